Context: an optimization exercise on an open-source flow, tuned for small area, a short achievable clock period and few clock cycles. The choices shown serve that exercise and are no tape-out recipe.
Where RTL was checked, it was by simulation tests only, not by an equivalence proof against the original.
Order is by start time. A run may have started before the one above it ended, and the first run may already hold edits.
Not every run is shown, and edits may drop behaviour that the tests do not exercise.
Only the layout flow was run in runs 5 to 12, 15 to 19, 24, 25, 29 to 31, 42 and 43; the RTL was not checked for function there.
The clock cells of runs 23 to 43 come from the design's own scripts or RTL, not from TritonCTS.
The clock input has no modelled driver; a real chip could not lean on it and would need a root buffer or a full tree.
Power and IR drop assume default switching activity.

### design/flow/design.v
module STI_DAC(clk ,reset, load, pi_data, pi_length, pi_fill, pi_msb, pi_low, pi_end,
	       so_data, so_valid,
	       oem_finish, oem_dataout, oem_addr,
	       odd1_wr, odd2_wr, odd3_wr, odd4_wr, even1_wr, even2_wr, even3_wr, even4_wr);
input		clk, reset;
input		load, pi_msb, pi_low, pi_end; 
input	[15:0]	pi_data;
input	[1:0]	pi_length;
input		pi_fill;
output	reg so_data, so_valid;
output  reg odd1_wr, odd2_wr, odd3_wr, odd4_wr, even1_wr, even2_wr, even3_wr, even4_wr;
output oem_finish;
output  reg [4:0] oem_addr;
output   [7:0] oem_dataout;
parameter IDLE = 0,	  
		  CLEAR = 1,
		  CLEAR2 = 2,
		  READ = 3,
		  WAIT = 4,
		  DATA_OUT8 = 5,
		  DATA_OUT16 = 6,
		  DATA_OUT24 = 7,
		  DATA_OUT32 = 8,
		  DONE = 9;
reg [9:0] cs, ns;
reg [7:0] o_8bit;
reg [15:0] o_16bit;
reg [23:0] o_24bit;
reg [31:0] o_32bit;
reg [4:0] so_cnt;
wire [0:7] o_8bit_rev;
wire [0:15] o_16bit_rev;
wire [0:23] o_24bit_rev;
wire [0:31] o_32bit_rev;
always@(*)begin
	case(pi_length)
		2'b00:begin
			o_8bit = (pi_low)? (pi_data[15:8]):(pi_data[7:0]);
			o_16bit = 'd0;
			o_24bit = 'd0;
			o_32bit = 'd0;
		end
		2'b01: begin
			o_8bit = 'd0;
			o_16bit = pi_data;
			o_24bit = 'd0;
			o_32bit = 'd0;
		end
		2'b10: begin
			o_8bit = 'd0;
			o_16bit = 'd0;
			o_24bit = (pi_fill)? ({pi_data,{8'd0}}):({{8'd0},pi_data});
			o_32bit = 'd0;
		end
		2'b11:begin
			o_8bit = 'd0;
			o_16bit = 'd0;
			o_24bit = 'd0;
			o_32bit = (pi_fill)? ({pi_data,{16'd0}}):({{16'd0},pi_data});
		end
	endcase
end
assign o_8bit_rev[0:7] = o_8bit[7:0];
assign o_16bit_rev[0:15] = o_16bit[15:0];
assign o_24bit_rev[0:23] = o_24bit[23:0];
assign o_32bit_rev[0:31] = o_32bit[31:0];
always@(posedge clk or posedge reset)begin
	if(reset)begin
		cs <= 'd0;
		cs[IDLE] <= 1'd1;
	end
	else cs <= ns;
end
always@(*)begin
	ns = 'd0;
	case(1'd1)
		cs[IDLE]: ns[CLEAR] = 1'd1;
		cs[CLEAR]: ns[CLEAR2] = 1'd1;
		cs[CLEAR2]: begin
			if(so_cnt == 'd31) ns[READ] = 1'd1;
			else ns[CLEAR] = 1'd1;
		end
		cs[READ]:begin
			case(pi_length)
				2'b00: ns[DATA_OUT8] = 1'd1;
				2'b01: ns[DATA_OUT16] = 1'd1;
				2'b10: ns[DATA_OUT24] = 1'd1;
				2'b11: ns[DATA_OUT32] = 1'd1;
			endcase
		end
		cs[DATA_OUT8]:begin
			if(so_cnt == 5'd0) ns[WAIT] = 1'd1;
			else ns[DATA_OUT8] = 1'd1;
		end
		cs[DATA_OUT16]:begin
			if(so_cnt == 5'd0) ns[WAIT] = 1'd1;
			else ns[DATA_OUT16] = 1'd1;
		end
		cs[DATA_OUT24]:begin
			if(so_cnt == 5'd0) ns[WAIT] = 1'd1;
			else ns[DATA_OUT24] = 1'd1;
		end
		cs[DATA_OUT32]:begin
			if(so_cnt == 5'd0) ns[WAIT] = 1'd1;
			else ns[DATA_OUT32] = 1'd1;
		end
		cs[WAIT]:begin
			if(pi_end) ns[DONE] = 1'd1;
			else if(load) ns[READ] = 1'd1;
			else ns[WAIT] = 1'd1;
		end
		cs[DONE]: ns[DONE] = 1'd1;
		default: ns[IDLE] = 1'd1;
	endcase
end
always@(posedge clk or posedge reset)begin
	if(reset)begin
		so_data <= 1'd0;
		so_valid <= 1'd0;
		so_cnt <= 'd0;
	end
	else begin
		case(1'd1)
			cs[IDLE]:begin 
				so_data <= 1'd0;
				so_valid <= 1'd0;
				so_cnt <= 'd31;
			end
			cs[CLEAR]:begin
				so_cnt <= so_cnt + 1'd1;
			end
			cs[CLEAR2]:begin
			end
			cs[WAIT]:begin
				so_valid <= 1'd0;
			end
			cs[READ]:begin
				case(pi_length)
					2'b00: so_cnt <= 5'd7;
					2'b01: so_cnt <= 5'd15;
					2'b10: so_cnt <= 5'd23;
					2'b11: so_cnt <= 5'd31;
				endcase
			end
			cs[DATA_OUT8]:begin
				so_valid <= 1'd1;
				so_cnt <= so_cnt - 1'd1;
				if(pi_msb)	so_data <= o_8bit[so_cnt];
				else 		so_data <= o_8bit_rev[so_cnt];
			end
			cs[DATA_OUT16]:begin
				so_valid <= 1'd1;
				so_cnt <= so_cnt - 1'd1;
				if(pi_msb)	so_data <= o_16bit[so_cnt];
				else 		so_data <= o_16bit_rev[so_cnt];
			end
			cs[DATA_OUT24]:begin
				so_valid <= 1'd1;
				so_cnt <= so_cnt - 1'd1;
				if(pi_msb)	so_data <= o_24bit[so_cnt];
				else 		so_data <= o_24bit_rev[so_cnt];
			end
			cs[DATA_OUT32]:begin
				so_valid <= 1'd1;
				so_cnt <= so_cnt - 1'd1;
				if(pi_msb)	so_data <= o_32bit[so_cnt];
				else 		so_data <= o_32bit_rev[so_cnt];
			end
			cs[DONE]:begin
			end
		endcase
	end
end
reg [8:0] mem_num;
reg [3:0] line_cnt;
reg [7:0] data_buffer;
reg [3:0] data_cnt;
reg [4:0] odd_cnt;
reg [4:0] even_cnt;
reg odd_even;
wire line_en;
wire data_buffer_en;
assign line_en = (line_cnt == 4'd7)? 1'd1: 1'd0;
assign data_buffer_en = ((data_cnt == 4'd7))? 1'd1: 1'd0;
assign oem_dataout = data_buffer;
assign oem_finish = (mem_num == 9'd255 );
always@(posedge clk or posedge reset)begin
	if(reset) data_cnt <= 4'd0;
	else if (so_valid)begin
		if(data_cnt == 4'd7) data_cnt <= 'd0;
		else data_cnt <= data_cnt + 1'd1;
	end
end
always@(posedge clk or posedge reset)begin
	if(reset) line_cnt <= 4'd0;
	else if(data_buffer_en) begin
		if(line_cnt == 4'd7) line_cnt <= 'd0;
		else line_cnt <= line_cnt + 1'd1;
	end
end
always@(posedge clk or posedge reset)begin
	if(reset) mem_num <= 9'd0;
	else if(pi_end) mem_num <= mem_num + 1'd1;
	else if (data_buffer_en) begin
		if(mem_num == 9'd255) mem_num <= 'd0;
		else mem_num <= mem_num + 1'd1;
	end
end
always@(posedge clk or posedge reset)begin
	if(reset) begin
		data_buffer <= 'd0;
	end
	else if(so_valid)begin
		data_buffer <= data_buffer << 1'd1;
		data_buffer[0] <= so_data;
	end
end
always@(posedge clk or posedge reset)begin
	if(reset) oem_addr <= 'd0;
	else if(cs == 'd2) oem_addr <= so_cnt;
	else oem_addr <= (odd_even)? odd_cnt: even_cnt;
end
always@(posedge clk or posedge reset)begin
	if(reset)begin
		odd_even <= 1'd1;
	end
	else if(data_buffer_en && line_en) odd_even <= odd_even;
	else if(data_buffer_en) odd_even <= ~odd_even;
end
always@(posedge clk or posedge reset)begin
	if(reset)begin
		odd_cnt <= 'd0;
		even_cnt <= 'd0;
	end
	else if(data_buffer_en)begin
		if(odd_even) odd_cnt <= odd_cnt + 1'd1;
		else even_cnt <= even_cnt + 1'd1;
	end
end
always@(posedge clk or posedge reset)begin
	if(reset)begin
		odd1_wr <= 'd0;
		even1_wr <= 'd0;
	end
	else if(cs  == 'd2)begin
		odd1_wr <= 1'd1;
		even1_wr <= 1'd1;
	end
	else if(cs == 'd4)begin
		odd1_wr <= 1'd0;
		even1_wr <= 1'd0;
	end
	else if(mem_num <= 9'd63)begin
		if(data_buffer_en)begin
			if(odd_even)begin
				odd1_wr <= 1'd1;
				even1_wr <= 1'd0;
			end
			else begin
				odd1_wr <= 1'd0;
				even1_wr <= 1'd1;
			end
		end
		else begin
			odd1_wr <= 'd0;
			even1_wr <= 'd0;
		end
	end
	else begin
		odd1_wr <= 'd0;
		even1_wr <= 'd0;
	end
end	
always@(posedge clk or posedge reset)begin
	if(reset)begin
		odd2_wr <= 'd0;
		even2_wr <= 'd0;
	end
	else if(cs  == 'd2)begin
		odd2_wr <= 1'd1;
		even2_wr <= 1'd1;
	end
	else if(cs == 'd4)begin
		odd2_wr <= 1'd0;
		even2_wr <= 1'd0;
	end
	else if((9'd63 < mem_num) && (mem_num <= 9'd127))begin
		if(data_buffer_en)begin
			if(odd_even)begin
				odd2_wr <= 1'd1;
				even2_wr <= 1'd0;
			end
			else begin
				odd2_wr <= 1'd0;
				even2_wr <= 1'd1;
			end
		end
		else begin
			odd2_wr <= 'd0;
			even2_wr <= 'd0;
		end
	end
	else begin
		odd2_wr <= 'd0;
		even2_wr <= 'd0;
	end
end
always@(posedge clk or posedge reset)begin
	if(reset)begin
		odd3_wr <= 'd0;
		even3_wr <= 'd0;
	end
	else if(cs  == 'd2)begin
		odd3_wr <= 1'd1;
		even3_wr <= 1'd1;
	end
	else if(cs == 'd2)begin
		odd3_wr <= 1'd0;
		even3_wr <= 1'd0;
	end
	else if((9'd127 < mem_num) && (mem_num <= 9'd191))begin
		if(data_buffer_en)begin
			if(odd_even)begin
				odd3_wr <= 1'd1;
				even3_wr <= 1'd0;
			end
			else begin
				odd3_wr <= 1'd0;
				even3_wr <= 1'd1;
			end
		end
		else begin
			odd3_wr <= 'd0;
			even3_wr <= 'd0;
		end
	end
	else begin
		odd3_wr <= 'd0;
		even3_wr <= 'd0;
	end
end
always@(posedge clk or posedge reset)begin
	if(reset)begin
		odd4_wr <= 'd0;
		even4_wr <= 'd0;
	end
	else if(cs  == 'd2)begin
		odd4_wr <= 1'd1;
		even4_wr <= 1'd1;
	end
	else if(cs == 'd4)begin
		odd4_wr <= 1'd0;
		even4_wr <= 1'd0;
	end
	else if((9'd191 < mem_num) && (mem_num <= 9'd255))begin
		if(data_buffer_en)begin
			if(odd_even)begin
				odd4_wr <= 1'd1;
				even4_wr <= 1'd0;
			end
			else begin
				odd4_wr <= 1'd0;
				even4_wr <= 1'd1;
			end
		end
		else begin
			odd4_wr <= 'd0;
			even4_wr <= 'd0;
		end
	end
	else begin
		odd4_wr <= 'd0;
		even4_wr <= 'd0;
	end
end
endmodule
### design/flow/run.sh
#!/bin/bash
# synth_recipe.tcl (not shown) runs the flow's synth.tcl, then flattens the netlist and writes it again
# the make line also repeats each setting of config.mk as NAME=value (left out here)
make -C /OpenROAD-flow-scripts/flow DESIGN_CONFIG=/design/flow/config.mk WORK_HOME=/design/flow/orfs CLKGATE_MAP_FILE= SYNTH_SCRIPT=/design/flow/synth_recipe.tcl finish
### design/flow/config.mk
export PLATFORM = sky130hd
export DESIGN_NAME = STI_DAC
export DESIGN_NICKNAME = STI_DAC
export VERILOG_FILES = /design/flow/design.v
export SDC_FILE = /design/flow/constraint.sdc
export NUM_CORES = 4
export LEC_CHECK = 0
export CAP_MARGIN = 20
export CORE_MARGIN = 2
export CORE_UTILIZATION = 40
export SLEW_MARGIN = 20
### design/flow/constraint.sdc
create_clock -name core_clock -period 4.0 [get_ports {clk}]
set_input_delay 0.8000 -clock core_clock [delete_from_list [all_inputs] [get_ports {clk}]]
set_output_delay 0.8000 -clock core_clock [all_outputs]
set_load 0.01 [all_outputs]
==> notes.md, run 1 <==
* Prevailing post-synth register cell: dfrtp_1
* Netlist Area Pre-Place at 0.00464 mm^2
* Row Count at 39
* I/O Pins at 49
* Cells after Synth at 485
* First-pass GRT wire length at 19.9 mm
* Min-delay worst type: flip-flop to flip-flop
* Synth Register Bits at 66
* Initial DRC count at 359
* DR vias/cell at 6.01
* Clk root buf: clkbuf_16
* Max Fanout on Critical Path at 16
* Outcome: no timing/DRC/antenna violations
* Worst Path Required at 4.21 ns
* Clk slew on worst S/H paths at 0.06 ns
* Final Skew at 0.00983 ns
* Leak pwr at 2.26 nW
* CP Launch Type: input port
* Syn avg cell area at 9.58 um^2
* Routed WL per cell at 18.5 um
* ANT cells at 0
* Distinct cell type count of the synthesized netlist at 67
* Setup-failing EPs final at 0
* Post-route antenna net violation count at 0
* Final nets at 552
* GRT Residual Overflow at 0
* GR peak layer: met2
* Vias in the first global route at 3843
* Worst slew pin tran at 0.839 ns
* Tot Pwr at 0.00361 W
* Total routed wirelength at 12.3 mm
* Buffers added on ports at 48
* DRC at 0
* CP Data Arrival Time at 3.31 ns
* Most numerous cell in the Yosys netlist: dfrtp_1
* Endpoint class of the critical path: flip-flop
* Clk sinks at 66
* CTS max path bufs at 2
* Sequential-to-total area share from yosys stat at 35.6%
* Largest net degree at the start of global routing at 33
* Die width at 112 um
* Final Hold Fails at 0
* Max IR drop VDD at 0.390 mV
* CTS tree: built
* Cell area power density at 656 mW/mm^2
* Yosys top cell area share at 34.5%
* Min cycle time layout at 3.10 ns
* Core Region at 0.0114 mm^2
* Met2 Usage GRT at 32.2%
* Cts repair resizes at 0
* CTS Hold Bufs at 0
* 1st-pass router iterations at 5
* TritonCTS Buffers at 9
* Largest area contributor in the netlist: dfrtp_1
* Period utilization at 77.4%
* Number of synthesized flops with an enable pin at 0
* Global routing usage on met3 at 2.72%
* Hpwl dp at 8.70 mm
* Max Clock Freq at 0.323 GHz
* Fillers at 1067
* GR Layer Usage met1 at 27.1%
* Setup total negative slack at 0 ns
* Fin. max-slew vios at 0
* Area Growth Syn to Fin at 18.5%
* YS warnings at 1
* Via count at 3997
* GP Congestion at 0.930
* # Max-Cap Violations at 0
* Largest cells by area after synthesis: dfrtp_1 (34%), mux4_2 (5.8%), mux4_1 (5.1%), a21oi_1 (3.7%), nand2_1 (3.5%)
* Share of cells above drive strength 1 at 11.3%
* Setup Crit Path Kind: input port to flip-flop
* Initial antenna violation count at 0
* Die area at 0.0125 mm^2
* RSZ-0062 raised after global routing: no
* Headroom to the max-slew limit at 44.1%
* Fraction of registers with async set/reset at 100%
* GRT Util Overall at 19.7%
* Cells after DPL at 649
* H-tree levels at 3
* Synth cell count leaders: dfrtp_1 (64), nand2_1 (43), a21oi_1 (34), nor2_1 (34), o21ai_0 (26)
* Die extent in y at 112 um
* Finished Layout Cells at 665
* Latest clock arrival within the worst-skew pair at 0.33 ns
* Initial Util at 40.8%
* Setup bufs post-CTS at 0
cell type report:
| cell class | instances | area (um^2) | area share, % |
|---|---|---|---|
| Clock inverter | 6 | 63.8 | 1.16 |
| Multi-Input combinational cell | 370 | 2750 | 50.0 |
| Timing Repair Buffer | 58 | 568 | 10.3 |
| Tap cell | 143 | 179 | 3.25 |
| Sequential cell | 66 | 1650 | 30.1 |
| Inverter | 12 | 45.0 | 0.819 |
| Clock buffer | 10 | 239 | 4.34 |
where the power goes:
group          switching [W]  total, W  leakage [nW]  internal, W
clock               0.000289  0.000788         0.145     0.000499
sequential          0.000293   0.00118         0.847     0.000883
combinational       0.000849   0.00165          1.27     0.000796
per-stage QoR:
step / setup WS, ns / util (%) / hold WS, ns / cell area, um^2
6_report: 0.905 / 48.4 / 0.478 / 5500
5_1_grt: 0.687 / 48.4 / 0.500 / 5500
4_1_cts: 0.955 / 48.4 / 0.474 / 5500
3_5_place_dp: 0.617 / 45.7 / 0.460 / 5200
3_3_place_gp: 0.615 / 45.6 / 0.460 / 5180
2_1_floorplan: 1.49 / - / 0.441 / 4640
per-layer routing:
metal	up-vias	part of all wire [%]
li1	1893	-
met1	1944	46
met2	145	47
met3	15	5.3
met4	0	1.8
met5	-	0
placed cells by master, fill, tap and decap left out, types with 6 or more instances in the layout:
cell type and n:
dfrtp_1 64, clkdlybuf4s50_1 48, nand2_1 43, nor2_1 34
a21oi_1 34, o21ai_0 26, nor3_1 16, xnor2_1 15
mux2i_1 15, nand3_1 15, mux2_2 13, mux4_2 12
a31oi_1 10, nand4_1 10, ha_1 10, inv_1 9
mux4_1 9, clkbuf_16 9, buf_4 9, and3_1 8
nor2b_1 8, nand2b_1 7, or3_1 6
path summary, 6_finish.rpt:
kind	start	to	slack, ns	cells after the start
min reg2reg	even_cnt[4]	even_cnt[4]	0.48	1
max reg2reg	so_cnt[1]	so_data	1.06	7
min	even_cnt[4]	even_cnt[4]	0.48	1
max in group asynchronous	reset	even3_wr	2.38	4
min in group asynchronous	reset	data_buffer[1]	0.81	2
max	pi_fill	so_data	0.90	8
sequential cells by signal (all words and copies together) (netlist names), 5 cells and up:
register and count:
cs 10, mem_num 9, data_buffer 8, even_cnt 5, odd_cnt 5, oem_addr 5
so_cnt 5
kinds of logic (layout without fill, tap and decap cells):
logic type,count (synthesis),count (layout),share of synthesized area (%)
xor+xnor,18,18,3.39
buf+inv,49,86,5.09
compound gates,122,122,16.8
simple gates,170,170,18.6
fa+ha+maj,10,10,2.69
mux,50,50,17.8
flops,66,66,35.6
worst max-delay path, cell delays in order:
cell	delay [ns]
clkdlybuf4s50_1	0.83
buf_4	0.29
mux4_2	0.50
nand4_1	0.11
o2111ai_1	0.11
a221oi_1	0.36
a311oi_1	0.08
a31o_1	0.22
Testbench counts, summed over its fixed seeds: cycles 13,134.
==> run 2, diff against run 1 <==
==> design/flow/design.v (replaced) <==
module STI_DAC(clk ,reset, load, pi_data, pi_length, pi_fill, pi_msb, pi_low, pi_end,
	       so_data, so_valid,
	       oem_finish, oem_dataout, oem_addr,
	       odd1_wr, odd2_wr, odd3_wr, odd4_wr, even1_wr, even2_wr, even3_wr, even4_wr);
input		clk, reset;
input		load, pi_msb, pi_low, pi_end;
input	[15:0]	pi_data;
input	[1:0]	pi_length;
input		pi_fill;
output		so_data;
output	reg	so_valid;
output		odd1_wr, odd2_wr, odd3_wr, odd4_wr, even1_wr, even2_wr, even3_wr, even4_wr;
output	reg	oem_finish;
output	[4:0]	oem_addr;
output	[7:0]	oem_dataout;
reg		busy;		 
reg	[2:0]	bit_cnt;	 
reg	[1:0]	byte_cnt;	 
reg	[7:0]	shift;		 
reg		wr_pend;	 
reg	[7:0]	pix;		 
reg	[5:0]	clr;		 
wire issue = load | busy;
wire byte_end = (bit_cnt == 3'd7);
wire last = byte_end & (byte_cnt == pi_length);
reg hi, zero;
always @(*) begin
	hi = 1'b0;
	zero = 1'b0;
	case (pi_length)
	2'd0: hi = pi_low;
	2'd1: hi = pi_msb ^ byte_cnt[0];
	2'd2: begin
		case (byte_cnt)
		2'd0: begin zero = pi_msb ^ pi_fill; hi = pi_msb; end
		2'd1: hi = ~pi_fill;
		default: begin zero = ~(pi_msb ^ pi_fill); hi = ~pi_msb; end
		endcase
	end
	default: begin
		zero = byte_cnt[1] ^ pi_msb ^ pi_fill;
		hi = pi_msb ^ byte_cnt[0];
	end
	endcase
end
wire [3:0] sel = {hi, bit_cnt ^ {3{pi_msb}}};
wire bit_out = ~zero & pi_data[sel];
always @(posedge clk or posedge reset) begin
	if (reset) begin
		busy <= 1'b0;
		so_valid <= 1'b0;
		bit_cnt <= 3'd0;
		byte_cnt <= 2'd0;
		wr_pend <= 1'b0;
	end else begin
		busy <= issue & ~last;
		so_valid <= issue;
		wr_pend <= issue & byte_end;
		if (issue) begin
			bit_cnt <= bit_cnt + 3'd1;
			if (byte_end) byte_cnt <= last ? 2'd0 : byte_cnt + 2'd1;
		end
	end
end
always @(posedge clk)
	if (issue) shift <= {shift[6:0], bit_out};
assign so_data = shift[0];
always @(posedge clk or posedge reset) begin
	if (reset) begin
		pix <= 8'd0;
		clr <= 6'd0;
		oem_finish <= 1'b0;
	end else begin
		if (wr_pend) pix <= pix + 8'd1;
		else if (~clr[5]) clr <= clr + 6'd1;
		oem_finish <= pi_end & clr[5];
	end
end
wire clearing = ~wr_pend & ~clr[5];
wire odd = ~(pix[3] ^ pix[0]);
wire [3:0] bank = {pix[7:6] == 2'd3, pix[7:6] == 2'd2, pix[7:6] == 2'd1, pix[7:6] == 2'd0};
assign {odd4_wr, odd3_wr, odd2_wr, odd1_wr} = clearing ? 4'hf : {4{wr_pend & odd}} & bank;
assign {even4_wr, even3_wr, even2_wr, even1_wr} = clearing ? 4'hf : {4{wr_pend & ~odd}} & bank;
assign oem_addr = wr_pend ? pix[5:1] : clr[4:0];
assign oem_dataout = shift & {8{wr_pend}};
endmodule
==> run 2 against run 1 <==
Against the previous run: still clean; clock power shrank 71%; power shrank 50%; clock skew shrank 0.0037 ns; sequential share of layout area grew 2.9 points; worst setup slack gained 0.15 ns; via count shrank 61%; flip-flop and latch count shrank 35; die area shrank 56%.
==> notes.md, run 2 <==
* Die area at 0.00544 mm^2 (was 0.0125 mm^2)
* Sequential-to-total area share from yosys stat at 41.9% (was 35.6%)
* Min-delay worst type: flip-flop to flip-flop (unchanged)
* Commonest cells after routing, fill and taps aside: clkdlybuf4s50_1 (48), dfrtp_1 (23), nand2_1 (17), xnor2_1 (12), o21ai_0 (10) (was dfrtp_1 (64), clkdlybuf4s50_1 (48), nand2_1 (43), nor2_1 (34), a21oi_1 (34))
* GRT Util Overall at 17.4% (was 19.7%)
* Most numerous cell in the Yosys netlist: dfrtp_1 (unchanged)
* GP Congestion at 0.875 (was 0.930)
* Largest cells by area after synthesis: dfrtp_1 (30%), edfxtp_1 (12%), xnor2_1 (5.4%), mux2_2 (4.6%), ha_1 (3.9%) (was dfrtp_1 (34%), mux4_2 (5.8%), mux4_1 (5.1%), a21oi_1 (3.7%), nand2_1 (3.5%))
* Max Fanout on Critical Path at 23 (was 16)
* CTS tree: built (unchanged)
* CP Launch Type: flip-flop (was input port)
* Distinct cell type count of the synthesized netlist at 45 (was 67)
* Share of cells above drive strength 1 at 11.3% (about the same)
* Largest net degree at the start of global routing at 24 (was 33)
* GRT Residual Overflow at 0 (unchanged)
* Endpoint class of the critical path: output pin (was flip-flop)
* Headroom to the max-slew limit at 41.8% (was 44.1%)
* # Max-Cap Violations at 0 (unchanged)
* Worst setup margin at 1.06 ns (was 0.905 ns)
* Clk slew on worst S/H paths at 0.06 ns (about the same)
* Prevailing post-synth register cell: dfrtp_1 (unchanged)
* Setup bufs post-CTS at 0 (unchanged)
* Synth cell count leaders: dfrtp_1 (23), nand2_1 (17), xnor2_1 (12), o21ai_0 (10), and2_1 (9) (was dfrtp_1 (64), nand2_1 (43), a21oi_1 (34), nor2_1 (34), o21ai_0 (26))
* Setup total negative slack at 0 ns (unchanged)
* Outcome: no timing/DRC/antenna violations (unchanged)
* Hpwl dp at 3.30 mm (was 8.70 mm)
* Regs by FF count: pix (8), shift (8), clr (6) (was cs (10), mem_num (9), data_buffer (8))
* TritonCTS Buffers at 5 (was 9)
* Initial antenna violation count at 0 (unchanged)
* Via count at 1559 (was 3997)
* Latest clock arrival within the worst-skew pair at 0.27 ns (was 0.33 ns)
* Total routed wirelength at 4.28 mm (was 12.3 mm)
* Vias in the first global route at 1571 (was 3843)
* Placement Setup Slack at 1.31 ns (was 0.617 ns)
* Clk sinks at 31 (was 66)
* Final Hold Fails at 0 (unchanged)
* Worst Path Required at 3.20 ns (was 4.21 ns)
* Yosys top cell area share at 29.6% (was 34.5%)
* CP Data Arrival Time at 2.14 ns (was 3.31 ns)
* Core Region at 0.00469 mm^2 (was 0.0114 mm^2)
* Die extent in y at 73.7 um (was 112 um)
* Area post-placement at 0.00240 mm^2 (was 0.00520 mm^2)
* Clk root buf: clkbuf_8 (was clkbuf_16)
* Fraction of registers with async set/reset at 74.2% (was 100%)
* CTS Hold Bufs at 0 (unchanged)
* Fin. max-slew vios at 0 (unchanged)
* Post-route antenna net violation count at 0 (unchanged)
* Cts repair resizes at 0 (unchanged)
* Netlist Area Pre-Place at 0.00195 mm^2 (was 0.00464 mm^2)
* Min cycle time layout at 2.94 ns (was 3.10 ns)
* Setup-failing EPs final at 0 (unchanged)
* H-tree levels at 2 (was 3)
* YS warnings at 1 (unchanged)
* Setup Crit Path Kind: flip-flop to output pin (was input port to flip-flop)
* DR vias/cell at 5.47 (was 6.01)
* Worst slew pin tran at 0.872 ns (was 0.839 ns)
* Number of synthesized flops with an enable pin at 8 (was 0)
* 1st-pass router iterations at 4 (was 5)
* First-pass GRT wire length at 7.28 mm (was 19.9 mm)
* Max IR drop VDD at 0.304 mV (was 0.390 mV)
* Die width at 73.7 um (was 112 um)
* Final Skew at 0.00611 ns (was 0.00983 ns)
* Buffers added on ports at 48 (unchanged)
* CTS max path bufs at 2 (unchanged)
* Tot Pwr at 0.00181 W (was 0.00361 W)
* Syn avg cell area at 10.3 um^2 (was 9.58 um^2)
* DRC at 0 (unchanged)
* Most common cell after layout, fill and taps aside: clkdlybuf4s50_1 (was dfrtp_1)
* Initial Util at 41.5% (was 40.8%)
* Synth Register Bits at 31 (was 66)
* Final instance area at 0.00248 mm^2 (was 0.00550 mm^2)
* Area Growth Syn to Fin at 27.3% (was 18.5%)
* Initial DRC count at 52 (was 359)
* RSZ-0062 raised after global routing: no (unchanged)
* I/O Pins at 49 (unchanged)
* Max Clock Freq at 0.340 GHz (was 0.323 GHz)
* ANT cells at 0 (unchanged)
* Cells after Synth at 188 (was 485)
* Leak pwr at 0.970 nW (was 2.26 nW)
* Routed WL per cell at 15.0 um (was 18.5 um)
* Period utilization at 73.6% (was 77.4%)
* Cell area power density at 732 mW/mm^2 (was 656 mW/mm^2)
* Row Count at 25 (was 39)
* Final nets at 261 (was 552)
* Largest area contributor in the netlist: dfrtp_1 (unchanged)
[run 2: changes by cell type after synthesis, moves of 13 or more]
cell,change
mux2i_1,-15
a21oi_1,-31
o21ai_0,-16
nand2_1,-26
clkbuf_1,-19
dfrtp_1,-41
nand3_1,-13
nor2_1,-27
[run 2: final timing paths]
path,endpoint,from,slack [ns],cells past startpoint
setup / recovery,odd2_wr,wr_pend,1.06,3
hold / removal,shift[7],shift[6],0.45,0
setup reg to reg,shift[0],byte_cnt[0],2.02,7
hold reg to reg,shift[7],shift[6],0.45,0
max in group asynchronous,busy,reset,2.44,2
min in group asynchronous,pix[3],reset,1.01,2
[run 2: per-stage QoR]
step,hold WS (ns),util (%),std cells
6_report,0.448,52.8,285
3_5_place_dp,0.439,51.1,277
3_3_place_gp,0.427,51.1,277
5_1_grt,0.467,52.8,285
4_1_cts,0.454,52.8,285
2_1_floorplan,0.418,-,188
[run 2: layer usage]
layer	GRT usage, %	wire (um)	up-vias
met2	28.6	2080	46
li1	-	-	765
met1	21.8	1960	744
met4	5.66	31	0
met3	5.21	216	4
met5	0	0	-
[run 2: area by class of cell]
class | instances | area [um^2]
well taps | 54 | 67.6
clock inverters | 1 | 5.00
fillers | 415 | 2210
flip-flops and latches | 31 | 816
multi-input cells | 138 | 1010
inverters | 6 | 22.5
clock buffers | 7 | 76.3
repair buffers | 48 | 480
[run 2: critical path, cell delays in order, from the launching register on]
cell and delay [ns]:
dfrtp_1 0.79, nand2_1 0.23, o31ai_1 0.27, clkdlybuf4s50_1 0.58
[run 2: kinds of logic after synthesis]
kind of cell | count (synthesis) | share of synthesized area (%)
buffers and inverters | 19 | 6.17
AO/OA/AOI/OAI | 41 | 15.8
flip-flops | 31 | 41.9
AND/OR/NAND/NOR | 64 | 18.6
multiplexers | 8 | 4.63
XOR/XNOR | 19 | 8.94
adder cells (fa/ha/maj) | 6 | 3.86
[run 2: power breakdown]
| group | internal (W) | switching (W) | leakage (nW) | total, W |
|---|---|---|---|---|
| combinational | 0.000518 | 0.000389 | 0.559 | 0.000907 |
| sequential | 0.000474 | 0.000207 | 0.369 | 0.000681 |
| clock | 0.000122 | 0.000104 | 0.0422 | 0.000226 |
| total | 0.00111 | 0.000700 | 0.970 | 0.00181 |
Testbench counts for the RTL of run 2, summed over its fixed seeds: cycles 10,845.
==> run 3, diff against run 2 <==
--- a/design/flow/config.mk
+++ b/design/flow/config.mk
@@ -9,3 +9,4 @@
 export CORE_MARGIN = 2
 export CORE_UTILIZATION = 40
+export SETUP_SLACK_MARGIN = 1.8
 export SLEW_MARGIN = 20
==> run 3 against run 2 <==
Against the previous run: still clean on timing, DRC and antenna; area after synthesis stayed put; critical path depth is 1 higher; first-iteration DRC count is 13% higher; maximum frequency is 33% higher; final cell count is 2.5% higher; count of clock-buffer cells in the layout stayed put; critical endpoint is now odd1_wr; largest cell class unchanged.
==> notes.md, run 3 <==
* RR Endpoint: shift[0] (unchanged)
* R2R depth at 7 (unchanged)
* Post-synthesis mux area share at 4.63% (unchanged)
* GP Congestion at 0.875 (unchanged)
* Min-delay worst type: flip-flop to flip-flop (unchanged)
* Routed WL per cell at 15.4 um (was 15.0 um)
* Prevailing post-synth register cell: dfrtp_1 (unchanged)
* TritonCTS Buffers at 5 (unchanged)
* Final nets at 268 (was 261)
* Max Clock Freq at 0.452 GHz (was 0.340 GHz)
* Most numerous cell in the Yosys netlist: dfrtp_1 (unchanged)
* Buffers added on ports at 48 (unchanged)
* Initial antenna violation count at 0 (unchanged)
* Commonest cells after routing, fill and taps aside: clkdlybuf4s50_1 (26), dfrtp_1 (20), nand2_1 (17), xnor2_1 (11), and2_1 (9) (was clkdlybuf4s50_1 (48), dfrtp_1 (23), nand2_1 (17), xnor2_1 (12), o21ai_0 (10))
* Finished Layout Cells at 292 (was 285)
* Compound-cell area share of the yosys netlist at 15.8% (unchanged)
* Headroom to the max-slew limit at 41.8% (about the same)
* Synth Register Bits at 31 (unchanged)
* Fraction of registers with async set/reset at 74.2% (unchanged)
* GRT Util Overall at 18.2% (was 17.4%)
* Startpoint of the worst hold path: shift[6] (unchanged)
* Setup total negative slack at 0 ns (unchanged)
* Die area at 0.00544 mm^2 (unchanged)
* Largest family of logic cells by synthesized area: simple AND/OR/NAND/NOR gates (unchanged)
* Hpwl dp at 3.30 mm (unchanged)
* I/O Pins at 49 (unchanged)
* Die extent in y at 73.7 um (unchanged)
* Netlist Area Pre-Place at 0.00195 mm^2 (unchanged)
* DRC at 0 (unchanged)
* CP Data Arrival Time at 1.41 ns (was 2.14 ns)
* Simple-Gate Fraction of Synth Area at 18.6% (unchanged)
* Largest area contributor in the netlist: dfrtp_1 (unchanged)
* Clk root buf: clkbuf_8 (unchanged)
* DR vias/cell at 5.48 (was 5.47)
* Tot Pwr at 0.00182 W (was 0.00181 W)
* Worst-case register-to-register setup slack at 2.02 ns (about the same)
* Vias in the first global route at 1631 (was 1571)
* Share of cells above drive strength 1 at 21.8% (was 11.3%)
* Core Region at 0.00469 mm^2 (unchanged)
* Post-Synth XOR/XNOR Area at 8.94% (unchanged)
* Fin. max-slew vios at 0 (unchanged)
* Clk sinks at 31 (unchanged)
* Period utilization at 55.3% (was 73.6%)
* H-tree levels at 2 (unchanged)
* RSZ-0062 raised after global routing: yes (was no)
* Distinct cell type count of the synthesized netlist at 45 (unchanged)
* Hold Path Stages at 0 (unchanged)
* Worst reg2reg path startpoint: byte_cnt[0] (unchanged)
* GRT Residual Overflow at 0 (unchanged)
* Largest net degree at the start of global routing at 24 (unchanged)
* Clk slew on worst S/H paths at 0.06 ns (about the same)
* Post-route antenna net violation count at 0 (unchanged)
* Min cycle time layout at 2.21 ns (was 2.94 ns)
* Fillers at 418 (was 415)
* Adder-cell share of the synthesized area at 3.86% (unchanged)
* Number of synthesized flops with an enable pin at 8 (unchanged)
* 1st-pass router iterations at 4 (unchanged)
* YS warnings at 1 (unchanged)
* CTS tree: built (unchanged)
* Setup Crit Path Kind: flip-flop to output pin (unchanged)
* Total routed wirelength at 4.51 mm (was 4.28 mm)
* Outcome: no timing/DRC/antenna violations (unchanged)
* Max IR drop VDD at 0.293 mV (was 0.304 mV)
* Syn avg cell area at 10.3 um^2 (unchanged)
* Regs by FF count: pix (8), shift (8), clr (6) (unchanged)
* Area Growth Syn to Fin at 28.0% (was 27.3%)
* Largest cells by area after synthesis: dfrtp_1 (30%), edfxtp_1 (12%), xnor2_1 (5.4%), mux2_2 (4.6%), ha_1 (3.9%) (unchanged)
* Row Count at 25 (unchanged)
* Cells after Synth at 188 (unchanged)
* Worst slew pin tran at 0.872 ns (about the same)
* Hold endpoint: shift[7] (unchanged)
* Worst Path Required at 3.20 ns (about the same)
* Synth cell count leaders: dfrtp_1 (23), nand2_1 (17), xnor2_1 (12), o21ai_0 (10), and2_1 (9) (unchanged)
* ANT cells at 0 (unchanged)
* Cells after DPL at 277 (unchanged)
* CTS max path bufs at 2 (unchanged)
* Setup-failing EPs final at 0 (unchanged)
* Most common cell after layout, fill and taps aside: clkdlybuf4s50_1 (unchanged)
* Leak pwr at 1.05 nW (was 0.970 nW)
* Latest clock arrival within the worst-skew pair at 0.27 ns (about the same)
* Sequential-to-total area share from yosys stat at 41.9% (unchanged)
* Final Hold Fails at 0 (unchanged)
* # Max-Cap Violations at 0 (unchanged)
* Initial DRC count at 59 (was 52)
* Cell area power density at 730 mW/mm^2 (was 732 mW/mm^2)
* Max Fanout on Critical Path at 6 (was 23)
* Die width at 73.7 um (unchanged)
* Endpoint class of the critical path: output pin (unchanged)
* Hold slack at 0.447 ns (was 0.448 ns)
* Yosys top cell area share at 29.6% (unchanged)
* First-pass GRT wire length at 7.57 mm (was 7.28 mm)
* CP Launch Type: flip-flop (unchanged)
* Final Skew at 0.00502 ns (was 0.00611 ns)
* Via count at 1601 (was 1559)
* Initial Util at 41.5% (unchanged)
-- run 3: changes by cell type in the layout (fill, tap and decap cells not counted), moves of 5 or more --
cell             delta
buf_4               +5
clkdlybuf4s50_1    -22
buf_2               +8
dlygate4sd2_1       +7
clkbuf_2            +5
-- run 3: repair_timing --
action / in CTS / in global routing
resized for setup: 56 / 17
buffers inserted: 5 / 1
gates cloned: 1 / 0
pin swaps: 1 / 1
setup endpoints to repair: 22 / 19
hold buffers: 0 / 0
-- run 3: stage by stage --
stage          utilization (%)  cell area [um^2]  worst slack [ns]
2_1_floorplan                -              1950              1.97
3_3_place_gp              51.1              2400              1.31
3_5_place_dp              51.1              2400              1.31
4_1_cts                   53.1              2490              1.70
5_1_grt                   53.1              2490              1.72
6_report                  53.1              2490              1.79
-- run 3: area by class of cell --
cell class | instances | area [um^2] | area share (%)
clock buffer | 7 | 76.3 | 3.07
clock inverter | 1 | 5.00 | 0.201
inverter | 6 | 22.5 | 0.905
multi-input combinational | 139 | 1040 | 41.8
sequential | 31 | 822 | 33.0
tap | 54 | 67.6 | 2.71
timing repair buffer | 54 | 455 | 18.3
-- run 3: logic make-up (layout without fill, tap and decap cells) --
group	count (synthesis)	count (layout)
fa+ha+maj	6	6
simple gates	64	65
compound gates	41	41
xor+xnor	19	19
mux	8	8
buf+inv	19	68
flops	31	31
-- run 3: how the worst max path moves through the flow --
stage	startpoint	to	slack (ns)	depth (start not counted)
2_1_floorplan	pi_msb	shift[0]	1.97	7
3_3_place_gp	pi_msb	shift[0]	1.31	6
3_5_place_dp	wr_pend	odd2_wr	1.31	3
4_1_cts	wr_pend	oem_addr[2]	1.70	3
5_1_grt	wr_pend	even3_wr	1.72	4
6_report	wr_pend	odd1_wr	1.79	4
-- run 3: power breakdown --
group          total [W]  internal (W)  switching (W)
combinational   0.000915      0.000485       0.000430
sequential      0.000677      0.000479       0.000198
clock           0.000226      0.000122       0.000104
-- run 3: routing by layer --
metal / up-vias / routed length (um) / global-route usage (%)
li1: 778 / - / -
met1: 768 / 2060 / 23.0
met2: 49 / 2130 / 29.8
met3: 6 / 239 / 5.08
met4: 0 / 67 / 6.67
met5: - / 0 / 0
-- run 3: worst max-delay path, cell delays in order, from the launching register on --
cell and delay, ns:
dfrtp_4 0.51, buf_6 0.15, or2_4 0.25, o31ai_1 0.07, buf_2 0.17
==> run 4, diff against run 3 <==
--- a/design/flow/config.mk
+++ b/design/flow/config.mk
@@ -9,4 +9,4 @@
 export CORE_MARGIN = 2
 export CORE_UTILIZATION = 40
-export SETUP_SLACK_MARGIN = 1.8
+export SETUP_SLACK_MARGIN = 2.3
 export SLEW_MARGIN = 20
==> run 4 against run 3 <==
Against the previous run: largest cell class unchanged; maximum frequency decreased by 0.70%; sequential power fell by 3%; clock power barely moved; clock skew is 0.0019 ns lower.
==> notes.md, run 4 <==
* Outcome: no timing/DRC/antenna violations (unchanged)
* DRC at 0 (unchanged)
* Prevailing post-synth register cell: dfrtp_1 (unchanged)
* H-tree levels at 2 (unchanged)
* Switching Share at 39.1% (was 40.3%)
* Synth Register Bits at 31 (unchanged)
* Fillers at 377 (was 418)
* Final nets at 293 (was 268)
* Regs by FF count: pix (8), shift (8), clr (6) (unchanged)
* Finished Core Util at 64.6% (was 53.1%)
* Die extent in y at 73.7 um (unchanged)
* Distinct cell type count of the synthesized netlist at 45 (unchanged)
* ANT cells at 0 (unchanged)
* Via count at 1685 (was 1601)
* Max Fanout on Critical Path at 3 (was 6)
* Clk slew on worst S/H paths at 0.06 ns (about the same)
* First-pass GRT wire length at 7.71 mm (was 7.57 mm)
* CTS tree: built (unchanged)
* # Max-Cap Violations at 0 (unchanged)
* Netlist Area Pre-Place at 0.00195 mm^2 (unchanged)
* Final Skew at 0.00309 ns (was 0.00502 ns)
* Adder-cell share of the synthesized area at 3.86% (unchanged)
* Latest clock arrival within the worst-skew pair at 0.28 ns (was 0.27 ns)
* Die width at 73.7 um (unchanged)
* CP Launch Type: flip-flop (unchanged)
* Core Region at 0.00469 mm^2 (unchanged)
* Initial antenna violation count at 0 (unchanged)
* 1st-pass router iterations at 4 (unchanged)
* Initial DRC count at 57 (was 59)
* Setup-failing EPs final at 0 (unchanged)
* I/O Pins at 49 (unchanged)
* Headroom to the max-slew limit at 65.3% (was 41.8%)
* Number of synthesized flops with an enable pin at 8 (unchanged)
* Hpwl dp at 3.21 mm (was 3.30 mm)
* Sequential share of power at 28.1% (was 37.2%)
* Share of cells above drive strength 1 at 51.3% (was 21.8%)
* CP Data Arrival Time at 1.43 ns (was 1.41 ns)
* Buffers added on ports at 48 (unchanged)
* Register cell area after layout at 831 um^2 (was 822 um^2)
* GP Congestion at 0.878 (was 0.875)
* TritonCTS Buffers at 5 (unchanged)
* Clk root buf: clkbuf_8 (unchanged)
* Routed WL per cell at 14.9 um (was 15.4 um)
* Area Growth Syn to Fin at 55.7% (was 28.0%)
* Post-Synth XOR/XNOR Area at 8.94% (unchanged)
* Sequential-to-total area share from yosys stat at 41.9% (unchanged)
* Final Hold Fails at 0 (unchanged)
* Largest family of logic cells by synthesized area: simple AND/OR/NAND/NOR gates (unchanged)
* Gate power share at 62.3% (was 50.3%)
* Post-route antenna net violation count at 0 (unchanged)
* Min-delay worst type: flip-flop to flip-flop (unchanged)
* Syn avg cell area at 10.3 um^2 (unchanged)
* Multi-input gate area in the final layout at 0.00131 mm^2 (was 0.00104 mm^2)
* Most common cell after layout, fill and taps aside: buf_4 (was clkdlybuf4s50_1)
* Endpoint class of the critical path: output pin (unchanged)
* Largest cells by area after synthesis: dfrtp_1 (30%), edfxtp_1 (12%), xnor2_1 (5.4%), mux2_2 (4.6%), ha_1 (3.9%) (unchanged)
* Cell area power density at 774 mW/mm^2 (was 730 mW/mm^2)
* YS warnings at 1 (unchanged)
* Fraction of registers with async set/reset at 74.2% (unchanged)
* Largest area contributor in the netlist: dfrtp_1 (unchanged)
* Max Clock Freq at 0.449 GHz (was 0.452 GHz)
* GRT Util Overall at 18.4% (was 18.2%)
* Min cycle time layout at 2.23 ns (was 2.21 ns)
* Most numerous cell in the Yosys netlist: dfrtp_1 (unchanged)
* Clk sinks at 31 (unchanged)
* Cells after Synth at 188 (unchanged)
* Sw Pwr at 0.000918 W (was 0.000732 W)
* Setup total negative slack at 0 ns (unchanged)
* Simple-Gate Fraction of Synth Area at 18.6% (unchanged)
* Setup Crit Path Kind: flip-flop to output pin (unchanged)
* CTS max path bufs at 2 (unchanged)
* Period utilization at 55.7% (was 55.3%)
* Largest net degree at the start of global routing at 24 (unchanged)
* Die area at 0.00544 mm^2 (unchanged)
* DR vias/cell at 5.32 (was 5.48)
* CTS Hold Bufs at 0 (unchanged)
* Commonest cells after routing, fill and taps aside: buf_4 (22), buf_6 (21), dfrtp_1 (17), nand2_1 (13) (was clkdlybuf4s50_1 (26), dfrtp_1 (20), nand2_1 (17), xnor2_1 (11), and2_1 (9))
* Leak pwr at 1.26 nW (was 1.05 nW)
* Vias in the first global route at 1641 (was 1631)
* Total routed wirelength at 4.74 mm (was 4.51 mm)
* Initial Util at 41.5% (unchanged)
* GRT Residual Overflow at 0 (unchanged)
* RSZ-0062 raised after global routing: yes (unchanged)
* Max IR drop VDD at 0.361 mV (was 0.293 mV)
* Fin. max-slew vios at 0 (unchanged)
* Yosys top cell area share at 29.6% (unchanged)
* Compound-cell area share of the yosys netlist at 15.8% (unchanged)
* Internal power at 0.00143 W (was 0.00109 W)
* Synth cell count leaders: dfrtp_1 (23), nand2_1 (17), xnor2_1 (12), o21ai_0 (10), and2_1 (9) (unchanged)
* Worst slew pin tran at 0.519 ns (was 0.872 ns)
* Clock share of power at 9.6% (was 12.4%)
* Post-synthesis mux area share at 4.63% (unchanged)
* Worst Path Required at 3.20 ns (about the same)
* Row Count at 25 (unchanged)
run 4: cell count changes in the layout (fill, tap and decap cells not counted), moves of 5 or more:
| cell | change |
|---|---|
| buf_6 | +20 |
| and2_4 | +7 |
| and2_1 | -7 |
| o221ai_1 | -5 |
| buf_4 | +17 |
| clkdlybuf4s50_1 | -19 |
| o221ai_2 | +5 |
run 4: path summary, 6_finish.rpt:
kind	start	end	slack (ns)	depth (start not counted)
worst max-delay path	pix[0]	odd1_wr	1.77	4
worst min-delay path	shift[1]	shift[2]	0.45	0
worst max register to register	byte_cnt[0]	shift[0]	2.21	6
worst min register to register	shift[1]	shift[2]	0.45	0
max in group asynchronous	reset	bit_cnt[1]	2.75	2
min in group asynchronous	reset	oem_finish	0.90	2
run 4: critical path, cell delays in order, from the launching register on:
cell	delay, ns
dfrtp_2	0.48
xor2_4	0.22
buf_12	0.14
o31ai_4	0.15
buf_2	0.16
run 4: metrics by stage:
stage	power (W)	hold WS, ns	instances	area (um^2)	setup slack [ns]
3_5_place_dp	0.00176	0.433	277	2570	1.31
3_3_place_gp	0.00172	0.425	277	2570	1.37
2_1_floorplan	0.00145	0.418	188	2150	2.02
4_1_cts	0.00222	0.454	307	2910	1.75
6_report	0.00235	0.449	317	3030	1.77
5_1_grt	0.00252	0.475	317	3030	1.72
run 4: cell families (layout without fill, tap and decap cells):
kind of cell / after synthesis / in the layout
simple gates: 64 / 65
mux: 8 / 8
compound gates: 41 / 41
fa+ha+maj: 6 / 6
flops: 31 / 31
xor+xnor: 19 / 19
buf+inv: 19 / 93
run 4: power groups by stage:
stage	sequential (W)	clock, W	combinational, W
after floorplan	0.000584	0	0.000869
after global placement	0.000697	0	0.00102
after detailed placement	0.000707	0	0.00105
after CTS	0.000671	0.000233	0.00132
after global routing	0.000688	0.000247	0.00159
final	0.000659	0.000226	0.00146
run 4: layout make-up:
type	count	share of cell area, %
multi-input combinational	139	43.2
sequential	31	27.4
timing repair buffer	79	23.5
clock buffer	6	2.40
tap	54	2.23
inverter	6	1.03
clock inverter	2	0.248
run 4: what timing repair did:
action,in CTS,in global routing
resized for setup,172,16
endpoints found under the hold margin,0,0
gates cloned,1,0
pin swaps,25,11
setup buffers,21,10
setup endpoints to repair,28,25
run 4: per-layer routing:
layer	vias to the layer above	global-route usage, %	wire (um)
met5	-	0	0
met1	794	25.7	2280
li1	837	-	-
met2	44	28.6	2200
met4	0	5.25	53
met3	10	4.12	201
==> run 5, diff against run 4 <==
--- a/design/flow/design.v
+++ b/design/flow/design.v
@@ -15,5 +15,7 @@
 output	[7:0]	oem_dataout;
 reg		busy;		 
-reg	[2:0]	bit_cnt;	 
+reg	[2:0]	idx;		 
+reg		hi;		 
+reg		zero;		 
 reg	[1:0]	byte_cnt;	 
 reg	[7:0]	shift;		 
@@ -21,48 +23,62 @@
 reg	[7:0]	pix;		 
 reg	[5:0]	clr;		 
-wire issue = load | busy;
-wire byte_end = (bit_cnt == 3'd7);
+function [1:0] byte_src;	 
+	input [1:0] len;
+	input msb, fill, low;
+	input [1:0] b;
+	reg bz, bh;
+	begin
+		bz = 1'b0;
+		bh = 1'b0;
+		case (len)
+		2'd0: bh = low;
+		2'd1: bh = msb ^ b[0];
+		2'd2: begin
+			case (b)
+			2'd0: begin bz = msb ^ fill; bh = msb; end
+			2'd1: bh = ~fill;
+			default: begin bz = ~(msb ^ fill); bh = ~msb; end
+			endcase
+		end
+		default: begin
+			bz = b[1] ^ msb ^ fill;
+			bh = msb ^ b[0];
+		end
+		endcase
+		byte_src = {bz, bh};
+	end
+endfunction
+wire [1:0] src0 = byte_src(pi_length, pi_msb, pi_fill, pi_low, 2'd0);
+wire first_bit = ~src0[1] & (pi_msb ? (src0[0] ? pi_data[15] : pi_data[7])
+				  : (src0[0] ? pi_data[8] : pi_data[0]));
+wire next_bit = ~zero & pi_data[{hi, idx}];
+wire byte_end = busy & (idx == {3{~pi_msb}});
 wire last = byte_end & (byte_cnt == pi_length);
-reg hi, zero;
-always @(*) begin
-	hi = 1'b0;
-	zero = 1'b0;
-	case (pi_length)
-	2'd0: hi = pi_low;
-	2'd1: hi = pi_msb ^ byte_cnt[0];
-	2'd2: begin
-		case (byte_cnt)
-		2'd0: begin zero = pi_msb ^ pi_fill; hi = pi_msb; end
-		2'd1: hi = ~pi_fill;
-		default: begin zero = ~(pi_msb ^ pi_fill); hi = ~pi_msb; end
-		endcase
-	end
-	default: begin
-		zero = byte_cnt[1] ^ pi_msb ^ pi_fill;
-		hi = pi_msb ^ byte_cnt[0];
-	end
-	endcase
-end
-wire [3:0] sel = {hi, bit_cnt ^ {3{pi_msb}}};
-wire bit_out = ~zero & pi_data[sel];
+wire [1:0] bc_next = load ? 2'd0 : byte_cnt + 2'd1;
+wire [1:0] src_next = byte_src(pi_length, pi_msb, pi_fill, pi_low, bc_next);
 always @(posedge clk or posedge reset) begin
 	if (reset) begin
 		busy <= 1'b0;
 		so_valid <= 1'b0;
-		bit_cnt <= 3'd0;
-		byte_cnt <= 2'd0;
 		wr_pend <= 1'b0;
 	end else begin
-		busy <= issue & ~last;
-		so_valid <= issue;
-		wr_pend <= issue & byte_end;
-		if (issue) begin
-			bit_cnt <= bit_cnt + 3'd1;
-			if (byte_end) byte_cnt <= last ? 2'd0 : byte_cnt + 2'd1;
-		end
+		busy <= load | (busy & ~last);
+		so_valid <= load | busy;
+		wr_pend <= byte_end;
 	end
 end
-always @(posedge clk)
-	if (issue) shift <= {shift[6:0], bit_out};
+always @(posedge clk) begin
+	if (load) begin
+		idx <= pi_msb ? 3'd6 : 3'd1;
+	end else if (busy) begin
+		idx <= pi_msb ? idx - 3'd1 : idx + 3'd1;
+	end
+	if (load | byte_end) begin
+		byte_cnt <= bc_next;
+		{zero, hi} <= src_next;
+	end
+	if (load) shift <= {shift[6:0], first_bit};
+	else if (busy) shift <= {shift[6:0], next_bit};
+end
 assign so_data = shift[0];
 always @(posedge clk or posedge reset) begin
==> run 5 against run 4 <==
Against the previous run: synthesized cell count decreased by 10%; maximum frequency increased by 0.83%; largest cell class unchanged; worst setup slack improved by 0.018 ns; area after synthesis decreased by 4.4%; first-iteration DRC count rose by 1.8%; power decreased by 23%; via count shrank 13%; global-route usage decreased by 1.1 points; count of clock-buffer cells in the layout did not move; critical path depth unchanged.
==> notes.md, run 5 <==
* GRT Util Overall at 17.3% (was 18.4%)
* # Max-Cap Violations at 0 (unchanged)
* Largest area contributor in the netlist: dfrtp_1 (unchanged)
* Leak pwr at 1.23 nW (was 1.26 nW)
* Min cycle time layout at 2.21 ns (was 2.23 ns)
* Largest net degree at the start of global routing at 19 (was 24)
* Area Growth Syn to Fin at 52.5% (was 55.7%)
* Sequential-to-total area share from yosys stat at 48.5% (was 41.9%)
* Gate power share at 47.5% (was 62.3%)
* I/O Pins at 49 (unchanged)
* Synth cell count leaders: dfrtp_1 (18), xnor2_1 (16), edfxtp_1 (15), nand2_1 (14) (was dfrtp_1 (23), nand2_1 (17), xnor2_1 (12), o21ai_0 (10), and2_1 (9))
* DRC at 0 (unchanged)
* Endpoint class of the critical path: output pin (unchanged)
* Headroom to the max-slew limit at 51.9% (was 65.3%)
* Cells after Synth at 169 (was 188)
* Crit path cell chain: xor2_4, buf_6, o31ai_4, buf_2 (was xor2_4, buf_12, o31ai_4, buf_2)
* Vias in the first global route at 1434 (was 1641)
* Internal power at 0.00118 W (was 0.00143 W)
* RSZ-0062 raised after global routing: yes (unchanged)
* Final nets at 263 (was 293)
* Die extent in y at 72.2 um (was 73.7 um)
* Syn avg cell area at 11.0 um^2 (was 10.3 um^2)
* Die width at 72.2 um (was 73.7 um)
* Worst Path Required at 3.20 ns (about the same)
* Final Hold Fails at 0 (unchanged)
* Total routed wirelength at 4.24 mm (was 4.74 mm)
* Final instance area at 0.00284 mm^2 (was 0.00303 mm^2)
* Yosys top cell area share at 24.2% (was 29.6%)
* Netlist Area Pre-Place at 0.00186 mm^2 (was 0.00195 mm^2)
* TritonCTS Buffers at 5 (unchanged)
* Initial DRC count at 58 (was 57)
* Largest cells by area after synthesis: dfrtp_1 (24%), edfxtp_1 (24%), xnor2_1 (7.5%), mux2i_1 (4.8%), mux2_2 (3.6%) (was dfrtp_1 (30%), edfxtp_1 (12%), xnor2_1 (5.4%), mux2_2 (4.6%), ha_1 (3.9%))
* CP delay by family, top: flip-flops (unchanged)
* Clk slew on worst S/H paths at 0.06 ns (about the same)
* CP Data Arrival Time at 1.41 ns (was 1.43 ns)
* Sequential share of power at 34.5% (was 28.1%)
* Routed WL per cell at 14.8 um (was 14.9 um)
* Row Count at 24 (was 25)
* Area post-placement at 0.00248 mm^2 (was 0.00257 mm^2)
* Setup Crit Path Kind: flip-flop to output pin (unchanged)
* Finished Core Util at 64.2% (was 64.6%)
* ANT cells at 0 (unchanged)
* Max Clock Freq at 0.453 GHz (was 0.449 GHz)
* First-pass GRT wire length at 6.90 mm (was 7.71 mm)
* Worst Setup SP: pix[3] (was pix[0])
* Hold slack at 0.461 ns (was 0.449 ns)
* Core Region at 0.00441 mm^2 (was 0.00469 mm^2)
* 1st-pass router iterations at 4 (unchanged)
* Commonest cells after routing, fill and taps aside: buf_6 (21), buf_2 (16), xnor2_1 (15), edfxtp_1 (15), dfrtp_1 (14) (was buf_4 (22), buf_6 (21), dfrtp_1 (17), nand2_1 (13))
* Share of cells above drive strength 1 at 46.0% (was 51.3%)
* Distinct cell type count of the synthesized netlist at 42 (was 45)
* Most common cell after layout, fill and taps aside: buf_6 (was buf_4)
* Max Fanout on Critical Path at 3 (unchanged)
* Final Skew at 0.00911 ns (was 0.00309 ns)
* Regs by FF count: pix (8), shift (8), clr (6) (unchanged)
* Initial Util at 42.1% (was 41.5%)
* Simple-Gate Fraction of Synth Area at 16.5% (was 18.6%)
* Period utilization at 55.2% (was 55.7%)
* YS warnings at 1 (unchanged)
* Latest clock arrival within the worst-skew pair at 0.29 ns (was 0.28 ns)
* Post-synthesis mux area share at 9.69% (was 4.63%)
* Adder-cell share of the synthesized area at 3.10% (was 3.86%)
* Switching Share at 35.0% (was 39.1%)
* CTS tree: built (unchanged)
* Bufs and invs on worst path at 2 (unchanged)
* GRT Residual Overflow at 0 (unchanged)
* Synth Register Bits at 33 (was 31)
* Compound-cell area share of the yosys netlist at 8.28% (was 15.8%)
* Setup-failing EPs final at 0 (unchanged)
* Max IR drop VDD at 0.337 mV (was 0.361 mV)
* Post-Synth XOR/XNOR Area at 9.89% (was 8.94%)
* Sw Pwr at 0.000633 W (was 0.000918 W)
* GP Congestion at 0.955 (was 0.878)
* CTS max path bufs at 2 (unchanged)
* Most numerous cell in the Yosys netlist: dfrtp_1 (unchanged)
* Post-route antenna net violation count at 0 (unchanged)
* Hpwl dp at 2.86 mm (was 3.21 mm)
* Outcome: no timing/DRC/antenna violations (unchanged)
* Fraction of registers with async set/reset at 54.5% (was 74.2%)
* Clk sinks at 33 (was 31)
* Slowest-stage cell, CP: dfrtp_2 (unchanged)
* Prevailing post-synth register cell: dfrtp_1 (unchanged)
* Worst slew pin tran at 0.721 ns (was 0.519 ns)
* CP Launch Type: flip-flop (unchanged)
* Worst reg2reg path startpoint: idx[0] (was byte_cnt[0])
* Via count at 1473 (was 1685)
* H-tree levels at 2 (unchanged)
* Clock share of power at 18.0% (was 9.6%)
* Initial antenna violation count at 0 (unchanged)
* Number of synthesized flops with an enable pin at 15 (was 8)
* Cell area power density at 639 mW/mm^2 (was 774 mW/mm^2)
* Fin. max-slew vios at 0 (unchanged)
* Clk root buf: clkbuf_8 (unchanged)
* Startpoint of the worst hold path: shift[6] (was shift[1])
* Setup total negative slack at 0 ns (unchanged)
* CP peak stage delay at 0.48 ns (about the same)
* Die area at 0.00521 mm^2 (was 0.00544 mm^2)
* Largest family of logic cells by synthesized area: simple AND/OR/NAND/NOR gates (unchanged)
* Min-delay worst type: flip-flop to flip-flop (unchanged)
* CTS Hold Bufs at 0 (unchanged)
* Buffers added on ports at 48 (unchanged)
* DR vias/cell at 5.13 (was 5.32)
==> run 5: changes by cell type after synthesis, sizes merged, moves of 4 or more <==
cell    before  now
mux2i        0    9
edfxtp       8   15
o221ai       7    0
nor3b        7    1
dfrtp       23   18
o21ai       10    5
buf          9    5
nand2b       5    1
o22ai        5    1
==> run 5: metal layers <==
metal | track usage (%) | wire length, um | part of all wire [%]
met2 | 28.2 | 2010 | 48
met5 | 0 | 0 | 0
met3 | 3.89 | 197 | 4.6
met4 | 5.66 | 48 | 1.1
met1 | 23.0 | 1980 | 47
==> run 5: worst reg2reg max path: cells and delay by family, from the launching register on <==
| family | cells | cell delay, ns |
|---|---|---|
| and+or+nand+nor | 1 | 0.09 |
| muxes | 1 | 0.56 |
| DFF | 1 | 0.51 |
| AOI/OAI and AO/OA | 2 | 0.37 |
==> run 5: area by class of cell <==
| class | count | area (um^2) |
|---|---|---|
| Clock buffer | 6 | 82.6 |
| Clock inverter | 2 | 37.5 |
| Fill cell | 347 | 1580 |
| Inverter | 6 | 30.0 |
| Multi-Input combinational cell | 120 | 1090 |
| Sequential cell | 33 | 908 |
| Tap cell | 52 | 65.1 |
| Timing Repair Buffer | 68 | 619 |
==> run 5: path summary, 6_finish.rpt <==
kind | cells after the start | endpoint | slack, ns
setup / recovery | 4 | odd1_wr | 1.79
hold / removal | 0 | shift[7] | 0.46
setup reg to reg | 4 | shift[0] | 2.22
hold reg to reg | 0 | shift[7] | 0.46
max in group asynchronous | 2 | wr_pend | 2.53
min in group asynchronous | 2 | so_valid | 0.93
==> run 5: kinds of logic (layout without fill, tap and decap cells) <==
logic type / count (synthesis) / after routing
mux: 16 / 16
simple gates: 57 / 57
xor+xnor: 21 / 21
flops: 33 / 33
buf+inv: 16 / 82
compound gates: 22 / 22
fa+ha+maj: 4 / 4
==> run 5: power by group through the flow <==
stage	sequential [W]	clock (W)	combinational [W]
2_1_floorplan	0.000560	0	0.000563
3_3_place_gp	0.000651	0	0.000684
3_5_place_dp	0.000656	0	0.000698
4_1_cts	0.000631	0.000336	0.000812
5_1_grt	0.000646	0.000347	0.000937
6_report	0.000625	0.000326	0.000860
==> run 5: timing repair <==
| action | CTS | global route |
|---|---|---|
| buffers inserted | 13 | 7 |
| setup endpoints to repair | 50 | 31 |
| gates resized for setup | 151 | 46 |
| pin swaps | 9 | 12 |
==> run 5: stage by stage <==
stage	instances	power [W]	setup slack [ns]
finish	287	0.00181	1.79
global route	287	0.00193	1.72
CTS	280	0.00178	1.77
detailed placement	259	0.00135	1.27
global placement	259	0.00133	1.34
floorplan	169	0.00112	2.07
==> run 6, diff against run 5 <==
--- a/design/flow/config.mk
+++ b/design/flow/config.mk
@@ -9,4 +9,4 @@
 export CORE_MARGIN = 2
 export CORE_UTILIZATION = 40
-export SETUP_SLACK_MARGIN = 2.3
+export SETUP_SLACK_MARGIN = 2.0
 export SLEW_MARGIN = 20
==> run 6 against run 5 <==
Against the previous run: still clean on timing, DRC and antenna; first-iteration DRC count is 26% lower; clock skew fell by 0.0058 ns; worst setup slack improved by 0.048 ns; largest cell class unchanged.
==> notes.md, run 6 <==
* Period utilization at 54.0% (was 55.2%)
* Initial DRC count at 43 (was 58)
* Worst Setup SP: pix[0] (was pix[3])
* Cells after Synth at 169 (unchanged)
* Distinct cell type count of the synthesized netlist at 42 (unchanged)
* Setup Crit Path Kind: flip-flop to output pin (unchanged)
* Final Skew at 0.00330 ns (was 0.00911 ns)
* Endpoint class of the critical path: output pin (unchanged)
* Outcome: no timing/DRC/antenna violations (unchanged)
* Latest clock arrival within the worst-skew pair at 0.27 ns (was 0.29 ns)
* 1st-pass router iterations at 4 (unchanged)
* Leak pwr at 1.15 nW (was 1.23 nW)
* Clk root buf: clkbuf_8 (unchanged)
* YS warnings at 1 (unchanged)
* Yosys top cell area share at 24.2% (unchanged)
* Row Count at 24 (unchanged)
* First-pass GRT wire length at 6.58 mm (was 6.90 mm)
* Routed WL per cell at 14.7 um (was 14.8 um)
* Prevailing post-synth register cell: dfrtp_1 (unchanged)
* Tot Pwr at 0.00163 W (was 0.00181 W)
* Cell area power density at 621 mW/mm^2 (was 639 mW/mm^2)
* Synth cell count leaders: dfrtp_1 (18), xnor2_1 (16), edfxtp_1 (15), nand2_1 (14) (unchanged)
* Initial Util at 42.1% (unchanged)
* Headroom to the max-slew limit at 55.5% (was 51.9%)
* Synth Register Bits at 33 (unchanged)
* CP Data Arrival Time at 1.36 ns (was 1.41 ns)
* TritonCTS Buffers at 5 (unchanged)
* Hpwl dp at 2.83 mm (was 2.86 mm)
* Clk sinks at 33 (unchanged)
* Vias in the first global route at 1427 (was 1434)
* Sequential-to-total area share from yosys stat at 48.5% (unchanged)
* Largest cells by area after synthesis: dfrtp_1 (24%), edfxtp_1 (24%), xnor2_1 (7.5%), mux2i_1 (4.8%), mux2_2 (3.6%) (unchanged)
* ANT cells at 0 (unchanged)
* Worst slew pin tran at 0.667 ns (was 0.721 ns)
* Min cycle time layout at 2.16 ns (was 2.21 ns)
* CTS max path bufs at 2 (unchanged)
* Max Fanout on Critical Path at 3 (unchanged)
* Buffers added on ports at 48 (unchanged)
* Die width at 72.2 um (unchanged)
* Netlist Area Pre-Place at 0.00186 mm^2 (unchanged)
* Largest area contributor in the netlist: dfrtp_1 (unchanged)
* CTS tree: built (unchanged)
* Setup-failing EPs final at 0 (unchanged)
* GRT Residual Overflow at 0 (unchanged)
* Largest net degree at the start of global routing at 19 (unchanged)
* Fin. max-slew vios at 0 (unchanged)
* Commonest cells after routing, fill and taps aside: xnor2_1 (15), dfrtp_1 (15), edfxtp_1 (15), clkdlybuf4s50_1 (15), buf_2 (13) (was buf_6 (21), buf_2 (16), xnor2_1 (15), edfxtp_1 (15), dfrtp_1 (14))
* RSZ-0062 raised after global routing: yes (unchanged)
* Post-route antenna net violation count at 0 (unchanged)
* Syn avg cell area at 11.0 um^2 (unchanged)
* Initial antenna violation count at 0 (unchanged)
* CP Launch Type: flip-flop (unchanged)
* GRT Util Overall at 16.4% (was 17.3%)
* Max Clock Freq at 0.463 GHz (was 0.453 GHz)
* Area Growth Syn to Fin at 40.8% (was 52.5%)
* Fraction of registers with async set/reset at 54.5% (unchanged)
* GP Congestion at 0.861 (was 0.955)
* Fillers at 391 (was 347)
* DRC at 0 (unchanged)
* Final nets at 257 (was 263)
* Final Hold Fails at 0 (unchanged)
* Min-delay worst type: flip-flop to flip-flop (unchanged)
* Via count at 1454 (was 1473)
* Max IR drop VDD at 0.269 mV (was 0.337 mV)
* DR vias/cell at 5.17 (was 5.13)
* Setup total negative slack at 0 ns (unchanged)
* Clk slew on worst S/H paths at 0.06 ns (about the same)
* Worst reg2reg path startpoint: idx[0] (unchanged)
* Most numerous cell in the Yosys netlist: dfrtp_1 (unchanged)
* Die area at 0.00521 mm^2 (unchanged)
* H-tree levels at 2 (unchanged)
* # Max-Cap Violations at 0 (unchanged)
* Number of synthesized flops with an enable pin at 15 (unchanged)
* Startpoint of the worst hold path: shift[2] (was shift[6])
* Share of cells above drive strength 1 at 31.4% (was 46.0%)
* Die extent in y at 72.2 um (unchanged)
* Worst Path Required at 3.20 ns (about the same)
* Core Region at 0.00441 mm^2 (unchanged)
* I/O Pins at 49 (unchanged)
* Total routed wirelength at 4.13 mm (was 4.24 mm)
* Regs by FF count: pix (8), shift (8), clr (6) (unchanged)
[run 6: changes by cell type in the layout (fill, tap and decap cells not counted), sizes merged]
cell	change
dlygate4sd2	+8
clkinv	+1
clkdlybuf4s15	+2
clkdlybuf4s50	+8
clkinvlp	-1
buf	-19
dlymetal6s2s	-4
clkbuf	-1
[run 6: repair_timing]
action / 4_1_cts / 5_1_grt
buffers inserted: 9 / 5
setup endpoints to repair: 42 / 28
hold buffers: 0 / 0
resized for setup: 119 / 14
pin swaps: 9 / 7
[run 6: worst paths after layout]
check,endpoint,slack [ns],cells after the start
worst max-delay path,odd4_wr,1.84,4
worst min register to register,shift[3],0.45,0
min in group asynchronous,oem_finish,0.92,2
worst min-delay path,shift[3],0.45,0
worst max register to register,byte_cnt[0],2.18,4
max in group asynchronous,wr_pend,2.59,2
[run 6: where the power goes]
group	total (W)	switching [W]	internal (W)	leakage, nW
Combinational	0.000698	0.000305	0.000394	0.718
Clock	0.000296	0.000112	0.000184	0.0528
Sequential	0.000633	0.000147	0.000486	0.378
[run 6: critical path, cell delays in order (launching register included)]
cell,delay (ns)
dfrtp_2,0.49
xnor2_4,0.24
nand2_2,0.09
o21ai_1,0.13
buf_2,0.14
[run 6: routing by layer]
| metal | up-vias | GRT usage, % | routed length, um |
|---|---|---|---|
| met1 | 690 | 21.1 | 1850 |
| met2 | 42 | 27.6 | 2040 |
| met4 | 0 | 5.24 | 40 |
| met5 | - | 0 | 0 |
| met3 | 7 | 3.75 | 203 |
| li1 | 715 | - | - |
[run 6: cell type report]
class                   instances  area (um^2)  share of cell area, %
flip-flops and latches         33          907                   34.6
inverters                       6         22.5                  0.860
well taps                      52         65.1                   2.48
clock inverters                 2         33.8                   1.29
repair buffers                 62          528                   20.2
multi-input cells             120          990                   37.8
clock buffers                   6         72.6                   2.77
[run 6: cell families after synthesis]
logic type,after synthesis,share of synthesized area [%]
AND/OR/NAND/NOR,57,16.5
flip-flops,33,48.5
AO/OA/AOI/OAI,22,8.28
XOR/XNOR,21,9.89
buffers and inverters,16,4.10
multiplexers,16,9.69
adder cells (fa/ha/maj),4,3.10
[run 6: metrics by stage]
| step | hold WS, ns | cell area (um^2) | setup slack (ns) | util [%] | std cells |
|---|---|---|---|---|---|
| 2_1_floorplan | 0.418 | 1860 | 1.98 | - | 169 |
| 3_3_place_gp | 0.426 | 2350 | 1.37 | 53.3 | 259 |
| 3_5_place_dp | 0.432 | 2350 | 1.29 | 53.3 | 259 |
| 4_1_cts | 0.452 | 2540 | 1.83 | 57.5 | 276 |
| 5_1_grt | 0.471 | 2620 | 1.75 | 59.3 | 281 |
| 6_report | 0.451 | 2620 | 1.84 | 59.3 | 281 |
==> run 7, diff against run 6 <==
==> design/flow/flow/run.sh (new file) <==
#!/bin/bash
# Standard synthesis and layout, with plain buf_1 port buffers and free cell sizing.
set -euo pipefail
bash standard.sh synth > synth.log 2>&1
bash standard.sh 'BUFFER_PORTS_ARGS=-buffer_cell sky130_fd_sc_hd__buf_1' MATCH_CELL_FOOTPRINT=0 finish > layout.log 2>&1
==> design/flow/standard.sh (new file) <==
#!/bin/bash
# synth_recipe.tcl (not shown) runs the flow's synth.tcl, then flattens the netlist and writes it again
# the make line also repeats each setting of config.mk as NAME=value (left out here)
make -C /OpenROAD-flow-scripts/flow DESIGN_CONFIG=/design/flow/config.mk WORK_HOME=/design/flow/orfs CLKGATE_MAP_FILE= SYNTH_SCRIPT=/design/flow/synth_recipe.tcl "${@:-finish}"
removed: design/flow/run.sh
==> run 7 against run 6 <==
Against the previous run: flip-flop and latch count unchanged; count of clock-buffer cells in the layout is 1 lower; combinational power is 14% lower; largest power group is now sequential cells; sequential power is 2% lower; non-clock buffer count down 2; hold slack worse by 0.0039 ns; clock power grew 25%; critical path depth decreased by 1; final cell count shrank 0.71%; first-iteration DRC count is 16% higher; synthesized cell count stayed put; die area unchanged.
==> notes.md, run 7 <==
* Outcome: no timing/DRC/antenna violations (unchanged)
* First-pass GRT wire length at 6.19 mm (was 6.58 mm)
* Core Region at 0.00441 mm^2 (unchanged)
* Max IR drop VDD at 0.277 mV (was 0.269 mV)
* Leak pwr at 1.00 nW (was 1.15 nW)
* Initial DRC count at 50 (was 43)
* R2R depth at 4 (unchanged)
* Max Fanout on Critical Path at 8 (was 3)
* GRT Util Overall at 15.4% (was 16.4%)
* Regs by FF count: pix (8), shift (8), clr (6) (unchanged)
* Row Count at 24 (unchanged)
* Hold endpoint: shift[3] (unchanged)
* Worst Path Required at 3.20 ns (about the same)
* Latest clock arrival within the worst-skew pair at 0.28 ns (was 0.27 ns)
* Netlist Area Pre-Place at 0.00186 mm^2 (unchanged)
* YS warnings at 1 (unchanged)
* Setup-failing EPs final at 0 (unchanged)
* Distinct cell type count of the synthesized netlist at 42 (unchanged)
* Fillers at 422 (was 391)
* Compound-cell area share of the yosys netlist at 8.28% (unchanged)
* CP Data Arrival Time at 1.35 ns (was 1.36 ns)
* Max Clock Freq at 0.464 GHz (was 0.463 GHz)
* Setup Crit Path Kind: flip-flop to output pin (unchanged)
* CP Launch Type: flip-flop (unchanged)
* Final Skew at 0.00669 ns (was 0.00330 ns)
* Post-route antenna net violation count at 0 (unchanged)
* Die width at 72.2 um (unchanged)
* DRC at 0 (unchanged)
* Syn avg cell area at 11.0 um^2 (unchanged)
* Worst reg2reg path startpoint: idx[0] (unchanged)
* 1st-pass router iterations at 6 (was 4)
* Min-delay worst type: flip-flop to flip-flop (unchanged)
* Via count at 1446 (was 1454)
* GP Congestion at 0.804 (was 0.861)
* Number of synthesized flops with an enable pin at 15 (unchanged)
* Initial Util at 42.1% (unchanged)
* Fin. max-slew vios at 0 (unchanged)
* Largest area contributor in the netlist: dfrtp_1 (unchanged)
* Most common cell after layout, fill and taps aside: buf_1
* Synth cell count leaders: dfrtp_1 (18), xnor2_1 (16), edfxtp_1 (15), nand2_1 (14) (unchanged)
* DR vias/cell at 5.18 (was 5.17)
* GRT Residual Overflow at 0 (unchanged)
* Largest family of logic cells by synthesized area: simple AND/OR/NAND/NOR gates (unchanged)
* Post-Synth XOR/XNOR Area at 9.89% (unchanged)
* Cells after Synth at 169 (unchanged)
* Largest cells by area after synthesis: dfrtp_1 (24%), edfxtp_1 (24%), xnor2_1 (7.5%), mux2i_1 (4.8%), mux2_2 (3.6%) (unchanged)
* Routed WL per cell at 13.3 um (was 14.7 um)
* Setup total negative slack at 0 ns (unchanged)
* Post-synthesis mux area share at 9.69% (unchanged)
* Share of cells above drive strength 1 at 26.4% (was 31.4%)
* Fraction of registers with async set/reset at 54.5% (unchanged)
* I/O Pins at 49 (unchanged)
* Adder-cell share of the synthesized area at 3.10% (unchanged)
* Simple-Gate Fraction of Synth Area at 16.5% (unchanged)
* Endpoint class of the critical path: output pin (unchanged)
* Hold Path Stages at 0 (unchanged)
* Vias in the first global route at 1363 (was 1427)
* Min cycle time layout at 2.15 ns (was 2.16 ns)
* Prevailing post-synth register cell: dfrtp_1 (unchanged)
* Die area at 0.00521 mm^2 (unchanged)
* Startpoint of the worst hold path: shift[2] (unchanged)
* Commonest cells after routing, fill and taps aside: buf_1 (29), xnor2_1 (15), dfrtp_1 (15), edfxtp_1 (15), nand2_1 (14) (was xnor2_1 (15), dfrtp_1 (15), edfxtp_1 (15), clkdlybuf4s50_1 (15), buf_2 (13))
* Largest net degree at the start of global routing at 19 (unchanged)
* ANT cells at 0 (unchanged)
* Headroom to the max-slew limit at 52.7% (was 55.5%)
* Clk sinks at 33 (unchanged)
* Yosys top cell area share at 24.2% (unchanged)
* Total routed wirelength at 3.70 mm (was 4.13 mm)
* Buffers added on ports at 48 (unchanged)
* Period utilization at 53.9% (was 54.0%)
* Final Hold Fails at 0 (unchanged)
* Synth Register Bits at 33 (unchanged)
* Area Growth Syn to Fin at 28.3% (was 40.8%)
* Hpwl dp at 2.58 mm (was 2.83 mm)
* RSZ-0062 raised after global routing: yes (unchanged)
* Worst-case register-to-register setup slack at 2.20 ns (was 2.18 ns)
* Cell area power density at 666 mW/mm^2 (was 621 mW/mm^2)
* CTS max path bufs at 2 (unchanged)
* Clk root buf: clkbuf_8 (unchanged)
* Clk slew on worst S/H paths at 0.07 ns (was 0.06 ns)
* Finished Core Util at 54.0% (was 59.3%)
* CTS tree: built (unchanged)
* Initial antenna violation count at 0 (unchanged)
* H-tree levels at 2 (unchanged)
* Final nets at 255 (was 257)
* TritonCTS Buffers at 5 (unchanged)
* RR Endpoint: shift[0] (was byte_cnt[0])
* Die extent in y at 72.2 um (unchanged)
* CTS Hold Bufs at 0 (unchanged)
* Worst slew pin tran at 0.709 ns (was 0.667 ns)
* Sequential-to-total area share from yosys stat at 48.5% (unchanged)
* Most numerous cell in the Yosys netlist: dfrtp_1 (unchanged)
* # Max-Cap Violations at 0 (unchanged)
-- run 7: cell counts after synthesis --
No cell type changed its count.
-- run 7: worst max-delay path by stage --
stage,endpoint,from
3_5_place_dp,idx[2],pi_msb
3_3_place_gp,idx[2],pi_msb
6_report,oem_addr[1],wr_pend
5_1_grt,odd2_wr,pix[0]
2_1_floorplan,idx[2],pi_msb
4_1_cts,oem_addr[1],wr_pend
-- run 7: worst max-delay path, cell delays in order, from the launching register on --
cell	delay (ns)
dfrtp_4	0.54
buf_6	0.14
mux2_2	0.28
buf_6	0.12
-- run 7: cell type report --
cell class | count | area, um^2 | share of cell area, %
Sequential cell | 33 | 907 | 38.0
Clock inverter | 3 | 65.1 | 2.73
Multi-Input combinational cell | 120 | 910 | 38.1
Inverter | 6 | 22.5 | 0.944
Tap cell | 52 | 65.1 | 2.73
Timing Repair Buffer | 60 | 347 | 14.5
Clock buffer | 5 | 68.8 | 2.89
-- run 7: cell families after synthesis --
| group | Yosys count |
|---|---|
| buf+inv | 16 |
| compound gates | 22 |
| simple gates | 57 |
| flops | 33 |
| xor+xnor | 21 |
| fa+ha+maj | 4 |
| mux | 16 |
-- run 7: power breakdown --
| part | internal [W] | switching, W |
|---|---|---|
| logic | 0.000327 | 0.000272 |
| clock network | 0.000248 | 0.000123 |
| registers | 0.000486 | 0.000132 |
| total | 0.00106 | 0.000527 |
-- run 7: per-stage QoR --
stage | setup slack, ns | power (W) | cell area (um^2) | cells | hold WS (ns)
global placement | 1.67 | 0.00108 | 2050 | 259 | 0.432
CTS | 1.85 | 0.00157 | 2300 | 274 | 0.446
detailed placement | 1.63 | 0.00109 | 2050 | 259 | 0.432
floorplan | 1.98 | 0.000952 | 1860 | 169 | 0.418
global route | 1.80 | 0.00169 | 2380 | 279 | 0.453
finish | 1.85 | 0.00159 | 2380 | 279 | 0.447
-- run 7: metal layers --
layer	global-route usage, %	share of wire [%]
met1	19.0	46
met2	26.2	48
met4	5.66	1.6
met3	3.47	4.1
met5	0	0
-- run 7: timing repair --
action | 4_1_cts | 5_1_grt
cloned | 0 | 0
setup buffers | 7 | 5
resized for setup | 37 | 21
setup endpoints to repair | 22 | 23
pin swaps | 2 | 3
==> run 8, diff against run 7 <==
--- a/design/flow/design.v
+++ b/design/flow/design.v
@@ -22,5 +22,8 @@
 reg		wr_pend;	 
 reg	[7:0]	pix;		 
-reg	[5:0]	clr;		 
+reg	[5:0]	clr;
+reg		ev;		 
+wire clearing = ~wr_pend & ~clr[5];
+wire [7:0] pix_inc = pix + {7'd0, wr_pend};		 
 function [1:0] byte_src;	 
 	input [1:0] len;
@@ -69,15 +72,11 @@
 end
 always @(posedge clk) begin
-	if (load) begin
-		idx <= pi_msb ? 3'd6 : 3'd1;
-	end else if (busy) begin
-		idx <= pi_msb ? idx - 3'd1 : idx + 3'd1;
-	end
+	if (load) idx <= pi_msb ? 3'd6 : 3'd1;
+	else idx <= pi_msb ? idx - 3'd1 : idx + 3'd1;
 	if (load | byte_end) begin
 		byte_cnt <= bc_next;
 		{zero, hi} <= src_next;
 	end
-	if (load) shift <= {shift[6:0], first_bit};
-	else if (busy) shift <= {shift[6:0], next_bit};
+	shift <= {shift[6:0], load ? first_bit : next_bit};
 end
 assign so_data = shift[0];
@@ -87,15 +86,15 @@
 		clr <= 6'd0;
 		oem_finish <= 1'b0;
+		ev <= 1'b0;
 	end else begin
-		if (wr_pend) pix <= pix + 8'd1;
-		else if (~clr[5]) clr <= clr + 6'd1;
+		pix <= pix_inc;
+		ev <= pix_inc[3] ^ pix_inc[0];
+		clr <= clr + {5'd0, clearing};
 		oem_finish <= pi_end & clr[5];
 	end
 end
-wire clearing = ~wr_pend & ~clr[5];
-wire odd = ~(pix[3] ^ pix[0]);
 wire [3:0] bank = {pix[7:6] == 2'd3, pix[7:6] == 2'd2, pix[7:6] == 2'd1, pix[7:6] == 2'd0};
-assign {odd4_wr, odd3_wr, odd2_wr, odd1_wr} = clearing ? 4'hf : {4{wr_pend & odd}} & bank;
-assign {even4_wr, even3_wr, even2_wr, even1_wr} = clearing ? 4'hf : {4{wr_pend & ~odd}} & bank;
+assign {odd4_wr, odd3_wr, odd2_wr, odd1_wr} = clearing ? 4'hf : {4{wr_pend & ~ev}} & bank;
+assign {even4_wr, even3_wr, even2_wr, even1_wr} = clearing ? 4'hf : {4{wr_pend & ev}} & bank;
 assign oem_addr = wr_pend ? pix[5:1] : clr[4:0];
 assign oem_dataout = shift & {8{wr_pend}};
==> design/flow/run.sh (new file) <==
#!/bin/bash
# synth_recipe.tcl (not shown) runs the flow's synth.tcl, then flattens the netlist and writes it again
# the make line also repeats each setting of config.mk as NAME=value (left out here)
make -C /OpenROAD-flow-scripts/flow DESIGN_CONFIG=/design/flow/config.mk WORK_HOME=/design/flow/orfs CLKGATE_MAP_FILE= SYNTH_SCRIPT=/design/flow/synth_recipe.tcl finish
removed: design/flow/flow/run.sh
removed: design/flow/standard.sh
==> run 8 against run 7 <==
Against the previous run: still clean; register-to-register slack got worse by 0.06 ns; clock power decreased by 31%; synthesized cell count decreased by 5.3%; wire length decreased by 2.5%; final area decreased by 1.3%; utilization increased by 3.6 points; power decreased by 15%; clock skew increased by 0.0067 ns; via count decreased by 8.3%; largest cell class unchanged; highest routed layer unchanged.
==> notes.md, run 8 <==
* Outcome: no timing/DRC/antenna violations (unchanged)
* Max IR drop VDD at 0.327 mV (was 0.277 mV)
* YS warnings at 1 (unchanged)
* Fillers at 354 (was 422)
* Period utilization at 52.7% (was 53.9%)
* Syn avg cell area at 10.8 um^2 (was 11.0 um^2)
* Hpwl dp at 2.71 mm (was 2.58 mm)
* Sequential-to-total area share from yosys stat at 47.1% (was 48.5%)
* RSZ-0062 raised after global routing: yes (unchanged)
* Clock share of power at 19.0% (was 23.3%)
* Cells after Synth at 160 (was 169)
* Most numerous cell in the Yosys netlist: dfrtp_1 (unchanged)
* Setup Crit Path Kind: flip-flop to output pin (unchanged)
* Via count at 1326 (was 1446)
* TritonCTS Buffers at 5 (unchanged)
* Number of synthesized flops with an enable pin at 4 (was 15)
* Internal power at 0.000898 W (was 0.00106 W)
* Setup total negative slack at 0 ns (unchanged)
* Hold endpoint: shift[2] (was shift[3])
* Die width at 69.8 um (was 72.2 um)
* Latest clock arrival within the worst-skew pair at 0.29 ns (was 0.28 ns)
* Buffers added on ports at 48 (unchanged)
* Leak pwr at 1.07 nW (was 1.00 nW)
* Sw Pwr at 0.000448 W (was 0.000527 W)
* # Max-Cap Violations at 0 (unchanged)
* Row Count at 23 (was 24)
* Synth cell count leaders: dfrtp_1 (19), xnor2_1 (13), dfxtp_1 (11), and2_1 (9), mux2i_1 (9) (was dfrtp_1 (18), xnor2_1 (16), edfxtp_1 (15), nand2_1 (14))
* Vias in the first global route at 1333 (was 1363)
* R2R depth at 4 (unchanged)
* Area post-placement at 0.00223 mm^2 (was 0.00205 mm^2)
* Worst Path Required at 3.20 ns (about the same)
* Register cell area after layout at 818 um^2 (was 907 um^2)
* Min-delay worst type: flip-flop to flip-flop (unchanged)
* GRT Util Overall at 16.5% (was 15.4%)
* Crit path cell chain: buf_6, or2_4, o31ai_1, buf_2 (was buf_6, mux2_2, buf_6)
* Worst setup margin at 1.89 ns (was 1.85 ns)
* Core Region at 0.00409 mm^2 (was 0.00441 mm^2)
* Headroom to the max-slew limit at 50.6% (was 52.7%)
* Worst reg2reg path startpoint: idx[0] (unchanged)
* DR vias/cell at 4.98 (was 5.18)
* Initial Util at 42.4% (was 42.1%)
* CP delay by family, top: flip-flops (unchanged)
* Final instance area at 0.00235 mm^2 (was 0.00238 mm^2)
* RR Endpoint: shift[0] (unchanged)
* Regs by FF count: pix (8), shift (8), clr (6) (unchanged)
* Share of cells above drive strength 1 at 24.1% (was 26.4%)
* Setup-failing EPs final at 0 (unchanged)
* Slowest-stage cell, CP: dfrtp_2 (was dfrtp_4)
* Commonest cells after routing, fill and taps aside: dfrtp_1 (17), clkdlybuf4s50_1 (17), buf_2 (16), xnor2_1 (13), dfxtp_1 (11) (was buf_1 (29), xnor2_1 (15), dfrtp_1 (15), edfxtp_1 (15), nand2_1 (14))
* Bufs and invs on worst path at 2 (unchanged)
* Multi-input gate area in the final layout at 901 um^2 (was 910 um^2)
* GRT Residual Overflow at 0 (unchanged)
* Cell area power density at 572 mW/mm^2 (was 666 mW/mm^2)
* Initial antenna violation count at 0 (unchanged)
* GP Congestion at 0.750 (was 0.804)
* Fraction of registers with async set/reset at 55.9% (was 54.5%)
* Worst-case register-to-register setup slack at 2.14 ns (was 2.20 ns)
* CP Launch Type: flip-flop (unchanged)
* ANT cells at 0 (unchanged)
* Die area at 0.00487 mm^2 (was 0.00521 mm^2)
* Post-route antenna net violation count at 0 (unchanged)
* Worst slew pin tran at 0.740 ns (was 0.709 ns)
* Routed WL per cell at 13.6 um (was 13.3 um)
* CP peak stage delay at 0.43 ns (was 0.54 ns)
* Initial DRC count at 41 (was 50)
* Max Clock Freq at 0.475 GHz (was 0.464 GHz)
* DRC at 0 (unchanged)
* 1st-pass router iterations at 4 (was 6)
* Switching Share at 33.3% (was 33.2%)
* Largest net degree at the start of global routing at 20 (was 19)
* Final Skew at 0.0134 ns (was 0.00669 ns)
* Clk root buf: clkbuf_8 (unchanged)
* H-tree levels at 2 (unchanged)
* Clk sinks at 34 (was 33)
* Startpoint of the worst hold path: shift[1] (was shift[2])
* Prevailing post-synth register cell: dfrtp_1 (unchanged)
* Largest area contributor in the netlist: dfrtp_1 (unchanged)
* Total routed wirelength at 3.61 mm (was 3.70 mm)
* Yosys top cell area share at 27.5% (was 24.2%)
* First-pass GRT wire length at 6.32 mm (was 6.19 mm)
* Distinct cell type count of the synthesized netlist at 41 (was 42)
* Synth Register Bits at 34 (was 33)
* Final nets at 246 (was 255)
* Gate power share at 39.5% (was 37.7%)
* Final Hold Fails at 0 (unchanged)
* Max Fanout on Critical Path at 5 (was 8)
* CTS Hold Bufs at 0 (unchanged)
* Sequential share of power at 41.5% (was 38.9%)
* Min cycle time layout at 2.11 ns (was 2.15 ns)
* Netlist Area Pre-Place at 0.00173 mm^2 (was 0.00186 mm^2)
* Endpoint class of the critical path: output pin (unchanged)
* Tot Pwr at 0.00135 W (was 0.00159 W)
* Finished Core Util at 57.6% (was 54.0%)
* Largest cells by area after synthesis: dfrtp_1 (27%), dfxtp_1 (13%), edfxtp_1 (6.9%), xnor2_1 (6.6%), mux2i_1 (5.2%) (was dfrtp_1 (24%), edfxtp_1 (24%), xnor2_1 (7.5%), mux2i_1 (4.8%), mux2_2 (3.6%))
* Area Growth Syn to Fin at 35.9% (was 28.3%)
* Fin. max-slew vios at 0 (unchanged)
* Hold Path Stages at 0 (unchanged)
* Die extent in y at 69.8 um (was 72.2 um)
* CP Data Arrival Time at 1.31 ns (was 1.35 ns)
* I/O Pins at 49 (unchanged)
* CTS max path bufs at 2 (unchanged)
* Placement Setup Slack at 1.34 ns (was 1.63 ns)
* Clk slew on worst S/H paths at 0.06 ns (was 0.07 ns)
* CTS tree: built (unchanged)
run 8: power groups by stage:
| stage | Combinational (W) | Clock (W) | Sequential [W] |
|---|---|---|---|
| 2_1_floorplan | 0.000307 | 0 | 0.000522 |
| 3_3_place_gp | 0.000491 | 0 | 0.000562 |
| 3_5_place_dp | 0.000505 | 0 | 0.000568 |
| 4_1_cts | 0.000524 | 0.000266 | 0.000558 |
| 5_1_grt | 0.000586 | 0.000280 | 0.000577 |
| 6_report | 0.000532 | 0.000256 | 0.000559 |
run 8: worst max-delay path by stage:
stage / startpoint / end / slack [ns] / depth (start not counted)
6_report: wr_pend / odd1_wr / 1.89 / 4
5_1_grt: wr_pend / odd3_wr / 1.84 / 4
4_1_cts: wr_pend / odd3_wr / 1.88 / 4
3_5_place_dp: pi_msb / idx[2] / 1.34 / 6
3_3_place_gp: pi_msb / byte_cnt[1] / 1.43 / 4
2_1_floorplan: wr_pend / even3_wr / 1.98 / 4
run 8: cells by family after synthesis:
group | Yosys count | synth area share [%]
adders and majority gates | 6 | 4.77
muxes | 15 | 9.75
xor gates and xnor gates | 19 | 9.61
DFF | 34 | 47.1
AOI/OAI and AO/OA | 21 | 8.02
buffers and inverters | 14 | 4.41
and+or+nand+nor | 51 | 16.3
run 8: per-layer routing:
metal  vias to the layer above  wire length, um  track usage (%)
li1                        670                -                -
met3                         5              206             5.23
met5                         -                0                0
met4                         0               63             7.69
met2                        44             1630             24.9
met1                       607             1710             21.6
run 8: through the flow:
| step | hold WS, ns | std cells |
|---|---|---|
| floorplan | 0.323 | 160 |
| global placement | 0.328 | 251 |
| global route | 0.351 | 266 |
| finish | 0.343 | 266 |
| CTS | 0.346 | 266 |
| detailed placement | 0.332 | 251 |
run 8: final cells by class:
cell class / instances / share of cell area, %
clock buffers: 8 / 3.83
inverters: 7 / 1.12
multi-input cells: 113 / 38.3
flip-flops and latches: 34 / 34.8
well taps: 50 / 2.66
repair buffers: 54 / 19.4
run 8: repair_timing:
action / in CTS / in global routing
resized for setup: 113 / 13
setup endpoints to repair: 31 / 25
setup buffers: 6 / 0
pin swaps: 4 / 1
cloned: 1 / 0
run 8: worst register-to-register path, stage by stage (launching register included):
cell	delay, ns
dfxtp_1	0.62
mux4_2	0.58
nor2_1	0.12
a31oi_1	0.05
a221o_1	0.38
==> run 9, diff against run 8 <==
==> design/flow/flow/run.sh (new file) <==
#!/bin/bash
# Standard synthesis and layout, with plain buf_1 port buffers and free cell sizing.
set -euo pipefail
bash standard.sh synth > synth.log 2>&1
bash standard.sh 'BUFFER_PORTS_ARGS=-buffer_cell sky130_fd_sc_hd__buf_1' MATCH_CELL_FOOTPRINT=0 finish > layout.log 2>&1
==> design/flow/standard.sh (new file) <==
#!/bin/bash
# synth_recipe.tcl (not shown) runs the flow's synth.tcl, then flattens the netlist and writes it again
# the make line also repeats each setting of config.mk as NAME=value (left out here)
make -C /OpenROAD-flow-scripts/flow DESIGN_CONFIG=/design/flow/config.mk WORK_HOME=/design/flow/orfs CLKGATE_MAP_FILE= SYNTH_SCRIPT=/design/flow/synth_recipe.tcl "${@:-finish}"
--- a/design/flow/config.mk
+++ b/design/flow/config.mk
@@ -9,4 +9,4 @@
 export CORE_MARGIN = 2
 export CORE_UTILIZATION = 40
-export SETUP_SLACK_MARGIN = 2.0
+export SETUP_SLACK_MARGIN = 2.1
 export SLEW_MARGIN = 20
removed: design/flow/run.sh
==> run 9 against run 8 <==
Against the previous run: worst setup slack got worse by 0.044 ns; largest power group unchanged; power decreased by 0.16%; final cell count decreased by 1.5%; area after synthesis unchanged; clock skew decreased by 0.0079 ns; wire length decreased by 0.86%; register-to-register slack improved by 0.08 ns; via count decreased by 0.83%; count of clock-buffer cells in the layout decreased by 1; synthesized cell count unchanged.
==> notes.md, run 9 <==
* Core Region at 0.00409 mm^2 (unchanged)
* Headroom to the max-slew limit at 53.4% (was 50.6%)
* Via count at 1315 (was 1326)
* H-tree levels at 2 (unchanged)
* Final Hold Fails at 0 (unchanged)
* Largest family of logic cells by synthesized area: simple AND/OR/NAND/NOR gates (unchanged)
* Regs by FF count: pix (8), shift (8), clr (6) (unchanged)
* CP peak stage delay at 0.50 ns (was 0.43 ns)
* Crit path cell chain: buf_12, mux2_4, buf_6 (was buf_6, or2_4, o31ai_1, buf_2)
* Setup total negative slack at 0 ns (unchanged)
* Clk root buf: clkbuf_8 (unchanged)
* Top Layer Used: met4 (unchanged)
* Initial Util at 42.4% (unchanged)
* Compound-cell area share of the yosys netlist at 8.02% (unchanged)
* Routed wl met3 at 167 um (was 206 um)
* Largest area contributor in the netlist: dfrtp_1 (unchanged)
* TritonCTS Buffers at 5 (unchanged)
* GRT Residual Overflow at 0 (unchanged)
* Slowest-stage cell, CP: dfrtp_2 (unchanged)
* Final Skew at 0.00548 ns (was 0.0134 ns)
* Share of cells above drive strength 1 at 20.3% (was 24.1%)
* Post-route antenna net violation count at 0 (unchanged)
* RSZ-0062 raised after global routing: yes (unchanged)
* Routed WL per cell at 13.7 um (was 13.6 um)
* Clk slew on worst S/H paths at 0.06 ns (about the same)
* Leak pwr at 0.911 nW (was 1.07 nW)
* Setup-failing EPs final at 0 (unchanged)
* Hpwl dp at 2.62 mm (was 2.71 mm)
* GP Congestion at 0.798 (was 0.750)
* CTS max path bufs at 2 (unchanged)
* I/O Pins at 49 (unchanged)
* Worst slew pin tran at 0.698 ns (was 0.740 ns)
* Largest cells by area after synthesis: dfrtp_1 (27%), dfxtp_1 (13%), edfxtp_1 (6.9%), xnor2_1 (6.6%), mux2i_1 (5.2%) (unchanged)
* Endpoint class of the critical path: output pin (unchanged)
* CP Data Arrival Time at 1.35 ns (was 1.31 ns)
* Row Count at 23 (unchanged)
* GRT Util Overall at 15.4% (was 16.5%)
* Latest clock arrival within the worst-skew pair at 0.28 ns (was 0.29 ns)
* Netlist Area Pre-Place at 0.00173 mm^2 (unchanged)
* Simple-Gate Fraction of Synth Area at 16.3% (unchanged)
* Metal-1 WL at 1.64 mm (was 1.71 mm)
* First-pass GRT wire length at 6.02 mm (was 6.32 mm)
* Buffers added on ports at 48 (unchanged)
* Clk sinks at 34 (unchanged)
* Most numerous cell in the Yosys netlist: dfrtp_1 (unchanged)
* Max Clock Freq at 0.465 GHz (was 0.475 GHz)
* Worst Path Required at 3.20 ns (about the same)
* ANT cells at 0 (unchanged)
* Area Growth Syn to Fin at 25.0% (was 35.9%)
* Met2 wire length at 1.73 mm (was 1.63 mm)
* Post-Synth XOR/XNOR Area at 9.61% (unchanged)
* Most common cell after layout, fill and taps aside: buf_1
* Initial antenna violation count at 0 (unchanged)
* Commonest cells after routing, fill and taps aside: buf_1 (34), dfrtp_1 (18), xnor2_1 (13), dfxtp_1 (11) (was dfrtp_1 (17), clkdlybuf4s50_1 (17), buf_2 (16), xnor2_1 (13), dfxtp_1 (11))
* Max IR drop VDD at 0.228 mV (was 0.327 mV)
* Initial DRC count at 61 (was 41)
* Outcome: no timing/DRC/antenna violations (unchanged)
* Cell area power density at 621 mW/mm^2 (was 572 mW/mm^2)
* Number of synthesized flops with an enable pin at 4 (unchanged)
* CTS Hold Bufs at 0 (unchanged)
* Final instance area at 0.00216 mm^2 (was 0.00235 mm^2)
* Synth cell count leaders: dfrtp_1 (19), xnor2_1 (13), dfxtp_1 (11), and2_1 (9), mux2i_1 (9) (unchanged)
* Post-synthesis mux area share at 9.75% (unchanged)
* Fillers at 366 (was 354)
* # Max-Cap Violations at 0 (unchanged)
* Adder-cell share of the synthesized area at 4.77% (unchanged)
* Synth Register Bits at 34 (unchanged)
* Sequential-to-total area share from yosys stat at 47.1% (unchanged)
* Die extent in y at 69.8 um (unchanged)
* Min cycle time layout at 2.15 ns (was 2.11 ns)
* Period utilization at 53.8% (was 52.7%)
* Area post-placement at 0.00196 mm^2 (was 0.00223 mm^2)
* Finished Core Util at 53.0% (was 57.6%)
* Syn avg cell area at 10.8 um^2 (unchanged)
* Final nets at 242 (was 246)
* Fin. max-slew vios at 0 (unchanged)
* Die area at 0.00487 mm^2 (unchanged)
* DRC at 0 (unchanged)
* Fraction of registers with async set/reset at 55.9% (unchanged)
* Yosys top cell area share at 27.5% (unchanged)
* Distinct cell type count of the synthesized netlist at 41 (unchanged)
* CTS tree: built (unchanged)
* Min-delay worst type: flip-flop to flip-flop (unchanged)
* YS warnings at 1 (unchanged)
* 1st-pass router iterations at 4 (unchanged)
* Prevailing post-synth register cell: dfrtp_1 (unchanged)
* CP Launch Type: flip-flop (unchanged)
* DR vias/cell at 5.02 (was 4.98)
* Max Fanout on Critical Path at 8 (was 5)
* Die width at 69.8 um (unchanged)
* Setup Crit Path Kind: flip-flop to output pin (unchanged)
* Cells after Synth at 160 (unchanged)
* Total routed wirelength at 3.58 mm (was 3.61 mm)
* Vias in the first global route at 1315 (was 1333)
* Largest net degree at the start of global routing at 20 (unchanged)
[run 9: cell counts after synthesis]
No cell type changed its count.
[run 9: cell families (layout without fill, tap and decap cells)]
logic type | after synthesis | in the layout
xor gates and xnor gates | 19 | 19
AOI/OAI and AO/OA | 21 | 21
adders and majority gates | 6 | 6
muxes | 15 | 15
DFF | 34 | 34
buffers and inverters | 14 | 65
and+or+nand+nor | 51 | 52
[run 9: critical path: cells and delay by family (launching register included)]
kind | cells | cell delay, ns
muxes | 1 | 0.29
buffers and inverters | 2 | 0.29
DFF | 1 | 0.50
[run 9: what timing repair did]
item,in CTS,in global routing
pin swaps,1,2
setup endpoints to repair,29,22
gates cloned,0,1
resized for setup,9,29
buffers inserted,2,0
[run 9: final timing paths]
kind,startpoint,to,slack [ns],depth (start not counted)
setup / recovery,wr_pend,oem_addr[2],1.85,3
hold / removal,shift[2],shift[3],0.35,0
setup reg to reg,idx[0],shift[0],2.22,4
hold reg to reg,shift[2],shift[3],0.35,0
max in group asynchronous,reset,wr_pend,2.91,2
min in group asynchronous,reset,oem_finish,0.59,2
[run 9: final cells by class]
class | instances | area (um^2) | area share, %
multi-input cells | 113 | 906 | 41.8
flip-flops and latches | 34 | 817 | 37.7
repair buffers | 50 | 246 | 11.4
clock buffers | 7 | 76.3 | 3.53
well taps | 50 | 62.6 | 2.89
clock inverters | 1 | 30.0 | 1.39
inverters | 7 | 26.3 | 1.21
[run 9: layer usage]
layer	GRT usage (%)	vias to the layer above
li1	-	658
met1	19.5	617
met2	25.2	35
met3	4.80	5
met4	4.49	0
met5	0	-
[run 9: per-stage QoR]
stage	worst slack (ns)	total power (W)	hold slack, ns	std cells
global placement	1.76	0.000948	0.328	251
finish	1.85	0.00134	0.348	262
detailed placement	1.64	0.000972	0.335	251
floorplan	2.07	0.000854	0.323	160
CTS	1.86	0.00131	0.351	261
global route	1.79	0.00144	0.356	262
[run 9: report_power, final]
group          total (W)  internal [W]  switching, W
clock network   0.000302      0.000186      0.000115
logic           0.000486      0.000261      0.000226
registers       0.000556      0.000453      0.000103
total            0.00134      0.000900      0.000444
==> run 10, diff against run 9 <==
--- a/design/flow/config.mk
+++ b/design/flow/config.mk
@@ -9,4 +9,4 @@
 export CORE_MARGIN = 2
 export CORE_UTILIZATION = 40
-export SETUP_SLACK_MARGIN = 2.1
+export SETUP_SLACK_MARGIN = 2.3
 export SLEW_MARGIN = 20
==> run 10 against run 9 <==
Against the previous run: clock power grew 9.3%; register-to-register slack gained 0.17 ns; count of clock-buffer cells in the layout is the same; synthesized cell count is the same; combinational power grew 8.6%; maximum frequency shrank 1.3%; largest cell class unchanged.
==> notes.md, run 10 <==
* GRT Util Overall at 15.6% (was 15.4%)
* Initial Util at 42.4% (unchanged)
* Setup total negative slack at 0 ns (unchanged)
* Commonest cells after routing, fill and taps aside: buf_1 (27), dfrtp_1 (17), xnor2_1 (13), clkbuf_2 (12), dfxtp_1 (10) (was buf_1 (34), dfrtp_1 (18), xnor2_1 (13), dfxtp_1 (11))
* Synth cell count leaders: dfrtp_1 (19), xnor2_1 (13), dfxtp_1 (11), and2_1 (9), mux2i_1 (9) (unchanged)
* Largest net degree at the start of global routing at 20 (unchanged)
* DRC at 0 (unchanged)
* Row Count at 23 (unchanged)
* Fraction of registers with async set/reset at 55.9% (unchanged)
* I/O Pins at 49 (unchanged)
* CP delay by family, top: flip-flops (unchanged)
* Worst Path Required at 3.20 ns (about the same)
* Fin. max-slew vios at 0 (unchanged)
* Post-route antenna net violation count at 0 (unchanged)
* Clk sinks at 34 (unchanged)
* GRT Residual Overflow at 0 (unchanged)
* Endpoint class of the critical path: output pin (unchanged)
* Max Clock Freq at 0.459 GHz (was 0.465 GHz)
* Largest family of logic cells by synthesized area: simple AND/OR/NAND/NOR gates (unchanged)
* Largest area contributor in the netlist: dfrtp_1 (unchanged)
* Yosys top cell area share at 27.5% (unchanged)
* CTS max path bufs at 2 (unchanged)
* Sequential share of power at 39.5% (was 41.4%)
* Regs by FF count: pix (8), shift (8), clr (6) (unchanged)
* CTS tree: built (unchanged)
* Clock share of power at 23.2% (was 22.4%)
* Initial antenna violation count at 0 (unchanged)
* Gate power share at 37.2% (was 36.2%)
* Max IR drop VDD at 0.315 mV (was 0.228 mV)
* Setup-failing EPs final at 0 (unchanged)
* Adder-cell share of the synthesized area at 4.77% (unchanged)
* Final nets at 246 (was 242)
* Internal power at 0.000931 W (was 0.000900 W)
* Tot Pwr at 0.00142 W (was 0.00134 W)
* Die width at 69.8 um (unchanged)
* Clk root buf: clkbuf_8 (unchanged)
* Synth Register Bits at 34 (unchanged)
* GP Congestion at 0.815 (was 0.798)
* Slowest-stage cell, CP: dfrtp_4 (was dfrtp_2)
* Worst slew pin tran at 0.739 ns (was 0.698 ns)
* Setup Crit Path Kind: flip-flop to output pin (unchanged)
* Cells after Synth at 160 (unchanged)
* Simple-Gate Fraction of Synth Area at 16.3% (unchanged)
* Most numerous cell in the Yosys netlist: dfrtp_1 (unchanged)
* Core Region at 0.00409 mm^2 (unchanged)
* Crit path cell chain: or2_4, o31ai_4, buf_2 (was buf_12, mux2_4, buf_6)
* Number of synthesized flops with an enable pin at 4 (unchanged)
* Bufs and invs on worst path at 1 (was 2)
* Die extent in y at 69.8 um (unchanged)
* Finished Layout Cells at 266 (was 262)
* Finished Core Util at 56.6% (was 53.0%)
* Min cycle time layout at 2.18 ns (was 2.15 ns)
* # Max-Cap Violations at 0 (unchanged)
* ANT cells at 0 (unchanged)
* Cells after DPL at 251 (unchanged)
* DR vias/cell at 5.08 (was 5.02)
* CP Launch Type: flip-flop (unchanged)
* TritonCTS Buffers at 5 (unchanged)
* Distinct cell type count of the synthesized netlist at 41 (unchanged)
* Most common cell after layout, fill and taps aside: buf_1 (unchanged)
* Sw Pwr at 0.000487 W (was 0.000444 W)
* H-tree levels at 2 (unchanged)
* Area Growth Syn to Fin at 33.7% (was 25.0%)
* Share of cells above drive strength 1 at 29.2% (was 20.3%)
* Outcome: no timing/DRC/antenna violations (unchanged)
* Final Skew at 0.00431 ns (was 0.00548 ns)
* Initial DRC count at 44 (was 61)
* Max Fanout on Critical Path at 8 (unchanged)
* Period utilization at 54.5% (was 53.8%)
* Total routed wirelength at 3.58 mm (unchanged)
* 1st-pass router iterations at 4 (unchanged)
* Switching Share at 34.3% (was 33.0%)
* Netlist Area Pre-Place at 0.00173 mm^2 (unchanged)
* Post-synthesis mux area share at 9.75% (unchanged)
* Sequential-to-total area share from yosys stat at 47.1% (unchanged)
* Global routing usage on met3 at 5.52% (was 4.80%)
* Min-delay worst type: flip-flop to flip-flop (unchanged)
* First-pass GRT wire length at 5.95 mm (was 6.02 mm)
* Die area at 0.00487 mm^2 (unchanged)
* Fillers at 379 (was 366)
* Final Hold Fails at 0 (unchanged)
* GR peak layer: met2 (unchanged)
* Leak pwr at 0.971 nW (was 0.911 nW)
* Hold slack at 0.354 ns (was 0.348 ns)
* Prevailing post-synth register cell: dfrtp_1 (unchanged)
* Syn avg cell area at 10.8 um^2 (unchanged)
* Post-Synth XOR/XNOR Area at 9.61% (unchanged)
* Headroom to the max-slew limit at 50.7% (was 53.4%)
* RSZ-0062 raised after global routing: yes (unchanged)
* Buffers added on ports at 48 (unchanged)
* YS warnings at 1 (unchanged)
* Compound-cell area share of the yosys netlist at 8.02% (unchanged)
* Largest cells by area after synthesis: dfrtp_1 (27%), dfxtp_1 (13%), edfxtp_1 (6.9%), xnor2_1 (6.6%), mux2i_1 (5.2%) (unchanged)
* Vias in the first global route at 1247 (was 1315)
* Clk slew on worst S/H paths at 0.07 ns (was 0.06 ns)
* Latest clock arrival within the worst-skew pair at 0.29 ns (was 0.28 ns)
* Routed WL per cell at 13.4 um (was 13.7 um)
* Met2 Usage GRT at 24.4% (was 25.2%)
* CP Data Arrival Time at 1.38 ns (was 1.35 ns)
* Hpwl dp at 2.62 mm (about the same)
* CP peak stage delay at 0.53 ns (was 0.50 ns)
* GR Layer Usage met1 at 20.0% (was 19.5%)
* Via count at 1350 (was 1315)
* Cell area power density at 612 mW/mm^2 (was 621 mW/mm^2)
run 10: layout make-up:
class                           instances  area, um^2  share of cell area (%)
Sequential cell                        34         822                    35.5
Clock inverter                          1        8.76                   0.378
Timing Repair Buffer                   54         284                    12.3
Multi-Input combinational cell        113         992                    42.9
Tap cell                               50        62.6                    2.70
Inverter                                7        26.3                    1.14
Clock buffer                            7         119                    5.14
run 10: kinds of logic (layout without fill, tap and decap cells):
group                    Yosys count  in the layout
AO/OA/AOI/OAI                     21             21
adder cells (fa/ha/maj)            6              6
buffers and inverters             14             69
multiplexers                      15             15
flip-flops                        34             34
XOR/XNOR                          19             19
AND/OR/NAND/NOR                   51             52
run 10: worst register-to-register path: cells and delay by family, from the launching register on:
kind	cells	cell delay, ns
DFF	1	0.48
and+or+nand+nor	1	0.10
AOI/OAI and AO/OA	2	0.39
muxes	1	0.53
run 10: what timing repair did:
action,CTS,global route
buffers inserted,5,1
endpoints found under the setup margin,36,29
pin swaps,3,3
hold buffers,0,0
hold endpoints to repair,0,0
cloned,1,0
resized for setup,30,19
run 10: final timing paths:
| path | startpoint | slack [ns] | endpoint | cells past startpoint |
|---|---|---|---|---|
| setup / recovery | wr_pend | 1.82 | odd1_wr | 3 |
| hold / removal | shift[3] | 0.35 | shift[4] | 0 |
| setup reg to reg | idx[0] | 2.39 | shift[0] | 4 |
| hold reg to reg | shift[3] | 0.35 | shift[4] | 0 |
| max in group asynchronous | reset | 2.86 | wr_pend | 2 |
| min in group asynchronous | reset | 0.60 | clr[4] | 2 |
run 10: per-stage QoR:
stage | worst slack [ns] | instance area [um^2]
after floorplan | 2.16 | 1890
after global placement | 1.78 | 2040
after detailed placement | 1.69 | 2040
after CTS | 1.80 | 2250
after global routing | 1.78 | 2310
final | 1.82 | 2310
run 10: routing by layer:
| layer | wire length [um] | vias up |
|---|---|---|
| li1 | - | 669 |
| met2 | 1740 | 38 |
| met5 | 0 | - |
| met4 | 42 | 0 |
| met3 | 201 | 5 |
| met1 | 1590 | 638 |
run 10: power groups by stage:
| stage | clock [W] | sequential, W | combinational (W) |
|---|---|---|---|
| 2_1_floorplan | 0 | 0.000527 | 0.000415 |
| 3_3_place_gp | 0 | 0.000562 | 0.000449 |
| 3_5_place_dp | 0 | 0.000570 | 0.000464 |
| 4_1_cts | 0.000338 | 0.000561 | 0.000507 |
| 5_1_grt | 0.000357 | 0.000579 | 0.000579 |
| 6_report | 0.000330 | 0.000560 | 0.000528 |
==> run 11, diff against run 10 <==
--- a/design/flow/design.v
+++ b/design/flow/design.v
@@ -20,10 +20,11 @@
 reg	[1:0]	byte_cnt;	 
 reg	[7:0]	shift;		 
-reg		wr_pend;	 
-reg	[7:0]	pix;		 
-reg	[5:0]	clr;
-reg		ev;		 
-wire clearing = ~wr_pend & ~clr[5];
-wire [7:0] pix_inc = pix + {7'd0, wr_pend};		 
+reg		wr_odd;		 
+reg		wr_even;	 
+reg	[5:0]	pix;		 
+reg	[3:0]	bank;		 
+reg	[5:0]	clr;		 
+reg		clearing;	 
+reg		clearing_n;	 
 function [1:0] byte_src;	 
 	input [1:0] len;
@@ -64,9 +65,7 @@
 		busy <= 1'b0;
 		so_valid <= 1'b0;
-		wr_pend <= 1'b0;
 	end else begin
 		busy <= load | (busy & ~last);
 		so_valid <= load | busy;
-		wr_pend <= byte_end;
 	end
 end
@@ -81,21 +80,32 @@
 end
 assign so_data = shift[0];
+wire pix_ev = pix[3] ^ pix[0];
+wire [5:0] clr_inc = clr + {5'd0, clearing};
 always @(posedge clk or posedge reset) begin
 	if (reset) begin
-		pix <= 8'd0;
+		pix <= 6'd0;
+		bank <= 4'b0001;
+		wr_odd <= 1'b0;
+		wr_even <= 1'b0;
 		clr <= 6'd0;
+		clearing <= 1'b1;
+		clearing_n <= 1'b0;
 		oem_finish <= 1'b0;
-		ev <= 1'b0;
 	end else begin
-		pix <= pix_inc;
-		ev <= pix_inc[3] ^ pix_inc[0];
-		clr <= clr + {5'd0, clearing};
+		wr_odd <= byte_end & ~pix_ev;
+		wr_even <= byte_end & pix_ev;
+		if (wr_odd | wr_even) begin
+			pix <= pix + 6'd1;
+			if (pix == 6'd63) bank <= {bank[2:0], bank[3]};
+		end
+		clr <= clr_inc;
+		clearing <= ~byte_end & ~clr_inc[5];
+		clearing_n <= byte_end | clr_inc[5];
 		oem_finish <= pi_end & clr[5];
 	end
 end
-wire [3:0] bank = {pix[7:6] == 2'd3, pix[7:6] == 2'd2, pix[7:6] == 2'd1, pix[7:6] == 2'd0};
-assign {odd4_wr, odd3_wr, odd2_wr, odd1_wr} = clearing ? 4'hf : {4{wr_pend & ~ev}} & bank;
-assign {even4_wr, even3_wr, even2_wr, even1_wr} = clearing ? 4'hf : {4{wr_pend & ev}} & bank;
-assign oem_addr = wr_pend ? pix[5:1] : clr[4:0];
-assign oem_dataout = shift & {8{wr_pend}};
+assign {odd4_wr, odd3_wr, odd2_wr, odd1_wr} = {4{clearing}} | {4{wr_odd}} & bank;
+assign {even4_wr, even3_wr, even2_wr, even1_wr} = {4{clearing}} | {4{wr_even}} & bank;
+assign oem_addr = clearing ? clr[4:0] : pix[5:1];
+assign oem_dataout = shift & {8{clearing_n}};
 endmodule
==> run 11 against run 10 <==
Against the previous run: still clean on timing, DRC and antenna; wire length down 1.4%; hold slack lost 0.00053 ns; first-iteration DRC count grew 140%; global-route usage fell by 1.7 points; final area rose by 2.5%.
==> notes.md, run 11 <==
* Gate power share at 38.6% (was 37.2%)
* Worst reg2reg path startpoint: clearing (was idx[0])
* Crit path cell chain: mux2_4, buf_6 (was or2_4, o31ai_4, buf_2)
* Buffers added on ports at 48 (unchanged)
* Met2 wire length at 1.56 mm (was 1.74 mm)
* Fin. max-slew vios at 0 (unchanged)
* Worst slew pin tran at 0.851 ns (was 0.739 ns)
* Netlist Area Pre-Place at 0.00188 mm^2 (was 0.00173 mm^2)
* Core Region at 0.00444 mm^2 (was 0.00409 mm^2)
* Total routed wirelength at 3.53 mm (was 3.58 mm)
* # Max-Cap Violations at 0 (unchanged)
* Synth Register Bits at 38 (was 34)
* Period utilization at 54.5% (about the same)
* GRT Util Overall at 13.9% (was 15.6%)
* Sequential share of power at 41.9% (was 39.5%)
* Largest cells by area after synthesis: dfrtp_1 (28%), dfxtp_1 (12%), edfxtp_1 (6.4%), mux2_2 (6.0%), xnor2_1 (5.1%) (was dfrtp_1 (27%), dfxtp_1 (13%), edfxtp_1 (6.9%), xnor2_1 (6.6%), mux2i_1 (5.2%))
* Latest clock arrival within the worst-skew pair at 0.29 ns (about the same)
* GP Congestion at 0.805 (was 0.815)
* Commonest cells after routing, fill and taps aside: buf_1 (30), dfrtp_1 (20), clkbuf_2 (12), xnor2_1 (11), dfxtp_1 (10) (was buf_1 (27), dfrtp_1 (17), xnor2_1 (13), clkbuf_2 (12), dfxtp_1 (10))
* CTS tree: built (unchanged)
* Max Clock Freq at 0.459 GHz (about the same)
* RSZ-0062 raised after global routing: yes (unchanged)
* Max IR drop VDD at 0.186 mV (was 0.315 mV)
* Area post-placement at 0.00208 mm^2 (was 0.00204 mm^2)
* Worst Path Required at 3.20 ns (about the same)
* Metal-1 WL at 1.71 mm (was 1.59 mm)
* Largest net degree at the start of global routing at 24 (was 20)
* Distinct cell type count of the synthesized netlist at 40 (was 41)
* Min cycle time layout at 2.18 ns (about the same)
* CP delay by family, top: flip-flops (unchanged)
* Fillers at 405 (was 379)
* End point of the critical path: oem_addr[0] (was odd1_wr)
* DRC at 0 (unchanged)
* Endpoint class of the critical path: output pin (unchanged)
* Die width at 72.5 um (was 69.8 um)
* Share of cells above drive strength 1 at 29.5% (was 29.2%)
* YS warnings at 1 (unchanged)
* Setup Crit Path Kind: flip-flop to output pin (unchanged)
* R2R depth at 7 (was 4)
* Largest reg by FF count: shift
* Final Skew at 0.00238 ns (was 0.00431 ns)
* TritonCTS Buffers at 5 (unchanged)
* First-pass GRT wire length at 5.66 mm (was 5.95 mm)
* CP Data Arrival Time at 1.38 ns (about the same)
* Worst Setup SP: clearing (was wr_pend)
* Setup-failing EPs final at 0 (unchanged)
* Fraction of registers with async set/reset at 60.5% (was 55.9%)
* Vias in the first global route at 1200 (was 1247)
* Headroom to the max-slew limit at 43.2% (was 50.7%)
* Clk sinks at 38 (was 34)
* RR Endpoint: clearing_n (was shift[0])
* Sequential-to-total area share from yosys stat at 48.9% (was 47.1%)
* Final Hold Fails at 0 (unchanged)
* Internal power at 0.00101 W (was 0.000931 W)
* H-tree levels at 2 (unchanged)
* Routed WL per cell at 13.0 um (was 13.4 um)
* DR vias/cell at 4.98 (was 5.08)
* Most common cell after layout, fill and taps aside: buf_1 (unchanged)
* Syn avg cell area at 11.4 um^2 (was 10.8 um^2)
* Max reg flops at 8
* Routed wl met3 at 231 um (was 201 um)
* CP peak stage delay at 0.64 ns (was 0.53 ns)
* CTS Hold Bufs at 0 (unchanged)
* Clk slew on worst S/H paths at 0.08 ns (was 0.07 ns)
* Worst-case register-to-register setup slack at 2.27 ns (was 2.39 ns)
* Cells after Synth at 165 (was 160)
* Switching Share at 34.0% (was 34.3%)
* Min-delay worst type: flip-flop to flip-flop (unchanged)
* Hpwl dp at 2.52 mm (was 2.62 mm)
* Prevailing post-synth register cell: dfrtp_1 (unchanged)
* Most numerous cell in the Yosys netlist: dfrtp_1 (unchanged)
* CP Launch Type: flip-flop (unchanged)
* Largest area contributor in the netlist: dfrtp_1 (unchanged)
* Setup total negative slack at 0 ns (unchanged)
* Row Count at 24 (was 23)
* Die extent in y at 72.5 um (was 69.8 um)
* Cell area power density at 642 mW/mm^2 (was 612 mW/mm^2)
* CTS max path bufs at 2 (unchanged)
* Initial DRC count at 106 (was 44)
* Clk root buf: clkbuf_8 (unchanged)
* Outcome: no timing/DRC/antenna violations (unchanged)
* Final nets at 249 (was 246)
* Slowest-stage cell, CP: dfstp_2 (was dfrtp_4)
* Initial antenna violation count at 0 (unchanged)
* Die area at 0.00526 mm^2 (was 0.00487 mm^2)
* Synth cell count leaders: dfrtp_1 (21), dfxtp_1 (11), xnor2_1 (11), mux2_2 (10), nor2_1 (10) (was dfrtp_1 (19), xnor2_1 (13), dfxtp_1 (11), and2_1 (9), mux2i_1 (9))
* Top Layer Used: met4 (unchanged)
* Regs by FF count: shift (8), clr (6), pix (6) (was pix (8), shift (8), clr (6))
* Final instance area at 0.00237 mm^2 (was 0.00231 mm^2)
* ANT cells at 0 (unchanged)
* Bufs and invs on worst path at 1 (unchanged)
* Number of synthesized flops with an enable pin at 4 (unchanged)
* Via count at 1355 (was 1350)
* Clock share of power at 19.5% (was 23.2%)
* Yosys top cell area share at 28.0% (was 27.5%)
* Leak pwr at 1.06 nW (was 0.971 nW)
* Area Growth Syn to Fin at 26.4% (was 33.7%)
* GRT Residual Overflow at 0 (unchanged)
* Sw Pwr at 0.000519 W (was 0.000487 W)
* Critical Path Stages at 2 (was 3)
* Max Fanout on Critical Path at 6 (was 8)
* Post-route antenna net violation count at 0 (unchanged)
* I/O Pins at 49 (unchanged)
* Initial Util at 42.3% (was 42.4%)
* 1st-pass router iterations at 4 (unchanged)
## run 11: metal layers
layer	up-vias	track usage, %
li1	679	-
met1	627	20.3
met2	45	19.1
met3	4	4.72
met4	0	4.94
met5	-	0
## run 11: worst min path at each step
stage,startpoint,endpoint,cells after the start
2_1_floorplan,shift[1],shift[2],0
3_3_place_gp,shift[6],shift[7],0
3_5_place_dp,shift[1],shift[2],0
4_1_cts,shift[1],shift[2],0
5_1_grt,shift[1],shift[2],0
6_report,shift[2],shift[3],0
## run 11: kinds of logic after synthesis
kind of cell / synth area share [%]
mux: 12.0
fa+ha+maj: 3.73
xor+xnor: 8.39
compound gates: 9.53
buf+inv: 3.86
flops: 48.9
simple gates: 13.6
## run 11: timing repair
action,in CTS,in global routing
setup endpoints to repair,34,29
setup buffers,2,4
pin swaps,2,3
gates resized for setup,23,33
## run 11: cell type report
| class | instances | area [um^2] | area share (%) |
|---|---|---|---|
| Multi-Input combinational cell | 114 | 976 | 41.1 |
| Inverter | 6 | 22.5 | 0.949 |
| Clock inverter | 2 | 10.0 | 0.422 |
| Sequential cell | 38 | 921 | 38.8 |
| Tap cell | 52 | 65.1 | 2.74 |
| Clock buffer | 6 | 93.8 | 3.95 |
| Timing Repair Buffer | 54 | 285 | 12.0 |
## run 11: through the flow
step / hold WS [ns] / utilization [%] / setup WS (ns) / total power [W] / cells
after detailed placement: 0.337 / 46.9 / 1.70 / 0.00109 / 258
after global routing: 0.366 / 53.4 / 1.78 / 0.00162 / 272
after CTS: 0.353 / 50.5 / 1.82 / 0.00144 / 268
after floorplan: 0.324 / - / 2.14 / 0.000968 / 165
after global placement: 0.329 / 46.9 / 1.70 / 0.00109 / 258
final: 0.354 / 53.4 / 1.82 / 0.00152 / 272
## run 11: power by group through the flow
stage / registers (W) / logic (W) / clock network (W)
after global placement: 0.000644 / 0.000446 / 0
after global routing: 0.000661 / 0.000646 / 0.000318
after floorplan: 0.000586 / 0.000381 / 0
after detailed placement: 0.000647 / 0.000446 / 0
final: 0.000639 / 0.000588 / 0.000297
after CTS: 0.000631 / 0.000510 / 0.000301
## run 11: worst reg2reg max path, cell delays in order, from the launching register on
cell and delay [ns]:
dfstp_2 0.64, buf_6 0.16, buf_4 0.11, ha_1 0.18, nand3_2 0.12, nor2_4 0.12, xor2_2 0.20, nand2b_1 0.14
==> run 12, diff against run 11 <==
--- a/design/flow/config.mk
+++ b/design/flow/config.mk
@@ -9,4 +9,4 @@
 export CORE_MARGIN = 2
 export CORE_UTILIZATION = 40
-export SETUP_SLACK_MARGIN = 2.3
+export SETUP_SLACK_MARGIN = 2.1
 export SLEW_MARGIN = 20
==> run 12 against run 11 <==
Against the previous run: combinational power down 9.9%; final area down 4.1%; worst setup slack worse by 0.00062 ns; flip-flop and latch count unchanged; maximum frequency about the same; global-route usage about the same; critical path type unchanged; wire length down 3.7%; final cell count down 1.5%; die area unchanged.
==> notes.md, run 12 <==
* Outcome: no timing/DRC/antenna violations (unchanged)
* Max Clock Freq at 0.459 GHz (about the same)
* Syn avg cell area at 11.4 um^2 (unchanged)
* Placement Setup Slack at 1.66 ns (was 1.70 ns)
* GRT Residual Overflow at 0 (unchanged)
* Number of synthesized flops with an enable pin at 4 (unchanged)
* Yosys top cell area share at 28.0% (unchanged)
* Distinct cell type count of the synthesized netlist at 40 (unchanged)
* Max Fanout on Critical Path at 7 (was 6)
* RSZ-0062 raised after global routing: yes (unchanged)
* CP delay by family, top: flip-flops (unchanged)
* Cells after DPL at 258 (unchanged)
* Share of cells above drive strength 1 at 15.3% (was 29.5%)
* Slowest-stage cell, CP: dfstp_2 (unchanged)
* Largest cells by area after synthesis: dfrtp_1 (28%), dfxtp_1 (12%), edfxtp_1 (6.4%), mux2_2 (6.0%), xnor2_1 (5.1%) (unchanged)
* Regs by FF count: shift (8), clr (6), pix (6) (unchanged)
* Area Growth Syn to Fin at 21.2% (was 26.4%)
* Synth Register Bits at 38 (unchanged)
* Bufs and invs on worst path at 1 (unchanged)
* Largest reg by FF count: shift (unchanged)
* Via count at 1305 (was 1355)
* Multi-input gate area in the final layout at 906 um^2 (was 976 um^2)
* Routed WL per cell at 12.7 um (was 13.0 um)
* Leak pwr at 0.999 nW (was 1.06 nW)
* Vias in the first global route at 1239 (was 1200)
* Headroom to the max-slew limit at 43.6% (was 43.2%)
* Commonest cells after routing, fill and taps aside: buf_1 (41), dfrtp_1 (20), xnor2_1 (11), dfxtp_1 (11), nor2_1 (10) (was buf_1 (30), dfrtp_1 (20), clkbuf_2 (12), xnor2_1 (11), dfxtp_1 (10))
* Cell area power density at 657 mW/mm^2 (was 642 mW/mm^2)
* 1st-pass router iterations at 4 (unchanged)
* CP Launch Type: flip-flop (unchanged)
* GP Congestion at 0.773 (was 0.805)
* I/O Pins at 49 (unchanged)
* # Max-Cap Violations at 0 (unchanged)
* YS warnings at 1 (unchanged)
* CTS max path bufs at 2 (unchanged)
* GRT Util Overall at 13.9% (about the same)
* ANT cells at 0 (unchanged)
* Most common cell after layout, fill and taps aside: buf_1 (unchanged)
* Die width at 72.5 um (unchanged)
* Clk sinks at 38 (unchanged)
* Clk root buf: clkbuf_8 (unchanged)
* H-tree levels at 2 (unchanged)
* Register cell area after layout at 920 um^2 (was 921 um^2)
* Worst slew pin tran at 0.845 ns (was 0.851 ns)
* Clk slew on worst S/H paths at 0.08 ns (about the same)
* Fillers at 411 (was 405)
* Hpwl dp at 2.52 mm (about the same)
* Row Count at 24 (unchanged)
* Prevailing post-synth register cell: dfrtp_1 (unchanged)
* Netlist Area Pre-Place at 0.00188 mm^2 (unchanged)
* Max reg flops at 8 (unchanged)
* Final nets at 245 (was 249)
* Largest net degree at the start of global routing at 24 (unchanged)
* TritonCTS Buffers at 5 (unchanged)
* Worst setup margin at 1.82 ns (about the same)
* Fraction of registers with async set/reset at 60.5% (unchanged)
* Total routed wirelength at 3.40 mm (was 3.53 mm)
* Final Hold Fails at 0 (unchanged)
* Most numerous cell in the Yosys netlist: dfrtp_1 (unchanged)
* Endpoint class of the critical path: output pin (unchanged)
* Setup Crit Path Kind: flip-flop to output pin (unchanged)
* DR vias/cell at 4.87 (was 4.98)
* CTS tree: built (unchanged)
* Setup total negative slack at 0 ns (unchanged)
* Final Skew at 0.00721 ns (was 0.00238 ns)
* Die extent in y at 72.5 um (unchanged)
* Fin. max-slew vios at 0 (unchanged)
* CP Data Arrival Time at 1.38 ns (about the same)
* Initial DRC count at 84 (was 106)
* Post-route antenna net violation count at 0 (unchanged)
* Synth cell count leaders: dfrtp_1 (21), dfxtp_1 (11), xnor2_1 (11), mux2_2 (10), nor2_1 (10) (unchanged)
* Largest area contributor in the netlist: dfrtp_1 (unchanged)
* Die area at 0.00526 mm^2 (unchanged)
* Sequential-to-total area share from yosys stat at 48.9% (unchanged)
* First-pass GRT wire length at 5.71 mm (was 5.66 mm)
* CP peak stage delay at 0.64 ns (about the same)
* Initial Util at 42.3% (unchanged)
* Core Region at 0.00444 mm^2 (unchanged)
* Finished Layout Cells at 268 (was 272)
* Period utilization at 54.5% (about the same)
* Latest clock arrival within the worst-skew pair at 0.28 ns (was 0.29 ns)
* DRC at 0 (unchanged)
* Buffers added on ports at 48 (unchanged)
* Crit path cell chain: mux2_4, buf_6 (unchanged)
* Setup-failing EPs final at 0 (unchanged)
* CTS Hold Bufs at 0 (unchanged)
* Min-delay worst type: flip-flop to flip-flop (unchanged)
* Cells after Synth at 165 (unchanged)
* Initial antenna violation count at 0 (unchanged)
* Worst Path Required at 3.20 ns (about the same)
* Min cycle time layout at 2.18 ns (about the same)
* Max IR drop VDD at 0.270 mV (was 0.186 mV)
-- run 12: cell types whose count changed in the layout (fill, tap and decap cells not counted), sizes merged --
cell and change:
clkinv -1, clkbuf -9, buf +6
-- run 12: layout make-up --
type | instances | area share (%)
Clock inverter | 1 | 0.385
Tap cell | 52 | 2.86
Inverter | 6 | 0.990
Clock buffer | 7 | 5.22
Sequential cell | 38 | 40.4
Multi-Input combinational cell | 114 | 39.8
Timing Repair Buffer | 50 | 10.3
-- run 12: through the flow --
stage	utilization [%]	area (um^2)	hold WS (ns)	power, W
final	51.2	2280	0.346	0.00150
after global routing	51.2	2280	0.360	0.00160
after CTS	50.6	2250	0.349	0.00148
after detailed placement	46.6	2070	0.330	0.00108
after global placement	46.6	2070	0.331	0.00108
after floorplan	-	1880	0.324	0.000950
-- run 12: what timing repair did --
action,CTS,global route
endpoints found under the setup margin,19,22
gates resized for setup,16,7
pin swaps,0,1
buffers inserted,1,1
gates cloned,0,0
-- run 12: logic make-up after synthesis --
kind of cell / Yosys count / synth area share, %
simple gates: 47 / 13.6
flops: 38 / 48.9
compound gates: 24 / 9.53
mux: 20 / 12.0
xor+xnor: 18 / 8.39
buf+inv: 13 / 3.86
fa+ha+maj: 5 / 3.73
-- run 12: power by group --
part | internal [W] | leakage (nW) | switching [W] | total [W]
clock | 0.000200 | 0.0647 | 0.000138 | 0.000337
sequential | 0.000504 | 0.413 | 0.000124 | 0.000629
combinational | 0.000299 | 0.521 | 0.000231 | 0.000530
total | 0.00100 | 0.999 | 0.000493 | 0.00150
-- run 12: final timing paths --
path	startpoint	end	slack (ns)	cells past startpoint
setup / recovery	clearing	oem_addr[3]	1.82	2
hold / removal	shift[4]	shift[5]	0.35	0
setup reg to reg	idx[0]	shift[0]	2.20	4
hold reg to reg	shift[4]	shift[5]	0.35	0
max in group asynchronous	reset	clearing_n	2.76	2
min in group asynchronous	reset	clr[0]	0.65	2
-- run 12: worst reg2reg max path: cells and delay by family, from the launching register on --
kind             cells  cell delay (ns)
AND/OR/NAND/NOR      1             0.10
AO/OA/AOI/OAI        2             0.38
flip-flops           1             0.61
multiplexers         1             0.58
-- run 12: layer usage --
metal  part of all wire (%)  GRT usage (%)
met2                     44           20.9
met5                      0              0
met4                    1.4           5.56
met3                    4.5           3.06
met1                     50           19.4
==> run 13, diff against run 12 <==
--- a/design/flow/design.v
+++ b/design/flow/design.v
@@ -20,11 +20,10 @@
 reg	[1:0]	byte_cnt;	 
 reg	[7:0]	shift;		 
+reg	[5:0]	pix;		 
+reg	[3:1]	bge;		 
+reg	[2:1]	beq;		 
 reg		wr_odd;		 
 reg		wr_even;	 
-reg	[5:0]	pix;		 
-reg	[3:0]	bank;		 
-reg	[5:0]	clr;		 
-reg		clearing;	 
-reg		clearing_n;	 
+reg		wr_data;	 
 function [1:0] byte_src;	 
 	input [1:0] len;
@@ -81,31 +80,36 @@
 assign so_data = shift[0];
 wire pix_ev = pix[3] ^ pix[0];
-wire [5:0] clr_inc = clr + {5'd0, clearing};
+wire fill = pi_end & ~bge[1] & ~(wr_odd | wr_even);
+wire slot = byte_end | fill;
 always @(posedge clk or posedge reset) begin
 	if (reset) begin
 		pix <= 6'd0;
-		bank <= 4'b0001;
+		bge <= 3'd0;
+		beq <= 2'd0;
 		wr_odd <= 1'b0;
 		wr_even <= 1'b0;
-		clr <= 6'd0;
-		clearing <= 1'b1;
-		clearing_n <= 1'b0;
+		wr_data <= 1'b0;
 		oem_finish <= 1'b0;
 	end else begin
-		wr_odd <= byte_end & ~pix_ev;
-		wr_even <= byte_end & pix_ev;
-		if (wr_odd | wr_even) begin
-			pix <= pix + 6'd1;
-			if (pix == 6'd63) bank <= {bank[2:0], bank[3]};
+		wr_odd <= slot & ~pix_ev;
+		wr_even <= slot & pix_ev;
+		wr_data <= byte_end;
+		if ((wr_odd | wr_even) & (pix == 6'd63)) begin
+			bge <= {bge[2:1], 1'b1};
+			beq <= {beq[1], ~bge[1]};
 		end
-		clr <= clr_inc;
-		clearing <= ~byte_end & ~clr_inc[5];
-		clearing_n <= byte_end | clr_inc[5];
-		oem_finish <= pi_end & clr[5];
+		if (wr_odd | wr_even) pix <= pix + 6'd1;
+		oem_finish <= pi_end & bge[1];
 	end
 end
-assign {odd4_wr, odd3_wr, odd2_wr, odd1_wr} = {4{clearing}} | {4{wr_odd}} & bank;
-assign {even4_wr, even3_wr, even2_wr, even1_wr} = {4{clearing}} | {4{wr_even}} & bank;
-assign oem_addr = clearing ? clr[4:0] : pix[5:1];
-assign oem_dataout = shift & {8{clearing_n}};
+assign odd1_wr  = wr_odd & ~bge[1];
+assign even1_wr = wr_even & ~bge[1];
+assign odd2_wr  = wr_odd & beq[1] | ~wr_data & ~bge[1];
+assign even2_wr = wr_even & beq[1] | ~wr_data & ~bge[1];
+assign odd3_wr  = wr_odd & beq[2] | ~wr_data & ~bge[2];
+assign even3_wr = wr_even & beq[2] | ~wr_data & ~bge[2];
+assign odd4_wr  = wr_odd & bge[3] | ~wr_data & ~bge[3];
+assign even4_wr = wr_even & bge[3] | ~wr_data & ~bge[3];
+assign oem_addr = pix[5:1];
+assign oem_dataout = shift & {8{wr_data}};
 endmodule
--- a/design/flow/config.mk
+++ b/design/flow/config.mk
@@ -9,4 +9,4 @@
 export CORE_MARGIN = 2
 export CORE_UTILIZATION = 40
-export SETUP_SLACK_MARGIN = 2.1
+export SETUP_SLACK_MARGIN = 2.4
 export SLEW_MARGIN = 20
==> run 13 against run 12 <==
Against the previous run: still clean; power fell by 24%; non-clock buffer count rose by 15; combinational power fell by about 20%; first-iteration DRC count fell by 50%; global-route usage rose by 0.79 points; clock skew rose by 0.00088 ns; die area fell by 12%; count of clock-buffer cells in the layout did not move; final cell count fell by 0.75%; critical path depth rose by 1; sequential power fell by 23%; critical endpoint is now oem_dataout[1]; largest power group unchanged; highest routed layer unchanged.
==> notes.md, run 13 <==
* Outcome: no timing/DRC/antenna violations (unchanged)
* Clock share of power at 20.1% (was 22.5%)
* Endpoint class of the critical path: output pin (unchanged)
* Initial DRC count at 42 (was 84)
* First-pass GRT wire length at 5.08 mm (was 5.71 mm)
* Most common cell after layout, fill and taps aside: buf_1 (unchanged)
* Min cycle time layout at 1.92 ns (was 2.18 ns)
* Netlist Area Pre-Place at 0.00164 mm^2 (was 0.00188 mm^2)
* Min-delay worst type: flip-flop to flip-flop (unchanged)
* Internal power at 0.000770 W (was 0.00100 W)
* CP peak stage delay at 0.45 ns (was 0.64 ns)
* Setup-failing EPs final at 0 (unchanged)
* Cells after DPL at 241 (was 258)
* Hpwl dp at 2.38 mm (was 2.52 mm)
* Total routed wirelength at 3.38 mm (was 3.40 mm)
* Cells after Synth at 154 (was 165)
* Final nets at 243 (was 245)
* Fin. max-slew vios at 0 (unchanged)
* GP Congestion at 0.755 (was 0.773)
* Leak pwr at 0.957 nW (was 0.999 nW)
* Die width at 68.0 um (was 72.5 um)
* Buffers added on ports at 48 (unchanged)
* DR vias/cell at 4.89 (was 4.87)
* Max Clock Freq at 0.522 GHz (was 0.459 GHz)
* Finished Layout Cells at 266 (was 268)
* # Max-Cap Violations at 0 (unchanged)
* RR Endpoint: hi (was shift[0])
* Max Fanout on Critical Path at 8 (was 7)
* Fillers at 366 (was 411)
* Share of cells above drive strength 1 at 34.7% (was 15.3%)
* CP delay by family, top: flip-flops (unchanged)
* Headroom to the max-slew limit at 57.8% (was 43.6%)
* Post-route antenna net violation count at 0 (unchanged)
* Vias in the first global route at 1149 (was 1239)
* Core Region at 0.00397 mm^2 (was 0.00444 mm^2)
* Area Growth Syn to Fin at 34.5% (was 21.2%)
* Largest reg by FF count: shift (unchanged)
* Number of synthesized flops with an enable pin at 4 (unchanged)
* Final Hold Fails at 0 (unchanged)
* Commonest cells after routing, fill and taps aside: buf_1 (22), buf_4 (16), dfrtp_1 (13), clkbuf_2 (13) (was buf_1 (41), dfrtp_1 (20), xnor2_1 (11), dfxtp_1 (11), nor2_1 (10))
* Slowest-stage cell, CP: dfrtp_2 (was dfstp_2)
* Initial Util at 41.2% (was 42.3%)
* Prevailing post-synth register cell: dfrtp_1 (unchanged)
* Routed WL per cell at 12.7 um (about the same)
* Via count at 1302 (was 1305)
* Sequential share of power at 42.6% (was 42.0%)
* Worst reg2reg path startpoint: byte_cnt[0] (was idx[0])
* Setup total negative slack at 0 ns (unchanged)
* CTS tree: built (unchanged)
* Distinct cell type count of the synthesized netlist at 42 (was 40)
* R2R depth at 4 (unchanged)
* I/O Pins at 49 (unchanged)
* RSZ-0062 raised after global routing: yes (unchanged)
* Clk sinks at 32 (was 38)
* Regs by FF count: shift (8), pix (6) (was shift (8), clr (6), pix (6))
* Cell area power density at 519 mW/mm^2 (was 657 mW/mm^2)
* ANT cells at 0 (unchanged)
* CTS Hold Bufs at 0 (unchanged)
* Sw Pwr at 0.000373 W (was 0.000493 W)
* Worst-case register-to-register setup slack at 2.48 ns (was 2.20 ns)
* End point of the critical path: oem_dataout[1] (was oem_addr[3])
* Period utilization at 47.9% (was 54.5%)
* Die area at 0.00462 mm^2 (was 0.00526 mm^2)
* Cell mode on critical path: buf_6
* CP Launch Type: flip-flop (unchanged)
* TritonCTS Buffers at 5 (unchanged)
* Final Skew at 0.00809 ns (was 0.00721 ns)
* Fraction of registers with async set/reset at 53.1% (was 60.5%)
* Clk root buf: clkbuf_8 (unchanged)
* Bufs and invs on worst path at 2 (was 1)
* Syn avg cell area at 10.6 um^2 (was 11.4 um^2)
* Clk slew on worst S/H paths at 0.06 ns (was 0.08 ns)
* Yosys top cell area share at 26.0% (was 28.0%)
* Switching Share at 32.7% (was 32.9%)
* Critical Path Stages at 3 (was 2)
* Max IR drop VDD at 0.210 mV (was 0.270 mV)
* 1st-pass router iterations at 4 (unchanged)
* Gate power share at 37.3% (was 35.4%)
* DRC at 0 (unchanged)
* Max reg flops at 8 (unchanged)
* Largest area contributor in the netlist: dfrtp_1 (unchanged)
* Most numerous cell in the Yosys netlist: dfrtp_1 (unchanged)
* Synth cell count leaders: dfrtp_1 (17), dfxtp_1 (11), xnor2_1 (11), nand2_1 (10), nor2_1 (10) (was dfrtp_1 (21), dfxtp_1 (11), xnor2_1 (11), mux2_2 (10), nor2_1 (10))
* Latest clock arrival within the worst-skew pair at 0.28 ns (about the same)
* Crit path cell chain: buf_6, and2_4, buf_6 (was mux2_4, buf_6)
* Worst Setup SP: wr_data (was clearing)
* CTS max path bufs at 2 (unchanged)
* GRT Residual Overflow at 0 (unchanged)
* Setup Crit Path Kind: flip-flop to output pin (unchanged)
* YS warnings at 1 (unchanged)
* Largest net degree at the start of global routing at 18 (was 24)
* H-tree levels at 2 (unchanged)
* GRT Util Overall at 14.7% (was 13.9%)
* Largest cells by area after synthesis: dfrtp_1 (26%), dfxtp_1 (13%), edfxtp_1 (7.3%), xnor2_1 (5.9%), mux2i_1 (4.3%) (was dfrtp_1 (28%), dfxtp_1 (12%), edfxtp_1 (6.4%), mux2_2 (6.0%), xnor2_1 (5.1%))
* Sequential-to-total area share from yosys stat at 46.8% (was 48.9%)
* CP Data Arrival Time at 1.12 ns (was 1.38 ns)
* Worst slew pin tran at 0.633 ns (was 0.845 ns)
* Synth Register Bits at 32 (was 38)
* Worst Path Required at 3.20 ns (about the same)
* Initial antenna violation count at 0 (unchanged)
* Row Count at 23 (was 24)
* Die extent in y at 68.0 um (was 72.5 um)
## run 13: cell count changes in the layout (fill, tap and decap cells not counted), moves of 7 or more
cell      delta
buf_1       -19
a21o_1       -7
and2_4       +7
dfrtp_1      -7
and2_1       -7
clkbuf_2    +11
buf_4       +14
## run 13: area by class of cell
cell class / instances / area (um^2) / area share, %
Sequential cell: 32 / 771 / 35.0
Multi-Input combinational cell: 103 / 825 / 37.5
Timing Repair Buffer: 65 / 432 / 19.6
Tap cell: 50 / 62.6 / 2.84
Clock buffer: 7 / 76.3 / 3.47
Clock inverter: 1 / 5.00 / 0.227
Inverter: 8 / 30.0 / 1.36
## run 13: cell families after synthesis
| group | count (synthesis) | share of synthesized area, % |
|---|---|---|
| compound gates | 23 | 9.63 |
| xor+xnor | 14 | 7.49 |
| fa+ha+maj | 3 | 2.75 |
| buf+inv | 19 | 6.65 |
| flops | 32 | 46.8 |
| mux | 15 | 11.2 |
| simple gates | 48 | 15.5 |
## run 13: how the worst min path moves through the flow
stage / start / end / slack, ns / cells after the start
floorplan: shift[1] / shift[2] / 0.32 / 0
global placement: shift[6] / shift[7] / 0.33 / 0
detailed placement: shift[1] / shift[2] / 0.33 / 0
CTS: shift[1] / shift[2] / 0.35 / 0
global route: shift[1] / shift[2] / 0.36 / 0
finish: shift[1] / shift[2] / 0.35 / 0
## run 13: power by group through the flow
stage / Sequential, W / Clock (W) / Combinational [W]
CTS: 0.000483 / 0.000237 / 0.000374
global route: 0.000497 / 0.000250 / 0.000473
finish: 0.000486 / 0.000230 / 0.000426
floorplan: 0.000470 / 0 / 0.000271
detailed placement: 0.000510 / 0 / 0.000288
global placement: 0.000505 / 0 / 0.000280
## run 13: metal layers
layer	track usage, %	routed length (um)	vias to the layer above
li1	-	-	645
met1	18.8	1490	618
met2	24.0	1680	34
met3	4.61	182	5
met4	3.75	34	0
met5	0	0	-
## run 13: timing repair
item,CTS,global route
buffers inserted,11,6
endpoints found under the setup margin,38,33
pin swaps,3,7
cloned,0,0
gates resized for setup,26,58
## run 13: per-stage QoR
step / power, W / util [%] / hold slack (ns) / instance area, um^2 / setup WS (ns)
finish: 0.00114 / 55.4 / 0.354 / 2200 / 2.08
global route: 0.00122 / 55.4 / 0.361 / 2200 / 2.04
CTS: 0.00109 / 51.0 / 0.345 / 2030 / 2.09
detailed placement: 0.000798 / 45.6 / 0.332 / 1810 / 1.68
global placement: 0.000785 / 45.6 / 0.331 / 1810 / 1.73
floorplan: 0.000741 / - / 0.324 / 1650 / 2.10
Testbench counts for the RTL of run 13, summed over its fixed seeds: cycles 10,845.
==> run 14, diff against run 13 <==
--- a/design/flow/config.mk
+++ b/design/flow/config.mk
@@ -9,4 +9,4 @@
 export CORE_MARGIN = 2
 export CORE_UTILIZATION = 40
-export SETUP_SLACK_MARGIN = 2.4
+export SETUP_SLACK_MARGIN = 2.1
 export SLEW_MARGIN = 20
==> run 14 against run 13 <==
Against the previous run: register-to-register slack worse by 0.11 ns; utilization shrank 4.6 points; die area unchanged; power is 4.7% lower; flip-flop and latch count stayed put; synthesized cell count unchanged; combinational power fell by 26%; sequential power rose by 4.1%; sequential share of layout area grew 3.1 points; final cell count down 5.6%; final area down 8.4%; worst setup slack worse by 0.018 ns; largest power group unchanged.
==> notes.md, run 14 <==
* Regs by FF count: shift (8), pix (6) (unchanged)
* Max reg flops at 8 (unchanged)
* GRT Util Overall at 15.3% (was 14.7%)
* CTS tree: built (unchanged)
* Fin. max-slew vios at 0 (unchanged)
* Cells after Synth at 154 (unchanged)
* Distinct cell type count of the synthesized netlist at 42 (unchanged)
* Die extent in y at 68.0 um (unchanged)
* Latest clock arrival within the worst-skew pair at 0.28 ns (about the same)
* # Max-Cap Violations at 0 (unchanged)
* Worst Path Required at 3.20 ns (about the same)
* Max Fanout on Critical Path at 8 (unchanged)
* Prevailing post-synth register cell: dfrtp_1 (unchanged)
* Setup Crit Path Kind: flip-flop to output pin (unchanged)
* GP Congestion at 0.752 (was 0.755)
* Startpoint of the worst hold path: shift[3] (was shift[1])
* Syn avg cell area at 10.6 um^2 (unchanged)
* Area Growth Syn to Fin at 23.2% (was 34.5%)
* Hpwl dp at 2.41 mm (was 2.38 mm)
* Headroom to the max-slew limit at 58.1% (was 57.8%)
* Sw Pwr at 0.000354 W (was 0.000373 W)
* DR vias/cell at 4.92 (was 4.89)
* RSZ-0062 raised after global routing: yes (unchanged)
* YS warnings at 1 (unchanged)
* Netlist Area Pre-Place at 0.00164 mm^2 (unchanged)
* Vias in the first global route at 1198 (was 1149)
* H-tree levels at 2 (unchanged)
* Min-delay worst type: flip-flop to flip-flop (unchanged)
* Via count at 1236 (was 1302)
* Max IR drop VDD at 0.333 mV (was 0.210 mV)
* Row Count at 23 (unchanged)
* Sequential-to-total area share from yosys stat at 46.8% (unchanged)
* Die width at 68.0 um (unchanged)
* Initial DRC count at 42 (unchanged)
* Leak pwr at 0.836 nW (was 0.957 nW)
* Final Hold Fails at 0 (unchanged)
* Worst reg2reg path startpoint: pix[0] (was byte_cnt[0])
* Clk sinks at 32 (unchanged)
* Number of synthesized flops with an enable pin at 4 (unchanged)
* Largest area contributor in the netlist: dfrtp_1 (unchanged)
* First-pass GRT wire length at 5.33 mm (was 5.08 mm)
* Largest net degree at the start of global routing at 18 (unchanged)
* TritonCTS Buffers at 5 (unchanged)
* Worst-case register-to-register setup slack at 2.37 ns (was 2.48 ns)
* Clock share of power at 24.6% (was 20.1%)
* Cell area power density at 540 mW/mm^2 (was 519 mW/mm^2)
* Initial Util at 41.2% (unchanged)
* Yosys top cell area share at 26.0% (unchanged)
* 1st-pass router iterations at 4 (unchanged)
* DRC at 0 (unchanged)
* Post-route antenna net violation count at 0 (unchanged)
* Worst Setup SP: wr_data (unchanged)
* Max Clock Freq at 0.517 GHz (was 0.522 GHz)
* Finished Core Util at 50.8% (was 55.4%)
* Final Skew at 0.00521 ns (was 0.00809 ns)
* Synth Register Bits at 32 (unchanged)
* Initial antenna violation count at 0 (unchanged)
* CTS max path bufs at 2 (unchanged)
* Total routed wirelength at 3.23 mm (was 3.38 mm)
* Routed WL per cell at 12.9 um (was 12.7 um)
* Synth cell count leaders: dfrtp_1 (17), dfxtp_1 (11), xnor2_1 (11), nand2_1 (10), nor2_1 (10) (unchanged)
* I/O Pins at 49 (unchanged)
* Period utilization at 48.4% (was 47.9%)
* Largest cells by area after synthesis: dfrtp_1 (26%), dfxtp_1 (13%), edfxtp_1 (7.3%), xnor2_1 (5.9%), mux2i_1 (4.3%) (unchanged)
* Most common cell after layout, fill and taps aside: buf_1 (unchanged)
* Setup-failing EPs final at 0 (unchanged)
* Share of cells above drive strength 1 at 21.4% (was 34.7%)
* Worst slew pin tran at 0.627 ns (was 0.633 ns)
* Endpoint class of the critical path: output pin (unchanged)
* Core Region at 0.00397 mm^2 (unchanged)
* ANT cells at 0 (unchanged)
* CP Launch Type: flip-flop (unchanged)
* Die area at 0.00462 mm^2 (unchanged)
* Sequential share of power at 46.5% (was 42.6%)
* GRT Residual Overflow at 0 (unchanged)
* Fraction of registers with async set/reset at 53.1% (unchanged)
* Internal power at 0.000735 W (was 0.000770 W)
* Buffers added on ports at 48 (unchanged)
* Outcome: no timing/DRC/antenna violations (unchanged)
* Commonest cells after routing, fill and taps aside: buf_1 (34), dfrtp_1 (14), xnor2_1 (11), dfxtp_1 (11) (was buf_1 (22), buf_4 (16), dfrtp_1 (13), clkbuf_2 (13))
* CP Data Arrival Time at 1.13 ns (was 1.12 ns)
* Setup total negative slack at 0 ns (unchanged)
* Min cycle time layout at 1.93 ns (was 1.92 ns)
* Gate power share at 29.0% (was 37.3%)
* Largest reg by FF count: shift (unchanged)
* Switching Share at 32.5% (was 32.7%)
* Clk slew on worst S/H paths at 0.07 ns (was 0.06 ns)
* Final nets at 228 (was 243)
* Most numerous cell in the Yosys netlist: dfrtp_1 (unchanged)
* Clk root buf: clkbuf_8 (unchanged)
-- run 14: routing by layer --
layer | vias to the layer above | track usage (%) | routed length, um
li1 | 614 | - | -
met2 | 28 | 24.3 | 1630
met5 | - | 0 | 0
met3 | 2 | 4.61 | 147
met4 | 0 | 5.25 | 12
met1 | 592 | 19.9 | 1440
-- run 14: logic make-up after synthesis --
logic type / synth area share (%)
AND/OR/NAND/NOR: 15.5
flip-flops: 46.8
AO/OA/AOI/OAI: 9.63
buffers and inverters: 6.65
multiplexers: 11.2
XOR/XNOR: 7.49
adder cells (fa/ha/maj): 2.75
-- run 14: final cells by class --
type	count	area [um^2]
inverter	8	30.0
tap	50	62.6
timing repair buffer	50	270
multi-input combinational	103	785
sequential	32	769
clock buffer	8	100
fill	384	1950
-- run 14: metrics by stage --
step           worst slack [ns]  power, W  instance area, um^2  std cells  hold slack (ns)
2_1_floorplan              2.10  0.000739                 1640        154            0.324
3_3_place_gp               1.74  0.000783                 1800        241            0.333
3_5_place_dp               1.67  0.000796                 1800        241            0.331
4_1_cts                    2.07   0.00108                 1950        251            0.341
5_1_grt                    2.02   0.00116                 2020        251            0.361
6_report                   2.07   0.00109                 2020        251            0.346
-- run 14: worst max-delay path, cell delays in order, from the launching register on --
cell	delay (ns)
dfrtp_2	0.46
buf_6	0.15
and2_4	0.13
buf_6	0.11
-- run 14: repair_timing --
action / 4_1_cts / 5_1_grt
gates resized for setup: 20 / 29
setup buffers: 2 / 0
hold buffers: 0 / 0
setup endpoints to repair: 22 / 19
-- run 14: final timing paths --
check | cells past startpoint | endpoint
setup / recovery | 3 | oem_dataout[2]
hold / removal | 0 | shift[4]
setup reg to reg | 4 | bge[3]
hold reg to reg | 0 | shift[4]
max in group asynchronous | 2 | wr_even
min in group asynchronous | 2 | pix[4]
-- run 14: power by group through the flow --
stage                     Clock [W]  Combinational, W  Sequential (W)
after global placement            0          0.000278        0.000505
after global routing       0.000288          0.000355        0.000519
final                      0.000267          0.000315        0.000506
after detailed placement          0          0.000287        0.000509
after CTS                  0.000273          0.000305        0.000503
after floorplan                   0          0.000269        0.000470
==> run 15, diff against run 14 <==
--- a/design/flow/design.v
+++ b/design/flow/design.v
@@ -19,4 +19,5 @@
 reg		zero;		 
 reg	[1:0]	byte_cnt;	 
+reg		be;		 
 reg	[7:0]	shift;		 
 reg	[5:0]	pix;		 
@@ -26,4 +27,5 @@
 reg		wr_even;	 
 reg		wr_data;	 
+reg		zen_n;		 
 function [1:0] byte_src;	 
 	input [1:0] len;
@@ -56,5 +58,5 @@
 				  : (src0[0] ? pi_data[8] : pi_data[0]));
 wire next_bit = ~zero & pi_data[{hi, idx}];
-wire byte_end = busy & (idx == {3{~pi_msb}});
+wire byte_end = be;
 wire last = byte_end & (byte_cnt == pi_length);
 wire [1:0] bc_next = load ? 2'd0 : byte_cnt + 2'd1;
@@ -64,12 +66,16 @@
 		busy <= 1'b0;
 		so_valid <= 1'b0;
+		be <= 1'b0;
 	end else begin
 		busy <= load | (busy & ~last);
 		so_valid <= load | busy;
+		be <= busy & (idx == (pi_msb ? 3'd1 : 3'd6));
 	end
 end
+wire [2:0] idx_up = idx + 3'd1;
+wire [2:0] idx_dn = idx - 3'd1;
 always @(posedge clk) begin
 	if (load) idx <= pi_msb ? 3'd6 : 3'd1;
-	else idx <= pi_msb ? idx - 3'd1 : idx + 3'd1;
+	else idx <= pi_msb ? idx_dn : idx_up;
 	if (load | byte_end) begin
 		byte_cnt <= bc_next;
@@ -90,4 +96,5 @@
 		wr_even <= 1'b0;
 		wr_data <= 1'b0;
+		zen_n <= 1'b0;
 		oem_finish <= 1'b0;
 	end else begin
@@ -95,4 +102,5 @@
 		wr_even <= slot & pix_ev;
 		wr_data <= byte_end;
+		zen_n <= byte_end | ~(load | busy | pi_end);
 		if ((wr_odd | wr_even) & (pix == 6'd63)) begin
 			bge <= {bge[2:1], 1'b1};
@@ -105,10 +113,10 @@
 assign odd1_wr  = wr_odd & ~bge[1];
 assign even1_wr = wr_even & ~bge[1];
-assign odd2_wr  = wr_odd & beq[1] | ~wr_data & ~bge[1];
-assign even2_wr = wr_even & beq[1] | ~wr_data & ~bge[1];
-assign odd3_wr  = wr_odd & beq[2] | ~wr_data & ~bge[2];
-assign even3_wr = wr_even & beq[2] | ~wr_data & ~bge[2];
-assign odd4_wr  = wr_odd & bge[3] | ~wr_data & ~bge[3];
-assign even4_wr = wr_even & bge[3] | ~wr_data & ~bge[3];
+assign odd2_wr  = wr_odd & beq[1] | ~zen_n & ~bge[1];
+assign even2_wr = wr_even & beq[1] | ~zen_n & ~bge[1];
+assign odd3_wr  = wr_odd & beq[2] | ~zen_n & ~bge[2];
+assign even3_wr = wr_even & beq[2] | ~zen_n & ~bge[2];
+assign odd4_wr  = wr_odd & bge[3] | ~zen_n & ~bge[3];
+assign even4_wr = wr_even & bge[3] | ~zen_n & ~bge[3];
 assign oem_addr = pix[5:1];
 assign oem_dataout = shift & {8{wr_data}};
--- a/design/flow/config.mk
+++ b/design/flow/config.mk
@@ -9,4 +9,4 @@
 export CORE_MARGIN = 2
 export CORE_UTILIZATION = 40
-export SETUP_SLACK_MARGIN = 2.1
+export SETUP_SLACK_MARGIN = 2.2
 export SLEW_MARGIN = 20
==> run 15 against run 14 <==
Against the previous run: clock power about the same; still clean on timing, DRC and antenna; sequential power up 4%; largest cell class is now sequential cells; final area up 3.0%; critical path type unchanged; synthesized cell count up 3.9%; via count up 5.0%.
==> notes.md, run 15 <==
* Outcome: no timing/DRC/antenna violations (unchanged)
* Max IR drop VDD at 0.312 mV (was 0.333 mV)
* Synth Register Bits at 34 (was 32)
* Cells after DPL at 249 (was 241)
* Largest family of logic cells by synthesized area: simple AND/OR/NAND/NOR gates (unchanged)
* Crit path cell chain: nor2b_4, a21oi_2, buf_2 (was buf_6, and2_4, buf_6)
* Setup Crit Path Kind: flip-flop to output pin (unchanged)
* Max Fanout on Critical Path at 5 (was 8)
* Register cell area after layout at 820 um^2 (was 769 um^2)
* Largest area contributor in the netlist: dfrtp_1 (unchanged)
* Share of cells above drive strength 1 at 27.5% (was 21.4%)
* Fraction of registers with async set/reset at 55.9% (was 53.1%)
* Cell area power density at 540 mW/mm^2 (about the same)
* Multi-input gate area in the final layout at 807 um^2 (was 785 um^2)
* CTS Hold Bufs at 0 (unchanged)
* Endpoint class of the critical path: output pin (unchanged)
* Placement Setup Slack at 1.78 ns (was 1.67 ns)
* Die area at 0.00474 mm^2 (was 0.00462 mm^2)
* Routed WL per cell at 12.6 um (was 12.9 um)
* Initial DRC count at 74 (was 42)
* Row Count at 23 (unchanged)
* Simple-Gate Fraction of Synth Area at 15.5% (about the same)
* Finished Layout Cells at 261 (was 251)
* Min-delay worst type: flip-flop to flip-flop (unchanged)
* GP Congestion at 0.789 (was 0.752)
* Slowest-stage cell, CP: dfrtp_1 (was dfrtp_2)
* Adder-cell share of the synthesized area at 2.68% (was 2.75%)
* Final nets at 238 (was 228)
* Buffers added on ports at 48 (unchanged)
* Min cycle time layout at 1.91 ns (was 1.93 ns)
* Setup-failing EPs final at 0 (unchanged)
* CTS max path bufs at 2 (unchanged)
* Clk root buf: clkbuf_8 (unchanged)
* Most common cell after layout, fill and taps aside: buf_1 (unchanged)
* Worst slew pin tran at 0.689 ns (was 0.627 ns)
* Sequential-to-total area share from yosys stat at 48.5% (was 46.8%)
* Most numerous cell in the Yosys netlist: dfrtp_1 (unchanged)
* DR vias/cell at 4.97 (was 4.92)
* Post-synthesis mux area share at 10.7% (was 11.2%)
* Regs by FF count: shift (8), pix (6) (unchanged)
* Number of synthesized flops with an enable pin at 4 (unchanged)
* Fin. max-slew vios at 0 (unchanged)
* First-pass GRT wire length at 5.13 mm (was 5.33 mm)
* Area Growth Syn to Fin at 23.5% (was 23.2%)
* Max Clock Freq at 0.524 GHz (was 0.517 GHz)
* H-tree levels at 2 (unchanged)
* CTS tree: built (unchanged)
* Leak pwr at 0.894 nW (was 0.836 nW)
* Prevailing post-synth register cell: dfrtp_1 (unchanged)
* CP peak stage delay at 0.42 ns (was 0.46 ns)
* Via count at 1298 (was 1236)
* Bufs and invs on worst path at 1 (was 2)
* Max reg flops at 8 (unchanged)
* ANT cells at 0 (unchanged)
* Post-route antenna net violation count at 0 (unchanged)
* # Max-Cap Violations at 0 (unchanged)
* Clk sinks at 34 (was 32)
* Final Skew at 0.00179 ns (was 0.00521 ns)
* CP Data Arrival Time at 1.11 ns (was 1.13 ns)
* Netlist Area Pre-Place at 0.00168 mm^2 (was 0.00164 mm^2)
* Worst Path Required at 3.20 ns (about the same)
* Yosys top cell area share at 28.3% (was 26.0%)
* Hpwl dp at 2.47 mm (was 2.41 mm)
* 1st-pass router iterations at 4 (unchanged)
* Die extent in y at 68.9 um (was 68.0 um)
* Vias in the first global route at 1171 (was 1198)
* Die width at 68.9 um (was 68.0 um)
* Initial Util at 41.8% (was 41.2%)
* DRC at 0 (unchanged)
* CP Launch Type: flip-flop (unchanged)
* Commonest cells after routing, fill and taps aside: buf_1 (30), dfrtp_1 (16), xnor2_1 (12), nand2_1 (11), dfxtp_1 (11) (was buf_1 (34), dfrtp_1 (14), xnor2_1 (11), dfxtp_1 (11))
* Cells after Synth at 160 (was 154)
* Total routed wirelength at 3.28 mm (was 3.23 mm)
* Syn avg cell area at 10.5 um^2 (was 10.6 um^2)
* GRT Util Overall at 14.8% (was 15.3%)
* Core Region at 0.00403 mm^2 (was 0.00397 mm^2)
* GRT Residual Overflow at 0 (unchanged)
* Final Hold Fails at 0 (unchanged)
* I/O Pins at 49 (unchanged)
* Worst setup margin at 2.09 ns (was 2.07 ns)
* RSZ-0062 raised after global routing: yes (unchanged)
* Period utilization at 47.7% (was 48.4%)
* TritonCTS Buffers at 5 (unchanged)
* Largest reg by FF count: shift (unchanged)
* Synth cell count leaders: dfrtp_1 (19), xnor2_1 (12), dfxtp_1 (11), nand2_1 (11) (was dfrtp_1 (17), dfxtp_1 (11), xnor2_1 (11), nand2_1 (10), nor2_1 (10))
* Fillers at 389 (was 384)
* Post-Synth XOR/XNOR Area at 7.29% (was 7.49%)
* Distinct cell type count of the synthesized netlist at 38 (was 42)
* Compound-cell area share of the yosys netlist at 9.07% (was 9.63%)
* Clk slew on worst S/H paths at 0.06 ns (was 0.07 ns)
* Initial antenna violation count at 0 (unchanged)
* Latest clock arrival within the worst-skew pair at 0.27 ns (was 0.28 ns)
* Setup total negative slack at 0 ns (unchanged)
* CP delay by family, top: flip-flops (unchanged)
* Largest net degree at the start of global routing at 20 (was 18)
* Headroom to the max-slew limit at 54.0% (was 58.1%)
* YS warnings at 1 (unchanged)
* Largest cells by area after synthesis: dfrtp_1 (28%), dfxtp_1 (13%), edfxtp_1 (7.1%), xnor2_1 (6.2%), mux2i_1 (5.4%) (was dfrtp_1 (26%), dfxtp_1 (13%), edfxtp_1 (7.3%), xnor2_1 (5.9%), mux2i_1 (4.3%))
## run 15: changes by cell type after synthesis, sizes merged, moves of 2 or more
cell	delta
inv	+2
dfrtp	+2
mux2i	+2
nand3	+3
buf	-2
o211ai	-2
## run 15: cell type report
type,count,area share (%)
Tap cell,50,3.01
Timing Repair Buffer,52,12.1
Sequential cell,34,39.4
Clock buffer,7,4.64
Multi-Input combinational cell,107,38.8
Clock inverter,1,0.181
Inverter,10,1.81
## run 15: power by group
group	switching (W)	internal (W)
Clock	0.000113	0.000154
Sequential	0.0000900	0.000435
Combinational	0.000158	0.000172
## run 15: worst paths after layout
path / start / to / slack [ns] / cells past startpoint
hold / removal: shift[5] / shift[6] / 0.35 / 0
max in group asynchronous: reset / wr_odd / 2.92 / 2
setup reg to reg: pix[0] / beq[1] / 2.38 / 4
min in group asynchronous: reset / so_valid / 0.60 / 2
setup / recovery: zen_n / even4_wr / 2.09 / 3
hold reg to reg: shift[5] / shift[6] / 0.35 / 0
## run 15: metrics by stage
stage               area, um^2  power, W  hold WS, ns  util [%]
floorplan                 1690  0.000765        0.324         -
global placement          1860  0.000813        0.331      46.1
detailed placement        1860  0.000826        0.335      46.1
CTS                       2000   0.00111        0.350      49.7
global route              2080   0.00121        0.358      51.6
finish                    2080   0.00112        0.346      51.6
## run 15: worst register-to-register path: stages, from the launching register on
cell and delay [ns]:
dfrtp_1 0.42, ha_1 0.19, o2111ai_1 0.18, nor2_1 0.35
mux2_2 0.38
## run 15: what timing repair did
item / in CTS / in global routing
hold endpoints to repair: 0 / 0
buffers inserted: 3 / 1
gates resized for setup: 15 / 31
endpoints found under the setup margin: 11 / 16
pin swaps: 0 / 1
## run 15: kinds of logic after synthesis
group | after synthesis
flops | 34
xor+xnor | 14
fa+ha+maj | 3
buf+inv | 19
mux | 16
simple gates | 51
compound gates | 23
## run 15: layer usage
layer | vias to the layer above | global-route usage (%) | wire length [um]
met5 | - | 0 | 0
met4 | 0 | 5.15 | 43
met3 | 6 | 4.38 | 157
met2 | 35 | 24.9 | 1720
met1 | 617 | 18.1 | 1360
li1 | 640 | - | -
==> run 16, diff against run 15 <==
--- a/design/flow/design.v
+++ b/design/flow/design.v
@@ -9,5 +9,5 @@
 input		pi_fill;
 output		so_data;
-output	reg	so_valid;
+output		so_valid;
 output		odd1_wr, odd2_wr, odd3_wr, odd4_wr, even1_wr, even2_wr, even3_wr, even4_wr;
 output	reg	oem_finish;
@@ -65,9 +65,7 @@
 	if (reset) begin
 		busy <= 1'b0;
-		so_valid <= 1'b0;
 		be <= 1'b0;
 	end else begin
 		busy <= load | (busy & ~last);
-		so_valid <= load | busy;
 		be <= busy & (idx == (pi_msb ? 3'd1 : 3'd6));
 	end
@@ -107,5 +105,5 @@
 			beq <= {beq[1], ~bge[1]};
 		end
-		if (wr_odd | wr_even) pix <= pix + 6'd1;
+		pix <= pix + {5'd0, wr_odd | wr_even};
 		oem_finish <= pi_end & bge[1];
 	end
@@ -120,4 +118,5 @@
 assign even4_wr = wr_even & bge[3] | ~zen_n & ~bge[3];
 assign oem_addr = pix[5:1];
+assign so_valid = busy | wr_data;
 assign oem_dataout = shift & {8{wr_data}};
 endmodule
==> design/flow/flow/run.sh (replaced) <==
#!/bin/bash
# Standard synthesis and layout, with plain buf_1 port buffers and free cell sizing.
set -euo pipefail
bash standard.sh synth > synth.log 2>&1
bash standard.sh 'BUFFER_PORTS_ARGS=-buffer_cell sky130_fd_sc_hd__buf_1' MATCH_CELL_FOOTPRINT=0 'CTS_ARGS=-sink_clustering_enable -repair_clock_nets -dont_use_dummy_load' finish > layout.log 2>&1
==> run 16 against run 15 <==
Against the previous run: sequential share of layout area is 0.99 points lower; combinational power shrank 2%; global-route usage up 0.78 points; first-iteration DRC count is 28% lower; largest power group unchanged; largest cell class is now multi-input gates; clock skew grew 0.012 ns; critical endpoint is now odd4_wr; die area fell by 1.5%; via count down 2.3%; power down 6.0%.
==> notes.md, run 16 <==
* Worst slew pin tran at 0.694 ns (was 0.689 ns)
* Fin. max-slew vios at 0 (unchanged)
* Worst reg2reg path startpoint: idx[0] (was pix[0])
* Routed WL per cell at 12.9 um (was 12.6 um)
* Sequential-to-total area share from yosys stat at 47.7% (was 48.5%)
* Outcome: no timing/DRC/antenna violations (unchanged)
* CP Launch Type: flip-flop (unchanged)
* Largest area contributor in the netlist: dfrtp_1 (unchanged)
* H-tree levels at 2 (unchanged)
* I/O Pins at 49 (unchanged)
* Crit path cell chain: nor2b_4, a21oi_2, buf_2 (unchanged)
* Hold endpoint: shift[7] (was shift[6])
* Finished Layout Cells at 256 (was 261)
* Initial Util at 41.4% (was 41.8%)
* Headroom to the max-slew limit at 53.7% (was 54.0%)
* Final instance area at 0.00206 mm^2 (was 0.00208 mm^2)
* Distinct cell type count of the synthesized netlist at 37 (was 38)
* Post-route antenna net violation count at 0 (unchanged)
* Endpoint class of the critical path: output pin (unchanged)
* Syn avg cell area at 10.5 um^2 (about the same)
* Clk sinks at 33 (was 34)
* Clk slew on worst S/H paths at 0.07 ns (was 0.06 ns)
* Period utilization at 47.4% (was 47.7%)
* Share of cells above drive strength 1 at 27.7% (was 27.5%)
* Cell area power density at 511 mW/mm^2 (was 540 mW/mm^2)
* Largest reg by FF count: shift (unchanged)
* Final nets at 237 (was 238)
* Startpoint of the worst hold path: shift[6] (was shift[5])
* Vias in the first global route at 1245 (was 1171)
* Worst-case register-to-register setup slack at 2.29 ns (was 2.38 ns)
* Leak pwr at 0.898 nW (was 0.894 nW)
* Max IR drop VDD at 0.207 mV (was 0.312 mV)
* Prevailing post-synth register cell: dfrtp_1 (unchanged)
* First-pass GRT wire length at 5.37 mm (was 5.13 mm)
* GRT Residual Overflow at 0 (unchanged)
* Buffers added on ports at 48 (unchanged)
* CTS Hold Bufs at 0 (unchanged)
* Synth Register Bits at 33 (was 34)
* Largest net degree at the start of global routing at 19 (was 20)
* Register cell area after layout at 793 um^2 (was 820 um^2)
* Most common cell after layout, fill and taps aside: buf_1 (unchanged)
* Synth cell count leaders: dfrtp_1 (18), dfxtp_1 (11), inv_1 (10), nor2_1 (10) (was dfrtp_1 (19), xnor2_1 (12), dfxtp_1 (11), nand2_1 (11))
* Setup Crit Path Kind: flip-flop to output pin (unchanged)
* ANT cells at 0 (unchanged)
* Min cycle time layout at 1.89 ns (was 1.91 ns)
* Regs by FF count: shift (8), pix (6) (unchanged)
* Setup-failing EPs final at 0 (unchanged)
* DRC at 0 (unchanged)
* Hpwl dp at 2.45 mm (was 2.47 mm)
* Area Growth Syn to Fin at 24.5% (was 23.5%)
* Worst Path Required at 3.20 ns (about the same)
* Fillers at 379 (was 389)
* YS warnings at 1 (unchanged)
* Die area at 0.00467 mm^2 (was 0.00474 mm^2)
* Total routed wirelength at 3.31 mm (was 3.28 mm)
* Initial antenna violation count at 0 (unchanged)
* CTS max path bufs at 2 (unchanged)
* RSZ-0062 raised after global routing: yes (unchanged)
* Die width at 68.4 um (was 68.9 um)
* Initial DRC count at 53 (was 74)
* Area post-placement at 0.00183 mm^2 (was 0.00186 mm^2)
* 1st-pass router iterations at 4 (unchanged)
* CP peak stage delay at 0.43 ns (was 0.42 ns)
* Hold slack at 0.355 ns (was 0.346 ns)
* Max reg flops at 8 (unchanged)
* Slowest-stage cell, CP: dfrtp_1 (unchanged)
* Largest cells by area after synthesis: dfrtp_1 (27%), dfxtp_1 (13%), edfxtp_1 (7.3%), mux2i_1 (5.4%), xnor2_1 (4.8%) (was dfrtp_1 (28%), dfxtp_1 (13%), edfxtp_1 (7.1%), xnor2_1 (6.2%), mux2i_1 (5.4%))
* Multi-input gate area in the final layout at 798 um^2 (was 807 um^2)
* GP Congestion at 0.801 (was 0.789)
* CP Data Arrival Time at 1.09 ns (was 1.11 ns)
* Yosys top cell area share at 27.2% (was 28.3%)
* GRT Util Overall at 15.6% (was 14.8%)
* Commonest cells after routing, fill and taps aside: buf_1 (29), dfrtp_1 (16), dfxtp_1 (11), buf_6 (11), nor2_1 (10) (was buf_1 (30), dfrtp_1 (16), xnor2_1 (12), nand2_1 (11), dfxtp_1 (11))
* Latest clock arrival within the worst-skew pair at 0.28 ns (was 0.27 ns)
* Via count at 1268 (was 1298)
* Final Hold Fails at 0 (unchanged)
* Hold Path Stages at 0 (unchanged)
* Most numerous cell in the Yosys netlist: dfrtp_1 (unchanged)
* Row Count at 23 (unchanged)
* Max Fanout on Critical Path at 5 (unchanged)
* Cells after Synth at 158 (was 160)
* DR vias/cell at 4.95 (was 4.97)
* R2R depth at 4 (unchanged)
* Die extent in y at 68.4 um (was 68.9 um)
* Cells after DPL at 247 (was 249)
* Final Skew at 0.0139 ns (was 0.00179 ns)
* Core Region at 0.00400 mm^2 (was 0.00403 mm^2)
* Fraction of registers with async set/reset at 54.5% (was 55.9%)
* CTS tree: built (unchanged)
* # Max-Cap Violations at 0 (unchanged)
* Setup total negative slack at 0 ns (unchanged)
* Netlist Area Pre-Place at 0.00166 mm^2 (was 0.00168 mm^2)
* Max Clock Freq at 0.528 GHz (was 0.524 GHz)
* RR Endpoint: shift[0] (was beq[1])
* Number of synthesized flops with an enable pin at 4 (unchanged)
* TritonCTS Buffers at 5 (unchanged)
* Clk root buf: clkbuf_8 (unchanged)
* Min-delay worst type: flip-flop to flip-flop (unchanged)
[run 16: layer usage]
layer / vias up / track usage (%) / part of all wire [%]
met5: - / 0 / 0
met4: 0 / 6.25 / 0.97
met3: 4 / 4.28 / 5.3
met2: 40 / 27.2 / 51
met1: 591 / 18.0 / 43
li1: 633 / - / -
[run 16: power by group]
| group | internal, W | switching (W) |
|---|---|---|
| registers | 0.000424 | 0.0000925 |
| clock network | 0.000112 | 0.000104 |
| logic | 0.000165 | 0.000158 |
[run 16: cells by family (layout without fill, tap and decap cells)]
family | count (synthesis) | count (layout) | share of synthesized area (%)
AOI/OAI and AO/OA | 20 | 20 | 8.16
xor gates and xnor gates | 13 | 13 | 6.87
buffers and inverters | 19 | 67 | 6.57
adders and majority gates | 4 | 4 | 3.47
and+or+nand+nor | 55 | 55 | 17.7
DFF | 33 | 33 | 47.7
muxes | 14 | 14 | 9.52
[run 16: worst max path at each step]
stage / startpoint / to / depth (start not counted)
floorplan: pi_data[0] / shift[0] / 4
global placement: load / hi / 5
detailed placement: load / hi / 5
CTS: zen_n / odd4_wr / 3
global route: zen_n / odd4_wr / 3
finish: zen_n / odd4_wr / 3
[run 16: through the flow]
stage	setup WS (ns)	total power, W	utilization (%)
final	2.11	0.00105	51.6
after global routing	2.03	0.00113	51.6
after CTS	2.09	0.00105	50.3
after detailed placement	1.64	0.000802	45.8
after global placement	1.78	0.000785	45.8
after floorplan	2.21	0.000745	-
[run 16: layout make-up]
| cell class | count | area share [%] |
|---|---|---|
| sequential | 33 | 38.4 |
| timing repair buffer | 52 | 14.6 |
| inverter | 10 | 1.94 |
| multi-input combinational | 106 | 38.7 |
| tap | 50 | 3.03 |
| clock buffer | 5 | 3.34 |
[run 16: critical path, delay by kind of cell, from the launching register on]
kind	cells	cell delay, ns
flops	1	0.43
simple gates	1	0.16
buf+inv	1	0.13
compound gates	1	0.09
[run 16: what timing repair did]
item / CTS / global route
setup buffers: 3 / 1
cloned: 0 / 0
setup endpoints to repair: 19 / 19
hold endpoints to repair: 0 / 0
pin swaps: 1 / 0
gates resized for setup: 41 / 24
==> run 17, diff against run 16 <==
==> design/flow/flow/run.sh (replaced) <==
#!/bin/bash
# Standard synthesis and layout, with plain buf_1 port buffers and free cell sizing.
set -euo pipefail
bash standard.sh synth > synth.log 2>&1
bash standard.sh 'BUFFER_PORTS_ARGS=-buffer_cell sky130_fd_sc_hd__buf_1' MATCH_CELL_FOOTPRINT=0 'CTS_ARGS=-sink_clustering_enable -repair_clock_nets -dont_use_dummy_load -sink_clustering_size 50 -sink_clustering_max_diameter 400' finish > layout.log 2>&1
==> run 17 against run 16 <==
Against the previous run: via count unchanged; critical path depth unchanged; still clean; largest power group unchanged; die area unchanged; hold slack is the same; wire length is the same; area after synthesis did not move; largest cell class unchanged; first-iteration DRC count is the same.
==> notes.md, run 17 <==
* Largest reg by FF count: shift (unchanged)
* Hold slack at 0.355 ns (unchanged)
* Outcome: no timing/DRC/antenna violations (unchanged)
* Largest cells by area after synthesis: dfrtp_1 (27%), dfxtp_1 (13%), edfxtp_1 (7.3%), mux2i_1 (5.4%), xnor2_1 (4.8%) (unchanged)
* Final instance area at 0.00206 mm^2 (unchanged)
* Fin. max-slew vios at 0 (unchanged)
* Setup-failing EPs final at 0 (unchanged)
* Max Fanout on Critical Path at 5 (unchanged)
* Initial Util at 41.4% (unchanged)
* Cells after Synth at 158 (unchanged)
* Largest family of logic cells by synthesized area: simple AND/OR/NAND/NOR gates (unchanged)
* Routed WL per cell at 12.9 um (unchanged)
* CTS Hold Bufs at 0 (unchanged)
* Max IR drop VDD at 0.207 mV (unchanged)
* Post-route antenna net violation count at 0 (unchanged)
* Clk sinks at 33 (unchanged)
* Clk slew on worst S/H paths at 0.07 ns (about the same)
* First-pass GRT wire length at 5.37 mm (unchanged)
* Initial antenna violation count at 0 (unchanged)
* Row Count at 23 (unchanged)
* Core Region at 0.00400 mm^2 (unchanged)
* YS warnings at 1 (unchanged)
* Final Skew at 0.0139 ns (unchanged)
* Initial DRC count at 53 (unchanged)
* Synth Register Bits at 33 (unchanged)
* CP Launch Type: flip-flop (unchanged)
* Switching Share at 33.6% (unchanged)
* Total routed wirelength at 3.31 mm (unchanged)
* Hpwl dp at 2.45 mm (unchanged)
* Setup Crit Path Kind: flip-flop to output pin (unchanged)
* CTS max path bufs at 2 (unchanged)
* GRT Residual Overflow at 0 (unchanged)
* # Max-Cap Violations at 0 (unchanged)
* Endpoint class of the critical path: output pin (unchanged)
* Compound-cell area share of the yosys netlist at 8.16% (unchanged)
* Simple-Gate Fraction of Synth Area at 17.7% (unchanged)
* CP Data Arrival Time at 1.09 ns (about the same)
* Sequential share of power at 49.0% (about the same)
* DR vias/cell at 4.95 (unchanged)
* Distinct cell type count of the synthesized netlist at 37 (unchanged)
* Period utilization at 47.4% (unchanged)
* ANT cells at 0 (unchanged)
* Largest net degree at the start of global routing at 19 (unchanged)
* Post-synthesis mux area share at 9.52% (unchanged)
* Adder-cell share of the synthesized area at 3.47% (unchanged)
* Buffers added on ports at 48 (unchanged)
* Fraction of registers with async set/reset at 54.5% (unchanged)
* Area Growth Syn to Fin at 24.5% (unchanged)
* CTS tree: built (unchanged)
* Latest clock arrival within the worst-skew pair at 0.28 ns (about the same)
* Most numerous cell in the Yosys netlist: dfrtp_1 (unchanged)
* Syn avg cell area at 10.5 um^2 (unchanged)
* Worst Path Required at 3.20 ns (about the same)
* Min cycle time layout at 1.89 ns (unchanged)
* Die extent in y at 68.4 um (unchanged)
* Final nets at 237 (unchanged)
* GP Congestion at 0.801 (unchanged)
* I/O Pins at 49 (unchanged)
* Cell area power density at 511 mW/mm^2 (unchanged)
* Internal power at 0.000701 W (unchanged)
* Regs by FF count: shift (8), pix (6) (unchanged)
* Worst slew pin tran at 0.694 ns (unchanged)
* Clk root buf: clkbuf_8 (unchanged)
* Tot Pwr at 0.00105 W (unchanged)
* Number of synthesized flops with an enable pin at 4 (unchanged)
* Gate power share at 30.6% (about the same)
* GRT Util Overall at 15.6% (unchanged)
* Most common cell after layout, fill and taps aside: buf_1 (unchanged)
* Max Clock Freq at 0.528 GHz (unchanged)
* RSZ-0062 raised after global routing: yes (unchanged)
* TritonCTS Buffers at 5 (unchanged)
* Post-Synth XOR/XNOR Area at 6.87% (unchanged)
* Commonest cells after routing, fill and taps aside: buf_1 (29), dfrtp_1 (16), dfxtp_1 (11), buf_6 (11), nor2_1 (10) (unchanged)
* Vias in the first global route at 1245 (unchanged)
* H-tree levels at 2 (unchanged)
* Die area at 0.00467 mm^2 (unchanged)
* Sequential-to-total area share from yosys stat at 47.7% (unchanged)
* Netlist Area Pre-Place at 0.00166 mm^2 (unchanged)
* Final Hold Fails at 0 (unchanged)
* Largest area contributor in the netlist: dfrtp_1 (unchanged)
* Via count at 1268 (unchanged)
* Area post-placement at 0.00183 mm^2 (unchanged)
* Prevailing post-synth register cell: dfrtp_1 (unchanged)
* Min-delay worst type: flip-flop to flip-flop (unchanged)
* Share of cells above drive strength 1 at 27.7% (unchanged)
* Die width at 68.4 um (unchanged)
* Max reg flops at 8 (unchanged)
* DRC at 0 (unchanged)
* Clock share of power at 20.4% (about the same)
* Setup total negative slack at 0 ns (unchanged)
* Leak pwr at 0.898 nW (unchanged)
* Sw Pwr at 0.000354 W (unchanged)
* Synth cell count leaders: dfrtp_1 (18), dfxtp_1 (11), inv_1 (10), nor2_1 (10) (unchanged)
* 1st-pass router iterations at 4 (unchanged)
* Yosys top cell area share at 27.2% (unchanged)
* Headroom to the max-slew limit at 53.7% (unchanged)
==> run 17: cell counts after synthesis <==
No cell type changed its count.
==> run 17: per-stage QoR <==
| stage | setup slack (ns) | std cells | utilization, % |
|---|---|---|---|
| finish | 2.11 | 256 | 51.6 |
| global route | 2.03 | 256 | 51.6 |
| CTS | 2.09 | 255 | 50.3 |
| detailed placement | 1.64 | 247 | 45.8 |
| global placement | 1.78 | 247 | 45.8 |
| floorplan | 2.21 | 158 | - |
==> run 17: timing repair <==
| item | 4_1_cts | 5_1_grt |
|---|---|---|
| pin swaps | 1 | 0 |
| setup buffers | 3 | 1 |
| gates resized for setup | 41 | 24 |
| endpoints found under the setup margin | 19 | 19 |
==> run 17: kinds of logic (layout without fill, tap and decap cells) <==
logic type | count (synthesis) | in the layout
AO/OA/AOI/OAI | 20 | 20
XOR/XNOR | 13 | 13
adder cells (fa/ha/maj) | 4 | 4
buffers and inverters | 19 | 67
flip-flops | 33 | 33
multiplexers | 14 | 14
AND/OR/NAND/NOR | 55 | 55
==> run 17: area by class of cell <==
class	instances	area, um^2
inverter	10	40.0
fill	379	1940
timing repair buffer	52	300
sequential	33	793
clock buffer	5	68.8
multi-input combinational	106	798
tap	50	62.6
==> run 17: power by group through the flow <==
stage / Sequential, W / Combinational, W / Clock [W]
final: 0.000517 / 0.000323 / 0.000215
after global routing: 0.000527 / 0.000369 / 0.000235
after CTS: 0.000514 / 0.000314 / 0.000224
after detailed placement: 0.000519 / 0.000283 / 0
after global placement: 0.000514 / 0.000272 / 0
after floorplan: 0.000488 / 0.000256 / 0
==> run 17: final timing paths <==
path / end / slack, ns / startpoint / depth (start not counted)
min in group asynchronous: be / 0.59 / reset / 2
min reg2reg: shift[7] / 0.35 / shift[6] / 0
max: odd4_wr / 2.11 / zen_n / 3
max reg2reg: shift[0] / 2.29 / idx[0] / 4
min: shift[7] / 0.35 / shift[6] / 0
max in group asynchronous: bge[1] / 2.91 / reset / 2
==> run 17: critical path, stage by stage, from the launching register on <==
cell	delay, ns
dfrtp_1	0.43
nor2b_4	0.16
a21oi_2	0.09
buf_2	0.13
==> run 17: metal layers <==
metal	GRT usage (%)	share of wire (%)	vias to the layer above
li1	-	-	633
met1	18.0	43	591
met5	0	0	-
met2	27.2	51	40
met4	6.25	0.97	0
met3	4.28	5.3	4
==> run 18, diff against run 17 <==
==> design/flow/flow/run.sh (replaced) <==
#!/bin/bash
# Standard synthesis and layout, with plain buf_1 port buffers and free cell sizing.
set -euo pipefail
bash standard.sh synth > synth.log 2>&1
bash standard.sh 'BUFFER_PORTS_ARGS=-buffer_cell sky130_fd_sc_hd__buf_1' MATCH_CELL_FOOTPRINT=0 'CTS_ARGS=-sink_clustering_enable -repair_clock_nets -dont_use_dummy_load' finish > layout.log 2>&1
--- a/design/flow/config.mk
+++ b/design/flow/config.mk
@@ -9,4 +9,4 @@
 export CORE_MARGIN = 2
 export CORE_UTILIZATION = 40
-export SETUP_SLACK_MARGIN = 2.2
+export SETUP_SLACK_MARGIN = 2.4
 export SLEW_MARGIN = 20
==> run 18 against run 17 <==
Against the previous run: still clean on timing, DRC and antenna; die area stayed put; clock skew is 0.0042 ns lower; non-clock buffer count is 6 higher; hold slack worse by 0.0041 ns; synthesized cell count stayed put; via count is 3.2% higher; global-route usage hardly changed; count of clock-buffer cells in the layout stayed put; register-to-register slack better by 0.12 ns; utilization is 2.8 points higher; critical path depth stayed put; clock power is 2% lower; highest routed layer unchanged; largest cell class unchanged.
==> notes.md, run 18 <==
* Outcome: no timing/DRC/antenna violations (unchanged)
* Clk root buf: clkbuf_8 (unchanged)
* Min cycle time layout at 1.87 ns (was 1.89 ns)
* Setup total negative slack at 0 ns (unchanged)
* Finished Core Util at 54.4% (was 51.6%)
* Max Fanout on Critical Path at 5 (unchanged)
* GP Congestion at 0.901 (was 0.801)
* Sequential-to-total area share from yosys stat at 47.7% (unchanged)
* Largest cells by area after synthesis: dfrtp_1 (27%), dfxtp_1 (13%), edfxtp_1 (7.3%), mux2i_1 (5.4%), xnor2_1 (4.8%) (unchanged)
* Initial antenna violation count at 0 (unchanged)
* Largest net degree at the start of global routing at 19 (unchanged)
* Max IR drop VDD at 0.206 mV (was 0.207 mV)
* Yosys top cell area share at 27.2% (unchanged)
* GRT Util Overall at 15.6% (about the same)
* Hold slack at 0.351 ns (was 0.355 ns)
* DRC at 0 (unchanged)
* Syn avg cell area at 10.5 um^2 (unchanged)
* DR vias/cell at 5.00 (was 4.95)
* TritonCTS Buffers at 5 (unchanged)
* Area post-placement at 0.00184 mm^2 (was 0.00183 mm^2)
* Distinct cell type count of the synthesized netlist at 37 (unchanged)
* Vias in the first global route at 1274 (was 1245)
* Crit path cell chain: nor2b_4, a21oi_2, buf_2 (unchanged)
* Area Growth Syn to Fin at 31.4% (was 24.5%)
* Number of synthesized flops with an enable pin at 4 (unchanged)
* Clk sinks at 33 (unchanged)
* Headroom to the max-slew limit at 56.1% (was 53.7%)
* Largest area contributor in the netlist: dfrtp_1 (unchanged)
* Total routed wirelength at 3.26 mm (was 3.31 mm)
* Endpoint class of the critical path: output pin (unchanged)
* Initial DRC count at 26 (was 53)
* Met2 Usage GRT at 26.7% (was 27.2%)
* Most numerous cell in the Yosys netlist: dfrtp_1 (unchanged)
* Largest reg by FF count: shift (unchanged)
* Slowest-stage cell, CP: dfrtp_2 (was dfrtp_1)
* Max Clock Freq at 0.534 GHz (was 0.528 GHz)
* Share of cells above drive strength 1 at 38.2% (was 27.7%)
* Most common cell after layout, fill and taps aside: buf_1 (unchanged)
* Final Skew at 0.00966 ns (was 0.0139 ns)
* Synth Register Bits at 33 (unchanged)
* Final Hold Fails at 0 (unchanged)
* Initial Util at 41.4% (unchanged)
* H-tree levels at 2 (unchanged)
* Worst Path Required at 3.20 ns (about the same)
* Finished Layout Cells at 262 (was 256)
* Latest clock arrival within the worst-skew pair at 0.27 ns (was 0.28 ns)
* Period utilization at 46.8% (was 47.4%)
* Setup-failing EPs final at 0 (unchanged)
* Die extent in y at 68.4 um (unchanged)
* Prevailing post-synth register cell: dfrtp_1 (unchanged)
* Final nets at 243 (was 237)
* Min-delay worst type: flip-flop to flip-flop (unchanged)
* Bufs and invs on worst path at 1 (unchanged)
* CP delay by family, top: flip-flops (unchanged)
* Fin. max-slew vios at 0 (unchanged)
* Die width at 68.4 um (unchanged)
* Core Region at 0.00400 mm^2 (unchanged)
* GR Layer Usage met1 at 17.9% (was 18.0%)
* Die area at 0.00467 mm^2 (unchanged)
* CTS max path bufs at 2 (unchanged)
* Via count at 1309 (was 1268)
* Hpwl dp at 2.42 mm (was 2.45 mm)
* First-pass GRT wire length at 5.44 mm (was 5.37 mm)
* Commonest cells after routing, fill and taps aside: buf_1 (21), dfrtp_1 (15), buf_6 (13) (was buf_1 (29), dfrtp_1 (16), dfxtp_1 (11), buf_6 (11), nor2_1 (10))
* Global routing usage on met3 at 4.93% (was 4.28%)
* CP Data Arrival Time at 1.07 ns (was 1.09 ns)
* GRT Residual Overflow at 0 (unchanged)
* Synth cell count leaders: dfrtp_1 (18), dfxtp_1 (11), inv_1 (10), nor2_1 (10) (unchanged)
* ANT cells at 0 (unchanged)
* Buffers added on ports at 48 (unchanged)
* Clk slew on worst S/H paths at 0.06 ns (was 0.07 ns)
* GR peak layer: met2 (unchanged)
* # Max-Cap Violations at 0 (unchanged)
* I/O Pins at 49 (unchanged)
* YS warnings at 1 (unchanged)
* CP peak stage delay at 0.44 ns (was 0.43 ns)
* Cells after Synth at 158 (unchanged)
* CTS tree: built (unchanged)
* Final instance area at 0.00218 mm^2 (was 0.00206 mm^2)
* Routed WL per cell at 12.5 um (was 12.9 um)
* Row Count at 23 (unchanged)
* Leak pwr at 0.970 nW (was 0.898 nW)
* Cell area power density at 513 mW/mm^2 (was 511 mW/mm^2)
* CP Launch Type: flip-flop (unchanged)
* Post-route antenna net violation count at 0 (unchanged)
* RSZ-0062 raised after global routing: yes (unchanged)
* 1st-pass router iterations at 4 (unchanged)
* Setup Crit Path Kind: flip-flop to output pin (unchanged)
* Fraction of registers with async set/reset at 54.5% (unchanged)
* Max reg flops at 8 (unchanged)
* Regs by FF count: shift (8), pix (6) (unchanged)
* Worst slew pin tran at 0.658 ns (was 0.694 ns)
* Netlist Area Pre-Place at 0.00166 mm^2 (unchanged)
* Cells after DPL at 247 (unchanged)
-- run 18: where the power goes --
group / total [W] / leakage, nW / internal [W] / switching (W)
Clock: 0.000210 / 0.0359 / 0.000112 / 0.0000985
Sequential: 0.000504 / 0.361 / 0.000426 / 0.0000776
Combinational: 0.000402 / 0.573 / 0.000213 / 0.000190
Total: 0.00112 / 0.970 / 0.000750 / 0.000366
-- run 18: routing by layer --
metal	share of wire, %	up-vias
met5	0	-
met4	2.1	0
met3	5.8	8
met2	50	38
met1	42	622
li1	-	641
-- run 18: logic make-up after synthesis --
logic type                 Yosys count  synth area share (%)
AOI/OAI and AO/OA                   20                  8.16
xor gates and xnor gates            13                  6.87
adders and majority gates            4                  3.47
buffers and inverters               19                  6.57
DFF                                 33                  47.7
muxes                               14                  9.52
and+or+nand+nor                     55                  17.7
-- run 18: repair_timing --
item,in CTS,in global routing
cloned,0,0
resized for setup,45,50
hold buffers,0,0
setup endpoints to repair,31,29
setup buffers,9,1
pin swaps,2,3
-- run 18: through the flow --
step / power, W / setup WS (ns)
finish: 0.00112 / 2.13
global route: 0.00120 / 2.06
CTS: 0.00109 / 2.11
detailed placement: 0.000806 / 1.65
global placement: 0.000787 / 1.77
floorplan: 0.000747 / 2.21
-- run 18: layout make-up --
class | instances | area [um^2]
Sequential cell | 33 | 798
Clock buffer | 5 | 68.8
Tap cell | 50 | 62.6
Inverter | 10 | 50.0
Fill cell | 376 | 1820
Timing Repair Buffer | 58 | 365
Multi-Input combinational cell | 106 | 832
-- run 18: path summary, 6_finish.rpt --
kind / startpoint / depth (start not counted) / slack [ns] / to
hold / removal: shift[1] / 0 / 0.35 / shift[2]
setup / recovery: zen_n / 3 / 2.13 / odd4_wr
min in group asynchronous: reset / 2 / 0.59 / beq[1]
setup reg to reg: idx[0] / 4 / 2.41 / shift[0]
max in group asynchronous: reset / 2 / 2.95 / bge[1]
hold reg to reg: shift[1] / 0 / 0.35 / shift[2]
-- run 18: worst register-to-register path, cell delays in order (launching register included) --
cell	delay, ns
dfxtp_2	0.45
mux4_2	0.54
nor2_2	0.10
a31oi_1	0.05
a221o_1	0.33
==> run 19, diff against run 18 <==
--- a/design/flow/config.mk
+++ b/design/flow/config.mk
@@ -9,4 +9,4 @@
 export CORE_MARGIN = 2
 export CORE_UTILIZATION = 40
-export SETUP_SLACK_MARGIN = 2.4
+export SETUP_SLACK_MARGIN = 1.9
 export SLEW_MARGIN = 20
==> run 19 against run 18 <==
Against the previous run: critical path depth fell by 1; clock skew is 0.0019 ns higher; die area unchanged; still clean on timing, DRC and antenna; via count decreased by 6.2%; flip-flop and latch count is the same; critical path type unchanged; critical endpoint is now so_valid; hold slack worse by 0.0019 ns.
==> notes.md, run 19 <==
* Regs by FF count: shift (8), pix (6) (unchanged)
* Bufs and invs on worst path at 1 (unchanged)
* Period utilization at 48.8% (was 46.8%)
* Setup Crit Path Kind: flip-flop to output pin (unchanged)
* Via count at 1228 (was 1309)
* Setup bufs post-CTS at 0 (was 9)
* Worst Path Required at 3.20 ns (about the same)
* R2R depth at 4 (unchanged)
* GRT Util Overall at 14.9% (was 15.6%)
* Synth cell count leaders: dfrtp_1 (18), dfxtp_1 (11), inv_1 (10), nor2_1 (10) (unchanged)
* Total routed wirelength at 3.23 mm (was 3.26 mm)
* Slowest-stage cell, CP: dfrtp_1 (was dfrtp_2)
* Max reg flops at 8 (unchanged)
* Cells after Synth at 158 (unchanged)
* Yosys top cell area share at 27.2% (unchanged)
* Core Region at 0.00400 mm^2 (unchanged)
* CTS max path bufs at 2 (unchanged)
* Post-route antenna net violation count at 0 (unchanged)
* ANT cells at 0 (unchanged)
* Largest area contributor in the netlist: dfrtp_1 (unchanged)
* Latest clock arrival within the worst-skew pair at 0.28 ns (was 0.27 ns)
* Hold slack at 0.349 ns (was 0.351 ns)
* Share of cells above drive strength 1 at 9.41% (was 38.2%)
* DRC at 0 (unchanged)
* Final nets at 233 (was 243)
* Endpoint class of the critical path: output pin (unchanged)
* Startpoint of the worst hold path: shift[2] (was shift[1])
* Cell area power density at 531 mW/mm^2 (was 513 mW/mm^2)
* Setup-failing EPs final at 0 (unchanged)
* Worst-case register-to-register setup slack at 2.30 ns (was 2.41 ns)
* Max IR drop VDD at 0.295 mV (was 0.206 mV)
* Synth Register Bits at 33 (unchanged)
* Initial antenna violation count at 0 (unchanged)
* Setup total negative slack at 0 ns (unchanged)
* Buffers added on ports at 48 (unchanged)
* Syn avg cell area at 10.5 um^2 (unchanged)
* Largest reg by FF count: shift (unchanged)
* Number of synthesized flops with an enable pin at 4 (unchanged)
* Hold Path Stages at 0 (unchanged)
* Row Count at 23 (unchanged)
* I/O Pins at 49 (unchanged)
* DR vias/cell at 4.87 (was 5.00)
* GP Congestion at 0.733 (was 0.901)
* CP Launch Type: flip-flop (unchanged)
* Netlist Area Pre-Place at 0.00166 mm^2 (unchanged)
* Sequential-to-total area share from yosys stat at 47.7% (unchanged)
* Leak pwr at 0.800 nW (was 0.970 nW)
* Largest cells by area after synthesis: dfrtp_1 (27%), dfxtp_1 (13%), edfxtp_1 (7.3%), mux2i_1 (5.4%), xnor2_1 (4.8%) (unchanged)
* Die area at 0.00467 mm^2 (unchanged)
* Max Fanout on Critical Path at 9 (was 5)
* # Max-Cap Violations at 0 (unchanged)
* Clk sinks at 33 (unchanged)
* Largest net degree at the start of global routing at 19 (unchanged)
* 1st-pass router iterations at 4 (unchanged)
* Area Growth Syn to Fin at 14.7% (was 31.4%)
* TritonCTS Buffers at 5 (unchanged)
* RSZ-0062 raised after global routing: no (was yes)
* Max Clock Freq at 0.512 GHz (was 0.534 GHz)
* Most common cell after layout, fill and taps aside: buf_1 (unchanged)
* Initial DRC count at 34 (was 26)
* Hold endpoint: shift[3] (was shift[2])
* Hpwl dp at 2.55 mm (was 2.42 mm)
* Outcome: no timing/DRC/antenna violations (unchanged)
* Worst reg2reg path startpoint: idx[0] (unchanged)
* Commonest cells after routing, fill and taps aside: buf_1 (46), dfrtp_1 (18), dfxtp_1 (11), nor2_1 (10), inv_1 (10) (was buf_1 (21), dfrtp_1 (15), buf_6 (13))
* Crit path cell chain: or2_2, buf_1 (was nor2b_4, a21oi_2, buf_2)
* Headroom to the max-slew limit at 55.0% (was 56.1%)
* RR Endpoint: shift[0] (unchanged)
* Fraction of registers with async set/reset at 54.5% (unchanged)
* Most numerous cell in the Yosys netlist: dfrtp_1 (unchanged)
* Distinct cell type count of the synthesized netlist at 37 (unchanged)
* Prevailing post-synth register cell: dfrtp_1 (unchanged)
* First-pass GRT wire length at 5.08 mm (was 5.44 mm)
* CP peak stage delay at 0.44 ns (about the same)
* GRT Residual Overflow at 0 (unchanged)
* Min cycle time layout at 1.95 ns (was 1.87 ns)
* Initial Util at 41.4% (unchanged)
* Fin. max-slew vios at 0 (unchanged)
* Final Hold Fails at 0 (unchanged)
* Routed WL per cell at 12.8 um (was 12.5 um)
* Finished Core Util at 47.5% (was 54.4%)
* Clk root buf: clkbuf_8 (unchanged)
* Min-delay worst type: flip-flop to flip-flop (unchanged)
* CTS tree: built (unchanged)
* Clk slew on worst S/H paths at 0.06 ns (about the same)
* YS warnings at 1 (unchanged)
* Worst slew pin tran at 0.675 ns (was 0.658 ns)
* Final Skew at 0.0116 ns (was 0.00966 ns)
* CP delay by family, top: flip-flops (unchanged)
* Die width at 68.4 um (unchanged)
* Vias in the first global route at 1194 (was 1274)
* Die extent in y at 68.4 um (unchanged)
* H-tree levels at 2 (unchanged)
* CP Data Arrival Time at 1.15 ns (was 1.07 ns)
==> run 19: cell counts after synthesis <==
Identical to the previous run, type by type.
==> run 19: worst max path at each step <==
stage	from	endpoint	slack, ns	cells past startpoint
after floorplan	pi_msb	idx[2]	1.93	6
after CTS	pi_msb	idx[2]	1.95	6
after global placement	load	hi	1.77	5
final	wr_data	so_valid	2.05	2
after global routing	wr_data	so_valid	1.99	2
after detailed placement	pi_msb	idx[2]	1.65	6
==> run 19: repair_timing <==
item | CTS | global route
endpoints found under the setup margin | 0 | 2
hold buffers | 0 | 0
resized for setup | 0 | 2
==> run 19: report_power, final <==
part           switching (W)  total (W)  leakage, nW  internal (W)
sequential         0.0000914   0.000515        0.366      0.000424
clock               0.000104   0.000216       0.0359      0.000112
combinational       0.000147   0.000278        0.399      0.000131
==> run 19: stage by stage <==
| stage | total power, W | worst slack [ns] | instances | area [um^2] |
|---|---|---|---|---|
| 3_3_place_gp | 0.000787 | 1.77 | 247 | 1830 |
| 2_1_floorplan | 0.000743 | 1.93 | 158 | 1660 |
| 5_1_grt | 0.00108 | 1.99 | 252 | 1900 |
| 6_report | 0.00101 | 2.05 | 252 | 1900 |
| 4_1_cts | 0.00103 | 1.95 | 252 | 1900 |
| 3_5_place_dp | 0.000808 | 1.65 | 247 | 1830 |
==> run 19: final cells by class <==
cell class,instances,area [um^2]
clock buffers,5,68.8
fillers,411,2100
inverters,10,37.5
multi-input cells,106,757
flip-flops and latches,33,791
well taps,50,62.6
repair buffers,48,183
==> run 19: cells by family after synthesis <==
| family | share of synthesized area [%] |
|---|---|
| and+or+nand+nor | 17.7 |
| DFF | 47.7 |
| AOI/OAI and AO/OA | 8.16 |
| buffers and inverters | 6.57 |
| muxes | 9.52 |
| xor gates and xnor gates | 6.87 |
| adders and majority gates | 3.47 |
==> run 19: layer usage <==
metal	up-vias	routed length (um)	track usage [%]
met1	565	1390	16.9
met4	0	38	5.50
li1	623	-	-
met2	36	1620	26.5
met5	-	0	0
met3	4	185	4.11
==> run 20, diff against run 19 <==
--- a/design/flow/design.v
+++ b/design/flow/design.v
@@ -18,5 +18,4 @@
 reg		hi;		 
 reg		zero;		 
-reg	[1:0]	byte_cnt;	 
 reg		be;		 
 reg	[7:0]	shift;		 
@@ -28,38 +27,24 @@
 reg		wr_data;	 
 reg		zen_n;		 
-function [1:0] byte_src;	 
-	input [1:0] len;
-	input msb, fill, low;
-	input [1:0] b;
-	reg bz, bh;
-	begin
-		bz = 1'b0;
-		bh = 1'b0;
-		case (len)
-		2'd0: bh = low;
-		2'd1: bh = msb ^ b[0];
-		2'd2: begin
-			case (b)
-			2'd0: begin bz = msb ^ fill; bh = msb; end
-			2'd1: bh = ~fill;
-			default: begin bz = ~(msb ^ fill); bh = ~msb; end
-			endcase
-		end
-		default: begin
-			bz = b[1] ^ msb ^ fill;
-			bh = msb ^ b[0];
-		end
-		endcase
-		byte_src = {bz, bh};
-	end
-endfunction
-wire [1:0] src0 = byte_src(pi_length, pi_msb, pi_fill, pi_low, 2'd0);
-wire first_bit = ~src0[1] & (pi_msb ? (src0[0] ? pi_data[15] : pi_data[7])
-				  : (src0[0] ? pi_data[8] : pi_data[0]));
+wire off = pi_length[1] & (pi_msb ^ pi_fill);	 
+reg zero0, hi0;					 
+always @(*) begin
+	case (pi_length)
+	2'd0: begin zero0 = 1'b0; hi0 = pi_low; end
+	2'd1: begin zero0 = 1'b0; hi0 = pi_msb; end
+	2'd2: begin zero0 = off; hi0 = off ^ pi_msb; end	 
+	default: begin zero0 = off; hi0 = pi_msb; end		 
+	endcase
+end
+wire k1 = hi ^ pi_msb;
+wire last_byte = (pi_length == 2'd0)
+	| (~zero & k1 & ((pi_length == 2'd1) | off))		 
+	| (zero & ~off & (pi_length == 2'd2) & ~k1)		 
+	| (zero & ~off & (pi_length == 2'd3) & k1);		 
+wire first_bit = ~zero0 & (pi_msb ? (hi0 ? pi_data[15] : pi_data[7])
+				  : (hi0 ? pi_data[8] : pi_data[0]));
 wire next_bit = ~zero & pi_data[{hi, idx}];
 wire byte_end = be;
-wire last = byte_end & (byte_cnt == pi_length);
-wire [1:0] bc_next = load ? 2'd0 : byte_cnt + 2'd1;
-wire [1:0] src_next = byte_src(pi_length, pi_msb, pi_fill, pi_low, bc_next);
+wire last = byte_end & last_byte;
 always @(posedge clk or posedge reset) begin
 	if (reset) begin
@@ -76,7 +61,10 @@
 	if (load) idx <= pi_msb ? 3'd6 : 3'd1;
 	else idx <= pi_msb ? idx_dn : idx_up;
-	if (load | byte_end) begin
-		byte_cnt <= bc_next;
-		{zero, hi} <= src_next;
+	if (load) begin
+		zero <= zero0;
+		hi <= hi0;
+	end else if (byte_end) begin
+		zero <= zero ^ k1;
+		hi <= ~hi;
 	end
 	shift <= {shift[6:0], load ? first_bit : next_bit};
--- a/design/flow/config.mk
+++ b/design/flow/config.mk
@@ -9,4 +9,4 @@
 export CORE_MARGIN = 2
 export CORE_UTILIZATION = 40
-export SETUP_SLACK_MARGIN = 1.9
+export SETUP_SLACK_MARGIN = 2.2
 export SLEW_MARGIN = 20
==> run 20 against run 19 <==
Against the previous run: still clean on timing, DRC and antenna; final area increased by 3.4%; clock skew up 0.0018 ns; register-to-register slack gained 0.05 ns; utilization grew 5.3 points; worst setup slack better by 0.070 ns; largest power group unchanged.
==> notes.md, run 20 <==
* CP Launch Type: flip-flop (unchanged)
* Largest reg by FF count: shift (unchanged)
* Syn avg cell area at 10.1 um^2 (was 10.5 um^2)
* Max Clock Freq at 0.531 GHz (was 0.512 GHz)
* RSZ-0062 raised after global routing: yes (was no)
* CTS Hold Bufs at 0 (unchanged)
* Worst slew pin tran at 0.673 ns (was 0.675 ns)
* ANT cells at 0 (unchanged)
* Routed WL per cell at 12.4 um (was 12.8 um)
* Fraction of registers with async set/reset at 58.1% (was 54.5%)
* TritonCTS Buffers at 5 (unchanged)
* Final Skew at 0.0134 ns (was 0.0116 ns)
* Endpoint class of the critical path: output pin (unchanged)
* Most numerous cell in the Yosys netlist: dfrtp_1 (unchanged)
* Final Hold Fails at 0 (unchanged)
* Worst Setup SP: zen_n (was wr_data)
* Share of cells above drive strength 1 at 27.7% (was 9.41%)
* Total routed wirelength at 3.10 mm (was 3.23 mm)
* DR vias/cell at 4.93 (was 4.87)
* CTS max path bufs at 2 (unchanged)
* Max Fanout on Critical Path at 5 (was 9)
* Leak pwr at 0.899 nW (was 0.800 nW)
* Buffers added on ports at 48 (unchanged)
* Period utilization at 47.1% (was 48.8%)
* DRC at 0 (unchanged)
* Prevailing post-synth register cell: dfrtp_1 (unchanged)
* Latest clock arrival within the worst-skew pair at 0.28 ns (about the same)
* Min cycle time layout at 1.88 ns (was 1.95 ns)
* Max reg flops at 8 (unchanged)
* Outcome: no timing/DRC/antenna violations (unchanged)
* Core Region at 0.00372 mm^2 (was 0.00400 mm^2)
* Commonest cells after routing, fill and taps aside: buf_1 (28), dfrtp_1 (16), nand2_1 (12), dfxtp_1 (11) (was buf_1 (46), dfrtp_1 (18), dfxtp_1 (11), nor2_1 (10), inv_1 (10))
* Regs by FF count: shift (8), pix (6) (unchanged)
* # Max-Cap Violations at 0 (unchanged)
* Netlist Area Pre-Place at 0.00156 mm^2 (was 0.00166 mm^2)
* Clk sinks at 31 (was 33)
* Clk slew on worst S/H paths at 0.06 ns (about the same)
* Post-route antenna net violation count at 0 (unchanged)
* Final nets at 234 (was 233)
* Setup total negative slack at 0 ns (unchanged)
* Sequential-to-total area share from yosys stat at 46.8% (was 47.7%)
* Worst reg2reg path startpoint: idx[1] (was idx[0])
* Via count at 1232 (was 1228)
* Distinct cell type count of the synthesized netlist at 36 (was 37)
* GRT Util Overall at 15.9% (was 14.9%)
* Max IR drop VDD at 0.254 mV (was 0.295 mV)
* Cells after Synth at 155 (was 158)
* Headroom to the max-slew limit at 55.1% (was 55.0%)
* Setup Crit Path Kind: flip-flop to output pin (unchanged)
* Largest cells by area after synthesis: dfrtp_1 (29%), dfxtp_1 (14%), mux2i_1 (5.1%), edfxtp_1 (3.8%), and2_1 (3.6%) (was dfrtp_1 (27%), dfxtp_1 (13%), edfxtp_1 (7.3%), mux2i_1 (5.4%), xnor2_1 (4.8%))
* CP Data Arrival Time at 1.08 ns (was 1.15 ns)
* Vias in the first global route at 1212 (was 1194)
* Row Count at 22 (was 23)
* Initial DRC count at 32 (was 34)
* Worst Path Required at 3.20 ns (about the same)
* 1st-pass router iterations at 4 (unchanged)
* GP Congestion at 0.846 (was 0.733)
* Initial antenna violation count at 0 (unchanged)
* Most common cell after layout, fill and taps aside: buf_1 (unchanged)
* Min-delay worst type: flip-flop to flip-flop (unchanged)
* Number of synthesized flops with an enable pin at 2 (was 4)
* YS warnings at 1 (unchanged)
* Area Growth Syn to Fin at 25.6% (was 14.7%)
* First-pass GRT wire length at 5.28 mm (was 5.08 mm)
* Setup-failing EPs final at 0 (unchanged)
* Die extent in y at 66.5 um (was 68.4 um)
* Cell area power density at 517 mW/mm^2 (was 531 mW/mm^2)
* I/O Pins at 49 (unchanged)
* Synth cell count leaders: dfrtp_1 (18), inv_1 (13), nand2_1 (12), dfxtp_1 (11), and2_1 (9) (was dfrtp_1 (18), dfxtp_1 (11), inv_1 (10), nor2_1 (10))
* Largest net degree at the start of global routing at 19 (unchanged)
* H-tree levels at 2 (unchanged)
* Die area at 0.00442 mm^2 (was 0.00467 mm^2)
* Clk root buf: clkbuf_8 (unchanged)
* Hpwl dp at 2.38 mm (was 2.55 mm)
* GRT Residual Overflow at 0 (unchanged)
* Tot Pwr at 0.00101 W (about the same)
* Yosys top cell area share at 28.8% (was 27.2%)
* Initial Util at 42.1% (was 41.4%)
* Fin. max-slew vios at 0 (unchanged)
* Synth Register Bits at 31 (was 33)
* Die width at 66.5 um (was 68.4 um)
* Startpoint of the worst hold path: shift[1] (was shift[2])
* CTS tree: built (unchanged)
* Largest area contributor in the netlist: dfrtp_1 (unchanged)
## run 20: report_power, final
group / switching, W / leakage [nW] / total [W] / internal (W)
clock network: 0.000101 / 0.0359 / 0.000213 / 0.000112
logic: 0.000152 / 0.521 / 0.000314 / 0.000163
registers: 0.0000868 / 0.342 / 0.000488 / 0.000401
total: 0.000339 / 0.899 / 0.00101 / 0.000675
## run 20: worst max-delay path, stage by stage (launching register included)
cell	delay (ns)
dfrtp_1	0.42
nor2b_4	0.15
a21oi_1	0.11
buf_2	0.14
## run 20: worst paths after layout
check,end,slack (ns),depth (start not counted)
worst max-delay path,odd4_wr,2.12,3
worst min-delay path,shift[2],0.35,0
worst min register to register,shift[2],0.35,0
worst max register to register,shift[0],2.35,4
max in group asynchronous,bge[1],2.93,2
min in group asynchronous,pix[1],0.59,2
## run 20: repair_timing
action / 4_1_cts / 5_1_grt
gates resized for setup: 40 / 24
cloned: 0 / 0
setup endpoints to repair: 18 / 18
pin swaps: 1 / 2
buffers inserted: 3 / 1
## run 20: cell families (layout without fill, tap and decap cells)
| logic type | count (synthesis) | count (layout) | synth area share [%] |
|---|---|---|---|
| fa+ha+maj | 5 | 5 | 4.48 |
| xor+xnor | 9 | 9 | 5.04 |
| flops | 31 | 31 | 46.8 |
| buf+inv | 23 | 70 | 7.77 |
| simple gates | 51 | 51 | 17.0 |
| mux | 14 | 14 | 10.9 |
| compound gates | 22 | 22 | 8.09 |
## run 20: through the flow
stage	hold WS, ns	instance area [um^2]	cells	worst slack (ns)	util (%)
floorplan	0.324	1580	155	2.22	-
global placement	0.325	1740	241	1.86	46.9
detailed placement	0.333	1740	241	1.85	46.9
CTS	0.348	1910	249	2.12	51.3
global route	0.357	1960	250	2.08	52.8
finish	0.353	1960	250	2.12	52.8
## run 20: layer usage
layer | GRT usage (%) | up-vias | wire length [um]
li1 | - | 607 | -
met1 | 18.0 | 572 | 1310
met2 | 26.5 | 45 | 1530
met3 | 4.22 | 8 | 184
met4 | 9.44 | 0 | 75
met5 | 0 | - | 0
## run 20: cell type report
type	instances	area (um^2)
fillers	339	1750
multi-input cells	101	754
flip-flops and latches	31	733
repair buffers	52	295
clock buffers	5	68.8
well taps	48	60.1
inverters	13	51.3
Testbench counts for the RTL of run 20, summed over its fixed seeds: cycles 10,845.
==> run 21, diff against run 20 <==
--- a/design/flow/config.mk
+++ b/design/flow/config.mk
@@ -9,4 +9,4 @@
 export CORE_MARGIN = 2
 export CORE_UTILIZATION = 40
-export SETUP_SLACK_MARGIN = 2.2
+export SETUP_SLACK_MARGIN = 1.9
 export SLEW_MARGIN = 20
==> run 21 against run 20 <==
Against the previous run: final cell count shrank 1.6%; area after synthesis is the same; power shrank 5.2%; synthesized cell count is the same; non-clock buffer count shrank 4; clock skew shrank 0.0032 ns; critical path depth shrank 1; final area shrank 8.3%; utilization shrank 4.4 points; critical endpoint is now so_valid; largest power group unchanged.
==> notes.md, run 21 <==
* Period utilization at 48.9% (was 47.1%)
* GRT Residual Overflow at 0 (unchanged)
* 1st-pass router iterations at 4 (unchanged)
* CTS max path bufs at 2 (unchanged)
* GP Congestion at 0.839 (was 0.846)
* Max Fanout on Critical Path at 9 (was 5)
* Die width at 66.5 um (unchanged)
* Outcome: no timing/DRC/antenna violations (unchanged)
* Max Clock Freq at 0.511 GHz (was 0.531 GHz)
* Worst-case register-to-register setup slack at 2.36 ns (was 2.35 ns)
* Final Hold Fails at 0 (unchanged)
* Latest clock arrival within the worst-skew pair at 0.27 ns (was 0.28 ns)
* CP Data Arrival Time at 1.16 ns (was 1.08 ns)
* Crit path cell chain: or2_2, buf_1 (was nor2b_4, a21oi_1, buf_2)
* ANT cells at 0 (unchanged)
* Cells after DPL at 241 (unchanged)
* Post-route antenna net violation count at 0 (unchanged)
* TritonCTS Buffers at 5 (unchanged)
* Slowest-stage cell, CP: dfrtp_1 (unchanged)
* Endpoint class of the critical path: output pin (unchanged)
* Regs by FF count: shift (8), pix (6) (unchanged)
* Setup-failing EPs final at 0 (unchanged)
* DRC at 0 (unchanged)
* Die area at 0.00442 mm^2 (unchanged)
* Hpwl dp at 2.35 mm (was 2.38 mm)
* Fraction of registers with async set/reset at 58.1% (unchanged)
* Routed WL per cell at 11.9 um (was 12.4 um)
* First-pass GRT wire length at 5.07 mm (was 5.28 mm)
* Setup bufs post-CTS at 0 (was 3)
* Cell area power density at 535 mW/mm^2 (was 517 mW/mm^2)
* Most numerous cell in the Yosys netlist: dfrtp_1 (unchanged)
* Worst Path Required at 3.20 ns (about the same)
* Finished Core Util at 48.4% (was 52.8%)
* Fillers at 392 (was 339)
* Cts repair resizes at 0 (was 40)
* Largest reg by FF count: shift (unchanged)
* # Max-Cap Violations at 0 (unchanged)
* Prevailing post-synth register cell: dfrtp_1 (unchanged)
* DR vias/cell at 4.88 (was 4.93)
* Distinct cell type count of the synthesized netlist at 36 (unchanged)
* CP Launch Type: flip-flop (unchanged)
* Setup total negative slack at 0 ns (unchanged)
* I/O Pins at 49 (unchanged)
* Worst slew pin tran at 0.660 ns (was 0.673 ns)
* Area Growth Syn to Fin at 15.1% (was 25.6%)
* Final instance area at 0.00180 mm^2 (was 0.00196 mm^2)
* Syn avg cell area at 10.1 um^2 (unchanged)
* Initial DRC count at 55 (was 32)
* Die extent in y at 66.5 um (unchanged)
* RSZ-0062 raised after global routing: no (was yes)
* GRT Util Overall at 15.3% (was 15.9%)
* Synth cell count leaders: dfrtp_1 (18), inv_1 (13), nand2_1 (12), dfxtp_1 (11), and2_1 (9) (unchanged)
* Yosys top cell area share at 28.8% (unchanged)
* Min cycle time layout at 1.96 ns (was 1.88 ns)
* Max reg flops at 8 (unchanged)
* CTS Hold Bufs at 0 (unchanged)
* Largest cells by area after synthesis: dfrtp_1 (29%), dfxtp_1 (14%), mux2i_1 (5.1%), edfxtp_1 (3.8%), and2_1 (3.6%) (unchanged)
* Buffers added on ports at 48 (unchanged)
* Largest area contributor in the netlist: dfrtp_1 (unchanged)
* Cells after Synth at 155 (unchanged)
* Commonest cells after routing, fill and taps aside: buf_1 (48), dfrtp_1 (18), inv_1 (13), nand2_1 (12), dfxtp_1 (11) (was buf_1 (28), dfrtp_1 (16), nand2_1 (12), dfxtp_1 (11))
* Leak pwr at 0.792 nW (was 0.899 nW)
* Max IR drop VDD at 0.219 mV (was 0.254 mV)
* Final nets at 230 (was 234)
* H-tree levels at 2 (unchanged)
* Core Region at 0.00372 mm^2 (unchanged)
* Number of synthesized flops with an enable pin at 2 (unchanged)
* Most common cell after layout, fill and taps aside: buf_1 (unchanged)
* Setup Crit Path Kind: flip-flop to output pin (unchanged)
* Total routed wirelength at 2.92 mm (was 3.10 mm)
* Final Skew at 0.0101 ns (was 0.0134 ns)
* Area post-placement at 0.00173 mm^2 (was 0.00174 mm^2)
* Initial Util at 42.1% (unchanged)
* Row Count at 22 (unchanged)
* Headroom to the max-slew limit at 55.9% (was 55.1%)
* Min-delay worst type: flip-flop to flip-flop (unchanged)
* Clk sinks at 31 (unchanged)
* Initial antenna violation count at 0 (unchanged)
* Netlist Area Pre-Place at 0.00156 mm^2 (unchanged)
* CP peak stage delay at 0.44 ns (was 0.42 ns)
* Via count at 1201 (was 1232)
* Share of cells above drive strength 1 at 7.58% (was 27.7%)
* CTS tree: built (unchanged)
* Register cell area after layout at 731 um^2 (was 733 um^2)
* Clk slew on worst S/H paths at 0.06 ns (about the same)
* Sequential-to-total area share from yosys stat at 46.8% (unchanged)
* Largest net degree at the start of global routing at 19 (unchanged)
* Multi-input gate area in the final layout at 711 um^2 (was 754 um^2)
* Synth Register Bits at 31 (unchanged)
* Finished Layout Cells at 246 (was 250)
* YS warnings at 1 (unchanged)
* Vias in the first global route at 1195 (was 1212)
* Fin. max-slew vios at 0 (unchanged)
* Clk root buf: clkbuf_8 (unchanged)
-- run 21: critical path: cells and delay by family, from the launching register on --
| kind | cells | cell delay (ns) |
|---|---|---|
| buffers and inverters | 1 | 0.13 |
| and+or+nand+nor | 1 | 0.31 |
| DFF | 1 | 0.44 |
-- run 21: layout make-up --
type	count	area share [%]
clock buffer	5	3.82
inverter	13	2.71
multi-input combinational	101	39.5
sequential	31	40.6
tap	48	3.34
timing repair buffer	48	10.0
-- run 21: final timing paths --
kind / from / endpoint / depth (start not counted)
worst max-delay path: wr_data / so_valid / 2
worst min register to register: shift[3] / shift[4] / 0
worst max register to register: idx[1] / shift[0] / 4
max in group asynchronous: reset / pix[5] / 2
min in group asynchronous: reset / wr_data / 2
worst min-delay path: shift[3] / shift[4] / 0
-- run 21: per-stage QoR --
step | total power (W) | hold slack, ns | setup WS, ns
6_report | 0.000962 | 0.347 | 2.04
5_1_grt | 0.00104 | 0.356 | 1.92
4_1_cts | 0.000983 | 0.346 | 2.01
3_5_place_dp | 0.000766 | 0.334 | 1.78
3_3_place_gp | 0.000752 | 0.328 | 1.82
2_1_floorplan | 0.000708 | 0.324 | 2.12
-- run 21: where the power goes --
group          internal [W]  switching (W)
registers          0.000400      0.0000819
logic              0.000128       0.000145
clock network      0.000111      0.0000956
-- run 21: cell families after synthesis --
logic type | count (synthesis) | share of synthesized area (%)
buffers and inverters | 23 | 7.77
DFF | 31 | 46.8
xor gates and xnor gates | 9 | 5.04
muxes | 14 | 10.9
and+or+nand+nor | 51 | 17.0
adders and majority gates | 5 | 4.48
AOI/OAI and AO/OA | 22 | 8.09
-- run 21: routing by layer --
metal	wire length (um)	vias to the layer above	GRT usage, %
met5	0	-	0
met4	50	0	5.36
met3	166	5	5.07
met2	1510	34	28.4
met1	1200	559	15.9
li1	-	603	-
==> run 22, diff against run 21 <==
--- a/design/flow/config.mk
+++ b/design/flow/config.mk
@@ -9,4 +9,4 @@
 export CORE_MARGIN = 2
 export CORE_UTILIZATION = 40
-export SETUP_SLACK_MARGIN = 1.9
+export SETUP_SLACK_MARGIN = 1.6
 export SLEW_MARGIN = 20
==> run 22 against run 21 <==
Against the previous run: still clean; sequential power barely moved; maximum frequency did not move; largest cell class unchanged; worst setup slack did not move; register-to-register slack barely moved; final area did not move.
==> notes.md, run 22 <==
* Number of synthesized flops with an enable pin at 2 (unchanged)
* Final Hold Fails at 0 (unchanged)
* I/O Pins at 49 (unchanged)
* Fraction of registers with async set/reset at 58.1% (unchanged)
* GP Congestion at 0.839 (unchanged)
* Share of cells above drive strength 1 at 7.58% (unchanged)
* Area Growth Syn to Fin at 15.1% (unchanged)
* Die area at 0.00442 mm^2 (unchanged)
* Most common cell after layout, fill and taps aside: buf_1 (unchanged)
* Max Fanout on Critical Path at 9 (unchanged)
* Headroom to the max-slew limit at 55.9% (unchanged)
* Sequential-to-total area share from yosys stat at 46.8% (unchanged)
* Die extent in y at 66.5 um (unchanged)
* Hpwl dp at 2.35 mm (unchanged)
* Most numerous cell in the Yosys netlist: dfrtp_1 (unchanged)
* Compound-cell area share of the yosys netlist at 8.09% (unchanged)
* First-pass GRT wire length at 5.07 mm (unchanged)
* Setup Crit Path Kind: flip-flop to output pin (unchanged)
* Multi-input gate area in the final layout at 711 um^2 (unchanged)
* Max Clock Freq at 0.511 GHz (unchanged)
* Largest cells by area after synthesis: dfrtp_1 (29%), dfxtp_1 (14%), mux2i_1 (5.1%), edfxtp_1 (3.8%), and2_1 (3.6%) (unchanged)
* ANT cells at 0 (unchanged)
* Setup-failing EPs final at 0 (unchanged)
* TritonCTS Buffers at 5 (unchanged)
* CTS tree: built (unchanged)
* Register cell area after layout at 731 um^2 (unchanged)
* CTS max path bufs at 2 (unchanged)
* H-tree levels at 2 (unchanged)
* Core Region at 0.00372 mm^2 (unchanged)
* Setup bufs post-CTS at 0 (unchanged)
* GRT Util Overall at 15.3% (unchanged)
* YS warnings at 1 (unchanged)
* Fin. max-slew vios at 0 (unchanged)
* CTS Hold Bufs at 0 (unchanged)
* Prevailing post-synth register cell: dfrtp_1 (unchanged)
* Max IR drop VDD at 0.219 mV (unchanged)
* Min-delay worst type: flip-flop to flip-flop (unchanged)
* Regs by FF count: shift (8), pix (6) (unchanged)
* Leak pwr at 0.792 nW (unchanged)
* Hold slack at 0.347 ns (unchanged)
* Synth Register Bits at 31 (unchanged)
* Die width at 66.5 um (unchanged)
* DRC at 0 (unchanged)
* Max reg flops at 8 (unchanged)
* Total routed wirelength at 2.92 mm (unchanged)
* Simple-Gate Fraction of Synth Area at 17.0% (unchanged)
* Post-route antenna net violation count at 0 (unchanged)
* CP Launch Type: flip-flop (unchanged)
* Cell area power density at 535 mW/mm^2 (unchanged)
* Post-synthesis mux area share at 10.9% (unchanged)
* Largest area contributor in the netlist: dfrtp_1 (unchanged)
* Row Count at 22 (unchanged)
* Via count at 1201 (unchanged)
* Period utilization at 48.9% (unchanged)
* Initial DRC count at 55 (unchanged)
* Setup total negative slack at 0 ns (unchanged)
* Largest net degree at the start of global routing at 19 (unchanged)
* Cells after Synth at 155 (unchanged)
* Latest clock arrival within the worst-skew pair at 0.27 ns (about the same)
* CP Data Arrival Time at 1.16 ns (about the same)
* Adder-cell share of the synthesized area at 4.48% (unchanged)
* GRT Residual Overflow at 0 (unchanged)
* Commonest cells after routing, fill and taps aside: buf_1 (48), dfrtp_1 (18), inv_1 (13), nand2_1 (12), dfxtp_1 (11) (unchanged)
* Final instance area at 0.00180 mm^2 (unchanged)
* Min cycle time layout at 1.96 ns (unchanged)
* Worst slew pin tran at 0.660 ns (unchanged)
* Fillers at 392 (unchanged)
* Final nets at 230 (unchanged)
* Endpoint class of the critical path: output pin (unchanged)
* Distinct cell type count of the synthesized netlist at 36 (unchanged)
* Buffers added on ports at 48 (unchanged)
* Initial Util at 42.1% (unchanged)
* Netlist Area Pre-Place at 0.00156 mm^2 (unchanged)
* Clk slew on worst S/H paths at 0.06 ns (about the same)
* Area post-placement at 0.00173 mm^2 (unchanged)
* Worst Path Required at 3.20 ns (about the same)
* Final Skew at 0.0101 ns (unchanged)
* Largest family of logic cells by synthesized area: simple AND/OR/NAND/NOR gates (unchanged)
* Initial antenna violation count at 0 (unchanged)
* Clk sinks at 31 (unchanged)
* DR vias/cell at 4.88 (unchanged)
* RSZ-0062 raised after global routing: no (unchanged)
* Yosys top cell area share at 28.8% (unchanged)
* Vias in the first global route at 1195 (unchanged)
* Cts repair resizes at 0 (unchanged)
* Tot Pwr at 0.000962 W (unchanged)
* Largest reg by FF count: shift (unchanged)
* # Max-Cap Violations at 0 (unchanged)
* Clk root buf: clkbuf_8 (unchanged)
* 1st-pass router iterations at 4 (unchanged)
* Outcome: no timing/DRC/antenna violations (unchanged)
* Post-Synth XOR/XNOR Area at 5.04% (unchanged)
* Synth cell count leaders: dfrtp_1 (18), inv_1 (13), nand2_1 (12), dfxtp_1 (11), and2_1 (9) (unchanged)
* Syn avg cell area at 10.1 um^2 (unchanged)
* Routed WL per cell at 11.9 um (unchanged)
[run 22: per-layer routing]
layer,up-vias,global-route usage (%),wire length (um)
met2,34,28.4,1510
met3,5,5.07,166
li1,603,-,-
met4,0,5.36,50
met1,559,15.9,1200
met5,-,0,0
[run 22: cell families after synthesis]
| kind of cell | count (synthesis) |
|---|---|
| simple gates | 51 |
| flops | 31 |
| buf+inv | 23 |
| compound gates | 22 |
| mux | 14 |
| xor+xnor | 9 |
| fa+ha+maj | 5 |
[run 22: final timing paths]
| kind | endpoint | from | depth (start not counted) | slack [ns] |
|---|---|---|---|---|
| worst max-delay path | so_valid | wr_data | 2 | 2.04 |
| worst min-delay path | shift[4] | shift[3] | 0 | 0.35 |
| worst max register to register | shift[0] | idx[1] | 4 | 2.36 |
| worst min register to register | shift[4] | shift[3] | 0 | 0.35 |
| max in group asynchronous | pix[5] | reset | 2 | 2.98 |
| min in group asynchronous | wr_data | reset | 2 | 0.59 |
[run 22: cell type report]
| type | instances | share of cell area (%) |
|---|---|---|
| Clock buffer | 5 | 3.82 |
| Timing Repair Buffer | 48 | 10.0 |
| Inverter | 13 | 2.71 |
| Sequential cell | 31 | 40.6 |
| Multi-Input combinational cell | 101 | 39.5 |
| Tap cell | 48 | 3.34 |
[run 22: power by group]
| part | internal [W] | total [W] | switching [W] | leakage [nW] |
|---|---|---|---|---|
| Clock | 0.000111 | 0.000207 | 0.0000956 | 0.0359 |
| Combinational | 0.000128 | 0.000273 | 0.000145 | 0.410 |
| Sequential | 0.000400 | 0.000482 | 0.0000819 | 0.345 |
| Total | 0.000640 | 0.000962 | 0.000322 | 0.792 |
[run 22: stage by stage]
| step | setup WS [ns] | cells | utilization (%) |
|---|---|---|---|
| 3_5_place_dp | 1.78 | 241 | 46.6 |
| 6_report | 2.04 | 246 | 48.4 |
| 5_1_grt | 1.92 | 246 | 48.4 |
| 2_1_floorplan | 2.12 | 155 | - |
| 3_3_place_gp | 1.82 | 241 | 46.6 |
| 4_1_cts | 2.01 | 246 | 48.4 |
[run 22: worst max-delay path: stages, from the launching register on]
cell	delay (ns)
dfrtp_1	0.44
or2_2	0.31
buf_1	0.13
==> run 23, diff against run 22 <==
==> design/flow/flow/run.sh (replaced) <==
#!/bin/bash
# Standard synthesis and layout, with plain buf_1 port buffers, free cell
# sizing, and a single clock buffer in place of the clock tree (pre_cts.tcl).
set -euo pipefail
here=$(pwd)
bash standard.sh synth > synth.log 2>&1
bash standard.sh 'BUFFER_PORTS_ARGS=-buffer_cell sky130_fd_sc_hd__buf_1' MATCH_CELL_FOOTPRINT=0 "PRE_CTS_TCL=$here/flow/pre_cts.tcl" finish > layout.log 2>&1
==> design/flow/flow/pre_cts.tcl (new file) <==
# Clock tree: one clkbuf_16, placed at the centre of the registers, drives
# every register's clock pin (the design has about 30 registers). This
# replaces ORFS's two-level H-tree; all registers still see the same clock.
set block [ord::get_db_block]
set clknet [$block findNet clk]
set sinks {}
set sx 0
set sy 0
foreach it [$clknet getITerms] {
  set inst [$it getInst]
  set box [$inst getBBox]
  set sx [expr {$sx + ([$box xMin] + [$box xMax]) / 2}]
  set sy [expr {$sy + ([$box yMin] + [$box yMax]) / 2}]
  lappend sinks $it
}
set n [llength $sinks]
puts "pre_cts: $n clock sinks"
set master [[ord::get_db] findMaster sky130_fd_sc_hd__clkbuf_16]
set buf [odb::dbInst_create $block $master clkbuf_root]
set leaf [odb::dbNet_create $block clknet_root]
$leaf setSigType CLOCK
foreach it $sinks {
  $it disconnect
  $it connect $leaf
}
[$buf findITerm A] connect $clknet
[$buf findITerm X] connect $leaf
$buf setLocation [expr {$sx / $n}] [expr {$sy / $n}]
$buf setPlacementStatus PLACED
set_propagated_clock [all_clocks]
# the tree is built; skip ORFS's clock tree synthesis
proc clock_tree_synthesis {args} { puts "pre_cts: clock_tree_synthesis skipped" }
==> run 23 against run 22 <==
Against the previous run: clock skew down 0.0068 ns; critical endpoint is now idx[2]; wire length is 1.7% lower; largest cell class unchanged; hold slack better by 0.0085 ns; final cell count fell by 1.6%; clock power is 42% lower; first-iteration DRC count grew 7.3%; combinational power about the same; power fell by 9.2%; sequential power barely moved; maximum frequency shrank 2.4%; critical path type is now input port to flip-flop.
==> notes.md, run 23 <==
* Via count at 1195 (was 1201)
* Largest net degree at the start of global routing at 32 (was 19)
* Core Region at 0.00372 mm^2 (unchanged)
* CTS Hold Bufs at 0 (unchanged)
* Row Count at 22 (unchanged)
* Initial DRC count at 59 (was 55)
* First-pass GRT wire length at 5.00 mm (was 5.07 mm)
* Leak pwr at 0.768 nW (was 0.792 nW)
* Startpoint of the worst hold path: shift[1] (was shift[3])
* Commonest cells after routing, fill and taps aside: buf_1 (48), dfrtp_1 (18), inv_1 (13), nand2_1 (12), dfxtp_1 (11) (unchanged)
* Die width at 66.5 um (unchanged)
* I/O Pins at 49 (unchanged)
* Area Growth Syn to Fin at 12.3% (was 15.1%)
* Setup total negative slack at 0 ns (unchanged)
* Max Fanout on Critical Path at 8 (was 9)
* Headroom to the max-slew limit at 55.7% (was 55.9%)
* Yosys top cell area share at 28.8% (unchanged)
* GP Congestion at 0.839 (unchanged)
* Hold endpoint: shift[2] (was shift[4])
* Cells after Synth at 155 (unchanged)
* Synth cell count leaders: dfrtp_1 (18), inv_1 (13), nand2_1 (12), dfxtp_1 (11), and2_1 (9) (unchanged)
* # Max-Cap Violations at 0 (unchanged)
* Final Skew at 0.00330 ns (was 0.0101 ns)
* GRT Util Overall at 13.8% (was 15.3%)
* Max reg flops at 8 (unchanged)
* RSZ-0062 raised after global routing: no (unchanged)
* Final Hold Fails at 0 (unchanged)
* DR vias/cell at 4.94 (was 4.88)
* Outcome: no timing/DRC/antenna violations (unchanged)
* Die extent in y at 66.5 um (unchanged)
* Buffers added on ports at 48 (unchanged)
* Synth Register Bits at 31 (unchanged)
* Latest clock arrival within the worst-skew pair at 0.17 ns (was 0.27 ns)
* ANT cells at 0 (unchanged)
* CP Data Arrival Time at 2.11 ns (was 1.16 ns)
* Final nets at 226 (was 230)
* Fillers at 392 (unchanged)
* Vias in the first global route at 1168 (was 1195)
* Max IR drop VDD at 0.258 mV (was 0.219 mV)
* Hpwl dp at 2.35 mm (unchanged)
* Min cycle time layout at 2.01 ns (was 1.96 ns)
* Worst setup margin at 1.99 ns (was 2.04 ns)
* Routed WL per cell at 11.9 um (about the same)
* CP Launch Type: input port (was flip-flop)
* Setup Crit Path Kind: input port to flip-flop (was flip-flop to output pin)
* Max Clock Freq at 0.499 GHz (was 0.511 GHz)
* Fin. max-slew vios at 0 (unchanged)
* Worst slew pin tran at 0.663 ns (was 0.660 ns)
* YS warnings at 1 (unchanged)
* Sequential-to-total area share from yosys stat at 46.8% (unchanged)
* Worst Path Required at 4.11 ns (was 3.20 ns)
* Worst reg2reg path startpoint: idx[1] (unchanged)
* Largest reg by FF count: shift (unchanged)
* Largest cells by area after synthesis: dfrtp_1 (29%), dfxtp_1 (14%), mux2i_1 (5.1%), edfxtp_1 (3.8%), and2_1 (3.6%) (unchanged)
* Min-delay worst type: flip-flop to flip-flop (unchanged)
* Total routed wirelength at 2.87 mm (was 2.92 mm)
* Most numerous cell in the Yosys netlist: dfrtp_1 (unchanged)
* Period utilization at 50.1% (was 48.9%)
* Placement Setup Slack at 1.78 ns (unchanged)
* Number of synthesized flops with an enable pin at 2 (unchanged)
* Most common cell after layout, fill and taps aside: buf_1 (unchanged)
* Syn avg cell area at 10.1 um^2 (unchanged)
* Largest area contributor in the netlist: dfrtp_1 (unchanged)
* Cts repair resizes at 0 (unchanged)
* Hold Path Stages at 0 (unchanged)
* Post-route antenna net violation count at 0 (unchanged)
* GRT Residual Overflow at 0 (unchanged)
* Initial Util at 42.1% (unchanged)
* Netlist Area Pre-Place at 0.00156 mm^2 (unchanged)
* Regs by FF count: shift (8), pix (6) (unchanged)
* Prevailing post-synth register cell: dfrtp_1 (unchanged)
* Endpoint class of the critical path: flip-flop (was output pin)
* Cell area power density at 497 mW/mm^2 (was 535 mW/mm^2)
* Setup-failing EPs final at 0 (unchanged)
* R2R depth at 4 (unchanged)
* Die area at 0.00442 mm^2 (unchanged)
* Setup bufs post-CTS at 0 (unchanged)
* Initial antenna violation count at 0 (unchanged)
* Distinct cell type count of the synthesized netlist at 36 (unchanged)
* RR Endpoint: shift[0] (unchanged)
* Fraction of registers with async set/reset at 58.1% (unchanged)
* 1st-pass router iterations at 4 (unchanged)
* DRC at 0 (unchanged)
* Worst-case register-to-register setup slack at 2.35 ns (was 2.36 ns)
* Share of cells above drive strength 1 at 5.67% (was 7.58%)
* Clk slew on worst S/H paths at 0.11 ns (was 0.06 ns)
run 23: area by class of cell:
class,count,area [um^2],area share [%]
inverters,13,48.8,2.78
well taps,48,60.1,3.42
repair buffers,48,180,10.3
multi-input cells,101,711,40.5
flip-flops and latches,31,731,41.6
plain buffers,1,25.0,1.43
run 23: how the worst max path moves through the flow:
stage	start	slack, ns	cells after the start	end
final	pi_msb	1.99	6	idx[2]
after global routing	pi_msb	1.83	6	idx[2]
after CTS	pi_msb	1.97	6	idx[2]
after detailed placement	pi_msb	1.78	6	idx[2]
after global placement	pi_msb	1.82	6	idx[2]
after floorplan	pi_msb	2.12	6	idx[2]
run 23: per-layer routing:
metal / track usage [%] / up-vias / wire length [um]
li1: - / 593 / -
met5: 0 / - / 0
met1: 16.6 / 571 / 1210
met3: 0.507 / 2 / 127
met4: 1.28 / 0 / 33
met2: 27.9 / 29 / 1510
run 23: cell families after synthesis:
group / after synthesis / synth area share (%)
AND/OR/NAND/NOR: 51 / 17.0
flip-flops: 31 / 46.8
buffers and inverters: 23 / 7.77
AO/OA/AOI/OAI: 22 / 8.09
multiplexers: 14 / 10.9
XOR/XNOR: 9 / 5.04
adder cells (fa/ha/maj): 5 / 4.48
run 23: worst max-delay path: stages:
cell and delay (ns):
buf_1 0.28, inv_1 0.19, fa_1 0.46, xor2_1 0.15, nor2_1 0.12, xnor2_1 0.12
run 23: power by group:
group	internal [W]	switching, W	total, W
Clock	0.0000465	0.0000739	0.000120
Combinational	0.000128	0.000144	0.000272
Sequential	0.000399	0.0000816	0.000481
Total	0.000574	0.000299	0.000873
run 23: through the flow:
step / instances / total power [W] / util, % / cell area [um^2] / hold WS, ns
after floorplan: 155 / 0.000708 / - / 1560 / 0.324
after global placement: 241 / 0.000752 / 46.6 / 1730 / 0.328
after detailed placement: 241 / 0.000766 / 46.6 / 1730 / 0.334
after CTS: 242 / 0.000887 / 47.2 / 1760 / 0.357
after global routing: 242 / 0.000946 / 47.2 / 1760 / 0.364
final: 242 / 0.000873 / 47.2 / 1760 / 0.355
==> run 24, diff against run 23 <==
--- a/design/flow/design.v
+++ b/design/flow/design.v
@@ -19,4 +19,6 @@
 reg		zero;		 
 reg		be;		 
+reg		lb;		 
+reg		msb_r;		 
 reg	[7:0]	shift;		 
 reg	[5:0]	pix;		 
@@ -37,14 +39,14 @@
 	endcase
 end
-wire k1 = hi ^ pi_msb;
-wire last_byte = (pi_length == 2'd0)
-	| (~zero & k1 & ((pi_length == 2'd1) | off))		 
-	| (zero & ~off & (pi_length == 2'd2) & ~k1)		 
-	| (zero & ~off & (pi_length == 2'd3) & k1);		 
-wire first_bit = ~zero0 & (pi_msb ? (hi0 ? pi_data[15] : pi_data[7])
-				  : (hi0 ? pi_data[8] : pi_data[0]));
+wire k1 = hi ^ msb_r;
+wire next_last = ((pi_length == 2'd1) | off) & ~zero & ~k1		 
+	| (pi_length == 2'd2) & ~off & ~zero & k1			 
+	| (pi_length == 2'd3) & ~off & zero & ~k1;			 
+wire first_bit = pi_msb ? ((pi_length == 2'd0) ? (pi_low ? pi_data[15] : pi_data[7])
+					       : ~(pi_length[1] & ~pi_fill) & pi_data[15])
+			: ((pi_length == 2'd0) ? (pi_low ? pi_data[8] : pi_data[0])
+					       : ~(pi_length[1] & pi_fill) & pi_data[0]);
 wire next_bit = ~zero & pi_data[{hi, idx}];
 wire byte_end = be;
-wire last = byte_end & last_byte;
 always @(posedge clk or posedge reset) begin
 	if (reset) begin
@@ -52,6 +54,6 @@
 		be <= 1'b0;
 	end else begin
-		busy <= load | (busy & ~last);
-		be <= busy & (idx == (pi_msb ? 3'd1 : 3'd6));
+		busy <= load | (busy & ~(be & lb));
+		be <= busy & (idx == (msb_r ? 3'd1 : 3'd6));
 	end
 end
@@ -59,12 +61,15 @@
 wire [2:0] idx_dn = idx - 3'd1;
 always @(posedge clk) begin
+	msb_r <= pi_msb;
 	if (load) idx <= pi_msb ? 3'd6 : 3'd1;
-	else idx <= pi_msb ? idx_dn : idx_up;
+	else idx <= msb_r ? idx_dn : idx_up;
 	if (load) begin
 		zero <= zero0;
 		hi <= hi0;
+		lb <= pi_length == 2'd0;
 	end else if (byte_end) begin
 		zero <= zero ^ k1;
 		hi <= ~hi;
+		lb <= next_last;
 	end
 	shift <= {shift[6:0], load ? first_bit : next_bit};
--- a/design/flow/config.mk
+++ b/design/flow/config.mk
@@ -9,4 +9,4 @@
 export CORE_MARGIN = 2
 export CORE_UTILIZATION = 40
-export SETUP_SLACK_MARGIN = 1.6
+export SETUP_SLACK_MARGIN = 2.3
 export SLEW_MARGIN = 20
==> run 24 against run 23 <==
Against the previous run: maximum frequency rose by 11%; utilization increased by 4.9 points; flip-flop and latch count is 2 higher; clock power up 7%; sequential share of layout area decreased by 3.9 points; still clean on timing, DRC and antenna; worst setup slack improved by 0.20 ns; global-route usage decreased by 1.2 points; first-iteration DRC count is 20% lower; combinational power grew 14%; largest cell class is now multi-input gates.
==> notes.md, run 24 <==
* Outcome: no timing/DRC/antenna violations (unchanged)
* YS warnings at 1 (unchanged)
* Clk slew on worst S/H paths at 0.12 ns (was 0.11 ns)
* Commonest cells after routing, fill and taps aside: buf_1 (26), dfrtp_1 (16), mux2i_1 (12), o21ai_0 (11), buf_6 (11) (was buf_1 (48), dfrtp_1 (18), inv_1 (13), nand2_1 (12), dfxtp_1 (11))
* Area Growth Syn to Fin at 26.2% (was 12.3%)
* Fraction of registers with async set/reset at 54.5% (was 58.1%)
* Max reg flops at 8 (unchanged)
* Share of cells above drive strength 1 at 30.3% (was 5.67%)
* Largest net degree at the start of global routing at 34 (was 32)
* Vias in the first global route at 1080 (was 1168)
* Core Region at 0.00400 mm^2 (was 0.00372 mm^2)
* Yosys top cell area share at 27.2% (was 28.8%)
* CP Launch Type: flip-flop (was input port)
* GP Congestion at 0.736 (was 0.839)
* Prevailing post-synth register cell: dfrtp_1 (unchanged)
* Initial DRC count at 47 (was 59)
* Distinct cell type count of the synthesized netlist at 39 (was 36)
* Leak pwr at 0.910 nW (was 0.768 nW)
* ANT cells at 0 (unchanged)
* Max Fanout on Critical Path at 7 (was 8)
* Cell area power density at 449 mW/mm^2 (was 497 mW/mm^2)
* Die area at 0.00467 mm^2 (was 0.00442 mm^2)
* Number of synthesized flops with an enable pin at 3 (was 2)
* Most common cell after layout, fill and taps aside: buf_1 (unchanged)
* I/O Pins at 49 (unchanged)
* GRT Util Overall at 12.7% (was 13.8%)
* Fillers at 357 (was 392)
* Tot Pwr at 0.000936 W (was 0.000873 W)
* First-pass GRT wire length at 4.72 mm (was 5.00 mm)
* Total routed wirelength at 2.98 mm (was 2.87 mm)
* Die extent in y at 68.3 um (was 66.5 um)
* Min-delay worst type: flip-flop to flip-flop (unchanged)
* Most numerous cell in the Yosys netlist: dfrtp_1 (unchanged)
* Final Hold Fails at 0 (unchanged)
* Row Count at 23 (was 22)
* Synth Register Bits at 33 (was 31)
* Synth cell count leaders: dfrtp_1 (18), dfxtp_1 (12), mux2i_1 (12), o21ai_0 (11) (was dfrtp_1 (18), inv_1 (13), nand2_1 (12), dfxtp_1 (11), and2_1 (9))
* DR vias/cell at 4.88 (was 4.94)
* Setup Crit Path Kind: flip-flop to output pin (was input port to flip-flop)
* Largest cells by area after synthesis: dfrtp_1 (27%), dfxtp_1 (15%), mux2i_1 (7.3%), edfxtp_1 (5.4%), and2_1 (3.4%) (was dfrtp_1 (29%), dfxtp_1 (14%), mux2i_1 (5.1%), edfxtp_1 (3.8%), and2_1 (3.6%))
* RSZ-0062 raised after global routing: yes (was no)
* Cells after Synth at 162 (was 155)
* Worst Path Required at 3.20 ns (was 4.11 ns)
* Min cycle time layout at 1.80 ns (was 2.01 ns)
* Max IR drop VDD at 0.228 mV (was 0.258 mV)
* Hpwl dp at 2.26 mm (was 2.35 mm)
* Fin. max-slew vios at 0 (unchanged)
* # Max-Cap Violations at 0 (unchanged)
* DRC at 0 (unchanged)
* Final Skew at 0.0123 ns (was 0.00330 ns)
* Setup total negative slack at 0 ns (unchanged)
* Netlist Area Pre-Place at 0.00165 mm^2 (was 0.00156 mm^2)
* Buffers added on ports at 48 (unchanged)
* Slowest-stage cell, CP: dfrtp_2 (was fa_1)
* Final nets at 239 (was 226)
* Setup-failing EPs final at 0 (unchanged)
* Syn avg cell area at 10.2 um^2 (was 10.1 um^2)
* Cell mode on critical path: buf_6
* Endpoint class of the critical path: output pin (was flip-flop)
* Register cell area after layout at 787 um^2 (was 731 um^2)
* Multi-input gate area in the final layout at 838 um^2 (was 711 um^2)
* Sequential-to-total area share from yosys stat at 47.2% (was 46.8%)
* Crit path cell chain: buf_6, and2_4, buf_6 (was buf_1, inv_1, fa_1, xor2_1, nor2_1, xnor2_1)
* Die width at 68.3 um (was 66.5 um)
* Latest clock arrival within the worst-skew pair at 0.18 ns (was 0.17 ns)
* Via count at 1259 (was 1195)
* Initial Util at 41.4% (was 42.1%)
* Headroom to the max-slew limit at 54.9% (was 55.7%)
* 1st-pass router iterations at 4 (unchanged)
* CTS Hold Bufs at 0 (unchanged)
* CP Data Arrival Time at 1.00 ns (was 2.11 ns)
* CP peak stage delay at 0.45 ns (was 0.46 ns)
* Post-route antenna net violation count at 0 (unchanged)
* Worst slew pin tran at 0.675 ns (was 0.663 ns)
* Largest reg by FF count: shift (unchanged)
* Max Clock Freq at 0.555 GHz (was 0.499 GHz)
* Initial antenna violation count at 0 (unchanged)
* GRT Residual Overflow at 0 (unchanged)
* Period utilization at 45.1% (was 50.1%)
* Routed WL per cell at 11.5 um (was 11.9 um)
* Largest area contributor in the netlist: dfrtp_1 (unchanged)
* Regs by FF count: shift (8), pix (6) (unchanged)
-- run 24: changes by cell type after synthesis, sizes merged, moves of 3 or more --
cell and delta:
mux2i +4, o32ai +3, inv -3, o21ai +3
a21oi -4, nand3 +3
-- run 24: path summary, 6_finish.rpt --
| kind | start | end | slack, ns | cells past startpoint |
|---|---|---|---|---|
| worst max-delay path | wr_data | oem_dataout[6] | 2.20 | 3 |
| worst min-delay path | shift[5] | shift[6] | 0.36 | 0 |
| worst max register to register | idx[2] | shift[0] | 2.34 | 4 |
| worst min register to register | shift[5] | shift[6] | 0.36 | 0 |
| max in group asynchronous | reset | wr_data | 2.86 | 2 |
| min in group asynchronous | reset | pix[5] | 0.67 | 2 |
-- run 24: per-stage QoR --
stage	hold WS (ns)	area [um^2]	setup slack [ns]	util, %	instances
2_1_floorplan	0.324	1660	2.19	-	162
3_3_place_gp	0.327	1830	2.03	45.8	250
3_5_place_dp	0.334	1830	2.02	45.8	250
4_1_cts	0.359	1980	2.21	49.5	257
5_1_grt	0.364	2090	2.15	52.2	258
6_report	0.362	2090	2.20	52.2	258
-- run 24: per-layer routing --
metal | up-vias | global-route usage [%] | share of wire [%]
met5 | - | 0 | 0
li1 | 650 | - | -
met2 | 34 | 23.1 | 46
met3 | 2 | 1.15 | 5.1
met1 | 573 | 16.9 | 48
met4 | 0 | 1.00 | 0.77
-- run 24: kinds of logic (layout without fill, tap and decap cells) --
kind of cell	after synthesis	in the layout	synth area share (%)
flops	33	33	47.2
fa+ha+maj	4	4	3.48
buf+inv	20	66	6.28
mux	17	17	10.7
xor+xnor	10	10	5.29
simple gates	53	53	17.5
compound gates	25	25	9.61
-- run 24: critical path: cells and delay by family, from the launching register on --
kind                   cells  cell delay, ns
buffers and inverters      2            0.24
DFF                        1            0.45
and+or+nand+nor            1            0.13
-- run 24: area by class of cell --
cell class,count,area share [%]
Tap cell,50,3.00
Inverter,10,1.80
Buffer,1,1.20
Sequential cell,33,37.7
Timing Repair Buffer,55,16.1
Multi-Input combinational cell,109,40.2
-- run 24: where the power goes --
group / internal (W) / switching, W
Clock: 0.0000469 / 0.0000812
Combinational: 0.000165 / 0.000143
Sequential: 0.000414 / 0.0000854
Total: 0.000626 / 0.000310
-- run 24: timing repair --
item	4_1_cts	5_1_grt
endpoints found under the setup margin	24	20
buffers inserted	6	1
gates cloned	0	0
pin swaps	0	7
resized for setup	41	39
==> run 25, diff against run 24 <==
--- a/design/flow/config.mk
+++ b/design/flow/config.mk
@@ -9,4 +9,4 @@
 export CORE_MARGIN = 2
 export CORE_UTILIZATION = 40
-export SETUP_SLACK_MARGIN = 2.3
+export SETUP_SLACK_MARGIN = 2.1
 export SLEW_MARGIN = 20
==> run 25 against run 24 <==
Against the previous run: still clean on timing, DRC and antenna; final area fell by 10%; worst setup slack got worse by 0.015 ns; power fell by 5.9%; first-iteration DRC count rose by 38%; sequential power fell by 0.8%; synthesized cell count did not move; combinational power fell by 15%; critical endpoint is now shift[0].
==> notes.md, run 25 <==
* Outcome: no timing/DRC/antenna violations (unchanged)
* First-pass GRT wire length at 4.46 mm (was 4.72 mm)
* Cell area power density at 471 mW/mm^2 (was 449 mW/mm^2)
* Final instance area at 0.00187 mm^2 (was 0.00209 mm^2)
* Die extent in y at 68.3 um (unchanged)
* Commonest cells after routing, fill and taps aside: buf_1 (47), dfrtp_1 (16), mux2i_1 (12), o21ai_0 (11), dfxtp_1 (11) (was buf_1 (26), dfrtp_1 (16), mux2i_1 (12), o21ai_0 (11), buf_6 (11))
* Area Growth Syn to Fin at 13.2% (was 26.2%)
* Hold endpoint: shift[6] (unchanged)
* Hpwl dp at 2.19 mm (was 2.26 mm)
* Number of synthesized flops with an enable pin at 3 (unchanged)
* Syn avg cell area at 10.2 um^2 (unchanged)
* YS warnings at 1 (unchanged)
* 1st-pass router iterations at 4 (unchanged)
* CTS Hold Bufs at 0 (unchanged)
* Via count at 1228 (was 1259)
* CP delay by family, top: simple AND/OR/NAND/NOR gates (was flip-flops)
* Max IR drop VDD at 0.249 mV (was 0.228 mV)
* Final Skew at 0.00355 ns (was 0.0123 ns)
* Latest clock arrival within the worst-skew pair at 0.17 ns (was 0.18 ns)
* DRC at 0 (unchanged)
* GRT Util Overall at 11.8% (was 12.7%)
* Largest area contributor in the netlist: dfrtp_1 (unchanged)
* Final Hold Fails at 0 (unchanged)
* Most numerous cell in the Yosys netlist: dfrtp_1 (unchanged)
* Period utilization at 45.4% (was 45.1%)
* Routed WL per cell at 11.2 um (was 11.5 um)
* I/O Pins at 49 (unchanged)
* Worst Path Required at 4.08 ns (was 3.20 ns)
* GP Congestion at 0.736 (about the same)
* Startpoint of the worst hold path: shift[5] (unchanged)
* CP Launch Type: input port (was flip-flop)
* Compound-cell area share of the yosys netlist at 9.61% (unchanged)
* Share of cells above drive strength 1 at 8.91% (was 30.3%)
* GRT Residual Overflow at 0 (unchanged)
* Largest net degree at the start of global routing at 34 (unchanged)
* Fin. max-slew vios at 0 (unchanged)
* Cells after DPL at 250 (unchanged)
* Max Fanout on Critical Path at 3 (was 7)
* Fraction of registers with async set/reset at 54.5% (unchanged)
* # Max-Cap Violations at 0 (unchanged)
* Max Clock Freq at 0.550 GHz (was 0.555 GHz)
* Worst slew pin tran at 0.674 ns (was 0.675 ns)
* Clk slew on worst S/H paths at 0.11 ns (was 0.12 ns)
* Critical Path Stages at 5 (was 3)
* Die width at 68.3 um (unchanged)
* Setup total negative slack at 0 ns (unchanged)
* Buffers added on ports at 48 (unchanged)
* DR vias/cell at 4.87 (was 4.88)
* Prevailing post-synth register cell: dfrtp_1 (unchanged)
* Synth cell count leaders: dfrtp_1 (18), dfxtp_1 (12), mux2i_1 (12), o21ai_0 (11) (unchanged)
* Initial DRC count at 65 (was 47)
* Post-Synth XOR/XNOR Area at 5.30% (unchanged)
* Initial antenna violation count at 0 (unchanged)
* Hold slack at 0.353 ns (was 0.362 ns)
* Core Region at 0.00400 mm^2 (unchanged)
* Endpoint class of the critical path: flip-flop (was output pin)
* Die area at 0.00467 mm^2 (unchanged)
* Leak pwr at 0.777 nW (was 0.910 nW)
* Most common cell after layout, fill and taps aside: buf_1 (unchanged)
* Min cycle time layout at 1.82 ns (was 1.80 ns)
* R2R depth at 5 (was 4)
* Distinct cell type count of the synthesized netlist at 39 (unchanged)
* Total routed wirelength at 2.82 mm (was 2.98 mm)
* Crit path cell chain: buf_1, mux2i_1, o32ai_1, or4_1, a32o_1 (was buf_6, and2_4, buf_6)
* Initial Util at 41.4% (unchanged)
* Post-route antenna net violation count at 0 (unchanged)
* Largest family of logic cells by synthesized area: simple AND/OR/NAND/NOR gates (unchanged)
* Headroom to the max-slew limit at 55.0% (was 54.9%)
* Finished Layout Cells at 252 (was 258)
* Area post-placement at 0.00183 mm^2 (unchanged)
* Netlist Area Pre-Place at 0.00165 mm^2 (unchanged)
* Synth Register Bits at 33 (unchanged)
* RSZ-0062 raised after global routing: no (was yes)
* Worst reg2reg path startpoint: idx[1] (was idx[2])
* Setup-failing EPs final at 0 (unchanged)
* CP peak stage delay at 0.54 ns (was 0.45 ns)
* Worst-case register-to-register setup slack at 2.26 ns (was 2.34 ns)
* CP Data Arrival Time at 1.90 ns (was 1.00 ns)
* Simple-Gate Fraction of Synth Area at 17.5% (unchanged)
* Fillers at 410 (was 357)
* Bufs and invs on worst path at 1 (was 2)
* Row Count at 23 (unchanged)
* Regs by FF count: shift (8), pix (6) (unchanged)
* Vias in the first global route at 1031 (was 1080)
* Adder-cell share of the synthesized area at 3.48% (unchanged)
* Hold Path Stages at 0 (unchanged)
* Slowest-stage cell, CP: or4_1 (was dfrtp_2)
* Sequential-to-total area share from yosys stat at 47.2% (unchanged)
* Max reg flops at 8 (unchanged)
* Final nets at 233 (was 239)
* ANT cells at 0 (unchanged)
* Setup Crit Path Kind: input port to flip-flop (was flip-flop to output pin)
* Min-delay worst type: flip-flop to flip-flop (unchanged)
* Largest cells by area after synthesis: dfrtp_1 (27%), dfxtp_1 (15%), mux2i_1 (7.3%), edfxtp_1 (5.4%), and2_1 (3.4%) (unchanged)
* Cells after Synth at 162 (unchanged)
* Post-synthesis mux area share at 10.7% (unchanged)
* Largest reg by FF count: shift (unchanged)
* Yosys top cell area share at 27.2% (unchanged)
* RR Endpoint: idx[2] (was shift[0])
-- run 25: repair_timing --
item                                    in CTS  in global routing
pin swaps                                    0                  0
resized for setup                            1                  4
setup buffers                                0                  1
endpoints found under the setup margin       1                  8
-- run 25: metrics by stage --
step	total power (W)	utilization (%)	setup WS, ns
2_1_floorplan	0.000715	-	2.17
6_report	0.000881	46.8	2.18
5_1_grt	0.000958	46.8	2.11
3_5_place_dp	0.000764	45.8	1.96
3_3_place_gp	0.000761	45.8	2.01
4_1_cts	0.000889	46.4	2.11
-- run 25: report_power, final --
part | total [W] | switching [W] | internal, W
Clock | 0.000125 | 0.0000783 | 0.0000467
Sequential | 0.000495 | 0.0000812 | 0.000413
Combinational | 0.000262 | 0.000134 | 0.000127
-- run 25: worst max path at each step --
stage	startpoint	endpoint	slack, ns
final	pi_data[0]	shift[0]	2.18
after detailed placement	pi_data[0]	shift[0]	1.96
after CTS	wr_data	so_valid	2.11
after global placement	pi_data[0]	shift[0]	2.01
after floorplan	pi_data[5]	shift[0]	2.17
after global routing	zen_n	odd4_wr	2.11
-- run 25: final cells by class --
class	instances	area, um^2	share of cell area, %
Tap cell	50	62.6	3.34
Timing Repair Buffer	49	189	10.1
Inverter	10	37.5	2.00
Buffer	1	25.0	1.34
Multi-Input combinational cell	109	774	41.3
Sequential cell	33	785	41.9
-- run 25: cells by family (layout without fill, tap and decap cells) --
family | after synthesis | after routing
flip-flops | 33 | 33
AND/OR/NAND/NOR | 53 | 53
AO/OA/AOI/OAI | 25 | 25
adder cells (fa/ha/maj) | 4 | 4
buffers and inverters | 20 | 60
multiplexers | 17 | 17
XOR/XNOR | 10 | 10
-- run 25: routing by layer --
layer / part of all wire, % / GRT usage (%) / vias up
li1: - / - / 632
met1: 50 / 16.5 / 557
met2: 45 / 21.1 / 37
met3: 4.9 / 0.658 / 2
met4: 0.92 / 0.750 / 0
met5: 0 / 0 / -
==> run 26, diff against run 25 <==
--- a/design/flow/design.v
+++ b/design/flow/design.v
@@ -19,6 +19,4 @@
 reg		zero;		 
 reg		be;		 
-reg		lb;		 
-reg		msb_r;		 
 reg	[7:0]	shift;		 
 reg	[5:0]	pix;		 
@@ -39,14 +37,14 @@
 	endcase
 end
-wire k1 = hi ^ msb_r;
-wire next_last = ((pi_length == 2'd1) | off) & ~zero & ~k1		 
-	| (pi_length == 2'd2) & ~off & ~zero & k1			 
-	| (pi_length == 2'd3) & ~off & zero & ~k1;			 
-wire first_bit = pi_msb ? ((pi_length == 2'd0) ? (pi_low ? pi_data[15] : pi_data[7])
-					       : ~(pi_length[1] & ~pi_fill) & pi_data[15])
-			: ((pi_length == 2'd0) ? (pi_low ? pi_data[8] : pi_data[0])
-					       : ~(pi_length[1] & pi_fill) & pi_data[0]);
+wire k1 = hi ^ pi_msb;
+wire last_byte = (pi_length == 2'd0)
+	| (~zero & k1 & ((pi_length == 2'd1) | off))		 
+	| (zero & ~off & (pi_length == 2'd2) & ~k1)		 
+	| (zero & ~off & (pi_length == 2'd3) & k1);		 
+wire first_bit = ~zero0 & (pi_msb ? (hi0 ? pi_data[15] : pi_data[7])
+				  : (hi0 ? pi_data[8] : pi_data[0]));
 wire next_bit = ~zero & pi_data[{hi, idx}];
 wire byte_end = be;
+wire last = byte_end & last_byte;
 always @(posedge clk or posedge reset) begin
 	if (reset) begin
@@ -54,6 +52,6 @@
 		be <= 1'b0;
 	end else begin
-		busy <= load | (busy & ~(be & lb));
-		be <= busy & (idx == (msb_r ? 3'd1 : 3'd6));
+		busy <= load | (busy & ~last);
+		be <= busy & (idx == (pi_msb ? 3'd1 : 3'd6));
 	end
 end
@@ -61,15 +59,12 @@
 wire [2:0] idx_dn = idx - 3'd1;
 always @(posedge clk) begin
-	msb_r <= pi_msb;
 	if (load) idx <= pi_msb ? 3'd6 : 3'd1;
-	else idx <= msb_r ? idx_dn : idx_up;
+	else idx <= pi_msb ? idx_dn : idx_up;
 	if (load) begin
 		zero <= zero0;
 		hi <= hi0;
-		lb <= pi_length == 2'd0;
 	end else if (byte_end) begin
 		zero <= zero ^ k1;
 		hi <= ~hi;
-		lb <= next_last;
 	end
 	shift <= {shift[6:0], load ? first_bit : next_bit};
--- a/design/flow/config.mk
+++ b/design/flow/config.mk
@@ -6,4 +6,5 @@
 export NUM_CORES = 4
 export LEC_CHECK = 0
+export ABC_AREA = 1
 export CAP_MARGIN = 20
 export CORE_MARGIN = 2
==> run 26 against run 25 <==
Against the previous run: power is 0.77% lower; register-to-register slack better by 0.23 ns; die area is 1.1% higher; critical path depth is 2 lower; combinational power is 14% higher; critical endpoint is now even4_wr; critical path type is now flip-flop to output pin; final area is 1.9% higher; maximum frequency is 1.8% lower; first-iteration DRC count is 6.2% higher; synthesized cell count is 36% higher; worst setup slack worse by 0.033 ns; final cell count is 24% higher; highest routed layer unchanged; largest power group unchanged; clock skew is 0.0079 ns higher; still clean on timing, DRC and antenna.
==> notes.md, run 26 <==
* DR vias/cell at 4.55 (was 4.87)
* Final nets at 295 (was 233)
* Sw Pwr at 0.000317 W (was 0.000294 W)
* CP Data Arrival Time at 1.05 ns (was 1.90 ns)
* R2R depth at 5 (unchanged)
* Initial Util at 41.8% (was 41.4%)
* Gate power share at 34.1% (was 29.7%)
* Worst slew pin tran at 0.663 ns (was 0.674 ns)
* Internal power at 0.000558 W (was 0.000587 W)
* Min cycle time layout at 1.85 ns (was 1.82 ns)
* Endpoint class of the critical path: output pin (was flip-flop)
* Synth Register Bits at 31 (was 33)
* GRT Util Overall at 13.6% (was 11.8%)
* Worst reg2reg path startpoint: idx[0] (was idx[1])
* Most common cell after layout, fill and taps aside: nand2_1 (was buf_1)
* Cells after Synth at 221 (was 162)
* Distinct cell type count of the synthesized netlist at 29 (was 39)
* Crit path cell chain: or2_4, o21ai_0, buf_2 (was buf_1, mux2i_1, o32ai_1, or4_1, a32o_1)
* Die area at 0.00472 mm^2 (was 0.00467 mm^2)
* Syn avg cell area at 7.57 um^2 (was 10.2 um^2)
* GRT Residual Overflow at 0 (unchanged)
* Sequential share of power at 51.8% (was 56.1%)
* YS warnings at 1 (unchanged)
* Buffers added on ports at 48 (unchanged)
* Initial antenna violation count at 0 (unchanged)
* Critical Path Stages at 3 (was 5)
* Headroom to the max-slew limit at 55.8% (was 55.0%)
* CTS Hold Bufs at 0 (unchanged)
* Largest cells by area after synthesis: dfrtp_1 (27%), nand2_1 (15%), dfxtp_1 (13%), inv_1 (9.4%), nand3_1 (4.5%) (was dfrtp_1 (27%), dfxtp_1 (15%), mux2i_1 (7.3%), edfxtp_1 (5.4%), and2_1 (3.4%))
* Final Hold Fails at 0 (unchanged)
* Synth cell count leaders: nand2_1 (68), inv_1 (42), dfrtp_1 (18), nand3_1 (15), dfxtp_1 (11) (was dfrtp_1 (18), dfxtp_1 (12), mux2i_1 (12), o21ai_0 (11))
* Max Clock Freq at 0.540 GHz (was 0.550 GHz)
* Slowest-stage cell, CP: dfrtp_1 (was or4_1)
* CP Launch Type: flip-flop (was input port)
* Prevailing post-synth register cell: dfrtp_1 (unchanged)
* Vias in the first global route at 1223 (was 1031)
* Setup Crit Path Kind: flip-flop to output pin (was input port to flip-flop)
* Bufs and invs on worst path at 1 (unchanged)
* GP Congestion at 0.796 (was 0.736)
* CP peak stage delay at 0.41 ns (was 0.54 ns)
* Latest clock arrival within the worst-skew pair at 0.17 ns (about the same)
* Yosys top cell area share at 26.9% (was 27.2%)
* Core Region at 0.00400 mm^2 (unchanged)
* Hpwl dp at 2.41 mm (was 2.19 mm)
* DRC at 0 (unchanged)
* RR Endpoint: idx[2] (unchanged)
* Worst-case register-to-register setup slack at 2.49 ns (was 2.26 ns)
* Tot Pwr at 0.000875 W (was 0.000881 W)
* Setup-failing EPs final at 0 (unchanged)
* Cell area power density at 458 mW/mm^2 (was 471 mW/mm^2)
* Clk slew on worst S/H paths at 0.11 ns (about the same)
* Clock share of power at 14.1% (was 14.2%)
* Fraction of registers with async set/reset at 58.1% (was 54.5%)
* Most numerous cell in the Yosys netlist: nand2_1 (was dfrtp_1)
* Number of synthesized flops with an enable pin at 2 (was 3)
* Regs by FF count: shift (8), pix (6) (unchanged)
* Die extent in y at 68.7 um (was 68.3 um)
* Initial DRC count at 69 (was 65)
* Leak pwr at 1.03 nW (was 0.777 nW)
* First-pass GRT wire length at 5.06 mm (was 4.46 mm)
* Cells after DPL at 309 (was 250)
* Setup total negative slack at 0 ns (unchanged)
* Max reg flops at 8 (unchanged)
* Switching Share at 36.2% (was 33.3%)
* Post-route antenna net violation count at 0 (unchanged)
* ANT cells at 0 (unchanged)
* Die width at 68.7 um (was 68.3 um)
* Min-delay worst type: flip-flop to flip-flop (unchanged)
* Sequential-to-total area share from yosys stat at 43.7% (was 47.2%)
* # Max-Cap Violations at 0 (unchanged)
* Largest area contributor in the netlist: dfrtp_1 (unchanged)
* Final Skew at 0.0114 ns (was 0.00355 ns)
* Via count at 1424 (was 1228)
* Worst Setup SP: bge[3] (was pi_data[0])
* I/O Pins at 49 (unchanged)
* Netlist Area Pre-Place at 0.00167 mm^2 (was 0.00165 mm^2)
* 1st-pass router iterations at 4 (unchanged)
* Outcome: no timing/DRC/antenna violations (unchanged)
* RSZ-0062 raised after global routing: yes (was no)
* Share of cells above drive strength 1 at 9.13% (was 8.91%)
* Largest net degree at the start of global routing at 32 (was 34)
* Worst Path Required at 3.20 ns (was 4.08 ns)
* Fin. max-slew vios at 0 (unchanged)
* Total routed wirelength at 3.07 mm (was 2.82 mm)
* Max IR drop VDD at 0.245 mV (was 0.249 mV)
* Area Growth Syn to Fin at 14.1% (was 13.2%)
* Period utilization at 46.3% (was 45.4%)
* End point of the critical path: even4_wr (was shift[0])
* Routed WL per cell at 9.82 um (was 11.2 um)
* Largest reg by FF count: shift (unchanged)
* CP delay by family, top: flip-flops (was simple AND/OR/NAND/NOR gates)
* Max Fanout on Critical Path at 3 (unchanged)
* Commonest cells after routing, fill and taps aside: nand2_1 (68), inv_1 (42), buf_1 (42), dfrtp_1 (17), nand3_1 (15) (was buf_1 (47), dfrtp_1 (16), mux2i_1 (12), o21ai_0 (11), dfxtp_1 (11))
* Finished Layout Cells at 313 (was 252)
* Row Count at 23 (unchanged)
run 26: metal layers:
layer  vias to the layer above  wire length, um  global-route usage [%]  part of all wire (%)
li1                        758                -                       -                     -
met1                       625             1490                    17.8                    48
met2                        39             1390                    25.4                    45
met3                         2              155                   0.649                   5.0
met4                         0               35                    1.25                   1.1
met5                         -                0                       0                     0
run 26: how the worst min path moves through the flow:
stage | slack [ns] | to | depth (start not counted) | from
after floorplan | 0.33 | shift[2] | 0 | shift[1]
after global placement | 0.33 | shift[2] | 0 | shift[1]
after detailed placement | 0.34 | shift[3] | 0 | shift[2]
after CTS | 0.36 | shift[3] | 0 | shift[2]
after global routing | 0.36 | shift[3] | 0 | shift[2]
final | 0.36 | shift[3] | 0 | shift[2]
run 26: what timing repair did:
action | in CTS | in global routing
pin swaps | 0 | 1
setup endpoints to repair | 3 | 8
gates resized for setup | 4 | 12
buffers inserted | 1 | 2
cloned | 0 | 0
run 26: metrics by stage:
stage,instance area (um^2),hold WS [ns],setup WS [ns],utilization [%]
2_1_floorplan,1670,0.331,2.23,-
3_3_place_gp,1840,0.334,1.94,45.9
3_5_place_dp,1840,0.335,1.91,45.9
4_1_cts,1870,0.357,2.10,46.8
5_1_grt,1910,0.362,2.10,47.7
6_report,1910,0.356,2.15,47.7
run 26: area by class of cell:
class                           count  area (um^2)
Fill cell                         433         2090
Sequential cell                    31          732
Multi-Input combinational cell    135          698
Timing Repair Buffer               51          216
Inverter                           45          174
Tap cell                           50         62.6
Buffer                              1         25.0
run 26: cells by family after synthesis:
kind of cell    count (synthesis)  share of synthesized area [%]
flops                          31                           43.7
buf+inv                        55                           15.1
compound gates                 20                           6.81
xor+xnor                        6                           3.14
fa+ha+maj                       5                           4.19
simple gates                  104                           27.1
run 26: power groups by stage:
stage          combinational (W)  clock, W  sequential, W
2_1_floorplan           0.000251         0       0.000444
3_3_place_gp            0.000282         0       0.000462
3_5_place_dp            0.000286         0       0.000463
4_1_cts                 0.000292  0.000126       0.000455
5_1_grt                 0.000345  0.000140       0.000465
6_report                0.000298  0.000124       0.000453
Testbench counts for the RTL of run 26, summed over its fixed seeds: cycles 10,845.
==> run 27, diff against run 26 <==
--- a/design/flow/config.mk
+++ b/design/flow/config.mk
@@ -6,5 +6,5 @@
 export NUM_CORES = 4
 export LEC_CHECK = 0
-export ABC_AREA = 1
+export ABC_CLOCK_PERIOD_IN_PS = 1200
 export CAP_MARGIN = 20
 export CORE_MARGIN = 2
==> run 27 against run 26 <==
Against the previous run: still clean; area after synthesis shrank 6.6%; clock power is essentially flat; final cell count is 22% lower; die area decreased by 6.2%; final area decreased by 6.9%; synthesized cell count fell by 30%; utilization up 0.11 points; maximum frequency is 2.2% higher; register-to-register slack worse by 0.14 ns; largest cell class unchanged; highest routed layer unchanged.
==> notes.md, run 27 <==
* Outcome: no timing/DRC/antenna violations (unchanged)
* Endpoint class of the critical path: output pin (unchanged)
* CP delay by family, top: flip-flops (unchanged)
* Setup Crit Path Kind: flip-flop to output pin (unchanged)
* Final Hold Fails at 0 (unchanged)
* ANT cells at 0 (unchanged)
* 1st-pass router iterations at 4 (unchanged)
* Most common cell after layout, fill and taps aside: buf_1 (was nand2_1)
* Largest net degree at the start of global routing at 32 (unchanged)
* Setup-failing EPs final at 0 (unchanged)
* Die extent in y at 66.5 um (was 68.7 um)
* First-pass GRT wire length at 5.00 mm (was 5.06 mm)
* Period utilization at 45.2% (was 46.3%)
* Vias in the first global route at 1168 (was 1223)
* Yosys top cell area share at 28.8% (was 26.9%)
* Fraction of registers with async set/reset at 58.1% (unchanged)
* Largest cells by area after synthesis: dfrtp_1 (29%), dfxtp_1 (14%), mux2i_1 (5.1%), edfxtp_1 (3.8%), and2_1 (3.6%) (was dfrtp_1 (27%), nand2_1 (15%), dfxtp_1 (13%), inv_1 (9.4%), nand3_1 (4.5%))
* CP peak stage delay at 0.43 ns (was 0.41 ns)
* Bufs and invs on worst path at 1 (unchanged)
* Die area at 0.00442 mm^2 (was 0.00472 mm^2)
* Buffers added on ports at 48 (unchanged)
* Slowest-stage cell, CP: dfrtp_1 (unchanged)
* Max Fanout on Critical Path at 5 (was 3)
* Sequential share of power at 54.5% (was 51.8%)
* Area post-placement at 0.00173 mm^2 (was 0.00184 mm^2)
* Fillers at 387 (was 433)
* Regs by FF count: shift (8), pix (6) (unchanged)
* Final Skew at 0.00495 ns (was 0.0114 ns)
* Most numerous cell in the Yosys netlist: dfrtp_1 (was nand2_1)
* Sw Pwr at 0.000301 W (was 0.000317 W)
* Hold Path Stages at 0 (unchanged)
* Hold slack at 0.356 ns (about the same)
* Placement Setup Slack at 1.78 ns (was 1.91 ns)
* Sequential-to-total area share from yosys stat at 46.8% (was 43.7%)
* Crit path cell chain: nor2b_1, a21oi_1, clkbuf_2 (was or2_4, o21ai_0, buf_2)
* Min-delay worst type: flip-flop to flip-flop (unchanged)
* Row Count at 22 (was 23)
* Internal power at 0.000578 W (was 0.000558 W)
* CP Data Arrival Time at 1.01 ns (was 1.05 ns)
* Max reg flops at 8 (unchanged)
* Setup total negative slack at 0 ns (unchanged)
* GRT Util Overall at 13.8% (was 13.6%)
* R2R depth at 4 (was 5)
* Clock share of power at 13.8% (was 14.1%)
* Initial antenna violation count at 0 (unchanged)
* Final instance area at 0.00178 mm^2 (was 0.00191 mm^2)
* Worst Path Required at 3.20 ns (about the same)
* Worst slew pin tran at 0.669 ns (was 0.663 ns)
* Fin. max-slew vios at 0 (unchanged)
* Min cycle time layout at 1.81 ns (was 1.85 ns)
* Syn avg cell area at 10.1 um^2 (was 7.57 um^2)
* # Max-Cap Violations at 0 (unchanged)
* Prevailing post-synth register cell: dfrtp_1 (unchanged)
* Hpwl dp at 2.35 mm (was 2.41 mm)
* YS warnings at 1 (unchanged)
* Largest area contributor in the netlist: dfrtp_1 (unchanged)
* Area Growth Syn to Fin at 13.7% (was 14.1%)
* DR vias/cell at 4.90 (was 4.55)
* Gate power share at 31.7% (was 34.1%)
* Total routed wirelength at 2.89 mm (was 3.07 mm)
* Max Clock Freq at 0.553 GHz (was 0.540 GHz)
* GP Congestion at 0.839 (was 0.796)
* CTS Hold Bufs at 0 (unchanged)
* Initial Util at 42.1% (was 41.8%)
* Initial DRC count at 42 (was 69)
* Via count at 1191 (was 1424)
* Cells after Synth at 155 (was 221)
* Routed WL per cell at 11.9 um (was 9.82 um)
* Switching Share at 34.2% (was 36.2%)
* Clk slew on worst S/H paths at 0.11 ns (about the same)
* Commonest cells after routing, fill and taps aside: buf_1 (44), dfrtp_1 (17), nand2_1 (12), inv_1 (12), dfxtp_1 (11) (was nand2_1 (68), inv_1 (42), buf_1 (42), dfrtp_1 (17), nand3_1 (15))
* Latest clock arrival within the worst-skew pair at 0.17 ns (about the same)
* Cell area power density at 495 mW/mm^2 (was 458 mW/mm^2)
* I/O Pins at 49 (unchanged)
* Distinct cell type count of the synthesized netlist at 36 (was 29)
* Max IR drop VDD at 0.254 mV (was 0.245 mV)
* Post-route antenna net violation count at 0 (unchanged)
* Netlist Area Pre-Place at 0.00156 mm^2 (was 0.00167 mm^2)
* RSZ-0062 raised after global routing: yes (unchanged)
* Largest reg by FF count: shift (unchanged)
* Core Region at 0.00372 mm^2 (was 0.00400 mm^2)
* Share of cells above drive strength 1 at 9.74% (was 9.13%)
* Number of synthesized flops with an enable pin at 2 (unchanged)
* DRC at 0 (unchanged)
* Headroom to the max-slew limit at 55.4% (was 55.8%)
* Die width at 66.5 um (was 68.7 um)
* GRT Residual Overflow at 0 (unchanged)
* CP Launch Type: flip-flop (unchanged)
* Leak pwr at 0.783 nW (was 1.03 nW)
* Worst setup margin at 2.19 ns (was 2.15 ns)
* Synth Register Bits at 31 (unchanged)
* Synth cell count leaders: dfrtp_1 (18), inv_1 (13), nand2_1 (12), dfxtp_1 (11), and2_1 (9) (was nand2_1 (68), inv_1 (42), dfrtp_1 (18), nand3_1 (15), dfxtp_1 (11))
* Critical Path Stages at 3 (unchanged)
* Final nets at 227 (was 295)
-- run 27: cell types whose count changed after synthesis, moves of 4 or more --
cell and change:
xnor2_1 +4, mux2i_1 +8, nand3_1 -9, and2_1 +9, a21oi_1 +4, nand2_1 -56
mux2_2 +4, inv_1 -29
-- run 27: final cells by class --
type                    instances  area, um^2  area share, %
repair buffers                 49         193           10.8
well taps                      48        60.1           3.38
inverters                      13        48.8           2.75
plain buffers                   1        25.0           1.41
multi-input cells             101         718           40.4
flip-flops and latches         31         732           41.2
-- run 27: power groups by stage --
| stage | clock (W) | combinational, W | sequential [W] |
|---|---|---|---|
| floorplan | 0 | 0.000250 | 0.000458 |
| global placement | 0 | 0.000267 | 0.000484 |
| detailed placement | 0 | 0.000276 | 0.000490 |
| CTS | 0.000126 | 0.000279 | 0.000482 |
| global route | 0.000139 | 0.000321 | 0.000495 |
| finish | 0.000121 | 0.000279 | 0.000479 |
-- run 27: per-stage QoR --
step                utilization, %  power, W  instances
floorplan                        -  0.000708        155
global route                  47.8  0.000955        243
CTS                           47.3  0.000887        242
global placement              46.6  0.000752        241
detailed placement            46.6  0.000766        241
finish                        47.8  0.000879        243
-- run 27: per-layer routing --
| metal | vias to the layer above | GRT usage, % | part of all wire (%) | wire length, um |
|---|---|---|---|---|
| met3 | 2 | 0.507 | 4.5 | 130 |
| met2 | 31 | 27.9 | 52 | 1490 |
| met1 | 564 | 16.6 | 43 | 1230 |
| li1 | 594 | - | - | - |
| met5 | - | 0 | 0 | 0 |
| met4 | 0 | 1.28 | 1.1 | 33 |
-- run 27: final timing paths --
check	from	to	slack [ns]
worst max-delay path	zen_n	even4_wr	2.19
worst max register to register	idx[1]	shift[0]	2.35
min in group asynchronous	reset	pix[4]	0.68
worst min-delay path	shift[1]	shift[2]	0.36
max in group asynchronous	reset	wr_data	2.86
worst min register to register	shift[1]	shift[2]	0.36
-- run 27: repair_timing --
item                                   4_1_cts  5_1_grt
setup endpoints to repair                    2        6
endpoints found under the hold margin        0        0
setup buffers                                0        1
resized for setup                            1        6
-- run 27: logic make-up (layout without fill, tap and decap cells) --
family | after synthesis | count (layout) | share of synthesized area [%]
AND/OR/NAND/NOR | 51 | 51 | 17.0
XOR/XNOR | 9 | 9 | 5.04
flip-flops | 31 | 31 | 46.8
AO/OA/AOI/OAI | 22 | 22 | 8.09
multiplexers | 14 | 14 | 10.9
adder cells (fa/ha/maj) | 5 | 5 | 4.48
buffers and inverters | 23 | 63 | 7.77
-- run 27: worst reg2reg max path, stage by stage, from the launching register on --
cell and delay [ns]:
dfxtp_1 0.60, mux4_2 0.56, nand4_1 0.10, o21ai_1 0.07, a211o_1 0.23
==> run 28, diff against run 27 <==
--- a/design/flow/config.mk
+++ b/design/flow/config.mk
@@ -6,5 +6,4 @@
 export NUM_CORES = 4
 export LEC_CHECK = 0
-export ABC_CLOCK_PERIOD_IN_PS = 1200
 export CAP_MARGIN = 20
 export CORE_MARGIN = 2
==> run 28 against run 27 <==
Against the previous run: flip-flop and latch count is the same; worst setup slack unchanged; largest power group unchanged; final area unchanged; maximum frequency is the same; wire length unchanged; combinational power barely moved; register-to-register slack about the same; area after synthesis unchanged; critical path depth did not move; via count unchanged; utilization unchanged; final cell count unchanged.
==> notes.md, run 28 <==
* Distinct cell type count of the synthesized netlist at 36 (unchanged)
* I/O Pins at 49 (unchanged)
* Crit path cell chain: nor2b_1, a21oi_1, clkbuf_2 (unchanged)
* GRT Residual Overflow at 0 (unchanged)
* CP Launch Type: flip-flop (unchanged)
* CP Data Arrival Time at 1.01 ns (about the same)
* Final nets at 227 (unchanged)
* Max Clock Freq at 0.553 GHz (unchanged)
* R2R depth at 4 (unchanged)
* Sequential-to-total area share from yosys stat at 46.8% (unchanged)
* Initial DRC count at 42 (unchanged)
* Hpwl dp at 2.35 mm (unchanged)
* Final Skew at 0.00495 ns (unchanged)
* First-pass GRT wire length at 5.00 mm (unchanged)
* Die area at 0.00442 mm^2 (unchanged)
* Largest net degree at the start of global routing at 32 (unchanged)
* GRT Util Overall at 13.8% (unchanged)
* # Max-Cap Violations at 0 (unchanged)
* Synth Register Bits at 31 (unchanged)
* CP peak stage delay at 0.43 ns (about the same)
* Largest cells by area after synthesis: dfrtp_1 (29%), dfxtp_1 (14%), mux2i_1 (5.1%), edfxtp_1 (3.8%), and2_1 (3.6%) (unchanged)
* DR vias/cell at 4.90 (unchanged)
* Vias in the first global route at 1168 (unchanged)
* Die width at 66.5 um (unchanged)
* ANT cells at 0 (unchanged)
* Share of cells above drive strength 1 at 9.74% (unchanged)
* Via count at 1191 (unchanged)
* Final Hold Fails at 0 (unchanged)
* RR Endpoint: shift[0] (unchanged)
* Min cycle time layout at 1.81 ns (unchanged)
* RSZ-0062 raised after global routing: yes (unchanged)
* Max IR drop VDD at 0.254 mV (unchanged)
* Setup Crit Path Kind: flip-flop to output pin (unchanged)
* Most numerous cell in the Yosys netlist: dfrtp_1 (unchanged)
* Fraction of registers with async set/reset at 58.1% (unchanged)
* Clk slew on worst S/H paths at 0.11 ns (about the same)
* GP Congestion at 0.839 (unchanged)
* DRC at 0 (unchanged)
* Routed WL per cell at 11.9 um (unchanged)
* YS warnings at 1 (unchanged)
* Die extent in y at 66.5 um (unchanged)
* Cell area power density at 495 mW/mm^2 (unchanged)
* Largest area contributor in the netlist: dfrtp_1 (unchanged)
* Routed wl met3 at 130 um (unchanged)
* Core Region at 0.00372 mm^2 (unchanged)
* Initial antenna violation count at 0 (unchanged)
* Startpoint of the worst hold path: shift[1] (unchanged)
* Slowest-stage cell, CP: dfrtp_1 (unchanged)
* Area Growth Syn to Fin at 13.7% (unchanged)
* Outcome: no timing/DRC/antenna violations (unchanged)
* Total routed wirelength at 2.89 mm (unchanged)
* Commonest cells after routing, fill and taps aside: buf_1 (44), dfrtp_1 (17), nand2_1 (12), inv_1 (12), dfxtp_1 (11) (unchanged)
* Number of synthesized flops with an enable pin at 2 (unchanged)
* Max reg flops at 8 (unchanged)
* Fin. max-slew vios at 0 (unchanged)
* Initial Util at 42.1% (unchanged)
* Worst-case register-to-register setup slack at 2.35 ns (about the same)
* Worst reg2reg path startpoint: idx[1] (unchanged)
* Setup-failing EPs final at 0 (unchanged)
* Worst Path Required at 3.20 ns (about the same)
* Finished Layout Cells at 243 (unchanged)
* Worst slew pin tran at 0.669 ns (unchanged)
* Synth cell count leaders: dfrtp_1 (18), inv_1 (13), nand2_1 (12), dfxtp_1 (11), and2_1 (9) (unchanged)
* Yosys top cell area share at 28.8% (unchanged)
* Headroom to the max-slew limit at 55.4% (unchanged)
* Latest clock arrival within the worst-skew pair at 0.17 ns (about the same)
* Syn avg cell area at 10.1 um^2 (unchanged)
* Cells after DPL at 241 (unchanged)
* Most common cell after layout, fill and taps aside: buf_1 (unchanged)
* Cells after Synth at 155 (unchanged)
* Period utilization at 45.2% (unchanged)
* Post-route antenna net violation count at 0 (unchanged)
* Metal-1 WL at 1.23 mm (unchanged)
* Hold endpoint: shift[2] (unchanged)
* Endpoint class of the critical path: output pin (unchanged)
* Buffers added on ports at 48 (unchanged)
* Met2 wire length at 1.49 mm (unchanged)
* Prevailing post-synth register cell: dfrtp_1 (unchanged)
* CTS Hold Bufs at 0 (unchanged)
* 1st-pass router iterations at 4 (unchanged)
* Setup total negative slack at 0 ns (unchanged)
* Hold Path Stages at 0 (unchanged)
* Top Layer Used: met4 (unchanged)
* Largest reg by FF count: shift (unchanged)
* Min-delay worst type: flip-flop to flip-flop (unchanged)
* Max Fanout on Critical Path at 5 (unchanged)
* Leak pwr at 0.783 nW (unchanged)
* Tot Pwr at 0.000879 W (unchanged)
* Netlist Area Pre-Place at 0.00156 mm^2 (unchanged)
* Row Count at 22 (unchanged)
* Regs by FF count: shift (8), pix (6) (unchanged)
run 28: through the flow:
step	utilization (%)	setup slack (ns)	area [um^2]	hold WS (ns)
after floorplan	-	2.12	1560	0.324
after global placement	46.6	1.82	1730	0.328
after detailed placement	46.6	1.78	1730	0.334
after CTS	47.3	2.11	1760	0.357
after global routing	47.8	2.05	1780	0.364
final	47.8	2.19	1780	0.356
run 28: worst max path at each step:
stage | start | end | slack [ns] | cells past startpoint
2_1_floorplan | pi_msb | idx[2] | 2.12 | 6
3_3_place_gp | pi_msb | idx[2] | 1.82 | 6
3_5_place_dp | pi_msb | idx[2] | 1.78 | 6
4_1_cts | wr_data | so_valid | 2.11 | 2
5_1_grt | load | shift[0] | 2.05 | 5
6_report | zen_n | even4_wr | 2.19 | 3
run 28: repair_timing:
item / 4_1_cts / 5_1_grt
hold endpoints to repair: 0 / 0
setup endpoints to repair: 2 / 6
resized for setup: 1 / 6
buffers inserted: 0 / 1
pin swaps: 0 / 0
run 28: final cells by class:
type / instances / area [um^2]
Fill cell: 387 / 1940
Inverter: 13 / 48.8
Tap cell: 48 / 60.1
Timing Repair Buffer: 49 / 193
Sequential cell: 31 / 732
Buffer: 1 / 25.0
Multi-Input combinational cell: 101 / 718
run 28: critical path: cells and delay by family, from the launching register on:
family,cells,cell delay [ns]
and+or+nand+nor,1,0.15
DFF,1,0.43
AOI/OAI and AO/OA,1,0.12
buffers and inverters,1,0.15
run 28: routing by layer:
| layer | GRT usage, % | vias to the layer above |
|---|---|---|
| met5 | 0 | - |
| met2 | 27.9 | 31 |
| met3 | 0.507 | 2 |
| li1 | - | 594 |
| met1 | 16.6 | 564 |
| met4 | 1.28 | 0 |
run 28: cells by family (layout without fill, tap and decap cells):
| logic type | Yosys count | in the layout | synth area share [%] |
|---|---|---|---|
| buf+inv | 23 | 63 | 7.77 |
| mux | 14 | 14 | 10.9 |
| simple gates | 51 | 51 | 17.0 |
| xor+xnor | 9 | 9 | 5.04 |
| flops | 31 | 31 | 46.8 |
| fa+ha+maj | 5 | 5 | 4.48 |
| compound gates | 22 | 22 | 8.09 |
run 28: power by group:
group          internal, W  total [W]  switching (W)  leakage, nW
clock            0.0000466   0.000121      0.0000745       0.0123
combinational     0.000132   0.000279       0.000146        0.427
sequential        0.000399   0.000479      0.0000801        0.344
==> run 29, diff against run 28 <==
--- a/design/flow/design.v
+++ b/design/flow/design.v
@@ -22,9 +22,8 @@
 reg	[5:0]	pix;		 
 reg	[3:1]	bge;		 
-reg	[2:1]	beq;		 
 reg		wr_odd;		 
 reg		wr_even;	 
 reg		wr_data;	 
-reg		zen_n;		 
+reg		zen;		 
 wire off = pi_length[1] & (pi_msb ^ pi_fill);	 
 reg zero0, hi0;					 
@@ -78,9 +77,7 @@
 		pix <= 6'd0;
 		bge <= 3'd0;
-		beq <= 2'd0;
 		wr_odd <= 1'b0;
 		wr_even <= 1'b0;
 		wr_data <= 1'b0;
-		zen_n <= 1'b0;
 		oem_finish <= 1'b0;
 	end else begin
@@ -88,21 +85,19 @@
 		wr_even <= slot & pix_ev;
 		wr_data <= byte_end;
-		zen_n <= byte_end | ~(load | busy | pi_end);
-		if ((wr_odd | wr_even) & (pix == 6'd63)) begin
-			bge <= {bge[2:1], 1'b1};
-			beq <= {beq[1], ~bge[1]};
-		end
+		bge <= bge | ({bge[2:1], 1'b1} & {3{(wr_odd | wr_even) & (pix == 6'd63)}});
 		pix <= pix + {5'd0, wr_odd | wr_even};
 		oem_finish <= pi_end & bge[1];
 	end
 end
+always @(posedge clk)
+	zen <= ~byte_end & (load | busy | pi_end);
 assign odd1_wr  = wr_odd & ~bge[1];
 assign even1_wr = wr_even & ~bge[1];
-assign odd2_wr  = wr_odd & beq[1] | ~zen_n & ~bge[1];
-assign even2_wr = wr_even & beq[1] | ~zen_n & ~bge[1];
-assign odd3_wr  = wr_odd & beq[2] | ~zen_n & ~bge[2];
-assign even3_wr = wr_even & beq[2] | ~zen_n & ~bge[2];
-assign odd4_wr  = wr_odd & bge[3] | ~zen_n & ~bge[3];
-assign even4_wr = wr_even & bge[3] | ~zen_n & ~bge[3];
+assign odd2_wr  = bge[1] ? wr_odd & ~bge[2] : zen;
+assign even2_wr = bge[1] ? wr_even & ~bge[2] : zen;
+assign odd3_wr  = bge[2] ? wr_odd & ~bge[3] : zen;
+assign even3_wr = bge[2] ? wr_even & ~bge[3] : zen;
+assign odd4_wr  = bge[3] ? wr_odd : zen;
+assign even4_wr = bge[3] ? wr_even : zen;
 assign oem_addr = pix[5:1];
 assign so_valid = busy | wr_data;
==> run 29 against run 28 <==
Against the previous run: still clean on timing, DRC and antenna; first-iteration DRC count is 43% lower; sequential share of layout area is 2.2 points lower; clock skew is 0.00060 ns lower; sequential power is 4% lower; combinational power is 4% higher; critical path depth is 3 higher; via count is 1.1% lower; final cell count stayed put.
==> notes.md, run 29 <==
* Outcome: no timing/DRC/antenna violations (unchanged)
* Placement Setup Slack at 1.75 ns (was 1.78 ns)
* Largest reg by FF count: shift (unchanged)
* Endpoint class of the critical path: flip-flop (was output pin)
* Number of synthesized flops with an enable pin at 2 (unchanged)
* Setup-failing EPs final at 0 (unchanged)
* Max Fanout on Critical Path at 8 (was 5)
* Leak pwr at 0.784 nW (was 0.783 nW)
* Worst Path Required at 4.10 ns (was 3.20 ns)
* Area Growth Syn to Fin at 16.9% (was 13.7%)
* Buffers added on ports at 48 (unchanged)
* RSZ-0062 raised after global routing: yes (unchanged)
* Max reg flops at 8 (unchanged)
* Min-delay worst type: flip-flop to flip-flop (unchanged)
* Initial DRC count at 24 (was 42)
* Regs by FF count: shift (8), pix (6) (unchanged)
* GP Congestion at 0.771 (was 0.839)
* Final Hold Fails at 0 (unchanged)
* Die extent in y at 65.0 um (was 66.5 um)
* Met2 wire length at 1.27 mm (was 1.49 mm)
* Max IR drop VDD at 0.209 mV (was 0.254 mV)
* Yosys top cell area share at 25.2% (was 28.8%)
* Cell area power density at 497 mW/mm^2 (was 495 mW/mm^2)
* Routed WL per cell at 11.3 um (was 11.9 um)
* Headroom to the max-slew limit at 63.0% (was 55.4%)
* Die width at 65.0 um (was 66.5 um)
* YS warnings at 1 (unchanged)
* Final Skew at 0.00435 ns (was 0.00495 ns)
* Most numerous cell in the Yosys netlist: dfrtp_1 (unchanged)
* Syn avg cell area at 9.80 um^2 (was 10.1 um^2)
* Largest net degree at the start of global routing at 30 (was 32)
* Sequential-to-total area share from yosys stat at 45.3% (was 46.8%)
* Metal-1 WL at 1.25 mm (was 1.23 mm)
* # Max-Cap Violations at 0 (unchanged)
* Synth Register Bits at 29 (was 31)
* ANT cells at 0 (unchanged)
* Fillers at 366 (was 387)
* 1st-pass router iterations at 4 (unchanged)
* Worst setup margin at 2.11 ns (was 2.19 ns)
* Final nets at 227 (unchanged)
* GRT Residual Overflow at 0 (unchanged)
* Prevailing post-synth register cell: dfrtp_1 (unchanged)
* CTS Hold Bufs at 0 (unchanged)
* Setup total negative slack at 0 ns (unchanged)
* I/O Pins at 49 (unchanged)
* Row Count at 22 (unchanged)
* Worst slew pin tran at 0.555 ns (was 0.669 ns)
* Period utilization at 47.2% (was 45.2%)
* Latest clock arrival within the worst-skew pair at 0.16 ns (was 0.17 ns)
* Max Clock Freq at 0.530 GHz (was 0.553 GHz)
* Cells after DPL at 239 (was 241)
* Fin. max-slew vios at 0 (unchanged)
* Distinct cell type count of the synthesized netlist at 33 (was 36)
* Vias in the first global route at 1067 (was 1168)
* Finished Layout Cells at 243 (unchanged)
* Cells after Synth at 152 (was 155)
* Routed wl met3 at 173 um (was 130 um)
* Min cycle time layout at 1.89 ns (was 1.81 ns)
* Total routed wirelength at 2.75 mm (was 2.89 mm)
* Clk slew on worst S/H paths at 0.10 ns (was 0.11 ns)
* GRT Util Overall at 13.4% (was 13.8%)
* Setup Crit Path Kind: input port to flip-flop (was flip-flop to output pin)
* CP Launch Type: input port (was flip-flop)
* CP Data Arrival Time at 1.98 ns (was 1.01 ns)
* Largest area contributor in the netlist: dfrtp_1 (unchanged)
* Post-route antenna net violation count at 0 (unchanged)
* Core Region at 0.00363 mm^2 (was 0.00372 mm^2)
* DRC at 0 (unchanged)
* Most common cell after layout, fill and taps aside: buf_1 (unchanged)
* Initial antenna violation count at 0 (unchanged)
* Finished Core Util at 47.9% (was 47.8%)
* Hpwl dp at 2.19 mm (was 2.35 mm)
* First-pass GRT wire length at 4.75 mm (was 5.00 mm)
* Initial Util at 41.0% (was 42.1%)
* Commonest cells after routing, fill and taps aside: buf_1 (43), nand2_1 (14), dfrtp_1 (12), dfxtp_1 (12), inv_1 (11) (was buf_1 (44), dfrtp_1 (17), nand2_1 (12), inv_1 (12), dfxtp_1 (11))
* Via count at 1178 (was 1191)
* DR vias/cell at 4.85 (was 4.90)
* Top Layer Used: met4 (unchanged)
* Hold slack at 0.349 ns (was 0.356 ns)
* Largest cells by area after synthesis: dfrtp_1 (25%), dfxtp_1 (16%), mux2i_1 (5.4%), edfxtp_1 (4.0%), and2_1 (3.8%) (was dfrtp_1 (29%), dfxtp_1 (14%), mux2i_1 (5.1%), edfxtp_1 (3.8%), and2_1 (3.6%))
* Synth cell count leaders: dfrtp_1 (15), nand2_1 (14), dfxtp_1 (12), inv_1 (11) (was dfrtp_1 (18), inv_1 (13), nand2_1 (12), dfxtp_1 (11), and2_1 (9))
* Share of cells above drive strength 1 at 9.74% (unchanged)
* Fraction of registers with async set/reset at 51.7% (was 58.1%)
* Netlist Area Pre-Place at 0.00149 mm^2 (was 0.00156 mm^2)
* Die area at 0.00423 mm^2 (was 0.00442 mm^2)
[run 29: cell count changes after synthesis, moves of 3 or more]
| cell | previous run | this run |
|---|---|---|
| a21o_1 | 1 | 7 |
| dfrtp_1 | 18 | 15 |
| mux2_2 | 4 | 0 |
| nor2b_1 | 2 | 7 |
| o21ai_0 | 7 | 3 |
[run 29: metrics by stage]
stage / total power (W) / area (um^2)
floorplan: 0.000694 / 1490
global placement: 0.000736 / 1660
detailed placement: 0.000749 / 1660
CTS: 0.000867 / 1700
global route: 0.000943 / 1740
finish: 0.000866 / 1740
[run 29: cells by family after synthesis]
family                   after synthesis  share of synthesized area, %
AND/OR/NAND/NOR                       57                          19.4
flip-flops                            29                          45.3
AO/OA/AOI/OAI                         22                          9.49
buffers and inverters                 20                          7.39
multiplexers                          10                          8.40
XOR/XNOR                               9                          5.29
adder cells (fa/ha/maj)                5                          4.70
[run 29: power by group]
part	switching [W]	internal [W]	total, W
registers	0.0000836	0.000378	0.000462
logic	0.000147	0.000142	0.000289
clock network	0.0000686	0.0000463	0.000115
total	0.000299	0.000567	0.000866
[run 29: critical path: stages]
cell and delay, ns:
clkbuf_2 0.18, inv_1 0.15, fa_1 0.45, xor2_1 0.15, nor2_1 0.12, xnor2_1 0.14
[run 29: area by class of cell]
type	count	area, um^2	share of cell area [%]
plain buffers	1	25.0	1.44
inverters	11	41.3	2.37
multi-input cells	103	714	41.0
flip-flops and latches	29	679	39.0
well taps	48	60.1	3.45
repair buffers	51	221	12.7
[run 29: what timing repair did]
| item | in CTS | in global routing |
|---|---|---|
| pin swaps | 0 | 2 |
| endpoints found under the setup margin | 5 | 8 |
| buffers inserted | 1 | 2 |
| gates resized for setup | 2 | 10 |
| endpoints found under the hold margin | 0 | 0 |
| gates cloned | 0 | 0 |
[run 29: routing by layer]
layer / track usage, % / up-vias
met2: 23.8 / 45
met1: 18.6 / 535
met3: 0.694 / 4
met5: 0 / -
li1: - / 594
met4: 1.82 / 0
[run 29: path summary, 6_finish.rpt]
kind	cells past startpoint	start	slack, ns	endpoint
setup / recovery	6	pi_msb	2.11	idx[2]
max in group asynchronous	2	reset	2.98	wr_data
min in group asynchronous	2	reset	0.63	pix[2]
hold / removal	0	shift[6]	0.35	shift[7]
hold reg to reg	0	shift[6]	0.35	shift[7]
setup reg to reg	4	idx[1]	2.35	shift[0]
==> run 30, diff against run 29 <==
--- a/design/flow/design.v
+++ b/design/flow/design.v
@@ -18,5 +18,5 @@
 reg		hi;		 
 reg		zero;		 
-reg		be;		 
+reg		msb_r;		 
 reg	[7:0]	shift;		 
 reg	[5:0]	pix;		 
@@ -44,13 +44,11 @@
 				  : (hi0 ? pi_data[8] : pi_data[0]));
 wire next_bit = ~zero & pi_data[{hi, idx}];
-wire byte_end = be;
+wire byte_end = busy & (idx == {3{~msb_r}});
 wire last = byte_end & last_byte;
 always @(posedge clk or posedge reset) begin
 	if (reset) begin
 		busy <= 1'b0;
-		be <= 1'b0;
 	end else begin
 		busy <= load | (busy & ~last);
-		be <= busy & (idx == (pi_msb ? 3'd1 : 3'd6));
 	end
 end
@@ -58,6 +56,7 @@
 wire [2:0] idx_dn = idx - 3'd1;
 always @(posedge clk) begin
+	msb_r <= pi_msb;
 	if (load) idx <= pi_msb ? 3'd6 : 3'd1;
-	else idx <= pi_msb ? idx_dn : idx_up;
+	else idx <= msb_r ? idx_dn : idx_up;
 	if (load) begin
 		zero <= zero0;
==> run 30 against run 29 <==
Against the previous run: sequential power decreased by 4.5%; area after synthesis increased by 0.42%; final area increased by 2.7%; largest power group unchanged.
==> notes.md, run 30 <==
* Post-route antenna net violation count at 0 (unchanged)
* RSZ-0062 raised after global routing: yes (unchanged)
* Worst setup margin at 2.16 ns (was 2.11 ns)
* Largest reg by FF count: shift (unchanged)
* DR vias/cell at 4.96 (was 4.85)
* Bufs and invs on worst path at 1 (was 2)
* Share of cells above drive strength 1 at 15.3% (was 9.74%)
* First-pass GRT wire length at 4.71 mm (was 4.75 mm)
* Sequential share of power at 53.7% (was 53.3%)
* Max Fanout on Critical Path at 5 (was 8)
* Setup Crit Path Kind: flip-flop to output pin (was input port to flip-flop)
* Largest area contributor in the netlist: dfrtp_1 (unchanged)
* Setup total negative slack at 0 ns (unchanged)
* I/O Pins at 49 (unchanged)
* Prevailing post-synth register cell: dfrtp_1 (unchanged)
* Most numerous cell in the Yosys netlist: dfrtp_1 (unchanged)
* Yosys top cell area share at 23.4% (was 25.2%)
* Initial Util at 41.2% (was 41.0%)
* Fin. max-slew vios at 0 (unchanged)
* Min cycle time layout at 1.84 ns (was 1.89 ns)
* Syn avg cell area at 10.3 um^2 (was 9.80 um^2)
* Die width at 65.2 um (was 65.0 um)
* Sw Pwr at 0.000278 W (was 0.000299 W)
* Tot Pwr at 0.000820 W (was 0.000866 W)
* GRT Residual Overflow at 0 (unchanged)
* Leak pwr at 0.787 nW (was 0.784 nW)
* Via count at 1181 (was 1178)
* Final Skew at 0.00297 ns (was 0.00435 ns)
* Min-delay worst type: flip-flop to flip-flop (unchanged)
* GP Congestion at 0.772 (was 0.771)
* # Max-Cap Violations at 0 (unchanged)
* Cells after Synth at 145 (was 152)
* Max Clock Freq at 0.543 GHz (was 0.530 GHz)
* Initial antenna violation count at 0 (unchanged)
* Core Region at 0.00363 mm^2 (unchanged)
* Synth cell count leaders: dfrtp_1 (14), dfxtp_1 (13), inv_1 (10), nor2_1 (10) (was dfrtp_1 (15), nand2_1 (14), dfxtp_1 (12), inv_1 (11))
* Sequential-to-total area share from yosys stat at 44.8% (was 45.3%)
* Clock share of power at 14.1% (was 13.3%)
* CP delay by family, top: flip-flops (was adder cells)
* Buffers added on ports at 48 (unchanged)
* Crit path cell chain: nor2b_4, a21o_1, clkbuf_2 (was clkbuf_2, inv_1, fa_1, xor2_1, nor2_1, xnor2_1)
* Most common cell after layout, fill and taps aside: buf_1 (unchanged)
* Largest cells by area after synthesis: dfrtp_1 (23%), dfxtp_1 (17%), mux2i_1 (6.0%), edfxtp_1 (4.0%), and2_1 (3.8%) (was dfrtp_1 (25%), dfxtp_1 (16%), mux2i_1 (5.4%), edfxtp_1 (4.0%), and2_1 (3.8%))
* Cell area power density at 459 mW/mm^2 (was 497 mW/mm^2)
* Gate power share at 32.2% (was 33.4%)
* Netlist Area Pre-Place at 0.00150 mm^2 (was 0.00149 mm^2)
* Largest net degree at the start of global routing at 30 (unchanged)
* CP Launch Type: flip-flop (was input port)
* Period utilization at 46.0% (was 47.2%)
* Finished Core Util at 49.2% (was 47.9%)
* Worst Path Required at 3.20 ns (was 4.10 ns)
* Area post-placement at 0.00167 mm^2 (was 0.00166 mm^2)
* Max reg flops at 8 (unchanged)
* Slowest-stage cell, CP: dfrtp_1 (was fa_1)
* Distinct cell type count of the synthesized netlist at 41 (was 33)
* ANT cells at 0 (unchanged)
* Final Hold Fails at 0 (unchanged)
* Area Growth Syn to Fin at 19.5% (was 16.9%)
* Final nets at 222 (was 227)
* Total routed wirelength at 2.84 mm (was 2.75 mm)
* Placement Setup Slack at 1.77 ns (was 1.75 ns)
* Endpoint class of the critical path: output pin (was flip-flop)
* Outcome: no timing/DRC/antenna violations (unchanged)
* YS warnings at 1 (unchanged)
* Final instance area at 0.00179 mm^2 (was 0.00174 mm^2)
* Die area at 0.00425 mm^2 (was 0.00423 mm^2)
* Row Count at 22 (unchanged)
* Routed WL per cell at 11.9 um (was 11.3 um)
* Clk slew on worst S/H paths at 0.10 ns (about the same)
* Vias in the first global route at 1120 (was 1067)
* Internal power at 0.000542 W (was 0.000567 W)
* Switching Share at 33.9% (was 34.5%)
* CP peak stage delay at 0.44 ns (was 0.45 ns)
* Number of synthesized flops with an enable pin at 2 (unchanged)
* 1st-pass router iterations at 4 (unchanged)
* GRT Util Overall at 13.5% (was 13.4%)
* Worst slew pin tran at 0.517 ns (was 0.555 ns)
* Die extent in y at 65.2 um (was 65.0 um)
* Synth Register Bits at 29 (unchanged)
* Fraction of registers with async set/reset at 48.3% (was 51.7%)
* Max IR drop VDD at 0.228 mV (was 0.209 mV)
* CTS Hold Bufs at 0 (unchanged)
* Headroom to the max-slew limit at 65.5% (was 63.0%)
* DRC at 0 (unchanged)
* Setup-failing EPs final at 0 (unchanged)
* Commonest cells after routing, fill and taps aside: buf_1 (43), dfxtp_1 (13), dfrtp_1 (12) (was buf_1 (43), nand2_1 (14), dfrtp_1 (12), dfxtp_1 (12), inv_1 (11))
* Regs by FF count: shift (8), pix (6) (unchanged)
* CP Data Arrival Time at 1.04 ns (was 1.98 ns)
* Latest clock arrival within the worst-skew pair at 0.16 ns (about the same)
* Initial DRC count at 25 (was 24)
* Hpwl dp at 2.33 mm (was 2.19 mm)
## run 30: cell type report
type	instances	area, um^2
multi-input combinational	97	768
fill	361	1850
tap	48	60.1
buffer	1	25.0
timing repair buffer	53	224
inverter	10	37.5
sequential	29	673
## run 30: cell families after synthesis
family | after synthesis | share of synthesized area [%]
flops | 29 | 44.8
xor+xnor | 9 | 5.77
simple gates | 50 | 18.6
fa+ha+maj | 5 | 4.68
buf+inv | 19 | 6.69
compound gates | 22 | 10.4
mux | 11 | 9.03
## run 30: worst reg2reg max path, cell delays in order (launching register included)
cell     delay [ns]
dfxtp_1        0.59
ha_1           0.31
nand2_1        0.07
a21oi_2        0.06
or2_2          0.30
## run 30: repair_timing
| item | CTS | global route |
|---|---|---|
| setup endpoints to repair | 4 | 7 |
| buffers inserted | 0 | 5 |
| gates resized for setup | 3 | 17 |
| pin swaps | 0 | 2 |
## run 30: routing by layer
layer / GRT usage [%] / up-vias / part of all wire, %
met2: 25.5 / 40 / 54
met3: 1.37 / 0 / 4.8
met5: 0 / - / 0
met1: 16.9 / 556 / 42
li1: - / 585 / -
met4: 2.08 / 0 / 0
## run 30: metrics by stage
| step | hold slack, ns | cells |
|---|---|---|
| final | 0.353 | 238 |
| after global routing | 0.363 | 238 |
| after CTS | 0.356 | 233 |
| after detailed placement | 0.329 | 232 |
| after global placement | 0.330 | 232 |
| after floorplan | 0.323 | 145 |
## run 30: power by group through the flow
| stage | Clock, W | Sequential (W) | Combinational (W) |
|---|---|---|---|
| 6_report | 0.000115 | 0.000441 | 0.000264 |
| 5_1_grt | 0.000134 | 0.000457 | 0.000302 |
| 4_1_cts | 0.000121 | 0.000444 | 0.000253 |
| 3_5_place_dp | 0 | 0.000450 | 0.000251 |
| 3_3_place_gp | 0 | 0.000447 | 0.000245 |
| 2_1_floorplan | 0 | 0.000423 | 0.000225 |
## run 30: worst paths after layout
path,from,endpoint,slack [ns],depth (start not counted)
max,bge[2],odd3_wr,2.16,3
max in group asynchronous,reset,wr_data,3.00,2
min,shift[1],shift[2],0.35,0
max reg2reg,idx[1],hi,2.42,4
min in group asynchronous,reset,bge[3],0.62,2
min reg2reg,shift[1],shift[2],0.35,0
==> run 31, diff against run 30 <==
--- a/design/flow/design.v
+++ b/design/flow/design.v
@@ -36,9 +36,10 @@
 	endcase
 end
-wire k1 = hi ^ pi_msb;
+wire k1 = hi ^ msb_r;
+wire off_r = pi_length[1] & (msb_r ^ pi_fill);
 wire last_byte = (pi_length == 2'd0)
-	| (~zero & k1 & ((pi_length == 2'd1) | off))		 
-	| (zero & ~off & (pi_length == 2'd2) & ~k1)		 
-	| (zero & ~off & (pi_length == 2'd3) & k1);		 
+	| (~zero & k1 & ((pi_length == 2'd1) | off_r))		 
+	| (zero & ~off_r & (pi_length == 2'd2) & ~k1)		 
+	| (zero & ~off_r & (pi_length == 2'd3) & k1);		 
 wire first_bit = ~zero0 & (pi_msb ? (hi0 ? pi_data[15] : pi_data[7])
 				  : (hi0 ? pi_data[8] : pi_data[0]));
==> run 31 against run 30 <==
Against the previous run: die area increased by 0.63%; hold slack gained 0.0019 ns; final cell count increased by 1.7%.
==> notes.md, run 31 <==
* Final Skew at 0.00945 ns (was 0.00297 ns)
* Die width at 65.4 um (was 65.2 um)
* Bufs and invs on worst path at 1 (unchanged)
* Sw Pwr at 0.000287 W (was 0.000278 W)
* Min cycle time layout at 1.87 ns (was 1.84 ns)
* Distinct cell type count of the synthesized netlist at 36 (was 41)
* Min-delay worst type: flip-flop to flip-flop (unchanged)
* RSZ-0062 raised after global routing: no (was yes)
* GRT Util Overall at 12.9% (was 13.5%)
* Final Hold Fails at 0 (unchanged)
* DR vias/cell at 4.89 (was 4.96)
* Startpoint of the worst hold path: shift[4] (was shift[1])
* Largest net degree at the start of global routing at 30 (unchanged)
* Worst-case register-to-register setup slack at 2.33 ns (was 2.42 ns)
* Sequential share of power at 53.8% (was 53.7%)
* Tot Pwr at 0.000833 W (was 0.000820 W)
* Commonest cells after routing, fill and taps aside: buf_1 (44), dfxtp_1 (12), nand2_1 (11), dfrtp_1 (11), inv_1 (10) (was buf_1 (43), dfxtp_1 (13), dfrtp_1 (12))
* Met2 wire length at 1.41 mm (was 1.52 mm)
* Max Fanout on Critical Path at 5 (unchanged)
* Period utilization at 46.6% (was 46.0%)
* Metal-1 WL at 1.25 mm (was 1.18 mm)
* Synth Register Bits at 29 (unchanged)
* Max Clock Freq at 0.536 GHz (was 0.543 GHz)
* CTS Hold Bufs at 0 (unchanged)
* GP Congestion at 0.756 (was 0.772)
* Top Layer Used: met4 (was met3)
* Leak pwr at 0.766 nW (was 0.787 nW)
* Routed WL per cell at 11.7 um (was 11.9 um)
* Outcome: no timing/DRC/antenna violations (unchanged)
* R2R depth at 5 (was 4)
* Cell mode on critical path: mux2i_1
* Most common cell after layout, fill and taps aside: buf_1 (unchanged)
* Synth cell count leaders: dfrtp_1 (14), dfxtp_1 (13), inv_1 (11), nand2_1 (11) (was dfrtp_1 (14), dfxtp_1 (13), inv_1 (10), nor2_1 (10))
* Critical Path Stages at 6 (was 3)
* Gate power share at 31.8% (was 32.2%)
* Clock share of power at 14.4% (was 14.1%)
* Register cell area after layout at 676 um^2 (was 673 um^2)
* CP delay by family, top: multiplexers (was flip-flops)
* Hold Path Stages at 0 (unchanged)
* Worst Path Required at 4.07 ns (was 3.20 ns)
* First-pass GRT wire length at 4.59 mm (was 4.71 mm)
* Slowest-stage cell, CP: a211o_1 (was dfrtp_1)
* Number of synthesized flops with an enable pin at 2 (unchanged)
* Latest clock arrival within the worst-skew pair at 0.17 ns (was 0.16 ns)
* Core Region at 0.00363 mm^2 (unchanged)
* RR Endpoint: idx[2] (was hi)
* Endpoint class of the critical path: flip-flop (was output pin)
* Initial DRC count at 40 (was 25)
* Max IR drop VDD at 0.252 mV (was 0.228 mV)
* GRT Residual Overflow at 0 (unchanged)
* Cells after DPL at 239 (was 232)
* YS warnings at 1 (unchanged)
* Worst slew pin tran at 0.508 ns (was 0.517 ns)
* # Max-Cap Violations at 0 (unchanged)
* Area Growth Syn to Fin at 15.7% (was 19.5%)
* Hold endpoint: shift[5] (was shift[2])
* Setup-failing EPs final at 0 (unchanged)
* 1st-pass router iterations at 4 (unchanged)
* Largest cells by area after synthesis: dfrtp_1 (23%), dfxtp_1 (17%), mux2i_1 (5.3%), edfxtp_1 (4.0%), and2_1 (3.7%) (was dfrtp_1 (23%), dfxtp_1 (17%), mux2i_1 (6.0%), edfxtp_1 (4.0%), and2_1 (3.8%))
* Die area at 0.00427 mm^2 (was 0.00425 mm^2)
* Buffers added on ports at 48 (unchanged)
* CP Launch Type: input port (was flip-flop)
* DRC at 0 (unchanged)
* Finished Layout Cells at 242 (was 238)
* Clk slew on worst S/H paths at 0.11 ns (was 0.10 ns)
* Total routed wirelength at 2.83 mm (was 2.84 mm)
* Yosys top cell area share at 23.3% (was 23.4%)
* CP Data Arrival Time at 1.94 ns (was 1.04 ns)
* Cell area power density at 478 mW/mm^2 (was 459 mW/mm^2)
* ANT cells at 0 (unchanged)
* Final nets at 226 (was 222)
* Largest area contributor in the netlist: dfrtp_1 (unchanged)
* Regs by FF count: shift (8), pix (6) (unchanged)
* Sequential-to-total area share from yosys stat at 44.5% (was 44.8%)
* Hpwl dp at 2.26 mm (was 2.33 mm)
* I/O Pins at 49 (unchanged)
* Setup Crit Path Kind: input port to flip-flop (was flip-flop to output pin)
* Vias in the first global route at 1079 (was 1120)
* Die extent in y at 65.4 um (was 65.2 um)
* Fraction of registers with async set/reset at 48.3% (unchanged)
* Routed wl met3 at 141 um (was 137 um)
* Syn avg cell area at 9.91 um^2 (was 10.3 um^2)
* Row Count at 22 (unchanged)
* Largest reg by FF count: shift (unchanged)
* Switching Share at 34.4% (was 33.9%)
* Initial Util at 41.5% (was 41.2%)
* Initial antenna violation count at 0 (unchanged)
* Cells after Synth at 152 (was 145)
* Crit path cell chain: buf_2, mux2i_2, and2_4, mux2i_1, mux2i_1, a211o_1 (was nor2b_4, a21o_1, clkbuf_2)
* Worst reg2reg path startpoint: msb_r (was idx[1])
* Fin. max-slew vios at 0 (unchanged)
* CP peak stage delay at 0.30 ns (was 0.44 ns)
* Max reg flops at 8 (unchanged)
* Internal power at 0.000546 W (was 0.000542 W)
* Headroom to the max-slew limit at 66.1% (was 65.5%)
* Setup total negative slack at 0 ns (unchanged)
* Fillers at 370 (was 361)
* Multi-input gate area in the final layout at 741 um^2 (was 768 um^2)
* Via count at 1184 (was 1181)
* Prevailing post-synth register cell: dfrtp_1 (unchanged)
* Most numerous cell in the Yosys netlist: dfrtp_1 (unchanged)
* Netlist Area Pre-Place at 0.00151 mm^2 (was 0.00150 mm^2)
* Share of cells above drive strength 1 at 11.3% (was 15.3%)
* Post-route antenna net violation count at 0 (unchanged)
## run 31: cells by family after synthesis
logic type	after synthesis	share of synthesized area, %
flip-flops	29	44.5
buffers and inverters	20	7.23
AND/OR/NAND/NOR	53	18.4
XOR/XNOR	10	5.81
multiplexers	11	9.05
adder cells (fa/ha/maj)	5	4.65
AO/OA/AOI/OAI	24	10.4
## run 31: final cells by class
class / count / area share (%)
Buffer: 1 / 1.44
Inverter: 11 / 2.37
Multi-Input combinational cell: 103 / 42.5
Sequential cell: 29 / 38.8
Tap cell: 48 / 3.45
Timing Repair Buffer: 50 / 11.5
## run 31: layer usage
layer  global-route usage, %  vias to the layer above
met2                    24.2                       36
met1                    16.6                      556
met5                       0                        -
met4                    1.82                        0
li1                        -                      590
met3                   0.856                        2
## run 31: worst max path at each step
stage / end / slack [ns] / startpoint
2_1_floorplan: shift[0] / 2.21 / pi_length[1]
3_3_place_gp: shift[0] / 1.97 / pi_length[1]
3_5_place_dp: shift[0] / 1.90 / pi_length[1]
4_1_cts: odd2_wr / 2.10 / bge[1]
5_1_grt: shift[0] / 2.06 / pi_length[1]
6_report: shift[0] / 2.13 / pi_length[1]
## run 31: per-stage QoR
step                      area (um^2)  hold slack [ns]  setup slack, ns  utilization, %
after CTS                        1710            0.354             2.10            47.0
after global placement           1680            0.328             1.97            46.2
final                            1740            0.355             2.13            48.0
after floorplan                  1510            0.323             2.21               -
after global routing             1740            0.360             2.06            48.0
after detailed placement         1680            0.331             1.90            46.2
## run 31: power by group through the flow
stage	combinational, W	sequential [W]	clock [W]
floorplan	0.000236	0.000429	0
global placement	0.000255	0.000451	0
detailed placement	0.000262	0.000455	0
CTS	0.000264	0.000448	0.000122
global route	0.000298	0.000461	0.000132
finish	0.000265	0.000448	0.000120
## run 31: what timing repair did
action	4_1_cts	5_1_grt
endpoints found under the setup margin	3	7
buffers inserted	0	2
pin swaps	0	2
resized for setup	2	13
==> run 32, diff against run 31 <==
--- a/design/flow/design.v
+++ b/design/flow/design.v
@@ -18,4 +18,5 @@
 reg		hi;		 
 reg		zero;		 
+reg		be;		 
 reg		msb_r;		 
 reg	[7:0]	shift;		 
@@ -36,20 +37,21 @@
 	endcase
 end
-wire k1 = hi ^ msb_r;
-wire off_r = pi_length[1] & (msb_r ^ pi_fill);
+wire k1 = hi ^ pi_msb;
 wire last_byte = (pi_length == 2'd0)
-	| (~zero & k1 & ((pi_length == 2'd1) | off_r))		 
-	| (zero & ~off_r & (pi_length == 2'd2) & ~k1)		 
-	| (zero & ~off_r & (pi_length == 2'd3) & k1);		 
+	| (~zero & k1 & ((pi_length == 2'd1) | off))		 
+	| (zero & ~off & (pi_length == 2'd2) & ~k1)		 
+	| (zero & ~off & (pi_length == 2'd3) & k1);		 
 wire first_bit = ~zero0 & (pi_msb ? (hi0 ? pi_data[15] : pi_data[7])
 				  : (hi0 ? pi_data[8] : pi_data[0]));
 wire next_bit = ~zero & pi_data[{hi, idx}];
-wire byte_end = busy & (idx == {3{~msb_r}});
+wire byte_end = be;
 wire last = byte_end & last_byte;
 always @(posedge clk or posedge reset) begin
 	if (reset) begin
 		busy <= 1'b0;
+		be <= 1'b0;
 	end else begin
 		busy <= load | (busy & ~last);
+		be <= busy & (idx == (msb_r ? 3'd1 : 3'd6));
 	end
 end
--- a/design/flow/config.mk
+++ b/design/flow/config.mk
@@ -8,5 +8,5 @@
 export CAP_MARGIN = 20
 export CORE_MARGIN = 2
-export CORE_UTILIZATION = 40
+export CORE_UTILIZATION = 65
 export SETUP_SLACK_MARGIN = 2.1
 export SLEW_MARGIN = 20
==> run 32 against run 31 <==
Against the previous run: still clean on timing, DRC and antenna; via count decreased by 0.17%; utilization increased by 31 points; die area decreased by 37%; area after synthesis decreased by 0.58%; wire length rose by 2.8%; critical path type is now flip-flop to output pin; highest routed layer unchanged.
==> notes.md, run 32 <==
* Outcome: no timing/DRC/antenna violations (unchanged)
* Vias in the first global route at 1149 (was 1079)
* DRC at 0 (unchanged)
* Register cell area after layout at 701 um^2 (was 676 um^2)
* Switching Share at 33.9% (was 34.4%)
* Die width at 52 um (was 65.4 um)
* Die extent in y at 52 um (was 65.4 um)
* Setup total negative slack at 0 ns (unchanged)
* Largest cells by area after synthesis: dfrtp_1 (25%), dfxtp_1 (17%), mux2i_1 (6.0%), edfxtp_1 (4.0%), and2_1 (3.8%) (was dfrtp_1 (23%), dfxtp_1 (17%), mux2i_1 (5.3%), edfxtp_1 (4.0%), and2_1 (3.7%))
* Routed WL per cell at 13.3 um (was 11.7 um)
* Cell area power density at 479 mW/mm^2 (was 478 mW/mm^2)
* Sequential share of power at 55.2% (was 53.8%)
* Synth cell count leaders: dfrtp_1 (15), dfxtp_1 (13), nand2_1 (11) (was dfrtp_1 (14), dfxtp_1 (13), inv_1 (11), nand2_1 (11))
* Max Clock Freq at 0.537 GHz (was 0.536 GHz)
* Buffers added on ports at 48 (unchanged)
* Initial Util at 68.4% (was 41.5%)
* Clock share of power at 13.9% (was 14.4%)
* Worst Path Required at 3.20 ns (was 4.07 ns)
* # Max-Cap Violations at 0 (unchanged)
* Fin. max-slew vios at 0 (unchanged)
* Multi-input gate area in the final layout at 728 um^2 (was 741 um^2)
* Syn avg cell area at 10.1 um^2 (was 9.91 um^2)
* Total routed wirelength at 2.91 mm (was 2.83 mm)
* Synth Register Bits at 30 (was 29)
* Endpoint class of the critical path: output pin (was flip-flop)
* GR Layer Usage met1 at 30.5% (was 16.6%)
* Area post-placement at 0.00165 mm^2 (was 0.00168 mm^2)
* Gate power share at 30.9% (was 31.8%)
* Area Growth Syn to Fin at 15.0% (was 15.7%)
* Clk slew on worst S/H paths at 0.10 ns (was 0.11 ns)
* CP Launch Type: flip-flop (was input port)
* Fillers at 166 (was 370)
* First-pass GRT wire length at 4.94 mm (was 4.59 mm)
* I/O Pins at 49 (unchanged)
* YS warnings at 1 (unchanged)
* Hpwl dp at 2.36 mm (was 2.26 mm)
* Sequential-to-total area share from yosys stat at 46.4% (was 44.5%)
* Distinct cell type count of the synthesized netlist at 33 (was 36)
* Met2 Usage GRT at 43.0% (was 24.2%)
* Largest net degree at the start of global routing at 31 (was 30)
* Final Skew at 0.00375 ns (was 0.00945 ns)
* Bufs and invs on worst path at 1 (unchanged)
* DR vias/cell at 5.40 (was 4.89)
* Initial antenna violation count at 0 (unchanged)
* Commonest cells after routing, fill and taps aside: buf_1 (44), dfxtp_1 (13), nand2_1 (11), dfrtp_1 (11) (was buf_1 (44), dfxtp_1 (12), nand2_1 (11), dfrtp_1 (11), inv_1 (10))
* Largest area contributor in the netlist: dfrtp_1 (unchanged)
* Min-delay worst type: flip-flop to flip-flop (unchanged)
* Die area at 0.00270 mm^2 (was 0.00427 mm^2)
* Cells after DPL at 216 (was 239)
* Sw Pwr at 0.000280 W (was 0.000287 W)
* Regs by FF count: shift (8), pix (6) (unchanged)
* Latest clock arrival within the worst-skew pair at 0.16 ns (was 0.17 ns)
* Via count at 1182 (was 1184)
* Most common cell after layout, fill and taps aside: buf_1 (unchanged)
* Most numerous cell in the Yosys netlist: dfrtp_1 (unchanged)
* Max IR drop VDD at 0.422 mV (was 0.252 mV)
* GR peak layer: met2 (unchanged)
* Leak pwr at 0.773 nW (was 0.766 nW)
* Worst slew pin tran at 0.606 ns (was 0.508 ns)
* Netlist Area Pre-Place at 0.00150 mm^2 (was 0.00151 mm^2)
* Share of cells above drive strength 1 at 11.5% (was 11.3%)
* CP delay by family, top: flip-flops (was multiplexers)
* Setup-failing EPs final at 0 (unchanged)
* Global routing usage on met3 at 2.59% (was 0.856%)
* Final nets at 223 (was 226)
* RSZ-0062 raised after global routing: yes (was no)
* 1st-pass router iterations at 5 (was 4)
* Finished Core Util at 78.6% (was 48.0%)
* Setup Crit Path Kind: flip-flop to output pin (was input port to flip-flop)
* Yosys top cell area share at 25.1% (was 23.3%)
* Prevailing post-synth register cell: dfrtp_1 (unchanged)
* GRT Residual Overflow at 0 (unchanged)
* CP Data Arrival Time at 1.06 ns (was 1.94 ns)
* ANT cells at 0 (unchanged)
* Number of synthesized flops with an enable pin at 2 (unchanged)
* Min cycle time layout at 1.86 ns (was 1.87 ns)
* Cells after Synth at 148 (was 152)
* Max Fanout on Critical Path at 5 (unchanged)
* Core Region at 0.00219 mm^2 (was 0.00363 mm^2)
* Finished Layout Cells at 219 (was 242)
* CTS Hold Bufs at 0 (unchanged)
* Period utilization at 46.5% (was 46.6%)
* GRT Util Overall at 23.5% (was 12.9%)
* Internal power at 0.000545 W (was 0.000546 W)
* Final Hold Fails at 0 (unchanged)
* CP peak stage delay at 0.46 ns (was 0.30 ns)
* Final instance area at 0.00172 mm^2 (was 0.00174 mm^2)
* Fraction of registers with async set/reset at 50.0% (was 48.3%)
* Post-route antenna net violation count at 0 (unchanged)
* Largest reg by FF count: shift (unchanged)
* Tot Pwr at 0.000825 W (was 0.000833 W)
* Crit path cell chain: nor2b_4, a21o_1, buf_1 (was buf_2, mux2i_2, and2_4, mux2i_1, mux2i_1, a211o_1)
* Headroom to the max-slew limit at 59.2% (was 66.1%)
* Max reg flops at 8 (unchanged)
* Row Count at 17 (was 22)
* Initial DRC count at 25 (was 40)
* Slowest-stage cell, CP: dfrtp_2 (was a211o_1)
* GP Congestion at 0.798 (was 0.756)
[run 32: layout make-up]
type                            count  area share [%]
Sequential cell                    30            40.7
Tap cell                           28            2.03
Multi-Input combinational cell    101            42.3
Timing Repair Buffer               50            11.6
Buffer                              1            1.45
Inverter                            9            1.96
[run 32: repair_timing]
action / in CTS / in global routing
buffers inserted: 0 / 2
setup endpoints to repair: 3 / 7
gates resized for setup: 2 / 13
hold endpoints to repair: 0 / 0
[run 32: final timing paths]
path	to	slack [ns]	cells after the start	from
worst max-delay path	even3_wr	2.14	3	bge[2]
worst min-delay path	shift[2]	0.35	0	shift[1]
worst max register to register	shift[0]	2.35	4	idx[0]
worst min register to register	shift[2]	0.35	0	shift[1]
max in group asynchronous	bge[2]	2.95	2	reset
min in group asynchronous	oem_finish	0.65	2	reset
[run 32: worst register-to-register path: cells and delay by family, from the launching register on]
kind,cells,cell delay (ns)
simple gates,1,0.10
flops,1,0.61
compound gates,2,0.29
mux,1,0.55
[run 32: routing by layer]
metal	vias up	part of all wire [%]
met4	0	0.96
met5	-	0
met3	6	6.3
li1	579	-
met2	38	51
met1	559	42
[run 32: cell families (layout without fill, tap and decap cells)]
kind of cell | after synthesis | in the layout | synth area share (%)
and+or+nand+nor | 54 | 54 | 18.8
DFF | 30 | 30 | 46.4
AOI/OAI and AO/OA | 22 | 22 | 9.19
buffers and inverters | 17 | 60 | 6.60
muxes | 11 | 11 | 9.02
xor gates and xnor gates | 9 | 9 | 5.26
adders and majority gates | 5 | 5 | 4.68
[run 32: through the flow]
stage / setup slack [ns] / hold WS, ns
after floorplan: 2.15 / 0.323
after global placement: 1.95 / 0.325
after detailed placement: 1.85 / 0.332
after CTS: 2.08 / 0.354
after global routing: 2.09 / 0.362
final: 2.14 / 0.353
[run 32: power groups by stage]
stage | clock network, W | registers, W | logic, W
after floorplan | 0 | 0.000436 | 0.000219
after detailed placement | 0 | 0.000461 | 0.000252
after CTS | 0.000119 | 0.000454 | 0.000253
after global placement | 0 | 0.000454 | 0.000236
after global routing | 0.000128 | 0.000467 | 0.000292
final | 0.000115 | 0.000455 | 0.000255
Testbench counts for the RTL of run 32, summed over its fixed seeds: cycles 10,845.
==> run 33, diff against run 32 <==
--- a/design/flow/config.mk
+++ b/design/flow/config.mk
@@ -8,5 +8,6 @@
 export CAP_MARGIN = 20
 export CORE_MARGIN = 2
-export CORE_UTILIZATION = 65
+export CORE_UTILIZATION = 50
+export PLACE_DENSITY = 0.75
 export SETUP_SLACK_MARGIN = 2.1
 export SLEW_MARGIN = 20
==> run 33 against run 32 <==
Against the previous run: combinational power barely moved; sequential share of layout area about the same; global-route usage shrank 7.3 points; worst setup slack lost 0.0012 ns; area after synthesis unchanged; highest routed layer unchanged; power fell by 0.10%; flip-flop and latch count stayed put.
==> notes.md, run 33 <==
* Outcome: no timing/DRC/antenna violations (unchanged)
* Slowest-stage cell, CP: dfrtp_1 (was dfrtp_2)
* # Max-Cap Violations at 0 (unchanged)
* Largest reg by FF count: shift (unchanged)
* Setup total negative slack at 0 ns (unchanged)
* Max Clock Freq at 0.537 GHz (about the same)
* Distinct cell type count of the synthesized netlist at 33 (unchanged)
* Syn avg cell area at 10.1 um^2 (unchanged)
* Die width at 58.7 um (was 52 um)
* Endpoint class of the critical path: output pin (unchanged)
* CTS Hold Bufs at 0 (unchanged)
* Min-delay worst type: flip-flop to flip-flop (unchanged)
* ANT cells at 0 (unchanged)
* Placement Setup Slack at 1.87 ns (was 1.85 ns)
* Sequential-to-total area share from yosys stat at 46.4% (unchanged)
* Number of synthesized flops with an enable pin at 2 (unchanged)
* Final Hold Fails at 0 (unchanged)
* Regs by FF count: shift (8), pix (6) (unchanged)
* Met2 Usage GRT at 33.2% (was 43.0%)
* CP Data Arrival Time at 1.06 ns (about the same)
* Fraction of registers with async set/reset at 50.0% (unchanged)
* 1st-pass router iterations at 15 (was 5)
* Post-route antenna net violation count at 0 (unchanged)
* Worst setup margin at 2.14 ns (about the same)
* Core Region at 0.00281 mm^2 (was 0.00219 mm^2)
* Crit path cell chain: nor2b_4, a21o_1, buf_1 (unchanged)
* Final nets at 224 (was 223)
* Yosys top cell area share at 25.1% (unchanged)
* Prevailing post-synth register cell: dfrtp_1 (unchanged)
* Initial Util at 53.4% (was 68.4%)
* Headroom to the max-slew limit at 63.2% (was 59.2%)
* GR peak layer: met2 (unchanged)
* Internal power at 0.000545 W (about the same)
* Area Growth Syn to Fin at 14.5% (was 15.0%)
* Most common cell after layout, fill and taps aside: buf_1 (unchanged)
* Synth Register Bits at 30 (unchanged)
* First-pass GRT wire length at 4.55 mm (was 4.94 mm)
* RR Endpoint: shift[0] (unchanged)
* Synth cell count leaders: dfrtp_1 (15), dfxtp_1 (13), nand2_1 (11) (unchanged)
* Die extent in y at 58.7 um (was 52 um)
* DRC at 0 (unchanged)
* GRT Residual Overflow at 0 (unchanged)
* Buffers added on ports at 48 (unchanged)
* Row Count at 19 (was 17)
* Routed WL per cell at 12.5 um (was 13.3 um)
* Tot Pwr at 0.000824 W (was 0.000825 W)
* Hpwl dp at 2.30 mm (was 2.36 mm)
* Initial antenna violation count at 0 (unchanged)
* Bufs and invs on worst path at 1 (unchanged)
* End point of the critical path: even3_wr (unchanged)
* Area post-placement at 0.00165 mm^2 (about the same)
* Clk slew on worst S/H paths at 0.11 ns (was 0.10 ns)
* Vias in the first global route at 1067 (was 1149)
* Sw Pwr at 0.000279 W (was 0.000280 W)
* Global routing usage on met3 at 0.879% (was 2.59%)
* GR Layer Usage met1 at 19.1% (was 30.5%)
* Initial DRC count at 30 (was 25)
* Critical Path Stages at 3 (unchanged)
* Setup Crit Path Kind: flip-flop to output pin (unchanged)
* GRT Util Overall at 16.2% (was 23.5%)
* Max IR drop VDD at 0.239 mV (was 0.422 mV)
* CP delay by family, top: flip-flops (unchanged)
* Gate power share at 30.9% (about the same)
* Netlist Area Pre-Place at 0.00150 mm^2 (unchanged)
* Switching Share at 33.8% (was 33.9%)
* R2R depth at 4 (unchanged)
* Clock share of power at 14.6% (was 13.9%)
* Die area at 0.00345 mm^2 (was 0.00270 mm^2)
* Share of cells above drive strength 1 at 8.85% (was 11.5%)
* Min cycle time layout at 1.86 ns (about the same)
* Cell area power density at 480 mW/mm^2 (was 479 mW/mm^2)
* Fin. max-slew vios at 0 (unchanged)
* Setup-failing EPs final at 0 (unchanged)
* YS warnings at 1 (unchanged)
* Worst reg2reg path startpoint: idx[0] (unchanged)
* Worst Setup SP: bge[2] (unchanged)
* Largest net degree at the start of global routing at 31 (unchanged)
* CP peak stage delay at 0.44 ns (was 0.46 ns)
* Latest clock arrival within the worst-skew pair at 0.17 ns (was 0.16 ns)
* Commonest cells after routing, fill and taps aside: buf_1 (44), dfrtp_1 (14), dfxtp_1 (13), nand2_1 (11) (was buf_1 (44), dfxtp_1 (13), nand2_1 (11), dfrtp_1 (11))
* Largest cells by area after synthesis: dfrtp_1 (25%), dfxtp_1 (17%), mux2i_1 (6.0%), edfxtp_1 (4.0%), and2_1 (3.8%) (unchanged)
* Via count at 1184 (was 1182)
* Worst slew pin tran at 0.551 ns (was 0.606 ns)
* Period utilization at 46.5% (about the same)
* Final instance area at 0.00172 mm^2 (about the same)
* Max reg flops at 8 (unchanged)
* Max Fanout on Critical Path at 5 (unchanged)
* Total routed wirelength at 2.79 mm (was 2.91 mm)
* Sequential share of power at 54.5% (was 55.2%)
* DR vias/cell at 5.31 (was 5.40)
* I/O Pins at 49 (unchanged)
* RSZ-0062 raised after global routing: yes (unchanged)
* Cells after Synth at 148 (unchanged)
* GP Congestion at 0.781 (was 0.798)
* CP Launch Type: flip-flop (unchanged)
* Worst-case register-to-register setup slack at 2.33 ns (was 2.35 ns)
* Worst Path Required at 3.20 ns (about the same)
* Most numerous cell in the Yosys netlist: dfrtp_1 (unchanged)
* Largest area contributor in the netlist: dfrtp_1 (unchanged)
* Final Skew at 0.00243 ns (was 0.00375 ns)
* Leak pwr at 0.781 nW (was 0.773 nW)
[run 33: cell counts after synthesis]
Identical to the previous run, type by type.
[run 33: worst register-to-register path: cells and delay by family (launching register included)]
family             cells  cell delay, ns
DFF                    1            0.61
muxes                  1            0.56
AOI/OAI and AO/OA      2            0.30
and+or+nand+nor        1            0.10
[run 33: how the worst min path moves through the flow]
stage | from | end | slack (ns) | cells after the start
2_1_floorplan | shift[5] | shift[6] | 0.32 | 0
3_3_place_gp | shift[2] | shift[3] | 0.33 | 0
3_5_place_dp | shift[6] | shift[7] | 0.33 | 0
4_1_cts | shift[6] | shift[7] | 0.36 | 0
5_1_grt | shift[4] | shift[5] | 0.36 | 0
6_report | shift[6] | shift[7] | 0.35 | 0
[run 33: what timing repair did]
item,in CTS,in global routing
endpoints found under the hold margin,0,0
setup endpoints to repair,3,6
gates resized for setup,2,7
pin swaps,0,1
gates cloned,0,0
setup buffers,1,2
[run 33: logic make-up (layout without fill, tap and decap cells)]
| logic type | count (synthesis) | after routing | synth area share, % |
|---|---|---|---|
| DFF | 30 | 30 | 46.4 |
| xor gates and xnor gates | 9 | 9 | 5.26 |
| buffers and inverters | 17 | 61 | 6.60 |
| AOI/OAI and AO/OA | 22 | 22 | 9.19 |
| muxes | 11 | 11 | 9.02 |
| and+or+nand+nor | 54 | 54 | 18.8 |
| adders and majority gates | 5 | 5 | 4.68 |
[run 33: per-stage QoR]
stage | std cells | hold WS, ns | util (%)
finish | 223 | 0.354 | 61.2
global route | 223 | 0.363 | 61.2
CTS | 221 | 0.356 | 60.2
detailed placement | 219 | 0.334 | 58.9
global placement | 219 | 0.326 | 58.9
floorplan | 148 | 0.323 | -
[run 33: routing by layer]
layer | up-vias | part of all wire (%)
met3 | 2 | 4.8
met1 | 574 | 39
met2 | 29 | 55
met4 | 0 | 0.54
li1 | 579 | -
met5 | - | 0
[run 33: power by group through the flow]
stage,Combinational [W],Sequential [W],Clock (W)
global route,0.000289,0.000463,0.000135
CTS,0.000253,0.000452,0.000123
detailed placement,0.000248,0.000460,0
finish,0.000254,0.000449,0.000120
global placement,0.000236,0.000453,0
floorplan,0.000219,0.000436,0
[run 33: area by class of cell]
type	count	area, um^2
Multi-Input combinational cell	101	713
Buffer	1	25.0
Timing Repair Buffer	51	208
Fill cell	260	1090
Inverter	9	33.8
Tap cell	31	38.8
Sequential cell	30	697
==> run 34, diff against run 33 <==
--- a/design/flow/config.mk
+++ b/design/flow/config.mk
@@ -8,6 +8,5 @@
 export CAP_MARGIN = 20
 export CORE_MARGIN = 2
-export CORE_UTILIZATION = 50
-export PLACE_DENSITY = 0.75
-export SETUP_SLACK_MARGIN = 2.1
+export CORE_UTILIZATION = 40
+export SETUP_SLACK_MARGIN = 2.25
 export SLEW_MARGIN = 20
==> run 34 against run 33 <==
Against the previous run: still clean; critical path depth stayed put; area after synthesis stayed put; maximum frequency is 1.9% higher; clock skew is 0.0024 ns higher; hold slack better by 0.0019 ns; global-route usage is 3.4 points lower; worst setup slack better by 0.035 ns; combinational power is 12% higher; sequential share of layout area is 4.7 points lower; synthesized cell count stayed put; flip-flop and latch count stayed put; largest cell class unchanged; highest routed layer unchanged.
==> notes.md, run 34 <==
* Outcome: no timing/DRC/antenna violations (unchanged)
* Most numerous cell in the Yosys netlist: dfrtp_1 (unchanged)
* Slowest-stage cell, CP: dfrtp_1 (unchanged)
* Synth Register Bits at 30 (unchanged)
* Bufs and invs on worst path at 1 (unchanged)
* Setup Crit Path Kind: flip-flop to output pin (unchanged)
* Metal-1 WL at 1.23 mm (was 1.10 mm)
* Distinct cell type count of the synthesized netlist at 33 (unchanged)
* Min cycle time layout at 1.83 ns (was 1.86 ns)
* YS warnings at 1 (unchanged)
* First-pass GRT wire length at 4.51 mm (was 4.55 mm)
* Period utilization at 45.7% (was 46.5%)
* Regs by FF count: shift (8), pix (6) (unchanged)
* Fin. max-slew vios at 0 (unchanged)
* Final Skew at 0.00485 ns (was 0.00243 ns)
* Setup-failing EPs final at 0 (unchanged)
* DRC at 0 (unchanged)
* Top Layer Used: met4 (unchanged)
* Latest clock arrival within the worst-skew pair at 0.17 ns (about the same)
* Max IR drop VDD at 0.299 mV (was 0.239 mV)
* Largest cells by area after synthesis: dfrtp_1 (25%), dfxtp_1 (17%), mux2i_1 (6.0%), edfxtp_1 (4.0%), and2_1 (3.8%) (unchanged)
* Syn avg cell area at 10.1 um^2 (unchanged)
* CTS Hold Bufs at 0 (unchanged)
* Most common cell after layout, fill and taps aside: buf_1 (unchanged)
* GP Congestion at 0.811 (was 0.781)
* Post-route antenna net violation count at 0 (unchanged)
* GRT Util Overall at 12.8% (was 16.2%)
* Worst slew pin tran at 0.554 ns (was 0.551 ns)
* Max reg flops at 8 (unchanged)
* Largest net degree at the start of global routing at 31 (unchanged)
* Initial Util at 41.2% (was 53.4%)
* DR vias/cell at 4.77 (was 5.31)
* CP peak stage delay at 0.44 ns (about the same)
* Sequential-to-total area share from yosys stat at 46.4% (unchanged)
* Hpwl dp at 2.25 mm (was 2.30 mm)
* R2R depth at 4 (unchanged)
* Prevailing post-synth register cell: dfrtp_1 (unchanged)
* Die width at 65.2 um (was 58.7 um)
* Core Region at 0.00363 mm^2 (was 0.00281 mm^2)
* Final Hold Fails at 0 (unchanged)
* Worst Setup SP: bge[2] (unchanged)
* Yosys top cell area share at 25.1% (unchanged)
* RSZ-0062 raised after global routing: yes (unchanged)
* Initial antenna violation count at 0 (unchanged)
* Total routed wirelength at 2.82 mm (was 2.79 mm)
* Placement Setup Slack at 1.93 ns (was 1.87 ns)
* Min-delay worst type: flip-flop to flip-flop (unchanged)
* Setup total negative slack at 0 ns (unchanged)
* Largest reg by FF count: shift (unchanged)
* Buffers added on ports at 48 (unchanged)
* Number of synthesized flops with an enable pin at 2 (unchanged)
* Worst setup margin at 2.17 ns (was 2.14 ns)
* End point of the critical path: odd3_wr (was even3_wr)
* Routed wl met3 at 90 um (was 133 um)
* Netlist Area Pre-Place at 0.00150 mm^2 (unchanged)
* Initial DRC count at 16 (was 30)
* RR Endpoint: shift[0] (unchanged)
* Vias in the first global route at 1040 (was 1067)
* Leak pwr at 0.880 nW (was 0.781 nW)
* Worst reg2reg path startpoint: idx[0] (unchanged)
* Commonest cells after routing, fill and taps aside: buf_1 (30), dfrtp_1 (12), dfxtp_1 (11), buf_6 (11), nand2_1 (9) (was buf_1 (44), dfrtp_1 (14), dfxtp_1 (13), nand2_1 (11))
* Critical Path Stages at 3 (unchanged)
* Endpoint class of the critical path: output pin (unchanged)
* Via count at 1168 (was 1184)
* Die area at 0.00425 mm^2 (was 0.00345 mm^2)
* Met2 wire length at 1.47 mm (was 1.54 mm)
* Clk slew on worst S/H paths at 0.11 ns (about the same)
* Cell area power density at 440 mW/mm^2 (was 480 mW/mm^2)
* CP delay by family, top: flip-flops (unchanged)
* Area Growth Syn to Fin at 30.4% (was 14.5%)
* Headroom to the max-slew limit at 63.0% (was 63.2%)
* Share of cells above drive strength 1 at 28.4% (was 8.85%)
* Max Fanout on Critical Path at 5 (unchanged)
* CP Data Arrival Time at 1.03 ns (was 1.06 ns)
* Worst Path Required at 3.20 ns (about the same)
* Routed WL per cell at 11.5 um (was 12.5 um)
* Row Count at 22 (was 19)
* Startpoint of the worst hold path: shift[1] (was shift[6])
* Max Clock Freq at 0.547 GHz (was 0.537 GHz)
* Worst-case register-to-register setup slack at 2.49 ns (was 2.33 ns)
* Fraction of registers with async set/reset at 50.0% (unchanged)
* CP Launch Type: flip-flop (unchanged)
* 1st-pass router iterations at 4 (was 15)
* Final nets at 229 (was 224)
* ANT cells at 0 (unchanged)
* Largest area contributor in the netlist: dfrtp_1 (unchanged)
* Fillers at 334 (was 260)
* I/O Pins at 49 (unchanged)
* Crit path cell chain: nor2b_4, a21o_1, buf_2 (was nor2b_4, a21o_1, buf_1)
* # Max-Cap Violations at 0 (unchanged)
* Die extent in y at 65.2 um (was 58.7 um)
* Cells after Synth at 148 (unchanged)
* GRT Residual Overflow at 0 (unchanged)
* Synth cell count leaders: dfrtp_1 (15), dfxtp_1 (13), nand2_1 (11) (unchanged)
[run 34: cell families (layout without fill, tap and decap cells)]
| kind of cell | Yosys count | in the layout | share of synthesized area, % |
|---|---|---|---|
| compound gates | 22 | 22 | 9.19 |
| xor+xnor | 9 | 9 | 5.26 |
| fa+ha+maj | 5 | 5 | 4.68 |
| buf+inv | 17 | 66 | 6.60 |
| flops | 30 | 30 | 46.4 |
| mux | 11 | 11 | 9.02 |
| simple gates | 54 | 54 | 18.8 |
[run 34: power by group]
group | switching, W | internal (W)
Sequential | 0.0000755 | 0.000380
Clock | 0.0000720 | 0.0000464
Combinational | 0.000135 | 0.000150
Total | 0.000283 | 0.000577
[run 34: worst register-to-register path: cells and delay by family, from the launching register on]
kind             cells  cell delay, ns
AND/OR/NAND/NOR      1            0.10
flip-flops           1            0.49
AO/OA/AOI/OAI        2            0.28
multiplexers         1            0.55
[run 34: repair_timing]
item / 4_1_cts / 5_1_grt
gates resized for setup: 26 / 52
setup buffers: 7 / 1
endpoints found under the setup margin: 10 / 18
pin swaps: 4 / 5
[run 34: per-layer routing]
layer / GRT usage, % / vias to the layer above
li1: - / 591
met1: 17.5 / 552
met2: 23.3 / 23
met3: 0.685 / 2
met4: 0.781 / 0
met5: 0 / -
[run 34: final cells by class]
type / instances / area [um^2] / share of cell area (%)
tap: 48 / 60.1 / 3.07
buffer: 1 / 25.0 / 1.28
inverter: 9 / 33.8 / 1.73
sequential: 30 / 702 / 35.9
timing repair buffer: 56 / 354 / 18.1
multi-input combinational: 101 / 778 / 39.8
[run 34: how the worst min path moves through the flow]
stage	end	slack (ns)	cells after the start
after floorplan	shift[6]	0.32	0
after global placement	shift[7]	0.33	0
after detailed placement	shift[2]	0.33	0
after CTS	shift[2]	0.35	0
after global routing	shift[2]	0.36	0
final	shift[2]	0.36	0
[run 34: per-stage QoR]
stage | utilization, % | instance area, um^2 | power, W | cells | hold WS (ns)
floorplan | - | 1510 | 0.000657 | 148 | 0.323
global placement | 46.4 | 1690 | 0.000697 | 236 | 0.332
detailed placement | 46.4 | 1690 | 0.000708 | 236 | 0.331
CTS | 49.9 | 1810 | 0.000844 | 244 | 0.354
global route | 53.8 | 1950 | 0.000922 | 245 | 0.356
finish | 53.8 | 1950 | 0.000860 | 245 | 0.356
==> run 35, diff against run 34 <==
--- a/design/flow/config.mk
+++ b/design/flow/config.mk
@@ -9,4 +9,4 @@
 export CORE_MARGIN = 2
 export CORE_UTILIZATION = 40
-export SETUP_SLACK_MARGIN = 2.25
+export SETUP_SLACK_MARGIN = 2.2
 export SLEW_MARGIN = 20
==> run 35 against run 34 <==
Against the previous run: still clean; sequential share of layout area decreased by 0.27 points; global-route usage increased by 1.4 points; area after synthesis unchanged; maximum frequency decreased by 1.2%; combinational power increased by 4%; critical path type unchanged; critical endpoint is now even1_wr; highest routed layer is now met3.
==> notes.md, run 35 <==
* Outcome: no timing/DRC/antenna violations (unchanged)
* CP peak stage delay at 0.46 ns (was 0.44 ns)
* Share of cells above drive strength 1 at 28.3% (was 28.4%)
* Cells after Synth at 148 (unchanged)
* Largest cells by area after synthesis: dfrtp_1 (25%), dfxtp_1 (17%), mux2i_1 (6.0%), edfxtp_1 (4.0%), and2_1 (3.8%) (unchanged)
* Min cycle time layout at 1.85 ns (was 1.83 ns)
* Via count at 1221 (was 1168)
* Netlist Area Pre-Place at 0.00150 mm^2 (unchanged)
* Total routed wirelength at 3.16 mm (was 2.82 mm)
* Max IR drop VDD at 0.274 mV (was 0.299 mV)
* Synth cell count leaders: dfrtp_1 (15), dfxtp_1 (13), nand2_1 (11) (unchanged)
* Final Skew at 0.00290 ns (was 0.00485 ns)
* Clk slew on worst S/H paths at 0.11 ns (about the same)
* Die extent in y at 65.2 um (unchanged)
* Final Hold Fails at 0 (unchanged)
* # Max-Cap Violations at 0 (unchanged)
* Latest clock arrival within the worst-skew pair at 0.17 ns (about the same)
* Max Fanout on Critical Path at 5 (unchanged)
* DR vias/cell at 4.83 (was 4.77)
* Setup Crit Path Kind: flip-flop to output pin (unchanged)
* Synth Register Bits at 30 (unchanged)
* Hold endpoint: shift[3] (was shift[2])
* Max reg flops at 8 (unchanged)
* Prevailing post-synth register cell: dfrtp_1 (unchanged)
* GP Congestion at 0.774 (was 0.811)
* Worst reg2reg path startpoint: bge[1] (was idx[0])
* Setup-failing EPs final at 0 (unchanged)
* DRC at 0 (unchanged)
* Row Count at 22 (unchanged)
* Yosys top cell area share at 25.1% (unchanged)
* CP Data Arrival Time at 1.05 ns (was 1.03 ns)
* Buffers added on ports at 48 (unchanged)
* Hpwl dp at 2.29 mm (was 2.25 mm)
* Initial antenna violation count at 0 (unchanged)
* Leak pwr at 0.901 nW (was 0.880 nW)
* GRT Util Overall at 14.1% (was 12.8%)
* First-pass GRT wire length at 4.89 mm (was 4.51 mm)
* Fraction of registers with async set/reset at 50.0% (unchanged)
* Largest area contributor in the netlist: dfrtp_1 (unchanged)
* Worst Path Required at 3.20 ns (about the same)
* Largest net degree at the start of global routing at 31 (unchanged)
* Post-route antenna net violation count at 0 (unchanged)
* Slowest-stage cell, CP: dfrtp_2 (was dfrtp_1)
* Worst-case register-to-register setup slack at 2.25 ns (was 2.49 ns)
* RSZ-0062 raised after global routing: yes (unchanged)
* R2R depth at 11 (was 4)
* Largest reg by FF count: shift (unchanged)
* Worst slew pin tran at 0.572 ns (was 0.554 ns)
* Vias in the first global route at 1113 (was 1040)
* Most numerous cell in the Yosys netlist: dfrtp_1 (unchanged)
* Sequential-to-total area share from yosys stat at 46.4% (unchanged)
* Startpoint of the worst hold path: shift[2] (was shift[1])
* Core Region at 0.00363 mm^2 (unchanged)
* Setup total negative slack at 0 ns (unchanged)
* Distinct cell type count of the synthesized netlist at 33 (unchanged)
* Max Clock Freq at 0.541 GHz (was 0.547 GHz)
* CP Launch Type: flip-flop (unchanged)
* Die width at 65.2 um (unchanged)
* Fin. max-slew vios at 0 (unchanged)
* Most common cell after layout, fill and taps aside: buf_1 (unchanged)
* Final nets at 237 (was 229)
* Cell area power density at 443 mW/mm^2 (was 440 mW/mm^2)
* I/O Pins at 49 (unchanged)
* ANT cells at 0 (unchanged)
* Regs by FF count: shift (8), pix (6) (unchanged)
* Min-delay worst type: flip-flop to flip-flop (unchanged)
* Headroom to the max-slew limit at 61.8% (was 63.0%)
* 1st-pass router iterations at 4 (unchanged)
* Finished Core Util at 54.1% (was 53.8%)
* Endpoint class of the critical path: output pin (unchanged)
* Routed WL per cell at 12.5 um (was 11.5 um)
* YS warnings at 1 (unchanged)
* Number of synthesized flops with an enable pin at 2 (unchanged)
* Initial Util at 41.2% (unchanged)
* Hold Path Stages at 0 (unchanged)
* Commonest cells after routing, fill and taps aside: buf_1 (31), buf_4 (15), dfxtp_1 (13), nand2_1 (11), dfrtp_1 (11) (was buf_1 (30), dfrtp_1 (12), dfxtp_1 (11), buf_6 (11), nand2_1 (9))
* GRT Residual Overflow at 0 (unchanged)
* Die area at 0.00425 mm^2 (unchanged)
* Period utilization at 46.2% (was 45.7%)
* RR Endpoint: wr_even (was shift[0])
* Fillers at 342 (was 334)
* Crit path cell chain: buf_4, nor2b_1, buf_2 (was nor2b_4, a21o_1, buf_2)
* Initial DRC count at 17 (was 16)
* Syn avg cell area at 10.1 um^2 (unchanged)
* Area Growth Syn to Fin at 31.2% (was 30.4%)
-- run 35: stage by stage --
stage	hold WS, ns	area (um^2)	instances	total power (W)	setup slack, ns
finish	0.357	1960	253	0.000871	2.15
detailed placement	0.335	1690	236	0.000711	1.90
global placement	0.332	1690	236	0.000697	1.99
CTS	0.357	1830	250	0.000847	2.15
global route	0.372	1960	253	0.000935	2.12
floorplan	0.323	1510	148	0.000657	2.21
-- run 35: layout make-up --
cell class / instances / area (um^2) / share of cell area (%)
multi-input combinational: 101 / 767 / 39.0
sequential: 30 / 701 / 35.7
timing repair buffer: 64 / 378 / 19.2
tap: 48 / 60.1 / 3.06
inverter: 9 / 33.8 / 1.72
buffer: 1 / 25.0 / 1.27
-- run 35: repair_timing --
action / CTS / global route
setup buffers: 13 / 3
gates resized for setup: 16 / 46
setup endpoints to repair: 7 / 19
pin swaps: 3 / 4
hold buffers: 0 / 0
-- run 35: worst max path at each step --
stage,from,to
floorplan,pi_msb,busy
global placement,pi_msb,busy
detailed placement,pi_msb,busy
CTS,bge[1],even1_wr
global route,bge[1],even2_wr
finish,bge[1],even1_wr
-- run 35: layer usage --
layer	vias up	global-route usage [%]	part of all wire [%]
met4	0	0.260	0
li1	608	-	-
met3	0	0.685	2.8
met1	589	18.4	43
met2	24	27.3	54
met5	-	0	0
-- run 35: cells by family after synthesis --
family | share of synthesized area (%)
flip-flops | 46.4
XOR/XNOR | 5.26
multiplexers | 9.02
AND/OR/NAND/NOR | 18.8
adder cells (fa/ha/maj) | 4.68
AO/OA/AOI/OAI | 9.19
buffers and inverters | 6.60
-- run 35: where the power goes --
part	switching (W)	leakage [nW]	total [W]	internal, W
Combinational	0.000145	0.574	0.000296	0.000151
Sequential	0.0000760	0.315	0.000456	0.000380
Clock	0.0000731	0.0123	0.000120	0.0000465
-- run 35: worst max-delay path: cells and delay by family (launching register included) --
kind / cells / cell delay, ns
flops: 1 / 0.46
buf+inv: 2 / 0.30
simple gates: 1 / 0.12
==> run 36, diff against run 35 <==
--- a/design/flow/config.mk
+++ b/design/flow/config.mk
@@ -9,4 +9,3 @@
 export CORE_MARGIN = 2
 export CORE_UTILIZATION = 40
-export SETUP_SLACK_MARGIN = 2.2
 export SLEW_MARGIN = 20
==> run 36 against run 35 <==
Against the previous run: worst setup slack got worse by 0.11 ns; largest cell class unchanged; largest power group unchanged; final cell count decreased by 6.3%; via count decreased by 7.1%; final area is 14% lower; utilization shrank 7.3 points; register-to-register slack gained 0.11 ns; sequential power fell by 1%; global-route usage fell by 1.6 points; maximum frequency down 5.5%; combinational power is 19% lower.
==> notes.md, run 36 <==
* Outcome: no timing/DRC/antenna violations (unchanged)
* Hold Path Stages at 0 (unchanged)
* Worst Path Required at 4.07 ns (was 3.20 ns)
* CP Data Arrival Time at 2.03 ns (was 1.05 ns)
* Initial antenna violation count at 0 (unchanged)
* Largest area contributor in the netlist: dfrtp_1 (unchanged)
* Max IR drop VDD at 0.251 mV (was 0.274 mV)
* 1st-pass router iterations at 4 (unchanged)
* Largest cells by area after synthesis: dfrtp_1 (25%), dfxtp_1 (17%), mux2i_1 (6.0%), edfxtp_1 (4.0%), and2_1 (3.8%) (unchanged)
* Leak pwr at 0.753 nW (was 0.901 nW)
* Post-route antenna net violation count at 0 (unchanged)
* Min cycle time layout at 1.96 ns (was 1.85 ns)
* Row Count at 22 (unchanged)
* # Max-Cap Violations at 0 (unchanged)
* Buffers added on ports at 48 (unchanged)
* Largest reg by FF count: shift (unchanged)
* Worst setup margin at 2.04 ns (was 2.15 ns)
* Most numerous cell in the Yosys netlist: dfrtp_1 (unchanged)
* Netlist Area Pre-Place at 0.00150 mm^2 (unchanged)
* Commonest cells after routing, fill and taps aside: buf_1 (48), dfrtp_1 (15), dfxtp_1 (13), nand2_1 (11) (was buf_1 (31), buf_4 (15), dfxtp_1 (13), nand2_1 (11), dfrtp_1 (11))
* Max reg flops at 8 (unchanged)
* Synth Register Bits at 30 (unchanged)
* Sequential-to-total area share from yosys stat at 46.4% (unchanged)
* I/O Pins at 49 (unchanged)
* Number of synthesized flops with an enable pin at 2 (unchanged)
* Hpwl dp at 2.22 mm (was 2.29 mm)
* Die extent in y at 65.2 um (unchanged)
* YS warnings at 1 (unchanged)
* Die width at 65.2 um (unchanged)
* Max Fanout on Critical Path at 7 (was 5)
* Setup bufs post-CTS at 0 (was 13)
* Area Growth Syn to Fin at 13.4% (was 31.2%)
* Share of cells above drive strength 1 at 3.17% (was 28.3%)
* First-pass GRT wire length at 4.42 mm (was 4.89 mm)
* Cell area power density at 475 mW/mm^2 (was 443 mW/mm^2)
* Max Clock Freq at 0.511 GHz (was 0.541 GHz)
* Cts repair resizes at 0 (was 16)
* Setup-failing EPs final at 0 (unchanged)
* Area post-placement at 0.00167 mm^2 (was 0.00169 mm^2)
* Endpoint class of the critical path: flip-flop (was output pin)
* Fin. max-slew vios at 0 (unchanged)
* Distinct cell type count of the synthesized netlist at 33 (unchanged)
* Syn avg cell area at 10.1 um^2 (unchanged)
* Worst slew pin tran at 0.574 ns (was 0.572 ns)
* Yosys top cell area share at 25.1% (unchanged)
* RSZ-0062 raised after global routing: no (was yes)
* CTS Hold Bufs at 0 (unchanged)
* Fillers at 371 (was 342)
* Synth cell count leaders: dfrtp_1 (15), dfxtp_1 (13), nand2_1 (11) (unchanged)
* Final instance area at 0.00170 mm^2 (was 0.00196 mm^2)
* Routed WL per cell at 11.1 um (was 12.5 um)
* GRT Util Overall at 12.5% (was 14.1%)
* Via count at 1134 (was 1221)
* Period utilization at 48.9% (was 46.2%)
* DRC at 0 (unchanged)
* Prevailing post-synth register cell: dfrtp_1 (unchanged)
* Headroom to the max-slew limit at 61.7% (was 61.8%)
* Regs by FF count: shift (8), pix (6) (unchanged)
* Setup Crit Path Kind: input port to flip-flop (was flip-flop to output pin)
* Fraction of registers with async set/reset at 50.0% (unchanged)
* CP Launch Type: input port (was flip-flop)
* DR vias/cell at 4.78 (was 4.83)
* Total routed wirelength at 2.63 mm (was 3.16 mm)
* Die area at 0.00425 mm^2 (unchanged)
* Vias in the first global route at 987 (was 1113)
* Final nets at 221 (was 237)
* Initial Util at 41.2% (unchanged)
* Final Skew at 0.00292 ns (was 0.00290 ns)
* Latest clock arrival within the worst-skew pair at 0.16 ns (was 0.17 ns)
* Cells after Synth at 148 (unchanged)
* Most common cell after layout, fill and taps aside: buf_1 (unchanged)
* GRT Residual Overflow at 0 (unchanged)
* Final Hold Fails at 0 (unchanged)
* R2R depth at 4 (was 11)
* Min-delay worst type: flip-flop to flip-flop (unchanged)
* ANT cells at 0 (unchanged)
* Placement Setup Slack at 1.87 ns (was 1.90 ns)
* Cells after DPL at 236 (unchanged)
* Clk slew on worst S/H paths at 0.10 ns (was 0.11 ns)
* Initial DRC count at 28 (was 17)
* Setup total negative slack at 0 ns (unchanged)
* GP Congestion at 0.809 (was 0.774)
* Finished Layout Cells at 237 (was 253)
* Largest net degree at the start of global routing at 31 (unchanged)
* Core Region at 0.00363 mm^2 (unchanged)
[run 36: cell count changes in the layout (fill, tap and decap cells not counted), sizes merged]
| cell | change |
|---|---|
| buf | -12 |
| clkbuf | -4 |
[run 36: final timing paths]
path | slack (ns) | end | from
max reg2reg | 2.36 | shift[0] | idx[0]
min reg2reg | 0.35 | shift[6] | shift[5]
max | 2.04 | busy | pi_msb
min | 0.35 | shift[6] | shift[5]
min in group asynchronous | 0.64 | pix[2] | reset
max in group asynchronous | 2.98 | bge[3] | reset
[run 36: per-stage QoR]
stage | utilization, % | total power [W] | hold slack [ns]
floorplan | - | 0.000655 | 0.323
global placement | 46.0 | 0.000695 | 0.331
detailed placement | 46.0 | 0.000704 | 0.335
CTS | 46.7 | 0.000821 | 0.358
global route | 46.7 | 0.000875 | 0.363
finish | 46.7 | 0.000807 | 0.354
[run 36: layer usage]
metal	global-route usage [%]	wire [um]	vias to the layer above
li1	-	-	576
met1	17.1	1220	531
met2	22.3	1270	25
met3	1.37	115	2
met4	0.781	14	0
met5	0	0	-
[run 36: area by class of cell]
cell class                      count  area (um^2)  area share [%]
Sequential cell                    30          696            41.0
Multi-Input combinational cell    101          703            41.4
Tap cell                           48         60.1            3.54
Timing Repair Buffer               48          180            10.6
Buffer                              1         25.0            1.47
Inverter                            9         33.8            1.99
[run 36: where the power goes]
part,leakage (nW),internal [W],switching [W],total [W]
clock network,0.0123,0.0000464,0.0000707,0.000117
registers,0.320,0.000379,0.0000719,0.000451
logic,0.421,0.000113,0.000126,0.000239
total,0.753,0.000538,0.000269,0.000807
[run 36: critical path, cell delays in order]
cell and delay [ns]:
buf_1 0.30, xor2_1 0.25, ha_1 0.20, nor2b_1 0.05, o21ai_0 0.17, o21ai_1 0.08, a21o_1 0.17
[run 36: logic make-up after synthesis]
logic type,synth area share [%]
AO/OA/AOI/OAI,9.19
XOR/XNOR,5.26
adder cells (fa/ha/maj),4.68
flip-flops,46.4
buffers and inverters,6.60
multiplexers,9.02
AND/OR/NAND/NOR,18.8
==> run 37, diff against run 36 <==
--- a/design/flow/config.mk
+++ b/design/flow/config.mk
@@ -9,3 +9,4 @@
 export CORE_MARGIN = 2
 export CORE_UTILIZATION = 40
+export SETUP_SLACK_MARGIN = 2.05
 export SLEW_MARGIN = 20
==> run 37 against run 36 <==
Against the previous run: still clean; flip-flop and latch count stayed put; combinational power hardly changed; global-route usage stayed put; worst setup slack better by 0.075 ns; critical path type is now flip-flop to output pin; critical endpoint is now odd3_wr; largest cell class unchanged; largest power group unchanged; highest routed layer unchanged.
==> notes.md, run 37 <==
* Outcome: no timing/DRC/antenna violations (unchanged)
* Die width at 65.2 um (unchanged)
* Die extent in y at 65.2 um (unchanged)
* Setup Crit Path Kind: flip-flop to output pin (was input port to flip-flop)
* Worst Setup SP: bge[2] (was pi_msb)
* Max IR drop VDD at 0.252 mV (was 0.251 mV)
* Max Clock Freq at 0.531 GHz (was 0.511 GHz)
* Cell area power density at 473 mW/mm^2 (was 475 mW/mm^2)
* Regs by FF count: shift (8), pix (6) (unchanged)
* Total routed wirelength at 2.61 mm (was 2.63 mm)
* GP Congestion at 0.809 (unchanged)
* Final nets at 222 (was 221)
* Hold slack at 0.354 ns (about the same)
* Distinct cell type count of the synthesized netlist at 33 (unchanged)
* Hpwl dp at 2.22 mm (unchanged)
* Worst reg2reg path startpoint: idx[0] (unchanged)
* Initial Util at 41.2% (unchanged)
* Period utilization at 47.1% (was 48.9%)
* Core Region at 0.00363 mm^2 (unchanged)
* Syn avg cell area at 10.1 um^2 (unchanged)
* Die area at 0.00425 mm^2 (unchanged)
* Setup-failing EPs final at 0 (unchanged)
* Worst slew pin tran at 0.570 ns (was 0.574 ns)
* Sequential-to-total area share from yosys stat at 46.4% (unchanged)
* End point of the critical path: odd3_wr (was busy)
* Post-route antenna net violation count at 0 (unchanged)
* Latest clock arrival within the worst-skew pair at 0.16 ns (about the same)
* DR vias/cell at 4.82 (was 4.78)
* Netlist Area Pre-Place at 0.00150 mm^2 (unchanged)
* Worst Path Required at 3.20 ns (was 4.07 ns)
* I/O Pins at 49 (unchanged)
* Most common cell after layout, fill and taps aside: buf_1 (unchanged)
* Startpoint of the worst hold path: shift[5] (unchanged)
* Yosys top cell area share at 25.1% (unchanged)
* Final Skew at 0.00288 ns (was 0.00292 ns)
* RR Endpoint: shift[0] (unchanged)
* Setup total negative slack at 0 ns (unchanged)
* Area Growth Syn to Fin at 14.2% (was 13.4%)
* First-pass GRT wire length at 4.42 mm (unchanged)
* Min cycle time layout at 1.88 ns (was 1.96 ns)
* Final Hold Fails at 0 (unchanged)
* Via count at 1148 (was 1134)
* Initial antenna violation count at 0 (unchanged)
* # Max-Cap Violations at 0 (unchanged)
* RSZ-0062 raised after global routing: yes (was no)
* Area post-placement at 0.00167 mm^2 (unchanged)
* CP Launch Type: flip-flop (was input port)
* Initial DRC count at 28 (unchanged)
* Vias in the first global route at 987 (unchanged)
* 1st-pass router iterations at 4 (unchanged)
* Fillers at 367 (was 371)
* Max Fanout on Critical Path at 5 (was 7)
* Largest cells by area after synthesis: dfrtp_1 (25%), dfxtp_1 (17%), mux2i_1 (6.0%), edfxtp_1 (4.0%), and2_1 (3.8%) (unchanged)
* Fraction of registers with async set/reset at 50.0% (unchanged)
* Worst-case register-to-register setup slack at 2.35 ns (was 2.36 ns)
* Fin. max-slew vios at 0 (unchanged)
* Buffers added on ports at 48 (unchanged)
* Tot Pwr at 0.000809 W (was 0.000807 W)
* Headroom to the max-slew limit at 62.0% (was 61.7%)
* Most numerous cell in the Yosys netlist: dfrtp_1 (unchanged)
* GRT Residual Overflow at 0 (unchanged)
* ANT cells at 0 (unchanged)
* YS warnings at 1 (unchanged)
* Cells after Synth at 148 (unchanged)
* Synth Register Bits at 30 (unchanged)
* Number of synthesized flops with an enable pin at 2 (unchanged)
* DRC at 0 (unchanged)
* GRT Util Overall at 12.5% (unchanged)
* Commonest cells after routing, fill and taps aside: buf_1 (47), dfrtp_1 (14), dfxtp_1 (13), nand2_1 (11) (was buf_1 (48), dfrtp_1 (15), dfxtp_1 (13), nand2_1 (11))
* Max reg flops at 8 (unchanged)
* Prevailing post-synth register cell: dfrtp_1 (unchanged)
* Largest area contributor in the netlist: dfrtp_1 (unchanged)
* Synth cell count leaders: dfrtp_1 (15), dfxtp_1 (13), nand2_1 (11) (unchanged)
* R2R depth at 4 (unchanged)
* Leak pwr at 0.760 nW (was 0.753 nW)
* CP Data Arrival Time at 1.08 ns (was 2.03 ns)
* Routed WL per cell at 11.0 um (was 11.1 um)
* Largest net degree at the start of global routing at 31 (unchanged)
* Final instance area at 0.00171 mm^2 (was 0.00170 mm^2)
* Row Count at 22 (unchanged)
* Share of cells above drive strength 1 at 5.26% (was 3.17%)
* Min-delay worst type: flip-flop to flip-flop (unchanged)
* Clk slew on worst S/H paths at 0.10 ns (about the same)
* Largest reg by FF count: shift (unchanged)
* Endpoint class of the critical path: output pin (was flip-flop)
-- run 37: changes by cell type in the layout (fill, tap and decap cells not counted) --
| cell | delta |
|---|---|
| buf_1 | -1 |
| nor2_2 | +1 |
| clkbuf_2 | +1 |
| dfrtp_1 | -1 |
| dfrtp_2 | +1 |
| nor2_1 | -1 |
| buf_4 | +1 |
-- run 37: what timing repair did --
| action | in CTS | in global routing |
|---|---|---|
| setup endpoints to repair | 0 | 3 |
| buffers inserted | 0 | 1 |
| gates resized for setup | 0 | 3 |
| hold buffers | 0 | 0 |
| hold endpoints to repair | 0 | 0 |
-- run 37: per-stage QoR --
stage	utilization [%]	setup WS, ns	instances
detailed placement	46.0	1.87	236
global placement	46.0	1.95	236
floorplan	-	2.15	148
CTS	46.7	2.06	237
finish	47.1	2.12	238
global route	47.1	2.04	238
-- run 37: worst min path at each step --
stage | slack (ns) | cells past startpoint | endpoint
2_1_floorplan | 0.32 | 0 | shift[6]
3_3_place_gp | 0.33 | 0 | shift[2]
3_5_place_dp | 0.34 | 0 | shift[5]
4_1_cts | 0.36 | 0 | shift[6]
5_1_grt | 0.36 | 0 | shift[6]
6_report | 0.35 | 0 | shift[6]
-- run 37: layout make-up --
type | instances | area, um^2 | share of cell area [%]
plain buffers | 1 | 25.0 | 1.46
inverters | 9 | 33.8 | 1.98
multi-input cells | 101 | 706 | 41.3
flip-flops and latches | 30 | 697 | 40.7
well taps | 48 | 60.1 | 3.51
repair buffers | 49 | 189 | 11.0
-- run 37: kinds of logic (layout without fill, tap and decap cells) --
group           Yosys count  after routing  share of synthesized area (%)
compound gates           22             22                           9.19
xor+xnor                  9              9                           5.26
fa+ha+maj                 5              5                           4.68
buf+inv                  17             59                           6.60
flops                    30             30                           46.4
mux                      11             11                           9.02
simple gates             54             54                           18.8
-- run 37: worst max-delay path, cell delays in order (launching register included) --
cell and delay, ns:
dfrtp_1 0.44, nor2b_1 0.20, a21o_1 0.13, buf_1 0.14
-- run 37: routing by layer --
metal  global-route usage, %  wire length [um]  up-vias
met5                       0                 0        -
met4                   0.781                14        0
met3                    1.37               134        2
met2                    22.3              1280       29
met1                    17.1              1180      538
li1                        -                 -      579
-- run 37: power by group --
| part | switching [W] | leakage [nW] | internal (W) |
|---|---|---|---|
| sequential | 0.0000716 | 0.318 | 0.000379 |
| combinational | 0.000127 | 0.429 | 0.000114 |
| clock | 0.0000711 | 0.0123 | 0.0000464 |
==> run 38, diff against run 37 <==
--- a/design/flow/config.mk
+++ b/design/flow/config.mk
@@ -9,4 +9,4 @@
 export CORE_MARGIN = 2
 export CORE_UTILIZATION = 40
-export SETUP_SLACK_MARGIN = 2.05
+export SETUP_SLACK_MARGIN = 2.15
 export SLEW_MARGIN = 20
==> run 38 against run 37 <==
Against the previous run: still clean; global-route usage decreased by 0.28 points; area after synthesis unchanged; combinational power increased by 6%; first-iteration DRC count decreased by 39%.
==> notes.md, run 38 <==
* Die extent in y at 65.2 um (unchanged)
* Netlist Area Pre-Place at 0.00150 mm^2 (unchanged)
* Largest area contributor in the netlist: dfrtp_1 (unchanged)
* Routed WL per cell at 10.8 um (was 11.0 um)
* Fin. max-slew vios at 0 (unchanged)
* Core Region at 0.00363 mm^2 (unchanged)
* Endpoint class of the critical path: output pin (unchanged)
* Most numerous cell in the Yosys netlist: dfrtp_1 (unchanged)
* Worst Path Required at 3.20 ns (about the same)
* Synth cell count leaders: dfrtp_1 (15), dfxtp_1 (13), nand2_1 (11) (unchanged)
* Outcome: no timing/DRC/antenna violations (unchanged)
* Setup Crit Path Kind: flip-flop to output pin (unchanged)
* Post-route antenna net violation count at 0 (unchanged)
* Slowest-stage cell, CP: dfrtp_1 (unchanged)
* Final Hold Fails at 0 (unchanged)
* Max Fanout on Critical Path at 5 (unchanged)
* Area Growth Syn to Fin at 18.3% (was 14.2%)
* Row Count at 22 (unchanged)
* Cells after Synth at 148 (unchanged)
* # Max-Cap Violations at 0 (unchanged)
* Largest net degree at the start of global routing at 31 (unchanged)
* Buffers added on ports at 48 (unchanged)
* RSZ-0062 raised after global routing: yes (unchanged)
* Cell area power density at 463 mW/mm^2 (was 473 mW/mm^2)
* Prevailing post-synth register cell: dfrtp_1 (unchanged)
* Cells after DPL at 236 (unchanged)
* Sequential-to-total area share from yosys stat at 46.4% (unchanged)
* Period utilization at 45.9% (was 47.1%)
* GRT Residual Overflow at 0 (unchanged)
* Fraction of registers with async set/reset at 50.0% (unchanged)
* Final Skew at 0.00336 ns (was 0.00288 ns)
* Synth Register Bits at 30 (unchanged)
* Regs by FF count: shift (8), pix (6) (unchanged)
* Initial DRC count at 17 (was 28)
* CP peak stage delay at 0.44 ns (about the same)
* Max reg flops at 8 (unchanged)
* GRT Util Overall at 12.2% (was 12.5%)
* DR vias/cell at 4.70 (was 4.82)
* Final nets at 227 (was 222)
* Finished Layout Cells at 243 (was 238)
* Hold slack at 0.351 ns (was 0.354 ns)
* Setup-failing EPs final at 0 (unchanged)
* Vias in the first global route at 1013 (was 987)
* Setup total negative slack at 0 ns (unchanged)
* GP Congestion at 0.831 (was 0.809)
* Clk slew on worst S/H paths at 0.10 ns (about the same)
* Max IR drop VDD at 0.208 mV (was 0.252 mV)
* Yosys top cell area share at 25.1% (unchanged)
* Headroom to the max-slew limit at 63.2% (was 62.0%)
* First-pass GRT wire length at 4.35 mm (was 4.42 mm)
* Min cycle time layout at 1.84 ns (was 1.88 ns)
* I/O Pins at 49 (unchanged)
* Share of cells above drive strength 1 at 12.8% (was 5.26%)
* Total routed wirelength at 2.63 mm (was 2.61 mm)
* Max Clock Freq at 0.544 GHz (was 0.531 GHz)
* Most common cell after layout, fill and taps aside: buf_1 (unchanged)
* Commonest cells after routing, fill and taps aside: buf_1 (40), dfrtp_1 (14), dfxtp_1 (13), nand2_1 (11) (was buf_1 (47), dfrtp_1 (14), dfxtp_1 (13), nand2_1 (11))
* Number of synthesized flops with an enable pin at 2 (unchanged)
* YS warnings at 1 (unchanged)
* DRC at 0 (unchanged)
* Hpwl dp at 2.18 mm (was 2.22 mm)
* Leak pwr at 0.803 nW (was 0.760 nW)
* Via count at 1143 (was 1148)
* Worst slew pin tran at 0.551 ns (was 0.570 ns)
* CP Data Arrival Time at 1.04 ns (was 1.08 ns)
* CP Launch Type: flip-flop (unchanged)
* 1st-pass router iterations at 4 (unchanged)
* Min-delay worst type: flip-flop to flip-flop (unchanged)
* ANT cells at 0 (unchanged)
* Die width at 65.2 um (unchanged)
* Latest clock arrival within the worst-skew pair at 0.16 ns (about the same)
* Distinct cell type count of the synthesized netlist at 33 (unchanged)
* Largest cells by area after synthesis: dfrtp_1 (25%), dfxtp_1 (17%), mux2i_1 (6.0%), edfxtp_1 (4.0%), and2_1 (3.8%) (unchanged)
* Die area at 0.00425 mm^2 (unchanged)
* Crit path cell chain: nor2b_4, a21o_1, clkbuf_2 (was nor2b_1, a21o_1, buf_1)
* Syn avg cell area at 10.1 um^2 (unchanged)
* Initial Util at 41.2% (unchanged)
* Largest reg by FF count: shift (unchanged)
* Initial antenna violation count at 0 (unchanged)
* Fillers at 371 (was 367)
[run 38: worst paths after layout]
check                      startpoint       end  slack [ns]  depth (start not counted)
max                            bge[2]  even3_wr        2.16                          3
min                          shift[6]  shift[7]        0.35                          0
max reg2reg                    idx[0]  shift[0]        2.36                          4
min reg2reg                  shift[6]  shift[7]        0.35                          0
max in group asynchronous       reset    bge[3]        2.97                          2
min in group asynchronous       reset    pix[4]        0.64                          2
[run 38: kinds of logic (layout without fill, tap and decap cells)]
kind of cell | count (synthesis) | after routing | synth area share, %
buffers and inverters | 17 | 64 | 6.60
multiplexers | 11 | 11 | 9.02
AO/OA/AOI/OAI | 22 | 22 | 9.19
AND/OR/NAND/NOR | 54 | 54 | 18.8
flip-flops | 30 | 30 | 46.4
adder cells (fa/ha/maj) | 5 | 5 | 4.68
XOR/XNOR | 9 | 9 | 5.26
[run 38: timing repair]
item / CTS / global route
endpoints found under the setup margin: 6 / 9
hold buffers: 0 / 0
pin swaps: 0 / 3
resized for setup: 1 / 16
setup buffers: 4 / 2
gates cloned: 0 / 0
[run 38: where the power goes]
| group | leakage, nW | internal, W | total, W | switching [W] |
|---|---|---|---|---|
| sequential | 0.318 | 0.000379 | 0.000451 | 0.0000715 |
| clock | 0.0123 | 0.0000463 | 0.000116 | 0.0000693 |
| combinational | 0.473 | 0.000124 | 0.000254 | 0.000130 |
| total | 0.803 | 0.000549 | 0.000820 | 0.000271 |
[run 38: per-layer routing]
metal | wire, um | GRT usage (%) | vias to the layer above
li1 | - | - | 586
met1 | 1220 | 17.5 | 528
met2 | 1270 | 21.3 | 27
met3 | 125 | 1.03 | 2
met4 | 8 | 0.521 | 0
met5 | 0 | 0 | -
[run 38: area by class of cell]
class | count | area [um^2] | share of cell area (%)
multi-input cells | 101 | 721 | 40.7
flip-flops and latches | 30 | 697 | 39.3
repair buffers | 54 | 235 | 13.3
well taps | 48 | 60.1 | 3.39
inverters | 9 | 33.8 | 1.91
plain buffers | 1 | 25.0 | 1.41
[run 38: metrics by stage]
step           util (%)  area [um^2]  power (W)  worst slack (ns)
6_report           48.8         1770   0.000820              2.16
5_1_grt            48.8         1770   0.000886              2.12
4_1_cts            47.6         1730   0.000828              2.11
3_5_place_dp       46.0         1670   0.000703              1.89
3_3_place_gp       46.0         1670   0.000695              1.97
2_1_floorplan         -         1500   0.000655              2.18
[run 38: critical path: cells and delay by family (launching register included)]
kind                   cells  cell delay, ns
flip-flops                 1            0.44
AO/OA/AOI/OAI              1            0.17
AND/OR/NAND/NOR            1            0.15
buffers and inverters      1            0.12
==> run 39, diff against run 38 <==
==> design/flow/flow/run.sh (replaced) <==
#!/bin/bash
# Standard synthesis and layout, with plain buf_1 port buffers, free cell
# sizing, no timing repair before placement (repair runs after the clock is
# built), and a single clock buffer in place of the clock tree (pre_cts.tcl).
set -euo pipefail
here=$(pwd)
bash standard.sh synth > synth.log 2>&1
bash standard.sh 'BUFFER_PORTS_ARGS=-buffer_cell sky130_fd_sc_hd__buf_1' MATCH_CELL_FOOTPRINT=0 REMOVE_ABC_BUFFERS=1 "PRE_CTS_TCL=$here/flow/pre_cts.tcl" finish > layout.log 2>&1
--- a/design/flow/config.mk
+++ b/design/flow/config.mk
@@ -9,4 +9,4 @@
 export CORE_MARGIN = 2
 export CORE_UTILIZATION = 40
-export SETUP_SLACK_MARGIN = 2.15
+export SETUP_SLACK_MARGIN = 2.4
 export SLEW_MARGIN = 20
==> run 39 against run 38 <==
Against the previous run: still clean; critical endpoint is now odd3_wr; maximum frequency grew 0.44%; global-route usage grew 0.67 points; clock power is essentially flat; power grew 7.6%; die area is the same; highest routed layer unchanged; sequential power grew 0.9%; flip-flop and latch count is the same; worst setup slack gained 0.0081 ns; area after synthesis is the same; critical path depth is the same; sequential share of layout area shrank 4.2 points; final area grew 12%.
==> notes.md, run 39 <==
* Initial DRC count at 26 (was 17)
* Die extent in y at 65.2 um (unchanged)
* Commonest cells after routing, fill and taps aside: buf_1 (24), dfrtp_1 (12), dfxtp_1 (12), nand2_1 (11), buf_6 (11) (was buf_1 (40), dfrtp_1 (14), dfxtp_1 (13), nand2_1 (11))
* Largest family of logic cells by synthesized area: simple AND/OR/NAND/NOR gates (unchanged)
* Setup total negative slack at 0 ns (unchanged)
* Endpoint class of the critical path: output pin (unchanged)
* Crit path cell chain: nor2b_4, a21o_1, buf_2 (was nor2b_4, a21o_1, clkbuf_2)
* Core Region at 0.00363 mm^2 (unchanged)
* RSZ-0062 raised after global routing: yes (unchanged)
* CP delay by family, top: flip-flops (unchanged)
* Buffers added on ports at 48 (unchanged)
* Final nets at 233 (was 227)
* Simple-Gate Fraction of Synth Area at 18.8% (unchanged)
* Max IR drop VDD at 0.227 mV (was 0.208 mV)
* Max Clock Freq at 0.547 GHz (was 0.544 GHz)
* Met2 wire length at 1.55 mm (was 1.27 mm)
* CP peak stage delay at 0.45 ns (was 0.44 ns)
* Cell area power density at 443 mW/mm^2 (was 463 mW/mm^2)
* Compound-cell area share of the yosys netlist at 9.19% (unchanged)
* Final Skew at 0.00318 ns (was 0.00336 ns)
* Fillers at 337 (was 371)
* Worst setup margin at 2.17 ns (was 2.16 ns)
* 1st-pass router iterations at 4 (unchanged)
* Headroom to the max-slew limit at 64.0% (was 63.2%)
* Regs by FF count: shift (8), pix (6) (unchanged)
* Final Hold Fails at 0 (unchanged)
* Metal-1 WL at 1.35 mm (was 1.22 mm)
* DR vias/cell at 4.78 (was 4.70)
* Period utilization at 45.7% (was 45.9%)
* Share of cells above drive strength 1 at 31.3% (was 12.8%)
* Distinct cell type count of the synthesized netlist at 33 (unchanged)
* Post-route antenna net violation count at 0 (unchanged)
* Most common cell after layout, fill and taps aside: buf_1 (unchanged)
* Startpoint of the worst hold path: shift[1] (was shift[6])
* Worst Path Required at 3.20 ns (about the same)
* Adder-cell share of the synthesized area at 4.68% (unchanged)
* Worst slew pin tran at 0.535 ns (was 0.551 ns)
* GRT Residual Overflow at 0 (unchanged)
* Cells after Synth at 148 (unchanged)
* Initial antenna violation count at 0 (unchanged)
* CTS Hold Bufs at 0 (unchanged)
* Max reg flops at 8 (unchanged)
* Vias in the first global route at 1013 (unchanged)
* Max Fanout on Critical Path at 5 (unchanged)
* Bufs and invs on worst path at 1 (unchanged)
* Netlist Area Pre-Place at 0.00150 mm^2 (unchanged)
* First-pass GRT wire length at 4.55 mm (was 4.35 mm)
* Leak pwr at 0.918 nW (was 0.803 nW)
* Worst Setup SP: bge[2] (unchanged)
* Synth cell count leaders: dfrtp_1 (15), dfxtp_1 (13), nand2_1 (11) (unchanged)
* # Max-Cap Violations at 0 (unchanged)
* GP Congestion at 0.889 (was 0.831)
* GRT Util Overall at 12.9% (was 12.2%)
* ANT cells at 0 (unchanged)
* Sequential-to-total area share from yosys stat at 46.4% (unchanged)
* Hpwl dp at 2.20 mm (was 2.18 mm)
* Worst reg2reg path startpoint: hi (was idx[0])
* DRC at 0 (unchanged)
* Largest reg by FF count: shift (unchanged)
* Total routed wirelength at 3.02 mm (was 2.63 mm)
* Placement Setup Slack at 1.89 ns (about the same)
* Fin. max-slew vios at 0 (unchanged)
* Area post-placement at 0.00167 mm^2 (unchanged)
* Prevailing post-synth register cell: dfrtp_1 (unchanged)
* Number of synthesized flops with an enable pin at 2 (unchanged)
* CP Launch Type: flip-flop (unchanged)
* CP Data Arrival Time at 1.03 ns (was 1.04 ns)
* Largest net degree at the start of global routing at 31 (unchanged)
* Min cycle time layout at 1.83 ns (was 1.84 ns)
* Latest clock arrival within the worst-skew pair at 0.17 ns (was 0.16 ns)
* Yosys top cell area share at 25.1% (unchanged)
* Synth Register Bits at 30 (unchanged)
* Row Count at 22 (unchanged)
* Setup Crit Path Kind: flip-flop to output pin (unchanged)
* Via count at 1189 (was 1143)
* Slowest-stage cell, CP: dfrtp_2 (was dfrtp_1)
* Clk slew on worst S/H paths at 0.11 ns (was 0.10 ns)
* Area Growth Syn to Fin at 33.0% (was 18.3%)
* Post-Synth XOR/XNOR Area at 5.26% (unchanged)
* Top Layer Used: met4 (unchanged)
* Final instance area at 0.00199 mm^2 (was 0.00177 mm^2)
* Routed wl met3 at 114 um (was 125 um)
* Die width at 65.2 um (unchanged)
* Die area at 0.00425 mm^2 (unchanged)
* YS warnings at 1 (unchanged)
* Initial Util at 41.2% (unchanged)
* Fraction of registers with async set/reset at 50.0% (unchanged)
* Largest area contributor in the netlist: dfrtp_1 (unchanged)
* Outcome: no timing/DRC/antenna violations (unchanged)
* Largest cells by area after synthesis: dfrtp_1 (25%), dfxtp_1 (17%), mux2i_1 (6.0%), edfxtp_1 (4.0%), and2_1 (3.8%) (unchanged)
* Syn avg cell area at 10.1 um^2 (unchanged)
* I/O Pins at 49 (unchanged)
* Min-delay worst type: flip-flop to flip-flop (unchanged)
* Post-synthesis mux area share at 9.02% (unchanged)
* Setup-failing EPs final at 0 (unchanged)
* Routed WL per cell at 12.1 um (was 10.8 um)
* Most numerous cell in the Yosys netlist: dfrtp_1 (unchanged)
[run 39: cell types whose count changed in the layout (fill, tap and decap cells not counted), moves of 2 or more]
cell / previous run / this run
buf_1: 40 / 24
a21oi_2: 0 / 3
and2_4: 0 / 7
buf_4: 6 / 10
dfrtp_2: 1 / 3
a21oi_1: 7 / 4
clkbuf_2: 5 / 8
buf_6: 0 / 11
dfrtp_1: 14 / 12
buf_2: 3 / 5
and2_1: 9 / 2
[run 39: cell families (layout without fill, tap and decap cells)]
group / after synthesis / after routing
AO/OA/AOI/OAI: 22 / 22
XOR/XNOR: 9 / 9
AND/OR/NAND/NOR: 54 / 54
adder cells (fa/ha/maj): 5 / 5
multiplexers: 11 / 11
buffers and inverters: 17 / 70
flip-flops: 30 / 30
[run 39: area by class of cell]
type	count	area, um^2	share of cell area (%)
Buffer	1	25.0	1.26
Inverter	9	33.8	1.70
Multi-Input combinational cell	101	783	39.3
Sequential cell	30	701	35.2
Tap cell	48	60.1	3.02
Timing Repair Buffer	60	389	19.5
[run 39: worst register-to-register path, stage by stage, from the launching register on]
cell	delay, ns
edfxtp_1	0.54
xor2_4	0.24
or2_1	0.27
a211oi_2	0.20
o21ai_1	0.08
a21o_1	0.16
[run 39: final timing paths]
check / to / slack, ns / depth (start not counted)
max: odd3_wr / 2.17 / 3
min: shift[2] / 0.36 / 0
min in group asynchronous: pix[0] / 0.63 / 2
max reg2reg: busy / 2.42 / 5
max in group asynchronous: bge[3] / 2.98 / 2
min reg2reg: shift[2] / 0.36 / 0
[run 39: what timing repair did]
| item | 4_1_cts | 5_1_grt |
|---|---|---|
| gates cloned | 0 | 0 |
| pin swaps | 5 | 8 |
| resized for setup | 34 | 49 |
| setup endpoints to repair | 22 | 23 |
| setup buffers | 6 | 6 |
[run 39: power by group]
group,internal (W),total [W],switching [W]
sequential,0.000381,0.000455,0.0000747
combinational,0.000163,0.000308,0.000145
clock,0.0000465,0.000119,0.0000723
total,0.000590,0.000882,0.000292
[run 39: routing by layer]
layer / up-vias / global-route usage [%]
met1: 563 / 19.1
met3: 2 / 1.20
met4: 0 / 0.260
li1: 601 / -
met2: 23 / 21.8
met5: - / 0
[run 39: metrics by stage]
stage / hold slack, ns / std cells / util [%] / power, W
6_report: 0.357 / 249 / 54.8 / 0.000882
5_1_grt: 0.368 / 249 / 54.8 / 0.000950
4_1_cts: 0.356 / 243 / 49.7 / 0.000844
3_5_place_dp: 0.334 / 236 / 46.0 / 0.000707
3_3_place_gp: 0.331 / 236 / 46.0 / 0.000695
2_1_floorplan: 0.323 / 140 / - / 0.000615
==> run 40, diff against run 39 <==
--- a/design/flow/config.mk
+++ b/design/flow/config.mk
@@ -9,4 +9,4 @@
 export CORE_MARGIN = 2
 export CORE_UTILIZATION = 40
-export SETUP_SLACK_MARGIN = 2.4
+export SETUP_SLACK_MARGIN = 2.1
 export SLEW_MARGIN = 20
==> run 40 against run 39 <==
Against the previous run: via count fell by 3.5%; final cell count fell by 3.6%; flip-flop and latch count did not move; highest routed layer unchanged; sequential power barely moved; final area fell by 13%.
==> notes.md, run 40 <==
* Outcome: no timing/DRC/antenna violations (unchanged)
* Leak pwr at 0.774 nW (was 0.918 nW)
* Largest net degree at the start of global routing at 31 (unchanged)
* CP delay by family, top: flip-flops (unchanged)
* Die area at 0.00425 mm^2 (unchanged)
* Hold slack at 0.353 ns (was 0.357 ns)
* Sequential-to-total area share from yosys stat at 46.4% (unchanged)
* Final Skew at 0.00332 ns (was 0.00318 ns)
* Share of cells above drive strength 1 at 7.81% (was 31.3%)
* Synth cell count leaders: dfrtp_1 (15), dfxtp_1 (13), nand2_1 (11) (unchanged)
* Post-route antenna net violation count at 0 (unchanged)
* Die width at 65.2 um (unchanged)
* GRT Util Overall at 12.5% (was 12.9%)
* Placement Setup Slack at 1.89 ns (unchanged)
* ANT cells at 0 (unchanged)
* Clk slew on worst S/H paths at 0.11 ns (about the same)
* Initial antenna violation count at 0 (unchanged)
* Most common cell after layout, fill and taps aside: buf_1 (unchanged)
* Commonest cells after routing, fill and taps aside: buf_1 (46), dfrtp_1 (14), dfxtp_1 (13), nand2_1 (11) (was buf_1 (24), dfrtp_1 (12), dfxtp_1 (12), nand2_1 (11), buf_6 (11))
* CTS Hold Bufs at 0 (unchanged)
* Final Hold Fails at 0 (unchanged)
* Min cycle time layout at 1.87 ns (was 1.83 ns)
* GRT Residual Overflow at 0 (unchanged)
* CP peak stage delay at 0.44 ns (was 0.45 ns)
* CP Data Arrival Time at 1.07 ns (was 1.03 ns)
* Routed WL per cell at 11.5 um (was 12.1 um)
* Setup total negative slack at 0 ns (unchanged)
* Latest clock arrival within the worst-skew pair at 0.17 ns (about the same)
* Setup-failing EPs final at 0 (unchanged)
* Endpoint class of the critical path: output pin (unchanged)
* Yosys top cell area share at 25.1% (unchanged)
* Worst Path Required at 3.20 ns (about the same)
* Fraction of registers with async set/reset at 50.0% (unchanged)
* Headroom to the max-slew limit at 62.9% (was 64.0%)
* Bufs and invs on worst path at 1 (unchanged)
* Number of synthesized flops with an enable pin at 2 (unchanged)
* Cell area power density at 473 mW/mm^2 (was 443 mW/mm^2)
* Min-delay worst type: flip-flop to flip-flop (unchanged)
* RSZ-0062 raised after global routing: yes (unchanged)
* Largest reg by FF count: shift (unchanged)
* Fin. max-slew vios at 0 (unchanged)
* DRC at 0 (unchanged)
* Prevailing post-synth register cell: dfrtp_1 (unchanged)
* Buffers added on ports at 48 (unchanged)
* DR vias/cell at 4.78 (about the same)
* Crit path cell chain: nor2b_2, a21o_1, buf_1 (was nor2b_4, a21o_1, buf_2)
* Netlist Area Pre-Place at 0.00150 mm^2 (unchanged)
* Largest area contributor in the netlist: dfrtp_1 (unchanged)
* First-pass GRT wire length at 4.43 mm (was 4.55 mm)
* Slowest-stage cell, CP: dfrtp_1 (was dfrtp_2)
* Total routed wirelength at 2.75 mm (was 3.02 mm)
* Period utilization at 46.8% (was 45.7%)
* # Max-Cap Violations at 0 (unchanged)
* Row Count at 22 (unchanged)
* Distinct cell type count of the synthesized netlist at 33 (unchanged)
* Cells after Synth at 148 (unchanged)
* Initial Util at 41.2% (unchanged)
* Synth Register Bits at 30 (unchanged)
* 1st-pass router iterations at 4 (unchanged)
* I/O Pins at 49 (unchanged)
* Regs by FF count: shift (8), pix (6) (unchanged)
* Max IR drop VDD at 0.228 mV (was 0.227 mV)
* Max Fanout on Critical Path at 5 (unchanged)
* Hpwl dp at 2.20 mm (unchanged)
* GP Congestion at 0.889 (unchanged)
* Via count at 1147 (was 1189)
* Max Clock Freq at 0.534 GHz (was 0.547 GHz)
* Die extent in y at 65.2 um (unchanged)
* YS warnings at 1 (unchanged)
* Worst setup margin at 2.13 ns (was 2.17 ns)
* Fillers at 363 (was 337)
* Area Growth Syn to Fin at 16.0% (was 33.0%)
* Worst slew pin tran at 0.557 ns (was 0.535 ns)
* Max reg flops at 8 (unchanged)
* Syn avg cell area at 10.1 um^2 (unchanged)
* Initial DRC count at 37 (was 26)
* Setup Crit Path Kind: flip-flop to output pin (unchanged)
* Most numerous cell in the Yosys netlist: dfrtp_1 (unchanged)
* Core Region at 0.00363 mm^2 (unchanged)
* Largest cells by area after synthesis: dfrtp_1 (25%), dfxtp_1 (17%), mux2i_1 (6.0%), edfxtp_1 (4.0%), and2_1 (3.8%) (unchanged)
* Vias in the first global route at 973 (was 1013)
* CP Launch Type: flip-flop (unchanged)
* Final nets at 224 (was 233)
==> run 40: cell counts after synthesis <==
Identical to the previous run, type by type.
==> run 40: repair_timing <==
item	in CTS	in global routing
endpoints found under the setup margin	3	6
buffers inserted	2	1
gates resized for setup	1	5
cloned	0	0
==> run 40: cell families (layout without fill, tap and decap cells) <==
family	after synthesis	in the layout	share of synthesized area, %
and+or+nand+nor	54	54	18.8
muxes	11	11	9.02
AOI/OAI and AO/OA	22	22	9.19
DFF	30	30	46.4
adders and majority gates	5	5	4.68
buffers and inverters	17	61	6.60
xor gates and xnor gates	9	9	5.26
==> run 40: power breakdown <==
group | internal, W | leakage (nW) | switching [W]
Combinational | 0.000117 | 0.444 | 0.000131
Clock | 0.0000465 | 0.0123 | 0.0000732
Sequential | 0.000379 | 0.318 | 0.0000745
==> run 40: cell type report <==
| cell class | count | area (um^2) | share of cell area, % |
|---|---|---|---|
| buffer | 1 | 25.0 | 1.44 |
| inverter | 9 | 33.8 | 1.95 |
| multi-input combinational | 101 | 716 | 41.2 |
| sequential | 30 | 697 | 40.1 |
| tap | 48 | 60.1 | 3.46 |
| timing repair buffer | 51 | 205 | 11.8 |
==> run 40: path summary, 6_finish.rpt <==
check	cells after the start	slack, ns	startpoint	end
worst max-delay path	3	2.13	bge[2]	odd3_wr
worst min-delay path	0	0.35	shift[1]	shift[2]
worst max register to register	4	2.34	idx[0]	shift[0]
worst min register to register	0	0.35	shift[1]	shift[2]
max in group asynchronous	2	2.97	reset	wr_data
min in group asynchronous	2	0.63	reset	pix[0]
==> run 40: through the flow <==
| step | area (um^2) | std cells | util [%] | power, W |
|---|---|---|---|---|
| after floorplan | 1430 | 140 | - | 0.000615 |
| after global placement | 1670 | 236 | 46.0 | 0.000695 |
| after detailed placement | 1670 | 236 | 46.0 | 0.000707 |
| after CTS | 1710 | 239 | 47.2 | 0.000827 |
| after global routing | 1740 | 240 | 47.8 | 0.000886 |
| final | 1740 | 240 | 47.8 | 0.000822 |
==> run 40: layer usage <==
layer	GRT usage, %	vias to the layer above	routed length [um]
li1	-	578	-
met1	19.0	544	1270
met2	20.4	23	1350
met3	1.20	2	122
met4	0.260	0	8
met5	0	-	0
==> run 41, diff against run 40 <==
==> design/flow/flow/run.sh (replaced) <==
#!/bin/bash
# Standard synthesis and layout, with plain buf_1 port buffers, free cell
# sizing, and a single clock buffer in place of the clock tree (pre_cts.tcl).
set -euo pipefail
here=$(pwd)
bash standard.sh synth > synth.log 2>&1
bash standard.sh 'BUFFER_PORTS_ARGS=-buffer_cell sky130_fd_sc_hd__buf_1' MATCH_CELL_FOOTPRINT=0 "PRE_CTS_TCL=$here/flow/pre_cts.tcl" finish > layout.log 2>&1
==> run 41 against run 40 <==
Against the previous run: still clean on timing, DRC and antenna; global-route usage about the same; synthesized cell count is the same; combinational power about the same; maximum frequency grew 1.3%; flip-flop and latch count unchanged; final cell count shrank 0.42%; die area unchanged; critical endpoint is now even2_wr; largest power group unchanged.
==> notes.md, run 41 <==
* Outcome: no timing/DRC/antenna violations (unchanged)
* GRT Residual Overflow at 0 (unchanged)
* Setup total negative slack at 0 ns (unchanged)
* Max Fanout on Critical Path at 6 (was 5)
* Die width at 65.2 um (unchanged)
* Netlist Area Pre-Place at 0.00150 mm^2 (unchanged)
* Die extent in y at 65.2 um (unchanged)
* Buffers added on ports at 48 (unchanged)
* Met2 wire length at 1.28 mm (was 1.35 mm)
* Number of synthesized flops with an enable pin at 2 (unchanged)
* Final Skew at 0.00475 ns (was 0.00332 ns)
* Leak pwr at 0.768 nW (was 0.774 nW)
* Most numerous cell in the Yosys netlist: dfrtp_1 (unchanged)
* Initial antenna violation count at 0 (unchanged)
* Largest net degree at the start of global routing at 31 (unchanged)
* CP Data Arrival Time at 1.05 ns (was 1.07 ns)
* Final Hold Fails at 0 (unchanged)
* Commonest cells after routing, fill and taps aside: buf_1 (45), dfxtp_1 (13), dfrtp_1 (12), nand2_1 (11) (was buf_1 (46), dfrtp_1 (14), dfxtp_1 (13), nand2_1 (11))
* Setup Crit Path Kind: flip-flop to output pin (unchanged)
* Initial Util at 41.2% (unchanged)
* ANT cells at 0 (unchanged)
* Routed wl met3 at 137 um (was 122 um)
* Endpoint class of the critical path: output pin (unchanged)
* Core Region at 0.00363 mm^2 (unchanged)
* Post-route antenna net violation count at 0 (unchanged)
* Distinct cell type count of the synthesized netlist at 33 (unchanged)
* First-pass GRT wire length at 4.42 mm (was 4.43 mm)
* Period utilization at 46.2% (was 46.8%)
* Syn avg cell area at 10.1 um^2 (unchanged)
* Sequential-to-total area share from yosys stat at 46.4% (unchanged)
* Regs by FF count: shift (8), pix (6) (unchanged)
* Fin. max-slew vios at 0 (unchanged)
* Min-delay worst type: flip-flop to flip-flop (unchanged)
* GRT Util Overall at 12.5% (about the same)
* Worst Path Required at 3.20 ns (about the same)
* Area Growth Syn to Fin at 16.0% (about the same)
* Worst-case register-to-register setup slack at 2.35 ns (was 2.34 ns)
* Register cell area after layout at 699 um^2 (was 697 um^2)
* Cells after Synth at 148 (unchanged)
* DR vias/cell at 4.82 (was 4.78)
* Setup-failing EPs final at 0 (unchanged)
* YS warnings at 1 (unchanged)
* Clk slew on worst S/H paths at 0.10 ns (was 0.11 ns)
* Share of cells above drive strength 1 at 8.90% (was 7.81%)
* Hold slack at 0.354 ns (was 0.353 ns)
* Fraction of registers with async set/reset at 50.0% (unchanged)
* Routed WL per cell at 11.0 um (was 11.5 um)
* CP Launch Type: flip-flop (unchanged)
* Min cycle time layout at 1.85 ns (was 1.87 ns)
* Latest clock arrival within the worst-skew pair at 0.17 ns (about the same)
* GP Congestion at 0.809 (was 0.889)
* Fillers at 368 (was 363)
* Total routed wirelength at 2.63 mm (was 2.75 mm)
* Largest cells by area after synthesis: dfrtp_1 (25%), dfxtp_1 (17%), mux2i_1 (6.0%), edfxtp_1 (4.0%), and2_1 (3.8%) (unchanged)
* Max IR drop VDD at 0.251 mV (was 0.228 mV)
* Prevailing post-synth register cell: dfrtp_1 (unchanged)
* Final nets at 223 (was 224)
* Max reg flops at 8 (unchanged)
* I/O Pins at 49 (unchanged)
* Top Layer Used: met4 (unchanged)
* Die area at 0.00425 mm^2 (unchanged)
* Most common cell after layout, fill and taps aside: buf_1 (unchanged)
* Max Clock Freq at 0.541 GHz (was 0.534 GHz)
* Largest reg by FF count: shift (unchanged)
* Yosys top cell area share at 25.1% (unchanged)
* Cell area power density at 468 mW/mm^2 (was 473 mW/mm^2)
* Vias in the first global route at 987 (was 973)
* Largest area contributor in the netlist: dfrtp_1 (unchanged)
* 1st-pass router iterations at 4 (unchanged)
* Synth cell count leaders: dfrtp_1 (15), dfxtp_1 (13), nand2_1 (11) (unchanged)
* Via count at 1152 (was 1147)
* Row Count at 22 (unchanged)
* RSZ-0062 raised after global routing: yes (unchanged)
* Hpwl dp at 2.22 mm (was 2.20 mm)
* Multi-input gate area in the final layout at 721 um^2 (was 716 um^2)
* Headroom to the max-slew limit at 62.0% (was 62.9%)
* DRC at 0 (unchanged)
* Synth Register Bits at 30 (unchanged)
* Worst slew pin tran at 0.569 ns (was 0.557 ns)
* Metal-1 WL at 1.19 mm (was 1.27 mm)
* # Max-Cap Violations at 0 (unchanged)
* Tot Pwr at 0.000813 W (was 0.000822 W)
* Initial DRC count at 27 (was 37)
==> run 41: power by group <==
group	switching (W)	leakage [nW]	total (W)	internal (W)
Sequential	0.0000706	0.315	0.000450	0.000379
Combinational	0.000129	0.441	0.000246	0.000117
Clock	0.0000705	0.0123	0.000117	0.0000464
Total	0.000270	0.768	0.000813	0.000543
==> run 41: final cells by class <==
type / count / share of cell area, %
Buffer: 1 / 1.44
Timing Repair Buffer: 50 / 11.4
Tap cell: 48 / 3.46
Sequential cell: 30 / 40.2
Multi-Input combinational cell: 101 / 41.5
Inverter: 9 / 1.94
==> run 41: metal layers <==
layer	track usage, %	vias up
met5	0	-
met4	0.781	0
met3	1.37	2
met2	22.3	29
met1	17.1	541
li1	-	580
==> run 41: critical path: stages (launching register included) <==
cell      delay (ns)
dfrtp_2         0.45
inv_1           0.09
nor2_2          0.05
a21o_1          0.17
clkbuf_2        0.12
==> run 41: final timing paths <==
kind	from	to	cells after the start
setup / recovery	bge[1]	even2_wr	4
min in group asynchronous	reset	pix[2]	2
hold reg to reg	shift[5]	shift[6]	0
setup reg to reg	idx[0]	shift[0]	4
hold / removal	shift[5]	shift[6]	0
max in group asynchronous	reset	wr_data	2
==> run 41: per-stage QoR <==
stage	instances	utilization [%]	instance area, um^2	worst slack, ns
6_report	239	47.8	1740	2.15
4_1_cts	237	46.8	1700	2.11
5_1_grt	239	47.8	1740	2.08
3_5_place_dp	236	46.0	1670	1.87
3_3_place_gp	236	46.0	1670	1.95
2_1_floorplan	148	-	1500	2.15
==> run 41: cells by family after synthesis <==
logic type	share of synthesized area, %
AOI/OAI and AO/OA	9.19
xor gates and xnor gates	5.26
adders and majority gates	4.68
buffers and inverters	6.60
DFF	46.4
muxes	9.02
and+or+nand+nor	18.8
==> run 41: repair_timing <==
| item | 4_1_cts | 5_1_grt |
|---|---|---|
| setup buffers | 0 | 2 |
| hold buffers | 0 | 0 |
| endpoints found under the hold margin | 0 | 0 |
| resized for setup | 2 | 8 |
| setup endpoints to repair | 3 | 6 |
==> run 42, diff against run 41 <==
--- a/design/flow/design.v
+++ b/design/flow/design.v
@@ -37,9 +37,10 @@
 	endcase
 end
-wire k1 = hi ^ pi_msb;
+wire k1 = hi ^ msb_r;
+wire off_r = pi_length[1] & (msb_r ^ pi_fill);
 wire last_byte = (pi_length == 2'd0)
-	| (~zero & k1 & ((pi_length == 2'd1) | off))		 
-	| (zero & ~off & (pi_length == 2'd2) & ~k1)		 
-	| (zero & ~off & (pi_length == 2'd3) & k1);		 
+	| (~zero & k1 & ((pi_length == 2'd1) | off_r))		 
+	| (zero & ~off_r & (pi_length == 2'd2) & ~k1)		 
+	| (zero & ~off_r & (pi_length == 2'd3) & k1);		 
 wire first_bit = ~zero0 & (pi_msb ? (hi0 ? pi_data[15] : pi_data[7])
 				  : (hi0 ? pi_data[8] : pi_data[0]));
==> run 42 against run 41 <==
Against the previous run: clock power rose by 3%; global-route usage increased by 0.75 points; clock skew hardly changed; combinational power up 3%; via count hardly changed; final cell count up 0.84%; still clean.
==> notes.md, run 42 <==
* Outcome: no timing/DRC/antenna violations (unchanged)
* YS warnings at 1 (unchanged)
* Routed WL per cell at 11.7 um (was 11.0 um)
* Largest net degree at the start of global routing at 31 (unchanged)
* Row Count at 22 (unchanged)
* Final Hold Fails at 0 (unchanged)
* Headroom to the max-slew limit at 62.0% (about the same)
* GP Congestion at 0.877 (was 0.809)
* Switching Share at 33.8% (was 33.2%)
* RSZ-0062 raised after global routing: yes (unchanged)
* Min-delay worst type: flip-flop to flip-flop (unchanged)
* Period utilization at 46.6% (was 46.2%)
* Final nets at 225 (was 223)
* Die width at 65.2 um (about the same)
* Clock share of power at 14.6% (was 14.4%)
* Post-route antenna net violation count at 0 (unchanged)
* Max reg flops at 8 (unchanged)
* Max Clock Freq at 0.537 GHz (was 0.541 GHz)
* GRT Residual Overflow at 0 (unchanged)
* Core Region at 0.00363 mm^2 (unchanged)
* DR vias/cell at 4.78 (was 4.82)
* GRT Util Overall at 13.3% (was 12.5%)
* Largest area contributor in the netlist: dfrtp_1 (unchanged)
* Total routed wirelength at 2.82 mm (was 2.63 mm)
* Fraction of registers with async set/reset at 50.0% (unchanged)
* First-pass GRT wire length at 4.71 mm (was 4.42 mm)
* Prevailing post-synth register cell: dfrtp_1 (unchanged)
* Largest cells by area after synthesis: dfrtp_1 (25%), dfxtp_1 (17%), mux2i_1 (4.7%), edfxtp_1 (4.0%), and2_1 (3.8%) (was dfrtp_1 (25%), dfxtp_1 (17%), mux2i_1 (6.0%), edfxtp_1 (4.0%), and2_1 (3.8%))
* Worst slew pin tran at 0.569 ns (about the same)
* Leak pwr at 0.778 nW (was 0.768 nW)
* Most numerous cell in the Yosys netlist: dfrtp_1 (unchanged)
* Sequential-to-total area share from yosys stat at 46.4% (about the same)
* Netlist Area Pre-Place at 0.00150 mm^2 (about the same)
* Max IR drop VDD at 0.231 mV (was 0.251 mV)
* Area post-placement at 0.00168 mm^2 (was 0.00167 mm^2)
* Initial Util at 41.3% (was 41.2%)
* Setup Crit Path Kind: flip-flop to output pin (unchanged)
* Fillers at 382 (was 368)
* Largest reg by FF count: shift (unchanged)
* 1st-pass router iterations at 4 (unchanged)
* Min cycle time layout at 1.86 ns (was 1.85 ns)
* Sw Pwr at 0.000280 W (was 0.000270 W)
* DRC at 0 (unchanged)
* Synth cell count leaders: dfrtp_1 (15), dfxtp_1 (13), nand2_1 (11) (unchanged)
* Buffers added on ports at 48 (unchanged)
* Final instance area at 0.00176 mm^2 (was 0.00174 mm^2)
* Initial DRC count at 38 (was 27)
* Endpoint class of the critical path: output pin (unchanged)
* CTS Hold Bufs at 0 (unchanged)
* Clk slew on worst S/H paths at 0.11 ns (was 0.10 ns)
* Syn avg cell area at 10.1 um^2 (about the same)
* Internal power at 0.000548 W (was 0.000543 W)
* Most common cell after layout, fill and taps aside: buf_1 (unchanged)
* Distinct cell type count of the synthesized netlist at 36 (was 33)
* Area Growth Syn to Fin at 17.6% (was 16.0%)
* Worst Path Required at 3.20 ns (about the same)
* Yosys top cell area share at 25.0% (was 25.1%)
* Setup-failing EPs final at 0 (unchanged)
* Hpwl dp at 2.26 mm (was 2.22 mm)
* Die area at 0.00426 mm^2 (was 0.00425 mm^2)
* Regs by FF count: shift (8), pix (6) (unchanged)
* Die extent in y at 65.2 um (about the same)
* Max Fanout on Critical Path at 4 (was 6)
* CP Launch Type: flip-flop (unchanged)
* Vias in the first global route at 1038 (was 987)
* Sequential share of power at 54.7% (was 55.4%)
* Initial antenna violation count at 0 (unchanged)
* ANT cells at 0 (unchanged)
* I/O Pins at 49 (unchanged)
* Fin. max-slew vios at 0 (unchanged)
* Final Skew at 0.00511 ns (was 0.00475 ns)
* Gate power share at 30.7% (was 30.3%)
* CP Data Arrival Time at 1.06 ns (was 1.05 ns)
* Cell area power density at 470 mW/mm^2 (was 468 mW/mm^2)
* Setup total negative slack at 0 ns (unchanged)
* Share of cells above drive strength 1 at 10.4% (was 8.90%)
* # Max-Cap Violations at 0 (unchanged)
* Cells after DPL at 237 (was 236)
* Number of synthesized flops with an enable pin at 2 (unchanged)
* Latest clock arrival within the worst-skew pair at 0.17 ns (about the same)
* Synth Register Bits at 30 (unchanged)
* Commonest cells after routing, fill and taps aside: buf_1 (44), dfrtp_1 (13), dfxtp_1 (13), nand2_1 (11), and2_1 (9) (was buf_1 (45), dfxtp_1 (13), dfrtp_1 (12), nand2_1 (11))
* Finished Layout Cells at 241 (was 239)
* Cells after Synth at 149 (was 148)
* Via count at 1151 (was 1152)
[run 42: path summary, 6_finish.rpt]
check                      cells after the start  slack (ns)  endpoint  startpoint
setup / recovery                               3        2.14  even3_wr      bge[2]
hold / removal                                 0        0.35  shift[3]    shift[2]
setup reg to reg                               4        2.34  shift[0]      idx[0]
hold reg to reg                                0        0.35  shift[3]    shift[2]
max in group asynchronous                      2        2.96   wr_data       reset
min in group asynchronous                      2        0.64    pix[4]       reset
[run 42: cell families after synthesis]
| group | after synthesis | synth area share (%) |
|---|---|---|
| compound gates | 23 | 10.2 |
| xor+xnor | 11 | 6.42 |
| fa+ha+maj | 5 | 4.67 |
| buf+inv | 17 | 6.09 |
| flops | 30 | 46.4 |
| mux | 9 | 7.67 |
| simple gates | 54 | 18.6 |
[run 42: layer usage]
layer / up-vias / track usage [%] / part of all wire [%]
li1: 585 / - / -
met1: 528 / 20.2 / 48
met2: 36 / 21.7 / 46
met3: 2 / 1.03 / 5.9
met4: 0 / 0.781 / 0.71
met5: - / 0 / 0
[run 42: area by class of cell]
class                   instances  area [um^2]  area share (%)
multi-input cells             102          727            41.2
flip-flops and latches         30          698            39.6
repair buffers                 51          220            12.5
well taps                      48         60.1            3.40
inverters                       9         33.8            1.91
plain buffers                   1         25.0            1.42
[run 42: power groups by stage]
stage	Combinational (W)	Clock, W	Sequential [W]
finish	0.000254	0.000121	0.000453
global route	0.000289	0.000137	0.000467
CTS	0.000251	0.000124	0.000455
detailed placement	0.000247	0	0.000462
global placement	0.000240	0	0.000457
floorplan	0.000218	0	0.000436
[run 42: repair_timing]
action                                 in CTS  in global routing
setup endpoints to repair                   3                  6
cloned                                      0                  0
endpoints found under the hold margin       0                  0
gates resized for setup                     3                  8
pin swaps                                   0                  1
buffers inserted                            1                  2
[run 42: metrics by stage]
stage                     hold WS, ns  power (W)  setup slack, ns  util [%]
after floorplan                 0.323   0.000654             2.25         -
after global placement          0.329   0.000697             1.98      46.3
after detailed placement        0.334   0.000709             1.83      46.3
after CTS                       0.356   0.000830             2.11      47.4
after global routing            0.360   0.000892             2.05      48.6
final                           0.354   0.000828             2.14      48.6
[run 42: critical path: stages (launching register included)]
cell,delay (ns)
dfrtp_1,0.43
nor2b_1,0.19
a21o_1,0.11
buf_1,0.15
==> run 43, diff against run 42 <==
--- a/design/flow/design.v
+++ b/design/flow/design.v
@@ -37,10 +37,9 @@
 	endcase
 end
-wire k1 = hi ^ msb_r;
-wire off_r = pi_length[1] & (msb_r ^ pi_fill);
+wire k1 = hi ^ pi_msb;
 wire last_byte = (pi_length == 2'd0)
-	| (~zero & k1 & ((pi_length == 2'd1) | off_r))		 
-	| (zero & ~off_r & (pi_length == 2'd2) & ~k1)		 
-	| (zero & ~off_r & (pi_length == 2'd3) & k1);		 
+	| (~zero & k1 & ((pi_length == 2'd1) | off))		 
+	| (zero & ~off & (pi_length == 2'd2) & ~k1)		 
+	| (zero & ~off & (pi_length == 2'd3) & k1);		 
 wire first_bit = ~zero0 & (pi_msb ? (hi0 ? pi_data[15] : pi_data[7])
 				  : (hi0 ? pi_data[8] : pi_data[0]));
@@ -94,5 +93,5 @@
 end
 always @(posedge clk)
-	zen <= ~byte_end & (load | busy | pi_end);
+	zen <= ~byte_end;
 assign odd1_wr  = wr_odd & ~bge[1];
 assign even1_wr = wr_even & ~bge[1];
==> run 43 against run 42 <==
Against the previous run: sequential power hardly changed; final cell count shrank 0.41%; critical path depth unchanged; critical endpoint unchanged.
==> notes.md, run 43 <==
* Setup total negative slack at 0 ns (unchanged)
* Finished Core Util at 47.9% (was 48.6%)
* GRT Util Overall at 13.7% (was 13.3%)
* Final Hold Fails at 0 (unchanged)
* Max Fanout on Critical Path at 5 (was 4)
* Period utilization at 46.2% (was 46.6%)
* Largest reg by FF count: shift (unchanged)
* # Max-Cap Violations at 0 (unchanged)
* Headroom to the max-slew limit at 63.4% (was 62.0%)
* Area Growth Syn to Fin at 16.7% (was 17.6%)
* Routed WL per cell at 11.4 um (was 11.7 um)
* Fin. max-slew vios at 0 (unchanged)
* Die width at 65.0 um (was 65.2 um)
* Outcome: no timing/DRC/antenna violations (unchanged)
* Core Region at 0.00363 mm^2 (unchanged)
* CP delay by family, top: flip-flops (unchanged)
* Min-delay worst type: flip-flop to flip-flop (unchanged)
* Latest clock arrival within the worst-skew pair at 0.17 ns (about the same)
* Buffers added on ports at 48 (unchanged)
* Sequential-to-total area share from yosys stat at 46.7% (was 46.4%)
* Netlist Area Pre-Place at 0.00149 mm^2 (was 0.00150 mm^2)
* Yosys top cell area share at 25.2% (was 25.0%)
* Distinct cell type count of the synthesized netlist at 34 (was 36)
* Most common cell after layout, fill and taps aside: buf_1 (unchanged)
* Largest cells by area after synthesis: dfrtp_1 (25%), dfxtp_1 (17%), mux2i_1 (6.0%), edfxtp_1 (4.0%), and2_1 (3.8%) (was dfrtp_1 (25%), dfxtp_1 (17%), mux2i_1 (4.7%), edfxtp_1 (4.0%), and2_1 (3.8%))
* Min cycle time layout at 1.85 ns (was 1.86 ns)
* GP Congestion at 0.811 (was 0.877)
* Max IR drop VDD at 0.255 mV (was 0.231 mV)
* Endpoint class of the critical path: output pin (unchanged)
* CP Launch Type: flip-flop (unchanged)
* DR vias/cell at 4.83 (was 4.78)
* Cells after DPL at 235 (was 237)
* Die extent in y at 65.0 um (was 65.2 um)
* ANT cells at 0 (unchanged)
* Hpwl dp at 2.25 mm (was 2.26 mm)
* Synth Register Bits at 30 (unchanged)
* 1st-pass router iterations at 2 (was 4)
* Post-route antenna net violation count at 0 (unchanged)
* Commonest cells after routing, fill and taps aside: buf_1 (43), dfrtp_1 (13), dfxtp_1 (13), nand2_1 (12) (was buf_1 (44), dfrtp_1 (13), dfxtp_1 (13), nand2_1 (11), and2_1 (9))
* DRC at 0 (unchanged)
* Die area at 0.00423 mm^2 (was 0.00426 mm^2)
* Share of cells above drive strength 1 at 9.90% (was 10.4%)
* Total routed wirelength at 2.74 mm (was 2.82 mm)
* CTS Hold Bufs at 0 (unchanged)
* Fraction of registers with async set/reset at 50.0% (unchanged)
* Cell area power density at 471 mW/mm^2 (was 470 mW/mm^2)
* Cells after Synth at 147 (was 149)
* YS warnings at 1 (unchanged)
* I/O Pins at 49 (unchanged)
* Leak pwr at 0.781 nW (was 0.778 nW)
* Prevailing post-synth register cell: dfrtp_1 (unchanged)
* Via count at 1158 (was 1151)
* Syn avg cell area at 10.1 um^2 (about the same)
* Largest area contributor in the netlist: dfrtp_1 (unchanged)
* Worst reg2reg path startpoint: idx[0] (unchanged)
* Slowest-stage cell, CP: dfrtp_1 (unchanged)
* Clk slew on worst S/H paths at 0.10 ns (was 0.11 ns)
* Final Skew at 0.00721 ns (was 0.00511 ns)
* Worst Setup SP: bge[2] (unchanged)
* Setup-failing EPs final at 0 (unchanged)
* Max reg flops at 8 (unchanged)
* Number of synthesized flops with an enable pin at 2 (unchanged)
* Bufs and invs on worst path at 1 (unchanged)
* Crit path cell chain: nor2b_4, a21o_1, clkbuf_2 (was nor2b_1, a21o_1, buf_1)
* Setup Crit Path Kind: flip-flop to output pin (unchanged)
* Worst Path Required at 3.20 ns (about the same)
* GRT Residual Overflow at 0 (unchanged)
* Max Clock Freq at 0.541 GHz (was 0.537 GHz)
* Largest net degree at the start of global routing at 31 (unchanged)
* Initial Util at 41.0% (was 41.3%)
* RSZ-0062 raised after global routing: yes (unchanged)
* First-pass GRT wire length at 4.84 mm (was 4.71 mm)
* Vias in the first global route at 1180 (was 1038)
* Startpoint of the worst hold path: shift[2] (unchanged)
* Most numerous cell in the Yosys netlist: dfrtp_1 (unchanged)
* Synth cell count leaders: dfrtp_1 (15), dfxtp_1 (13), nand2_1 (12) (was dfrtp_1 (15), dfxtp_1 (13), nand2_1 (11))
* CP peak stage delay at 0.44 ns (was 0.43 ns)
* Initial DRC count at 24 (was 38)
* Finished Layout Cells at 240 (was 241)
* Fillers at 387 (was 382)
* Final nets at 224 (was 225)
* CP Data Arrival Time at 1.05 ns (was 1.06 ns)
* Row Count at 22 (unchanged)
* Initial antenna violation count at 0 (unchanged)
* Regs by FF count: shift (8), pix (6) (unchanged)
* Worst slew pin tran at 0.548 ns (was 0.569 ns)
[run 43: cell families (layout without fill, tap and decap cells)]
family                   count (synthesis)  after routing  share of synthesized area (%)
XOR/XNOR                                 9              9                           5.29
AO/OA/AOI/OAI                           22             22                           9.24
adder cells (fa/ha/maj)                  5              5                           4.70
multiplexers                            11             11                           9.07
flip-flops                              30             30                           46.7
AND/OR/NAND/NOR                         52             52                           18.1
buffers and inverters                   18             63                           6.88
[run 43: through the flow]
step,power [W],worst slack (ns),hold slack [ns],instance area (um^2)
after floorplan,0.000652,2.15,0.323,1490
after global placement,0.000689,1.94,0.326,1670
after detailed placement,0.000704,1.88,0.332,1670
after CTS,0.000826,2.11,0.355,1710
after global routing,0.000891,2.10,0.363,1740
final,0.000818,2.15,0.352,1740
[run 43: path summary, 6_finish.rpt]
path / endpoint / slack (ns) / depth (start not counted)
setup / recovery: even3_wr / 2.15 / 3
hold / removal: shift[3] / 0.35 / 0
setup reg to reg: shift[0] / 2.36 / 4
hold reg to reg: shift[3] / 0.35 / 0
max in group asynchronous: bge[1] / 2.97 / 2
min in group asynchronous: bge[3] / 0.64 / 2
[run 43: final cells by class]
cell class,count,area [um^2],area share (%)
Timing Repair Buffer,52,216,12.4
Buffer,1,25.0,1.44
Inverter,10,37.5,2.16
Tap cell,48,60.1,3.45
Sequential cell,30,698,40.1
Multi-Input combinational cell,99,702,40.4
[run 43: timing repair]
item / CTS / global route
setup endpoints to repair: 3 / 5
gates resized for setup: 2 / 9
hold endpoints to repair: 0 / 0
setup buffers: 2 / 2
[run 43: worst register-to-register path, delay by kind of cell (launching register included)]
family | cells | cell delay, ns
AO/OA/AOI/OAI | 2 | 0.30
multiplexers | 1 | 0.55
AND/OR/NAND/NOR | 1 | 0.10
flip-flops | 1 | 0.59
[run 43: layer usage]
metal	vias up	share of wire [%]	track usage [%]
met5	-	0	0
met4	0	1.2	1.56
met3	4	4.9	1.04
met2	31	52	27.8
met1	543	41	15.9
li1	580	-	-
[run 43: power breakdown]
| part | switching, W | leakage (nW) | internal, W |
|---|---|---|---|
| Sequential | 0.0000703 | 0.317 | 0.000379 |
| Combinational | 0.000133 | 0.452 | 0.000119 |
| Clock | 0.0000705 | 0.0123 | 0.0000464 |
| Total | 0.000274 | 0.781 | 0.000545 |

## re-timing with driven ports
In the flow no input, the clock included, has a driving cell. The finished layouts below were timed again as built, in two steps.
Step 1 assumes that a clkbuf_16 drives the clock port and a buf_2 every other input.
Step 2, shift: input delay + t, output delay - t, t = (earliest + latest rising clock arrival at the registers) / 2. This alone moves slack from input paths to output paths.
Slacks: ideal / step 1 / step 2; pairs: ideal / step 1.
run	t (ns)	slack for setup (ns)	hold WS [ns]	worst setup path after step 2	slew at the worst register clock pin (ns)
run 1	0.359	0.905 / 0.918 / 0.559	0.478 / 0.478 / 0.478	input to register	0.06 / 0.06
run 2	0.294	1.055 / 1.030 / 1.291	0.448 / 0.448 / 0.448	input to register	0.06 / 0.06
run 3	0.295	1.787 / 1.762 / 1.594	0.447 / 0.447 / 0.447	input to register	0.06 / 0.06
run 4	0.298	1.772 / 1.749 / 1.882	0.449 / 0.449 / 0.449	input to register	0.06 / 0.06
run 5	0.307	1.790 / 1.764 / 1.870	0.461 / 0.461 / 0.461	input to register	0.07 / 0.07
run 6	0.299	1.838 / 1.812 / 1.754	0.451 / 0.451 / 0.451	input to register	0.07 / 0.07
run 7	0.305	1.845 / 1.818 / 1.822	0.447 / 0.447 / 0.447	input to register	0.07 / 0.07
run 8	0.308	1.894 / 1.865 / 1.779	0.343 / 0.343 / 0.343	input to register	0.07 / 0.07
run 9	0.300	1.849 / 1.823 / 1.909	0.348 / 0.348 / 0.348	input to register	0.07 / 0.07
run 10	0.312	1.822 / 1.796 / 2.033	0.354 / 0.354 / 0.354	input to register	0.07 / 0.07
run 11	0.315	1.821 / 1.795 / 2.017	0.354 / 0.354 / 0.354	input to register	0.08 / 0.08
run 12	0.307	1.820 / 1.794 / 1.919	0.346 / 0.346 / 0.346	input to register	0.08 / 0.08
run 13	0.296	2.084 / 2.061 / 2.054	0.354 / 0.354 / 0.354	input to register	0.07 / 0.07
run 14	0.298	2.066 / 2.040 / 1.879	0.346 / 0.346 / 0.346	input to register	0.07 / 0.07
run 15	0.298	2.090 / 2.064 / 1.964	0.346 / 0.346 / 0.346	input to register	0.06 / 0.06
run 16	0.296	2.105 / 2.080 / 2.013	0.355 / 0.355 / 0.355	input to register	0.07 / 0.07
run 17	0.296	2.105 / 2.080 / 2.013	0.355 / 0.355 / 0.355	input to register	0.07 / 0.07
run 18	0.292	2.127 / 2.102 / 2.037	0.351 / 0.351 / 0.351	input to register	0.06 / 0.06
run 19	0.294	2.048 / 2.023 / 1.878	0.349 / 0.349 / 0.349	input to register	0.07 / 0.07
run 20	0.296	2.118 / 2.093 / 2.006	0.353 / 0.353 / 0.353	input to register	0.06 / 0.06
run 21	0.293	2.044 / 2.021 / 1.797	0.347 / 0.347 / 0.347	input to register	0.06 / 0.06
run 22	0.293	2.044 / 2.021 / 1.797	0.347 / 0.347 / 0.347	input to register	0.06 / 0.06
run 23	0.197	1.995 / 2.001 / 1.804	0.355 / 0.355 / 0.355	input to register	0.11 / 0.11
run 24	0.204	2.198 / 2.166 / 2.010	0.362 / 0.362 / 0.362	input to register	0.12 / 0.12
run 25	0.198	2.183 / 2.165 / 1.991	0.353 / 0.353 / 0.353	input to register	0.11 / 0.11
run 26	0.202	2.150 / 2.117 / 2.090	0.356 / 0.356 / 0.356	input to register	0.11 / 0.11
run 27	0.197	2.190 / 2.160 / 2.002	0.356 / 0.356 / 0.356	input to register	0.11 / 0.11
run 28	0.197	2.190 / 2.160 / 2.002	0.356 / 0.356 / 0.356	input to register	0.11 / 0.11
run 29	0.192	2.112 / 2.121 / 1.930	0.349 / 0.349 / 0.349	input to register	0.10 / 0.10
run 30	0.188	2.159 / 2.132 / 1.979	0.353 / 0.353 / 0.353	input to register	0.10 / 0.10
run 31	0.194	2.134 / 2.112 / 1.947	0.355 / 0.355 / 0.355	input to register	0.11 / 0.11
run 32	0.190	2.139 / 2.111 / 2.002	0.353 / 0.353 / 0.353	input to register	0.10 / 0.10
run 33	0.196	2.138 / 2.109 / 1.993	0.354 / 0.354 / 0.354	input to register	0.11 / 0.11
run 34	0.196	2.173 / 2.142 / 2.095	0.356 / 0.356 / 0.356	input to register	0.11 / 0.11
run 35	0.194	2.151 / 2.122 / 2.066	0.357 / 0.357 / 0.357	input to register	0.11 / 0.11
run 36	0.194	2.042 / 2.039 / 1.859	0.354 / 0.354 / 0.354	input to register	0.10 / 0.10
run 37	0.194	2.117 / 2.087 / 1.996	0.354 / 0.354 / 0.354	input to register	0.10 / 0.10
run 38	0.189	2.163 / 2.135 / 2.056	0.351 / 0.351 / 0.351	input to register	0.10 / 0.10
run 39	0.193	2.171 / 2.142 / 2.092	0.357 / 0.357 / 0.357	input to register	0.11 / 0.11
run 40	0.194	2.128 / 2.100 / 1.963	0.353 / 0.353 / 0.353	input to register	0.11 / 0.11
run 41	0.194	2.153 / 2.122 / 2.015	0.354 / 0.354 / 0.354	input to register	0.10 / 0.10
run 42	0.200	2.137 / 2.105 / 1.974	0.354 / 0.354 / 0.354	input to register	0.11 / 0.11
run 43	0.192	2.151 / 2.122 / 2.017	0.352 / 0.352 / 0.352	input to register	0.10 / 0.10
After both steps every run listed still meets setup and hold. The setup slack of run 1, which loses most, moves by +0.013 ns with the drivers and by -0.346 ns with both steps.
